Source: an optimization exercise on an open RTL-to-GDS flow (aim: small area, a short achievable clock period and few clock cycles). Production flows keep margins and buffers that such runs may drop.
Where RTL was checked, it was by simulation tests only, not by an equivalence proof against the original.
Order is by start time. A run may have started before the one above it ended, and the first run may already hold edits.
Not every run is shown, and edits may drop behaviour that the tests do not exercise.
No functional check of the RTL was part of runs 1 to 11, 13 to 16, 18 to 33, 36, 40, 41, 45 and 56.

--- design.v ---
module sqrt_u32(
        input             clk,
        input             rst_n,
        input             vld_in,
        input      [31:0] x,
        output reg        vld_out,
        output     [15:0] y
    );
    localparam K  = 1;                  
    localparam F  = 2;                  
    localparam L  = (16 - F) / K;       
    localparam XW = 32 - 2 * F;         
    reg         busy;
    reg [3:0]   cnt;                    
    reg [15:0]  r;                      
    reg [15:0]  q;                      
    reg [XW-1:0] xs;                    
    assign y = q;
    function [31:0] step(input [31:0] rq, input [1:0] xx);
        reg [17:0] c;
        reg [17:0] d;
        begin
            c = {rq[31:16], xx};
            d = c - {1'b0, rq[14:0], 2'b01};
            if (!d[17])
                step = {d[15:0], rq[14:0], 1'b1};
            else
                step = {c[15:0], rq[14:0], 1'b0};
        end
    endfunction
    reg [31:0] ld;                      
    reg [31:0] it;                      
    integer k;
    always @* begin
        ld = 32'd0;
        for (k = 0; k < F; k = k + 1)
            ld = step(ld, x[31-2*k -: 2]);
        it = {r, q};
        for (k = 0; k < K; k = k + 1)
            it = step(it, xs[XW-1-2*k -: 2]);
    end
    always @(posedge clk or negedge rst_n) begin
        if (!rst_n) begin
            busy    <= 1'b0;
            vld_out <= 1'b0;
        end else begin
            vld_out <= busy && cnt == 4'd0;
            if (!busy)
                busy <= vld_in;
            else if (cnt == 4'd0)
                busy <= 1'b0;
        end
    end
    always @(posedge clk) begin
        if (!busy) begin
            if (vld_in) begin
                {r, q} <= ld;
                xs     <= x[XW-1:0];
                cnt    <= L - 1;
            end
        end else begin
            {r, q} <= it;
            xs     <= xs << (2 * K);
            cnt    <= cnt - 4'd1;
        end
    end
endmodule
--- run.sh ---
#!/bin/bash
# synth_recipe.tcl (not shown) runs the flow's synth.tcl, then flattens the netlist and writes it again
# the make line also repeats each setting of config.mk as NAME=value (left out here)
make -C /OpenROAD-flow-scripts/flow DESIGN_CONFIG=/design/flow/config.mk WORK_HOME=/design/flow/orfs CLKGATE_MAP_FILE= SYNTH_SCRIPT=/design/flow/synth_recipe.tcl finish
--- config.mk ---
export PLATFORM = sky130hd
export DESIGN_NAME = sqrt_u32
export DESIGN_NICKNAME = sqrt_u32
export VERILOG_FILES = /design/flow/design.v
export SDC_FILE = /design/flow/constraint.sdc
export NUM_CORES = 4
export LEC_CHECK = 0
export CAP_MARGIN = 20
export CORE_MARGIN = 2
export CORE_UTILIZATION = 40
export SLEW_MARGIN = 20
--- constraint.sdc ---
create_clock -name core_clock -period 10.0 [get_ports {clk}]
set_input_delay 2.0000 -clock core_clock [delete_from_list [all_inputs] [get_ports {clk}]]
set_output_delay 2.0000 -clock core_clock [all_outputs]
set_load 0.01 [all_outputs]
==> results of run 1 <==
==> path summary, 6_finish.rpt <==
kind	startpoint	slack [ns]	endpoint	cells past startpoint
setup reg to reg	r[12]$_DFFE_PP_	7.07	r[12]$_DFFE_PP_	7
hold reg to reg	cnt[3]$_SDFFCE_PN1P_	0.49	vld_out$_DFF_PN0_	1
max in group asynchronous	rst_n	8.05	busy$_DFF_PN0_	1
setup / recovery	x[28]	6.56	r[12]$_DFFE_PP_	7
hold / removal	cnt[3]$_SDFFCE_PN1P_	0.49	vld_out$_DFF_PN0_	1
min in group asynchronous	rst_n	1.82	vld_out$_DFF_PN0_	1
==> per-layer routing <==
layer	global-route usage (%)	up-vias	wire, um
met5	0	-	0
met4	5.13	0	52
met3	4.31	4	558
met2	26.1	91	4020
met1	22.5	1378	3870
li1	-	1426	-
==> placed cells by master (no fill, tap or decap), drive strengths merged, types with 2 or more instances in the layout <==
master	count
nor4	3
dfxtp	2
o211ai	9
o21ai	14
edfxtp	62
o221ai	4
mux2i	3
nand2b	5
clkbuf	10
nand3	6
buf	3
nor2	30
nor3	5
xnor2	11
bufinv	3
a211o	2
a311o	5
o21a	3
nand2	32
nor2b	2
ha	20
a22o	26
xor2	2
a21o	4
nand4	13
a21oi	27
clkinv	2
clkdlybuf4s50	51
o21bai	2
dfrtp	2
inv	24
==> flip-flops by register name (all words and copies together) (netlist names) <==
| signal | count |
|---|---|
| busy | 1 |
| q | 16 |
| r | 16 |
| cnt | 4 |
| vld_out | 1 |
| xs | 28 |
==> worst max-delay path: stages <==
cell and delay, ns:
clkdlybuf4s50_1 0.54, nor2_1 0.08, or2_2 0.29, a21oi_1 0.24, nand3b_1 0.25, inv_1 0.13, a311o_1 0.12
==> logic make-up after synthesis <==
| group | synth area share (%) |
|---|---|
| muxes | 1.16 |
| and+or+nand+nor | 13.1 |
| xor gates and xnor gates | 2.95 |
| adders and majority gates | 6.47 |
| AOI/OAI and AO/OA | 20.7 |
| DFF | 50.5 |
| buffers and inverters | 5.11 |
==> metrics by stage <==
| stage | worst slack (ns) | util (%) | hold WS, ns | cells | instance area [um2] |
|---|---|---|---|---|---|
| 3_5_place_dp | 6.20 | 47.8 | 0.483 | 516 | 4450 |
| 3_3_place_gp | 6.25 | 47.8 | 0.481 | 516 | 4450 |
| 6_report | 6.56 | 50.4 | 0.493 | 532 | 4700 |
| 5_1_grt | 6.43 | 50.4 | 0.500 | 532 | 4700 |
| 2_1_floorplan | 6.32 | - | 0.450 | 355 | 3870 |
| 4_1_cts | 6.56 | 50.4 | 0.496 | 532 | 4700 |
==> final cells by class <==
cell class / count / area (um2)
clock buffer: 10 / 128
clock inverter: 6 / 115
fill: 869 / 4630
inverter: 24 / 90.1
multi-input combinational: 243 / 1720
sequential: 66 / 1950
tap: 129 / 161
timing repair buffer: 54 / 533
==> reports/qor.yml, run 1 <==
finish:
  synthToLayoutAreaGrowth_pct: 21.5
  nNetsFinal: 453
  n_antenna_cell: 0
  layout-drive-gt1-share_pct: 9.18
sta:
  fin_skew_ns: 0.0137
  slew_viol_final: 0
  setup_viol: 0
  relSlewSlack_pct: 45.3
  timing.final.crit_share_pct: 34.4
  hold_viol_final: 0
  period_needed_ns: 3.44
  worst_pin_slew_ns: 0.819
  rsz0062_at_grt: "no"
  max_freq_mhz: 291
  setup_tns_ns: 0
global_routing:
  grt_usage_pct: 16.6
  grt_pass1_vias: 2722
  grt_pass1_wl_um: 13300
  grt_max_degree: 65
  grt_overflow: 0
  grt_antenna_before_repair: 0
status:
  outcome: "finished clean"
critical_path:
  crit_arrival_ns: 3.65
  criticalPathCategory: "input port to flip-flop"
  worstPathMaxFanout: 5
  critPathLaunchType: "input port"
  critPathCaptureType: "flip-flop"
  cp.required_ns: 10.21
clock_network:
  ctsHtreeMaxLevel: 3
  cts_setup_buffers: 0
  ctsHoldBuffers: 0
  insertion_delay_ns: 0.34
  cts_made_buffers: 9
  cts_tree: "done"
  cts_sinks: 66
  clkTransAtPathRegs_ns: 0.08
  cts_resized: 0
  clk_path_buf_depth: 2
  clock-root-buffer: "clkbuf_8"
synthesis:
  ys_types: 55
  syn-cell-area_um2: 3870
  synth.area.top_cells: "edfxtp_1, ha_1, a22o_1, nand2_1, a21oi_1"
  yosys-top-cells-count: "edfxtp_1, nand2_1, nor2_1, a22o_1, inv_1"
  synth_top_area_share_pct: 48.2
  synth.most_common_cell: "edfxtp_1"
  synth-seq-cells: 66
  ys.warnings.count: 1
  avgSynthCellArea_um2: 10.9
  yosys.area.top_type: "edfxtp_1"
  seq_area_frac_synth_pct: 50.5
  synth-edff-count: 62
  synth_fp_nets: 410
  synthArstFlopShare_pct: 3.03
  syn_inst: 355
  synth_top_flop_cell: "edfxtp_1"
drt:
  wl_per_cell_um: 16.0
  viasPerCell: 5.45
  first_pass_iters: 4
  finalWirelength_um: 8500
  num_vias: 2899
  detail-route-antenna-nets: 0
  drc: 0
  drt_iter0_drc: 237
floorplan:
  num_rows: 35
  initial_core_util_pct: 41.4
  num_io_pins: 52
  fp.dieW_um: 102
  core-area_um2: 9330
  die_h_um: 102
  dieArea_um2: 10500
worst_hold_path:
  hp-class: "flip-flop to flip-flop"
placed_design:
  port_buffers: 51
  dp_hpwl_um: 5760
  place_congestion: 0.903
flow_run:
  max_cap_violations: 0
Power of run 1 is not shown: the default activity estimate is doubtful for this run.
==> run 2, diff against run 1 <==
==> design.v (replaced) <==
module sqrt_u32(
        input             clk,
        input             rst_n,
        input             vld_in,
        input      [31:0] x,
        output reg        vld_out,
        output     [15:0] y
    );
    localparam K  = 1;                      
    localparam F  = 1;                      
    localparam G  = 0;                      
    localparam L  = (16 - F - G) / K;       
    localparam XW = 32 - 2 * F;             
    localparam CW = (L > 1) ? $clog2(L) : 1;
    reg          busy;
    reg [CW-1:0] cnt;                       
    reg [16:0]   r;                         
    reg [15:0]   q;                         
    reg [XW-1:0] xs;                        
    function [32:0] step(input [32:0] rq, input [1:0] xx);
        reg [18:0] c;
        reg [18:0] d;
        begin
            c = {rq[32:16], xx};
            if (!rq[32])
                d = c - {2'b00, rq[14:0], 2'b01};
            else
                d = c + {2'b00, rq[14:0], 2'b11};
            step = {d[16:0], rq[14:0], ~d[18]};
        end
    endfunction
    reg [32:0] ld;                          
    reg [32:0] it;                          
    reg [32:0] ot;                          
    integer k;
    always @* begin
        ld = 33'd0;
        for (k = 0; k < F; k = k + 1)
            ld = step(ld, x[31-2*k -: 2]);
        it = {r, q};
        for (k = 0; k < K; k = k + 1)
            it = step(it, xs[XW-1-2*k -: 2]);
        ot = {r, q};
        for (k = 0; k < G; k = k + 1)
            ot = step(ot, xs[XW-1-2*k -: 2]);
    end
    assign y = ot[15:0];
    always @(posedge clk or negedge rst_n) begin
        if (!rst_n) begin
            busy    <= 1'b0;
            vld_out <= 1'b0;
        end else begin
            vld_out <= busy && cnt == 0;
            if (!busy)
                busy <= vld_in;
            else if (cnt == 0)
                busy <= 1'b0;
        end
    end
    always @(posedge clk) begin
        if (!busy) begin
            {r, q} <= ld;
            xs     <= x[XW-1:0];
            cnt    <= L - 1;
        end else begin
            {r, q} <= it;
            xs     <= xs << (2 * K);
            cnt    <= cnt - 1'b1;
        end
    end
endmodule
==> reports/qor.yml, run 2 <==
status:
  outcome: "finished clean"
critical_path:
  rr_endpoint: "r[10]$_DFF_P_"
  crit_arrival_ns: 1.31  # -2.34 ns
  critPathTopFamily: "buffers and inverters"
  reg2reg_from: "r[16]$_DFF_P_"
  critPathLaunchType: "flip-flop"
  max_stage_delay_ns: 0.57  # +0.03 ns
  r2r_slack_ns: 7.16  # +0.09 ns
  criticalPathCategory: "flip-flop to output pin"
  path_cells: "clkdlybuf4s50_1"
  cp.required_ns: 8.00  # -2.21 ns
  ff2ff_path_depth: 7  # unchanged
  path_buf_inv: 1  # -1
  critPathCaptureType: "output pin"
  worstPathMaxFanout: 3  # -2
  cp_slowest_cell: "clkdlybuf4s50_1"
global_routing:
  grt_max_degree: 81  # +25%
  grt_pass1_wl_um: 10700  # -20%
  grt_usage_pct: 15.3  # -1.3 points
  grt_overflow: 0  # unchanged
  grt_pass1_vias: 2275  # -16%
  grt_antenna_before_repair: 0  # unchanged
finish:
  stdcell_area_um2: 4020  # -14%
  layout_common_cells: "dfxtp_1, clkdlybuf4s50_1, mux2_2, ha_1, xnor2_1"
  fillers: 799  # -8.1%
  largest_register: "xs"
  synthToLayoutAreaGrowth_pct: 19.0
  utilization_pct: 49.0  # -1.4 points
  largest_reg_flops: 30  # +7.1%
  nNetsFinal: 419  # -7.5%
  n_antenna_cell: 0  # unchanged
  layout_commonest_cell: "dfxtp_1"
  layout-drive-gt1-share_pct: 17.1  # +7.9 points
floorplan:
  num_io_pins: 52  # unchanged
  num_rows: 33  # -5.7%
  fp.dieW_um: 95.9  # -6.3%
  initial_core_util_pct: 41.1  # -0.32 points
  die_h_um: 95.9  # -6.3%
  core-area_um2: 8220  # -12%
  dieArea_um2: 9200  # -12%
synthesis:
  synth.area.top_cells: "dfxtp_1, mux2_2, ha_1, xnor2_1, buf_4"
  ys_types: 58  # +5.5%
  synth_fp_nets: 386  # -5.9%
  yosys-top-cells-count: "dfxtp_1, mux2_2, ha_1, xnor2_1, buf_4"
  ys.warnings.count: 1  # unchanged
  seq_area_frac_synth_pct: 41.2  # -9.3 points
  avgSynthCellArea_um2: 10.2  # -6.3%
  synthArstFlopShare_pct: 2.90  # -0.13 points
  syn_inst: 331  # -6.8%
  synth-edff-count: 0  # -100%
  synth_top_flop_cell: "dfxtp_1"
  syn-cell-area_um2: 3380  # -13%
  synth.most_common_cell: "dfxtp_1"
  yosys.area.top_type: "dfxtp_1"
  synth_top_area_share_pct: 39.7  # -8.5 points
  synth-seq-cells: 69  # +4.5%
placed_design:
  dpl_cell_area_um2: 3850  # -14%
  port_buffers: 51  # unchanged
  place_congestion: 0.741  # -18%
  place_ws_ns: 6.37  # +0.175 ns
  dp_hpwl_um: 4390  # -24%
worst_hold_path:
  min_to: "cnt[0]$_SDFF_PN0_"
  min_path_cells: 1  # unchanged
  hp-start: "cnt[0]$_SDFF_PN0_"
  hp-class: "flip-flop to flip-flop"
clock_network:
  clk_path_buf_depth: 2  # unchanged
  cts_tree: "done"
  insertion_delay_ns: 0.35  # about the same
  ctsHoldBuffers: 0  # unchanged
  cts_sinks: 69  # +4.5%
  clkTransAtPathRegs_ns: 0.08  # about the same
  clock-root-buffer: "clkbuf_8"
  cts_resized: 0  # unchanged
  cts_made_buffers: 9  # unchanged
  ctsHtreeMaxLevel: 3  # unchanged
  cts_setup_buffers: 0  # unchanged
drt:
  finalWirelength_um: 6320  # -26%
  wl_per_cell_um: 13.3  # -17%
  drc: 0  # unchanged
  viasPerCell: 5.01  # -8.1%
  detail-route-antenna-nets: 0  # unchanged
  drt_iter0_drc: 108  # -54%
  num_vias: 2375  # -18%
  first_pass_iters: 5  # +1
sta:
  timing.final.crit_share_pct: 33.1  # -1.3 points
  slew_viol_final: 0  # unchanged
  setup_tns_ns: 0  # unchanged
  hold_viol_final: 0  # unchanged
  setup_viol: 0  # unchanged
  rsz0062_at_grt: "no"
  max_freq_mhz: 302  # +4.1%
  worst_pin_slew_ns: 0.971  # +0.152 ns
  fin_skew_ns: 0.00573  # -0.00799 ns
  setup_slack_ns: 6.69  # +0.135 ns
  relSlewSlack_pct: 35.2  # -10 points
  period_needed_ns: 3.31  # -0.135 ns
flow_run:
  max_cap_violations: 0  # unchanged
-- run 2: how the worst max path moves through the flow --
stage	slack, ns	startpoint	cells after the start	end
floorplan	7.00	x[30]	7	r[15]$_DFF_P_
global placement	6.45	x[30]	7	r[9]$_DFF_P_
detailed placement	6.37	x[30]	7	r[9]$_DFF_P_
finish	6.69	q[0]$_DFF_P_	1	y[0]
global route	6.61	q[0]$_DFF_P_	1	y[0]
CTS	6.66	q[0]$_DFF_P_	1	y[0]
-- run 2: area by class of cell --
class	instances	area, um2	share of cell area [%]
Multi-Input combinational cell	221	1760	43.8
Inverter	10	37.5	0.933
Timing Repair Buffer	53	526	13.1
Sequential cell	69	1390	34.6
Clock buffer	9	124	3.08
Clock inverter	7	50.0	1.24
Tap cell	105	131	3.27
-- run 2: kinds of logic after synthesis --
logic type,after synthesis,share of synthesized area (%)
DFF,69,41.2
muxes,31,10.2
buffers and inverters,41,6.70
and+or+nand+nor,79,13.6
adders and majority gates,20,7.40
AOI/OAI and AO/OA,69,15.2
xor gates and xnor gates,22,5.70
-- run 2: routing by layer --
layer,GRT usage [%],routed length (um),vias to the layer above
met5,0,0,-
met4,7.86,157,0
met3,5.25,410,13
met2,22.1,2750,60
met1,20.0,3000,1086
li1,-,-,1216
-- run 2: through the flow --
step,hold slack [ns],instances
final,0.446,474
after global routing,0.471,474
after CTS,0.449,474
after detailed placement,0.436,458
after global placement,0.436,458
after floorplan,0.415,331
Power of run 2 is not shown: default switching activity piles up to over one toggle a cycle in this logic, so the estimate is an artifact.
==> run 3, diff against run 2 <==
--- a/design.v
+++ b/design.v
@@ -7,7 +7,7 @@
         output     [15:0] y
     );
     localparam K  = 1;                      
-    localparam F  = 1;                      
+    localparam F  = 2;                      
     localparam G  = 0;                      
     localparam L  = (16 - F - G) / K;       
     localparam XW = 32 - 2 * F;             
==> reports/qor.yml, run 3 <==
synthesis:
  synth_fp_nets: 381  # -1.3%
  synth_compound_area_share_pct: 13.7  # -1.5 points
  synth_top_area_share_pct: 40.0  # +0.26 points
  seq_area_frac_synth_pct: 41.5  # +0.32 points
  synth_top_family_by_area: "compound AO/OA/AOI/OAI gates"
  syn_inst: 326  # -1.5%
  synthXorXnorAreaFrac_pct: 6.99  # +1.3 points
  synth-edff-count: 0  # unchanged
  syn-cell-area_um2: 3260  # -3.6%
  synth-seq-cells: 67  # -2.9%
  synth.most_common_cell: "dfxtp_1"
  ys.warnings.count: 1  # unchanged
  avgSynthCellArea_um2: 9.99  # -2.2%
  synth_top_flop_cell: "dfxtp_1"
  yosys-top-cells-count: "dfxtp_1, mux2_2, xnor2_1, ha_1, buf_4"
  synth.area.top_cells: "dfxtp_1, mux2_2, ha_1, xnor2_1, buf_4"
  ys_types: 49  # -16%
  yosys.area.top_type: "dfxtp_1"
  synth_mux_area_share_pct: 9.91  # -0.31 points
  synthArstFlopShare_pct: 2.99  # +0.087 points
  synth_fa_ha_area_share_pct: 7.68  # +0.28 points
  synth-simple-area-share_pct: 12.8  # -0.79 points
critical_path:
  cp.required_ns: 8.00  # about the same
  worstPathMaxFanout: 3  # unchanged
  critPathTopFamily: "buffers and inverters"
  crit_arrival_ns: 1.33  # +0.02 ns
  max_stage_delay_ns: 0.58  # about the same
  cp_slowest_cell: "clkdlybuf4s50_1"
  critPathCaptureType: "output pin"
  path_buf_inv: 1  # unchanged
  criticalPathCategory: "flip-flop to output pin"
  path_cells: "clkdlybuf4s50_1"
  critPathLaunchType: "flip-flop"
finish:
  n_antenna_cell: 0  # unchanged
  layout_common_cells: "dfxtp_1, clkdlybuf4s50_1, mux2_2, xnor2_1, ha_1"
  utilization_pct: 50.8  # +1.8 points
  largest_register: "xs"
  nNetsFinal: 413  # -1.4%
  layout-drive-gt1-share_pct: 13.8  # -3.3 points
  layout_commonest_cell: "dfxtp_1"
  largest_reg_flops: 28  # -6.7%
  synthToLayoutAreaGrowth_pct: 21.8
clock_network:
  insertion_delay_ns: 0.35  # about the same
  cts_sinks: 67  # -2.9%
  cts_resized: 0  # unchanged
  clk_path_buf_depth: 2  # unchanged
  clkTransAtPathRegs_ns: 0.08  # about the same
  ctsHtreeMaxLevel: 3  # unchanged
  cts_setup_buffers: 0  # unchanged
  cts_tree: "done"
  ctsHoldBuffers: 0  # unchanged
  cts_made_buffers: 9  # unchanged
  clock-root-buffer: "clkbuf_8"
sta:
  rsz0062_at_grt: "no"
  timing.final.crit_share_pct: 33.3  # +0.22 points
  slew_viol_final: 0  # unchanged
  hold_viol_final: 0  # unchanged
  setup_viol: 0  # unchanged
  fin_skew_ns: 0.00805  # +0.00233 ns
  worst_pin_slew_ns: 0.957  # -0.0142 ns
  relSlewSlack_pct: 36.1  # +0.95 points
  max_freq_mhz: 300  # -0.65%
  period_needed_ns: 3.33  # +0.0215 ns
  hold-worst-slack_ns: 0.406  # -0.0395 ns
  setup_tns_ns: 0  # unchanged
floorplan:
  core-area_um2: 7810  # -5.0%
  fp.dieW_um: 94.2  # -1.8%
  die_h_um: 94.2  # -1.8%
  dieArea_um2: 8880  # -3.5%
  num_io_pins: 52  # unchanged
  initial_core_util_pct: 41.7  # +0.58 points
  num_rows: 32  # -3.0%
placed_design:
  place_congestion: 0.819  # +11%
  port_buffers: 51  # unchanged
  dp_hpwl_um: 4350  # -1.0%
worst_hold_path:
  hp-class: "flip-flop to flip-flop"
global_routing:
  grt_max_degree: 46  # -43%
  grt_pass1_wl_um: 10800  # +0.90%
  grt_antenna_before_repair: 0  # unchanged
  grt_usage_pct: 15.7  # +0.39 points
  grt_overflow: 0  # unchanged
  grt_pass1_vias: 2262  # -0.57%
flow_run:
  max_cap_violations: 0  # unchanged
drt:
  drc: 0  # unchanged
  first_pass_iters: 4  # -1
  finalWirelength_um: 6210  # -1.6%
  detail-route-antenna-nets: 0  # unchanged
  num_vias: 2339  # -1.5%
  wl_per_cell_um: 13.4  # +0.26%
  drt_iter0_drc: 79  # -27%
  viasPerCell: 5.03  # +0.39%
status:
  outcome: "finished clean"
==> run 3: cell types whose count changed after synthesis, sizes merged, moves of 5 or more <==
cell / previous run / this run
a21o: 6 / 15
nor2: 13 / 8
xnor2: 19 / 24
a21oi: 15 / 9
==> run 3: cell type report <==
type | instances | area [um2]
multi-input cells | 214 | 1660
clock buffers | 9 | 124
fillers | 737 | 3840
repair buffers | 53 | 526
flip-flops and latches | 67 | 1350
inverters | 13 | 48.8
well taps | 102 | 128
clock inverters | 7 | 124
==> run 3: kinds of logic after synthesis <==
logic type | after synthesis
buffers and inverters | 45
xor gates and xnor gates | 26
adders and majority gates | 20
muxes | 29
AOI/OAI and AO/OA | 63
DFF | 67
and+or+nand+nor | 76
==> run 3: path summary, 6_finish.rpt <==
path	startpoint	endpoint	slack (ns)	cells past startpoint
worst max-delay path	q[0]$_DFF_P_	y[0]	6.67	1
worst min-delay path	cnt[0]$_SDFF_PN1_	cnt[0]$_SDFF_PN1_	0.41	1
worst max register to register	r[16]$_DFF_P_	r[16]$_DFF_P_	7.01	7
worst min register to register	cnt[0]$_SDFF_PN1_	cnt[0]$_SDFF_PN1_	0.41	1
max in group asynchronous	rst_n	busy$_DFF_PN0_	8.05	1
min in group asynchronous	rst_n	vld_out$_DFF_PN0_	1.82	1
==> run 3: stage by stage <==
step / cells / worst slack (ns) / instance area, um2
after floorplan: 326 / 6.88 / 3260
after global placement: 449 / 6.46 / 3720
after detailed placement: 449 / 6.45 / 3720
after CTS: 465 / 6.65 / 3970
after global routing: 465 / 6.60 / 3970
final: 465 / 6.67 / 3970
==> run 3: per-layer routing <==
| layer | vias up | global-route usage [%] | share of wire (%) |
|---|---|---|---|
| met5 | - | 0 | 0 |
| li1 | 1201 | - | - |
| met2 | 51 | 23.4 | 45 |
| met3 | 10 | 3.93 | 5.3 |
| met1 | 1077 | 21.1 | 47 |
| met4 | 0 | 7.25 | 2.0 |
Power of run 3 is left out for the same reason.
==> run 4, diff against run 3 <==
--- a/design.v
+++ b/design.v
@@ -6,7 +6,7 @@
         output reg        vld_out,
         output     [15:0] y
     );
-    localparam K  = 1;                      
+    localparam K  = 2;                      
     localparam F  = 2;                      
     localparam G  = 0;                      
     localparam L  = (16 - F - G) / K;       
==> reports/qor.yml, run 4 <==
synthesis:
  avgSynthCellArea_um2: 9.50  # -4.9%
  yosys-top-cells-count: "dfxtp_1, ha_1, xnor2_1, mux2_2"
  synth.most_common_cell: "dfxtp_1"
  syn_inst: 412  # +26%
  ys_types: 50  # +2.0%
  yosys.area.top_type: "dfxtp_1"
  syn-cell-area_um2: 3910  # +20%
  synthArstFlopShare_pct: 3.03  # +0.045 points
  synth-edff-count: 0  # unchanged
  seq_area_frac_synth_pct: 34.0  # -7.5 points
  ys.warnings.count: 1  # unchanged
  synth.area.top_cells: "dfxtp_1, ha_1, mux2_2, xnor2_1, xor2_1"
  synth_top_area_share_pct: 32.7  # -7.2 points
  synth_top_flop_cell: "dfxtp_1"
  synth-seq-cells: 66  # -1.5%
  synth_fp_nets: 486  # +28%
clock_network:
  insertion_delay_ns: 0.36  # about the same
  ctsHoldBuffers: 0  # unchanged
  cts_tree: "done"
  clkTransAtPathRegs_ns: 0.08  # about the same
  cts_resized: 0  # unchanged
  cts_sinks: 66  # -1.5%
  clock-root-buffer: "clkbuf_8"
  clk_path_buf_depth: 2  # unchanged
  ctsHtreeMaxLevel: 3  # unchanged
  cts_made_buffers: 9  # unchanged
  cts_setup_buffers: 0  # unchanged
placed_design:
  place_congestion: 0.891  # +8.8%
  dp_hpwl_um: 6360  # +46%
  port_buffers: 51  # unchanged
  dpl_cell_area_um2: 4430  # +19%
sta:
  fin_skew_ns: 0.00691  # -0.00114 ns
  worst_pin_slew_ns: 1.07  # +0.111 ns
  hold_viol_final: 0  # unchanged
  period_needed_ns: 5.67  # +2.34 ns
  slew_viol_final: 0  # unchanged
  rsz0062_at_grt: "no"
  setup_tns_ns: 0  # unchanged
  relSlewSlack_pct: 28.7  # -7.4 points
  timing.final.crit_share_pct: 56.7  # +23 points
  setup_viol: 0  # unchanged
  max_freq_mhz: 176  # -41%
drt:
  viasPerCell: 5.14  # +2.1%
  drc: 0  # unchanged
  num_vias: 3010  # +29%
  drt_iter0_drc: 87  # +10%
  detail-route-antenna-nets: 0  # unchanged
  wl_per_cell_um: 14.2  # +6.6%
  finalWirelength_um: 8350  # +34%
  first_pass_iters: 4  # unchanged
flow_run:
  max_cap_violations: 0  # unchanged
worst_hold_path:
  min_path_cells: 1  # unchanged
  hp-class: "flip-flop to flip-flop"
  min_to: "cnt[0]$_SDFF_PN0_"
  hp-start: "cnt[0]$_SDFF_PN0_"
finish:
  layout_common_cells: "dfxtp_1, clkdlybuf4s50_1, ha_1, xnor2_1, mux2_2"
  largest_register: "xs"
  layout_commonest_cell: "dfxtp_1"
  n_antenna_cell: 0  # unchanged
  largest_reg_flops: 28  # unchanged
  stdcell_area_um2: 4610  # +16%
  nNetsFinal: 522  # +26%
  layout-drive-gt1-share_pct: 10.6  # -3.2 points
  synthToLayoutAreaGrowth_pct: 17.9
critical_path:
  rr_endpoint: "r[16]$_DFF_P_"
  r2r_slack_ns: 4.33  # -2.68 ns
  path_cells: "xnor2_1 > ha_1 > a21o_1 > a21oi_1 > o211ai_1 > o21a_2 > o311ai_4 > xor2_1 > ha_1 > a21oi_1 > nand2_1 > o21ai_0 > a211oi_1 > or3_1 > a31o_2"
  max_stage_delay_ns: 1.03  # +0.45 ns
  ff2ff_path_depth: 15  # +8
  cp.required_ns: 10.25  # +2.25 ns
  reg2reg_from: "r[16]$_DFF_P_"
  criticalPathCategory: "flip-flop to flip-flop"
  critPathLaunchType: "flip-flop"
  cp_slowest_cell: "dfxtp_1"
  worstPathMaxFanout: 16  # +13
  crit_arrival_ns: 5.92  # +4.59 ns
  critPathCaptureType: "flip-flop"
global_routing:
  grt_usage_pct: 17.3  # +1.7 points
  grt_overflow: 0  # unchanged
  grt_pass1_vias: 3038  # +34%
  grt_antenna_before_repair: 0  # unchanged
  grt_pass1_wl_um: 14000  # +30%
  grt_max_degree: 45  # -2.2%
floorplan:
  die_h_um: 103  # +9.2%
  num_io_pins: 52  # unchanged
  dieArea_um2: 10600  # +19%
  fp.dieW_um: 103  # +9.2%
  initial_core_util_pct: 40.6  # -1.1 points
  num_rows: 36  # +13%
  core-area_um2: 9640  # +23%
status:
  outcome: "finished clean"
[run 4: critical path: cells and delay by family, from the launching register on]
family / cells / cell delay, ns
compound gates: 9 / 2.91
flops: 1 / 1.03
fa+ha+maj: 2 / 0.78
simple gates: 2 / 0.45
xor+xnor: 2 / 0.38
[run 4: kinds of logic (layout without fill, tap and decap cells)]
kind of cell	Yosys count	in the layout	share of synthesized area [%]
and+or+nand+nor	97	97	12.9
buffers and inverters	44	85	5.95
adders and majority gates	39	39	12.5
AOI/OAI and AO/OA	90	90	16.1
muxes	26	26	7.42
xor gates and xnor gates	50	50	11.2
DFF	66	66	34.0
[run 4: how the worst max path moves through the flow]
stage                  start       endpoint  slack (ns)  cells past startpoint
3_5_place_dp   r[16]$_DFF_P_  r[16]$_DFF_P_        4.42                     15
6_report       r[16]$_DFF_P_  r[16]$_DFF_P_        4.33                     15
5_1_grt        r[16]$_DFF_P_  r[16]$_DFF_P_        3.95                     15
2_1_floorplan  r[16]$_DFF_P_  r[16]$_DFF_P_        5.20                     18
4_1_cts        r[16]$_DFF_P_  r[16]$_DFF_P_        4.38                     15
3_3_place_gp   r[16]$_DFF_P_  r[16]$_DFF_P_        4.67                     15
[run 4: routing by layer]
layer	GRT usage, %	share of wire [%]	routed length (um)
met1	20.8	46	3840
met2	28.6	46	3810
met3	5.56	5.7	479
met4	7.39	2.6	214
met5	0	0	0
[run 4: area by class of cell]
type                       instances  area [um2]
clock inverter                     7        61.3
tap                              133         166
clock buffer                       9         124
fill                             932        5020
sequential                        66        1330
multi-input combinational        302        2350
timing repair buffer              52         518
inverter                          17        63.8
[run 4: per-stage QoR]
step / instances / worst slack (ns) / util (%) / hold slack [ns]
after global routing: 586 / 3.95 / 47.9 / 0.450
after CTS: 586 / 4.38 / 47.9 / 0.423
after global placement: 570 / 4.67 / 46.0 / 0.407
after floorplan: 412 / 5.20 / - / 0.393
after detailed placement: 570 / 4.42 / 46.0 / 0.411
final: 586 / 4.33 / 47.9 / 0.418
Power of run 4 is left out for the same reason.
==> run 5, diff against run 4 <==
--- a/design.v
+++ b/design.v
@@ -6,8 +6,8 @@
         output reg        vld_out,
         output     [15:0] y
     );
-    localparam K  = 2;                      
-    localparam F  = 2;                      
+    localparam K  = 3;                      
+    localparam F  = 1;                      
     localparam G  = 0;                      
     localparam L  = (16 - F - G) / K;       
     localparam XW = 32 - 2 * F;             
==> reports/qor.yml, run 5 <==
sta:
  timing.final.crit_share_pct: 67.9  # +11 points
  setup_slack_ns: 3.21  # -1.12 ns
  max_freq_mhz: 147  # -17%
  setup_tns_ns: 0  # unchanged
  slew_viol_final: 0  # unchanged
  relSlewSlack_pct: 42.5  # +14 points
  fin_skew_ns: 0.0131  # +0.00616 ns
  rsz0062_at_grt: "no"
  hold-worst-slack_ns: 0.422  # +0.00339 ns
  setup_viol: 0  # unchanged
  period_needed_ns: 6.79  # +1.12 ns
  worst_pin_slew_ns: 0.861  # -0.207 ns
  hold_viol_final: 0  # unchanged
finish:
  layout_commonest_cell: "xnor2_1"
  layout_common_cells: "xnor2_1, dfxtp_1, ha_1, clkdlybuf4s50_1, a21oi_1"
  synthToLayoutAreaGrowth_pct: 16.3
  n_antenna_cell: 0  # unchanged
  fillers: 1229  # +32%
  stdcell_count: 783  # +34%
  stdcell_area_um2: 5910  # +28%
  largest_reg_flops: 30  # +7.1%
  layout-drive-gt1-share_pct: 8.84  # -1.8 points
  largest_register: "xs"
  utilization_pct: 47.2  # -0.66 points
  nNetsFinal: 697  # +34%
worst_hold_path:
  hp-class: "flip-flop to flip-flop"
  min_to: "cnt[0]$_SDFF_PN0_"
  hp-start: "cnt[0]$_SDFF_PN0_"
  min_path_cells: 1  # unchanged
synthesis:
  yosys.area.top_type: "dfxtp_1"
  synthArstFlopShare_pct: 2.94  # -0.089 points
  syn_inst: 574  # +39%
  synth_top_family_by_area: "compound AO/OA/AOI/OAI gates"
  avgSynthCellArea_um2: 8.85  # -6.8%
  synth_fa_ha_area_share_pct: 13.8  # +1.3 points
  synth-edff-count: 0  # unchanged
  synth_top_area_share_pct: 26.0  # -6.7 points
  synth.most_common_cell: "xnor2_1"
  synth_mux_area_share_pct: 5.94  # -1.5 points
  synthXorXnorAreaFrac_pct: 14.2  # +3.0 points
  synth.area.top_cells: "dfxtp_1, ha_1, xnor2_1, mux2_2, a21oi_1"
  yosys-top-cells-count: "xnor2_1, dfxtp_1, ha_1, a21oi_1, nor2_1"
  syn-cell-area_um2: 5080  # +30%
  seq_area_frac_synth_pct: 27.0  # -7.0 points
  ys_types: 64  # +28%
  synth-simple-area-share_pct: 14.5  # +1.6 points
  synth_compound_area_share_pct: 18.7  # +2.7 points
  synth_fp_nets: 665  # +37%
  synth_top_flop_cell: "dfxtp_1"
  synth-seq-cells: 68  # +3.0%
  ys.warnings.count: 1  # unchanged
floorplan:
  initial_core_util_pct: 40.6  # about the same
  dieArea_um2: 13600  # +29%
  core-area_um2: 12500  # +30%
  fp.dieW_um: 117  # +13%
  die_h_um: 117  # +13%
  num_io_pins: 52  # unchanged
  num_rows: 41  # +14%
global_routing:
  grt_pass1_vias: 3943  # +30%
  grt_max_degree: 64  # +42%
  grt_antenna_before_repair: 0  # unchanged
  grt_usage_pct: 19.3  # +1.9 points
  grt_overflow: 0  # unchanged
  grt_pass1_wl_um: 19800  # +41%
critical_path:
  worstPathMaxFanout: 16  # unchanged
  ff2ff_path_depth: 22  # +7
  crit_arrival_ns: 7.01  # +1.09 ns
  reg2reg_from: "r[16]$_DFF_P_"
  r2r_slack_ns: 3.21  # -1.12 ns
  rr_endpoint: "r[11]$_DFF_P_"
  critPathCaptureType: "flip-flop"
  critPathLaunchType: "flip-flop"
  criticalPathCategory: "flip-flop to flip-flop"
  cp.required_ns: 10.22  # -0.03 ns
flow_run:
  max_cap_violations: 0  # unchanged
clock_network:
  insertion_delay_ns: 0.35  # about the same
  ctsHtreeMaxLevel: 3  # unchanged
  cts_made_buffers: 9  # unchanged
  cts_resized: 0  # unchanged
  cts_tree: "done"
  clkTransAtPathRegs_ns: 0.05  # -0.03 ns
  ctsHoldBuffers: 0  # unchanged
  cts_setup_buffers: 0  # unchanged
  clk_path_buf_depth: 2  # unchanged
  clock-root-buffer: "clkbuf_16"
  cts_sinks: 68  # +3.0%
drt:
  wl_per_cell_um: 16.0  # +12%
  detail-route-antenna-nets: 0  # unchanged
  viasPerCell: 5.28  # +2.7%
  drc: 0  # unchanged
  finalWirelength_um: 12500  # +50%
  num_vias: 4131  # +37%
  drt_iter0_drc: 347  # +300%
  first_pass_iters: 7  # +3
placed_design:
  place_congestion: 0.865  # -3.0%
  dp_hpwl_um: 9740  # +53%
  dp.cells: 767  # +35%
  port_buffers: 51  # unchanged
  place_ws_ns: 3.20  # -1.22 ns
  dpl_cell_area_um2: 5620  # +27%
status:
  outcome: "finished clean"
[run 5: changes by cell type after synthesis, sizes merged, moves of 6 or more]
| cell | previous run | this run |
|---|---|---|
| nand4 | 2 | 11 |
| a21oi | 18 | 43 |
| inv | 17 | 28 |
| xor2 | 22 | 7 |
| nor2 | 22 | 29 |
| o21ai | 17 | 26 |
| nand2 | 18 | 26 |
| a21o | 8 | 14 |
| ha | 39 | 56 |
| xnor2 | 28 | 73 |
[run 5: layout make-up]
class / instances / area, um2 / area share (%)
multi-input cells: 447 / 3410 / 57.7
flip-flops and latches: 68 / 1370 / 23.2
repair buffers: 52 / 518 / 8.77
clock buffers: 10 / 239 / 4.04
well taps: 172 / 215 / 3.64
inverters: 28 / 105 / 1.78
clock inverters: 6 / 48.8 / 0.826
[run 5: routing by layer]
layer | GRT usage (%) | part of all wire (%)
met5 | 0 | 0
met3 | 3.94 | 5.0
met2 | 30.5 | 45
met1 | 24.9 | 47
met4 | 9.96 | 3.2
[run 5: how the worst max path moves through the flow]
stage,startpoint,endpoint
3_3_place_gp,r[16]$_DFF_P_,r[11]$_DFF_P_
3_5_place_dp,r[16]$_DFF_P_,r[11]$_DFF_P_
5_1_grt,r[16]$_DFF_P_,r[11]$_DFF_P_
4_1_cts,r[16]$_DFF_P_,r[11]$_DFF_P_
2_1_floorplan,r[16]$_DFF_P_,r[13]$_DFF_P_
6_report,r[16]$_DFF_P_,r[11]$_DFF_P_
[run 5: critical path, stage by stage, from the launching register on]
cell and delay [ns]:
dfxtp_1 0.88, xnor2_1 0.18, ha_1 0.43, nand4_1 0.25, nor4_1 0.29, nor3_1 0.09, and3_4 0.22, xnor2_4 0.53
xnor2_1 0.15, ha_1 0.40, o21a_1 0.18, o31ai_1 0.12, a21o_1 0.22, o311ai_1 0.33, nand2_2 0.37, xnor2_1 0.26
ha_1 0.34, o21ai_0 0.17, a211o_1 0.36, a21oi_1 0.27, o21ai_0 0.15, nor3b_1 0.16, o31ai_1 0.32
[run 5: logic make-up (layout without fill, tap and decap cells)]
logic type	count (synthesis)	after routing
simple gates	141	141
compound gates	143	143
flops	68	68
fa+ha+maj	56	56
xor+xnor	80	80
buf+inv	59	96
mux	27	27
Power of run 5 is left out for the same reason.
==> run 6, diff against run 5 <==
--- a/design.v
+++ b/design.v
@@ -6,8 +6,8 @@
         output reg        vld_out,
         output     [15:0] y
     );
-    localparam K  = 3;                      
-    localparam F  = 1;                      
+    localparam K  = 4;                      
+    localparam F  = 0;                      
     localparam G  = 0;                      
     localparam L  = (16 - F - G) / K;       
     localparam XW = 32 - 2 * F;             
==> reports/qor.yml, run 6 <==
status:
  outcome: "finished clean"
drt:
  wl_per_cell_um: 17.0  # +6.5%
  wl_met2_um: 6860  # +22%
  num_vias: 4586  # +11%
  drc: 0  # unchanged
  viasPerCell: 5.36  # +1.5%
  m1WireLength_um: 6470  # +10%
  dr_wl_met3_um: 829  # +33%
  detail-route-antenna-nets: 0  # unchanged
  first_pass_iters: 6  # -1
  drt_iter0_drc: 318  # -8.4%
  highest_layer: "met4"
  finalWirelength_um: 14600  # +16%
placed_design:
  port_buffers: 51  # unchanged
  dp_hpwl_um: 11400  # +17%
  place_congestion: 0.936  # +8.2%
sta:
  setup_viol: 0  # unchanged
  fin_skew_ns: 0.00882  # -0.00425 ns
  period_needed_ns: 9.11  # +2.32 ns
  slew_viol_final: 0  # unchanged
  hold_viol_final: 0  # unchanged
  rsz0062_at_grt: "no"
  timing.final.crit_share_pct: 91.1  # +23 points
  worst_pin_slew_ns: 0.930  # +0.0683 ns
  max_freq_mhz: 110  # -25%
  relSlewSlack_pct: 38.0  # -4.5 points
  setup_tns_ns: 0  # unchanged
synthesis:
  seq_area_frac_synth_pct: 23.3  # -3.7 points
  avgSynthCellArea_um2: 9.31  # +5.2%
  synth_fp_nets: 746  # +12%
  synth-edff-count: 0  # unchanged
  syn_inst: 640  # +11%
  synth-seq-cells: 69  # +1.5%
  syn-cell-area_um2: 5960  # +17%
  synth.most_common_cell: "xnor2_1"
  synthArstFlopShare_pct: 2.90  # -0.043 points
  synth_top_flop_cell: "dfxtp_1"
  ys.warnings.count: 1  # unchanged
  yosys-top-cells-count: "xnor2_1, ha_1, dfxtp_1, a21oi_1, inv_1"
  synth.area.top_cells: "dfxtp_1, ha_1, xnor2_1, mux2_2, a21oi_1"
  synth_top_area_share_pct: 22.5  # -3.5 points
  ys_types: 68  # +6.3%
  yosys.area.top_type: "dfxtp_1"
finish:
  layout_commonest_cell: "xnor2_1"
  largest_reg_flops: 32  # +6.7%
  n_antenna_cell: 0  # unchanged
  nNetsFinal: 773  # +11%
  largest_register: "xs"
  layout_common_cells: "xnor2_1, ha_1, dfxtp_1, a21oi_1, clkdlybuf4s50_1"
  layout-drive-gt1-share_pct: 13.7  # +4.9 points
  fillers: 1425  # +16%
  synthToLayoutAreaGrowth_pct: 14.9
clock_network:
  cts_resized: 0  # unchanged
  clk_path_buf_depth: 2  # unchanged
  cts_tree: "done"
  clkTransAtPathRegs_ns: 0.06  # about the same
  cts_sinks: 69  # +1.5%
  insertion_delay_ns: 0.34  # about the same
  clock-root-buffer: "clkbuf_16"
  ctsHtreeMaxLevel: 3  # unchanged
  ctsHoldBuffers: 0  # unchanged
  cts_setup_buffers: 0  # unchanged
  cts_made_buffers: 9  # unchanged
global_routing:
  grt_pass1_vias: 4547  # +15%
  use_met1_pct: 24.0  # -0.82 points
  grt_usage_pct: 18.7  # -0.55 points
  grt_overflow: 0  # unchanged
  grt_antenna_before_repair: 0  # unchanged
  grt-busiest-layer: "met2"
  use_met3_pct: 3.65  # -0.29 points
  grt_max_degree: 74  # +16%
  grt_pass1_wl_um: 23400  # +18%
  met2_usage_pct: 31.0  # +0.54 points
floorplan:
  dieArea_um2: 15900  # +17%
  initial_core_util_pct: 41.0  # +0.43 points
  die_h_um: 126  # +8.0%
  num_io_pins: 52  # unchanged
  fp.dieW_um: 126  # +8.0%
  core-area_um2: 14500  # +16%
  num_rows: 44  # +7.3%
critical_path:
  worstPathMaxFanout: 16  # unchanged
  cpMostUsedCell: "ha_1"
  r2r_slack_ns: 0.89  # -2.32 ns
  rr_endpoint: "r[16]$_SDFF_PN0_"
  cp_slowest_cell: "xnor2_4"
  critPathCaptureType: "flip-flop"
  crit_arrival_ns: 9.33  # +2.32 ns
  criticalPathCategory: "flip-flop to flip-flop"
  max_stage_delay_ns: 0.74  # -0.14 ns
  ff2ff_path_depth: 34  # +55%
  reg2reg_from: "r[16]$_SDFF_PN0_"
  critPathLaunchType: "flip-flop"
  cp.required_ns: 10.22  # about the same
worst_hold_path:
  hp-class: "flip-flop to flip-flop"
  min_to: "cnt[0]$_SDFF_PN1_"
  min_path_cells: 1  # unchanged
  hp-start: "cnt[0]$_SDFF_PN1_"
flow_run:
  max_cap_violations: 0  # unchanged
==> run 6: logic make-up (layout without fill, tap and decap cells) <==
logic type | Yosys count | count (layout) | synth area share (%)
xor+xnor | 112 | 112 | 19.7
flops | 69 | 69 | 23.3
simple gates | 136 | 136 | 12.9
compound gates | 154 | 154 | 18.2
buf+inv | 73 | 105 | 6.28
fa+ha+maj | 71 | 71 | 14.9
mux | 25 | 25 | 4.70
==> run 6: worst max-delay path by stage <==
stage               slack [ns]             start          endpoint
floorplan                 2.07  r[16]$_SDFF_PN0_  r[13]$_SDFF_PN0_
global placement          1.31  r[16]$_SDFF_PN0_  r[16]$_SDFF_PN0_
detailed placement        0.99  r[16]$_SDFF_PN0_  r[16]$_SDFF_PN0_
CTS                       0.95  r[16]$_SDFF_PN0_  r[16]$_SDFF_PN0_
global route              0.21  r[16]$_SDFF_PN0_  r[16]$_SDFF_PN0_
finish                    0.89  r[16]$_SDFF_PN0_  r[16]$_SDFF_PN0_
==> run 6: final cells by class <==
| type | instances | area [um2] | area share, % |
|---|---|---|---|
| inverters | 26 | 97.6 | 1.42 |
| clock buffers | 10 | 239 | 3.49 |
| multi-input cells | 498 | 4200 | 61.3 |
| well taps | 184 | 230 | 3.36 |
| clock inverters | 6 | 93.8 | 1.37 |
| repair buffers | 63 | 601 | 8.77 |
| flip-flops and latches | 69 | 1390 | 20.3 |
==> run 6: worst max-delay path: cells and delay by family (launching register included) <==
family | cells | cell delay, ns
compound gates | 19 | 3.81
xor+xnor | 7 | 2.25
fa+ha+maj | 4 | 1.41
buf+inv | 2 | 0.60
flops | 1 | 0.55
simple gates | 2 | 0.33
==> run 6: through the flow <==
stage / instance area, um2 / util, % / instances / hold WS, ns / setup WS (ns)
final: 6850 / 47.1 / 856 / 0.387 / 0.893
after floorplan: 5960 / - / 640 / 0.358 / 2.07
after global placement: 6520 / 44.8 / 840 / 0.364 / 1.31
after CTS: 6850 / 47.1 / 856 / 0.394 / 0.955
after global routing: 6850 / 47.1 / 856 / 0.403 / 0.211
after detailed placement: 6520 / 44.8 / 840 / 0.380 / 0.990
Power of run 6 is left out for the same reason.
==> run 7, diff against run 6 <==
--- a/design.v
+++ b/design.v
@@ -7,7 +7,7 @@
         output     [15:0] y
     );
     localparam K  = 4;                      
-    localparam F  = 0;                      
+    localparam F  = 4;                      
     localparam G  = 0;                      
     localparam L  = (16 - F - G) / K;       
     localparam XW = 32 - 2 * F;             
==> reports/qor.yml, run 7 <==
finish:
  layout-drive-gt1-share_pct: 8.16  # -5.5 points
  layout_commonest_cell: "xnor2_1"
  n_antenna_cell: 0  # unchanged
  layout_common_cells: "xnor2_1, ha_1, a21oi_1, dfxtp_1, clkdlybuf4s50_1"
  largest_register: "xs"
  nNetsFinal: 930  # +20%
  synthToLayoutAreaGrowth_pct: 14.9  # about the same
  largest_reg_flops: 24  # -25%
clock_network:
  ctsHoldBuffers: 0  # unchanged
  cts_resized: 0  # unchanged
  clkTransAtPathRegs_ns: 0.06  # about the same
  insertion_delay_ns: 0.33  # about the same
  cts_tree: "done"
  cts_sinks: 61  # -12%
  cts_setup_buffers: 0  # unchanged
  clock-root-buffer: "clkbuf_16"
  cts_made_buffers: 9  # unchanged
  clk_path_buf_depth: 2  # unchanged
  ctsHtreeMaxLevel: 3  # unchanged
placed_design:
  port_buffers: 51  # unchanged
  dp_hpwl_um: 13200  # +16%
  place_congestion: 0.917  # -2.0%
sta:
  worst_pin_slew_ns: 0.787  # -0.143 ns
  slew_viol_final: 0  # unchanged
  setup_tns_ns: 0  # unchanged
  relSlewSlack_pct: 47.3  # +9.2 points
  rsz0062_at_grt: "no"
  setup_viol: 0  # unchanged
  timing.final.crit_share_pct: 91.8  # +0.70 points
  hold_viol_final: 0  # unchanged
  max_freq_mhz: 109  # -0.77%
  period_needed_ns: 9.18  # +0.0705 ns
  fin_skew_ns: 0.0107  # +0.00187 ns
synthesis:
  synth-edff-count: 0  # unchanged
  synth.most_common_cell: "xnor2_1"
  ys.warnings.count: 1  # unchanged
  seq_area_frac_synth_pct: 19.1  # -4.3 points
  synth_fp_nets: 901  # +21%
  yosys.area.top_type: "dfxtp_1"
  syn-cell-area_um2: 6450  # +8.3%
  synth_top_flop_cell: "dfxtp_1"
  synthArstFlopShare_pct: 3.28  # +0.38 points
  avgSynthCellArea_um2: 8.33  # -11%
  synth.area.top_cells: "dfxtp_1, ha_1, xnor2_1, a21oi_1, xor2_1"
  synth-seq-cells: 61  # -12%
  ys_types: 60  # -12%
  synth_top_area_share_pct: 18.3  # -4.2 points
  syn_inst: 775  # +21%
  yosys-top-cells-count: "xnor2_1, ha_1, a21oi_1, dfxtp_1, inv_1"
drt:
  first_pass_iters: 5  # -1
  wl_per_cell_um: 16.0  # -5.9%
  detail-route-antenna-nets: 0  # unchanged
  drc: 0  # unchanged
  viasPerCell: 5.22  # -2.6%
  finalWirelength_um: 16400  # +13%
  num_vias: 5346  # +17%
  drt_iter0_drc: 306  # -3.8%
critical_path:
  reg2reg_from: "q[1]$_DFF_P_"
  startpoint: "q[1]$_DFF_P_"
  worstPathMaxFanout: 16  # unchanged
  criticalPathCategory: "flip-flop to flip-flop"
  max_stage_delay_ns: 0.53  # -0.21 ns
  cp_slowest_cell: "dfxtp_1"
  cp.required_ns: 10.18  # -0.04 ns
  critPathLaunchType: "flip-flop"
  critPathCaptureType: "flip-flop"
  crit_arrival_ns: 9.36  # +0.03 ns
status:
  outcome: "finished clean"
floorplan:
  num_rows: 46  # +4.5%
  dieArea_um2: 17200  # +8.0%
  initial_core_util_pct: 40.8  # -0.24 points
  die_h_um: 131  # +3.9%
  core-area_um2: 15800  # +8.9%
  num_io_pins: 52  # unchanged
  fp.dieW_um: 131  # +3.9%
global_routing:
  grt_max_degree: 68  # -8.1%
  grt_usage_pct: 20.1  # +1.4 points
  grt_pass1_vias: 5271  # +16%
  grt_antenna_before_repair: 0  # unchanged
  grt_pass1_wl_um: 26700  # +14%
  grt_overflow: 0  # unchanged
worst_hold_path:
  hp-start: "cnt[0]$_SDFF_PN0_"
  hp-class: "flip-flop to flip-flop"
flow_run:
  max_cap_violations: 0  # unchanged
run 7: kinds of logic (layout without fill, tap and decap cells):
kind of cell | count (synthesis) | after routing | synth area share, %
adder cells (fa/ha/maj) | 91 | 91 | 17.8
AND/OR/NAND/NOR | 158 | 158 | 12.5
AO/OA/AOI/OAI | 217 | 217 | 21.5
flip-flops | 61 | 61 | 19.1
multiplexers | 27 | 27 | 4.61
XOR/XNOR | 132 | 132 | 18.3
buffers and inverters | 89 | 123 | 6.28
run 7: final cells by class:
class	count	area [um2]
fill	1551	8410
clock inverter	6	71.3
sequential	61	1230
multi-input combinational	625	4830
timing repair buffer	65	616
tap	216	270
inverter	42	158
clock buffer	10	239
run 7: critical path, delay by kind of cell, from the launching register on:
family / cells / cell delay, ns
XOR/XNOR: 7 / 1.58
AO/OA/AOI/OAI: 14 / 4.20
AND/OR/NAND/NOR: 5 / 0.89
flip-flops: 1 / 0.53
adder cells (fa/ha/maj): 4 / 1.48
multiplexers: 2 / 0.35
run 7: path summary, 6_finish.rpt:
check                                    end  slack, ns  depth (start not counted)
hold reg to reg            cnt[0]$_SDFF_PN0_       0.42                          1
setup / recovery               r[15]$_DFF_P_       0.82                         32
max in group asynchronous     busy$_DFF_PN0_       8.05                          1
min in group asynchronous  vld_out$_DFF_PN0_       1.82                          1
hold / removal             cnt[0]$_SDFF_PN0_       0.42                          1
setup reg to reg               r[15]$_DFF_P_       0.82                         32
run 7: per-stage QoR:
| stage | hold WS, ns | setup slack [ns] | instance area [um2] | cells | utilization (%) |
|---|---|---|---|---|---|
| after floorplan | 0.392 | 0.976 | 6450 | 775 | - |
| after global placement | 0.404 | 0.722 | 7090 | 1009 | 44.8 |
| after detailed placement | 0.404 | 0.671 | 7090 | 1009 | 44.8 |
| after CTS | 0.420 | 0.625 | 7400 | 1025 | 46.8 |
| after global routing | 0.443 | 0.166 | 7410 | 1025 | 46.8 |
| final | 0.419 | 0.823 | 7410 | 1025 | 46.8 |
run 7: routing by layer:
metal  GRT usage [%]  part of all wire (%)  up-vias  wire [um]
met4            4.51                   1.2        0        205
met3            2.73                   4.4       13        727
li1                -                     -     2778          -
met5               0                     0        -          0
met2            33.4                    46      117       7520
met1            27.8                    49     2438       7990
Power of run 7 is left out for the same reason.
==> run 8, diff against run 7 <==
--- a/design.v
+++ b/design.v
@@ -6,8 +6,8 @@
         output reg        vld_out,
         output     [15:0] y
     );
-    localparam K  = 4;                      
-    localparam F  = 4;                      
+    localparam K  = 1;                      
+    localparam F  = 2;                      
     localparam G  = 0;                      
     localparam L  = (16 - F - G) / K;       
     localparam XW = 32 - 2 * F;             
--- a/config.mk
+++ b/config.mk
@@ -5,6 +5,7 @@
 export SDC_FILE = /design/flow/constraint.sdc
 export NUM_CORES = 4
 export LEC_CHECK = 0
+export ABC_CLOCK_PERIOD_IN_PS = 1500
 export CAP_MARGIN = 20
 export CORE_MARGIN = 2
 export CORE_UTILIZATION = 40
==> reports/qor.yml, run 8 <==
sta:
  timing.final.crit_share_pct: 33.3  # -58 points
  rsz0062_at_grt: "no"
  setup_viol: 0  # unchanged
  period_needed_ns: 3.33  # -5.85 ns
  worst_pin_slew_ns: 0.957  # +0.170 ns
  setup_tns_ns: 0  # unchanged
  hold_viol_final: 0  # unchanged
  hold-worst-slack_ns: 0.406  # -0.0132 ns
  max_freq_mhz: 300  # +180%
  relSlewSlack_pct: 36.1  # -11 points
  fin_skew_ns: 0.00805  # -0.00264 ns
  slew_viol_final: 0  # unchanged
critical_path:
  crit_arrival_ns: 1.33  # -8.03 ns
  worstPathMaxFanout: 3  # -13
  startpoint: "q[0]$_DFF_P_"
  cp.required_ns: 8.00  # -2.18 ns
  path_cells: "clkdlybuf4s50_1"
  cp_slowest_cell: "clkdlybuf4s50_1"
  reg2reg_from: "r[16]$_DFF_P_"
  max_stage_delay_ns: 0.58  # +0.05 ns
  critPathTopFamily: "buffers and inverters"
  criticalPathCategory: "flip-flop to output pin"
  critPathLaunchType: "flip-flop"
  path_buf_inv: 1  # +1
  critPathCaptureType: "output pin"
floorplan:
  initial_core_util_pct: 41.7  # +0.94 points
  dieArea_um2: 8880  # -48%
  num_io_pins: 52  # unchanged
  core-area_um2: 7810  # -51%
  die_h_um: 94.2  # -28%
  fp.dieW_um: 94.2  # -28%
  num_rows: 32  # -30%
global_routing:
  grt_max_degree: 46  # -32%
  grt_overflow: 0  # unchanged
  grt_pass1_vias: 2262  # -57%
  grt_antenna_before_repair: 0  # unchanged
  grt_usage_pct: 15.7  # -4.4 points
  grt_pass1_wl_um: 10800  # -60%
drt:
  finalWirelength_um: 6210  # -62%
  viasPerCell: 5.03  # -3.6%
  num_vias: 2339  # -56%
  drc: 0  # unchanged
  first_pass_iters: 4  # -1
  wl_per_cell_um: 13.4  # -17%
  drt_iter0_drc: 79  # -74%
  detail-route-antenna-nets: 0  # unchanged
synthesis:
  synth_fp_nets: 381  # -58%
  synth_compound_area_share_pct: 13.7  # -7.8 points
  synthArstFlopShare_pct: 2.99  # -0.29 points
  ys.warnings.count: 1  # unchanged
  synthXorXnorAreaFrac_pct: 6.99  # -11 points
  synth_mux_area_share_pct: 9.91  # +5.3 points
  syn_inst: 326  # -58%
  seq_area_frac_synth_pct: 41.5  # +22 points
  synth.most_common_cell: "dfxtp_1"
  synth-edff-count: 0  # unchanged
  avgSynthCellArea_um2: 9.99  # +20%
  synth-simple-area-share_pct: 12.8  # +0.29 points
  synth_fa_ha_area_share_pct: 7.68  # -10 points
  yosys.area.top_type: "dfxtp_1"
  synth_top_family_by_area: "compound AO/OA/AOI/OAI gates"
  ys_types: 49  # -18%
  syn-cell-area_um2: 3260  # -50%
  synth_top_area_share_pct: 40.0  # +22 points
  yosys-top-cells-count: "dfxtp_1, mux2_2, xnor2_1, ha_1, buf_4"
  synth.area.top_cells: "dfxtp_1, mux2_2, ha_1, xnor2_1, buf_4"
  synth_top_flop_cell: "dfxtp_1"
  synth-seq-cells: 67  # +9.8%
clock_network:
  clkTransAtPathRegs_ns: 0.08  # +0.02 ns
  clock-root-buffer: "clkbuf_8"
  cts_sinks: 67  # +9.8%
  clk_path_buf_depth: 2  # unchanged
  cts_setup_buffers: 0  # unchanged
  cts_resized: 0  # unchanged
  cts_made_buffers: 9  # unchanged
  insertion_delay_ns: 0.35  # +0.02 ns
  ctsHoldBuffers: 0  # unchanged
  ctsHtreeMaxLevel: 3  # unchanged
  cts_tree: "done"
finish:
  largest_register: "xs"
  nNetsFinal: 413  # -56%
  largest_reg_flops: 28  # +17%
  n_antenna_cell: 0  # unchanged
  layout-drive-gt1-share_pct: 13.8  # +5.6 points
  synthToLayoutAreaGrowth_pct: 21.8
  layout_commonest_cell: "dfxtp_1"
  layout_common_cells: "dfxtp_1, clkdlybuf4s50_1, mux2_2, xnor2_1, ha_1"
flow_run:
  max_cap_violations: 0  # unchanged
worst_hold_path:
  hp-start: "cnt[0]$_SDFF_PN1_"
  hp-class: "flip-flop to flip-flop"
placed_design:
  port_buffers: 51  # unchanged
  dp_hpwl_um: 4350  # -67%
  place_congestion: 0.819  # -11%
status:
  outcome: "finished clean"
run 8: logic make-up (layout without fill, tap and decap cells):
kind of cell             after synthesis  in the layout
AO/OA/AOI/OAI                         63             63
XOR/XNOR                              26             26
adder cells (fa/ha/maj)               20             20
buffers and inverters                 45             82
flip-flops                            67             67
multiplexers                          29             29
AND/OR/NAND/NOR                       76             76
run 8: path summary, 6_finish.rpt:
path                       slack (ns)  depth (start not counted)                 to
hold / removal                   0.41                          1  cnt[0]$_SDFF_PN1_
max in group asynchronous        8.05                          1     busy$_DFF_PN0_
setup reg to reg                 7.01                          7      r[16]$_DFF_P_
hold reg to reg                  0.41                          1  cnt[0]$_SDFF_PN1_
min in group asynchronous        1.82                          1  vld_out$_DFF_PN0_
setup / recovery                 6.67                          1               y[0]
run 8: final cells by class:
type | instances | area (um2)
clock buffers | 9 | 124
clock inverters | 7 | 124
fillers | 737 | 3840
inverters | 13 | 48.8
multi-input cells | 214 | 1660
flip-flops and latches | 67 | 1350
well taps | 102 | 128
repair buffers | 53 | 526
run 8: metal layers:
layer | track usage, % | vias up | share of wire, %
li1 | - | 1201 | -
met1 | 21.1 | 1077 | 47
met2 | 23.4 | 51 | 45
met3 | 3.93 | 10 | 5.3
met4 | 7.25 | 0 | 2.0
met5 | 0 | - | 0
run 8: metrics by stage:
stage                     setup WS (ns)  instances  cell area (um2)  util [%]
after CTS                          6.65        465             3970      50.8
after detailed placement           6.45        449             3720      47.6
after global routing               6.60        465             3970      50.8
final                              6.67        465             3970      50.8
after global placement             6.46        449             3720      47.6
after floorplan                    6.88        326             3260         -
Power of run 8 is left out for the same reason.
==> run 9, diff against run 8 <==
--- a/design.v
+++ b/design.v
@@ -6,7 +6,7 @@
         output reg        vld_out,
         output     [15:0] y
     );
-    localparam K  = 1;                      
+    localparam K  = 2;                      
     localparam F  = 2;                      
     localparam G  = 0;                      
     localparam L  = (16 - F - G) / K;       
==> reports/qor.yml, run 9 <==
status:
  outcome: "finished clean"
sta:
  relSlewSlack_pct: 28.7  # -7.4 points
  fin_skew_ns: 0.00691  # -0.00114 ns
  rsz0062_at_grt: "no"
  hold-worst-slack_ns: 0.418  # +0.0123 ns
  worst_pin_slew_ns: 1.07  # +0.111 ns
  setup_viol: 0  # unchanged
  setup_tns_ns: 0  # unchanged
  max_freq_mhz: 176  # -41%
  timing.final.crit_share_pct: 56.7  # +23 points
  hold_viol_final: 0  # unchanged
  setup_slack_ns: 4.33  # -2.34 ns
  period_needed_ns: 5.67  # +2.34 ns
  slew_viol_final: 0  # unchanged
drt:
  viasPerCell: 5.14  # +2.1%
  drc: 0  # unchanged
  detail-route-antenna-nets: 0  # unchanged
  drt_iter0_drc: 87  # +10%
  finalWirelength_um: 8350  # +34%
  num_vias: 3010  # +29%
  first_pass_iters: 4  # unchanged
  wl_per_cell_um: 14.2  # +6.6%
clock_network:
  clkTransAtPathRegs_ns: 0.08  # about the same
  clk_path_buf_depth: 2  # unchanged
  cts_tree: "done"
  insertion_delay_ns: 0.36  # about the same
  cts_made_buffers: 9  # unchanged
  ctsHoldBuffers: 0  # unchanged
  cts_resized: 0  # unchanged
  clock-root-buffer: "clkbuf_8"
  cts_setup_buffers: 0  # unchanged
  ctsHtreeMaxLevel: 3  # unchanged
  cts_sinks: 66  # -1.5%
critical_path:
  reg2reg_from: "r[16]$_DFF_P_"
  critPathCaptureType: "flip-flop"
  path_cells: "xnor2_1 > ha_1 > a21o_1 > a21oi_1 > o211ai_1 > o21a_2 > o311ai_4 > xor2_1 > ha_1 > a21oi_1 > nand2_1 > o21ai_0 > a211oi_1 > or3_1 > a31o_2"
  max_stage_delay_ns: 1.03  # +0.45 ns
  startpoint: "r[16]$_DFF_P_"
  cp.required_ns: 10.25  # +2.25 ns
  critPathLaunchType: "flip-flop"
  worstPathMaxFanout: 16  # +13
  cp_slowest_cell: "dfxtp_1"
  crit_arrival_ns: 5.92  # +4.59 ns
  criticalPathCategory: "flip-flop to flip-flop"
synthesis:
  synth-seq-cells: 66  # -1.5%
  avgSynthCellArea_um2: 9.50  # -4.9%
  ys.warnings.count: 1  # unchanged
  seq_area_frac_synth_pct: 34.0  # -7.5 points
  syn_inst: 412  # +26%
  synth_top_area_share_pct: 32.7  # -7.2 points
  synth_fp_nets: 486  # +28%
  synth-edff-count: 0  # unchanged
  synth_top_flop_cell: "dfxtp_1"
  synth.area.top_cells: "dfxtp_1, ha_1, mux2_2, xnor2_1, xor2_1"
  synth.most_common_cell: "dfxtp_1"
  yosys.area.top_type: "dfxtp_1"
  syn-cell-area_um2: 3910  # +20%
  ys_types: 50  # +2.0%
  yosys-top-cells-count: "dfxtp_1, ha_1, xnor2_1, mux2_2"
  synthArstFlopShare_pct: 3.03  # +0.045 points
floorplan:
  num_io_pins: 52  # unchanged
  fp.dieW_um: 103  # +9.2%
  num_rows: 36  # +13%
  core-area_um2: 9640  # +23%
  initial_core_util_pct: 40.6  # -1.1 points
  die_h_um: 103  # +9.2%
  dieArea_um2: 10600  # +19%
placed_design:
  place_congestion: 0.891  # +8.8%
  place_ws_ns: 4.42  # -2.02 ns
  dp.cells: 570  # +27%
  port_buffers: 51  # unchanged
  dp_hpwl_um: 6360  # +46%
worst_hold_path:
  hp-class: "flip-flop to flip-flop"
  hp-start: "cnt[0]$_SDFF_PN0_"
global_routing:
  grt_antenna_before_repair: 0  # unchanged
  met2_usage_pct: 28.6  # +5.2 points
  grt-busiest-layer: "met2"
  grt_max_degree: 45  # -2.2%
  use_met1_pct: 20.8  # -0.33 points
  grt_pass1_wl_um: 14000  # +30%
  use_met3_pct: 5.56  # +1.6 points
  grt_usage_pct: 17.3  # +1.7 points
  grt_pass1_vias: 3038  # +34%
  grt_overflow: 0  # unchanged
finish:
  largest_register: "xs"
  largest_reg_flops: 28  # unchanged
  stdcell_count: 586  # +26%
  nNetsFinal: 522  # +26%
  synthToLayoutAreaGrowth_pct: 17.9
  layout_common_cells: "dfxtp_1, clkdlybuf4s50_1, ha_1, xnor2_1, mux2_2"
  layout-drive-gt1-share_pct: 10.6  # -3.2 points
  fillers: 932  # +26%
  n_antenna_cell: 0  # unchanged
  layout_commonest_cell: "dfxtp_1"
flow_run:
  max_cap_violations: 0  # unchanged
-- run 9: changes by cell type after synthesis, moves of 4 or more --
cell | previous run | this run
o21ai_0 | 10 | 17
o21a_1 | 2 | 6
xor2_1 | 2 | 22
inv_1 | 13 | 17
a211oi_1 | 1 | 7
nor2_1 | 8 | 22
ha_1 | 20 | 39
a21o_1 | 15 | 8
a21oi_1 | 9 | 18
xnor2_1 | 24 | 28
-- run 9: area by class of cell --
type                    instances  area, um2  share of cell area [%]
inverters                      17       63.8                    1.38
multi-input cells             302       2350                    50.9
clock buffers                   9        124                    2.68
clock inverters                 7       61.3                    1.33
flip-flops and latches         66       1330                    28.9
well taps                     133        166                    3.61
repair buffers                 52        518                    11.2
-- run 9: metrics by stage --
step / util [%] / cell area (um2)
global placement: 46.0 / 4430
global route: 47.9 / 4610
floorplan: - / 3910
CTS: 47.9 / 4610
finish: 47.9 / 4610
detailed placement: 46.0 / 4430
-- run 9: kinds of logic after synthesis --
kind of cell | count (synthesis) | synth area share [%]
buffers and inverters | 44 | 5.95
adder cells (fa/ha/maj) | 39 | 12.5
AO/OA/AOI/OAI | 90 | 16.1
flip-flops | 66 | 34.0
XOR/XNOR | 50 | 11.2
AND/OR/NAND/NOR | 97 | 12.9
multiplexers | 26 | 7.42
-- run 9: critical path, delay by kind of cell, from the launching register on --
kind	cells	cell delay [ns]
xor gates and xnor gates	2	0.38
AOI/OAI and AO/OA	9	2.91
and+or+nand+nor	2	0.45
adders and majority gates	2	0.78
DFF	1	1.03
-- run 9: path summary, 6_finish.rpt --
| path | to | slack (ns) | cells past startpoint |
|---|---|---|---|
| setup reg to reg | r[16]$_DFF_P_ | 4.33 | 15 |
| hold reg to reg | cnt[0]$_SDFF_PN0_ | 0.42 | 1 |
| min in group asynchronous | vld_out$_DFF_PN0_ | 1.80 | 1 |
| setup / recovery | r[16]$_DFF_P_ | 4.33 | 15 |
| hold / removal | cnt[0]$_SDFF_PN0_ | 0.42 | 1 |
| max in group asynchronous | busy$_DFF_PN0_ | 8.07 | 1 |
-- run 9: per-layer routing --
| layer | vias to the layer above | wire length, um |
|---|---|---|
| met1 | 1400 | 3840 |
| li1 | 1519 | - |
| met3 | 19 | 479 |
| met4 | 0 | 214 |
| met5 | - | 0 |
| met2 | 72 | 3810 |
Power of run 9 is left out for the same reason.
==> run 10, diff against run 9 <==
--- a/design.v
+++ b/design.v
@@ -8,7 +8,7 @@
     );
     localparam K  = 2;                      
     localparam F  = 2;                      
-    localparam G  = 0;                      
+    localparam G  = 2;                      
     localparam L  = (16 - F - G) / K;       
     localparam XW = 32 - 2 * F;             
     localparam CW = (L > 1) ? $clog2(L) : 1;
--- a/config.mk
+++ b/config.mk
@@ -5,7 +5,6 @@
 export SDC_FILE = /design/flow/constraint.sdc
 export NUM_CORES = 4
 export LEC_CHECK = 0
-export ABC_CLOCK_PERIOD_IN_PS = 1500
 export CAP_MARGIN = 20
 export CORE_MARGIN = 2
 export CORE_UTILIZATION = 40
==> reports/qor.yml, run 10 <==
status:
  outcome: "finished clean"
finish:
  largest_register: "xs"
  synthToLayoutAreaGrowth_pct: 16.7
  layout-drive-gt1-share_pct: 10.1  # -0.49 points
  n_antenna_cell: 0  # unchanged
  largest_reg_flops: 28  # unchanged
  nNetsFinal: 554  # +6.1%
  utilization_pct: 48.3  # +0.40 points
  layout_common_cells: "dfxtp_1, clkdlybuf4s50_1, ha_1, xnor2_1, mux2_2"
  layout_commonest_cell: "dfxtp_1"
global_routing:
  grt_max_degree: 60  # +33%
  grt_antenna_before_repair: 0  # unchanged
  grt_usage_pct: 18.4  # +1.0 points
  grt_pass1_wl_um: 16500  # +17%
  grt_pass1_vias: 3324  # +9.4%
  grt_overflow: 0  # unchanged
worst_hold_path:
  hp-class: "flip-flop to flip-flop"
synthesis:
  synth-edff-count: 0  # unchanged
  ys_types: 58  # +16%
  yosys.area.top_type: "dfxtp_1"
  avgSynthCellArea_um2: 9.64  # +1.5%
  synth-simple-area-share_pct: 12.9  # about the same
  yosys-top-cells-count: "dfxtp_1, ha_1, xnor2_1, mux2_2"
  synthXorXnorAreaFrac_pct: 14.9  # +3.7 points
  synth_top_family_by_area: "compound AO/OA/AOI/OAI gates"
  ys.warnings.count: 1  # unchanged
  synthArstFlopShare_pct: 3.08  # +0.047 points
  synth.most_common_cell: "dfxtp_1"
  seq_area_frac_synth_pct: 30.6  # -3.4 points
  synth_top_area_share_pct: 29.4  # -3.3 points
  synth_fa_ha_area_share_pct: 11.4  # -1.1 points
  synth_top_flop_cell: "dfxtp_1"
  synth-seq-cells: 65  # -1.5%
  synth_fp_nets: 519  # +6.8%
  syn-cell-area_um2: 4290  # +9.6%
  syn_inst: 445  # +8.0%
  synth_mux_area_share_pct: 7.27  # -0.15 points
  synth.area.top_cells: "dfxtp_1, ha_1, xnor3_1, mux2_2, xnor2_1"
  synth_compound_area_share_pct: 17.4  # +1.4 points
flow_run:
  max_cap_violations: 0  # unchanged
critical_path:
  critPathLaunchType: "flip-flop"
  critPathCaptureType: "output pin"
  crit_arrival_ns: 5.47  # -0.45 ns
  cp.required_ns: 8.00  # -2.25 ns
  criticalPathCategory: "flip-flop to output pin"
  worstPathMaxFanout: 16  # unchanged
clock_network:
  clock-root-buffer: "clkbuf_8"
  cts_tree: "done"
  ctsHtreeMaxLevel: 3  # unchanged
  clkTransAtPathRegs_ns: 0.08  # about the same
  cts_sinks: 65  # -1.5%
  cts_resized: 0  # unchanged
  ctsHoldBuffers: 0  # unchanged
  cts_setup_buffers: 0  # unchanged
  clk_path_buf_depth: 2  # unchanged
  insertion_delay_ns: 0.35  # about the same
  cts_made_buffers: 9  # unchanged
sta:
  setup_tns_ns: 0  # unchanged
  relSlewSlack_pct: 40.3  # +12 points
  max_freq_mhz: 134  # -24%
  hold_viol_final: 0  # unchanged
  setup_viol: 0  # unchanged
  rsz0062_at_grt: "no"
  slew_viol_final: 0  # unchanged
  timing.final.crit_share_pct: 74.7  # +18 points
  period_needed_ns: 7.47  # +1.80 ns
  worst_pin_slew_ns: 0.894  # -0.174 ns
  fin_skew_ns: 0.00994  # +0.00303 ns
floorplan:
  num_io_pins: 52  # unchanged
  fp.dieW_um: 108  # +4.5%
  core-area_um2: 10400  # +7.6%
  die_h_um: 108  # +4.5%
  num_rows: 37  # +2.8%
  initial_core_util_pct: 41.3  # +0.76 points
  dieArea_um2: 11600  # +9.2%
placed_design:
  place_congestion: 0.816  # -8.4%
  port_buffers: 51  # unchanged
  dp_hpwl_um: 7500  # +18%
drt:
  drc: 0  # unchanged
  detail-route-antenna-nets: 0  # unchanged
  finalWirelength_um: 9870  # +18%
  drt_iter0_drc: 98  # +13%
  first_pass_iters: 4  # unchanged
  num_vias: 3253  # +8.1%
  viasPerCell: 5.24  # +2.0%
  wl_per_cell_um: 15.9  # +12%
-- run 10: cell types whose count changed after synthesis, moves of 4 or more --
cell and change:
xor2_1 -15, xnor3_1 +14, a21oi_1 +5, nand2_1 +5, a21o_1 +4, a31oi_1 +4, nand4_1 +4, or3_1 -4
-- run 10: path summary, 6_finish.rpt --
path / start / to / slack [ns] / cells after the start
min in group asynchronous: rst_n / busy$_DFF_PN0_ / 1.80 / 1
max: r[16]$_DFF_P_ / y[0] / 2.53 / 16
min reg2reg: cnt[0]$_SDFF_PN1_ / cnt[0]$_SDFF_PN1_ / 0.40 / 1
max reg2reg: r[16]$_DFF_P_ / r[14]$_DFF_P_ / 4.89 / 15
min: cnt[0]$_SDFF_PN1_ / cnt[0]$_SDFF_PN1_ / 0.40 / 1
max in group asynchronous: rst_n / busy$_DFF_PN0_ / 8.07 / 1
-- run 10: layout make-up --
class                      instances  area [um2]
sequential                        65        1310
clock buffer                      10         128
timing repair buffer              52         518
tap                              136         170
multi-input combinational        333        2740
clock inverter                     6        67.6
fill                            1029        5360
inverter                          19        71.3
-- run 10: critical path, cell delays in order, from the launching register on --
cell and delay, ns:
dfxtp_1 0.91, xnor2_1 0.21, ha_1 0.37, a21o_1 0.22, a22o_1 0.25, o311ai_4 0.34
a21oi_2 0.13, a21oi_4 0.49, xnor3_1 0.30, ha_1 0.36, o21a_1 0.19, o31a_1 0.14
o31ai_2 0.26, nand2b_1 0.16, a21oi_1 0.19, nand2_1 0.08, clkdlybuf4s50_1 0.49
-- run 10: layer usage --
metal | GRT usage [%] | up-vias | part of all wire [%]
li1 | - | 1648 | -
met1 | 24.3 | 1518 | 47
met2 | 30.1 | 80 | 46
met3 | 5.08 | 7 | 5.6
met4 | 3.75 | 0 | 0.85
met5 | 0 | - | 0
-- run 10: stage by stage --
step                      cells  hold WS [ns]  setup WS [ns]  cell area (um2)
final                       621         0.399           2.53             5010
after global routing        621         0.437           2.15             5010
after CTS                   621         0.401           2.47             5010
after detailed placement    605         0.380           2.87             4810
after global placement      605         0.376           3.02             4810
after floorplan             445         0.366           3.70             4290
Power of run 10 is left out for the same reason.
==> run 11, diff against run 10 <==
--- a/design.v
+++ b/design.v
@@ -6,9 +6,9 @@
         output reg        vld_out,
         output     [15:0] y
     );
-    localparam K  = 2;                      
-    localparam F  = 2;                      
-    localparam G  = 2;                      
+    localparam K  = 1;                      
+    localparam F  = 1;                      
+    localparam G  = 1;                      
     localparam L  = (16 - F - G) / K;       
     localparam XW = 32 - 2 * F;             
     localparam CW = (L > 1) ? $clog2(L) : 1;
==> reports/qor.yml, run 11 <==
synthesis:
  synth_top_family_by_area: "compound AO/OA/AOI/OAI gates"
  yosys.area.top_type: "dfxtp_1"
  synth_top_flop_cell: "dfxtp_1"
  synth-seq-cells: 68  # +4.6%
  avgSynthCellArea_um2: 10.6  # +9.8%
  ys.warnings.count: 1  # unchanged
  synth_fp_nets: 341  # -34%
  seq_area_frac_synth_pct: 45.3  # +15 points
  syn-cell-area_um2: 3030  # -29%
  synthXorXnorAreaFrac_pct: 8.39  # -6.5 points
  synth_compound_area_share_pct: 13.5  # -3.9 points
  synth.area.top_cells: "dfxtp_1, mux2_2, ha_1, xnor2_1, a21o_1"
  synth_fa_ha_area_share_pct: 8.27  # -3.1 points
  synth-edff-count: 0  # unchanged
  yosys-top-cells-count: "dfxtp_1, mux2_2, xnor2_1, ha_1"
  synth_top_area_share_pct: 43.7  # +14 points
  synthArstFlopShare_pct: 2.94  # -0.14 points
  synth-simple-area-share_pct: 10.2  # -2.7 points
  syn_inst: 286  # -36%
  synth_mux_area_share_pct: 11.4  # +4.1 points
  ys_types: 42  # -28%
  synth.most_common_cell: "dfxtp_1"
sta:
  max_freq_mhz: 182  # +36%
  hold-worst-slack_ns: 0.401  # +0.00215 ns
  hold_viol_final: 0  # unchanged
  setup_viol: 0  # unchanged
  setup_tns_ns: 0  # unchanged
  period_needed_ns: 5.50  # -1.97 ns
  rsz0062_at_grt: "no"
  worst_pin_slew_ns: 0.909  # +0.0149 ns
  relSlewSlack_pct: 39.3  # -0.99 points
  setup_slack_ns: 4.50  # +1.97 ns
  slew_viol_final: 0  # unchanged
  fin_skew_ns: 0.00703  # -0.00291 ns
  timing.final.crit_share_pct: 55.0  # -20 points
flow_run:
  max_cap_violations: 0  # unchanged
finish:
  largest_register: "xs"
  n_antenna_cell: 0  # unchanged
  layout_commonest_cell: "dfxtp_1"
  layout-drive-gt1-share_pct: 15.8  # +5.7 points
  synthToLayoutAreaGrowth_pct: 27.0
  largest_reg_flops: 30  # +7.1%
  nNetsFinal: 392  # -29%
  layout_common_cells: "dfxtp_1, clkdlybuf4s50_1, mux2_2, xnor2_1, ha_1"
  stdcell_area_um2: 3840  # -23%
floorplan:
  dieArea_um2: 8280  # -28%
  num_io_pins: 52  # unchanged
  die_h_um: 91.0  # -15%
  fp.dieW_um: 91.0  # -15%
  core-area_um2: 7290  # -30%
  initial_core_util_pct: 41.5  # +0.16 points
  num_rows: 31  # -16%
drt:
  num_vias: 2133  # -34%
  viasPerCell: 4.84  # -7.7%
  wl_per_cell_um: 13.0  # -18%
  first_pass_iters: 4  # unchanged
  detail-route-antenna-nets: 0  # unchanged
  drt_iter0_drc: 90  # -8.2%
  drc: 0  # unchanged
  finalWirelength_um: 5750  # -42%
worst_hold_path:
  hp-class: "flip-flop to flip-flop"
clock_network:
  clock-root-buffer: "clkbuf_8"
  cts_tree: "done"
  ctsHoldBuffers: 0  # unchanged
  cts_sinks: 68  # +4.6%
  cts_resized: 0  # unchanged
  clkTransAtPathRegs_ns: 0.07  # about the same
  cts_made_buffers: 9  # unchanged
  cts_setup_buffers: 0  # unchanged
  clk_path_buf_depth: 2  # unchanged
  insertion_delay_ns: 0.35  # about the same
  ctsHtreeMaxLevel: 3  # unchanged
placed_design:
  dpl_cell_area_um2: 3620  # -25%
  place_congestion: 0.796  # -2.5%
  dp_hpwl_um: 4010  # -47%
  place_ws_ns: 4.85  # +1.98 ns
  port_buffers: 51  # unchanged
critical_path:
  path_cells: "xnor2_1 > ha_1 > and2b_1 > o211ai_2 > a211o_1 > a211oi_2 > o21ai_1 > nand2_1 > clkdlybuf4s50_1"
  worstPathMaxFanout: 16  # unchanged
  max_stage_delay_ns: 0.92  # about the same
  criticalPathCategory: "flip-flop to output pin"
  critPathCaptureType: "output pin"
  cp.required_ns: 8.00  # about the same
  crit_arrival_ns: 3.50  # -1.97 ns
  critPathLaunchType: "flip-flop"
  cp_slowest_cell: "dfxtp_1"
global_routing:
  grt_max_degree: 71  # +18%
  grt_pass1_wl_um: 10100  # -39%
  grt_pass1_vias: 2202  # -34%
  grt_usage_pct: 15.3  # -3.1 points
  grt_overflow: 0  # unchanged
  grt_antenna_before_repair: 0  # unchanged
status:
  outcome: "finished clean"
-- run 11: worst paths after layout --
check	startpoint	endpoint	slack [ns]	depth (start not counted)
max in group asynchronous	rst_n	busy$_DFF_PN0_	8.06	1
max	r[16]$_DFF_P_	y[0]	4.50	9
min in group asynchronous	rst_n	vld_out$_DFF_PN0_	1.81	1
max reg2reg	r[16]$_DFF_P_	r[15]$_DFF_P_	7.16	8
min reg2reg	cnt[0]$_SDFF_PN1_	cnt[0]$_SDFF_PN1_	0.40	1
min	cnt[0]$_SDFF_PN1_	cnt[0]$_SDFF_PN1_	0.40	1
-- run 11: area by class of cell --
cell class                      count  area (um2)
Clock inverter                      4        72.6
Tap cell                           99         124
Inverter                           11        41.3
Clock buffer                       12         145
Multi-Input combinational cell    195        1570
Timing Repair Buffer               52         518
Sequential cell                    68        1370
Fill cell                         701        3450
-- run 11: cell families (layout without fill, tap and decap cells) --
logic type,after synthesis,count (layout)
xor+xnor,29,29
flops,68,68
fa+ha+maj,20,20
simple gates,59,59
compound gates,56,56
buf+inv,23,79
mux,31,31
-- run 11: worst max-delay path, delay by kind of cell (launching register included) --
kind | cells | cell delay, ns
adder cells (fa/ha/maj) | 1 | 0.37
buffers and inverters | 1 | 0.53
AND/OR/NAND/NOR | 2 | 0.27
flip-flops | 1 | 0.92
XOR/XNOR | 1 | 0.17
AO/OA/AOI/OAI | 4 | 0.88
-- run 11: stage by stage --
stage | util (%) | instances
floorplan | - | 286
global placement | 49.7 | 425
detailed placement | 49.7 | 425
CTS | 52.7 | 441
global route | 52.7 | 441
finish | 52.7 | 441
-- run 11: per-layer routing --
metal,global-route usage [%],vias up,share of wire (%)
met5,0,-,0
li1,-,1092,-
met4,7.20,0,2.2
met2,23.4,43,44
met3,4.32,12,4.4
met1,19.9,986,50
Power of run 11 is not shown: the default activity estimate is doubtful for this run.
==> run 12, diff against run 11 <==
--- a/design.v
+++ b/design.v
@@ -7,11 +7,11 @@
         output     [15:0] y
     );
     localparam K  = 1;                      
-    localparam F  = 1;                      
-    localparam G  = 1;                      
+    localparam F  = 2;                      
+    localparam G  = 0;                      
     localparam L  = (16 - F - G) / K;       
     localparam XW = 32 - 2 * F;             
-    localparam CW = (L > 1) ? $clog2(L) : 1;
+    localparam CW = (L > 8) ? 4 : (L > 4) ? 3 : (L > 2) ? 2 : 1;
     reg          busy;
     reg [CW-1:0] cnt;                       
     reg [16:0]   r;                         
==> reports/qor.yml, run 12 <==
status:
  outcome: "finished clean"
synthesis:
  ys.warnings.count: 1  # unchanged
  synth-seq-cells: 67  # -1.5%
  synth_top_area_share_pct: 40.0  # -3.7 points
  seq_area_frac_synth_pct: 41.5  # -3.8 points
  synthArstFlopShare_pct: 2.99  # +0.044 points
  synth.area.top_cells: "dfxtp_1, mux2_2, ha_1, xnor2_1, buf_4"
  yosys-top-cells-count: "dfxtp_1, mux2_2, xnor2_1, ha_1, buf_4"
  synth.most_common_cell: "dfxtp_1"
  synth-edff-count: 0  # unchanged
  synth_fp_nets: 381  # +12%
  syn_inst: 326  # +14%
  synth_top_flop_cell: "dfxtp_1"
  ys_types: 49  # +17%
  avgSynthCellArea_um2: 9.99  # -5.6%
  yosys.area.top_type: "dfxtp_1"
  syn-cell-area_um2: 3260  # +7.6%
placed_design:
  place_congestion: 0.819  # +2.9%
  dp_hpwl_um: 4350  # +8.4%
  dpl_cell_area_um2: 3720  # +2.7%
  port_buffers: 51  # unchanged
  dp.cells: 449  # +5.6%
floorplan:
  die_h_um: 94.2  # +3.6%
  dieArea_um2: 8880  # +7.3%
  fp.dieW_um: 94.2  # +3.6%
  num_rows: 32  # +3.2%
  core-area_um2: 7810  # +7.1%
  initial_core_util_pct: 41.7  # +0.21 points
  num_io_pins: 52  # unchanged
sta:
  setup_viol: 0  # unchanged
  max_freq_mhz: 300  # +65%
  setup_tns_ns: 0  # unchanged
  hold_viol_final: 0  # unchanged
  timing.final.crit_share_pct: 33.3  # -22 points
  period_needed_ns: 3.33  # -2.17 ns
  worst_pin_slew_ns: 0.957  # +0.0477 ns
  rsz0062_at_grt: "no"
  slew_viol_final: 0  # unchanged
  fin_skew_ns: 0.00805  # +0.00102 ns
  relSlewSlack_pct: 36.1  # -3.2 points
finish:
  synthToLayoutAreaGrowth_pct: 21.8
  layout_common_cells: "dfxtp_1, clkdlybuf4s50_1, mux2_2, xnor2_1, ha_1"
  stdcell_count: 465  # +5.4%
  n_antenna_cell: 0  # unchanged
  nNetsFinal: 413  # +5.4%
  layout-drive-gt1-share_pct: 13.8  # -2.0 points
  stdcell_area_um2: 3970  # +3.2%
  largest_reg_flops: 28  # -6.7%
  largest_register: "xs"
  layout_commonest_cell: "dfxtp_1"
drt:
  detail-route-antenna-nets: 0  # unchanged
  first_pass_iters: 4  # unchanged
  wl_per_cell_um: 13.4  # +2.5%
  num_vias: 2339  # +9.7%
  drc: 0  # unchanged
  finalWirelength_um: 6210  # +8.1%
  drt_iter0_drc: 79  # -12%
  viasPerCell: 5.03  # +4.0%
critical_path:
  cp_slowest_cell: "clkdlybuf4s50_1"
  cp.required_ns: 8.00  # about the same
  critPathCaptureType: "output pin"
  path_buf_inv: 1  # unchanged
  max_stage_delay_ns: 0.58  # -0.34 ns
  worstPathMaxFanout: 3  # -13
  path_cells: "clkdlybuf4s50_1"
  crit_arrival_ns: 1.33  # -2.17 ns
  critPathLaunchType: "flip-flop"
  criticalPathCategory: "flip-flop to output pin"
  critPathTopFamily: "buffers and inverters"
clock_network:
  cts_tree: "done"
  cts_resized: 0  # unchanged
  insertion_delay_ns: 0.35  # about the same
  clkTransAtPathRegs_ns: 0.08  # about the same
  cts_sinks: 67  # -1.5%
  ctsHoldBuffers: 0  # unchanged
  clock-root-buffer: "clkbuf_8"
  cts_setup_buffers: 0  # unchanged
  ctsHtreeMaxLevel: 3  # unchanged
  cts_made_buffers: 9  # unchanged
  clk_path_buf_depth: 2  # unchanged
global_routing:
  grt_pass1_vias: 2262  # +2.7%
  grt_overflow: 0  # unchanged
  grt_pass1_wl_um: 10800  # +6.8%
  grt_antenna_before_repair: 0  # unchanged
  grt_usage_pct: 15.7  # +0.35 points
  grt_max_degree: 46  # -35%
worst_hold_path:
  hp-class: "flip-flop to flip-flop"
flow_run:
  max_cap_violations: 0  # unchanged
## run 12: cell types whose count changed after synthesis, moves of 3 or more
cell       change
a21oi_1        -3
buf_4         +17
nand3_1        +5
nand4_1        +3
o2111ai_1      +3
o21ai_0        +6
or3_1          +5
xor2_1         -4
## run 12: layer usage
metal / wire (um) / part of all wire (%) / track usage [%]
met1: 2940 / 47 / 21.1
met3: 332 / 5.3 / 3.93
met2: 2810 / 45 / 23.4
met4: 125 / 2.0 / 7.25
met5: 0 / 0 / 0
## run 12: worst paths after layout
check / start / end / slack [ns] / cells past startpoint
max in group asynchronous: rst_n / busy$_DFF_PN0_ / 8.05 / 1
min in group asynchronous: rst_n / vld_out$_DFF_PN0_ / 1.82 / 1
min reg2reg: cnt[0]$_SDFF_PN1_ / cnt[0]$_SDFF_PN1_ / 0.41 / 1
max reg2reg: r[16]$_DFF_P_ / r[16]$_DFF_P_ / 7.01 / 7
max: q[0]$_DFF_P_ / y[0] / 6.67 / 1
min: cnt[0]$_SDFF_PN1_ / cnt[0]$_SDFF_PN1_ / 0.41 / 1
## run 12: cells by family after synthesis
family	Yosys count	share of synthesized area [%]
and+or+nand+nor	76	12.8
DFF	67	41.5
AOI/OAI and AO/OA	63	13.7
buffers and inverters	45	7.41
muxes	29	9.91
xor gates and xnor gates	26	6.99
adders and majority gates	20	7.68
## run 12: layout make-up
| cell class | count | area, um2 |
|---|---|---|
| Timing Repair Buffer | 53 | 526 |
| Multi-Input combinational cell | 214 | 1660 |
| Tap cell | 102 | 128 |
| Clock buffer | 9 | 124 |
| Fill cell | 737 | 3840 |
| Sequential cell | 67 | 1350 |
| Inverter | 13 | 48.8 |
| Clock inverter | 7 | 124 |
## run 12: per-stage QoR
stage | util (%) | hold slack, ns | setup WS (ns)
finish | 50.8 | 0.406 | 6.67
global placement | 47.6 | 0.384 | 6.46
floorplan | - | 0.372 | 6.88
detailed placement | 47.6 | 0.386 | 6.45
CTS | 50.8 | 0.408 | 6.65
global route | 50.8 | 0.421 | 6.60
Testbench counts for the RTL of run 12, summed over its fixed seeds: cycles 36,008.
Power of run 12 is not shown: default switching activity piles up to over one toggle a cycle in this logic, so the estimate is an artifact.
==> run 13, diff against run 12 <==
--- a/design.v
+++ b/design.v
@@ -6,8 +6,8 @@
         output reg        vld_out,
         output     [15:0] y
     );
-    localparam K  = 1;                      
-    localparam F  = 2;                      
+    localparam K  = 4;                      
+    localparam F  = 4;                      
     localparam G  = 0;                      
     localparam L  = (16 - F - G) / K;       
     localparam XW = 32 - 2 * F;             
--- a/config.mk
+++ b/config.mk
@@ -8,4 +8,5 @@
 export CAP_MARGIN = 20
 export CORE_MARGIN = 2
 export CORE_UTILIZATION = 40
+export SETUP_SLACK_MARGIN = 5
 export SLEW_MARGIN = 20
==> reports/qor.yml, run 13 <==
sta:
  setup_tns_ns: 0  # unchanged
  slew_viol_final: 0  # unchanged
  relSlewSlack_pct: 50.2  # +14 points
  max_freq_mhz: 127  # -58%
  rsz0062_at_grt: "yes"
  worst_pin_slew_ns: 0.747  # -0.210 ns
  setup_viol: 0  # unchanged
  timing.final.crit_share_pct: 78.8  # +46 points
  fin_skew_ns: 0.0105  # +0.00243 ns
  period_needed_ns: 7.88  # +4.56 ns
  hold_viol_final: 0  # unchanged
critical_path:
  criticalPathCategory: "flip-flop to flip-flop"
  reg2reg_from: "r[16]$_DFF_P_"
  max_stage_delay_ns: 0.42  # -0.16 ns
  ff2ff_path_depth: 37  # +30
  cp_slowest_cell: "a221o_2"
  startpoint: "r[16]$_DFF_P_"
  cp.required_ns: 10.20  # +2.20 ns
  critPathCaptureType: "flip-flop"
  critPathLaunchType: "flip-flop"
  critPathTopFamily: "compound AO/OA/AOI/OAI gates"
  crit_arrival_ns: 8.08  # +6.75 ns
  cp.depth: 37  # +36
  worstPathMaxFanout: 6  # +3
  rr_endpoint: "r[15]$_DFF_P_"
  r2r_slack_ns: 2.12  # -4.89 ns
  path_buf_inv: 5  # +4
synthesis:
  synth-edff-count: 0  # unchanged
  avgSynthCellArea_um2: 8.33  # -17%
  seq_area_frac_synth_pct: 19.1  # -22 points
  synth.most_common_cell: "xnor2_1"
  ys_types: 60  # +22%
  yosys-top-cells-count: "xnor2_1, ha_1, a21oi_1, dfxtp_1, inv_1"
  yosys.area.top_type: "dfxtp_1"
  synth_top_area_share_pct: 18.3  # -22 points
  ys.warnings.count: 1  # unchanged
  synth_fp_nets: 901  # +140%
  synthArstFlopShare_pct: 3.28  # +0.29 points
  synth_top_flop_cell: "dfxtp_1"
  synth.area.top_cells: "dfxtp_1, ha_1, xnor2_1, a21oi_1, xor2_1"
  syn_inst: 775  # +140%
  syn-cell-area_um2: 6450  # +98%
  synth-seq-cells: 61  # -9.0%
floorplan:
  fp.dieW_um: 131  # +39%
  die_h_um: 131  # +39%
  initial_core_util_pct: 40.8  # -0.94 points
  num_rows: 46  # +44%
  dieArea_um2: 17200  # +93%
  core-area_um2: 15800  # +100%
  num_io_pins: 52  # unchanged
global_routing:
  use_met1_pct: 27.9  # +6.8 points
  use_met3_pct: 4.07  # +0.14 points
  grt_pass1_vias: 5956  # +160%
  grt_max_degree: 68  # +48%
  grt_pass1_wl_um: 29700  # +180%
  grt-busiest-layer: "met2"
  met2_usage_pct: 38.6  # +15 points
  grt_overflow: 0  # unchanged
  grt_antenna_before_repair: 0  # unchanged
  grt_usage_pct: 22.5  # +6.9 points
finish:
  largest_reg_flops: 24  # -14%
  n_antenna_cell: 0  # unchanged
  layout_commonest_cell: "xnor2_1"
  layout-drive-gt1-share_pct: 26.2  # +12 points
  layout_common_cells: "xnor2_1, ha_1, buf_4, a21oi_1, dfxtp_1"
  largest_register: "xs"
  stdcell_count: 1098  # +140%
  synthToLayoutAreaGrowth_pct: 38.1
  nNetsFinal: 1003  # +140%
  fillers: 1360  # +85%
drt:
  drc: 0  # unchanged
  dr_wl_met3_um: 888  # +170%
  wl_per_cell_um: 17.9  # +34%
  wl_met2_um: 9710  # +240%
  num_vias: 6035  # +160%
  detail-route-antenna-nets: 0  # unchanged
  first_pass_iters: 5  # +1
  finalWirelength_um: 19600  # +220%
  drt_iter0_drc: 435  # +450%
  m1WireLength_um: 8430  # +190%
  highest_layer: "met4"
  viasPerCell: 5.50  # +9.3%
clock_network:
  clkTransAtPathRegs_ns: 0.06  # -0.02 ns
  cts_sinks: 61  # -9.0%
  ctsHtreeMaxLevel: 3  # unchanged
  clock-root-buffer: "clkbuf_16"
  clk_path_buf_depth: 2  # unchanged
  cts_tree: "done"
  cts_made_buffers: 9  # unchanged
  ctsHoldBuffers: 0  # unchanged
  insertion_delay_ns: 0.35  # about the same
placed_design:
  port_buffers: 51  # unchanged
  dp_hpwl_um: 13500  # +210%
  place_congestion: 0.953  # +16%
  dp.cells: 1002  # +120%
worst_hold_path:
  min_to: "cnt[0]$_SDFF_PN0_"
  min_path_cells: 1  # unchanged
  hp-class: "flip-flop to flip-flop"
  hp-start: "cnt[0]$_SDFF_PN0_"
flow_run:
  max_cap_violations: 0  # unchanged
status:
  outcome: "finished clean"
==> run 13: changes by cell type after synthesis, moves of 11 or more <==
| cell | before | now |
|---|---|---|
| a21oi_1 | 9 | 70 |
| nand2b_1 | 2 | 13 |
| o21ai_0 | 10 | 40 |
| inv_1 | 13 | 42 |
| nor2_1 | 8 | 34 |
| xor2_1 | 2 | 30 |
| buf_1 | 2 | 13 |
| xnor2_1 | 24 | 99 |
| ha_1 | 20 | 90 |
| nand2_1 | 16 | 34 |
| nor2b_1 | 4 | 15 |
| o21a_1 | 2 | 14 |
==> run 13: through the flow <==
step / setup slack (ns) / area, um2 / hold WS, ns / utilization, %
final: 2.12 / 8910 / 0.413 / 56.3
after global routing: 1.81 / 8910 / 0.441 / 56.3
after CTS: 2.28 / 8360 / 0.414 / 52.8
after detailed placement: 0.930 / 7190 / 0.404 / 45.5
after global placement: 0.925 / 7190 / 0.403 / 45.5
after floorplan: 2.08 / 6660 / 0.392 / -
==> run 13: final cells by class <==
class                      instances  area [um2]  area share (%)
multi-input combinational        625        5560            62.4
timing repair buffer             138        1340            15.1
sequential                        61        1250            14.0
tap                              216         270            3.03
clock buffer                      10         239            2.68
inverter                          42         158            1.77
clock inverter                     6        93.8            1.05
==> run 13: cell families (layout without fill, tap and decap cells) <==
family | Yosys count | in the layout | share of synthesized area, %
AO/OA/AOI/OAI | 217 | 217 | 21.5
XOR/XNOR | 132 | 132 | 18.3
adder cells (fa/ha/maj) | 91 | 91 | 17.8
buffers and inverters | 89 | 196 | 6.28
flip-flops | 61 | 61 | 19.1
multiplexers | 27 | 27 | 4.61
AND/OR/NAND/NOR | 158 | 158 | 12.5
==> run 13: repair_timing <==
| item | in CTS | in global routing |
|---|---|---|
| pin swaps | 40 | 42 |
| buffers inserted | 51 | 27 |
| endpoints found under the setup margin | 18 | 17 |
| gates resized for setup | 75 | 51 |
| cloned | 2 | 0 |
==> run 13: worst max path at each step <==
stage | to | slack [ns]
2_1_floorplan | r[15]$_DFF_P_ | 2.08
3_3_place_gp | r[15]$_DFF_P_ | 0.92
3_5_place_dp | r[15]$_DFF_P_ | 0.93
4_1_cts | r[15]$_DFF_P_ | 2.28
5_1_grt | r[15]$_DFF_P_ | 1.81
6_report | r[15]$_DFF_P_ | 2.12
Power of run 13 is left out for the same reason.
==> run 14, diff against run 13 <==
--- a/design.v
+++ b/design.v
@@ -6,8 +6,8 @@
         output reg        vld_out,
         output     [15:0] y
     );
-    localparam K  = 4;                      
-    localparam F  = 4;                      
+    localparam K  = 2;                      
+    localparam F  = 2;                      
     localparam G  = 0;                      
     localparam L  = (16 - F - G) / K;       
     localparam XW = 32 - 2 * F;             
==> reports/qor.yml, run 14 <==
finish:
  layout-drive-gt1-share_pct: 11.6  # -15 points
  fillers: 933  # -31%
  stdcell_area_um2: 4660  # -48%
  largest_register: "xs"
  layout_common_cells: "dfxtp_1, clkdlybuf4s50_1, ha_1, xnor2_1, mux2_2"
  utilization_pct: 48.4  # -7.9 points
  layout_commonest_cell: "dfxtp_1"
  nNetsFinal: 526  # -48%
  synthToLayoutAreaGrowth_pct: 19.1
  n_antenna_cell: 0  # unchanged
  largest_reg_flops: 28  # +17%
synthesis:
  synth.most_common_cell: "dfxtp_1"
  synth_top_area_share_pct: 32.7  # +14 points
  synth-edff-count: 0  # unchanged
  synth-seq-cells: 66  # +8.2%
  seq_area_frac_synth_pct: 34.0  # +15 points
  syn-cell-area_um2: 3910  # -39%
  synth.area.top_cells: "dfxtp_1, ha_1, mux2_2, xnor2_1, xor2_1"
  ys_types: 50  # -17%
  ys.warnings.count: 1  # unchanged
  synth_fp_nets: 486  # -46%
  avgSynthCellArea_um2: 9.50  # +14%
  synth_top_flop_cell: "dfxtp_1"
  synthArstFlopShare_pct: 3.03  # -0.25 points
  syn_inst: 412  # -47%
  yosys-top-cells-count: "dfxtp_1, ha_1, xnor2_1, mux2_2"
  yosys.area.top_type: "dfxtp_1"
global_routing:
  grt_pass1_wl_um: 14200  # -52%
  grt_antenna_before_repair: 0  # unchanged
  grt_pass1_vias: 3065  # -49%
  grt_usage_pct: 17.5  # -5.0 points
  grt_max_degree: 45  # -34%
  grt_overflow: 0  # unchanged
drt:
  num_vias: 3015  # -50%
  first_pass_iters: 4  # -1
  viasPerCell: 5.11  # -7.0%
  drt_iter0_drc: 98  # -77%
  finalWirelength_um: 8430  # -57%
  detail-route-antenna-nets: 0  # unchanged
  drc: 0  # unchanged
  wl_per_cell_um: 14.3  # -20%
flow_run:
  max_cap_violations: 0  # unchanged
critical_path:
  criticalPathCategory: "flip-flop to flip-flop"
  cp_slowest_cell: "dfxtp_4"
  startpoint: "r[16]$_DFF_P_"
  max_stage_delay_ns: 0.56  # +0.14 ns
  path_cells: "xnor2_1 > ha_1 > a21o_1 > a21oi_1 > o211ai_1 > o21a_2 > o311ai_4 > buf_12 > xor2_1 > ha_1 > a21oi_1 > nand2_1 > o21ai_0 > a211oi_1 > or3_1 > a31o_2"
  ff2ff_path_depth: 16  # -57%
  reg2reg_from: "r[16]$_DFF_P_"
  rr_endpoint: "r[16]$_DFF_P_"
  critPathTopFamily: "compound AO/OA/AOI/OAI gates"
  cp.required_ns: 10.25  # +0.05 ns
  critical_path.endpoint: "r[16]$_DFF_P_"
  worstPathMaxFanout: 16  # +10
  path_buf_inv: 1  # -4
  critPathLaunchType: "flip-flop"
  crit_arrival_ns: 4.81  # -3.27 ns
  r2r_slack_ns: 5.44  # +3.32 ns
  cp.depth: 16  # -57%
  critPathCaptureType: "flip-flop"
clock_network:
  clock-root-buffer: "clkbuf_8"
  clkTransAtPathRegs_ns: 0.08  # +0.02 ns
  cts_sinks: 66  # +8.2%
  cts_made_buffers: 9  # unchanged
  clk_path_buf_depth: 2  # unchanged
  insertion_delay_ns: 0.35  # about the same
  ctsHoldBuffers: 0  # unchanged
  ctsHtreeMaxLevel: 3  # unchanged
  cts_tree: "done"
floorplan:
  die_h_um: 103  # -21%
  fp.dieW_um: 103  # -21%
  num_io_pins: 52  # unchanged
  initial_core_util_pct: 40.6  # -0.19 points
  dieArea_um2: 10600  # -38%
  num_rows: 36  # -22%
  core-area_um2: 9640  # -39%
sta:
  relSlewSlack_pct: 58.7  # +8.5 points
  hold_viol_final: 0  # unchanged
  setup_tns_ns: 0  # unchanged
  slew_viol_final: 0  # unchanged
  period_needed_ns: 4.56  # -3.32 ns
  rsz0062_at_grt: "no"
  fin_skew_ns: 0.00692  # -0.00356 ns
  max_freq_mhz: 219  # +73%
  worst_pin_slew_ns: 0.612  # -0.135 ns
  setup_viol: 0  # unchanged
  timing.final.crit_share_pct: 45.6  # -33 points
placed_design:
  port_buffers: 51  # unchanged
  dpl_cell_area_um2: 4430  # -38%
  dp_hpwl_um: 6360  # -53%
  place_congestion: 0.891  # -6.4%
worst_hold_path:
  hp-class: "flip-flop to flip-flop"
status:
  outcome: "finished clean"
## run 14: cell type report
type	count	area (um2)	area share, %
well taps	133	166	3.57
inverters	17	63.8	1.37
flip-flops and latches	66	1340	28.7
clock inverters	7	61.3	1.32
multi-input cells	302	2350	50.4
clock buffers	9	124	2.66
repair buffers	56	561	12.0
## run 14: per-stage QoR
step	worst slack (ns)	hold WS (ns)	std cells
2_1_floorplan	5.20	0.393	412
3_3_place_gp	4.67	0.407	570
3_5_place_dp	4.42	0.411	570
4_1_cts	5.31	0.423	590
5_1_grt	5.11	0.450	590
6_report	5.44	0.418	590
## run 14: cell families after synthesis
| logic type | synth area share [%] |
|---|---|
| DFF | 34.0 |
| adders and majority gates | 12.5 |
| and+or+nand+nor | 12.9 |
| xor gates and xnor gates | 11.2 |
| AOI/OAI and AO/OA | 16.1 |
| muxes | 7.42 |
| buffers and inverters | 5.95 |
## run 14: worst min path at each step
stage                 startpoint                 to  slack, ns  cells past startpoint
2_1_floorplan  cnt[0]$_SDFF_PN0_  cnt[0]$_SDFF_PN0_       0.39                      1
3_3_place_gp   cnt[0]$_SDFF_PN0_  cnt[0]$_SDFF_PN0_       0.41                      1
3_5_place_dp   cnt[0]$_SDFF_PN0_  cnt[0]$_SDFF_PN0_       0.41                      1
4_1_cts        cnt[0]$_SDFF_PN0_  cnt[0]$_SDFF_PN0_       0.42                      1
5_1_grt        cnt[0]$_SDFF_PN0_  cnt[0]$_SDFF_PN0_       0.45                      1
6_report       cnt[0]$_SDFF_PN0_  cnt[0]$_SDFF_PN0_       0.42                      1
## run 14: repair_timing
item | 4_1_cts | 5_1_grt
resized for setup | 1 | 1
buffers inserted | 4 | 0
gates cloned | 0 | 0
pin swaps | 1 | 0
endpoints found under the setup margin | 13 | 4
## run 14: metal layers
layer | vias to the layer above | track usage, % | part of all wire (%)
li1 | 1527 | - | -
met4 | 0 | 7.49 | 2.7
met2 | 76 | 29.2 | 46
met3 | 22 | 5.42 | 6.4
met1 | 1390 | 20.9 | 45
met5 | - | 0 | 0
Power of run 14 is left out for the same reason.
==> run 15, diff against run 14 <==
--- a/design.v
+++ b/design.v
@@ -6,8 +6,8 @@
         output reg        vld_out,
         output     [15:0] y
     );
-    localparam K  = 2;                      
-    localparam F  = 2;                      
+    localparam K  = 3;                      
+    localparam F  = 1;                      
     localparam G  = 0;                      
     localparam L  = (16 - F - G) / K;       
     localparam XW = 32 - 2 * F;             
==> reports/qor.yml, run 15 <==
status:
  outcome: "finished clean"
clock_network:
  clkTransAtPathRegs_ns: 0.06  # -0.02 ns
  cts_tree: "done"
  cts_sinks: 68  # +3.0%
  clk_path_buf_depth: 2  # unchanged
  ctsHtreeMaxLevel: 3  # unchanged
  insertion_delay_ns: 0.34  # about the same
  clock-root-buffer: "clkbuf_16"
  cts_made_buffers: 9  # unchanged
  ctsHoldBuffers: 0  # unchanged
sta:
  rsz0062_at_grt: "yes"
  worst_pin_slew_ns: 0.681  # +0.0695 ns
  setup_slack_ns: 4.64  # -0.794 ns
  relSlewSlack_pct: 54.6  # -4.1 points
  hold_viol_final: 0  # unchanged
  hold-worst-slack_ns: 0.439  # +0.0206 ns
  timing.final.crit_share_pct: 53.6  # +7.9 points
  slew_viol_final: 0  # unchanged
  setup_tns_ns: 0  # unchanged
  period_needed_ns: 5.36  # +0.794 ns
  setup_viol: 0  # unchanged
  fin_skew_ns: 0.0101  # +0.00320 ns
  max_freq_mhz: 187  # -15%
synthesis:
  synth-simple-area-share_pct: 14.5  # +1.6 points
  ys.warnings.count: 1  # unchanged
  syn_inst: 574  # +39%
  synth_fa_ha_area_share_pct: 13.8  # +1.3 points
  synthXorXnorAreaFrac_pct: 14.2  # +3.0 points
  synth-seq-cells: 68  # +3.0%
  syn-cell-area_um2: 5080  # +30%
  synth_compound_area_share_pct: 18.7  # +2.7 points
  synth_top_area_share_pct: 26.0  # -6.7 points
  synth.area.top_cells: "dfxtp_1, ha_1, xnor2_1, mux2_2, a21oi_1"
  synth_mux_area_share_pct: 5.94  # -1.5 points
  seq_area_frac_synth_pct: 27.0  # -7.0 points
  yosys.area.top_type: "dfxtp_1"
  synth.most_common_cell: "xnor2_1"
  ys_types: 64  # +28%
  yosys-top-cells-count: "xnor2_1, dfxtp_1, ha_1, a21oi_1, nor2_1"
  avgSynthCellArea_um2: 8.85  # -6.8%
  synth-edff-count: 0  # unchanged
  synth_top_family_by_area: "compound AO/OA/AOI/OAI gates"
  synth_fp_nets: 665  # +37%
  synthArstFlopShare_pct: 2.94  # -0.089 points
  synth_top_flop_cell: "dfxtp_1"
finish:
  layout_common_cells: "dfxtp_1, xnor2_1, clkdlybuf4s50_1, buf_4, ha_1"
  layout-drive-gt1-share_pct: 30.2  # +19 points
  layout_commonest_cell: "dfxtp_1"
  nNetsFinal: 746  # +42%
  stdcell_area_um2: 6980  # +50%
  largest_reg_flops: 30  # +7.1%
  n_antenna_cell: 0  # unchanged
  fillers: 1121  # +20%
  largest_register: "xs"
  synthToLayoutAreaGrowth_pct: 37.4
worst_hold_path:
  hp-class: "flip-flop to flip-flop"
placed_design:
  dp_hpwl_um: 9960  # +57%
  dpl_cell_area_um2: 5830  # +32%
  place_congestion: 0.898  # +0.77%
  port_buffers: 51  # unchanged
  place_ws_ns: 3.81  # -0.608 ns
critical_path:
  cp_slowest_cell: "or3_1"
  worstPathMaxFanout: 8  # -8
  cpMostUsedCell: "xnor2_1"
  path_cells: "buf_12 > xnor2_1 > ha_1 > and2_4 > a22o_4 > o21ai_2 > and3_4 > xnor2_4 > buf_12 > buf_16 > xnor2_1 > ha_1 > nand3_2 > or2_4 > o311ai_4 > nand2_4 > xnor2_1 > ha_2 > o21ai_1 > a21oi_2 > o31ai_4 > a21oi_4 > or3_1 > o311ai_1"
  critPathCaptureType: "flip-flop"
  criticalPathCategory: "flip-flop to flip-flop"
  critPathLaunchType: "flip-flop"
  crit_arrival_ns: 5.58  # +0.77 ns
  max_stage_delay_ns: 0.40  # -0.16 ns
  cp.required_ns: 10.23  # -0.02 ns
floorplan:
  dieArea_um2: 13600  # +29%
  die_h_um: 117  # +13%
  initial_core_util_pct: 40.6  # about the same
  num_io_pins: 52  # unchanged
  num_rows: 41  # +14%
  core-area_um2: 12500  # +30%
  fp.dieW_um: 117  # +13%
global_routing:
  grt_usage_pct: 21.3  # +3.7 points
  grt_antenna_before_repair: 0  # unchanged
  grt_pass1_wl_um: 22200  # +56%
  grt_overflow: 0  # unchanged
  grt_max_degree: 64  # +42%
  grt_pass1_vias: 4346  # +42%
drt:
  drc: 0  # unchanged
  drt_iter0_drc: 282  # +190%
  first_pass_iters: 6  # +2
  wl_per_cell_um: 16.8  # +18%
  viasPerCell: 5.37  # +5.1%
  num_vias: 4467  # +48%
  finalWirelength_um: 14000  # +66%
  detail-route-antenna-nets: 0  # unchanged
flow_run:
  max_cap_violations: 0  # unchanged
[run 15: changes by cell type in the layout (fill, tap and decap cells not counted), sizes merged, moves of 6 or more]
cell,delta
a21o,+6
a21oi,+25
buf,+45
ha,+17
inv,+10
nand2,+8
nand4,+9
nor2,+7
o21ai,+9
xnor2,+45
xor2,-15
[run 15: critical path, delay by kind of cell (launching register included)]
| kind | cells | cell delay (ns) |
|---|---|---|
| and+or+nand+nor | 6 | 1.43 |
| AOI/OAI and AO/OA | 8 | 1.39 |
| adders and majority gates | 3 | 1.05 |
| xor gates and xnor gates | 4 | 0.56 |
| buffers and inverters | 3 | 0.44 |
| DFF | 1 | 0.37 |
[run 15: final cells by class]
class,count,area (um2),share of cell area [%]
multi-input combinational,447,3990,57.1
sequential,68,1390,19.9
timing repair buffer,101,978,14.0
clock buffer,9,225,3.23
tap,172,215,3.08
inverter,28,105,1.51
clock inverter,7,81.3,1.16
[run 15: path summary, 6_finish.rpt]
kind | start | end | slack [ns] | depth (start not counted)
worst max-delay path | r[16]$_DFF_P_ | r[16]$_DFF_P_ | 4.64 | 24
worst min register to register | cnt[0]$_SDFF_PN0_ | cnt[0]$_SDFF_PN0_ | 0.44 | 1
worst min-delay path | cnt[0]$_SDFF_PN0_ | cnt[0]$_SDFF_PN0_ | 0.44 | 1
min in group asynchronous | rst_n | vld_out$_DFF_PN0_ | 1.83 | 1
max in group asynchronous | rst_n | busy$_DFF_PN0_ | 8.05 | 1
worst max register to register | r[16]$_DFF_P_ | r[16]$_DFF_P_ | 4.64 | 24
[run 15: through the flow]
step / util, % / std cells
3_5_place_dp: 46.5 / 768
5_1_grt: 55.8 / 832
3_3_place_gp: 46.5 / 768
6_report: 55.8 / 832
4_1_cts: 53.8 / 821
2_1_floorplan: - / 574
[run 15: repair_timing]
item,in CTS,in global routing
cloned,2,0
endpoints found under the setup margin,16,16
pin swaps,53,25
gates resized for setup,67,35
setup buffers,35,11
[run 15: cell families after synthesis]
family,after synthesis
buf+inv,59
fa+ha+maj,56
xor+xnor,80
simple gates,141
flops,68
compound gates,143
mux,27
[run 15: layer usage]
metal  part of all wire [%]  vias to the layer above  GRT usage [%]
met1                     47                     2148           27.8
met3                    3.9                       19           4.36
li1                       -                     2197              -
met4                    2.0                        0           7.45
met2                     48                      103           34.9
met5                      0                        -              0
Power of run 15 is left out for the same reason.
==> run 16, diff against run 15 <==
--- a/design.v
+++ b/design.v
@@ -6,8 +6,8 @@
         output reg        vld_out,
         output     [15:0] y
     );
-    localparam K  = 3;                      
-    localparam F  = 1;                      
+    localparam K  = 2;                      
+    localparam F  = 2;                      
     localparam G  = 0;                      
     localparam L  = (16 - F - G) / K;       
     localparam XW = 32 - 2 * F;             
==> flow/run.sh (new file) <==
#!/bin/bash
set -euo pipefail
MARGIN=$(cat flow/margin.txt)
bash standard.sh \
  "SETUP_SLACK_MARGIN=$MARGIN" \
  "BUFFER_PORTS_ARGS=-buffer_cell sky130_fd_sc_hd__buf_1" \
  finish > standard.log 2>&1
==> flow/margin.txt (new file) <==
7
==> standard.sh (new file) <==
#!/bin/bash
# synth_recipe.tcl (not shown) runs the flow's synth.tcl, then flattens the netlist and writes it again
# the make line also repeats each setting of config.mk as NAME=value (left out here)
make -C /OpenROAD-flow-scripts/flow DESIGN_CONFIG=/design/flow/config.mk WORK_HOME=/design/flow/orfs CLKGATE_MAP_FILE= SYNTH_SCRIPT=/design/flow/synth_recipe.tcl "${@:-finish}"
--- a/config.mk
+++ b/config.mk
@@ -8,5 +8,4 @@
 export CAP_MARGIN = 20
 export CORE_MARGIN = 2
 export CORE_UTILIZATION = 40
-export SETUP_SLACK_MARGIN = 5
 export SLEW_MARGIN = 20
removed: run.sh
==> reports/qor.yml, run 16 <==
placed_design:
  dp_hpwl_um: 6180  # -38%
  port_buffers: 51  # unchanged
  place_congestion: 0.825  # -8.1%
  dp.cells: 570  # -26%
  place_ws_ns: 4.68  # +0.863 ns
finish:
  largest_reg_flops: 28  # -6.7%
  n_antenna_cell: 0  # unchanged
  fillers: 888  # -21%
  layout_commonest_cell: "dfxtp_1"
  regArea_um2: 1350  # -2.6%
  layout-drive-gt1-share_pct: 31.8  # +1.6 points
  layout_common_cells: "dfxtp_1, buf_1, buf_4, ha_1, mux2_2"
  largest_register: "xs"
  nNetsFinal: 566  # -24%
  multi_input_area_um2: 2760  # -31%
  synthToLayoutAreaGrowth_pct: 32.1
  stdcell_count: 630  # -24%
status:
  outcome: "finished clean"
synthesis:
  synth.area.top_cells: "dfxtp_1, ha_1, mux2_2, xnor2_1, xor2_1"
  synth.most_common_cell: "dfxtp_1"
  synth_top_flop_cell: "dfxtp_1"
  avgSynthCellArea_um2: 9.50  # +7.3%
  synth-seq-cells: 66  # -2.9%
  synth-edff-count: 0  # unchanged
  synth_top_area_share_pct: 32.7  # +6.7 points
  syn_inst: 412  # -28%
  ys_types: 50  # -22%
  yosys.area.top_type: "dfxtp_1"
  yosys-top-cells-count: "dfxtp_1, ha_1, xnor2_1, mux2_2"
  syn-cell-area_um2: 3910  # -23%
  seq_area_frac_synth_pct: 34.0  # +7.0 points
  ys.warnings.count: 1  # unchanged
  synthArstFlopShare_pct: 3.03  # +0.089 points
  synth_fp_nets: 486  # -27%
sta:
  setup_slack_ns: 5.96  # +1.32 ns
  worst_pin_slew_ns: 0.685  # +0.00375 ns
  setup_viol: 0  # unchanged
  relSlewSlack_pct: 53.7  # -0.83 points
  hold-worst-slack_ns: 0.418  # -0.0202 ns
  slew_viol_final: 0  # unchanged
  fin_skew_ns: 0.0104  # +0.000296 ns
  setup_tns_ns: 0  # unchanged
  max_freq_mhz: 248  # +33%
  hold_viol_final: 0  # unchanged
  timing.final.crit_share_pct: 40.4  # -13 points
  period_needed_ns: 4.04  # -1.32 ns
  rsz0062_at_grt: "yes"
global_routing:
  grt_pass1_vias: 3051  # -30%
  grt_max_degree: 61  # -4.7%
  grt_antenna_before_repair: 0  # unchanged
  grt_overflow: 0  # unchanged
  grt_usage_pct: 17.8  # -3.4 points
  grt_pass1_wl_um: 14500  # -34%
drt:
  drc: 0  # unchanged
  wl_per_cell_um: 14.9  # -12%
  first_pass_iters: 4  # -2
  drt_iter0_drc: 118  # -58%
  finalWirelength_um: 9360  # -33%
  num_vias: 3183  # -29%
  viasPerCell: 5.05  # -5.9%
  detail-route-antenna-nets: 0  # unchanged
clock_network:
  cts_made_buffers: 9  # unchanged
  clk_path_buf_depth: 2  # unchanged
  insertion_delay_ns: 0.34  # about the same
  clkTransAtPathRegs_ns: 0.08  # +0.02 ns
  ctsHoldBuffers: 0  # unchanged
  clock-root-buffer: "clkbuf_8"
  cts_tree: "done"
  ctsHtreeMaxLevel: 3  # unchanged
  cts_sinks: 66  # -2.9%
critical_path:
  path_cells: "buf_12 > xnor2_4 > ha_4 > a211o_1 > o211ai_1 > o211ai_1 > o21a_2 > o311ai_4 > buf_6 > xor2_1 > ha_1 > a21oi_2 > nand2_1 > o21ai_2 > a211oi_2 > or3_1 > a31o_2"
  cp_slowest_cell: "dfxtp_4"
  max_stage_delay_ns: 0.46  # +0.06 ns
  critPathCaptureType: "flip-flop"
  worstPathMaxFanout: 8  # unchanged
  cpMostUsedCell: "o211ai_1"
  criticalPathCategory: "flip-flop to flip-flop"
  crit_arrival_ns: 4.28  # -1.30 ns
  cp.required_ns: 10.24  # about the same
  critPathLaunchType: "flip-flop"
worst_hold_path:
  hp-class: "flip-flop to flip-flop"
floorplan:
  core-area_um2: 9640  # -23%
  num_io_pins: 52  # unchanged
  num_rows: 36  # -12%
  fp.dieW_um: 103  # -12%
  initial_core_util_pct: 40.6  # about the same
  dieArea_um2: 10600  # -22%
  die_h_um: 103  # -12%
flow_run:
  max_cap_violations: 0  # unchanged
[run 16: cell types whose count changed after synthesis, moves of 7 or more]
cell     change
inv_1        -9
xnor2_1     -44
nand2_1      -7
a21oi_1     -23
xor2_1      +15
nand4_1      -9
nor2_1       -7
o21ai_0      -8
ha_1        -17
[run 16: logic make-up (layout without fill, tap and decap cells)]
logic type	Yosys count	in the layout	synth area share [%]
simple gates	97	97	12.9
fa+ha+maj	39	39	12.5
flops	66	66	34.0
buf+inv	44	129	5.95
mux	26	26	7.42
xor+xnor	50	50	11.2
compound gates	90	90	16.1
[run 16: layout make-up]
type / instances / area share (%)
inverter: 17 / 1.23
timing repair buffer: 96 / 11.2
clock inverter: 6 / 2.18
sequential: 66 / 26.2
multi-input combinational: 302 / 53.3
clock buffer: 10 / 2.66
tap: 133 / 3.22
[run 16: critical path, delay by kind of cell (launching register included)]
family / cells / cell delay [ns]
AOI/OAI and AO/OA: 9 / 1.87
adders and majority gates: 2 / 0.55
DFF: 1 / 0.46
and+or+nand+nor: 2 / 0.44
buffers and inverters: 2 / 0.33
xor gates and xnor gates: 2 / 0.28
[run 16: through the flow]
step,instance area (um2),util (%)
finish,5170,53.6
CTS,4740,49.2
global placement,4170,43.3
detailed placement,4170,43.3
floorplan,4010,-
global route,5170,53.6
[run 16: worst paths after layout]
check	startpoint	end	slack [ns]	cells after the start
hold / removal	cnt[0]$_SDFF_PN0_	cnt[0]$_SDFF_PN0_	0.42	1
hold reg to reg	cnt[0]$_SDFF_PN0_	cnt[0]$_SDFF_PN0_	0.42	1
min in group asynchronous	rst_n	busy$_DFF_PN0_	1.42	1
max in group asynchronous	rst_n	busy$_DFF_PN0_	8.44	1
setup / recovery	r[16]$_DFF_P_	r[16]$_DFF_P_	5.96	17
setup reg to reg	r[16]$_DFF_P_	r[16]$_DFF_P_	5.96	17
[run 16: what timing repair did]
action                     CTS  global route
setup buffers               25            19
pin swaps                   22            44
setup endpoints to repair   19            24
gates resized for setup     30            50
[run 16: routing by layer]
metal  part of all wire, %  global-route usage [%]  vias up
met5                     0                       0        -
met1                    44                    22.5     1490
met4                   1.6                    6.78        0
met2                    49                    29.4       73
met3                   5.3                    4.34       13
li1                      -                       -     1607
Power of run 16 is left out for the same reason.
==> run 17, diff against run 16 <==
--- a/design.v
+++ b/design.v
@@ -6,7 +6,7 @@
         output reg        vld_out,
         output     [15:0] y
     );
-    localparam K  = 2;                      
+    localparam K  = 1;                      
     localparam F  = 2;                      
     localparam G  = 0;                      
     localparam L  = (16 - F - G) / K;       
==> flow/margin.txt (replaced) <==
7.3
==> reports/qor.yml, run 17 <==
status:
  outcome: "finished clean"
finish:
  largest_register: "xs"
  n_antenna_cell: 0  # unchanged
  synthToLayoutAreaGrowth_pct: 23.1
  nNetsFinal: 431  # -24%
  layout_commonest_cell: "dfxtp_1"
  stdcell_count: 483  # -23%
  layout_common_cells: "dfxtp_1, buf_1, mux2_2, xnor2_1, ha_1"
  largest_reg_flops: 28  # unchanged
  layout-drive-gt1-share_pct: 28.6  # -3.2 points
synthesis:
  yosys-top-cells-count: "dfxtp_1, mux2_2, xnor2_1, ha_1, buf_4"
  synth_top_flop_cell: "dfxtp_1"
  synthArstFlopShare_pct: 2.99  # -0.045 points
  avgSynthCellArea_um2: 9.99  # +5.2%
  synth-seq-cells: 67  # +1.5%
  ys.warnings.count: 1  # unchanged
  synth-edff-count: 0  # unchanged
  synth.area.top_cells: "dfxtp_1, mux2_2, ha_1, xnor2_1, buf_4"
  syn-cell-area_um2: 3260  # -17%
  synth_fp_nets: 381  # -22%
  synth.most_common_cell: "dfxtp_1"
  yosys.area.top_type: "dfxtp_1"
  syn_inst: 326  # -21%
  ys_types: 49  # -2.0%
  seq_area_frac_synth_pct: 41.5  # +7.5 points
  synth_top_area_share_pct: 40.0  # +7.2 points
global_routing:
  use_met1_pct: 19.8  # -2.7 points
  grt_antenna_before_repair: 0  # unchanged
  grt-busiest-layer: "met2"
  grt_usage_pct: 15.4  # -2.4 points
  grt_overflow: 0  # unchanged
  use_met3_pct: 4.98  # +0.64 points
  met2_usage_pct: 23.9  # -5.5 points
  grt_pass1_wl_um: 10700  # -26%
  grt_max_degree: 41  # -33%
  grt_pass1_vias: 2394  # -22%
drt:
  highest_layer: "met4"
  wl_per_cell_um: 13.2  # -12%
  dr_wl_met3_um: 363  # -27%
  viasPerCell: 5.05  # about the same
  finalWirelength_um: 6350  # -32%
  drc: 0  # unchanged
  num_vias: 2440  # -23%
  detail-route-antenna-nets: 0  # unchanged
  drt_iter0_drc: 59  # -50%
  wl_met2_um: 2850  # -38%
  m1WireLength_um: 3050  # -26%
  first_pass_iters: 4  # unchanged
placed_design:
  port_buffers: 51  # unchanged
  place_congestion: 0.834  # +1.1%
  dp.cells: 448  # -21%
  dp_hpwl_um: 4220  # -32%
floorplan:
  die_h_um: 94.2  # -8.4%
  dieArea_um2: 8880  # -16%
  num_io_pins: 52  # unchanged
  core-area_um2: 7810  # -19%
  fp.dieW_um: 94.2  # -8.4%
  initial_core_util_pct: 41.7  # +1.1 points
  num_rows: 32  # -11%
sta:
  fin_skew_ns: 0.00855  # -0.00187 ns
  rsz0062_at_grt: "yes"
  hold_viol_final: 0  # unchanged
  setup_tns_ns: 0  # unchanged
  worst_pin_slew_ns: 0.673  # -0.0123 ns
  period_needed_ns: 2.83  # -1.21 ns
  setup_viol: 0  # unchanged
  timing.final.crit_share_pct: 28.3  # -12 points
  max_freq_mhz: 353  # +43%
  slew_viol_final: 0  # unchanged
  relSlewSlack_pct: 55.1  # +1.4 points
flow_run:
  max_cap_violations: 0  # unchanged
clock_network:
  cts_tree: "done"
  insertion_delay_ns: 0.35  # about the same
  clk_path_buf_depth: 2  # unchanged
  clock-root-buffer: "clkbuf_8"
  clkTransAtPathRegs_ns: 0.07  # about the same
  ctsHtreeMaxLevel: 3  # unchanged
  cts_made_buffers: 9  # unchanged
  cts_sinks: 67  # +1.5%
critical_path:
  critPathCaptureType: "output pin"
  reg2reg_from: "r[16]$_DFF_P_"
  worstPathMaxFanout: 1  # -7
  cp.required_ns: 8.00  # -2.24 ns
  max_stage_delay_ns: 0.36  # -0.10 ns
  path_buf_inv: 1  # -1
  rr_endpoint: "r[13]$_DFF_P_"
  criticalPathCategory: "flip-flop to output pin"
  critPathTopFamily: "flip-flops"
  path_cells: "clkbuf_2"
  crit_arrival_ns: 0.83  # -3.45 ns
  ff2ff_path_depth: 7  # -10
  critPathLaunchType: "flip-flop"
  cp_slowest_cell: "dfrtp_1"
  r2r_slack_ns: 7.55  # +1.59 ns
worst_hold_path:
  min_to: "cnt[0]$_SDFF_PN1_"
  hp-class: "flip-flop to flip-flop"
  hp-start: "cnt[0]$_SDFF_PN1_"
  min_path_cells: 1  # unchanged
## run 17: cell types whose count changed after synthesis, moves of 4 or more
cell      delta
a21oi_1      -9
xor2_1      -20
ha_1        -19
o21a_1       -4
a21o_1       +7
nor2_1      -14
o21ai_0      -7
inv_1        -4
xnor2_1      -4
a211oi_1     -6
## run 17: worst reg2reg max path: stages, from the launching register on
cell	delay [ns]
dfxtp_4	0.52
xnor2_1	0.14
ha_1	0.37
a21o_1	0.23
a221oi_2	0.27
o21ai_1	0.12
or4_1	0.48
a31o_1	0.22
## run 17: cell families after synthesis
kind of cell             share of synthesized area [%]
multiplexers                                      9.91
AND/OR/NAND/NOR                                   12.8
flip-flops                                        41.5
XOR/XNOR                                          6.99
buffers and inverters                             7.41
AO/OA/AOI/OAI                                     13.7
adder cells (fa/ha/maj)                           7.68
## run 17: final cells by class
| type | count | area [um2] |
|---|---|---|
| clock buffers | 11 | 151 |
| fillers | 740 | 3800 |
| clock inverters | 5 | 85.1 |
| flip-flops and latches | 67 | 1380 |
| multi-input cells | 214 | 1730 |
| repair buffers | 71 | 492 |
| inverters | 13 | 48.8 |
| well taps | 102 | 128 |
## run 17: how the worst max path moves through the flow
stage                                 start            end  slack [ns]  cells after the start
after floorplan                       x[29]  r[12]$_DFF_P_        7.05                      5
after global placement                x[30]  r[16]$_DFF_P_        6.51                      5
after detailed placement              x[30]  r[16]$_DFF_P_        6.49                      5
after CTS                 vld_out$_DFF_PN0_        vld_out        7.15                      1
after global routing      vld_out$_DFF_PN0_        vld_out        7.14                      1
final                     vld_out$_DFF_PN0_        vld_out        7.17                      1
## run 17: what timing repair did
action / in CTS / in global routing
gates resized for setup: 55 / 13
pin swaps: 4 / 3
buffers inserted: 17 / 2
endpoints found under the setup margin: 31 / 29
hold buffers: 0 / 0
## run 17: through the flow
step | util (%) | cell area, um2 | hold slack (ns) | setup slack (ns)
floorplan | - | 3270 | 0.372 | 7.05
global placement | 43.5 | 3400 | 0.384 | 6.51
detailed placement | 43.5 | 3400 | 0.391 | 6.49
CTS | 50.4 | 3940 | 0.411 | 7.15
global route | 51.3 | 4010 | 0.420 | 7.14
finish | 51.3 | 4010 | 0.409 | 7.17
Testbench counts for the RTL of run 17, summed over its fixed seeds: cycles 36,008.
Power of run 17 is left out for the same reason.
==> run 18, diff against run 17 <==
--- a/design.v
+++ b/design.v
@@ -6,8 +6,8 @@
         output reg        vld_out,
         output     [15:0] y
     );
-    localparam K  = 1;                      
-    localparam F  = 2;                      
+    localparam K  = 4;                      
+    localparam F  = 0;                      
     localparam G  = 0;                      
     localparam L  = (16 - F - G) / K;       
     localparam XW = 32 - 2 * F;             
==> run.sh (new file) <==
#!/bin/bash
# synth_recipe.tcl (not shown) runs the flow's synth.tcl, then flattens the netlist and writes it again
# the make line also repeats each setting of config.mk as NAME=value (left out here)
make -C /OpenROAD-flow-scripts/flow DESIGN_CONFIG=/design/flow/config.mk WORK_HOME=/design/flow/orfs CLKGATE_MAP_FILE= SYNTH_SCRIPT=/design/flow/synth_recipe.tcl finish
--- a/config.mk
+++ b/config.mk
@@ -8,4 +8,5 @@
 export CAP_MARGIN = 20
 export CORE_MARGIN = 2
 export CORE_UTILIZATION = 40
+export SETUP_SLACK_MARGIN = 5
 export SLEW_MARGIN = 20
removed: flow/run.sh
removed: flow/margin.txt
removed: standard.sh
==> reports/qor.yml, run 18 <==
critical_path:
  critPathLaunchType: "flip-flop"
  cp.required_ns: 10.22  # +2.22 ns
  critPathCaptureType: "flip-flop"
  criticalPathCategory: "flip-flop to flip-flop"
  max_stage_delay_ns: 0.41  # +0.05 ns
  cp.depth: 36  # +35
  cpMostUsedCell: "xnor2_4"
  ff2ff_path_depth: 36  # +29
  crit_arrival_ns: 7.58  # +6.75 ns
  worstPathMaxFanout: 8  # +7
  path_buf_inv: 5  # +4
  critPathTopFamily: "compound AO/OA/AOI/OAI gates"
  cp_slowest_cell: "a2111o_1"
synthesis:
  synth.area.top_cells: "dfxtp_1, ha_1, xnor2_1, mux2_2, a21oi_1"
  syn-cell-area_um2: 5960  # +83%
  synth-edff-count: 0  # unchanged
  synth_top_flop_cell: "dfxtp_1"
  seq_area_frac_synth_pct: 23.3  # -18 points
  synth_fp_nets: 746  # +96%
  yosys.area.top_type: "dfxtp_1"
  syn_inst: 640  # +96%
  synthArstFlopShare_pct: 2.90  # -0.087 points
  synth.most_common_cell: "xnor2_1"
  avgSynthCellArea_um2: 9.31  # -6.8%
  yosys-top-cells-count: "xnor2_1, ha_1, dfxtp_1, a21oi_1, inv_1"
  ys_types: 68  # +39%
  synth_top_area_share_pct: 22.5  # -17 points
  ys.warnings.count: 1  # unchanged
  synth-seq-cells: 69  # +3.0%
finish:
  largest_reg_flops: 32  # +14%
  layout_commonest_cell: "dfxtp_1"
  layout_common_cells: "dfxtp_1, xnor2_1, buf_4, clkdlybuf4s50_1, ha_1"
  fillers: 1256  # +70%
  n_antenna_cell: 0  # unchanged
  synthToLayoutAreaGrowth_pct: 37.0
  largest_register: "xs"
  nNetsFinal: 837  # +94%
  layout-drive-gt1-share_pct: 33.0  # +4.4 points
drt:
  viasPerCell: 5.30  # +4.9%
  drc: 0  # unchanged
  drt_iter0_drc: 239  # +310%
  num_vias: 4875  # +100%
  wl_per_cell_um: 17.9  # +36%
  detail-route-antenna-nets: 0  # unchanged
  first_pass_iters: 4  # unchanged
  finalWirelength_um: 16500  # +160%
worst_hold_path:
  min_path_cells: 1  # unchanged
  hp-class: "flip-flop to flip-flop"
floorplan:
  core-area_um2: 14500  # +86%
  fp.dieW_um: 126  # +34%
  num_rows: 44  # +38%
  die_h_um: 126  # +34%
  dieArea_um2: 15900  # +79%
  initial_core_util_pct: 41.0  # -0.70 points
  num_io_pins: 52  # unchanged
placed_design:
  place_congestion: 0.939  # +13%
  port_buffers: 51  # unchanged
  dp_hpwl_um: 12000  # +190%
sta:
  rsz0062_at_grt: "yes"
  hold_viol_final: 0  # unchanged
  slew_viol_final: 0  # unchanged
  max_freq_mhz: 136  # -62%
  period_needed_ns: 7.35  # +4.52 ns
  setup_tns_ns: 0  # unchanged
  worst_pin_slew_ns: 0.708  # +0.0349 ns
  fin_skew_ns: 0.00850  # -0.0000479 ns
  relSlewSlack_pct: 52.8  # -2.3 points
  setup_viol: 0  # unchanged
  timing.final.crit_share_pct: 73.5  # +45 points
status:
  outcome: "finished clean"
clock_network:
  clk_path_buf_depth: 2  # unchanged
  clock-root-buffer: "clkbuf_16"
  ctsHoldBuffers: 0  # unchanged
  cts_made_buffers: 9  # unchanged
  insertion_delay_ns: 0.34  # about the same
  ctsHtreeMaxLevel: 3  # unchanged
  cts_sinks: 69  # +3.0%
  clkTransAtPathRegs_ns: 0.06  # about the same
  cts_tree: "done"
global_routing:
  grt-busiest-layer: "met2"
  grt_antenna_before_repair: 0  # unchanged
  grt_pass1_wl_um: 25900  # +140%
  grt_overflow: 0  # unchanged
  grt_max_degree: 74  # +80%
  use_met1_pct: 27.4  # +7.5 points
  met2_usage_pct: 34.2  # +10 points
  use_met3_pct: 3.02  # -2.0 points
  grt_usage_pct: 20.5  # +5.1 points
  grt_pass1_vias: 4919  # +110%
flow_run:
  max_cap_violations: 0  # unchanged
-- run 18: kinds of logic after synthesis --
logic type / after synthesis / synth area share (%)
mux: 25 / 4.70
fa+ha+maj: 71 / 14.9
flops: 69 / 23.3
xor+xnor: 112 / 19.7
buf+inv: 73 / 6.28
compound gates: 154 / 18.2
simple gates: 136 / 12.9
-- run 18: final cells by class --
class	instances	area (um2)	share of cell area (%)
clock buffers	9	225	2.76
clock inverters	7	62.6	0.766
inverters	26	97.6	1.19
multi-input cells	498	4960	60.7
flip-flops and latches	69	1400	17.2
well taps	184	230	2.82
repair buffers	127	1190	14.6
-- run 18: per-layer routing --
| metal | vias up | share of wire (%) |
|---|---|---|
| met5 | - | 0 |
| met4 | 0 | 2.2 |
| met3 | 28 | 3.9 |
| met2 | 104 | 48 |
| met1 | 2332 | 46 |
| li1 | 2411 | - |
-- run 18: final timing paths --
kind / start / to / slack, ns
worst max-delay path: r[16]$_SDFF_PN0_ / r[15]$_SDFF_PN0_ / 2.65
worst max register to register: r[16]$_SDFF_PN0_ / r[15]$_SDFF_PN0_ / 2.65
max in group asynchronous: rst_n / busy$_DFF_PN0_ / 8.04
worst min register to register: cnt[0]$_SDFF_PN1_ / cnt[0]$_SDFF_PN1_ / 0.38
worst min-delay path: cnt[0]$_SDFF_PN1_ / cnt[0]$_SDFF_PN1_ / 0.38
min in group asynchronous: rst_n / vld_out$_DFF_PN0_ / 1.82
-- run 18: stage by stage --
stage	hold slack, ns	setup slack (ns)	util (%)	std cells	instance area (um2)
floorplan	0.358	2.66	-	640	6270
global placement	0.364	1.18	46.8	842	6800
detailed placement	0.369	0.956	46.8	842	6800
CTS	0.384	2.72	53.1	901	7720
global route	0.413	2.36	56.2	920	8170
finish	0.379	2.65	56.2	920	8170
-- run 18: what timing repair did --
item                       in CTS  in global routing
pin swaps                      42                 37
setup buffers                  43                 19
gates cloned                    0                  0
gates resized for setup        62                 44
setup endpoints to repair      18                 17
Power of run 18 is left out for the same reason.
==> run 19, diff against run 18 <==
==> design.v (replaced) <==
module sqrt_u32(
        input             clk,
        input             rst_n,
        input             vld_in,
        input      [31:0] x,
        output reg        vld_out,
        output     [15:0] y
    );
    localparam F  = 2;                      
    localparam L  = (16 - F) / 2;           
    localparam XW = 32 - 2 * F;             
    reg          busy;
    reg [2:0]    cnt;                       
    reg [14:0]   r;                         
    reg [15:0]   q;                         
    reg [XW-1:0] xs;                        
    assign y = q;
    function [30:0] step(input [30:0] rq, input [3:0] xxxx);
        reg [18:0] c;
        reg [19:0] d1, d2, d3;
        reg        b1, b2;
        reg [14:0] rn;
        begin
            c  = {rq[30:16], xxxx};
            d1 = {1'b0, c} - {3'd0, rq[13:0], 3'b001};
            d2 = {1'b0, c} - {2'd0, rq[13:0], 4'b0100};
            d3 = {1'b0, c} - {3'd0, rq[13:0], 3'b000} - {2'd0, rq[13:0], 4'b0000} - 20'd9;
            b1 = !d2[19];
            b2 = b1 ? !d3[19] : !d1[19];
            case ({b1, b2})
                2'b00: rn = c[14:0];
                2'b01: rn = d1[14:0];
                2'b10: rn = d2[14:0];
                default: rn = d3[14:0];
            endcase
            step = {rn, rq[13:0], b1, b2};
        end
    endfunction
    reg [30:0] ld;                          
    reg [30:0] it;                          
    integer k;
    always @* begin
        ld = 31'd0;
        for (k = 0; k < F / 2; k = k + 1)
            ld = step(ld, x[31-4*k -: 4]);
        it = step({r, q}, xs[XW-1 -: 4]);
    end
    always @(posedge clk or negedge rst_n) begin
        if (!rst_n) begin
            busy    <= 1'b0;
            vld_out <= 1'b0;
        end else begin
            vld_out <= busy && cnt == 3'd0;
            if (!busy)
                busy <= vld_in;
            else if (cnt == 3'd0)
                busy <= 1'b0;
        end
    end
    always @(posedge clk) begin
        if (!busy) begin
            {r, q} <= ld;
            xs     <= x[XW-1:0];
            cnt    <= L - 1;
        end else begin
            {r, q} <= it;
            xs     <= xs << 4;
            cnt    <= cnt - 3'd1;
        end
    end
endmodule
==> flow/run.sh (new file) <==
#!/bin/bash
set -euo pipefail
MARGIN=$(cat flow/margin.txt)
bash standard.sh \
  "SETUP_SLACK_MARGIN=$MARGIN" \
  "BUFFER_PORTS_ARGS=-buffer_cell sky130_fd_sc_hd__buf_1" \
  finish > standard.log 2>&1
==> flow/margin.txt (new file) <==
7.2
==> standard.sh (new file) <==
#!/bin/bash
# synth_recipe.tcl (not shown) runs the flow's synth.tcl, then flattens the netlist and writes it again
# the make line also repeats each setting of config.mk as NAME=value (left out here)
make -C /OpenROAD-flow-scripts/flow DESIGN_CONFIG=/design/flow/config.mk WORK_HOME=/design/flow/orfs CLKGATE_MAP_FILE= SYNTH_SCRIPT=/design/flow/synth_recipe.tcl "${@:-finish}"
--- a/config.mk
+++ b/config.mk
@@ -8,5 +8,4 @@
 export CAP_MARGIN = 20
 export CORE_MARGIN = 2
 export CORE_UTILIZATION = 40
-export SETUP_SLACK_MARGIN = 5
 export SLEW_MARGIN = 20
removed: run.sh
==> reports/qor.yml, run 19 <==
status:
  outcome: "finished clean"
floorplan:
  dieArea_um2: 14000  # -12%
  core-area_um2: 12700  # -13%
  num_rows: 41  # -6.8%
  initial_core_util_pct: 41.2  # +0.23 points
  num_io_pins: 52  # unchanged
  fp.dieW_um: 118  # -6.2%
  die_h_um: 118  # -6.2%
synthesis:
  ys.warnings.count: 1  # unchanged
  synth_top_flop_cell: "dfxtp_1"
  synth_fa_ha_area_share_pct: 22.8  # +7.9 points
  synth-edff-count: 0  # unchanged
  yosys-top-cells-count: "ha_1, inv_1, dfxtp_1, nor2_1, mux2_2"
  synthArstFlopShare_pct: 3.13  # +0.23 points
  avgSynthCellArea_um2: 8.98  # -3.6%
  yosys.area.top_type: "dfxtp_1"
  synth_top_area_share_pct: 23.7  # +1.2 points
  synth.most_common_cell: "ha_1"
  synth_top_family_by_area: "adder cells"
  synthXorXnorAreaFrac_pct: 5.03  # -15 points
  synth_fp_nets: 704  # -5.6%
  synth-seq-cells: 64  # -7.2%
  seq_area_frac_synth_pct: 24.7  # +1.4 points
  synth.area.top_cells: "dfxtp_1, ha_1, mux2_2, fa_1, inv_1"
  ys_types: 67  # -1.5%
  syn_inst: 582  # -9.1%
  syn-cell-area_um2: 5230  # -12%
  synth_mux_area_share_pct: 8.09  # +3.4 points
  synth_compound_area_share_pct: 17.8  # -0.37 points
  synth-simple-area-share_pct: 14.4  # +1.5 points
critical_path:
  worstPathMaxFanout: 5  # -3
  criticalPathCategory: "flip-flop to flip-flop"
  path_cells: "ha_4 > fa_1 > inv_2 > ha_4 > buf_4 > or3_1 > o2111ai_2 > a311oi_1 > o21a_2 > nor3_1 > and3b_1 > o32a_1"
  critPathCaptureType: "flip-flop"
  reg2reg_from: "q[2]$_SDFF_PN0_"
  cpMostUsedCell: "ha_4"
  max_stage_delay_ns: 0.49  # +0.08 ns
  path_buf_inv: 2  # -3
  critPathLaunchType: "flip-flop"
  critPathTopFamily: "compound AO/OA/AOI/OAI gates"
  crit_arrival_ns: 3.53  # -4.05 ns
  startpoint: "q[2]$_SDFF_PN0_"
  cp.required_ns: 10.23  # about the same
  cp_slowest_cell: "fa_1"
clock_network:
  cts_sinks: 64  # -7.2%
  cts_tree: "done"
  cts_made_buffers: 9  # unchanged
  ctsHoldBuffers: 0  # unchanged
  insertion_delay_ns: 0.34  # about the same
  ctsHtreeMaxLevel: 3  # unchanged
  clk_path_buf_depth: 2  # unchanged
  clock-root-buffer: "clkbuf_16"
  clkTransAtPathRegs_ns: 0.06  # about the same
sta:
  rsz0062_at_grt: "yes"
  setup_viol: 0  # unchanged
  worst_pin_slew_ns: 0.692  # -0.0158 ns
  setup_tns_ns: 0  # unchanged
  period_needed_ns: 3.30  # -4.05 ns
  timing.final.crit_share_pct: 33.0  # -40 points
  fin_skew_ns: 0.00486  # -0.00365 ns
  relSlewSlack_pct: 53.5  # +0.66 points
  hold_viol_final: 0  # unchanged
  slew_viol_final: 0  # unchanged
  max_freq_mhz: 303  # +120%
drt:
  drc: 0  # unchanged
  first_pass_iters: 5  # +1
  finalWirelength_um: 13400  # -19%
  wl_per_cell_um: 15.9  # -12%
  viasPerCell: 5.29  # -0.15%
  num_vias: 4476  # -8.2%
  highest_layer: "met4"
  detail-route-antenna-nets: 0  # unchanged
  wl_met2_um: 6810  # -14%
  dr_wl_met3_um: 660  # +2.5%
  m1WireLength_um: 5780  # -24%
  drt_iter0_drc: 209  # -13%
finish:
  largest_register: "xs"
  nNetsFinal: 791  # -5.5%
  layout_commonest_cell: "inv_1"
  largest_reg_flops: 28  # -13%
  synthToLayoutAreaGrowth_pct: 28.2
  fillers: 1201  # -4.4%
  layout-drive-gt1-share_pct: 26.9  # -6.2 points
  layout_common_cells: "inv_1, ha_1, dfxtp_1, nor2_1, buf_1"
  n_antenna_cell: 0  # unchanged
placed_design:
  dp_hpwl_um: 9710  # -19%
  port_buffers: 51  # unchanged
  place_congestion: 0.918  # -2.2%
global_routing:
  grt_usage_pct: 19.5  # -0.93 points
  grt_pass1_wl_um: 22000  # -15%
  grt_max_degree: 45  # -39%
  grt_pass1_vias: 4496  # -8.6%
  grt_antenna_before_repair: 0  # unchanged
  grt_overflow: 0  # unchanged
worst_hold_path:
  hp-class: "flip-flop to flip-flop"
  hp-start: "cnt[0]$_SDFF_PN0_"
flow_run:
  max_cap_violations: 0  # unchanged
run 19: metal layers:
| metal | GRT usage, % | vias up |
|---|---|---|
| met5 | 0 | - |
| met4 | 6.40 | 0 |
| met3 | 4.15 | 18 |
| met2 | 34.6 | 112 |
| met1 | 23.4 | 2106 |
| li1 | - | 2240 |
run 19: final cells by class:
cell class                 instances  area [um2]  area share, %
clock buffer                       9         225           3.36
sequential                        64        1350           20.1
multi-input combinational        432        3890           58.1
inverter                          72         290           4.33
timing repair buffer              90         651           9.71
tap                              172         215           3.21
clock inverter                     7        80.1           1.19
run 19: path summary, 6_finish.rpt:
check                                    end  cells past startpoint  slack (ns)
setup / recovery               r[14]$_DFF_P_                     12        6.70
hold / removal             cnt[0]$_SDFF_PN0_                      1        0.43
setup reg to reg               r[14]$_DFF_P_                     12        6.70
hold reg to reg            cnt[0]$_SDFF_PN0_                      1        0.43
max in group asynchronous     busy$_DFF_PN0_                      1        8.43
min in group asynchronous  vld_out$_DFF_PN0_                      1        1.43
run 19: metrics by stage:
stage / util [%] / setup WS [ns] / instance area [um2] / std cells / hold slack (ns)
after floorplan: - / 6.81 / 5370 / 582 / 0.392
after global placement: 44.9 / 6.40 / 5690 / 791 / 0.404
after detailed placement: 44.9 / 6.30 / 5690 / 791 / 0.419
after CTS: 51.0 / 6.74 / 6460 / 833 / 0.429
after global routing: 52.9 / 6.62 / 6700 / 846 / 0.450
final: 52.9 / 6.70 / 6700 / 846 / 0.428
run 19: kinds of logic (layout without fill, tap and decap cells):
family | Yosys count | after routing
flops | 64 | 64
mux | 39 | 39
simple gates | 144 | 144
xor+xnor | 30 | 30
fa+ha+maj | 87 | 87
compound gates | 131 | 132
buf+inv | 87 | 178
run 19: timing repair:
action	CTS	global route
setup endpoints to repair	33	34
buffers inserted	25	13
pin swaps	19	22
resized for setup	80	30
cloned	1	0
run 19: worst register-to-register path, delay by kind of cell (launching register included):
family | cells | cell delay, ns
compound gates | 4 | 0.97
fa+ha+maj | 3 | 0.89
simple gates | 3 | 0.80
flops | 1 | 0.37
buf+inv | 2 | 0.17
Power of run 19 is left out for the same reason.
==> run 20, diff against run 19 <==
--- a/design.v
+++ b/design.v
@@ -6,7 +6,7 @@
         output reg        vld_out,
         output     [15:0] y
     );
-    localparam F  = 2;                      
+    localparam F  = 4;                      
     localparam L  = (16 - F) / 2;           
     localparam XW = 32 - 2 * F;             
     reg          busy;
==> reports/qor.yml, run 20 <==
status:
  outcome: "finished clean"
sta:
  timing.final.crit_share_pct: 44.0  # +11 points
  max_freq_mhz: 227  # -25%
  relSlewSlack_pct: 31.3  # -22 points
  setup_tns_ns: 0  # unchanged
  worst_pin_slew_ns: 1.03  # +0.339 ns
  hold_viol_final: 0  # unchanged
  rsz0062_at_grt: "yes"
  slew_viol_final: 0  # unchanged
  fin_skew_ns: 0.00619  # +0.00133 ns
  period_needed_ns: 4.40  # +1.10 ns
  setup_viol: 0  # unchanged
drt:
  detail-route-antenna-nets: 0  # unchanged
  num_vias: 5615  # +25%
  viasPerCell: 5.63  # +6.4%
  drt_iter0_drc: 301  # +44%
  drc: 0  # unchanged
  finalWirelength_um: 17400  # +30%
  wl_per_cell_um: 17.5  # +10%
  first_pass_iters: 5  # unchanged
synthesis:
  synth-seq-cells: 60  # -6.3%
  syn_inst: 727  # +25%
  synth_top_area_share_pct: 18.9  # -4.9 points
  synth.area.top_cells: "dfxtp_1, ha_1, fa_1, mux2_2, inv_1"
  syn-cell-area_um2: 6150  # +18%
  synthArstFlopShare_pct: 3.33  # +0.21 points
  synth_fp_nets: 867  # +23%
  synth-edff-count: 0  # unchanged
  ys.warnings.count: 1  # unchanged
  yosys.area.top_type: "dfxtp_1"
  synth.most_common_cell: "ha_1"
  ys_types: 77  # +15%
  avgSynthCellArea_um2: 8.46  # -5.8%
  seq_area_frac_synth_pct: 19.7  # -5.0 points
  synth_top_flop_cell: "dfxtp_1"
  yosys-top-cells-count: "ha_1, inv_1, dfxtp_1, nor2_1, a21oi_1"
finish:
  fillers: 1405  # +17%
  synthToLayoutAreaGrowth_pct: 27.3
  largest_reg_flops: 24  # -14%
  utilization_pct: 51.9  # -1.0 points
  layout_common_cells: "ha_1, inv_1, nor2_1, dfxtp_1, a21oi_1"
  n_antenna_cell: 0  # unchanged
  layout-drive-gt1-share_pct: 25.6  # -1.3 points
  layout_commonest_cell: "ha_1"
  stdcell_area_um2: 7830  # +17%
  stdcell_count: 997  # +18%
  largest_register: "xs"
  nNetsFinal: 944  # +19%
floorplan:
  num_io_pins: 52  # unchanged
  die_h_um: 128  # +8.2%
  core-area_um2: 15100  # +19%
  fp.dieW_um: 128  # +8.2%
  num_rows: 45  # +9.8%
  initial_core_util_pct: 40.7  # -0.50 points
  dieArea_um2: 16400  # +17%
placed_design:
  dpl_cell_area_um2: 6630  # +17%
  port_buffers: 51  # unchanged
  dp.cells: 946  # +20%
  dp_hpwl_um: 12700  # +31%
  place_congestion: 0.865  # -5.8%
worst_hold_path:
  min_path_cells: 1  # unchanged
  hp-start: "cnt[0]$_SDFF_PN1_"
  hp-class: "flip-flop to flip-flop"
global_routing:
  grt_antenna_before_repair: 0  # unchanged
  grt_pass1_vias: 5546  # +23%
  grt_pass1_wl_um: 28000  # +27%
  grt_max_degree: 54  # +20%
  grt_overflow: 0  # unchanged
  grt_usage_pct: 21.5  # +2.0 points
critical_path:
  reg2reg_from: "q[0]$_DFF_P_"
  max_stage_delay_ns: 0.33  # -0.16 ns
  path_cells: "buf_12 > inv_6 > ha_4 > or2_4 > a211oi_2 > a21oi_2 > inv_2 > ha_4 > a211o_4 > or2_4 > a211o_1 > a311oi_2 > o21ba_1"
  startpoint: "x[28]"
  cp.required_ns: 10.23  # about the same
  cp_slowest_cell: "a211o_4"
  ff2ff_path_depth: 12  # unchanged
  criticalPathCategory: "input port to flip-flop"
  critPathCaptureType: "flip-flop"
  critPathLaunchType: "input port"
  crit_arrival_ns: 4.63  # +1.10 ns
  worstPathMaxFanout: 8  # +3
clock_network:
  clock-root-buffer: "clkbuf_16"
  insertion_delay_ns: 0.34  # about the same
  cts_made_buffers: 9  # unchanged
  clk_path_buf_depth: 2  # unchanged
  ctsHtreeMaxLevel: 3  # unchanged
  cts_tree: "done"
  cts_sinks: 60  # -6.3%
  clkTransAtPathRegs_ns: 0.05  # about the same
  ctsHoldBuffers: 0  # unchanged
flow_run:
  max_cap_violations: 0  # unchanged
run 20: what timing repair did:
action,4_1_cts,5_1_grt
gates cloned,2,0
gates resized for setup,114,53
pin swaps,26,29
endpoints found under the setup margin,34,33
buffers inserted,23,10
run 20: layout make-up:
class	instances	area (um2)	share of cell area, %
inverter	78	325	4.16
sequential	60	1260	16.1
clock inverter	5	62.6	0.799
multi-input combinational	566	5030	64.3
tap	188	235	3.01
timing repair buffer	89	674	8.62
clock buffer	11	233	2.97
run 20: stage by stage:
| stage | worst slack (ns) | hold WS, ns |
|---|---|---|
| 2_1_floorplan | 5.31 | 0.358 |
| 3_3_place_gp | 4.35 | 0.367 |
| 3_5_place_dp | 4.27 | 0.369 |
| 4_1_cts | 5.66 | 0.381 |
| 5_1_grt | 5.53 | 0.396 |
| 6_report | 5.60 | 0.380 |
run 20: cells by family (layout without fill, tap and decap cells):
| kind of cell | count (synthesis) | count (layout) | share of synthesized area [%] |
|---|---|---|---|
| fa+ha+maj | 105 | 105 | 23.3 |
| simple gates | 188 | 188 | 15.3 |
| buf+inv | 101 | 183 | 6.53 |
| compound gates | 182 | 182 | 20.6 |
| flops | 60 | 60 | 19.7 |
| xor+xnor | 39 | 39 | 5.56 |
| mux | 52 | 52 | 9.02 |
run 20: final timing paths:
check	endpoint	slack, ns
setup / recovery	r[4]$_DFF_P_	5.60
hold / removal	cnt[0]$_SDFF_PN1_	0.38
setup reg to reg	r[10]$_DFF_P_	6.29
hold reg to reg	cnt[0]$_SDFF_PN1_	0.38
max in group asynchronous	busy$_DFF_PN0_	8.42
min in group asynchronous	vld_out$_DFF_PN0_	1.44
run 20: critical path, delay by kind of cell:
family	cells	cell delay, ns
AND/OR/NAND/NOR	2	0.56
buffers and inverters	3	0.21
adder cells (fa/ha/maj)	2	0.37
AO/OA/AOI/OAI	6	1.47
run 20: per-layer routing:
layer	track usage, %	wire [um]	share of wire [%]
met4	7.76	519	3.0
met1	27.4	7670	44
met2	36.9	8450	48
met5	0	0	0
met3	3.34	788	4.5
Power of run 20 is left out for the same reason.
==> run 21, diff against run 20 <==
==> design.v (replaced) <==
module sqrt_u32(
        input             clk,
        input             rst_n,
        input             vld_in,
        input      [31:0] x,
        output reg        vld_out,
        output     [15:0] y
    );
    reg          busy;
    reg [3:0]    cnt;                       
    reg [16:0]   r;                         
    reg [15:0]   q;                         
    reg [23:0]  xs;                        
    assign y = q;
    function [32:0] step(input [32:0] rq, input [1:0] xx);
        reg [18:0] c;
        reg [18:0] b;
        reg [18:0] d;
        reg        s;
        begin
            s = rq[32];
            c = {rq[32:16], xx};
            b = {{2{~s}}, rq[14:0] ^ {15{~s}}, 1'b1, s};
            d = c + b + {18'd0, ~s};
            step = {d[16:0], rq[14:0], ~d[18]};
        end
    endfunction
    reg [32:0] ld;                          
    always @* begin
        case (x[31:24])
            8'd0: ld = {17'h1ffff, 16'd0};
            8'd1: ld = {17'h00000, 16'd1};
            8'd2: ld = {17'h00001, 16'd1};
            8'd3: ld = {17'h00002, 16'd1};
            8'd4: ld = {17'h1fffb, 16'd2};
            8'd5: ld = {17'h1fffc, 16'd2};
            8'd6: ld = {17'h1fffd, 16'd2};
            8'd7: ld = {17'h1fffe, 16'd2};
            8'd8: ld = {17'h1ffff, 16'd2};
            8'd9: ld = {17'h00000, 16'd3};
            8'd10: ld = {17'h00001, 16'd3};
            8'd11: ld = {17'h00002, 16'd3};
            8'd12: ld = {17'h00003, 16'd3};
            8'd13: ld = {17'h00004, 16'd3};
            8'd14: ld = {17'h00005, 16'd3};
            8'd15: ld = {17'h00006, 16'd3};
            8'd16: ld = {17'h1fff7, 16'd4};
            8'd17: ld = {17'h1fff8, 16'd4};
            8'd18: ld = {17'h1fff9, 16'd4};
            8'd19: ld = {17'h1fffa, 16'd4};
            8'd20: ld = {17'h1fffb, 16'd4};
            8'd21: ld = {17'h1fffc, 16'd4};
            8'd22: ld = {17'h1fffd, 16'd4};
            8'd23: ld = {17'h1fffe, 16'd4};
            8'd24: ld = {17'h1ffff, 16'd4};
            8'd25: ld = {17'h00000, 16'd5};
            8'd26: ld = {17'h00001, 16'd5};
            8'd27: ld = {17'h00002, 16'd5};
            8'd28: ld = {17'h00003, 16'd5};
            8'd29: ld = {17'h00004, 16'd5};
            8'd30: ld = {17'h00005, 16'd5};
            8'd31: ld = {17'h00006, 16'd5};
            8'd32: ld = {17'h00007, 16'd5};
            8'd33: ld = {17'h00008, 16'd5};
            8'd34: ld = {17'h00009, 16'd5};
            8'd35: ld = {17'h0000a, 16'd5};
            8'd36: ld = {17'h1fff3, 16'd6};
            8'd37: ld = {17'h1fff4, 16'd6};
            8'd38: ld = {17'h1fff5, 16'd6};
            8'd39: ld = {17'h1fff6, 16'd6};
            8'd40: ld = {17'h1fff7, 16'd6};
            8'd41: ld = {17'h1fff8, 16'd6};
            8'd42: ld = {17'h1fff9, 16'd6};
            8'd43: ld = {17'h1fffa, 16'd6};
            8'd44: ld = {17'h1fffb, 16'd6};
            8'd45: ld = {17'h1fffc, 16'd6};
            8'd46: ld = {17'h1fffd, 16'd6};
            8'd47: ld = {17'h1fffe, 16'd6};
            8'd48: ld = {17'h1ffff, 16'd6};
            8'd49: ld = {17'h00000, 16'd7};
            8'd50: ld = {17'h00001, 16'd7};
            8'd51: ld = {17'h00002, 16'd7};
            8'd52: ld = {17'h00003, 16'd7};
            8'd53: ld = {17'h00004, 16'd7};
            8'd54: ld = {17'h00005, 16'd7};
            8'd55: ld = {17'h00006, 16'd7};
            8'd56: ld = {17'h00007, 16'd7};
            8'd57: ld = {17'h00008, 16'd7};
            8'd58: ld = {17'h00009, 16'd7};
            8'd59: ld = {17'h0000a, 16'd7};
            8'd60: ld = {17'h0000b, 16'd7};
            8'd61: ld = {17'h0000c, 16'd7};
            8'd62: ld = {17'h0000d, 16'd7};
            8'd63: ld = {17'h0000e, 16'd7};
            8'd64: ld = {17'h1ffef, 16'd8};
            8'd65: ld = {17'h1fff0, 16'd8};
            8'd66: ld = {17'h1fff1, 16'd8};
            8'd67: ld = {17'h1fff2, 16'd8};
            8'd68: ld = {17'h1fff3, 16'd8};
            8'd69: ld = {17'h1fff4, 16'd8};
            8'd70: ld = {17'h1fff5, 16'd8};
            8'd71: ld = {17'h1fff6, 16'd8};
            8'd72: ld = {17'h1fff7, 16'd8};
            8'd73: ld = {17'h1fff8, 16'd8};
            8'd74: ld = {17'h1fff9, 16'd8};
            8'd75: ld = {17'h1fffa, 16'd8};
            8'd76: ld = {17'h1fffb, 16'd8};
            8'd77: ld = {17'h1fffc, 16'd8};
            8'd78: ld = {17'h1fffd, 16'd8};
            8'd79: ld = {17'h1fffe, 16'd8};
            8'd80: ld = {17'h1ffff, 16'd8};
            8'd81: ld = {17'h00000, 16'd9};
            8'd82: ld = {17'h00001, 16'd9};
            8'd83: ld = {17'h00002, 16'd9};
            8'd84: ld = {17'h00003, 16'd9};
            8'd85: ld = {17'h00004, 16'd9};
            8'd86: ld = {17'h00005, 16'd9};
            8'd87: ld = {17'h00006, 16'd9};
            8'd88: ld = {17'h00007, 16'd9};
            8'd89: ld = {17'h00008, 16'd9};
            8'd90: ld = {17'h00009, 16'd9};
            8'd91: ld = {17'h0000a, 16'd9};
            8'd92: ld = {17'h0000b, 16'd9};
            8'd93: ld = {17'h0000c, 16'd9};
            8'd94: ld = {17'h0000d, 16'd9};
            8'd95: ld = {17'h0000e, 16'd9};
            8'd96: ld = {17'h0000f, 16'd9};
            8'd97: ld = {17'h00010, 16'd9};
            8'd98: ld = {17'h00011, 16'd9};
            8'd99: ld = {17'h00012, 16'd9};
            8'd100: ld = {17'h1ffeb, 16'd10};
            8'd101: ld = {17'h1ffec, 16'd10};
            8'd102: ld = {17'h1ffed, 16'd10};
            8'd103: ld = {17'h1ffee, 16'd10};
            8'd104: ld = {17'h1ffef, 16'd10};
            8'd105: ld = {17'h1fff0, 16'd10};
            8'd106: ld = {17'h1fff1, 16'd10};
            8'd107: ld = {17'h1fff2, 16'd10};
            8'd108: ld = {17'h1fff3, 16'd10};
            8'd109: ld = {17'h1fff4, 16'd10};
            8'd110: ld = {17'h1fff5, 16'd10};
            8'd111: ld = {17'h1fff6, 16'd10};
            8'd112: ld = {17'h1fff7, 16'd10};
            8'd113: ld = {17'h1fff8, 16'd10};
            8'd114: ld = {17'h1fff9, 16'd10};
            8'd115: ld = {17'h1fffa, 16'd10};
            8'd116: ld = {17'h1fffb, 16'd10};
            8'd117: ld = {17'h1fffc, 16'd10};
            8'd118: ld = {17'h1fffd, 16'd10};
            8'd119: ld = {17'h1fffe, 16'd10};
            8'd120: ld = {17'h1ffff, 16'd10};
            8'd121: ld = {17'h00000, 16'd11};
            8'd122: ld = {17'h00001, 16'd11};
            8'd123: ld = {17'h00002, 16'd11};
            8'd124: ld = {17'h00003, 16'd11};
            8'd125: ld = {17'h00004, 16'd11};
            8'd126: ld = {17'h00005, 16'd11};
            8'd127: ld = {17'h00006, 16'd11};
            8'd128: ld = {17'h00007, 16'd11};
            8'd129: ld = {17'h00008, 16'd11};
            8'd130: ld = {17'h00009, 16'd11};
            8'd131: ld = {17'h0000a, 16'd11};
            8'd132: ld = {17'h0000b, 16'd11};
            8'd133: ld = {17'h0000c, 16'd11};
            8'd134: ld = {17'h0000d, 16'd11};
            8'd135: ld = {17'h0000e, 16'd11};
            8'd136: ld = {17'h0000f, 16'd11};
            8'd137: ld = {17'h00010, 16'd11};
            8'd138: ld = {17'h00011, 16'd11};
            8'd139: ld = {17'h00012, 16'd11};
            8'd140: ld = {17'h00013, 16'd11};
            8'd141: ld = {17'h00014, 16'd11};
            8'd142: ld = {17'h00015, 16'd11};
            8'd143: ld = {17'h00016, 16'd11};
            8'd144: ld = {17'h1ffe7, 16'd12};
            8'd145: ld = {17'h1ffe8, 16'd12};
            8'd146: ld = {17'h1ffe9, 16'd12};
            8'd147: ld = {17'h1ffea, 16'd12};
            8'd148: ld = {17'h1ffeb, 16'd12};
            8'd149: ld = {17'h1ffec, 16'd12};
            8'd150: ld = {17'h1ffed, 16'd12};
            8'd151: ld = {17'h1ffee, 16'd12};
            8'd152: ld = {17'h1ffef, 16'd12};
            8'd153: ld = {17'h1fff0, 16'd12};
            8'd154: ld = {17'h1fff1, 16'd12};
            8'd155: ld = {17'h1fff2, 16'd12};
            8'd156: ld = {17'h1fff3, 16'd12};
            8'd157: ld = {17'h1fff4, 16'd12};
            8'd158: ld = {17'h1fff5, 16'd12};
            8'd159: ld = {17'h1fff6, 16'd12};
            8'd160: ld = {17'h1fff7, 16'd12};
            8'd161: ld = {17'h1fff8, 16'd12};
            8'd162: ld = {17'h1fff9, 16'd12};
            8'd163: ld = {17'h1fffa, 16'd12};
            8'd164: ld = {17'h1fffb, 16'd12};
            8'd165: ld = {17'h1fffc, 16'd12};
            8'd166: ld = {17'h1fffd, 16'd12};
            8'd167: ld = {17'h1fffe, 16'd12};
            8'd168: ld = {17'h1ffff, 16'd12};
            8'd169: ld = {17'h00000, 16'd13};
            8'd170: ld = {17'h00001, 16'd13};
            8'd171: ld = {17'h00002, 16'd13};
            8'd172: ld = {17'h00003, 16'd13};
            8'd173: ld = {17'h00004, 16'd13};
            8'd174: ld = {17'h00005, 16'd13};
            8'd175: ld = {17'h00006, 16'd13};
            8'd176: ld = {17'h00007, 16'd13};
            8'd177: ld = {17'h00008, 16'd13};
            8'd178: ld = {17'h00009, 16'd13};
            8'd179: ld = {17'h0000a, 16'd13};
            8'd180: ld = {17'h0000b, 16'd13};
            8'd181: ld = {17'h0000c, 16'd13};
            8'd182: ld = {17'h0000d, 16'd13};
            8'd183: ld = {17'h0000e, 16'd13};
            8'd184: ld = {17'h0000f, 16'd13};
            8'd185: ld = {17'h00010, 16'd13};
            8'd186: ld = {17'h00011, 16'd13};
            8'd187: ld = {17'h00012, 16'd13};
            8'd188: ld = {17'h00013, 16'd13};
            8'd189: ld = {17'h00014, 16'd13};
            8'd190: ld = {17'h00015, 16'd13};
            8'd191: ld = {17'h00016, 16'd13};
            8'd192: ld = {17'h00017, 16'd13};
            8'd193: ld = {17'h00018, 16'd13};
            8'd194: ld = {17'h00019, 16'd13};
            8'd195: ld = {17'h0001a, 16'd13};
            8'd196: ld = {17'h1ffe3, 16'd14};
            8'd197: ld = {17'h1ffe4, 16'd14};
            8'd198: ld = {17'h1ffe5, 16'd14};
            8'd199: ld = {17'h1ffe6, 16'd14};
            8'd200: ld = {17'h1ffe7, 16'd14};
            8'd201: ld = {17'h1ffe8, 16'd14};
            8'd202: ld = {17'h1ffe9, 16'd14};
            8'd203: ld = {17'h1ffea, 16'd14};
            8'd204: ld = {17'h1ffeb, 16'd14};
            8'd205: ld = {17'h1ffec, 16'd14};
            8'd206: ld = {17'h1ffed, 16'd14};
            8'd207: ld = {17'h1ffee, 16'd14};
            8'd208: ld = {17'h1ffef, 16'd14};
            8'd209: ld = {17'h1fff0, 16'd14};
            8'd210: ld = {17'h1fff1, 16'd14};
            8'd211: ld = {17'h1fff2, 16'd14};
            8'd212: ld = {17'h1fff3, 16'd14};
            8'd213: ld = {17'h1fff4, 16'd14};
            8'd214: ld = {17'h1fff5, 16'd14};
            8'd215: ld = {17'h1fff6, 16'd14};
            8'd216: ld = {17'h1fff7, 16'd14};
            8'd217: ld = {17'h1fff8, 16'd14};
            8'd218: ld = {17'h1fff9, 16'd14};
            8'd219: ld = {17'h1fffa, 16'd14};
            8'd220: ld = {17'h1fffb, 16'd14};
            8'd221: ld = {17'h1fffc, 16'd14};
            8'd222: ld = {17'h1fffd, 16'd14};
            8'd223: ld = {17'h1fffe, 16'd14};
            8'd224: ld = {17'h1ffff, 16'd14};
            8'd225: ld = {17'h00000, 16'd15};
            8'd226: ld = {17'h00001, 16'd15};
            8'd227: ld = {17'h00002, 16'd15};
            8'd228: ld = {17'h00003, 16'd15};
            8'd229: ld = {17'h00004, 16'd15};
            8'd230: ld = {17'h00005, 16'd15};
            8'd231: ld = {17'h00006, 16'd15};
            8'd232: ld = {17'h00007, 16'd15};
            8'd233: ld = {17'h00008, 16'd15};
            8'd234: ld = {17'h00009, 16'd15};
            8'd235: ld = {17'h0000a, 16'd15};
            8'd236: ld = {17'h0000b, 16'd15};
            8'd237: ld = {17'h0000c, 16'd15};
            8'd238: ld = {17'h0000d, 16'd15};
            8'd239: ld = {17'h0000e, 16'd15};
            8'd240: ld = {17'h0000f, 16'd15};
            8'd241: ld = {17'h00010, 16'd15};
            8'd242: ld = {17'h00011, 16'd15};
            8'd243: ld = {17'h00012, 16'd15};
            8'd244: ld = {17'h00013, 16'd15};
            8'd245: ld = {17'h00014, 16'd15};
            8'd246: ld = {17'h00015, 16'd15};
            8'd247: ld = {17'h00016, 16'd15};
            8'd248: ld = {17'h00017, 16'd15};
            8'd249: ld = {17'h00018, 16'd15};
            8'd250: ld = {17'h00019, 16'd15};
            8'd251: ld = {17'h0001a, 16'd15};
            8'd252: ld = {17'h0001b, 16'd15};
            8'd253: ld = {17'h0001c, 16'd15};
            8'd254: ld = {17'h0001d, 16'd15};
            8'd255: ld = {17'h0001e, 16'd15};
            default: ld = 33'd0;
        endcase
    end
    reg [32:0] it;                          
    integer k;
    always @* begin
        it = {r, q};
        for (k = 0; k < 1; k = k + 1)
            it = step(it, xs[23-2*k -: 2]);
    end
    always @(posedge clk or negedge rst_n) begin
        if (!rst_n) begin
            busy    <= 1'b0;
            vld_out <= 1'b0;
        end else begin
            vld_out <= busy && cnt == 4'd0;
            if (!busy)
                busy <= vld_in;
            else if (cnt == 4'd0)
                busy <= 1'b0;
        end
    end
    always @(posedge clk) begin
        if (!busy) begin
            {r, q} <= ld;
            xs     <= x[23:0];
            cnt    <= 4'd11;
        end else begin
            {r, q} <= it;
            xs     <= xs << 2;
            cnt    <= cnt - 4'd1;
        end
    end
endmodule
==> flow/margin.txt (replaced) <==
7.0
==> reports/qor.yml, run 21 <==
status:
  first-error: "ERROR: TCL interpreter returned an error: Source files actually used in the design:"
  outcome: "did not finish"
  stop_stage: "synthesis (1_2_yosys)"
synthesis:
  ys.warnings.count: 1  # unchanged
==> run 22, diff against run 21 <==
==> design.v (replaced) <==
module sqrt_u32(
        input             clk,
        input             rst_n,
        input             vld_in,
        input      [31:0] x,
        output reg        vld_out,
        output     [15:0] y
    );
    reg          busy;
    reg [3:0]    cnt;                       
    reg [16:0]   r;                         
    reg [15:0]   q;                         
    reg [25:0]  xs;                        
    assign y = q;
    function [32:0] step(input [32:0] rq, input [1:0] xx);
        reg [18:0] c;
        reg [18:0] b;
        reg [18:0] d;
        reg        s;
        begin
            s = rq[32];
            c = {rq[32:16], xx};
            b = {{2{~s}}, rq[14:0] ^ {15{~s}}, 1'b1, s};
            d = c + b + {18'd0, ~s};
            step = {d[16:0], rq[14:0], ~d[18]};
        end
    endfunction
    reg [32:0] ld;                          
    always @* begin
        case (x[31:26])
            6'd0: ld = {17'h1ffff, 16'd0};
            6'd1: ld = {17'h00000, 16'd1};
            6'd2: ld = {17'h00001, 16'd1};
            6'd3: ld = {17'h00002, 16'd1};
            6'd4: ld = {17'h1fffb, 16'd2};
            6'd5: ld = {17'h1fffc, 16'd2};
            6'd6: ld = {17'h1fffd, 16'd2};
            6'd7: ld = {17'h1fffe, 16'd2};
            6'd8: ld = {17'h1ffff, 16'd2};
            6'd9: ld = {17'h00000, 16'd3};
            6'd10: ld = {17'h00001, 16'd3};
            6'd11: ld = {17'h00002, 16'd3};
            6'd12: ld = {17'h00003, 16'd3};
            6'd13: ld = {17'h00004, 16'd3};
            6'd14: ld = {17'h00005, 16'd3};
            6'd15: ld = {17'h00006, 16'd3};
            6'd16: ld = {17'h1fff7, 16'd4};
            6'd17: ld = {17'h1fff8, 16'd4};
            6'd18: ld = {17'h1fff9, 16'd4};
            6'd19: ld = {17'h1fffa, 16'd4};
            6'd20: ld = {17'h1fffb, 16'd4};
            6'd21: ld = {17'h1fffc, 16'd4};
            6'd22: ld = {17'h1fffd, 16'd4};
            6'd23: ld = {17'h1fffe, 16'd4};
            6'd24: ld = {17'h1ffff, 16'd4};
            6'd25: ld = {17'h00000, 16'd5};
            6'd26: ld = {17'h00001, 16'd5};
            6'd27: ld = {17'h00002, 16'd5};
            6'd28: ld = {17'h00003, 16'd5};
            6'd29: ld = {17'h00004, 16'd5};
            6'd30: ld = {17'h00005, 16'd5};
            6'd31: ld = {17'h00006, 16'd5};
            6'd32: ld = {17'h00007, 16'd5};
            6'd33: ld = {17'h00008, 16'd5};
            6'd34: ld = {17'h00009, 16'd5};
            6'd35: ld = {17'h0000a, 16'd5};
            6'd36: ld = {17'h1fff3, 16'd6};
            6'd37: ld = {17'h1fff4, 16'd6};
            6'd38: ld = {17'h1fff5, 16'd6};
            6'd39: ld = {17'h1fff6, 16'd6};
            6'd40: ld = {17'h1fff7, 16'd6};
            6'd41: ld = {17'h1fff8, 16'd6};
            6'd42: ld = {17'h1fff9, 16'd6};
            6'd43: ld = {17'h1fffa, 16'd6};
            6'd44: ld = {17'h1fffb, 16'd6};
            6'd45: ld = {17'h1fffc, 16'd6};
            6'd46: ld = {17'h1fffd, 16'd6};
            6'd47: ld = {17'h1fffe, 16'd6};
            6'd48: ld = {17'h1ffff, 16'd6};
            6'd49: ld = {17'h00000, 16'd7};
            6'd50: ld = {17'h00001, 16'd7};
            6'd51: ld = {17'h00002, 16'd7};
            6'd52: ld = {17'h00003, 16'd7};
            6'd53: ld = {17'h00004, 16'd7};
            6'd54: ld = {17'h00005, 16'd7};
            6'd55: ld = {17'h00006, 16'd7};
            6'd56: ld = {17'h00007, 16'd7};
            6'd57: ld = {17'h00008, 16'd7};
            6'd58: ld = {17'h00009, 16'd7};
            6'd59: ld = {17'h0000a, 16'd7};
            6'd60: ld = {17'h0000b, 16'd7};
            6'd61: ld = {17'h0000c, 16'd7};
            6'd62: ld = {17'h0000d, 16'd7};
            6'd63: ld = {17'h0000e, 16'd7};
            default: ld = 33'd0;
        endcase
    end
    reg [32:0] it;                          
    integer k;
    always @* begin
        it = {r, q};
        for (k = 0; k < 1; k = k + 1)
            it = step(it, xs[25-2*k -: 2]);
    end
    always @(posedge clk or negedge rst_n) begin
        if (!rst_n) begin
            busy    <= 1'b0;
            vld_out <= 1'b0;
        end else begin
            vld_out <= busy && cnt == 4'd0;
            if (!busy)
                busy <= vld_in;
            else if (cnt == 4'd0)
                busy <= 1'b0;
        end
    end
    always @(posedge clk) begin
        if (!busy) begin
            {r, q} <= ld;
            xs     <= x[25:0];
            cnt    <= 4'd12;
        end else begin
            {r, q} <= it;
            xs     <= xs << 2;
            cnt    <= cnt - 4'd1;
        end
    end
endmodule
==> reports/qor.yml, run 22 <==
status:
  outcome: "finished clean"
global_routing:
  grt_antenna_before_repair: 0
  grt_max_degree: 60
  grt_overflow: 0
  grt_usage_pct: 16.0
  grt_pass1_vias: 2412
  grt_pass1_wl_um: 11300
finish:
  stdcell_count: 500
  nNetsFinal: 449
  layout_commonest_cell: "dfxtp_1"
  largest_reg_flops: 26
  layout-drive-gt1-share_pct: 17.7
  n_antenna_cell: 0
  regArea_um2: 1310
  fillers: 803
  layout_common_cells: "dfxtp_1, buf_1, mux2_2, nand2_1, ha_1"
  multi_input_area_um2: 1900
  largest_register: "xs"
  synthToLayoutAreaGrowth_pct: 14.0
synthesis:
  syn_inst: 345
  synth_top_family_by_area: "compound AO/OA/AOI/OAI gates"
  synth.area.top_cells: "dfxtp_1, ha_1, mux2_2, xnor2_1, a21oi_1"
  synth-edff-count: 0
  synth_mux_area_share_pct: 9.91
  synth_top_area_share_pct: 37.7
  synthArstFlopShare_pct: 3.08
  avgSynthCellArea_um2: 9.70
  synth-simple-area-share_pct: 13.7
  seq_area_frac_synth_pct: 39.2
  syn-cell-area_um2: 3350
  synth.most_common_cell: "dfxtp_1"
  synth_fp_nets: 404
  synth_top_flop_cell: "dfxtp_1"
  synthXorXnorAreaFrac_pct: 7.07
  synth-seq-cells: 65
  yosys.area.top_type: "dfxtp_1"
  synth_compound_area_share_pct: 16.0
  yosys-top-cells-count: "dfxtp_1, mux2_2, ha_1, nand2_1"
  synth_fa_ha_area_share_pct: 8.97
  ys_types: 53
  ys.warnings.count: 1  # unchanged
drt:
  viasPerCell: 5.08
  m1WireLength_um: 3280
  detail-route-antenna-nets: 0
  highest_layer: "met4"
  wl_per_cell_um: 13.4
  drt_iter0_drc: 81
  finalWirelength_um: 6690
  first_pass_iters: 5
  wl_met2_um: 3070
  dr_wl_met3_um: 235
  num_vias: 2542
  drc: 0
clock_network:
  cts_tree: "done"
  clk_path_buf_depth: 2
  cts_made_buffers: 9
  insertion_delay_ns: 0.35
  ctsHoldBuffers: 0
  clock-root-buffer: "clkbuf_8"
  clkTransAtPathRegs_ns: 0.08
  cts_sinks: 65
  ctsHtreeMaxLevel: 3
worst_hold_path:
  hp-class: "flip-flop to flip-flop"
  hp-start: "xs[3]$_DFF_P_"
  min_to: "xs[5]$_DFF_P_"
  min_path_cells: 1
sta:
  period_needed_ns: 2.96
  relSlewSlack_pct: 49.4
  setup_slack_ns: 7.04
  slew_viol_final: 0
  setup_viol: 0
  worst_pin_slew_ns: 0.758
  timing.final.crit_share_pct: 29.6
  fin_skew_ns: 0.00631
  rsz0062_at_grt: "no"
  hold_viol_final: 0
  max_freq_mhz: 338
  hold-worst-slack_ns: 0.454
  setup_tns_ns: 0
critical_path:
  cp.required_ns: 10.24
  critPathCaptureType: "flip-flop"
  critPathLaunchType: "input port"
  crit_arrival_ns: 3.20
  rr_endpoint: "r[16]$_DFF_P_"
  worstPathMaxFanout: 8
  r2r_slack_ns: 7.50
  ff2ff_path_depth: 7
  reg2reg_from: "r[16]$_DFF_P_"
  criticalPathCategory: "input port to flip-flop"
placed_design:
  dp.cells: 481
  dp_hpwl_um: 4700
  port_buffers: 51
  place_ws_ns: 6.28
  place_congestion: 0.873
floorplan:
  num_io_pins: 52
  core-area_um2: 8180
  dieArea_um2: 9120
  initial_core_util_pct: 40.9
  fp.dieW_um: 95.5
  num_rows: 33
  die_h_um: 95.5
flow_run:
  max_cap_violations: 0
run 22: final cells by class:
class | count | share of cell area, %
multi-input cells | 248 | 49.7
well taps | 105 | 3.44
flip-flops and latches | 65 | 34.4
clock inverters | 7 | 2.23
repair buffers | 55 | 5.87
clock buffers | 9 | 3.25
inverters | 11 | 1.08
run 22: critical path, stage by stage:
cell and delay, ns:
buf_1 0.31, nand2b_1 0.18, o32ai_2 0.11, o21ai_4 0.22
o21ai_1 0.09, mux2_4 0.28
run 22: worst max path at each step:
stage                          to    startpoint  cells after the start  slack [ns]
finish              r[16]$_DFF_P_         x[30]                      6        7.04
global route        r[16]$_DFF_P_         x[30]                      6        7.01
CTS                          y[0]  q[0]$_DFF_P_                      1        7.05
detailed placement  r[16]$_DFF_P_         x[31]                      5        6.28
global placement    r[16]$_DFF_P_         x[31]                      5        6.34
floorplan           r[16]$_DFF_P_         x[29]                      6        7.00
run 22: per-stage QoR:
step | utilization (%) | area (um2)
4_1_cts | 46.6 | 3810
3_5_place_dp | 43.6 | 3560
3_3_place_gp | 43.6 | 3560
2_1_floorplan | - | 3370
6_report | 46.7 | 3820
5_1_grt | 46.7 | 3820
run 22: kinds of logic (layout without fill, tap and decap cells):
kind of cell | Yosys count | after routing
AO/OA/AOI/OAI | 77 | 77
XOR/XNOR | 27 | 27
adder cells (fa/ha/maj) | 24 | 24
buffers and inverters | 32 | 82
flip-flops | 65 | 65
multiplexers | 30 | 30
AND/OR/NAND/NOR | 90 | 90
run 22: timing repair:
| action | in CTS | in global routing |
|---|---|---|
| resized for setup | 3 | 4 |
| endpoints found under the setup margin | 13 | 8 |
| buffers inserted | 3 | 0 |
| pin swaps | 1 | 1 |
run 22: per-layer routing:
metal	vias to the layer above	global-route usage [%]
met5	-	0
li1	1298	-
met3	9	3.56
met1	1196	20.9
met2	39	25.4
met4	0	6.79
Power of run 22 is left out for the same reason.
==> run 23, diff against run 22 <==
==> design.v (replaced) <==
module sqrt_u32(
        input             clk,
        input             rst_n,
        input             vld_in,
        input      [31:0] x,
        output reg        vld_out,
        output     [15:0] y
    );
    reg          busy;
    reg [3:0]    cnt;                       
    reg [16:0]   r;                         
    reg [15:0]   q;                         
    reg [27:0]  xs;                        
    assign y = q;
    function [32:0] step(input [32:0] rq, input [1:0] xx);
        reg [18:0] c;
        reg [18:0] b;
        reg [18:0] d;
        reg        s;
        begin
            s = rq[32];
            c = {rq[32:16], xx};
            b = {{2{~s}}, rq[14:0] ^ {15{~s}}, 1'b1, s};
            d = c + b + {18'd0, ~s};
            step = {d[16:0], rq[14:0], ~d[18]};
        end
    endfunction
    reg [32:0] ld;                          
    always @* begin
        case (x[31:28])
            4'd0: ld = {17'h1ffff, 16'd0};
            4'd1: ld = {17'h00000, 16'd1};
            4'd2: ld = {17'h00001, 16'd1};
            4'd3: ld = {17'h00002, 16'd1};
            4'd4: ld = {17'h1fffb, 16'd2};
            4'd5: ld = {17'h1fffc, 16'd2};
            4'd6: ld = {17'h1fffd, 16'd2};
            4'd7: ld = {17'h1fffe, 16'd2};
            4'd8: ld = {17'h1ffff, 16'd2};
            4'd9: ld = {17'h00000, 16'd3};
            4'd10: ld = {17'h00001, 16'd3};
            4'd11: ld = {17'h00002, 16'd3};
            4'd12: ld = {17'h00003, 16'd3};
            4'd13: ld = {17'h00004, 16'd3};
            4'd14: ld = {17'h00005, 16'd3};
            4'd15: ld = {17'h00006, 16'd3};
            default: ld = 33'd0;
        endcase
    end
    reg [32:0] it;                          
    integer k;
    always @* begin
        it = {r, q};
        for (k = 0; k < 1; k = k + 1)
            it = step(it, xs[27-2*k -: 2]);
    end
    always @(posedge clk or negedge rst_n) begin
        if (!rst_n) begin
            busy    <= 1'b0;
            vld_out <= 1'b0;
        end else begin
            vld_out <= busy && cnt == 4'd0;
            if (!busy)
                busy <= vld_in;
            else if (cnt == 4'd0)
                busy <= 1'b0;
        end
    end
    always @(posedge clk) begin
        if (!busy) begin
            {r, q} <= ld;
            xs     <= x[27:0];
            cnt    <= 4'd13;
        end else begin
            {r, q} <= it;
            xs     <= xs << 2;
            cnt    <= cnt - 4'd1;
        end
    end
endmodule
==> reports/qor.yml, run 23 <==
global_routing:
  grt_antenna_before_repair: 0  # unchanged
  grt_max_degree: 59  # -1.7%
  grt_pass1_wl_um: 9900  # -13%
  grt_pass1_vias: 2151  # -11%
  grt_usage_pct: 15.1  # -0.92 points
  grt_overflow: 0  # unchanged
finish:
  synthToLayoutAreaGrowth_pct: 17.7
  layout_commonest_cell: "dfxtp_1"
  multi_input_area_um2: 1640  # -14%
  largest_reg_flops: 28  # +7.7%
  fillers: 736  # -8.3%
  layout_common_cells: "dfxtp_1, buf_1, mux2_2, a21oi_1, ha_1"
  largest_register: "xs"
  n_antenna_cell: 0  # unchanged
  regArea_um2: 1350  # +3.0%
  layout-drive-gt1-share_pct: 14.1  # -3.6 points
  nNetsFinal: 414  # -7.8%
synthesis:
  seq_area_frac_synth_pct: 44.0  # +4.8 points
  synthArstFlopShare_pct: 2.99  # -0.092 points
  synth_top_area_share_pct: 42.4  # +4.7 points
  avgSynthCellArea_um2: 10.0  # +3.5%
  synth-edff-count: 0  # unchanged
  yosys-top-cells-count: "dfxtp_1, mux2_2, a21oi_1, ha_1, nand2_1"
  synth_fp_nets: 363  # -10%
  yosys.area.top_type: "dfxtp_1"
  ys_types: 39  # -26%
  syn-cell-area_um2: 3070  # -8.2%
  synth.area.top_cells: "dfxtp_1, mux2_2, ha_1, xnor2_1, a21oi_1"
  ys.warnings.count: 1  # unchanged
  syn_inst: 306  # -11%
  synth_top_flop_cell: "dfxtp_1"
  synth-seq-cells: 67  # +3.1%
  synth.most_common_cell: "dfxtp_1"
sta:
  relSlewSlack_pct: 56.8  # +7.4 points
  worst_pin_slew_ns: 0.647  # -0.111 ns
  hold_viol_final: 0  # unchanged
  setup_tns_ns: 0  # unchanged
  hold-worst-slack_ns: 0.424  # -0.0300 ns
  slew_viol_final: 0  # unchanged
  period_needed_ns: 2.90  # -0.0579 ns
  max_freq_mhz: 345  # +2.0%
  timing.final.crit_share_pct: 29.0  # -0.58 points
  rsz0062_at_grt: "no"
  fin_skew_ns: 0.00882  # +0.00251 ns
  setup_viol: 0  # unchanged
floorplan:
  fp.dieW_um: 91.6  # -4.0%
  dieArea_um2: 8400  # -7.9%
  die_h_um: 91.6  # -4.0%
  num_rows: 31  # -6.1%
  initial_core_util_pct: 41.9  # +0.96 points
  core-area_um2: 7330  # -10%
  num_io_pins: 52  # unchanged
critical_path:
  critPathTopFamily: "flip-flops"
  cp_slowest_cell: "dfxtp_1"
  worstPathMaxFanout: 3  # -5
  path_buf_inv: 1  # unchanged
  critPathLaunchType: "flip-flop"
  criticalPathCategory: "flip-flop to output pin"
  max_stage_delay_ns: 0.38  # +0.07 ns
  critPathCaptureType: "output pin"
  cp.required_ns: 8.00  # -2.24 ns
  path_cells: "buf_1"
  crit_arrival_ns: 0.90  # -2.30 ns
drt:
  wl_per_cell_um: 13.0  # -3.0%
  first_pass_iters: 4  # -1
  drt_iter0_drc: 57  # -30%
  viasPerCell: 4.90  # -3.6%
  detail-route-antenna-nets: 0  # unchanged
  finalWirelength_um: 5990  # -11%
  drc: 0  # unchanged
  num_vias: 2260  # -11%
clock_network:
  insertion_delay_ns: 0.35  # about the same
  clkTransAtPathRegs_ns: 0.07  # about the same
  ctsHtreeMaxLevel: 3  # unchanged
  cts_sinks: 67  # +3.1%
  clk_path_buf_depth: 2  # unchanged
  ctsHoldBuffers: 0  # unchanged
  cts_made_buffers: 9  # unchanged
  cts_tree: "done"
  clock-root-buffer: "clkbuf_8"
status:
  outcome: "finished clean"
placed_design:
  place_congestion: 0.862  # -1.2%
  dp_hpwl_um: 4260  # -9.2%
  port_buffers: 51  # unchanged
worst_hold_path:
  hp-class: "flip-flop to flip-flop"
flow_run:
  max_cap_violations: 0  # unchanged
run 23: timing repair:
item,in CTS,in global routing
setup buffers,0,0
resized for setup,2,0
endpoints found under the setup margin,2,0
run 23: metrics by stage:
stage / instances / instance area, um2 / utilization, % / setup WS, ns
2_1_floorplan: 306 / 3070 / - / 7.05
3_3_place_gp: 445 / 3350 / 45.7 / 6.64
3_5_place_dp: 445 / 3350 / 45.7 / 6.59
4_1_cts: 461 / 3610 / 49.3 / 7.06
5_1_grt: 461 / 3610 / 49.3 / 7.03
6_report: 461 / 3610 / 49.3 / 7.10
run 23: logic make-up (layout without fill, tap and decap cells):
kind of cell	after synthesis	after routing	share of synthesized area [%]
xor+xnor	25	25	7.13
fa+ha+maj	22	22	8.96
simple gates	70	70	11.9
compound gates	73	73	15.2
buf+inv	21	77	2.69
mux	28	28	10.2
flops	67	67	44.0
run 23: worst paths after layout:
kind	start	slack, ns	cells past startpoint	to
max	q[0]$_DFF_P_	7.10	1	y[0]
min	cnt[0]$_SDFF_PN1_	0.42	1	cnt[0]$_SDFF_PN1_
max reg2reg	r[16]$_DFF_P_	7.41	9	r[16]$_DFF_P_
min reg2reg	cnt[0]$_SDFF_PN1_	0.42	1	cnt[0]$_SDFF_PN1_
max in group asynchronous	rst_n	8.44	1	busy$_DFF_PN0_
min in group asynchronous	rst_n	1.42	1	vld_out$_DFF_PN0_
run 23: layout make-up:
cell class,count,area share [%]
Inverter,9,0.935
Clock inverter,7,3.88
Tap cell,99,3.43
Clock buffer,9,3.43
Sequential cell,67,37.5
Timing Repair Buffer,52,5.50
Multi-Input combinational cell,218,45.4
run 23: routing by layer:
| layer | GRT usage [%] | routed length (um) | up-vias |
|---|---|---|---|
| met5 | 0 | 0 | - |
| met4 | 5.68 | 78 | 0 |
| li1 | - | - | 1178 |
| met3 | 5.18 | 276 | 7 |
| met1 | 19.3 | 2870 | 1025 |
| met2 | 23.4 | 2760 | 50 |
Power of run 23 is left out for the same reason.
==> run 24, diff against run 23 <==
==> design.v (replaced) <==
module sqrt_u32(
        input             clk,
        input             rst_n,
        input             vld_in,
        input      [31:0] x,
        output reg        vld_out,
        output     [15:0] y
    );
    reg          busy;
    reg [3:0]    c;                         
    reg [16:0]   r;                         
    reg [13:0]   xh;                        
    reg [15:0]   z;                         
    assign y = z;
    function [32:0] step(input [32:0] rq, input [1:0] xx);
        reg [18:0] a;
        reg [18:0] b;
        reg [18:0] d;
        reg        s;
        begin
            s = rq[32];
            a = {rq[32:16], xx};
            b = {{2{~s}}, rq[14:0] ^ {15{~s}}, 1'b1, s};
            d = a + b + {18'd0, ~s};
            step = {d[16:0], rq[14:0], ~d[18]};
        end
    endfunction
    function [18:0] first(input [3:0] top);
        begin
            case (top)
            4'd0: first = {17'h1ffff, 2'd0};
            4'd1: first = {17'h00000, 2'd1};
            4'd2: first = {17'h00001, 2'd1};
            4'd3: first = {17'h00002, 2'd1};
            4'd4: first = {17'h1fffb, 2'd2};
            4'd5: first = {17'h1fffc, 2'd2};
            4'd6: first = {17'h1fffd, 2'd2};
            4'd7: first = {17'h1fffe, 2'd2};
            4'd8: first = {17'h1ffff, 2'd2};
            4'd9: first = {17'h00000, 2'd3};
            4'd10: first = {17'h00001, 2'd3};
            4'd11: first = {17'h00002, 2'd3};
            4'd12: first = {17'h00003, 2'd3};
            4'd13: first = {17'h00004, 2'd3};
            4'd14: first = {17'h00005, 2'd3};
            4'd15: first = {17'h00006, 2'd3};
            default: first = 19'd0;
            endcase
        end
    endfunction
    function [14:0] valid(input [3:0] cyc);
        begin
            case (cyc)
            4'd0: valid = 15'b000000000000011;
            4'd1: valid = 15'b000000000000111;
            4'd2: valid = 15'b000000000001111;
            4'd3: valid = 15'b000000000011111;
            4'd4: valid = 15'b000000000111111;
            4'd5: valid = 15'b000000001111111;
            4'd6: valid = 15'b000000011111111;
            4'd7: valid = 15'b000000111111111;
            4'd8: valid = 15'b000001111111111;
            4'd9: valid = 15'b000011111111111;
            4'd10: valid = 15'b000111111111111;
            4'd11: valid = 15'b001111111111111;
            4'd12: valid = 15'b011111111111111;
            4'd13: valid = 15'b111111111111111;
            default: valid = 15'h7fff;
            endcase
        end
    endfunction
    wire [18:0] ld = first(x[31:28]);
    reg [32:0] it;                          
    integer k;
    always @* begin
        it = {r, 1'b0, z[14:0] & valid(c)};
        for (k = 0; k < 1; k = k + 1)
            it = step(it, {xh[13-k], z[15-k]});
    end
    always @(posedge clk or negedge rst_n) begin
        if (!rst_n) begin
            busy    <= 1'b0;
            vld_out <= 1'b0;
        end else begin
            vld_out <= busy && c == 4'd13;
            if (!busy)
                busy <= vld_in;
            else if (c == 4'd13)
                busy <= 1'b0;
        end
    end
    always @(posedge clk) begin
        if (!busy) begin
            r  <= ld[18:2];
            xh <= {x[27], x[25], x[23], x[21], x[19], x[17], x[15], x[13], x[11], x[9], x[7], x[5], x[3], x[1]};
            z  <= {x[26], x[24], x[22], x[20], x[18], x[16], x[14], x[12], x[10], x[8], x[6], x[4], x[2], x[0], ld[1:0]};
            c  <= 4'd0;
        end else begin
            r  <= it[32:16];
            xh <= xh << 1;
            z  <= {z[14:0], it[0:0]};
            c  <= c + 4'd1;
        end
    end
endmodule
==> reports/qor.yml, run 24 <==
critical_path:
  cp.required_ns: 8.00  # about the same
  critPathTopFamily: "flip-flops"
  path_buf_inv: 1  # unchanged
  max_stage_delay_ns: 0.44  # +0.06 ns
  critPathCaptureType: "output pin"
  worstPathMaxFanout: 3  # unchanged
  path_cells: "buf_1"
  criticalPathCategory: "flip-flop to output pin"
  crit_arrival_ns: 0.95  # +0.05 ns
  critPathLaunchType: "flip-flop"
  cp_slowest_cell: "dfxtp_1"
worst_hold_path:
  hp-class: "flip-flop to flip-flop"
floorplan:
  initial_core_util_pct: 40.6  # -1.3 points
  core-area_um2: 7610  # +3.8%
  fp.dieW_um: 91.8  # +0.23%
  num_rows: 32  # +3.2%
  die_h_um: 91.8  # +0.23%
  dieArea_um2: 8440  # +0.47%
  num_io_pins: 52  # unchanged
placed_design:
  dp_hpwl_um: 4420  # +3.8%
  dpl_cell_area_um2: 3390  # +1.3%
  dp.cells: 447  # +0.45%
  place_congestion: 0.812  # -5.8%
  port_buffers: 51  # unchanged
synthesis:
  syn-cell-area_um2: 3090  # +0.49%
  synth.area.top_cells: "dfxtp_1, ha_1, mux2_2, xnor2_1, a21o_1"
  ys.warnings.count: 1  # unchanged
  synth_compound_area_share_pct: 13.6  # -1.6 points
  synthXorXnorAreaFrac_pct: 8.51  # +1.4 points
  synth_top_flop_cell: "dfxtp_1"
  synth-seq-cells: 66  # -1.5%
  yosys-top-cells-count: "dfxtp_1, nand2_1, mux2_2, ha_1, xnor2_1"
  synth_fp_nets: 363  # unchanged
  synth_top_area_share_pct: 41.5  # -0.85 points
  seq_area_frac_synth_pct: 43.1  # -0.86 points
  synth_mux_area_share_pct: 10.8  # +0.64 points
  synth-simple-area-share_pct: 11.2  # -0.63 points
  synth_fa_ha_area_share_pct: 10.1  # +1.2 points
  ys_types: 44  # +13%
  avgSynthCellArea_um2: 10.2  # +1.5%
  synth.most_common_cell: "dfxtp_1"
  synthArstFlopShare_pct: 3.03  # +0.045 points
  yosys.area.top_type: "dfxtp_1"
  synth_top_family_by_area: "compound AO/OA/AOI/OAI gates"
  syn_inst: 303  # -0.98%
  synth-edff-count: 0  # unchanged
drt:
  drt_iter0_drc: 40  # -30%
  wl_per_cell_um: 13.0  # -0.25%
  first_pass_iters: 4  # unchanged
  num_vias: 2246  # -0.62%
  viasPerCell: 4.84  # -1.3%
  detail-route-antenna-nets: 0  # unchanged
  finalWirelength_um: 6010  # +0.40%
  drc: 0  # unchanged
clock_network:
  insertion_delay_ns: 0.34  # about the same
  ctsHtreeMaxLevel: 3  # unchanged
  cts_tree: "done"
  clk_path_buf_depth: 2  # unchanged
  cts_made_buffers: 9  # unchanged
  clock-root-buffer: "clkbuf_8"
  clkTransAtPathRegs_ns: 0.07  # about the same
  cts_sinks: 66  # -1.5%
global_routing:
  grt_antenna_before_repair: 0  # unchanged
  grt_pass1_vias: 2223  # +3.3%
  grt_max_degree: 59  # unchanged
  grt_overflow: 0  # unchanged
  grt_usage_pct: 14.9  # -0.20 points
  grt_pass1_wl_um: 9940  # +0.41%
finish:
  fillers: 748  # +1.6%
  regArea_um2: 1330  # -1.6%
  layout_common_cells: "dfxtp_1, buf_1, nand2_1, mux2_2, ha_1"
  multi_input_area_um2: 1690  # +3.0%
  synthToLayoutAreaGrowth_pct: 17.2
  stdcell_area_um2: 3620  # about the same
  utilization_pct: 47.5  # -1.8 points
  layout_commonest_cell: "dfxtp_1"
  layout-drive-gt1-share_pct: 15.5  # +1.4 points
  stdcell_count: 464  # +0.65%
  nNetsFinal: 417  # +0.72%
  n_antenna_cell: 0  # unchanged
sta:
  rsz0062_at_grt: "no"
  period_needed_ns: 2.95  # +0.0505 ns
  max_freq_mhz: 339  # -1.7%
  timing.final.crit_share_pct: 29.5  # +0.50 points
  setup_tns_ns: 0  # unchanged
  relSlewSlack_pct: 57.2  # +0.37 points
  hold_viol_final: 0  # unchanged
  worst_pin_slew_ns: 0.642  # -0.00490 ns
  fin_skew_ns: 0.00658  # -0.00224 ns
  slew_viol_final: 0  # unchanged
  setup_viol: 0  # unchanged
status:
  outcome: "finished clean"
flow_run:
  max_cap_violations: 0  # unchanged
run 24: changes by cell type after synthesis, moves of 4 or more:
cell,previous run,this run
nor2_1,9,14
nor3_1,6,1
or3_1,1,6
o21ai_0,17,9
o21a_1,7,1
nand2_1,22,28
and2_1,15,2
a21oi_1,22,14
o211ai_1,4,0
nand3_1,1,6
a21o_1,4,14
run 24: path summary, 6_finish.rpt:
| check | start | cells past startpoint | slack [ns] | to |
|---|---|---|---|---|
| setup / recovery | z[1]$_DFF_P_ | 1 | 7.05 | y[1] |
| hold / removal | xh[8]$_DFF_P_ | 1 | 0.46 | xh[9]$_DFF_P_ |
| setup reg to reg | r[16]$_DFF_P_ | 9 | 7.35 | r[16]$_DFF_P_ |
| hold reg to reg | xh[8]$_DFF_P_ | 1 | 0.46 | xh[9]$_DFF_P_ |
| max in group asynchronous | rst_n | 1 | 8.43 | busy$_DFF_PN0_ |
| min in group asynchronous | rst_n | 1 | 1.43 | vld_out$_DFF_PN0_ |
run 24: cell type report:
| cell class | count | share of cell area, % |
|---|---|---|
| multi-input combinational | 216 | 46.7 |
| clock inverter | 4 | 1.38 |
| tap | 102 | 3.53 |
| timing repair buffer | 53 | 6.05 |
| clock buffer | 12 | 4.29 |
| inverter | 11 | 1.21 |
| sequential | 66 | 36.8 |
run 24: metrics by stage:
stage	setup WS, ns	hold WS (ns)
detailed placement	6.70	0.442
finish	7.05	0.456
CTS	7.03	0.460
global placement	6.42	0.436
global route	7.02	0.471
floorplan	7.03	0.433
run 24: what timing repair did:
action                                  4_1_cts  5_1_grt
endpoints found under the setup margin        9       15
hold endpoints to repair                      0        0
buffers inserted                              0        1
gates resized for setup                       1        1
pin swaps                                     0        1
hold buffers                                  0        0
run 24: layer usage:
| layer | wire length (um) | GRT usage [%] | up-vias | share of wire (%) |
|---|---|---|---|---|
| met5 | 0 | 0 | - | 0 |
| met4 | 82 | 5.35 | 0 | 1.4 |
| met3 | 201 | 3.94 | 9 | 3.3 |
| met2 | 2820 | 24.5 | 32 | 47 |
| met1 | 2900 | 18.7 | 1042 | 48 |
| li1 | - | - | 1163 | - |
Power of run 24 is left out for the same reason.
==> run 25, diff against run 24 <==
==> design.v (replaced) <==
module sqrt_u32(
        input             clk,
        input             rst_n,
        input             vld_in,
        input      [31:0] x,
        output reg        vld_out,
        output     [15:0] y
    );
    reg          busy;
    reg [3:0]    c;                         
    reg [16:0]   r;                         
    reg [12:0]   xh;                        
    reg [15:0]   z;                         
    assign y = z;
    function [32:0] step(input [32:0] rq, input [1:0] xx);
        reg [18:0] a;
        reg [18:0] b;
        reg [18:0] d;
        reg        s;
        begin
            s = rq[32];
            a = {rq[32:16], xx};
            b = {{2{~s}}, rq[14:0] ^ {15{~s}}, 1'b1, s};
            d = a + b + {18'd0, ~s};
            step = {d[16:0], rq[14:0], ~d[18]};
        end
    endfunction
    function [19:0] first(input [5:0] top);
        begin
            case (top)
            6'd0: first = {17'h1ffff, 3'd0};
            6'd1: first = {17'h00000, 3'd1};
            6'd2: first = {17'h00001, 3'd1};
            6'd3: first = {17'h00002, 3'd1};
            6'd4: first = {17'h1fffb, 3'd2};
            6'd5: first = {17'h1fffc, 3'd2};
            6'd6: first = {17'h1fffd, 3'd2};
            6'd7: first = {17'h1fffe, 3'd2};
            6'd8: first = {17'h1ffff, 3'd2};
            6'd9: first = {17'h00000, 3'd3};
            6'd10: first = {17'h00001, 3'd3};
            6'd11: first = {17'h00002, 3'd3};
            6'd12: first = {17'h00003, 3'd3};
            6'd13: first = {17'h00004, 3'd3};
            6'd14: first = {17'h00005, 3'd3};
            6'd15: first = {17'h00006, 3'd3};
            6'd16: first = {17'h1fff7, 3'd4};
            6'd17: first = {17'h1fff8, 3'd4};
            6'd18: first = {17'h1fff9, 3'd4};
            6'd19: first = {17'h1fffa, 3'd4};
            6'd20: first = {17'h1fffb, 3'd4};
            6'd21: first = {17'h1fffc, 3'd4};
            6'd22: first = {17'h1fffd, 3'd4};
            6'd23: first = {17'h1fffe, 3'd4};
            6'd24: first = {17'h1ffff, 3'd4};
            6'd25: first = {17'h00000, 3'd5};
            6'd26: first = {17'h00001, 3'd5};
            6'd27: first = {17'h00002, 3'd5};
            6'd28: first = {17'h00003, 3'd5};
            6'd29: first = {17'h00004, 3'd5};
            6'd30: first = {17'h00005, 3'd5};
            6'd31: first = {17'h00006, 3'd5};
            6'd32: first = {17'h00007, 3'd5};
            6'd33: first = {17'h00008, 3'd5};
            6'd34: first = {17'h00009, 3'd5};
            6'd35: first = {17'h0000a, 3'd5};
            6'd36: first = {17'h1fff3, 3'd6};
            6'd37: first = {17'h1fff4, 3'd6};
            6'd38: first = {17'h1fff5, 3'd6};
            6'd39: first = {17'h1fff6, 3'd6};
            6'd40: first = {17'h1fff7, 3'd6};
            6'd41: first = {17'h1fff8, 3'd6};
            6'd42: first = {17'h1fff9, 3'd6};
            6'd43: first = {17'h1fffa, 3'd6};
            6'd44: first = {17'h1fffb, 3'd6};
            6'd45: first = {17'h1fffc, 3'd6};
            6'd46: first = {17'h1fffd, 3'd6};
            6'd47: first = {17'h1fffe, 3'd6};
            6'd48: first = {17'h1ffff, 3'd6};
            6'd49: first = {17'h00000, 3'd7};
            6'd50: first = {17'h00001, 3'd7};
            6'd51: first = {17'h00002, 3'd7};
            6'd52: first = {17'h00003, 3'd7};
            6'd53: first = {17'h00004, 3'd7};
            6'd54: first = {17'h00005, 3'd7};
            6'd55: first = {17'h00006, 3'd7};
            6'd56: first = {17'h00007, 3'd7};
            6'd57: first = {17'h00008, 3'd7};
            6'd58: first = {17'h00009, 3'd7};
            6'd59: first = {17'h0000a, 3'd7};
            6'd60: first = {17'h0000b, 3'd7};
            6'd61: first = {17'h0000c, 3'd7};
            6'd62: first = {17'h0000d, 3'd7};
            6'd63: first = {17'h0000e, 3'd7};
            default: first = 20'd0;
            endcase
        end
    endfunction
    function [14:0] valid(input [3:0] cyc);
        begin
            case (cyc)
            4'd0: valid = 15'b000000000000111;
            4'd1: valid = 15'b000000000001111;
            4'd2: valid = 15'b000000000011111;
            4'd3: valid = 15'b000000000111111;
            4'd4: valid = 15'b000000001111111;
            4'd5: valid = 15'b000000011111111;
            4'd6: valid = 15'b000000111111111;
            4'd7: valid = 15'b000001111111111;
            4'd8: valid = 15'b000011111111111;
            4'd9: valid = 15'b000111111111111;
            4'd10: valid = 15'b001111111111111;
            4'd11: valid = 15'b011111111111111;
            4'd12: valid = 15'b111111111111111;
            default: valid = 15'h7fff;
            endcase
        end
    endfunction
    wire [19:0] ld = first(x[31:26]);
    reg [32:0] it;                          
    integer k;
    always @* begin
        it = {r, 1'b0, z[14:0] & valid(c)};
        for (k = 0; k < 1; k = k + 1)
            it = step(it, {xh[12-k], z[15-k]});
    end
    always @(posedge clk or negedge rst_n) begin
        if (!rst_n) begin
            busy    <= 1'b0;
            vld_out <= 1'b0;
        end else begin
            vld_out <= busy && c == 4'd12;
            if (!busy)
                busy <= vld_in;
            else if (c == 4'd12)
                busy <= 1'b0;
        end
    end
    always @(posedge clk) begin
        if (!busy) begin
            r  <= ld[19:3];
            xh <= {x[25], x[23], x[21], x[19], x[17], x[15], x[13], x[11], x[9], x[7], x[5], x[3], x[1]};
            z  <= {x[24], x[22], x[20], x[18], x[16], x[14], x[12], x[10], x[8], x[6], x[4], x[2], x[0], ld[2:0]};
            c  <= 4'd0;
        end else begin
            r  <= it[32:16];
            xh <= xh << 1;
            z  <= {z[14:0], it[0:0]};
            c  <= c + 4'd1;
        end
    end
endmodule
==> reports/qor.yml, run 25 <==
synthesis:
  syn_inst: 340  # +12%
  synth_top_family_by_area: "compound AO/OA/AOI/OAI gates"
  synth.area.top_cells: "dfxtp_1, ha_1, mux2_2, xnor2_1, nand2_1"
  synth_compound_area_share_pct: 16.4  # +2.8 points
  yosys-top-cells-count: "dfxtp_1, nand2_1, ha_1, mux2_2, xnor2_1"
  synth_top_area_share_pct: 37.3  # -4.2 points
  synthArstFlopShare_pct: 3.13  # +0.095 points
  synth_fa_ha_area_share_pct: 10.2  # +0.028 points
  synth-seq-cells: 64  # -3.0%
  synth_top_flop_cell: "dfxtp_1"
  ys.warnings.count: 1  # unchanged
  synth-edff-count: 0  # unchanged
  synth_fp_nets: 402  # +11%
  synthXorXnorAreaFrac_pct: 8.43  # -0.082 points
  synth_mux_area_share_pct: 9.07  # -1.8 points
  avgSynthCellArea_um2: 9.78  # -4.0%
  yosys.area.top_type: "dfxtp_1"
  syn-cell-area_um2: 3320  # +7.7%
  synth.most_common_cell: "dfxtp_1"
  seq_area_frac_synth_pct: 38.8  # -4.3 points
  synth-simple-area-share_pct: 12.1  # +0.89 points
  ys_types: 53  # +20%
flow_run:
  max_cap_violations: 0  # unchanged
sta:
  relSlewSlack_pct: 59.8  # +2.6 points
  fin_skew_ns: 0.00500  # -0.00158 ns
  period_needed_ns: 2.94  # -0.0159 ns
  max_freq_mhz: 341  # +0.54%
  setup_tns_ns: 0  # unchanged
  slew_viol_final: 0  # unchanged
  rsz0062_at_grt: "yes"
  hold_viol_final: 0  # unchanged
  setup_viol: 0  # unchanged
  worst_pin_slew_ns: 0.603  # -0.0393 ns
  timing.final.crit_share_pct: 29.4  # -0.16 points
global_routing:
  use_met3_pct: 2.69  # -1.3 points
  grt_antenna_before_repair: 0  # unchanged
  grt_usage_pct: 16.0  # +1.1 points
  grt_overflow: 0  # unchanged
  met2_usage_pct: 26.3  # +1.8 points
  grt_pass1_vias: 2455  # +10%
  grt_max_degree: 53  # -10%
  grt-busiest-layer: "met2"
  use_met1_pct: 20.2  # +1.4 points
  grt_pass1_wl_um: 11200  # +12%
critical_path:
  r2r_slack_ns: 7.17  # -0.18 ns
  cp_slowest_cell: "a311o_1"
  path_cells: "buf_12 > inv_12 > ha_4 > nand2b_1 > a311o_1 > a21oi_4 > nor2_2 > a211oi_1"
  startpoint: "x[27]"
  ff2ff_path_depth: 10  # +1
  max_stage_delay_ns: 0.30  # -0.14 ns
  reg2reg_from: "r[16]$_DFF_P_"
  cp.required_ns: 10.25  # +2.25 ns
  critPathLaunchType: "input port"
  critPathCaptureType: "flip-flop"
  crit_arrival_ns: 3.19  # +2.24 ns
  worstPathMaxFanout: 7  # +4
  rr_endpoint: "z[0]$_DFF_P_"
  criticalPathCategory: "input port to flip-flop"
worst_hold_path:
  hp-start: "xh[9]$_DFF_P_"
  min_path_cells: 1  # unchanged
  min_to: "xh[10]$_DFF_P_"
  hp-class: "flip-flop to flip-flop"
drt:
  finalWirelength_um: 6950  # +16%
  wl_per_cell_um: 13.8  # +6.9%
  first_pass_iters: 4  # unchanged
  num_vias: 2527  # +13%
  drt_iter0_drc: 181  # +350%
  viasPerCell: 5.03  # +4.0%
  drc: 0  # unchanged
  detail-route-antenna-nets: 0  # unchanged
clock_network:
  ctsHoldBuffers: 0  # unchanged
  cts_made_buffers: 9  # unchanged
  insertion_delay_ns: 0.33  # about the same
  cts_tree: "done"
  cts_sinks: 64  # -3.0%
  ctsHtreeMaxLevel: 3  # unchanged
  clk_path_buf_depth: 2  # unchanged
  clock-root-buffer: "clkbuf_8"
  clkTransAtPathRegs_ns: 0.07  # about the same
placed_design:
  port_buffers: 51  # unchanged
  dp_hpwl_um: 5110  # +15%
  place_congestion: 0.889  # +9.4%
finish:
  layout_commonest_cell: "dfxtp_1"
  n_antenna_cell: 0  # unchanged
  nNetsFinal: 454  # +8.9%
  layout-drive-gt1-share_pct: 17.1  # +1.7 points
  fillers: 780  # +4.3%
  synthToLayoutAreaGrowth_pct: 17.3
  layout_common_cells: "dfxtp_1, buf_1, nand2_1, ha_1, mux2_2"
floorplan:
  num_rows: 33  # +3.1%
  fp.dieW_um: 95.2  # +3.6%
  num_io_pins: 52  # unchanged
  initial_core_util_pct: 40.9  # +0.29 points
  die_h_um: 95.2  # +3.6%
  core-area_um2: 8130  # +6.9%
  dieArea_um2: 9060  # +7.4%
status:
  outcome: "finished clean"
[run 25: cell type report]
type | count | area [um2] | share of cell area (%)
sequential | 64 | 1290 | 33.1
clock inverter | 5 | 81.3 | 2.09
multi-input combinational | 242 | 1900 | 48.8
clock buffer | 11 | 131 | 3.37
tap | 105 | 131 | 3.37
inverter | 17 | 88.8 | 2.28
timing repair buffer | 58 | 273 | 6.99
[run 25: how the worst max path moves through the flow]
stage	endpoint	slack (ns)	cells after the start
finish	r[13]$_DFF_P_	7.06	8
global route	r[8]$_DFF_P_	7.00	8
CTS	r[8]$_DFF_P_	7.01	7
detailed placement	r[13]$_DFF_P_	6.20	8
global placement	r[13]$_DFF_P_	6.24	8
floorplan	r[13]$_DFF_P_	6.93	7
[run 25: critical path, delay by kind of cell]
| kind | cells | cell delay (ns) |
|---|---|---|
| AO/OA/AOI/OAI | 3 | 0.74 |
| adder cells (fa/ha/maj) | 1 | 0.15 |
| buffers and inverters | 2 | 0.15 |
| AND/OR/NAND/NOR | 2 | 0.13 |
[run 25: kinds of logic (layout without fill, tap and decap cells)]
kind of cell / count (synthesis) / in the layout
multiplexers: 27 / 27
XOR/XNOR: 32 / 32
AND/OR/NAND/NOR: 80 / 80
AO/OA/AOI/OAI: 76 / 76
flip-flops: 64 / 64
adder cells (fa/ha/maj): 27 / 27
buffers and inverters: 34 / 91
[run 25: through the flow]
step / area, um2 / hold WS, ns / setup slack, ns / utilization [%] / cells
after floorplan: 3390 / 0.433 / 6.93 / - / 340
after global placement: 3600 / 0.436 / 6.24 / 44.2 / 480
after detailed placement: 3600 / 0.440 / 6.20 / 44.2 / 480
after CTS: 3850 / 0.458 / 7.01 / 47.3 / 499
after global routing: 3900 / 0.467 / 7.00 / 47.9 / 502
final: 3900 / 0.454 / 7.06 / 47.9 / 502
[run 25: what timing repair did]
item,CTS,global route
resized for setup,7,11
setup buffers,3,3
setup endpoints to repair,16,15
pin swaps,1,3
[run 25: metal layers]
metal | share of wire (%) | vias to the layer above
met4 | 1.7 | 0
met2 | 47 | 65
li1 | - | 1293
met3 | 4.5 | 9
met1 | 46 | 1160
met5 | 0 | -
Power of run 25 is left out for the same reason.
==> run 26, diff against run 25 <==
==> design.v (replaced) <==
module sqrt_u32(
        input             clk,
        input             rst_n,
        input             vld_in,
        input      [31:0] x,
        output reg        vld_out,
        output     [15:0] y
    );
    reg          busy;
    reg [2:0]    c;                         
    reg [16:0]   r;                         
    reg [13:0]   xh;                        
    reg [15:0]   z;                         
    assign y = z;
    function [32:0] step(input [32:0] rq, input [1:0] xx);
        reg [18:0] a;
        reg [18:0] b;
        reg [18:0] d;
        reg        s;
        begin
            s = rq[32];
            a = {rq[32:16], xx};
            b = {{2{~s}}, rq[14:0] ^ {15{~s}}, 1'b1, s};
            d = a + b + {18'd0, ~s};
            step = {d[16:0], rq[14:0], ~d[18]};
        end
    endfunction
    function [18:0] first(input [3:0] top);
        begin
            case (top)
            4'd0: first = {17'h1ffff, 2'd0};
            4'd1: first = {17'h00000, 2'd1};
            4'd2: first = {17'h00001, 2'd1};
            4'd3: first = {17'h00002, 2'd1};
            4'd4: first = {17'h1fffb, 2'd2};
            4'd5: first = {17'h1fffc, 2'd2};
            4'd6: first = {17'h1fffd, 2'd2};
            4'd7: first = {17'h1fffe, 2'd2};
            4'd8: first = {17'h1ffff, 2'd2};
            4'd9: first = {17'h00000, 2'd3};
            4'd10: first = {17'h00001, 2'd3};
            4'd11: first = {17'h00002, 2'd3};
            4'd12: first = {17'h00003, 2'd3};
            4'd13: first = {17'h00004, 2'd3};
            4'd14: first = {17'h00005, 2'd3};
            4'd15: first = {17'h00006, 2'd3};
            default: first = 19'd0;
            endcase
        end
    endfunction
    function [14:0] valid(input [2:0] cyc);
        begin
            case (cyc)
            3'd0: valid = 15'b000000000000011;
            3'd1: valid = 15'b000000000001111;
            3'd2: valid = 15'b000000000111111;
            3'd3: valid = 15'b000000011111111;
            3'd4: valid = 15'b000001111111111;
            3'd5: valid = 15'b000111111111111;
            3'd6: valid = 15'b011111111111111;
            default: valid = 15'h7fff;
            endcase
        end
    endfunction
    wire [18:0] ld = first(x[31:28]);
    reg [32:0] it;                          
    integer k;
    always @* begin
        it = {r, 1'b0, z[14:0] & valid(c)};
        for (k = 0; k < 2; k = k + 1)
            it = step(it, {xh[13-k], z[15-k]});
    end
    always @(posedge clk or negedge rst_n) begin
        if (!rst_n) begin
            busy    <= 1'b0;
            vld_out <= 1'b0;
        end else begin
            vld_out <= busy && c == 3'd6;
            if (!busy)
                busy <= vld_in;
            else if (c == 3'd6)
                busy <= 1'b0;
        end
    end
    always @(posedge clk) begin
        if (!busy) begin
            r  <= ld[18:2];
            xh <= {x[27], x[25], x[23], x[21], x[19], x[17], x[15], x[13], x[11], x[9], x[7], x[5], x[3], x[1]};
            z  <= {x[26], x[24], x[22], x[20], x[18], x[16], x[14], x[12], x[10], x[8], x[6], x[4], x[2], x[0], ld[1:0]};
            c  <= 3'd0;
        end else begin
            r  <= it[32:16];
            xh <= xh << 2;
            z  <= {z[13:0], it[1:0]};
            c  <= c + 3'd1;
        end
    end
endmodule
==> flow/margin.txt (replaced) <==
6.2
==> reports/qor.yml, run 26 <==
status:
  outcome: "finished clean"
critical_path:
  path_cells: "inv_4 > ha_4 > nor3_4 > or3_4 > or3_4 > nand2_4 > xnor2_4 > ha_4 > o21a_1 > o31a_1 > o211ai_1 > a31o_4 > xnor2_4 > buf_12 > xnor2_4 > ha_2 > or4_4 > o22ai_4 > buf_6 > o31ai_4 > o221ai_2 > a31oi_1 > and3_1"
  cp_slowest_cell: "or4_4"
  crit_arrival_ns: 5.12  # +1.93 ns
  cpMostUsedCell: "xnor2_4"
  worstPathMaxFanout: 4  # -3
  cp.required_ns: 10.22  # -0.03 ns
  critPathTopFamily: "simple AND/OR/NAND/NOR gates"
  path_buf_inv: 3  # +1
  critPathLaunchType: "flip-flop"
  criticalPathCategory: "flip-flop to flip-flop"
  max_stage_delay_ns: 0.54  # +0.24 ns
  critPathCaptureType: "flip-flop"
floorplan:
  initial_core_util_pct: 40.9  # +0.075 points
  dieArea_um2: 9650  # +6.6%
  core-area_um2: 8680  # +6.7%
  die_h_um: 98.3  # +3.2%
  num_rows: 34  # +3.0%
  num_io_pins: 52  # unchanged
  fp.dieW_um: 98.3  # +3.2%
sta:
  period_needed_ns: 4.89  # +1.96 ns
  setup_tns_ns: 0  # unchanged
  relSlewSlack_pct: 63.1  # +3.3 points
  slew_viol_final: 0  # unchanged
  hold_viol_final: 0  # unchanged
  max_freq_mhz: 204  # -40%
  setup_viol: 0  # unchanged
  timing.final.crit_share_pct: 48.9  # +20 points
  worst_pin_slew_ns: 0.550  # -0.0533 ns
  fin_skew_ns: 0.00865  # +0.00365 ns
  rsz0062_at_grt: "yes"
flow_run:
  max_cap_violations: 0  # unchanged
clock_network:
  insertion_delay_ns: 0.32  # about the same
  clkTransAtPathRegs_ns: 0.11  # +0.04 ns
  ctsHtreeMaxLevel: 2  # -1
  cts_tree: "done"
  cts_made_buffers: 5  # -4
  cts_sinks: 52  # -19%
  ctsHoldBuffers: 0  # unchanged
  clk_path_buf_depth: 2  # unchanged
  clock-root-buffer: "clkbuf_8"
synthesis:
  synth_top_flop_cell: "dfxtp_1"
  yosys-top-cells-count: "xnor2_1, dfxtp_1, ha_1, mux2_2, a21oi_1"
  synth-edff-count: 0  # unchanged
  ys_types: 48  # -9.4%
  synth.most_common_cell: "xnor2_1"
  ys.warnings.count: 1  # unchanged
  synth_fp_nets: 462  # +15%
  synth_top_area_share_pct: 28.2  # -9.2 points
  synth-seq-cells: 52  # -19%
  avgSynthCellArea_um2: 9.23  # -5.6%
  seq_area_frac_synth_pct: 29.6  # -9.3 points
  synth.area.top_cells: "dfxtp_1, ha_1, xnor2_1, mux2_2, a21o_1"
  syn_inst: 385  # +13%
  synthArstFlopShare_pct: 3.85  # +0.72 points
  yosys.area.top_type: "dfxtp_1"
  syn-cell-area_um2: 3550  # +6.9%
drt:
  drc: 0  # unchanged
  detail-route-antenna-nets: 0  # unchanged
  viasPerCell: 5.41  # +7.4%
  drt_iter0_drc: 141  # -22%
  num_vias: 3125  # +24%
  first_pass_iters: 5  # +1
  finalWirelength_um: 9580  # +38%
  wl_per_cell_um: 16.6  # +20%
worst_hold_path:
  hp-class: "flip-flop to flip-flop"
global_routing:
  grt_pass1_vias: 3199  # +30%
  grt_usage_pct: 19.8  # +3.8 points
  grt_antenna_before_repair: 0  # unchanged
  grt_overflow: 0  # unchanged
  grt_max_degree: 34  # -36%
  grt_pass1_wl_um: 15400  # +37%
finish:
  multi_input_area_um2: 2810  # +48%
  largest_reg_flops: 17
  synthToLayoutAreaGrowth_pct: 32.0
  layout_commonest_cell: "buf_1"
  largest_register: "r"
  n_antenna_cell: 0  # unchanged
  nNetsFinal: 546  # +20%
  regArea_um2: 1060  # -18%
  layout_common_cells: "buf_1, dfxtp_1, xnor2_1, buf_4, ha_1"
  fillers: 802  # +2.8%
  layout-drive-gt1-share_pct: 29.8  # +13 points
placed_design:
  dp_hpwl_um: 6770  # +33%
  port_buffers: 51  # unchanged
  place_congestion: 0.822  # -7.5%
==> run 26: path summary, 6_finish.rpt <==
| path | start | to | slack [ns] | cells after the start |
|---|---|---|---|---|
| hold reg to reg | xh[4]$_DFF_P_ | xh[6]$_DFF_P_ | 0.46 | 1 |
| setup / recovery | c[0]$_SDFF_PN0_ | z[0]$_DFF_P_ | 5.11 | 23 |
| hold / removal | xh[4]$_DFF_P_ | xh[6]$_DFF_P_ | 0.46 | 1 |
| min in group asynchronous | rst_n | vld_out$_DFF_PN0_ | 1.44 | 1 |
| max in group asynchronous | rst_n | busy$_DFF_PN0_ | 8.42 | 1 |
| setup reg to reg | c[0]$_SDFF_PN0_ | z[0]$_DFF_P_ | 5.11 | 23 |
==> run 26: metal layers <==
metal  track usage [%]  vias up  wire length, um
met4              7.17        0              227
li1                  -     1534                -
met1              23.6     1476             4040
met5                 0        -                0
met2              35.5       96             4840
met3              3.65       19              467
==> run 26: cell families (layout without fill, tap and decap cells) <==
group                    after synthesis  in the layout  share of synthesized area (%)
XOR/XNOR                              59             59                           14.8
AO/OA/AOI/OAI                         99             99                           18.5
multiplexers                          29             29                           9.08
flip-flops                            52             52                           29.6
buffers and inverters                 31            116                           3.38
adder cells (fa/ha/maj)               42             42                           14.8
AND/OR/NAND/NOR                       73             73                           9.93
==> run 26: final cells by class <==
cell class / instances / area share [%]
Clock buffer: 5 / 1.47
Clock inverter: 3 / 0.720
Inverter: 20 / 1.76
Multi-Input combinational cell: 302 / 60.0
Sequential cell: 52 / 22.5
Tap cell: 108 / 2.88
Timing Repair Buffer: 88 / 10.7
==> run 26: metrics by stage <==
step | setup slack (ns) | hold slack (ns) | instances | area [um2] | utilization [%]
floorplan | 5.18 | 0.433 | 385 | 3660 | -
global placement | 4.65 | 0.438 | 535 | 3950 | 45.5
detailed placement | 4.49 | 0.439 | 535 | 3950 | 45.5
CTS | 5.15 | 0.468 | 569 | 4410 | 50.8
global route | 4.90 | 0.483 | 578 | 4690 | 54.1
finish | 5.11 | 0.463 | 578 | 4690 | 54.1
==> run 26: what timing repair did <==
item,4_1_cts,5_1_grt
resized for setup,36,37
setup buffers,26,9
endpoints found under the setup margin,16,16
pin swaps,40,18
Power of run 26 is left out for the same reason.
==> run 27, diff against run 26 <==
--- a/design.v
+++ b/design.v
@@ -7,7 +7,7 @@
         output     [15:0] y
     );
     reg          busy;
-    reg [2:0]    c;                         
+    reg [3:0]    c;                         
     reg [16:0]   r;                         
     reg [13:0]   xh;                        
     reg [15:0]   z;                         
@@ -48,26 +48,13 @@
             endcase
         end
     endfunction
-    function [14:0] valid(input [2:0] cyc);
-        begin
-            case (cyc)
-            3'd0: valid = 15'b000000000000011;
-            3'd1: valid = 15'b000000000001111;
-            3'd2: valid = 15'b000000000111111;
-            3'd3: valid = 15'b000000011111111;
-            3'd4: valid = 15'b000001111111111;
-            3'd5: valid = 15'b000111111111111;
-            3'd6: valid = 15'b011111111111111;
-            default: valid = 15'h7fff;
-            endcase
-        end
-    endfunction
+    wire [14:0] valid = {c >= 4'd13, c >= 4'd12, c >= 4'd11, c >= 4'd10, c >= 4'd9, c >= 4'd8, c >= 4'd7, c >= 4'd6, c >= 4'd5, c >= 4'd4, c >= 4'd3, c >= 4'd2, c >= 4'd1, 1'b1, 1'b1};
     wire [18:0] ld = first(x[31:28]);
     reg [32:0] it;                          
     integer k;
     always @* begin
-        it = {r, 1'b0, z[14:0] & valid(c)};
-        for (k = 0; k < 2; k = k + 1)
+        it = {r, 1'b0, z[14:0] & valid};
+        for (k = 0; k < 1; k = k + 1)
             it = step(it, {xh[13-k], z[15-k]});
     end
     always @(posedge clk or negedge rst_n) begin
@@ -75,10 +62,10 @@
             busy    <= 1'b0;
             vld_out <= 1'b0;
         end else begin
-            vld_out <= busy && c == 3'd6;
+            vld_out <= busy && c == 4'd13;
             if (!busy)
                 busy <= vld_in;
-            else if (c == 3'd6)
+            else if (c == 4'd13)
                 busy <= 1'b0;
         end
     end
@@ -87,12 +74,12 @@
             r  <= ld[18:2];
             xh <= {x[27], x[25], x[23], x[21], x[19], x[17], x[15], x[13], x[11], x[9], x[7], x[5], x[3], x[1]};
             z  <= {x[26], x[24], x[22], x[20], x[18], x[16], x[14], x[12], x[10], x[8], x[6], x[4], x[2], x[0], ld[1:0]};
-            c  <= 3'd0;
+            c  <= 4'd0;
         end else begin
             r  <= it[32:16];
-            xh <= xh << 2;
-            z  <= {z[13:0], it[1:0]};
-            c  <= c + 3'd1;
+            xh <= xh << 1;
+            z  <= {z[14:0], it[0:0]};
+            c  <= c + 4'd1;
         end
     end
 endmodule
==> flow/margin.txt (replaced) <==
7.0
==> reports/qor.yml, run 27 <==
clock_network:
  clock-root-buffer: "clkbuf_8"
  cts_sinks: 53  # +1.9%
  clkTransAtPathRegs_ns: 0.10  # about the same
  clk_path_buf_depth: 2  # unchanged
  cts_tree: "done"
  cts_made_buffers: 5  # unchanged
  ctsHtreeMaxLevel: 2  # unchanged
  insertion_delay_ns: 0.31  # about the same
drt:
  drt_iter0_drc: 60  # -57%
  drc: 0  # unchanged
  viasPerCell: 4.90  # -9.3%
  finalWirelength_um: 5760  # -40%
  num_vias: 2158  # -31%
  detail-route-antenna-nets: 0  # unchanged
  wl_per_cell_um: 13.1  # -21%
  first_pass_iters: 5  # unchanged
finish:
  fillers: 639  # -20%
  utilization_pct: 49.4  # -4.7 points
  layout-drive-gt1-share_pct: 20.9  # -8.9 points
  n_antenna_cell: 0  # unchanged
  synthToLayoutAreaGrowth_pct: 19.2
  largest_reg_flops: 17  # unchanged
  layout_common_cells: "buf_1, dfxtp_1, mux2_2, xnor2_1, ha_1"
  nNetsFinal: 403  # -26%
  layout_commonest_cell: "buf_1"
  largest_register: "r"
synthesis:
  synth.most_common_cell: "dfxtp_1"
  synth_compound_area_share_pct: 16.5  # -1.9 points
  ys.warnings.count: 1  # unchanged
  yosys-top-cells-count: "dfxtp_1, mux2_2, ha_1, xnor2_1, a21oi_1"
  syn_inst: 286  # -26%
  synth_fa_ha_area_share_pct: 11.1  # -3.7 points
  avgSynthCellArea_um2: 9.83  # +6.6%
  synth_top_flop_cell: "dfxtp_1"
  synth-simple-area-share_pct: 10.3  # +0.35 points
  syn-cell-area_um2: 2810  # -21%
  ys_types: 45  # -6.3%
  synthXorXnorAreaFrac_pct: 9.34  # -5.4 points
  synth.area.top_cells: "dfxtp_1, ha_1, mux2_2, xnor2_1, a21o_1"
  synth_top_family_by_area: "compound AO/OA/AOI/OAI gates"
  synth_mux_area_share_pct: 11.5  # +2.4 points
  seq_area_frac_synth_pct: 38.1  # +8.5 points
  synth_top_area_share_pct: 36.3  # +8.1 points
  yosys.area.top_type: "dfxtp_1"
  synth-seq-cells: 53  # +1.9%
  synthArstFlopShare_pct: 3.77  # -0.073 points
  synth-edff-count: 0  # unchanged
  synth_fp_nets: 346  # -25%
floorplan:
  initial_core_util_pct: 41.4  # +0.45 points
  die_h_um: 87.9  # -11%
  num_rows: 30  # -12%
  dieArea_um2: 7720  # -20%
  num_io_pins: 52  # unchanged
  core-area_um2: 6790  # -22%
  fp.dieW_um: 87.9  # -11%
sta:
  worst_pin_slew_ns: 0.620  # +0.0701 ns
  timing.final.crit_share_pct: 28.9  # -20 points
  max_freq_mhz: 346  # +69%
  slew_viol_final: 0  # unchanged
  setup_viol: 0  # unchanged
  fin_skew_ns: 0.00624  # -0.00241 ns
  period_needed_ns: 2.89  # -2.00 ns
  relSlewSlack_pct: 58.7  # -4.4 points
  setup_tns_ns: 0  # unchanged
  hold_viol_final: 0  # unchanged
  rsz0062_at_grt: "yes"
global_routing:
  use_met3_pct: 3.02  # -0.63 points
  grt_antenna_before_repair: 0  # unchanged
  grt_max_degree: 55  # +62%
  grt_pass1_vias: 2053  # -36%
  met2_usage_pct: 26.2  # -9.3 points
  use_met1_pct: 20.5  # -3.1 points
  grt-busiest-layer: "met2"
  grt_pass1_wl_um: 9400  # -39%
  grt_usage_pct: 15.5  # -4.3 points
  grt_overflow: 0  # unchanged
status:
  outcome: "finished clean"
placed_design:
  port_buffers: 51  # unchanged
  place_congestion: 0.886  # +7.7%
  dp_hpwl_um: 4370  # -36%
critical_path:
  path_cells: "buf_1"
  ff2ff_path_depth: 13  # -43%
  criticalPathCategory: "flip-flop to output pin"
  critical_path.endpoint: "y[14]"
  startpoint: "z[14]$_DFF_P_"
  rr_endpoint: "z[0]$_DFF_P_"
  cp.depth: 1  # -96%
  worstPathMaxFanout: 3  # -1
  crit_arrival_ns: 0.89  # -4.23 ns
  critPathTopFamily: "flip-flops"
  reg2reg_from: "c[1]$_SDFF_PN0_"
  cp_slowest_cell: "dfxtp_1"
  r2r_slack_ns: 7.16  # +2.05 ns
  cp.required_ns: 8.00  # -2.22 ns
  critPathCaptureType: "output pin"
  critPathLaunchType: "flip-flop"
  path_buf_inv: 1  # -2
  max_stage_delay_ns: 0.42  # -0.12 ns
worst_hold_path:
  hp-class: "flip-flop to flip-flop"
flow_run:
  max_cap_violations: 0  # unchanged
==> run 27: worst min path at each step <==
stage / from / end / slack [ns] / depth (start not counted)
finish: c[0]$_SDFF_PN0_ / c[0]$_SDFF_PN0_ / 0.45 / 1
CTS: xh[10]$_DFF_P_ / xh[11]$_DFF_P_ / 0.47 / 1
global route: xh[11]$_DFF_P_ / xh[12]$_DFF_P_ / 0.48 / 1
detailed placement: xh[11]$_DFF_P_ / xh[12]$_DFF_P_ / 0.44 / 1
floorplan: xh[9]$_DFF_P_ / xh[10]$_DFF_P_ / 0.43 / 1
global placement: xh[11]$_DFF_P_ / xh[12]$_DFF_P_ / 0.44 / 1
==> run 27: what timing repair did <==
action | 4_1_cts | 5_1_grt
pin swaps | 4 | 11
setup endpoints to repair | 15 | 10
gates resized for setup | 6 | 18
buffers inserted | 4 | 5
hold buffers | 0 | 0
==> run 27: area by class of cell <==
class,count,area [um2],area share [%]
multi-input combinational,210,1730,51.5
clock inverter,2,17.5,0.522
timing repair buffer,61,279,8.32
sequential,53,1080,32.2
tap,96,120,3.58
inverter,12,48.8,1.46
clock buffer,6,82.6,2.46
==> run 27: logic make-up (layout without fill, tap and decap cells) <==
| family | count (synthesis) | count (layout) |
|---|---|---|
| AO/OA/AOI/OAI | 67 | 67 |
| AND/OR/NAND/NOR | 59 | 59 |
| flip-flops | 53 | 53 |
| XOR/XNOR | 30 | 30 |
| multiplexers | 29 | 29 |
| adder cells (fa/ha/maj) | 25 | 25 |
| buffers and inverters | 23 | 81 |
==> run 27: per-stage QoR <==
| stage | instances | setup WS (ns) | cell area (um2) | hold WS (ns) |
|---|---|---|---|---|
| 6_report | 440 | 7.11 | 3350 | 0.453 |
| 3_5_place_dp | 423 | 6.36 | 3090 | 0.439 |
| 2_1_floorplan | 286 | 7.01 | 2810 | 0.433 |
| 5_1_grt | 440 | 6.97 | 3350 | 0.478 |
| 4_1_cts | 435 | 7.01 | 3240 | 0.466 |
| 3_3_place_gp | 423 | 6.46 | 3090 | 0.437 |
==> run 27: per-layer routing <==
layer / up-vias / wire, um
li1: 1129 / -
met5: - / 0
met1: 983 / 2780
met2: 40 / 2760
met3: 6 / 173
met4: 0 / 45
Power of run 27 is left out for the same reason.
==> run 28, diff against run 27 <==
--- a/design.v
+++ b/design.v
@@ -7,7 +7,7 @@
         output     [15:0] y
     );
     reg          busy;
-    reg [3:0]    c;                         
+    reg [2:0]    c;                         
     reg [16:0]   r;                         
     reg [13:0]   xh;                        
     reg [15:0]   z;                         
@@ -48,13 +48,13 @@
             endcase
         end
     endfunction
-    wire [14:0] valid = {c >= 4'd13, c >= 4'd12, c >= 4'd11, c >= 4'd10, c >= 4'd9, c >= 4'd8, c >= 4'd7, c >= 4'd6, c >= 4'd5, c >= 4'd4, c >= 4'd3, c >= 4'd2, c >= 4'd1, 1'b1, 1'b1};
+    wire [14:0] valid = {1'b0, c >= 3'd6, c >= 3'd6, c >= 3'd5, c >= 3'd5, c >= 3'd4, c >= 3'd4, c >= 3'd3, c >= 3'd3, c >= 3'd2, c >= 3'd2, c >= 3'd1, c >= 3'd1, 1'b1, 1'b1};
     wire [18:0] ld = first(x[31:28]);
     reg [32:0] it;                          
     integer k;
     always @* begin
         it = {r, 1'b0, z[14:0] & valid};
-        for (k = 0; k < 1; k = k + 1)
+        for (k = 0; k < 2; k = k + 1)
             it = step(it, {xh[13-k], z[15-k]});
     end
     always @(posedge clk or negedge rst_n) begin
@@ -62,10 +62,10 @@
             busy    <= 1'b0;
             vld_out <= 1'b0;
         end else begin
-            vld_out <= busy && c == 4'd13;
+            vld_out <= busy && c == 3'd6;
             if (!busy)
                 busy <= vld_in;
-            else if (c == 4'd13)
+            else if (c == 3'd6)
                 busy <= 1'b0;
         end
     end
@@ -74,12 +74,12 @@
             r  <= ld[18:2];
             xh <= {x[27], x[25], x[23], x[21], x[19], x[17], x[15], x[13], x[11], x[9], x[7], x[5], x[3], x[1]};
             z  <= {x[26], x[24], x[22], x[20], x[18], x[16], x[14], x[12], x[10], x[8], x[6], x[4], x[2], x[0], ld[1:0]};
-            c  <= 4'd0;
+            c  <= 3'd0;
         end else begin
             r  <= it[32:16];
-            xh <= xh << 1;
-            z  <= {z[14:0], it[0:0]};
-            c  <= c + 4'd1;
+            xh <= xh << 2;
+            z  <= {z[13:0], it[1:0]};
+            c  <= c + 3'd1;
         end
     end
 endmodule
==> flow/margin.txt (replaced) <==
6.2
==> reports/qor.yml, run 28 <==
critical_path:
  max_stage_delay_ns: 0.54  # +0.12 ns
  worstPathMaxFanout: 4  # +1
  cpMostUsedCell: "o21a_1"
  criticalPathCategory: "flip-flop to flip-flop"
  path_cells: "inv_4 > ha_4 > or4_4 > nand2_4 > xnor2_2 > ha_1 > o21a_1 > o31a_1 > o311ai_4 > nand4_2 > nand2_4 > xnor2_4 > a2bb2oi_2 > o22ai_4 > ha_4 > o21a_1 > o21a_1 > o21ai_2 > a21boi_2 > o31ai_4 > a211oi_2 > or3_1 > a31o_2"
  crit_arrival_ns: 5.11  # +4.22 ns
  critPathLaunchType: "flip-flop"
  critPathCaptureType: "flip-flop"
  cp.required_ns: 10.22  # +2.22 ns
  cp_slowest_cell: "or4_4"
  r2r_slack_ns: 5.11  # -2.05 ns
synthesis:
  synth_top_area_share_pct: 28.2  # -8.1 points
  synth_fp_nets: 457  # +32%
  synth.area.top_cells: "dfxtp_1, ha_1, mux2_2, xnor2_1, xor2_1"
  ys.warnings.count: 1  # unchanged
  avgSynthCellArea_um2: 9.38  # -4.6%
  synthArstFlopShare_pct: 3.85  # +0.073 points
  yosys-top-cells-count: "dfxtp_1, ha_1, xnor2_1, mux2_2, nor2_1"
  synth_top_flop_cell: "dfxtp_1"
  ys_types: 53  # +18%
  seq_area_frac_synth_pct: 29.6  # -8.5 points
  yosys.area.top_type: "dfxtp_1"
  syn-cell-area_um2: 3550  # +26%
  syn_inst: 379  # +33%
  synth-seq-cells: 52  # -1.9%
  synth.most_common_cell: "dfxtp_1"
  synth-edff-count: 0  # unchanged
sta:
  timing.final.crit_share_pct: 48.9  # +20 points
  hold_viol_final: 0  # unchanged
  slew_viol_final: 0  # unchanged
  relSlewSlack_pct: 51.9  # -6.8 points
  period_needed_ns: 4.89  # +2.00 ns
  setup_viol: 0  # unchanged
  setup_tns_ns: 0  # unchanged
  worst_pin_slew_ns: 0.713  # +0.0939 ns
  rsz0062_at_grt: "yes"
  fin_skew_ns: 0.00762  # +0.00138 ns
  setup_slack_ns: 5.11  # -2.00 ns
  max_freq_mhz: 205  # -41%
drt:
  first_pass_iters: 4  # -1
  num_vias: 3089  # +43%
  wl_per_cell_um: 16.3  # +25%
  detail-route-antenna-nets: 0  # unchanged
  drc: 0  # unchanged
  drt_iter0_drc: 88  # +47%
  finalWirelength_um: 9470  # +65%
  viasPerCell: 5.33  # +8.6%
floorplan:
  dieArea_um2: 9660  # +25%
  die_h_um: 98.3  # +12%
  initial_core_util_pct: 41.0  # -0.44 points
  num_rows: 34  # +13%
  num_io_pins: 52  # unchanged
  core-area_um2: 8680  # +28%
  fp.dieW_um: 98.3  # +12%
placed_design:
  dp_hpwl_um: 6620  # +52%
  place_ws_ns: 4.44  # -1.93 ns
  port_buffers: 51  # unchanged
  dpl_cell_area_um2: 3910  # +27%
  place_congestion: 0.870  # -1.8%
clock_network:
  cts_setup_buffers: 20  # +16
  cts_sinks: 52  # -1.9%
  clkTransAtPathRegs_ns: 0.10  # about the same
  ctsHtreeMaxLevel: 2  # unchanged
  insertion_delay_ns: 0.31  # about the same
  cts_resized: 21  # +15
  clock-root-buffer: "clkbuf_8"
  clk_path_buf_depth: 2  # unchanged
  ctsHoldBuffers: 0  # unchanged
  cts_tree: "done"
  cts_made_buffers: 5  # unchanged
finish:
  layout-drive-gt1-share_pct: 29.4  # +8.5 points
  synthToLayoutAreaGrowth_pct: 29.8
  layout_common_cells: "buf_1, dfxtp_1, buf_4, ha_1, mux2_2"
  largest_register: "r"
  utilization_pct: 53.2  # +3.8 points
  largest_reg_flops: 17  # unchanged
  n_antenna_cell: 0  # unchanged
  stdcell_area_um2: 4620  # +38%
  layout_commonest_cell: "buf_1"
  nNetsFinal: 549  # +36%
global_routing:
  grt_antenna_before_repair: 0  # unchanged
  grt_usage_pct: 19.0  # +3.5 points
  grt_max_degree: 56  # +1.8%
  grt_overflow: 0  # unchanged
  grt_pass1_vias: 3127  # +52%
  grt_pass1_wl_um: 14800  # +57%
worst_hold_path:
  hp-class: "flip-flop to flip-flop"
status:
  outcome: "finished clean"
flow_run:
  max_cap_violations: 0  # unchanged
==> run 28: cell types whose count changed after synthesis, moves of 5 or more <==
cell	previous run	this run
ha_1	25	43
xor2_1	6	21
nor2_1	16	25
nand2_1	15	21
a31o_2	1	6
o21a_1	1	6
or3_1	3	8
xnor2_1	24	29
==> run 28: cell families (layout without fill, tap and decap cells) <==
family	after synthesis	after routing	synth area share (%)
flops	52	52	29.6
simple gates	93	93	13.3
mux	28	28	8.80
compound gates	86	86	17.1
buf+inv	25	118	2.75
xor+xnor	51	51	13.1
fa+ha+maj	44	44	15.5
==> run 28: area by class of cell <==
| class | count | area, um2 |
|---|---|---|
| inverter | 15 | 63.8 |
| clock inverter | 2 | 60.1 |
| fill | 809 | 4060 |
| clock buffer | 6 | 72.6 |
| sequential | 52 | 1060 |
| tap | 108 | 135 |
| multi-input combinational | 302 | 2680 |
| timing repair buffer | 95 | 544 |
==> run 28: routing by layer <==
layer	GRT usage, %	share of wire (%)	vias up
li1	-	-	1532
met1	24.8	46	1461
met2	32.1	48	81
met3	3.15	4.2	15
met4	6.22	2.2	0
met5	0	0	-
==> run 28: path summary, 6_finish.rpt <==
path                                  from  depth (start not counted)                 to
setup reg to reg           c[1]$_SDFF_PN0_                         23      r[15]$_DFF_P_
min in group asynchronous            rst_n                          1  vld_out$_DFF_PN0_
hold reg to reg              xh[6]$_DFF_P_                          1      xh[8]$_DFF_P_
max in group asynchronous            rst_n                          1     busy$_DFF_PN0_
setup / recovery           c[1]$_SDFF_PN0_                         23      r[15]$_DFF_P_
hold / removal               xh[6]$_DFF_P_                          1      xh[8]$_DFF_P_
==> run 28: per-stage QoR <==
stage / std cells / hold WS, ns
2_1_floorplan: 379 / 0.433
3_3_place_gp: 530 / 0.438
3_5_place_dp: 530 / 0.443
4_1_cts: 558 / 0.467
5_1_grt: 580 / 0.476
6_report: 580 / 0.458
==> run 28: critical path: cells and delay by family, from the launching register on <==
kind / cells / cell delay (ns)
flip-flops: 1 / 0.38
AND/OR/NAND/NOR: 5 / 1.29
adder cells (fa/ha/maj): 3 / 0.69
XOR/XNOR: 2 / 0.20
buffers and inverters: 1 / 0.04
AO/OA/AOI/OAI: 12 / 2.18
Power of run 28 is left out for the same reason.
==> run 29, diff against run 28 <==
--- a/design.v
+++ b/design.v
@@ -7,7 +7,7 @@
         output     [15:0] y
     );
     reg          busy;
-    reg [2:0]    c;                         
+    reg [3:0]    c;                         
     reg [16:0]   r;                         
     reg [13:0]   xh;                        
     reg [15:0]   z;                         
@@ -48,13 +48,27 @@
             endcase
         end
     endfunction
-    wire [14:0] valid = {1'b0, c >= 3'd6, c >= 3'd6, c >= 3'd5, c >= 3'd5, c >= 3'd4, c >= 3'd4, c >= 3'd3, c >= 3'd3, c >= 3'd2, c >= 3'd2, c >= 3'd1, c >= 3'd1, 1'b1, 1'b1};
+    wire [14:0] valid = {(c[3] & (c[2] & (c[1] | c[0]))),
+                     (c[3] & c[2]),
+                     (c[3] & (c[2] | (c[1] & c[0]))),
+                     (c[3] & (c[2] | c[1])),
+                     (c[3] & (c[2] | (c[1] | c[0]))),
+                     c[3],
+                     (c[3] | (c[2] & (c[1] & c[0]))),
+                     (c[3] | (c[2] & c[1])),
+                     (c[3] | (c[2] & (c[1] | c[0]))),
+                     (c[3] | c[2]),
+                     (c[3] | (c[2] | (c[1] & c[0]))),
+                     (c[3] | (c[2] | c[1])),
+                     (c[3] | (c[2] | (c[1] | c[0]))),
+                     1'b1,
+                     1'b1};
     wire [18:0] ld = first(x[31:28]);
     reg [32:0] it;                          
     integer k;
     always @* begin
         it = {r, 1'b0, z[14:0] & valid};
-        for (k = 0; k < 2; k = k + 1)
+        for (k = 0; k < 1; k = k + 1)
             it = step(it, {xh[13-k], z[15-k]});
     end
     always @(posedge clk or negedge rst_n) begin
@@ -62,10 +76,10 @@
             busy    <= 1'b0;
             vld_out <= 1'b0;
         end else begin
-            vld_out <= busy && c == 3'd6;
+            vld_out <= busy && c == 4'd13;
             if (!busy)
                 busy <= vld_in;
-            else if (c == 3'd6)
+            else if (c == 4'd13)
                 busy <= 1'b0;
         end
     end
@@ -74,12 +88,12 @@
             r  <= ld[18:2];
             xh <= {x[27], x[25], x[23], x[21], x[19], x[17], x[15], x[13], x[11], x[9], x[7], x[5], x[3], x[1]};
             z  <= {x[26], x[24], x[22], x[20], x[18], x[16], x[14], x[12], x[10], x[8], x[6], x[4], x[2], x[0], ld[1:0]};
-            c  <= 3'd0;
+            c  <= 4'd0;
         end else begin
             r  <= it[32:16];
-            xh <= xh << 2;
-            z  <= {z[13:0], it[1:0]};
-            c  <= c + 3'd1;
+            xh <= xh << 1;
+            z  <= {z[14:0], it[0:0]};
+            c  <= c + 4'd1;
         end
     end
 endmodule
==> flow/margin.txt (replaced) <==
7.0
--- a/config.mk
+++ b/config.mk
@@ -7,5 +7,7 @@
 export LEC_CHECK = 0
 export CAP_MARGIN = 20
 export CORE_MARGIN = 2
-export CORE_UTILIZATION = 40
+export CORE_UTILIZATION = 60
+export CTS_CLUSTER_DIAMETER = 100
+export CTS_CLUSTER_SIZE = 40
 export SLEW_MARGIN = 20
==> reports/qor.yml, run 29 <==
critical_path:
  ff2ff_path_depth: 11  # -52%
  critPathLaunchType: "flip-flop"
  worstPathMaxFanout: 3  # -1
  r2r_slack_ns: 7.15  # +2.04 ns
  rr_endpoint: "r[16]$_DFF_P_"
  criticalPathCategory: "flip-flop to output pin"
  crit_arrival_ns: 0.88  # -4.23 ns
  critPathTopFamily: "flip-flops"
  max_stage_delay_ns: 0.39  # -0.15 ns
  reg2reg_from: "c[2]$_SDFF_PN0_"
  path_cells: "buf_1"
  path_buf_inv: 1  # unchanged
  critPathCaptureType: "output pin"
  cp_slowest_cell: "dfxtp_1"
  startpoint: "z[15]$_DFF_P_"
  cp.required_ns: 8.00  # -2.22 ns
synthesis:
  synth_fp_nets: 366  # -20%
  seq_area_frac_synth_pct: 36.3  # +6.7 points
  ys_types: 54  # +1.9%
  synth.area.top_cells: "dfxtp_1, ha_1, mux2_2, xnor2_1, o21ai_0"
  yosys-top-cells-count: "dfxtp_1, ha_1, mux2_2, xnor2_1, nor2_1"
  syn_inst: 304  # -20%
  avgSynthCellArea_um2: 9.71  # +3.5%
  synth-edff-count: 0  # unchanged
  synth.most_common_cell: "dfxtp_1"
  yosys.area.top_type: "dfxtp_1"
  synth_top_flop_cell: "dfxtp_1"
  synth-seq-cells: 53  # +1.9%
  ys.warnings.count: 1  # unchanged
  syn-cell-area_um2: 2950  # -17%
  synth_top_area_share_pct: 34.6  # +6.4 points
  synthArstFlopShare_pct: 3.77  # -0.073 points
finish:
  largest_reg_flops: 17  # unchanged
  synthToLayoutAreaGrowth_pct: 12.3
  layout-drive-gt1-share_pct: 14.8  # -15 points
  largest_register: "r"
  n_antenna_cell: 0  # unchanged
  nNetsFinal: 412  # -25%
  layout_common_cells: "dfxtp_1, buf_1, mux2_2, ha_1, xnor2_1"
worst_hold_path:
  hp-class: "flip-flop to flip-flop"
  min_to: "xh[8]$_DFF_P_"
  min_path_cells: 1  # unchanged
  hp-start: "xh[7]$_DFF_P_"
floorplan:
  initial_core_util_pct: 62.5  # +22 points
  die_h_um: 74.1  # -25%
  num_rows: 25  # -26%
  dieArea_um2: 5500  # -43%
  num_io_pins: 52  # unchanged
  core-area_um2: 4720  # -46%
  fp.dieW_um: 74.1  # -25%
sta:
  max_freq_mhz: 347  # +70%
  worst_pin_slew_ns: 0.721  # +0.00723 ns
  rsz0062_at_grt: "no"
  relSlewSlack_pct: 51.9  # about the same
  setup_viol: 0  # unchanged
  slew_viol_final: 0  # unchanged
  period_needed_ns: 2.88  # -2.01 ns
  hold_viol_final: 0  # unchanged
  timing.final.crit_share_pct: 28.8  # -20 points
  fin_skew_ns: 0.00898  # +0.00135 ns
  setup_tns_ns: 0  # unchanged
placed_design:
  port_buffers: 51  # unchanged
  place_congestion: 0.952  # +9.5%
  dp_hpwl_um: 4680  # -29%
global_routing:
  grt_max_degree: 43  # -23%
  grt_pass1_vias: 2191  # -30%
  grt_antenna_before_repair: 0  # unchanged
  grt_pass1_wl_um: 10100  # -32%
  grt_usage_pct: 23.7  # +4.7 points
  grt_overflow: 0  # unchanged
drt:
  finalWirelength_um: 6280  # -34%
  wl_per_cell_um: 15.0  # -8.0%
  drt_iter0_drc: 133  # +51%
  drc: 0  # unchanged
  first_pass_iters: 4  # unchanged
  num_vias: 2334  # -24%
  detail-route-antenna-nets: 0  # unchanged
  viasPerCell: 5.58  # +4.8%
clock_network:
  ctsHtreeMaxLevel: 2  # unchanged
  clkTransAtPathRegs_ns: 0.10  # about the same
  cts_made_buffers: 5  # unchanged
  cts_tree: "done"
  insertion_delay_ns: 0.31  # about the same
  cts_sinks: 53  # +1.9%
  ctsHoldBuffers: 0  # unchanged
  clk_path_buf_depth: 2  # unchanged
  clock-root-buffer: "clkbuf_8"
status:
  outcome: "finished clean"
flow_run:
  max_cap_violations: 0  # unchanged
[run 29: cell types whose count changed in the layout (fill, tap and decap cells not counted), sizes merged, moves of 5 or more]
cell,previous run,this run
o21ai,15,22
xor2,21,5
a21o,15,9
nor2,25,17
nand2b,1,6
ha,43,27
nor2b,8,1
or3,8,2
xnor2,30,18
buf,95,54
o31ai,1,7
nand2,22,17
nand3,8,2
[run 29: timing repair]
item | in CTS | in global routing
buffers inserted | 0 | 2
setup endpoints to repair | 3 | 1
gates resized for setup | 1 | 0
pin swaps | 0 | 2
[run 29: worst max path at each step]
stage	cells after the start	slack (ns)	end
after floorplan	7	7.02	r[15]$_DFF_P_
after global placement	7	6.83	r[11]$_DFF_P_
after detailed placement	7	6.77	r[11]$_DFF_P_
after CTS	7	7.11	r[11]$_DFF_P_
after global routing	12	7.00	r[16]$_DFF_P_
final	1	7.12	y[15]
[run 29: per-layer routing]
metal | share of wire (%) | GRT usage [%] | routed length [um] | up-vias
met4 | 0.92 | 5.25 | 58 | 0
li1 | - | - | - | 1189
met3 | 3.1 | 3.39 | 194 | 6
met2 | 49 | 40.2 | 3050 | 59
met5 | 0 | 0 | 0 | -
met1 | 47 | 32.1 | 2980 | 1080
[run 29: logic make-up (layout without fill, tap and decap cells)]
group / after synthesis / count (layout) / synth area share, %
flops: 53 / 53 / 36.3
compound gates: 83 / 83 / 20.1
simple gates: 62 / 62 / 10.6
mux: 28 / 28 / 10.6
buf+inv: 28 / 75 / 4.15
fa+ha+maj: 27 / 27 / 11.4
xor+xnor: 23 / 23 / 6.82
[run 29: final cells by class]
type | count | area, um2
fillers | 390 | 1410
well taps | 67 | 83.8
repair buffers | 54 | 214
multi-input cells | 223 | 1760
clock inverters | 3 | 68.8
clock buffers | 5 | 68.8
inverters | 13 | 50.0
flip-flops and latches | 53 | 1070
[run 29: stage by stage]
stage	util (%)	cell area (um2)	hold slack, ns	cells	worst slack, ns
after global routing	70.2	3310	0.473	418	7.00
after CTS	69.9	3300	0.469	416	7.11
after global placement	66.9	3160	0.437	408	6.83
final	70.2	3310	0.465	418	7.12
after detailed placement	66.9	3160	0.443	408	6.77
after floorplan	-	2950	0.433	304	7.02
Power of run 29 is left out for the same reason.
==> run 30, diff against run 29 <==
--- a/config.mk
+++ b/config.mk
@@ -7,7 +7,5 @@
 export LEC_CHECK = 0
 export CAP_MARGIN = 20
 export CORE_MARGIN = 2
-export CORE_UTILIZATION = 60
-export CTS_CLUSTER_DIAMETER = 100
-export CTS_CLUSTER_SIZE = 40
+export CORE_UTILIZATION = 40
 export SLEW_MARGIN = 20
==> reports/qor.yml, run 30 <==
status:
  outcome: "finished clean"
worst_hold_path:
  min_path_cells: 1  # unchanged
  hp-class: "flip-flop to flip-flop"
  min_to: "xh[8]$_DFF_P_"
  hp-start: "xh[7]$_DFF_P_"
synthesis:
  synth.area.top_cells: "dfxtp_1, ha_1, mux2_2, xnor2_1, o21ai_0"
  synth-seq-cells: 53  # unchanged
  synthArstFlopShare_pct: 3.77  # unchanged
  synth.most_common_cell: "dfxtp_1"
  syn-cell-area_um2: 2950  # unchanged
  synth_top_flop_cell: "dfxtp_1"
  syn_inst: 304  # unchanged
  synth_fp_nets: 366  # unchanged
  synth-edff-count: 0  # unchanged
  avgSynthCellArea_um2: 9.71  # unchanged
  yosys.area.top_type: "dfxtp_1"
  ys_types: 54  # unchanged
  yosys-top-cells-count: "dfxtp_1, ha_1, mux2_2, xnor2_1, nor2_1"
  synth_top_area_share_pct: 34.6  # unchanged
  ys.warnings.count: 1  # unchanged
  seq_area_frac_synth_pct: 36.3  # unchanged
critical_path:
  max_stage_delay_ns: 0.39  # about the same
  rr_endpoint: "r[16]$_DFF_P_"
  critPathLaunchType: "flip-flop"
  crit_arrival_ns: 0.89  # about the same
  cp_slowest_cell: "dfxtp_1"
  critPathTopFamily: "flip-flops"
  worstPathMaxFanout: 3  # unchanged
  criticalPathCategory: "flip-flop to output pin"
  path_buf_inv: 1  # unchanged
  ff2ff_path_depth: 12  # +1
  r2r_slack_ns: 7.21  # +0.06 ns
  critPathCaptureType: "output pin"
  path_cells: "buf_1"
  cp.required_ns: 8.00  # about the same
  reg2reg_from: "c[2]$_SDFF_PN0_"
sta:
  period_needed_ns: 2.89  # +0.00605 ns
  hold_viol_final: 0  # unchanged
  timing.final.crit_share_pct: 28.9  # +0.060 points
  hold-worst-slack_ns: 0.465  # -0.000123 ns
  setup_tns_ns: 0  # unchanged
  max_freq_mhz: 347  # -0.21%
  worst_pin_slew_ns: 0.729  # +0.00849 ns
  relSlewSlack_pct: 51.3  # -0.57 points
  setup_viol: 0  # unchanged
  rsz0062_at_grt: "no"
  fin_skew_ns: 0.0122  # +0.00318 ns
  slew_viol_final: 0  # unchanged
clock_network:
  clock-root-buffer: "clkbuf_8"
  cts_made_buffers: 5  # unchanged
  cts_sinks: 53  # unchanged
  clk_path_buf_depth: 2  # unchanged
  insertion_delay_ns: 0.31  # about the same
  ctsHtreeMaxLevel: 2  # unchanged
  ctsHoldBuffers: 0  # unchanged
  cts_tree: "done"
  clkTransAtPathRegs_ns: 0.11  # about the same
drt:
  drc: 0  # unchanged
  first_pass_iters: 4  # unchanged
  wl_per_cell_um: 14.0  # -7.0%
  viasPerCell: 5.18  # -7.1%
  num_vias: 2328  # -0.26%
  detail-route-antenna-nets: 0  # unchanged
  finalWirelength_um: 6270  # -0.13%
  drt_iter0_drc: 128  # -3.8%
placed_design:
  port_buffers: 51  # unchanged
  place_congestion: 0.878  # -7.8%
  dp_hpwl_um: 4810  # +2.7%
global_routing:
  grt_antenna_before_repair: 0  # unchanged
  grt_pass1_vias: 2290  # +4.5%
  grt_pass1_wl_um: 10600  # +5.8%
  grt_usage_pct: 15.9  # -7.8 points
  grt_max_degree: 43  # unchanged
  grt_overflow: 0  # unchanged
finish:
  fillers: 746  # +91%
  layout-drive-gt1-share_pct: 15.1  # +0.33 points
  largest_reg_flops: 17  # unchanged
  multi_input_area_um2: 1760  # +0.14%
  layout_commonest_cell: "buf_1"
  layout_common_cells: "buf_1, dfxtp_1, mux2_2, ha_1, xnor2_1"
  largest_register: "r"
  n_antenna_cell: 0  # unchanged
  regArea_um2: 1070  # +0.12%
  synthToLayoutAreaGrowth_pct: 12.3  # about the same
  nNetsFinal: 411  # -0.24%
floorplan:
  core-area_um2: 7210  # +53%
  num_rows: 31  # +24%
  die_h_um: 89.9  # +21%
  num_io_pins: 52  # unchanged
  fp.dieW_um: 89.9  # +21%
  initial_core_util_pct: 40.9  # -22 points
  dieArea_um2: 8080  # +47%
flow_run:
  max_cap_violations: 0  # unchanged
[run 30: metrics by stage]
step | worst slack [ns] | utilization [%] | area (um2) | instances
floorplan | 7.02 | - | 2950 | 304
global placement | 6.80 | 44.4 | 3200 | 440
detailed placement | 6.79 | 44.4 | 3200 | 440
CTS | 7.08 | 45.8 | 3300 | 448
global route | 7.05 | 46.0 | 3320 | 449
finish | 7.11 | 46.0 | 3320 | 449
[run 30: worst max-delay path by stage]
stage                          from       endpoint  slack (ns)  cells past startpoint
finish                z[15]$_DFF_P_          y[15]        7.11                      1
floorplan                     x[28]  r[15]$_DFF_P_        7.02                      7
global route        c[1]$_SDFF_PN0_  r[16]$_DFF_P_        7.05                     13
CTS                           x[28]  r[15]$_DFF_P_        7.08                      7
global placement              x[28]  r[11]$_DFF_P_        6.80                      7
detailed placement            x[28]  r[11]$_DFF_P_        6.79                      7
[run 30: final cells by class]
| cell class | instances | share of cell area [%] |
|---|---|---|
| Inverter | 13 | 1.51 |
| Multi-Input combinational cell | 223 | 53.1 |
| Clock inverter | 3 | 1.02 |
| Tap cell | 99 | 3.74 |
| Timing Repair Buffer | 53 | 6.23 |
| Sequential cell | 53 | 32.3 |
| Clock buffer | 5 | 2.08 |
[run 30: cells by family (layout without fill, tap and decap cells)]
family | Yosys count | count (layout) | share of synthesized area, %
AOI/OAI and AO/OA | 83 | 83 | 20.1
xor gates and xnor gates | 23 | 23 | 6.82
adders and majority gates | 27 | 27 | 11.4
buffers and inverters | 28 | 74 | 4.15
DFF | 53 | 53 | 36.3
muxes | 28 | 28 | 10.6
and+or+nand+nor | 62 | 62 | 10.6
[run 30: layer usage]
metal | vias to the layer above | wire length, um | track usage, %
met4 | 0 | 105 | 4.74
li1 | 1185 | - | -
met5 | - | 0 | 0
met1 | 1080 | 3000 | 21.2
met3 | 11 | 273 | 3.19
met2 | 52 | 2900 | 26.1
[run 30: timing repair]
action                                  4_1_cts  5_1_grt
gates resized for setup                       1        2
pin swaps                                     0        1
setup buffers                                 0        1
endpoints found under the setup margin        4        5
Power of run 30 is left out for the same reason.
==> run 31, diff against run 30 <==
==> design.v (replaced) <==
module sqrt_u32(
        input             clk,
        input             rst_n,
        input             vld_in,
        input      [31:0] x,
        output reg        vld_out,
        output     [15:0] y
    );
    reg          busy;
    reg [3:0]    c;                         
    reg [16:0]   r;                         
    reg [12:0]   xh;                        
    reg [15:0]   z;                         
    assign y = z;
    function [32:0] step(input [32:0] rq, input [1:0] xx);
        reg [17:0] a;
        reg [17:0] b;
        reg [17:0] d;
        reg        s;
        begin
            s = rq[32];
            a = {rq[31:16], xx};
            b = {~s, rq[14:0] ^ {15{~s}}, 1'b1, s};
            d = a + b + {17'd0, ~s};
            step = {d[16:0], rq[14:0], ~d[17]};
        end
    endfunction
    function [7:0] first(input [5:0] top);
        begin
            case (top)
            6'd0: first = {5'd31, 3'd0};
            6'd1: first = {5'd0, 3'd1};
            6'd2: first = {5'd1, 3'd1};
            6'd3: first = {5'd2, 3'd1};
            6'd4: first = {5'd27, 3'd2};
            6'd5: first = {5'd28, 3'd2};
            6'd6: first = {5'd29, 3'd2};
            6'd7: first = {5'd30, 3'd2};
            6'd8: first = {5'd31, 3'd2};
            6'd9: first = {5'd0, 3'd3};
            6'd10: first = {5'd1, 3'd3};
            6'd11: first = {5'd2, 3'd3};
            6'd12: first = {5'd3, 3'd3};
            6'd13: first = {5'd4, 3'd3};
            6'd14: first = {5'd5, 3'd3};
            6'd15: first = {5'd6, 3'd3};
            6'd16: first = {5'd23, 3'd4};
            6'd17: first = {5'd24, 3'd4};
            6'd18: first = {5'd25, 3'd4};
            6'd19: first = {5'd26, 3'd4};
            6'd20: first = {5'd27, 3'd4};
            6'd21: first = {5'd28, 3'd4};
            6'd22: first = {5'd29, 3'd4};
            6'd23: first = {5'd30, 3'd4};
            6'd24: first = {5'd31, 3'd4};
            6'd25: first = {5'd0, 3'd5};
            6'd26: first = {5'd1, 3'd5};
            6'd27: first = {5'd2, 3'd5};
            6'd28: first = {5'd3, 3'd5};
            6'd29: first = {5'd4, 3'd5};
            6'd30: first = {5'd5, 3'd5};
            6'd31: first = {5'd6, 3'd5};
            6'd32: first = {5'd7, 3'd5};
            6'd33: first = {5'd8, 3'd5};
            6'd34: first = {5'd9, 3'd5};
            6'd35: first = {5'd10, 3'd5};
            6'd36: first = {5'd19, 3'd6};
            6'd37: first = {5'd20, 3'd6};
            6'd38: first = {5'd21, 3'd6};
            6'd39: first = {5'd22, 3'd6};
            6'd40: first = {5'd23, 3'd6};
            6'd41: first = {5'd24, 3'd6};
            6'd42: first = {5'd25, 3'd6};
            6'd43: first = {5'd26, 3'd6};
            6'd44: first = {5'd27, 3'd6};
            6'd45: first = {5'd28, 3'd6};
            6'd46: first = {5'd29, 3'd6};
            6'd47: first = {5'd30, 3'd6};
            6'd48: first = {5'd31, 3'd6};
            6'd49: first = {5'd0, 3'd7};
            6'd50: first = {5'd1, 3'd7};
            6'd51: first = {5'd2, 3'd7};
            6'd52: first = {5'd3, 3'd7};
            6'd53: first = {5'd4, 3'd7};
            6'd54: first = {5'd5, 3'd7};
            6'd55: first = {5'd6, 3'd7};
            6'd56: first = {5'd7, 3'd7};
            6'd57: first = {5'd8, 3'd7};
            6'd58: first = {5'd9, 3'd7};
            6'd59: first = {5'd10, 3'd7};
            6'd60: first = {5'd11, 3'd7};
            6'd61: first = {5'd12, 3'd7};
            6'd62: first = {5'd13, 3'd7};
            6'd63: first = {5'd14, 3'd7};
            default: first = 8'd0;
            endcase
        end
    endfunction
    wire [14:0] valid = {(c[3] & c[2]),
                     (c[3] & (c[2] | (c[1] & c[0]))),
                     (c[3] & (c[2] | c[1])),
                     (c[3] & (c[2] | (c[1] | c[0]))),
                     c[3],
                     (c[3] | (c[2] & (c[1] & c[0]))),
                     (c[3] | (c[2] & c[1])),
                     (c[3] | (c[2] & (c[1] | c[0]))),
                     (c[3] | c[2]),
                     (c[3] | (c[2] | (c[1] & c[0]))),
                     (c[3] | (c[2] | c[1])),
                     (c[3] | (c[2] | (c[1] | c[0]))),
                     1'b1,
                     1'b1,
                     1'b1};
    wire [7:0] ld = first(x[31:26]);
    reg [32:0] it;                          
    integer k;
    always @* begin
        it = {r, 1'b0, z[14:0] & valid};
        for (k = 0; k < 1; k = k + 1)
            it = step(it, {xh[12-k], z[15-k]});
    end
    always @(posedge clk or negedge rst_n) begin
        if (!rst_n) begin
            busy    <= 1'b0;
            vld_out <= 1'b0;
        end else begin
            vld_out <= busy && c == 4'd12;
            if (!busy)
                busy <= vld_in;
            else if (c == 4'd12)
                busy <= 1'b0;
        end
    end
    always @(posedge clk) begin
        if (!busy) begin
            r  <= {{12{ld[7]}}, ld[7:3]};
            xh <= {x[25], x[23], x[21], x[19], x[17], x[15], x[13], x[11], x[9], x[7], x[5], x[3], x[1]};
            z  <= {x[24], x[22], x[20], x[18], x[16], x[14], x[12], x[10], x[8], x[6], x[4], x[2], x[0], ld[2:0]};
            c  <= 4'd0;
        end else begin
            r  <= it[32:16];
            xh <= xh << 1;
            z  <= {z[14:0], it[0:0]};
            c  <= c + 4'd1;
        end
    end
endmodule
==> reports/qor.yml, run 31 <==
global_routing:
  grt_usage_pct: 15.3  # -0.62 points
  grt-busiest-layer: "met2"
  use_met1_pct: 20.4  # -0.85 points
  grt_pass1_vias: 2133  # -6.9%
  grt_antenna_before_repair: 0  # unchanged
  met2_usage_pct: 25.0  # -1.1 points
  use_met3_pct: 3.32  # +0.14 points
  grt_max_degree: 65  # +51%
  grt_overflow: 0  # unchanged
  grt_pass1_wl_um: 9490  # -11%
synthesis:
  synth_top_family_by_area: "compound AO/OA/AOI/OAI gates"
  synth-simple-area-share_pct: 11.5  # +0.88 points
  synth_fa_ha_area_share_pct: 9.97  # -1.5 points
  synth_top_area_share_pct: 34.7  # +0.071 points
  synth.most_common_cell: "dfxtp_1"
  yosys-top-cells-count: "dfxtp_1, xnor2_1, mux2_2, ha_1, nor2_1"
  syn-cell-area_um2: 2890  # -2.2%
  ys_types: 47  # -13%
  avgSynthCellArea_um2: 9.56  # -1.5%
  synth_top_flop_cell: "dfxtp_1"
  synthArstFlopShare_pct: 3.85  # +0.073 points
  ys.warnings.count: 1  # unchanged
  seq_area_frac_synth_pct: 36.4  # +0.11 points
  synth-seq-cells: 52  # -1.9%
  synth.area.top_cells: "dfxtp_1, ha_1, mux2_2, xnor2_1, a21o_1"
  synth_fp_nets: 360  # -1.6%
  syn_inst: 302  # -0.66%
  synth-edff-count: 0  # unchanged
  synth_mux_area_share_pct: 11.8  # +1.2 points
  synthXorXnorAreaFrac_pct: 9.10  # +2.3 points
  yosys.area.top_type: "dfxtp_1"
  synth_compound_area_share_pct: 17.6  # -2.5 points
sta:
  setup_tns_ns: 0  # unchanged
  period_needed_ns: 3.04  # +0.155 ns
  timing.final.crit_share_pct: 30.4  # +1.6 points
  rsz0062_at_grt: "yes"
  slew_viol_final: 0  # unchanged
  fin_skew_ns: 0.0145  # +0.00235 ns
  max_freq_mhz: 329  # -5.1%
  hold_viol_final: 0  # unchanged
  worst_pin_slew_ns: 0.706  # -0.0236 ns
  relSlewSlack_pct: 53.0  # +1.6 points
  setup_viol: 0  # unchanged
clock_network:
  clock-root-buffer: "clkbuf_8"
  cts_sinks: 52  # -1.9%
  clkTransAtPathRegs_ns: 0.10  # about the same
  cts_tree: "done"
  ctsHtreeMaxLevel: 2  # unchanged
  clk_path_buf_depth: 2  # unchanged
  cts_made_buffers: 5  # unchanged
  insertion_delay_ns: 0.31  # about the same
placed_design:
  dp.cells: 435  # -1.1%
  dp_hpwl_um: 4350  # -9.5%
  place_congestion: 0.787  # -10%
  port_buffers: 51  # unchanged
  dpl_cell_area_um2: 3190  # -0.47%
finish:
  nNetsFinal: 412  # +0.24%
  largest_reg_flops: 17  # unchanged
  stdcell_area_um2: 3390  # +2.3%
  layout_common_cells: "buf_1, dfxtp_1, xnor2_1, mux2_2, ha_1"
  stdcell_count: 451  # +0.45%
  regArea_um2: 1060  # -1.4%
  layout-drive-gt1-share_pct: 18.0  # +2.9 points
  multi_input_area_um2: 1770  # +0.36%
  fillers: 699  # -6.3%
  synthToLayoutAreaGrowth_pct: 17.4
  largest_register: "r"
  layout_commonest_cell: "buf_1"
  n_antenna_cell: 0  # unchanged
floorplan:
  num_rows: 30  # -3.2%
  num_io_pins: 52  # unchanged
  core-area_um2: 6910  # -4.3%
  dieArea_um2: 7910  # -2.1%
  fp.dieW_um: 89.0  # -1.0%
  die_h_um: 89.0  # -1.0%
  initial_core_util_pct: 41.8  # +0.90 points
worst_hold_path:
  hp-class: "flip-flop to flip-flop"
flow_run:
  max_cap_violations: 0  # unchanged
status:
  outcome: "finished clean"
drt:
  dr_wl_met3_um: 160  # -41%
  m1WireLength_um: 2890  # -3.6%
  viasPerCell: 4.93  # -4.9%
  wl_per_cell_um: 13.2  # -5.7%
  finalWirelength_um: 5940  # -5.3%
  detail-route-antenna-nets: 0  # unchanged
  first_pass_iters: 4  # unchanged
  drc: 0  # unchanged
  wl_met2_um: 2820  # -2.7%
  highest_layer: "met4"
  drt_iter0_drc: 57  # -55%
  num_vias: 2224  # -4.5%
critical_path:
  critPathCaptureType: "flip-flop"
  criticalPathCategory: "input port to flip-flop"
  worstPathMaxFanout: 7  # +4
  crit_arrival_ns: 3.25  # +2.36 ns
  cp.required_ns: 10.21  # +2.21 ns
  critPathLaunchType: "input port"
==> run 31: cell count changes after synthesis, sizes merged, moves of 4 or more <==
| cell | delta |
|---|---|
| xnor2 | +8 |
| mux2i | +5 |
| o21a | -5 |
| o31ai | -5 |
| a21o | +4 |
| ha | -4 |
| nor2b | +4 |
==> run 31: per-stage QoR <==
stage          worst slack (ns)  utilization, %  hold slack [ns]
2_1_floorplan              6.84               -            0.433
3_3_place_gp               6.20            46.1            0.443
3_5_place_dp               6.18            46.1            0.442
4_1_cts                    6.96            48.6            0.464
5_1_grt                    6.93            49.1            0.468
6_report                   6.96            49.1            0.449
==> run 31: worst max-delay path: stages <==
cell      delay, ns
buf_8          0.08
clkinv_4       0.04
ha_4           0.16
nand2b_4       0.07
a311o_1        0.22
a21oi_4        0.11
or3_1          0.38
mux2i_1        0.14
nor2_1         0.05
==> run 31: path summary, 6_finish.rpt <==
| check | slack (ns) | start | cells past startpoint | to |
|---|---|---|---|---|
| worst max-delay path | 6.96 | x[26] | 9 | r[14]$_DFF_P_ |
| worst min-delay path | 0.45 | c[0]$_SDFF_PN0_ | 1 | c[0]$_SDFF_PN0_ |
| worst max register to register | 7.06 | c[1]$_SDFF_PN0_ | 11 | r[16]$_DFF_P_ |
| worst min register to register | 0.45 | c[0]$_SDFF_PN0_ | 1 | c[0]$_SDFF_PN0_ |
| max in group asynchronous | 8.41 | rst_n | 1 | busy$_DFF_PN0_ |
| min in group asynchronous | 1.45 | rst_n | 1 | vld_out$_DFF_PN0_ |
==> run 31: timing repair <==
action | CTS | global route
buffers inserted | 6 | 2
endpoints found under the setup margin | 14 | 13
hold buffers | 0 | 0
resized for setup | 13 | 9
pin swaps | 5 | 6
==> run 31: cell type report <==
cell class	instances	share of cell area (%)
clock inverters	2	0.480
repair buffers	60	8.60
inverters	12	1.96
multi-input cells	223	52.1
flip-flops and latches	52	31.2
clock buffers	6	2.14
well taps	96	3.54
==> run 31: kinds of logic (layout without fill, tap and decap cells) <==
group / Yosys count / in the layout
simple gates: 67 / 67
xor+xnor: 30 / 30
fa+ha+maj: 23 / 23
mux: 31 / 31
compound gates: 72 / 72
flops: 52 / 52
buf+inv: 27 / 80
Power of run 31 is left out for the same reason.
==> run 32, diff against run 31 <==
==> design.v (replaced) <==
module sqrt_u32(
        input             clk,
        input             rst_n,
        input             vld_in,
        input      [31:0] x,
        output reg        vld_out,
        output     [15:0] y
    );
    reg          busy;
    reg [3:0]    c;                         
    reg [16:0]   r;                         
    reg [11:0]   xh;                        
    reg [15:0]   z;                         
    assign y = z;
    function [32:0] step(input [32:0] rq, input [1:0] xx);
        reg [17:0] a;
        reg [17:0] b;
        reg [17:0] d;
        reg        s;
        begin
            s = rq[32];
            a = {rq[31:16], xx};
            b = {~s, rq[14:0] ^ {15{~s}}, 1'b1, s};
            d = a + b + {17'd0, ~s};
            step = {d[16:0], rq[14:0], ~d[17]};
        end
    endfunction
    function [9:0] first(input [7:0] top);
        begin
            case (top)
            8'd0: first = {6'd63, 4'd0};
            8'd1: first = {6'd0, 4'd1};
            8'd2: first = {6'd1, 4'd1};
            8'd3: first = {6'd2, 4'd1};
            8'd4: first = {6'd59, 4'd2};
            8'd5: first = {6'd60, 4'd2};
            8'd6: first = {6'd61, 4'd2};
            8'd7: first = {6'd62, 4'd2};
            8'd8: first = {6'd63, 4'd2};
            8'd9: first = {6'd0, 4'd3};
            8'd10: first = {6'd1, 4'd3};
            8'd11: first = {6'd2, 4'd3};
            8'd12: first = {6'd3, 4'd3};
            8'd13: first = {6'd4, 4'd3};
            8'd14: first = {6'd5, 4'd3};
            8'd15: first = {6'd6, 4'd3};
            8'd16: first = {6'd55, 4'd4};
            8'd17: first = {6'd56, 4'd4};
            8'd18: first = {6'd57, 4'd4};
            8'd19: first = {6'd58, 4'd4};
            8'd20: first = {6'd59, 4'd4};
            8'd21: first = {6'd60, 4'd4};
            8'd22: first = {6'd61, 4'd4};
            8'd23: first = {6'd62, 4'd4};
            8'd24: first = {6'd63, 4'd4};
            8'd25: first = {6'd0, 4'd5};
            8'd26: first = {6'd1, 4'd5};
            8'd27: first = {6'd2, 4'd5};
            8'd28: first = {6'd3, 4'd5};
            8'd29: first = {6'd4, 4'd5};
            8'd30: first = {6'd5, 4'd5};
            8'd31: first = {6'd6, 4'd5};
            8'd32: first = {6'd7, 4'd5};
            8'd33: first = {6'd8, 4'd5};
            8'd34: first = {6'd9, 4'd5};
            8'd35: first = {6'd10, 4'd5};
            8'd36: first = {6'd51, 4'd6};
            8'd37: first = {6'd52, 4'd6};
            8'd38: first = {6'd53, 4'd6};
            8'd39: first = {6'd54, 4'd6};
            8'd40: first = {6'd55, 4'd6};
            8'd41: first = {6'd56, 4'd6};
            8'd42: first = {6'd57, 4'd6};
            8'd43: first = {6'd58, 4'd6};
            8'd44: first = {6'd59, 4'd6};
            8'd45: first = {6'd60, 4'd6};
            8'd46: first = {6'd61, 4'd6};
            8'd47: first = {6'd62, 4'd6};
            8'd48: first = {6'd63, 4'd6};
            8'd49: first = {6'd0, 4'd7};
            8'd50: first = {6'd1, 4'd7};
            8'd51: first = {6'd2, 4'd7};
            8'd52: first = {6'd3, 4'd7};
            8'd53: first = {6'd4, 4'd7};
            8'd54: first = {6'd5, 4'd7};
            8'd55: first = {6'd6, 4'd7};
            8'd56: first = {6'd7, 4'd7};
            8'd57: first = {6'd8, 4'd7};
            8'd58: first = {6'd9, 4'd7};
            8'd59: first = {6'd10, 4'd7};
            8'd60: first = {6'd11, 4'd7};
            8'd61: first = {6'd12, 4'd7};
            8'd62: first = {6'd13, 4'd7};
            8'd63: first = {6'd14, 4'd7};
            8'd64: first = {6'd47, 4'd8};
            8'd65: first = {6'd48, 4'd8};
            8'd66: first = {6'd49, 4'd8};
            8'd67: first = {6'd50, 4'd8};
            8'd68: first = {6'd51, 4'd8};
            8'd69: first = {6'd52, 4'd8};
            8'd70: first = {6'd53, 4'd8};
            8'd71: first = {6'd54, 4'd8};
            8'd72: first = {6'd55, 4'd8};
            8'd73: first = {6'd56, 4'd8};
            8'd74: first = {6'd57, 4'd8};
            8'd75: first = {6'd58, 4'd8};
            8'd76: first = {6'd59, 4'd8};
            8'd77: first = {6'd60, 4'd8};
            8'd78: first = {6'd61, 4'd8};
            8'd79: first = {6'd62, 4'd8};
            8'd80: first = {6'd63, 4'd8};
            8'd81: first = {6'd0, 4'd9};
            8'd82: first = {6'd1, 4'd9};
            8'd83: first = {6'd2, 4'd9};
            8'd84: first = {6'd3, 4'd9};
            8'd85: first = {6'd4, 4'd9};
            8'd86: first = {6'd5, 4'd9};
            8'd87: first = {6'd6, 4'd9};
            8'd88: first = {6'd7, 4'd9};
            8'd89: first = {6'd8, 4'd9};
            8'd90: first = {6'd9, 4'd9};
            8'd91: first = {6'd10, 4'd9};
            8'd92: first = {6'd11, 4'd9};
            8'd93: first = {6'd12, 4'd9};
            8'd94: first = {6'd13, 4'd9};
            8'd95: first = {6'd14, 4'd9};
            8'd96: first = {6'd15, 4'd9};
            8'd97: first = {6'd16, 4'd9};
            8'd98: first = {6'd17, 4'd9};
            8'd99: first = {6'd18, 4'd9};
            8'd100: first = {6'd43, 4'd10};
            8'd101: first = {6'd44, 4'd10};
            8'd102: first = {6'd45, 4'd10};
            8'd103: first = {6'd46, 4'd10};
            8'd104: first = {6'd47, 4'd10};
            8'd105: first = {6'd48, 4'd10};
            8'd106: first = {6'd49, 4'd10};
            8'd107: first = {6'd50, 4'd10};
            8'd108: first = {6'd51, 4'd10};
            8'd109: first = {6'd52, 4'd10};
            8'd110: first = {6'd53, 4'd10};
            8'd111: first = {6'd54, 4'd10};
            8'd112: first = {6'd55, 4'd10};
            8'd113: first = {6'd56, 4'd10};
            8'd114: first = {6'd57, 4'd10};
            8'd115: first = {6'd58, 4'd10};
            8'd116: first = {6'd59, 4'd10};
            8'd117: first = {6'd60, 4'd10};
            8'd118: first = {6'd61, 4'd10};
            8'd119: first = {6'd62, 4'd10};
            8'd120: first = {6'd63, 4'd10};
            8'd121: first = {6'd0, 4'd11};
            8'd122: first = {6'd1, 4'd11};
            8'd123: first = {6'd2, 4'd11};
            8'd124: first = {6'd3, 4'd11};
            8'd125: first = {6'd4, 4'd11};
            8'd126: first = {6'd5, 4'd11};
            8'd127: first = {6'd6, 4'd11};
            8'd128: first = {6'd7, 4'd11};
            8'd129: first = {6'd8, 4'd11};
            8'd130: first = {6'd9, 4'd11};
            8'd131: first = {6'd10, 4'd11};
            8'd132: first = {6'd11, 4'd11};
            8'd133: first = {6'd12, 4'd11};
            8'd134: first = {6'd13, 4'd11};
            8'd135: first = {6'd14, 4'd11};
            8'd136: first = {6'd15, 4'd11};
            8'd137: first = {6'd16, 4'd11};
            8'd138: first = {6'd17, 4'd11};
            8'd139: first = {6'd18, 4'd11};
            8'd140: first = {6'd19, 4'd11};
            8'd141: first = {6'd20, 4'd11};
            8'd142: first = {6'd21, 4'd11};
            8'd143: first = {6'd22, 4'd11};
            8'd144: first = {6'd39, 4'd12};
            8'd145: first = {6'd40, 4'd12};
            8'd146: first = {6'd41, 4'd12};
            8'd147: first = {6'd42, 4'd12};
            8'd148: first = {6'd43, 4'd12};
            8'd149: first = {6'd44, 4'd12};
            8'd150: first = {6'd45, 4'd12};
            8'd151: first = {6'd46, 4'd12};
            8'd152: first = {6'd47, 4'd12};
            8'd153: first = {6'd48, 4'd12};
            8'd154: first = {6'd49, 4'd12};
            8'd155: first = {6'd50, 4'd12};
            8'd156: first = {6'd51, 4'd12};
            8'd157: first = {6'd52, 4'd12};
            8'd158: first = {6'd53, 4'd12};
            8'd159: first = {6'd54, 4'd12};
            8'd160: first = {6'd55, 4'd12};
            8'd161: first = {6'd56, 4'd12};
            8'd162: first = {6'd57, 4'd12};
            8'd163: first = {6'd58, 4'd12};
            8'd164: first = {6'd59, 4'd12};
            8'd165: first = {6'd60, 4'd12};
            8'd166: first = {6'd61, 4'd12};
            8'd167: first = {6'd62, 4'd12};
            8'd168: first = {6'd63, 4'd12};
            8'd169: first = {6'd0, 4'd13};
            8'd170: first = {6'd1, 4'd13};
            8'd171: first = {6'd2, 4'd13};
            8'd172: first = {6'd3, 4'd13};
            8'd173: first = {6'd4, 4'd13};
            8'd174: first = {6'd5, 4'd13};
            8'd175: first = {6'd6, 4'd13};
            8'd176: first = {6'd7, 4'd13};
            8'd177: first = {6'd8, 4'd13};
            8'd178: first = {6'd9, 4'd13};
            8'd179: first = {6'd10, 4'd13};
            8'd180: first = {6'd11, 4'd13};
            8'd181: first = {6'd12, 4'd13};
            8'd182: first = {6'd13, 4'd13};
            8'd183: first = {6'd14, 4'd13};
            8'd184: first = {6'd15, 4'd13};
            8'd185: first = {6'd16, 4'd13};
            8'd186: first = {6'd17, 4'd13};
            8'd187: first = {6'd18, 4'd13};
            8'd188: first = {6'd19, 4'd13};
            8'd189: first = {6'd20, 4'd13};
            8'd190: first = {6'd21, 4'd13};
            8'd191: first = {6'd22, 4'd13};
            8'd192: first = {6'd23, 4'd13};
            8'd193: first = {6'd24, 4'd13};
            8'd194: first = {6'd25, 4'd13};
            8'd195: first = {6'd26, 4'd13};
            8'd196: first = {6'd35, 4'd14};
            8'd197: first = {6'd36, 4'd14};
            8'd198: first = {6'd37, 4'd14};
            8'd199: first = {6'd38, 4'd14};
            8'd200: first = {6'd39, 4'd14};
            8'd201: first = {6'd40, 4'd14};
            8'd202: first = {6'd41, 4'd14};
            8'd203: first = {6'd42, 4'd14};
            8'd204: first = {6'd43, 4'd14};
            8'd205: first = {6'd44, 4'd14};
            8'd206: first = {6'd45, 4'd14};
            8'd207: first = {6'd46, 4'd14};
            8'd208: first = {6'd47, 4'd14};
            8'd209: first = {6'd48, 4'd14};
            8'd210: first = {6'd49, 4'd14};
            8'd211: first = {6'd50, 4'd14};
            8'd212: first = {6'd51, 4'd14};
            8'd213: first = {6'd52, 4'd14};
            8'd214: first = {6'd53, 4'd14};
            8'd215: first = {6'd54, 4'd14};
            8'd216: first = {6'd55, 4'd14};
            8'd217: first = {6'd56, 4'd14};
            8'd218: first = {6'd57, 4'd14};
            8'd219: first = {6'd58, 4'd14};
            8'd220: first = {6'd59, 4'd14};
            8'd221: first = {6'd60, 4'd14};
            8'd222: first = {6'd61, 4'd14};
            8'd223: first = {6'd62, 4'd14};
            8'd224: first = {6'd63, 4'd14};
            8'd225: first = {6'd0, 4'd15};
            8'd226: first = {6'd1, 4'd15};
            8'd227: first = {6'd2, 4'd15};
            8'd228: first = {6'd3, 4'd15};
            8'd229: first = {6'd4, 4'd15};
            8'd230: first = {6'd5, 4'd15};
            8'd231: first = {6'd6, 4'd15};
            8'd232: first = {6'd7, 4'd15};
            8'd233: first = {6'd8, 4'd15};
            8'd234: first = {6'd9, 4'd15};
            8'd235: first = {6'd10, 4'd15};
            8'd236: first = {6'd11, 4'd15};
            8'd237: first = {6'd12, 4'd15};
            8'd238: first = {6'd13, 4'd15};
            8'd239: first = {6'd14, 4'd15};
            8'd240: first = {6'd15, 4'd15};
            8'd241: first = {6'd16, 4'd15};
            8'd242: first = {6'd17, 4'd15};
            8'd243: first = {6'd18, 4'd15};
            8'd244: first = {6'd19, 4'd15};
            8'd245: first = {6'd20, 4'd15};
            8'd246: first = {6'd21, 4'd15};
            8'd247: first = {6'd22, 4'd15};
            8'd248: first = {6'd23, 4'd15};
            8'd249: first = {6'd24, 4'd15};
            8'd250: first = {6'd25, 4'd15};
            8'd251: first = {6'd26, 4'd15};
            8'd252: first = {6'd27, 4'd15};
            8'd253: first = {6'd28, 4'd15};
            8'd254: first = {6'd29, 4'd15};
            8'd255: first = {6'd30, 4'd15};
            default: first = 10'd0;
            endcase
        end
    endfunction
    wire [14:0] valid = {(c[3] & (c[2] | (c[1] & c[0]))),
                     (c[3] & (c[2] | c[1])),
                     (c[3] & (c[2] | (c[1] | c[0]))),
                     c[3],
                     (c[3] | (c[2] & (c[1] & c[0]))),
                     (c[3] | (c[2] & c[1])),
                     (c[3] | (c[2] & (c[1] | c[0]))),
                     (c[3] | c[2]),
                     (c[3] | (c[2] | (c[1] & c[0]))),
                     (c[3] | (c[2] | c[1])),
                     (c[3] | (c[2] | (c[1] | c[0]))),
                     1'b1,
                     1'b1,
                     1'b1,
                     1'b1};
    wire [9:0] ld = first(x[31:24]);
    reg [32:0] it;                          
    integer k;
    always @* begin
        it = {r, 1'b0, z[14:0] & valid};
        for (k = 0; k < 1; k = k + 1)
            it = step(it, {xh[11-k], z[15-k]});
    end
    always @(posedge clk or negedge rst_n) begin
        if (!rst_n) begin
            busy    <= 1'b0;
            vld_out <= 1'b0;
        end else begin
            vld_out <= busy && c == 4'd11;
            if (!busy)
                busy <= vld_in;
            else if (c == 4'd11)
                busy <= 1'b0;
        end
    end
    always @(posedge clk) begin
        if (!busy) begin
            r  <= {{11{ld[9]}}, ld[9:4]};
            xh <= {x[23], x[21], x[19], x[17], x[15], x[13], x[11], x[9], x[7], x[5], x[3], x[1]};
            z  <= {x[22], x[20], x[18], x[16], x[14], x[12], x[10], x[8], x[6], x[4], x[2], x[0], ld[3:0]};
            c  <= 4'd0;
        end else begin
            r  <= it[32:16];
            xh <= xh << 1;
            z  <= {z[14:0], it[0:0]};
            c  <= c + 4'd1;
        end
    end
endmodule
==> reports/qor.yml, run 32 <==
critical_path:
  criticalPathCategory: "input port to flip-flop"
  max_stage_delay_ns: 0.29  # -0.09 ns
  reg2reg_from: "c[1]$_SDFF_PN0_"
  cp.required_ns: 10.19  # -0.02 ns
  critPathCaptureType: "flip-flop"
  path_cells: "buf_8 > inv_12 > ha_4 > nand2b_4 > a21oi_2 > o221ai_2 > a221oi_4 > buf_6 > or3_1"
  ff2ff_path_depth: 12  # +1
  crit_arrival_ns: 3.32  # +0.07 ns
  critPathLaunchType: "input port"
  r2r_slack_ns: 7.07  # about the same
  cp_slowest_cell: "or3_1"
  rr_endpoint: "r[12]$_DFF_P_"
  worstPathMaxFanout: 8  # +1
sta:
  max_freq_mhz: 320  # -2.6%
  hold-worst-slack_ns: 0.458  # +0.00933 ns
  setup_tns_ns: 0  # unchanged
  hold_viol_final: 0  # unchanged
  period_needed_ns: 3.12  # +0.0820 ns
  worst_pin_slew_ns: 0.713  # +0.00750 ns
  slew_viol_final: 0  # unchanged
  setup_viol: 0  # unchanged
  timing.final.crit_share_pct: 31.2  # +0.82 points
  fin_skew_ns: 0.0117  # -0.00276 ns
  relSlewSlack_pct: 52.5  # -0.50 points
  setup_slack_ns: 6.88  # -0.0820 ns
  rsz0062_at_grt: "yes"
clock_network:
  ctsHtreeMaxLevel: 2  # unchanged
  cts_made_buffers: 5  # unchanged
  cts_tree: "done"
  cts_sinks: 51  # -1.9%
  insertion_delay_ns: 0.31  # about the same
  clk_path_buf_depth: 2  # unchanged
  clkTransAtPathRegs_ns: 0.09  # about the same
  clock-root-buffer: "clkbuf_8"
finish:
  synthToLayoutAreaGrowth_pct: 24.9
  n_antenna_cell: 0  # unchanged
  fillers: 783  # +12%
  stdcell_area_um2: 4280  # +26%
  layout_commonest_cell: "dfxtp_1"
  largest_reg_flops: 17  # unchanged
  largest_register: "r"
  layout-drive-gt1-share_pct: 25.3  # +7.3 points
  nNetsFinal: 508  # +23%
  regArea_um2: 1040  # -1.9%
  multi_input_area_um2: 2410  # +36%
  layout_common_cells: "dfxtp_1, buf_1, xnor2_1, nor2_1, ha_1"
global_routing:
  grt_antenna_before_repair: 0  # unchanged
  grt_overflow: 0  # unchanged
  grt_usage_pct: 18.3  # +3.0 points
  grt_pass1_wl_um: 13400  # +41%
  grt_max_degree: 66  # +1.5%
  grt_pass1_vias: 2787  # +31%
drt:
  drt_iter0_drc: 237  # +320%
  finalWirelength_um: 8430  # +42%
  num_vias: 3001  # +35%
  viasPerCell: 5.44  # +10%
  detail-route-antenna-nets: 0  # unchanged
  drc: 0  # unchanged
  first_pass_iters: 4  # unchanged
  wl_per_cell_um: 15.3  # +16%
floorplan:
  initial_core_util_pct: 41.5  # -0.31 points
  fp.dieW_um: 96.6  # +8.5%
  num_rows: 33  # +10%
  die_h_um: 96.6  # +8.5%
  num_io_pins: 52  # unchanged
  core-area_um2: 8260  # +20%
  dieArea_um2: 9320  # +18%
synthesis:
  synth-edff-count: 0  # unchanged
  ys_types: 63  # +34%
  synth_top_area_share_pct: 28.6  # -6.0 points
  synth.area.top_cells: "dfxtp_1, ha_1, mux2_2, xnor2_1, a21oi_1"
  synthArstFlopShare_pct: 3.92  # +0.075 points
  synth_fp_nets: 449  # +25%
  yosys.area.top_type: "dfxtp_1"
  synth.most_common_cell: "dfxtp_1"
  seq_area_frac_synth_pct: 30.1  # -6.3 points
  synth-seq-cells: 51  # -1.9%
  ys.warnings.count: 1  # unchanged
  avgSynthCellArea_um2: 8.83  # -7.6%
  yosys-top-cells-count: "dfxtp_1, nor2_1, ha_1, nand2_1, xnor2_1"
  syn-cell-area_um2: 3430  # +19%
  syn_inst: 388  # +28%
  synth_top_flop_cell: "dfxtp_1"
worst_hold_path:
  hp-start: "xh[5]$_DFF_P_"
  min_path_cells: 1  # unchanged
  hp-class: "flip-flop to flip-flop"
  min_to: "xh[6]$_DFF_P_"
placed_design:
  port_buffers: 51  # unchanged
  place_ws_ns: 5.49  # -0.696 ns
  dp_hpwl_um: 5860  # +35%
  dpl_cell_area_um2: 3720  # +17%
  place_congestion: 0.951  # +21%
status:
  outcome: "finished clean"
flow_run:
  max_cap_violations: 0  # unchanged
==> run 32: cells by family after synthesis <==
logic type	after synthesis	share of synthesized area (%)
AOI/OAI and AO/OA	108	23.3
and+or+nand+nor	102	15.2
DFF	51	30.1
buffers and inverters	45	5.48
xor gates and xnor gates	30	7.67
muxes	26	8.80
adders and majority gates	26	9.49
==> run 32: worst max path at each step <==
stage | start | to | cells after the start
after floorplan | x[25] | r[14]$_DFF_P_ | 10
after global placement | x[27] | r[16]$_DFF_P_ | 7
after detailed placement | x[27] | r[16]$_DFF_P_ | 7
after CTS | x[24] | r[16]$_DFF_P_ | 10
after global routing | x[28] | r[16]$_DFF_P_ | 8
final | x[25] | r[12]$_DFF_P_ | 9
==> run 32: what timing repair did <==
item                                    in CTS  in global routing
buffers inserted                            11                 10
hold buffers                                 0                  0
endpoints found under the setup margin      17                 16
cloned                                       1                  0
gates resized for setup                     60                 15
pin swaps                                   16                 12
==> run 32: routing by layer <==
layer	part of all wire, %	routed length, um	GRT usage (%)
met1	48	4050	25.9
met2	47	3950	29.5
met3	4.2	357	2.79
met4	0.87	73	3.76
met5	0	0	0
==> run 32: final cells by class <==
cell class                      instances  area share, %
Inverter                               23           2.57
Tap cell                              105           3.07
Clock buffer                            6           1.93
Clock inverter                          1          0.117
Timing Repair Buffer                   74           11.8
Multi-Input combinational cell        292           56.3
Sequential cell                        51           24.2
==> run 32: worst max-delay path, delay by kind of cell <==
family	cells	cell delay, ns
AOI/OAI and AO/OA	3	0.38
adders and majority gates	1	0.17
buffers and inverters	3	0.31
and+or+nand+nor	2	0.44
==> run 32: stage by stage <==
step                std cells  utilization (%)
finish                    552             51.8
global placement          523             45.1
floorplan                 388                -
detailed placement        523             45.1
CTS                       542             49.9
global route              552             51.8
Power of run 32 is not shown: the default activity estimate is doubtful for this run.
==> run 33, diff against run 32 <==
==> design.v (replaced) <==
module sqrt_u32(
        input             clk,
        input             rst_n,
        input             vld_in,
        input      [31:0] x,
        output reg        vld_out,
        output     [15:0] y
    );
    reg          busy;
    reg [3:0]    c;                         
    reg [16:0]   r;                         
    reg [12:0]   xh;                        
    reg [15:0]   z;                         
    assign y = z;
    function [32:0] step(input [32:0] rq, input [1:0] xx);
        reg [17:0] a;
        reg [17:0] b;
        reg [17:0] d;
        reg        s;
        begin
            s = rq[32];
            a = {rq[31:16], xx};
            b = {~s, rq[14:0] ^ {15{~s}}, 1'b1, s};
            d = a + b + {17'd0, ~s};
            step = {d[16:0], rq[14:0], ~d[17]};
        end
    endfunction
    function [19:0] first(input [5:0] top);
        begin
            case (top)
            6'd0: first = {17'd131071, 3'd0};
            6'd1: first = {17'd0, 3'd1};
            6'd2: first = {17'd1, 3'd1};
            6'd3: first = {17'd2, 3'd1};
            6'd4: first = {17'd131067, 3'd2};
            6'd5: first = {17'd131068, 3'd2};
            6'd6: first = {17'd131069, 3'd2};
            6'd7: first = {17'd131070, 3'd2};
            6'd8: first = {17'd131071, 3'd2};
            6'd9: first = {17'd0, 3'd3};
            6'd10: first = {17'd1, 3'd3};
            6'd11: first = {17'd2, 3'd3};
            6'd12: first = {17'd3, 3'd3};
            6'd13: first = {17'd4, 3'd3};
            6'd14: first = {17'd5, 3'd3};
            6'd15: first = {17'd6, 3'd3};
            6'd16: first = {17'd131063, 3'd4};
            6'd17: first = {17'd131064, 3'd4};
            6'd18: first = {17'd131065, 3'd4};
            6'd19: first = {17'd131066, 3'd4};
            6'd20: first = {17'd131067, 3'd4};
            6'd21: first = {17'd131068, 3'd4};
            6'd22: first = {17'd131069, 3'd4};
            6'd23: first = {17'd131070, 3'd4};
            6'd24: first = {17'd131071, 3'd4};
            6'd25: first = {17'd0, 3'd5};
            6'd26: first = {17'd1, 3'd5};
            6'd27: first = {17'd2, 3'd5};
            6'd28: first = {17'd3, 3'd5};
            6'd29: first = {17'd4, 3'd5};
            6'd30: first = {17'd5, 3'd5};
            6'd31: first = {17'd6, 3'd5};
            6'd32: first = {17'd7, 3'd5};
            6'd33: first = {17'd8, 3'd5};
            6'd34: first = {17'd9, 3'd5};
            6'd35: first = {17'd10, 3'd5};
            6'd36: first = {17'd131059, 3'd6};
            6'd37: first = {17'd131060, 3'd6};
            6'd38: first = {17'd131061, 3'd6};
            6'd39: first = {17'd131062, 3'd6};
            6'd40: first = {17'd131063, 3'd6};
            6'd41: first = {17'd131064, 3'd6};
            6'd42: first = {17'd131065, 3'd6};
            6'd43: first = {17'd131066, 3'd6};
            6'd44: first = {17'd131067, 3'd6};
            6'd45: first = {17'd131068, 3'd6};
            6'd46: first = {17'd131069, 3'd6};
            6'd47: first = {17'd131070, 3'd6};
            6'd48: first = {17'd131071, 3'd6};
            6'd49: first = {17'd0, 3'd7};
            6'd50: first = {17'd1, 3'd7};
            6'd51: first = {17'd2, 3'd7};
            6'd52: first = {17'd3, 3'd7};
            6'd53: first = {17'd4, 3'd7};
            6'd54: first = {17'd5, 3'd7};
            6'd55: first = {17'd6, 3'd7};
            6'd56: first = {17'd7, 3'd7};
            6'd57: first = {17'd8, 3'd7};
            6'd58: first = {17'd9, 3'd7};
            6'd59: first = {17'd10, 3'd7};
            6'd60: first = {17'd11, 3'd7};
            6'd61: first = {17'd12, 3'd7};
            6'd62: first = {17'd13, 3'd7};
            6'd63: first = {17'd14, 3'd7};
            default: first = 20'd0;
            endcase
        end
    endfunction
    wire [14:0] valid = {(c[3] & c[2]),
                     (c[3] & (c[2] | (c[1] & c[0]))),
                     (c[3] & (c[2] | c[1])),
                     (c[3] & (c[2] | (c[1] | c[0]))),
                     c[3],
                     (c[3] | (c[2] & (c[1] & c[0]))),
                     (c[3] | (c[2] & c[1])),
                     (c[3] | (c[2] & (c[1] | c[0]))),
                     (c[3] | c[2]),
                     (c[3] | (c[2] | (c[1] & c[0]))),
                     (c[3] | (c[2] | c[1])),
                     (c[3] | (c[2] | (c[1] | c[0]))),
                     1'b1,
                     1'b1,
                     1'b1};
    wire [19:0] ld = first(x[31:26]);
    reg [32:0] it;                          
    integer k;
    always @* begin
        it = {r, 1'b0, z[14:0] & valid};
        for (k = 0; k < 1; k = k + 1)
            it = step(it, {xh[12-k], z[15-k]});
    end
    always @(posedge clk or negedge rst_n) begin
        if (!rst_n) begin
            busy    <= 1'b0;
            vld_out <= 1'b0;
        end else begin
            vld_out <= busy && c == 4'd12;
            if (!busy)
                busy <= vld_in;
            else if (c == 4'd12)
                busy <= 1'b0;
        end
    end
    always @(posedge clk) begin
        if (!busy) begin
            r  <= ld[19:3];
            xh <= {x[25], x[23], x[21], x[19], x[17], x[15], x[13], x[11], x[9], x[7], x[5], x[3], x[1]};
            z  <= {x[24], x[22], x[20], x[18], x[16], x[14], x[12], x[10], x[8], x[6], x[4], x[2], x[0], ld[2:0]};
            c  <= 4'd0;
        end else begin
            r  <= it[32:16];
            xh <= xh << 1;
            z  <= {z[14:0], it[0:0]};
            c  <= c + 4'd1;
        end
    end
endmodule
==> reports/qor.yml, run 33 <==
status:
  outcome: "finished clean"
synthesis:
  synth_top_flop_cell: "dfxtp_1"
  synth-simple-area-share_pct: 11.5  # -3.7 points
  synth_fa_ha_area_share_pct: 9.97  # +0.47 points
  synth.most_common_cell: "dfxtp_1"
  ys.warnings.count: 1  # unchanged
  syn-cell-area_um2: 2890  # -16%
  yosys.area.top_type: "dfxtp_1"
  synth_mux_area_share_pct: 11.8  # +3.0 points
  syn_inst: 302  # -22%
  synth_top_area_share_pct: 34.7  # +6.0 points
  synth_top_family_by_area: "compound AO/OA/AOI/OAI gates"
  synth-edff-count: 0  # unchanged
  synth_compound_area_share_pct: 17.6  # -5.7 points
  seq_area_frac_synth_pct: 36.4  # +6.3 points
  synth.area.top_cells: "dfxtp_1, ha_1, mux2_2, xnor2_1, a21o_1"
  synth-seq-cells: 52  # +2.0%
  avgSynthCellArea_um2: 9.56  # +8.3%
  ys_types: 47  # -25%
  yosys-top-cells-count: "dfxtp_1, xnor2_1, mux2_2, ha_1, nor2_1"
  synthArstFlopShare_pct: 3.85  # -0.075 points
  synthXorXnorAreaFrac_pct: 9.10  # +1.4 points
  synth_fp_nets: 360  # -20%
global_routing:
  grt_usage_pct: 15.3  # -3.0 points
  grt_pass1_wl_um: 9490  # -29%
  grt_antenna_before_repair: 0  # unchanged
  grt_overflow: 0  # unchanged
  grt_max_degree: 65  # -1.5%
  grt_pass1_vias: 2133  # -23%
drt:
  first_pass_iters: 4  # unchanged
  finalWirelength_um: 5940  # -30%
  detail-route-antenna-nets: 0  # unchanged
  num_vias: 2224  # -26%
  drt_iter0_drc: 57  # -76%
  viasPerCell: 4.93  # -9.3%
  wl_per_cell_um: 13.2  # -14%
  drc: 0  # unchanged
clock_network:
  clk_path_buf_depth: 2  # unchanged
  insertion_delay_ns: 0.31  # about the same
  ctsHoldBuffers: 0  # unchanged
  cts_tree: "done"
  cts_sinks: 52  # +2.0%
  clock-root-buffer: "clkbuf_8"
  ctsHtreeMaxLevel: 2  # unchanged
  cts_made_buffers: 5  # unchanged
  clkTransAtPathRegs_ns: 0.10  # about the same
finish:
  nNetsFinal: 412  # -19%
  synthToLayoutAreaGrowth_pct: 17.4
  fillers: 699  # -11%
  layout_common_cells: "buf_1, dfxtp_1, xnor2_1, mux2_2, ha_1"
  layout-drive-gt1-share_pct: 18.0  # -7.3 points
  largest_reg_flops: 17  # unchanged
  largest_register: "r"
  n_antenna_cell: 0  # unchanged
  layout_commonest_cell: "buf_1"
critical_path:
  crit_arrival_ns: 3.25  # -0.07 ns
  max_stage_delay_ns: 0.38  # +0.09 ns
  cp.required_ns: 10.21  # +0.02 ns
  cp_slowest_cell: "or3_1"
  worstPathMaxFanout: 7  # -1
  r2r_slack_ns: 7.06  # about the same
  reg2reg_from: "c[1]$_SDFF_PN0_"
  criticalPathCategory: "input port to flip-flop"
  startpoint: "x[26]"
  path_buf_inv: 2  # -1
  path_cells: "buf_8 > clkinv_4 > ha_4 > nand2b_4 > a311o_1 > a21oi_4 > or3_1 > mux2i_1 > nor2_1"
  critPathCaptureType: "flip-flop"
  critPathLaunchType: "input port"
  critPathTopFamily: "simple AND/OR/NAND/NOR gates"
sta:
  rsz0062_at_grt: "yes"
  worst_pin_slew_ns: 0.706  # -0.00750 ns
  setup_viol: 0  # unchanged
  relSlewSlack_pct: 53.0  # +0.50 points
  slew_viol_final: 0  # unchanged
  fin_skew_ns: 0.0145  # +0.00276 ns
  max_freq_mhz: 329  # +2.7%
  hold_viol_final: 0  # unchanged
  period_needed_ns: 3.04  # -0.0820 ns
  setup_tns_ns: 0  # unchanged
  timing.final.crit_share_pct: 30.4  # -0.82 points
placed_design:
  place_congestion: 0.787  # -17%
  dp_hpwl_um: 4350  # -26%
  port_buffers: 51  # unchanged
worst_hold_path:
  hp-class: "flip-flop to flip-flop"
  hp-start: "c[0]$_SDFF_PN0_"
floorplan:
  dieArea_um2: 7910  # -15%
  core-area_um2: 6910  # -16%
  num_io_pins: 52  # unchanged
  fp.dieW_um: 89.0  # -7.9%
  initial_core_util_pct: 41.8  # +0.31 points
  die_h_um: 89.0  # -7.9%
  num_rows: 30  # -9.1%
flow_run:
  max_cap_violations: 0  # unchanged
==> run 33: changes by cell type in the layout (fill, tap and decap cells not counted), moves of 6 or more <==
cell,delta
a21o_1,+6
o31ai_1,-6
inv_1,-10
buf_4,-12
nand2_1,-6
==> run 33: stage by stage <==
stage               std cells  util (%)  cell area (um2)  hold WS (ns)  setup slack (ns)
finish                    451      49.1             3390         0.449              6.96
global route              451      49.1             3390         0.468              6.93
CTS                       449      48.6             3360         0.464              6.96
detailed placement        435      46.1             3190         0.442              6.18
global placement          435      46.1             3190         0.443              6.20
floorplan                 302         -             2930         0.433              6.84
==> run 33: layer usage <==
metal | GRT usage (%) | up-vias | wire length (um)
met5 | 0 | - | 0
met4 | 4.48 | 0 | 70
met3 | 3.32 | 7 | 160
met2 | 25.0 | 31 | 2820
met1 | 20.4 | 1013 | 2890
li1 | - | 1173 | -
==> run 33: kinds of logic after synthesis <==
| group | after synthesis |
|---|---|
| flip-flops | 52 |
| AND/OR/NAND/NOR | 67 |
| AO/OA/AOI/OAI | 72 |
| buffers and inverters | 27 |
| adder cells (fa/ha/maj) | 23 |
| multiplexers | 31 |
| XOR/XNOR | 30 |
==> run 33: worst register-to-register path: cells and delay by family (launching register included) <==
family / cells / cell delay, ns
xor gates and xnor gates: 1 / 0.19
adders and majority gates: 2 / 0.55
buffers and inverters: 2 / 0.17
muxes: 1 / 0.13
DFF: 1 / 0.36
AOI/OAI and AO/OA: 5 / 1.42
==> run 33: what timing repair did <==
action                     4_1_cts  5_1_grt
buffers inserted                 6        2
pin swaps                        5        6
setup endpoints to repair       14       13
gates resized for setup         13        9
==> run 33: layout make-up <==
cell class                 instances  area [um2]  area share [%]
clock buffer                       6        72.6            2.14
clock inverter                     2        16.3           0.480
inverter                          12        66.3            1.96
multi-input combinational        223        1770            52.1
sequential                        52        1060            31.2
tap                               96         120            3.54
timing repair buffer              60         292            8.60
==> run 33: final timing paths <==
kind	end	cells after the start
worst min-delay path	c[0]$_SDFF_PN0_	1
worst max-delay path	r[14]$_DFF_P_	9
min in group asynchronous	vld_out$_DFF_PN0_	1
worst min register to register	c[0]$_SDFF_PN0_	1
max in group asynchronous	busy$_DFF_PN0_	1
worst max register to register	r[16]$_DFF_P_	11
Power of run 33 is not shown: default switching activity piles up to over one toggle a cycle in this logic, so the estimate is an artifact.
==> run 34, diff against run 33 <==
==> design.v (replaced) <==
module sqrt_u32(
        input             clk,
        input             rst_n,
        input             vld_in,
        input      [31:0] x,
        output reg        vld_out,
        output     [15:0] y
    );
    reg          busy;
    reg [3:0]    c;                         
    reg [16:0]   r;                         
    reg [12:0]   xh;                        
    reg [15:0]   z;                         
    assign y = z;
    function [32:0] step(input [32:0] rq, input [1:0] xx);
        reg [18:0] a;
        reg [18:0] b;
        reg [18:0] d;
        reg        s;
        begin
            s = rq[32];
            a = {rq[32:16], xx};
            b = {{2{~s}}, rq[14:0] ^ {15{~s}}, 1'b1, s};
            d = a + b + {18'd0, ~s};
            step = {d[16:0], rq[14:0], ~d[18]};
        end
    endfunction
    function [19:0] first(input [5:0] top);
        begin
            case (top)
            6'd0: first = {17'h1ffff, 3'd0};
            6'd1: first = {17'h00000, 3'd1};
            6'd2: first = {17'h00001, 3'd1};
            6'd3: first = {17'h00002, 3'd1};
            6'd4: first = {17'h1fffb, 3'd2};
            6'd5: first = {17'h1fffc, 3'd2};
            6'd6: first = {17'h1fffd, 3'd2};
            6'd7: first = {17'h1fffe, 3'd2};
            6'd8: first = {17'h1ffff, 3'd2};
            6'd9: first = {17'h00000, 3'd3};
            6'd10: first = {17'h00001, 3'd3};
            6'd11: first = {17'h00002, 3'd3};
            6'd12: first = {17'h00003, 3'd3};
            6'd13: first = {17'h00004, 3'd3};
            6'd14: first = {17'h00005, 3'd3};
            6'd15: first = {17'h00006, 3'd3};
            6'd16: first = {17'h1fff7, 3'd4};
            6'd17: first = {17'h1fff8, 3'd4};
            6'd18: first = {17'h1fff9, 3'd4};
            6'd19: first = {17'h1fffa, 3'd4};
            6'd20: first = {17'h1fffb, 3'd4};
            6'd21: first = {17'h1fffc, 3'd4};
            6'd22: first = {17'h1fffd, 3'd4};
            6'd23: first = {17'h1fffe, 3'd4};
            6'd24: first = {17'h1ffff, 3'd4};
            6'd25: first = {17'h00000, 3'd5};
            6'd26: first = {17'h00001, 3'd5};
            6'd27: first = {17'h00002, 3'd5};
            6'd28: first = {17'h00003, 3'd5};
            6'd29: first = {17'h00004, 3'd5};
            6'd30: first = {17'h00005, 3'd5};
            6'd31: first = {17'h00006, 3'd5};
            6'd32: first = {17'h00007, 3'd5};
            6'd33: first = {17'h00008, 3'd5};
            6'd34: first = {17'h00009, 3'd5};
            6'd35: first = {17'h0000a, 3'd5};
            6'd36: first = {17'h1fff3, 3'd6};
            6'd37: first = {17'h1fff4, 3'd6};
            6'd38: first = {17'h1fff5, 3'd6};
            6'd39: first = {17'h1fff6, 3'd6};
            6'd40: first = {17'h1fff7, 3'd6};
            6'd41: first = {17'h1fff8, 3'd6};
            6'd42: first = {17'h1fff9, 3'd6};
            6'd43: first = {17'h1fffa, 3'd6};
            6'd44: first = {17'h1fffb, 3'd6};
            6'd45: first = {17'h1fffc, 3'd6};
            6'd46: first = {17'h1fffd, 3'd6};
            6'd47: first = {17'h1fffe, 3'd6};
            6'd48: first = {17'h1ffff, 3'd6};
            6'd49: first = {17'h00000, 3'd7};
            6'd50: first = {17'h00001, 3'd7};
            6'd51: first = {17'h00002, 3'd7};
            6'd52: first = {17'h00003, 3'd7};
            6'd53: first = {17'h00004, 3'd7};
            6'd54: first = {17'h00005, 3'd7};
            6'd55: first = {17'h00006, 3'd7};
            6'd56: first = {17'h00007, 3'd7};
            6'd57: first = {17'h00008, 3'd7};
            6'd58: first = {17'h00009, 3'd7};
            6'd59: first = {17'h0000a, 3'd7};
            6'd60: first = {17'h0000b, 3'd7};
            6'd61: first = {17'h0000c, 3'd7};
            6'd62: first = {17'h0000d, 3'd7};
            6'd63: first = {17'h0000e, 3'd7};
            default: first = 20'd0;
            endcase
        end
    endfunction
    wire [14:0] valid = {(c[3] & c[2]),
                     (c[3] & (c[2] | (c[1] & c[0]))),
                     (c[3] & (c[2] | c[1])),
                     (c[3] & (c[2] | (c[1] | c[0]))),
                     c[3],
                     (c[3] | (c[2] & (c[1] & c[0]))),
                     (c[3] | (c[2] & c[1])),
                     (c[3] | (c[2] & (c[1] | c[0]))),
                     (c[3] | c[2]),
                     (c[3] | (c[2] | (c[1] & c[0]))),
                     (c[3] | (c[2] | c[1])),
                     (c[3] | (c[2] | (c[1] | c[0]))),
                     1'b1,
                     1'b1,
                     1'b1};
    wire [19:0] ld = first(x[31:26]);
    reg [32:0] it;                          
    integer k;
    always @* begin
        it = {r, 1'b0, z[14:0] & valid};
        for (k = 0; k < 1; k = k + 1)
            it = step(it, {xh[12-k], z[15-k]});
    end
    always @(posedge clk or negedge rst_n) begin
        if (!rst_n) begin
            busy    <= 1'b0;
            vld_out <= 1'b0;
        end else begin
            vld_out <= busy && c == 4'd12;
            if (!busy)
                busy <= vld_in;
            else if (c == 4'd12)
                busy <= 1'b0;
        end
    end
    always @(posedge clk) begin
        if (!busy) begin
            r  <= ld[19:3];
            xh <= {x[25], x[23], x[21], x[19], x[17], x[15], x[13], x[11], x[9], x[7], x[5], x[3], x[1]};
            z  <= {x[24], x[22], x[20], x[18], x[16], x[14], x[12], x[10], x[8], x[6], x[4], x[2], x[0], ld[2:0]};
            c  <= 4'd0;
        end else begin
            r  <= it[32:16];
            xh <= xh << 1;
            z  <= {z[14:0], it[0:0]};
            c  <= c + 4'd1;
        end
    end
endmodule
==> reports/qor.yml, run 34 <==
status:
  outcome: "finished clean"
critical_path:
  crit_arrival_ns: 3.12  # -0.13 ns
  cp.required_ns: 10.19  # -0.02 ns
  path_cells: "buf_1 > inv_1 > ha_2 > nand2b_1 > a21oi_1 > o21ai_4 > o31a_1 > o311ai_1"
  critPathTopFamily: "compound AO/OA/AOI/OAI gates"
  ff2ff_path_depth: 12  # +1
  criticalPathCategory: "input port to flip-flop"
  cp_slowest_cell: "o21ai_4"
  max_stage_delay_ns: 0.31  # -0.07 ns
  critPathCaptureType: "flip-flop"
  worstPathMaxFanout: 8  # +1
  critPathLaunchType: "input port"
  cp.depth: 8  # -1
  path_buf_inv: 2  # unchanged
sta:
  relSlewSlack_pct: 65.3  # +12 points
  max_freq_mhz: 341  # +3.8%
  setup_slack_ns: 7.07  # +0.112 ns
  rsz0062_at_grt: "yes"
  timing.final.crit_share_pct: 29.3  # -1.1 points
  slew_viol_final: 0  # unchanged
  period_needed_ns: 2.93  # -0.112 ns
  worst_pin_slew_ns: 0.520  # -0.186 ns
  setup_tns_ns: 0  # unchanged
  setup_viol: 0  # unchanged
  hold_viol_final: 0  # unchanged
  fin_skew_ns: 0.00686  # -0.00765 ns
clock_network:
  clk_path_buf_depth: 2  # unchanged
  ctsHoldBuffers: 0  # unchanged
  insertion_delay_ns: 0.31  # about the same
  cts_made_buffers: 5  # unchanged
  clkTransAtPathRegs_ns: 0.10  # about the same
  cts_tree: "done"
  ctsHtreeMaxLevel: 2  # unchanged
  clock-root-buffer: "clkbuf_8"
  cts_sinks: 52  # unchanged
flow_run:
  max_cap_violations: 0  # unchanged
drt:
  wl_per_cell_um: 13.6  # +3.2%
  detail-route-antenna-nets: 0  # unchanged
  num_vias: 2342  # +5.3%
  drc: 0  # unchanged
  finalWirelength_um: 6170  # +3.9%
  viasPerCell: 5.16  # +4.6%
  drt_iter0_drc: 71  # +25%
  first_pass_iters: 4  # unchanged
placed_design:
  port_buffers: 51  # unchanged
  place_ws_ns: 6.24  # +0.0613 ns
  place_congestion: 0.809  # +2.7%
  dpl_cell_area_um2: 3150  # -1.1%
  dp_hpwl_um: 4570  # +5.0%
finish:
  synthToLayoutAreaGrowth_pct: 14.4
  layout_commonest_cell: "buf_1"
  layout_common_cells: "buf_1, dfxtp_1, mux2_2, ha_1, xnor2_1"
  layout-drive-gt1-share_pct: 15.8  # -2.3 points
  largest_register: "r"
  n_antenna_cell: 0  # unchanged
  stdcell_area_um2: 3330  # -1.8%
  fillers: 735  # +5.2%
  largest_reg_flops: 17  # unchanged
  nNetsFinal: 415  # +0.73%
  multi_input_area_um2: 1740  # -1.3%
  regArea_um2: 1050  # -0.47%
synthesis:
  synth_fp_nets: 362  # +0.56%
  seq_area_frac_synth_pct: 36.1  # -0.27 points
  synth_top_area_share_pct: 34.4  # -0.25 points
  synth.most_common_cell: "dfxtp_1"
  yosys-top-cells-count: "dfxtp_1, ha_1, mux2_2, xnor2_1, nor2_1"
  ys.warnings.count: 1  # unchanged
  synth.area.top_cells: "dfxtp_1, ha_1, mux2_2, xnor2_1, xor2_1"
  avgSynthCellArea_um2: 9.66  # +1.1%
  yosys.area.top_type: "dfxtp_1"
  synth_top_flop_cell: "dfxtp_1"
  synthArstFlopShare_pct: 3.85  # unchanged
  synth-edff-count: 0  # unchanged
  syn_inst: 301  # -0.33%
  ys_types: 50  # +6.4%
  syn-cell-area_um2: 2910  # +0.74%
  synth-seq-cells: 52  # unchanged
global_routing:
  grt_usage_pct: 15.6  # +0.32 points
  grt_antenna_before_repair: 0  # unchanged
  grt_pass1_vias: 2140  # +0.33%
  grt_max_degree: 46  # -29%
  grt_pass1_wl_um: 9680  # +2.0%
  grt_overflow: 0  # unchanged
floorplan:
  initial_core_util_pct: 40.8  # -1.1 points
  core-area_um2: 7140  # +3.3%
  fp.dieW_um: 89.3  # +0.35%
  dieArea_um2: 7970  # +0.71%
  die_h_um: 89.3  # +0.35%
  num_io_pins: 52  # unchanged
  num_rows: 31  # +3.3%
worst_hold_path:
  hp-class: "flip-flop to flip-flop"
  min_path_cells: 1  # unchanged
run 34: cell types whose count changed after synthesis, sizes merged, moves of 4 or more:
cell    change
nor2        -4
a21o        -5
nand2       -4
o311ai      +4
nand3       +4
mux2i       -5
xor2        +4
xnor2       -9
nand4       +5
run 34: final timing paths:
kind / slack [ns] / start / end
max: 7.07 / x[26] / r[12]$_DFF_P_
min: 0.47 / xh[10]$_DFF_P_ / xh[11]$_DFF_P_
max reg2reg: 7.19 / c[1]$_SDFF_PN0_ / r[16]$_DFF_P_
min reg2reg: 0.47 / xh[10]$_DFF_P_ / xh[11]$_DFF_P_
max in group asynchronous: 8.43 / rst_n / busy$_DFF_PN0_
min in group asynchronous: 1.45 / rst_n / vld_out$_DFF_PN0_
run 34: final cells by class:
type,instances,area share (%)
clock buffers,5,2.07
flip-flops and latches,52,31.6
multi-input cells,222,52.4
well taps,99,3.72
inverters,13,1.58
clock inverters,3,0.827
repair buffers,60,7.78
run 34: cells by family after synthesis:
family	after synthesis	share of synthesized area [%]
DFF	52	36.1
xor gates and xnor gates	25	7.53
AOI/OAI and AO/OA	79	19.0
muxes	26	10.0
buffers and inverters	27	4.56
adders and majority gates	26	11.2
and+or+nand+nor	66	11.6
run 34: per-stage QoR:
stage                     hold WS [ns]  util, %  instances
final                            0.466     46.6        454
after global routing             0.480     46.6        454
after CTS                        0.470     45.7        446
after detailed placement         0.444     44.1        438
after global placement           0.438     44.1        438
after floorplan                  0.430        -        301
run 34: what timing repair did:
item / in CTS / in global routing
pin swaps: 1 / 1
setup endpoints to repair: 12 / 7
cloned: 0 / 0
buffers inserted: 0 / 8
gates resized for setup: 2 / 3
run 34: metal layers:
layer / GRT usage, % / up-vias / wire [um]
li1: - / 1196 / -
met1: 19.6 / 1077 / 2880
met2: 26.8 / 61 / 2920
met3: 3.88 / 8 / 274
met4: 3.80 / 0 / 97
met5: 0 / - / 0
Testbench counts for the RTL of run 34, summed over its fixed seeds: cycles 33,608.
Power of run 34 is left out for the same reason.
==> run 35, diff against run 34 <==
--- a/design.v
+++ b/design.v
@@ -96,21 +96,7 @@
             endcase
         end
     endfunction
-    wire [14:0] valid = {(c[3] & c[2]),
-                     (c[3] & (c[2] | (c[1] & c[0]))),
-                     (c[3] & (c[2] | c[1])),
-                     (c[3] & (c[2] | (c[1] | c[0]))),
-                     c[3],
-                     (c[3] | (c[2] & (c[1] & c[0]))),
-                     (c[3] | (c[2] & c[1])),
-                     (c[3] | (c[2] & (c[1] | c[0]))),
-                     (c[3] | c[2]),
-                     (c[3] | (c[2] | (c[1] & c[0]))),
-                     (c[3] | (c[2] | c[1])),
-                     (c[3] | (c[2] | (c[1] | c[0]))),
-                     1'b1,
-                     1'b1,
-                     1'b1};
+    wire [14:0] valid = {c >= 4'd12, c >= 4'd11, c >= 4'd10, c >= 4'd9, c >= 4'd8, c >= 4'd7, c >= 4'd6, c >= 4'd5, c >= 4'd4, c >= 4'd3, c >= 4'd2, c >= 4'd1, 1'b1, 1'b1, 1'b1};
     wire [19:0] ld = first(x[31:26]);
     reg [32:0] it;                          
     integer k;
==> reports/qor.yml, run 35 <==
status:
  outcome: "finished clean"
critical_path:
  critPathLaunchType: "input port"
  path_cells: "buf_1 > inv_2 > ha_4 > nand2b_1 > maj3_2 > a21oi_2 > a221o_1 > nand3b_1"
  path_buf_inv: 2  # unchanged
  criticalPathCategory: "input port to flip-flop"
  critPathCaptureType: "flip-flop"
  max_stage_delay_ns: 0.28  # -0.03 ns
  crit_arrival_ns: 3.12  # about the same
  cp_slowest_cell: "a221o_1"
  critPathTopFamily: "adder cells"
  cp.required_ns: 10.21  # +0.02 ns
  worstPathMaxFanout: 3  # -5
sta:
  hold_viol_final: 0  # unchanged
  worst_pin_slew_ns: 0.951  # +0.431 ns
  setup_slack_ns: 7.09  # +0.0188 ns
  rsz0062_at_grt: "no"
  max_freq_mhz: 344  # +0.65%
  setup_tns_ns: 0  # unchanged
  fin_skew_ns: 0.00817  # +0.00130 ns
  timing.final.crit_share_pct: 29.1  # -0.19 points
  period_needed_ns: 2.91  # -0.0188 ns
  setup_viol: 0  # unchanged
  slew_viol_final: 0  # unchanged
  relSlewSlack_pct: 36.6  # -29 points
floorplan:
  fp.dieW_um: 90.3  # +1.1%
  die_h_um: 90.3  # +1.1%
  core-area_um2: 7210  # +1.1%
  num_rows: 31  # unchanged
  initial_core_util_pct: 41.3  # +0.52 points
  dieArea_um2: 8150  # +2.3%
  num_io_pins: 52  # unchanged
finish:
  layout-drive-gt1-share_pct: 13.9  # -1.9 points
  regArea_um2: 1050  # unchanged
  synthToLayoutAreaGrowth_pct: 13.0
  layout_common_cells: "buf_1, dfxtp_1, mux2_2, ha_1"
  nNetsFinal: 420  # +1.2%
  utilization_pct: 46.6  # about the same
  multi_input_area_um2: 1850  # +6.2%
  layout_commonest_cell: "buf_1"
  stdcell_count: 460  # +1.3%
  n_antenna_cell: 0  # unchanged
  largest_reg_flops: 17  # unchanged
  largest_register: "r"
  fillers: 732  # -0.41%
global_routing:
  grt_max_degree: 50  # +8.7%
  grt_usage_pct: 17.2  # +1.6 points
  grt_overflow: 0  # unchanged
  grt_pass1_vias: 2468  # +15%
  grt_antenna_before_repair: 0  # unchanged
  grt_pass1_wl_um: 11600  # +19%
clock_network:
  ctsHoldBuffers: 0  # unchanged
  insertion_delay_ns: 0.31  # about the same
  clkTransAtPathRegs_ns: 0.10  # about the same
  cts_made_buffers: 5  # unchanged
  cts_tree: "done"
  clock-root-buffer: "clkbuf_8"
  cts_sinks: 52  # unchanged
  ctsHtreeMaxLevel: 2  # unchanged
  clk_path_buf_depth: 2  # unchanged
drt:
  num_vias: 2387  # +1.9%
  drt_iter0_drc: 111  # +56%
  drc: 0  # unchanged
  first_pass_iters: 4  # unchanged
  viasPerCell: 5.19  # +0.59%
  detail-route-antenna-nets: 0  # unchanged
  finalWirelength_um: 6880  # +11%
  wl_per_cell_um: 14.9  # +10%
synthesis:
  synthArstFlopShare_pct: 3.85  # unchanged
  ys_types: 55  # +10%
  syn_inst: 315  # +4.7%
  synth_mux_area_share_pct: 10.5  # +0.44 points
  synth_compound_area_share_pct: 20.1  # +1.1 points
  synth_fp_nets: 374  # +3.3%
  synth-edff-count: 0  # unchanged
  syn-cell-area_um2: 2980  # +2.4%
  avgSynthCellArea_um2: 9.45  # -2.2%
  yosys.area.top_type: "dfxtp_1"
  ys.warnings.count: 1  # unchanged
  synth-seq-cells: 52  # unchanged
  synth.area.top_cells: "dfxtp_1, ha_1, mux2_2, xnor2_1, a21oi_1"
  synth-simple-area-share_pct: 13.2  # +1.6 points
  synthXorXnorAreaFrac_pct: 7.06  # -0.47 points
  synth_top_area_share_pct: 33.6  # -0.80 points
  synth_top_family_by_area: "compound AO/OA/AOI/OAI gates"
  synth_top_flop_cell: "dfxtp_1"
  synth.most_common_cell: "dfxtp_1"
  yosys-top-cells-count: "dfxtp_1, mux2_2, ha_1, a21oi_1, nand2_1"
  synth_fa_ha_area_share_pct: 10.4  # -0.76 points
  seq_area_frac_synth_pct: 35.3  # -0.83 points
placed_design:
  place_ws_ns: 6.72  # +0.480 ns
  dp_hpwl_um: 5270  # +15%
  dp.cells: 452  # +3.2%
  place_congestion: 0.866  # +7.0%
  port_buffers: 51  # unchanged
worst_hold_path:
  hp-class: "flip-flop to flip-flop"
flow_run:
  max_cap_violations: 0  # unchanged
-- run 35: cell count changes after synthesis, sizes merged, moves of 3 or more --
cell	delta
o21ai	-6
nand2	+6
a21oi	+8
nand4	-4
buf	-3
o2111ai	+4
o311ai	-4
-- run 35: layout make-up --
cell class	count	area share (%)
sequential	52	31.3
clock inverter	2	0.483
tap	99	3.68
timing repair buffer	52	5.91
multi-input combinational	237	55.1
clock buffer	5	2.05
inverter	13	1.52
-- run 35: kinds of logic after synthesis --
logic type      after synthesis
xor+xnor                     24
simple gates                 77
fa+ha+maj                    25
mux                          28
buf+inv                      26
compound gates               83
flops                        52
-- run 35: path summary, 6_finish.rpt --
check / depth (start not counted) / end / slack, ns / from
setup reg to reg: 8 / r[15]$_DFF_P_ / 7.20 / r[16]$_DFF_P_
max in group asynchronous: 1 / busy$_DFF_PN0_ / 8.42 / rst_n
min in group asynchronous: 1 / busy$_DFF_PN0_ / 1.45 / rst_n
hold / removal: 1 / xh[2]$_DFF_P_ / 0.46 / xh[1]$_DFF_P_
hold reg to reg: 1 / xh[2]$_DFF_P_ / 0.46 / xh[1]$_DFF_P_
setup / recovery: 8 / r[13]$_DFF_P_ / 7.09 / x[26]
-- run 35: repair_timing --
action / 4_1_cts / 5_1_grt
setup endpoints to repair: 0 / 7
setup buffers: 0 / 1
hold endpoints to repair: 0 / 0
gates resized for setup: 0 / 2
-- run 35: worst register-to-register path: stages (launching register included) --
cell and delay [ns]:
dfxtp_1 0.54, inv_1 0.38, xnor2_1 0.26, ha_1 0.40
a21oi_1 0.34, inv_1 0.09, a211oi_2 0.40, a211o_1 0.19
o211ai_1 0.09
-- run 35: routing by layer --
layer / share of wire, % / wire [um] / vias up / track usage, %
met5: 0 / 0 / - / 0
met4: 0.96 / 66 / 0 / 3.33
met3: 4.0 / 275 / 6 / 3.67
met2: 48 / 3310 / 52 / 30.6
met1: 47 / 3230 / 1101 / 21.6
li1: - / - / 1228 / -
-- run 35: through the flow --
stage | hold WS, ns | cell area (um2)
2_1_floorplan | 0.433 | 3010
3_3_place_gp | 0.436 | 3260
3_5_place_dp | 0.442 | 3260
4_1_cts | 0.468 | 3350
5_1_grt | 0.478 | 3360
6_report | 0.464 | 3360
Testbench counts for the RTL of run 35, summed over its fixed seeds: cycles 33,608.
Power of run 35 is left out for the same reason.
==> run 36, diff against run 35 <==
==> design.v (replaced) <==
module sqrt_u32(
        input             clk,
        input             rst_n,
        input             vld_in,
        input      [31:0] x,
        output reg        vld_out,
        output     [15:0] y
    );
    reg          busy;
    reg [16:0]   r;                         
    reg [13:0]   m;                         
    reg [15:0]   z;                         
    assign y = z;
    function [32:0] step(input [32:0] rq, input [1:0] xx);
        reg [18:0] a;
        reg [18:0] b;
        reg [18:0] d;
        reg        s;
        begin
            s = rq[32];
            a = {rq[32:16], xx};
            b = {{2{~s}}, rq[14:0] ^ {15{~s}}, 1'b1, s};
            d = a + b + {18'd0, ~s};
            step = {d[16:0], rq[14:0], ~d[18]};
        end
    endfunction
    function [19:0] first(input [5:0] top);
        begin
            case (top)
            6'd0: first = {17'd131071, 3'd0};
            6'd1: first = {17'd0, 3'd1};
            6'd2: first = {17'd1, 3'd1};
            6'd3: first = {17'd2, 3'd1};
            6'd4: first = {17'd131067, 3'd2};
            6'd5: first = {17'd131068, 3'd2};
            6'd6: first = {17'd131069, 3'd2};
            6'd7: first = {17'd131070, 3'd2};
            6'd8: first = {17'd131071, 3'd2};
            6'd9: first = {17'd0, 3'd3};
            6'd10: first = {17'd1, 3'd3};
            6'd11: first = {17'd2, 3'd3};
            6'd12: first = {17'd3, 3'd3};
            6'd13: first = {17'd4, 3'd3};
            6'd14: first = {17'd5, 3'd3};
            6'd15: first = {17'd6, 3'd3};
            6'd16: first = {17'd131063, 3'd4};
            6'd17: first = {17'd131064, 3'd4};
            6'd18: first = {17'd131065, 3'd4};
            6'd19: first = {17'd131066, 3'd4};
            6'd20: first = {17'd131067, 3'd4};
            6'd21: first = {17'd131068, 3'd4};
            6'd22: first = {17'd131069, 3'd4};
            6'd23: first = {17'd131070, 3'd4};
            6'd24: first = {17'd131071, 3'd4};
            6'd25: first = {17'd0, 3'd5};
            6'd26: first = {17'd1, 3'd5};
            6'd27: first = {17'd2, 3'd5};
            6'd28: first = {17'd3, 3'd5};
            6'd29: first = {17'd4, 3'd5};
            6'd30: first = {17'd5, 3'd5};
            6'd31: first = {17'd6, 3'd5};
            6'd32: first = {17'd7, 3'd5};
            6'd33: first = {17'd8, 3'd5};
            6'd34: first = {17'd9, 3'd5};
            6'd35: first = {17'd10, 3'd5};
            6'd36: first = {17'd131059, 3'd6};
            6'd37: first = {17'd131060, 3'd6};
            6'd38: first = {17'd131061, 3'd6};
            6'd39: first = {17'd131062, 3'd6};
            6'd40: first = {17'd131063, 3'd6};
            6'd41: first = {17'd131064, 3'd6};
            6'd42: first = {17'd131065, 3'd6};
            6'd43: first = {17'd131066, 3'd6};
            6'd44: first = {17'd131067, 3'd6};
            6'd45: first = {17'd131068, 3'd6};
            6'd46: first = {17'd131069, 3'd6};
            6'd47: first = {17'd131070, 3'd6};
            6'd48: first = {17'd131071, 3'd6};
            6'd49: first = {17'd0, 3'd7};
            6'd50: first = {17'd1, 3'd7};
            6'd51: first = {17'd2, 3'd7};
            6'd52: first = {17'd3, 3'd7};
            6'd53: first = {17'd4, 3'd7};
            6'd54: first = {17'd5, 3'd7};
            6'd55: first = {17'd6, 3'd7};
            6'd56: first = {17'd7, 3'd7};
            6'd57: first = {17'd8, 3'd7};
            6'd58: first = {17'd9, 3'd7};
            6'd59: first = {17'd10, 3'd7};
            6'd60: first = {17'd11, 3'd7};
            6'd61: first = {17'd12, 3'd7};
            6'd62: first = {17'd13, 3'd7};
            6'd63: first = {17'd14, 3'd7};
            default: first = 20'd0;
            endcase
        end
    endfunction
    wire [19:0] ld = first(x[31:26]);
    wire [14:0] valid = {~|m[11:0],
                        ~|m[10:0],
                        ~|m[9:0],
                        ~|m[8:0],
                        ~|m[7:0],
                        ~|m[6:0],
                        ~|m[5:0],
                        ~|m[4:0],
                        ~|m[3:0],
                        ~|m[2:0],
                        ~|m[1:0],
                        ~|m[0:0],
                        1'b1,
                        1'b1,
                        1'b1};
    wire        last = valid[14];           
    wire [32:0] it = step({r, 1'b0, z[14:0] & valid}, {m[13], z[15]});
    always @(posedge clk or negedge rst_n) begin
        if (!rst_n) begin
            busy    <= 1'b0;
            vld_out <= 1'b0;
        end else begin
            vld_out <= busy && last;
            if (!busy)
                busy <= vld_in;
            else if (last)
                busy <= 1'b0;
        end
    end
    always @(posedge clk) begin
        if (!busy) begin
            r <= ld[19:3];
            m <= {x[25], x[23], x[21], x[19], x[17], x[15], x[13], x[11], x[9], x[7], x[5], x[3], x[1], 1'b1};
            z <= {x[24], x[22], x[20], x[18], x[16], x[14], x[12], x[10], x[8], x[6], x[4], x[2], x[0], ld[2:0]};
        end else begin
            r <= it[32:16];
            m <= {m[12:0], 1'b0};
            z <= {z[14:0], it[0]};
        end
    end
endmodule
==> reports/qor.yml, run 36 <==
status:
  outcome: "finished clean"
clock_network:
  clk_path_buf_depth: 2  # unchanged
  cts_resized: 13  # +13
  insertion_delay_ns: 0.30  # about the same
  clock-root-buffer: "clkbuf_8"
  ctsHtreeMaxLevel: 2  # unchanged
  cts_tree: "done"
  cts_sinks: 49  # -5.8%
  cts_setup_buffers: 11  # +11
  cts_made_buffers: 5  # unchanged
  clkTransAtPathRegs_ns: 0.09  # about the same
  ctsHoldBuffers: 0  # unchanged
drt:
  m1WireLength_um: 3010  # -6.7%
  finalWirelength_um: 6610  # -3.8%
  drt_iter0_drc: 70  # -37%
  wl_met2_um: 3250  # -1.7%
  num_vias: 2321  # -2.8%
  drc: 0  # unchanged
  dr_wl_met3_um: 252  # -8.4%
  highest_layer: "met4"
  viasPerCell: 5.35  # +3.1%
  first_pass_iters: 4  # unchanged
  detail-route-antenna-nets: 0  # unchanged
  wl_per_cell_um: 15.2  # +1.9%
floorplan:
  core-area_um2: 6720  # -6.9%
  num_io_pins: 52  # unchanged
  num_rows: 30  # -3.2%
  dieArea_um2: 7580  # -7.0%
  die_h_um: 87.1  # -3.5%
  initial_core_util_pct: 41.1  # -0.18 points
  fp.dieW_um: 87.1  # -3.5%
placed_design:
  dp_hpwl_um: 4720  # -10%
  port_buffers: 51  # unchanged
  place_ws_ns: 6.59  # -0.131 ns
  place_congestion: 0.840  # -3.0%
synthesis:
  synth_top_flop_cell: "dfxtp_1"
  synth.area.top_cells: "dfxtp_1, mux2_2, ha_1, xnor2_1, a21oi_1"
  ys_types: 47  # -15%
  synth-seq-cells: 49  # -5.8%
  synth_top_area_share_pct: 34.1  # +0.46 points
  yosys-top-cells-count: "dfxtp_1, mux2_2, ha_1, xnor2_1, nand2_1"
  yosys.area.top_type: "dfxtp_1"
  syn-cell-area_um2: 2760  # -7.3%
  synth_fp_nets: 349  # -6.7%
  ys.warnings.count: 1  # unchanged
  synth.most_common_cell: "dfxtp_1"
  seq_area_frac_synth_pct: 35.9  # +0.59 points
  avgSynthCellArea_um2: 9.52  # +0.73%
  synthArstFlopShare_pct: 4.08  # +0.24 points
  synth-edff-count: 0  # unchanged
  syn_inst: 290  # -7.9%
global_routing:
  grt_usage_pct: 18.0  # +0.83 points
  grt-busiest-layer: "met2"
  grt_overflow: 0  # unchanged
  met2_usage_pct: 31.4  # +0.86 points
  grt_pass1_wl_um: 10900  # -6.1%
  grt_pass1_vias: 2347  # -4.9%
  grt_max_degree: 43  # -14%
  grt_antenna_before_repair: 0  # unchanged
  use_met3_pct: 2.84  # -0.83 points
  use_met1_pct: 23.1  # +1.6 points
finish:
  nNetsFinal: 412  # -1.9%
  layout_commonest_cell: "buf_1"
  synthToLayoutAreaGrowth_pct: 21.4
  multi_input_area_um2: 1790  # -3.6%
  layout_common_cells: "buf_1, dfxtp_1, mux2_2, ha_1, xnor2_1"
  largest_reg_flops: 17  # unchanged
  utilization_pct: 49.9  # +3.3 points
  n_antenna_cell: 0  # unchanged
  fillers: 650  # -11%
  layout-drive-gt1-share_pct: 24.3  # +10 points
  largest_register: "r"
  regArea_um2: 996  # -5.4%
sta:
  hold_viol_final: 0  # unchanged
  max_freq_mhz: 332  # -3.4%
  relSlewSlack_pct: 63.3  # +27 points
  worst_pin_slew_ns: 0.549  # -0.402 ns
  slew_viol_final: 0  # unchanged
  fin_skew_ns: 0.00660  # -0.00157 ns
  setup_viol: 0  # unchanged
  rsz0062_at_grt: "yes"
  timing.final.crit_share_pct: 30.1  # +1.0 points
  period_needed_ns: 3.01  # +0.104 ns
  setup_tns_ns: 0  # unchanged
  setup_slack_ns: 6.99  # -0.104 ns
critical_path:
  cp.required_ns: 10.18  # -0.03 ns
  critPathLaunchType: "flip-flop"
  worstPathMaxFanout: 3  # unchanged
  criticalPathCategory: "flip-flop to flip-flop"
  crit_arrival_ns: 3.19  # +0.07 ns
  critPathCaptureType: "flip-flop"
flow_run:
  max_cap_violations: 0  # unchanged
worst_hold_path:
  hp-class: "flip-flop to flip-flop"
run 36: cell types whose count changed after synthesis, sizes merged, moves of 4 or more:
| cell | delta |
|---|---|
| o211ai | -6 |
| a21o | -5 |
| a21oi | -5 |
| xnor2 | +5 |
| buf | -4 |
| o2111ai | -4 |
run 36: metrics by stage:
step	instance area [um2]	instances	hold slack (ns)
6_report	3350	434	0.465
5_1_grt	3350	434	0.480
4_1_cts	3260	431	0.469
3_5_place_dp	3030	412	0.444
3_3_place_gp	3030	412	0.447
2_1_floorplan	2790	290	0.433
run 36: path summary, 6_finish.rpt:
path,startpoint,end,slack [ns],cells past startpoint
max in group asynchronous,rst_n,vld_out$_DFF_PN0_,8.42,1
worst max register to register,m[3]$_DFF_P_,r[15]$_DFF_P_,6.99,14
worst min-delay path,m[12]$_DFF_P_,m[13]$_DFF_P_,0.46,1
worst min register to register,m[12]$_DFF_P_,m[13]$_DFF_P_,0.46,1
min in group asynchronous,rst_n,busy$_DFF_PN0_,1.46,1
worst max-delay path,m[3]$_DFF_P_,r[15]$_DFF_P_,6.99,14
run 36: layout make-up:
| class | count | area share, % |
|---|---|---|
| Multi-Input combinational cell | 218 | 53.3 |
| Sequential cell | 49 | 29.7 |
| Timing Repair Buffer | 65 | 8.96 |
| Tap cell | 80 | 2.99 |
| Clock buffer | 6 | 2.16 |
| Inverter | 13 | 1.64 |
| Clock inverter | 2 | 1.05 |
| Timing Repair inverter | 1 | 0.224 |
run 36: worst max-delay path, cell delays in order, from the launching register on:
cell and delay [ns]:
dfxtp_2 0.33, or4_4 0.56, nor4_4 0.17, buf_4 0.16, nand3_1 0.09, xnor2_1 0.14, ha_1 0.32, nand2_2 0.07
buf_4 0.13, buf_4 0.13, or3_1 0.34, o211ai_1 0.14, a41oi_2 0.08, xor2_1 0.16, o21ai_1 0.07
run 36: kinds of logic (layout without fill, tap and decap cells):
logic type               after synthesis  in the layout  share of synthesized area, %
AND/OR/NAND/NOR                       69             69                          13.4
adder cells (fa/ha/maj)               24             24                          10.9
buffers and inverters                 23             87                          3.17
AO/OA/AOI/OAI                         71             71                          17.0
flip-flops                            49             49                          35.9
XOR/XNOR                              26             26                          8.25
multiplexers                          28             28                          11.4
Power of run 36 is left out for the same reason.
==> run 37, diff against run 36 <==
==> design.v: back to that of run 34 <==
==> flow/margin.txt (replaced) <==
7.2
==> reports/qor.yml, run 37 <==
status:
  outcome: "finished clean"
synthesis:
  synth_top_area_share_pct: 34.4  # +0.34 points
  synth_top_flop_cell: "dfxtp_1"
  synth.most_common_cell: "dfxtp_1"
  ys_types: 50  # +6.4%
  synthArstFlopShare_pct: 3.85  # -0.24 points
  synth_fp_nets: 362  # +3.7%
  synth-edff-count: 0  # unchanged
  avgSynthCellArea_um2: 9.66  # +1.5%
  syn-cell-area_um2: 2910  # +5.3%
  yosys-top-cells-count: "dfxtp_1, ha_1, mux2_2, xnor2_1, nor2_1"
  synth.area.top_cells: "dfxtp_1, ha_1, mux2_2, xnor2_1, xor2_1"
  syn_inst: 301  # +3.8%
  yosys.area.top_type: "dfxtp_1"
  seq_area_frac_synth_pct: 36.1  # +0.24 points
  synth-seq-cells: 52  # +6.1%
  ys.warnings.count: 1  # unchanged
finish:
  design.seq.count: 52  # +6.1%
  buffer_area_share_pct: 14.2  # +5.2 points
  largestClassByArea: "multi-input combinational cells"
  layout-drive-gt1-share_pct: 35.4  # +11 points
  sh_seq_area_pct: 29.0  # -0.67 points
  multi_input_cells: 222  # +1.8%
  layout_commonest_cell: "dfxtp_1"
  n_all_buffers: 78  # +20%
  n_antenna_cell: 0  # unchanged
  synthToLayoutAreaGrowth_pct: 28.1
  largest_register: "r"
  clkbuf_count: 5  # -1
  area_share_clock_buf_inv_pct: 2.59  # -0.62 points
  fillers: 698  # +7.4%
  multi_input_area_share_pct: 49.0  # -4.3 points
  regArea_um2: 1080  # +8.7%
  nNetsFinal: 433  # +5.1%
  largest_reg_flops: 17  # unchanged
  multi_input_area_um2: 1820  # +2.2%
  layout_common_cells: "dfxtp_1, buf_1, buf_4, mux2_2, ha_1"
  n_all_inverters: 13  # -1
clock_network:
  insertion_delay_ns: 0.31  # about the same
  ctsHoldBuffers: 0  # unchanged
  cts_sinks: 52  # +6.1%
  clkTransAtPathRegs_ns: 0.10  # about the same
  clock-root-buffer: "clkbuf_8"
  clk_path_buf_depth: 2  # unchanged
  cts_tree: "done"
  ctsHtreeMaxLevel: 2  # unchanged
  cts_made_buffers: 5  # unchanged
sta:
  hold-worst-slack_ns: 0.436  # -0.0286 ns
  hold_viol_final: 0  # unchanged
  setup_viol: 0  # unchanged
  max_freq_mhz: 355  # +7.0%
  timing.final.crit_share_pct: 28.2  # -2.0 points
  rsz0062_at_grt: "yes"
  fin_skew_ns: 0.0107  # +0.00413 ns
  setup_tns_ns: 0  # unchanged
  worst_pin_slew_ns: 0.529  # -0.0201 ns
  relSlewSlack_pct: 64.7  # +1.4 points
  period_needed_ns: 2.82  # -0.198 ns
  slew_viol_final: 0  # unchanged
critical_path:
  criticalPathCategory: "flip-flop to output pin"
  path_buf_inv: 1  # -2
  cp_slowest_cell: "dfrtp_1"
  critPathTopFamily: "flip-flops"
  cp.required_ns: 8.00  # -2.18 ns
  critPathLaunchType: "flip-flop"
  critPathCaptureType: "output pin"
  r2r_slack_ns: 7.34  # +0.35 ns
  path_cells: "clkbuf_2"
  worstPathMaxFanout: 1  # -2
  max_stage_delay_ns: 0.38  # -0.18 ns
  crit_arrival_ns: 0.82  # -2.37 ns
placed_design:
  dp_hpwl_um: 4630  # -2.0%
  port_buffers: 51  # unchanged
  place_congestion: 0.809  # -3.6%
global_routing:
  grt_antenna_before_repair: 0  # unchanged
  grt_pass1_vias: 2176  # -7.3%
  grt_usage_pct: 16.4  # -1.7 points
  grt_max_degree: 46  # +7.0%
  grt_pass1_wl_um: 10000  # -7.6%
  grt_overflow: 0  # unchanged
drt:
  drt_iter0_drc: 90  # +29%
  first_pass_iters: 4  # unchanged
  drc: 0  # unchanged
  num_vias: 2393  # +3.1%
  wl_per_cell_um: 14.0  # -8.4%
  detail-route-antenna-nets: 0  # unchanged
  finalWirelength_um: 6590  # -0.39%
  viasPerCell: 5.07  # -5.2%
floorplan:
  die_h_um: 89.3  # +2.5%
  num_io_pins: 52  # unchanged
  initial_core_util_pct: 40.8  # -0.34 points
  dieArea_um2: 7970  # +5.1%
  num_rows: 31  # +3.3%
  core-area_um2: 7140  # +6.2%
  n_tap_cell: 99  # +24%
  fp.dieW_um: 89.3  # +2.5%
flow_run:
  max_cap_violations: 0  # unchanged
worst_hold_path:
  hp-class: "flip-flop to flip-flop"
run 37: cell count changes after synthesis, sizes merged, moves of 5 or more:
cell / change
o21ai: +5
buf: +7
nand3: +5
nand4: +7
a21o: +6
xnor2: -5
nand2: -7
run 37: per-stage QoR:
step / util, % / worst slack, ns / cells / area [um2]
floorplan: - / 7.16 / 301 / 2970
global placement: 44.8 / 6.48 / 438 / 3200
detailed placement: 44.8 / 6.44 / 438 / 3200
CTS: 48.4 / 7.18 / 458 / 3450
global route: 52.2 / 7.15 / 472 / 3730
finish: 52.2 / 7.18 / 472 / 3730
run 37: cells by family (layout without fill, tap and decap cells):
logic type                 count (synthesis)  in the layout  synth area share [%]
and+or+nand+nor                           66             66                  11.6
buffers and inverters                     27             99                  4.56
adders and majority gates                 26             26                  11.2
xor gates and xnor gates                  25             25                  7.53
AOI/OAI and AO/OA                         79             79                  19.0
DFF                                       52             52                  36.1
muxes                                     26             26                  10.0
run 37: path summary, 6_finish.rpt:
| check | startpoint | end | cells past startpoint |
|---|---|---|---|
| worst max-delay path | vld_out$_DFF_PN0_ | vld_out | 1 |
| worst min-delay path | c[0]$_SDFF_PN0_ | c[0]$_SDFF_PN0_ | 1 |
| worst max register to register | c[1]$_SDFF_PN0_ | r[16]$_DFF_P_ | 12 |
| worst min register to register | c[0]$_SDFF_PN0_ | c[0]$_SDFF_PN0_ | 1 |
| max in group asynchronous | rst_n | busy$_DFF_PN0_ | 1 |
| min in group asynchronous | rst_n | busy$_DFF_PN0_ | 1 |
run 37: repair_timing:
action / 4_1_cts / 5_1_grt
buffers inserted: 12 / 14
gates resized for setup: 40 / 46
pin swaps: 1 / 7
endpoints found under the setup margin: 31 / 32
run 37: worst reg2reg max path, stage by stage, from the launching register on:
cell and delay (ns):
dfxtp_4 0.37, ha_1 0.20, inv_1 0.07, ha_1 0.14, inv_1 0.05, o21ai_1 0.17, xnor2_1 0.17, ha_2 0.35
a21o_2 0.27, a311oi_2 0.28, o21a_2 0.22, o211a_1 0.18, o311ai_2 0.08
run 37: per-layer routing:
layer	share of wire [%]	track usage, %	up-vias
met3	4.6	3.32	8
met2	49	27.0	55
met1	46	21.6	1101
met5	0	0	-
met4	0.97	4.88	0
li1	-	-	1229
Testbench counts for the RTL of run 37, summed over its fixed seeds: cycles 33,608.
Power of run 37 is left out for the same reason.
==> run 38, diff against run 37 <==
==> flow/margin.txt (replaced) <==
6.8
==> reports/qor.yml, run 38 <==
finish:
  synthToLayoutAreaGrowth_pct: 12.6
  layout_common_cells: "buf_1, dfxtp_1, ha_1, mux2_2, xnor2_1"
  regArea_um2: 1050  # -2.9%
  layout-drive-gt1-share_pct: 12.7  # -23 points
  utilization_pct: 45.9  # -6.3 points
  largest_reg_flops: 17  # unchanged
  nNetsFinal: 407  # -6.0%
  layout_commonest_cell: "buf_1"
  largest_register: "r"
  n_antenna_cell: 0  # unchanged
  fillers: 706  # +1.1%
  multi_input_area_um2: 1740  # -4.8%
synthesis:
  avgSynthCellArea_um2: 9.66  # unchanged
  synth.most_common_cell: "dfxtp_1"
  synth_fp_nets: 362  # unchanged
  synth.area.top_cells: "dfxtp_1, ha_1, mux2_2, xnor2_1, xor2_1"
  yosys-top-cells-count: "dfxtp_1, ha_1, mux2_2, xnor2_1, nor2_1"
  ys_types: 50  # unchanged
  synth_top_area_share_pct: 34.4  # unchanged
  yosys.area.top_type: "dfxtp_1"
  syn-cell-area_um2: 2910  # unchanged
  synthArstFlopShare_pct: 3.85  # unchanged
  synth-seq-cells: 52  # unchanged
  synth_top_flop_cell: "dfxtp_1"
  syn_inst: 301  # unchanged
  synth-edff-count: 0  # unchanged
  seq_area_frac_synth_pct: 36.1  # unchanged
  ys.warnings.count: 1  # unchanged
critical_path:
  worstPathMaxFanout: 12  # +11
  startpoint: "x[26]"
  criticalPathCategory: "input port to flip-flop"
  ff2ff_path_depth: 8  # -4
  critical_path.endpoint: "r[12]$_DFF_P_"
  critPathCaptureType: "flip-flop"
  crit_arrival_ns: 3.23  # +2.41 ns
  rr_endpoint: "r[11]$_DFF_P_"
  critPathLaunchType: "input port"
  path_cells: "buf_1 > inv_1 > ha_1 > nand2b_1 > a21oi_1 > o21ai_4 > o31a_1 > o311ai_1"
  cp.required_ns: 10.19  # +2.19 ns
  reg2reg_from: "r[16]$_DFF_P_"
  r2r_slack_ns: 7.05  # -0.29 ns
  max_stage_delay_ns: 0.36  # -0.02 ns
  cp_slowest_cell: "o21ai_4"
clock_network:
  clk_path_buf_depth: 2  # unchanged
  cts_tree: "done"
  cts_made_buffers: 5  # unchanged
  clkTransAtPathRegs_ns: 0.10  # about the same
  ctsHtreeMaxLevel: 2  # unchanged
  insertion_delay_ns: 0.31  # about the same
  cts_sinks: 52  # unchanged
  cts_setup_buffers: 0  # -12
  clock-root-buffer: "clkbuf_8"
  ctsHoldBuffers: 0  # unchanged
drt:
  viasPerCell: 5.17  # +2.0%
  num_vias: 2307  # -3.6%
  detail-route-antenna-nets: 0  # unchanged
  first_pass_iters: 4  # unchanged
  wl_per_cell_um: 13.6  # -2.5%
  finalWirelength_um: 6070  # -7.8%
  drc: 0  # unchanged
  drt_iter0_drc: 110  # +22%
sta:
  relSlewSlack_pct: 61.4  # -3.3 points
  setup_tns_ns: 0  # unchanged
  period_needed_ns: 3.03  # +0.219 ns
  timing.final.crit_share_pct: 30.3  # +2.2 points
  setup_viol: 0  # unchanged
  max_freq_mhz: 330  # -7.2%
  fin_skew_ns: 0.00849  # -0.00224 ns
  slew_viol_final: 0  # unchanged
  hold_viol_final: 0  # unchanged
  worst_pin_slew_ns: 0.578  # +0.0489 ns
  rsz0062_at_grt: "no"
global_routing:
  grt_antenna_before_repair: 0  # unchanged
  grt_overflow: 0  # unchanged
  grt_pass1_vias: 2163  # -0.60%
  grt_pass1_wl_um: 10100  # +0.21%
  met2_usage_pct: 25.9  # -1.1 points
  grt_max_degree: 46  # unchanged
  grt_usage_pct: 16.2  # -0.13 points
  grt-busiest-layer: "met2"
  use_met3_pct: 3.23  # -0.092 points
  use_met1_pct: 21.9  # +0.31 points
floorplan:
  fp.dieW_um: 89.3  # unchanged
  num_rows: 31  # unchanged
  num_io_pins: 52  # unchanged
  die_h_um: 89.3  # unchanged
  core-area_um2: 7140  # unchanged
  dieArea_um2: 7970  # unchanged
  initial_core_util_pct: 40.8  # unchanged
worst_hold_path:
  hp-class: "flip-flop to flip-flop"
status:
  outcome: "finished clean"
placed_design:
  port_buffers: 51  # unchanged
  place_congestion: 0.803  # -0.83%
  dp_hpwl_um: 4550  # -1.7%
flow_run:
  max_cap_violations: 0  # unchanged
run 38: cell counts after synthesis:
Identical to the previous run, type by type.
run 38: what timing repair did:
action | in CTS | in global routing
gates resized for setup | 1 | 1
pin swaps | 0 | 0
setup endpoints to repair | 12 | 5
gates cloned | 0 | 0
run 38: cell type report:
type / count / area share [%]
well taps: 99 / 3.78
repair buffers: 52 / 6.08
clock inverters: 3 / 1.41
multi-input cells: 222 / 53.0
flip-flops and latches: 52 / 32.1
clock buffers: 5 / 2.10
inverters: 13 / 1.49
run 38: kinds of logic after synthesis:
logic type	Yosys count	share of synthesized area [%]
and+or+nand+nor	66	11.6
xor gates and xnor gates	25	7.53
AOI/OAI and AO/OA	79	19.0
buffers and inverters	27	4.56
muxes	26	10.0
adders and majority gates	26	11.2
DFF	52	36.1
run 38: layer usage:
layer	up-vias	share of wire [%]
met4	0	2.1
met2	63	46
met3	10	4.4
met5	-	0
li1	1179	-
met1	1055	47
run 38: metrics by stage:
step	cell area [um2]	setup WS, ns	hold slack [ns]	instances
after floorplan	2910	6.87	0.430	301
after global placement	3150	6.26	0.438	438
after detailed placement	3150	6.21	0.439	438
after CTS	3270	6.83	0.468	446
after global routing	3270	6.80	0.483	446
final	3270	6.97	0.462	446
run 38: worst min path at each step:
| stage | startpoint | endpoint | slack [ns] | cells past startpoint |
|---|---|---|---|---|
| floorplan | c[0]$_SDFF_PN0_ | c[0]$_SDFF_PN0_ | 0.43 | 1 |
| global placement | xh[0]$_SDFF_PP0_ | xh[1]$_DFF_P_ | 0.44 | 1 |
| detailed placement | xh[11]$_DFF_P_ | xh[12]$_DFF_P_ | 0.44 | 1 |
| CTS | xh[11]$_DFF_P_ | xh[12]$_DFF_P_ | 0.47 | 1 |
| global route | xh[2]$_DFF_P_ | xh[3]$_DFF_P_ | 0.48 | 1 |
| finish | xh[2]$_DFF_P_ | xh[3]$_DFF_P_ | 0.46 | 1 |
run 38: critical path: cells and delay by family:
family                     cells  cell delay (ns)
buffers and inverters          2             0.15
and+or+nand+nor                1             0.12
adders and majority gates      1             0.22
AOI/OAI and AO/OA              4             0.73
Power of run 38 is left out for the same reason.
==> run 39, diff against run 38 <==
==> flow/margin.txt (replaced) <==
7.0
--- a/config.mk
+++ b/config.mk
@@ -7,5 +7,5 @@
 export LEC_CHECK = 0
 export CAP_MARGIN = 20
 export CORE_MARGIN = 2
-export CORE_UTILIZATION = 40
+export CORE_UTILIZATION = 70
 export SLEW_MARGIN = 20
==> reports/qor.yml, run 39 <==
status:
  outcome: "finished clean"
drt:
  drt_iter0_drc: 209  # +90%
  drc: 0  # unchanged
  wl_per_cell_um: 14.9  # +9.8%
  num_vias: 2382  # +3.3%
  detail-route-antenna-nets: 0  # unchanged
  viasPerCell: 5.87  # +13%
  finalWirelength_um: 6070  # about the same
  first_pass_iters: 4  # unchanged
sta:
  setup_slack_ns: 7.07  # +0.106 ns
  setup_viol: 0  # unchanged
  rsz0062_at_grt: "yes"
  setup_tns_ns: 0  # unchanged
  max_freq_mhz: 342  # +3.6%
  fin_skew_ns: 0.00723  # -0.00127 ns
  slew_viol_final: 0  # unchanged
  hold_viol_final: 0  # unchanged
  period_needed_ns: 2.93  # -0.106 ns
  worst_pin_slew_ns: 0.507  # -0.0713 ns
  timing.final.crit_share_pct: 29.3  # -1.1 points
  relSlewSlack_pct: 66.2  # +4.8 points
floorplan:
  initial_core_util_pct: 72.7  # +32 points
  core-area_um2: 4000  # -44%
  fp.dieW_um: 68.5  # -23%
  num_rows: 23  # -26%
  num_io_pins: 52  # unchanged
  die_h_um: 68.5  # -23%
  dieArea_um2: 4690  # -41%
synthesis:
  synth-seq-cells: 52  # unchanged
  ys_types: 50  # unchanged
  ys.warnings.count: 1  # unchanged
  yosys.area.top_type: "dfxtp_1"
  synth_top_area_share_pct: 34.4  # unchanged
  yosys-top-cells-count: "dfxtp_1, ha_1, mux2_2, xnor2_1, nor2_1"
  syn-cell-area_um2: 2910  # unchanged
  synth.most_common_cell: "dfxtp_1"
  synth_top_flop_cell: "dfxtp_1"
  synth_fp_nets: 362  # unchanged
  synth-edff-count: 0  # unchanged
  seq_area_frac_synth_pct: 36.1  # unchanged
  avgSynthCellArea_um2: 9.66  # unchanged
  synth.area.top_cells: "dfxtp_1, ha_1, mux2_2, xnor2_1, xor2_1"
  synthArstFlopShare_pct: 3.85  # unchanged
  syn_inst: 301  # unchanged
clock_network:
  cts_made_buffers: 5  # unchanged
  insertion_delay_ns: 0.30  # about the same
  cts_sinks: 52  # unchanged
  ctsHtreeMaxLevel: 2  # unchanged
  clock-root-buffer: "clkbuf_8"
  ctsHoldBuffers: 0  # unchanged
  clk_path_buf_depth: 2  # unchanged
  clkTransAtPathRegs_ns: 0.09  # about the same
  cts_tree: "done"
finish:
  regArea_um2: 1050  # unchanged
  fillers: 252  # -64%
  n_antenna_cell: 0  # unchanged
  layout_commonest_cell: "buf_1"
  layout_common_cells: "buf_1, dfxtp_1, mux2_2, ha_1, xnor2_1"
  nNetsFinal: 416  # +2.2%
  largest_reg_flops: 17  # unchanged
  synthToLayoutAreaGrowth_pct: 13.5
  largest_register: "r"
  multi_input_area_um2: 1740  # +0.43%
  layout-drive-gt1-share_pct: 15.7  # +3.1 points
global_routing:
  grt_antenna_before_repair: 0  # unchanged
  grt_usage_pct: 27.4  # +11 points
  grt_pass1_vias: 2085  # -3.6%
  grt_overflow: 0  # unchanged
  grt_pass1_wl_um: 9670  # -3.8%
  grt_max_degree: 46  # unchanged
critical_path:
  criticalPathCategory: "input port to flip-flop"
  critPathTopFamily: "compound AO/OA/AOI/OAI gates"
  critPathLaunchType: "input port"
  worstPathMaxFanout: 8  # -4
  critPathCaptureType: "flip-flop"
  path_cells: "buf_1 > inv_1 > ha_2 > nand2b_1 > a21oi_1 > o21ai_4 > o31a_1 > o311ai_1"
  cp.required_ns: 10.18  # about the same
  path_buf_inv: 2  # unchanged
  cp_slowest_cell: "o21ai_4"
  max_stage_delay_ns: 0.30  # -0.06 ns
  crit_arrival_ns: 3.10  # -0.13 ns
placed_design:
  place_congestion: 0.889  # +11%
  dp_hpwl_um: 4310  # -5.2%
  place_ws_ns: 6.27  # +0.0664 ns
  port_buffers: 51  # unchanged
flow_run:
  max_cap_violations: 0  # unchanged
worst_hold_path:
  hp-class: "flip-flop to flip-flop"
==> run 39: cell count changes in the layout (fill, tap and decap cells not counted), sizes merged <==
cell,change
inv,-2
clkbuf,+2
buf,+9
==> run 39: worst paths after layout <==
| check | startpoint | endpoint | slack [ns] | cells past startpoint |
|---|---|---|---|---|
| max in group asynchronous | rst_n | busy$_DFF_PN0_ | 8.40 | 1 |
| max reg2reg | r[16]$_DFF_P_ | r[15]$_DFF_P_ | 7.19 | 10 |
| min in group asynchronous | rst_n | vld_out$_DFF_PN0_ | 1.47 | 1 |
| min reg2reg | xh[11]$_DFF_P_ | xh[12]$_DFF_P_ | 0.46 | 1 |
| max | x[26] | r[12]$_DFF_P_ | 7.07 | 8 |
| min | xh[11]$_DFF_P_ | xh[12]$_DFF_P_ | 0.46 | 1 |
==> run 39: cells by family (layout without fill, tap and decap cells) <==
kind of cell               after synthesis  count (layout)  share of synthesized area (%)
xor gates and xnor gates                25              25                           7.53
muxes                                   26              26                           10.0
DFF                                     52              52                           36.1
adders and majority gates               26              26                           11.2
buffers and inverters                   27              82                           4.56
AOI/OAI and AO/OA                       79              79                           19.0
and+or+nand+nor                         66              66                           11.6
==> run 39: routing by layer <==
layer	GRT usage, %	vias to the layer above	part of all wire [%]
li1	-	1202	-
met1	38.3	1101	47
met2	44.8	74	47
met3	3.78	5	5.4
met4	6.00	0	0.66
met5	0	-	0
==> run 39: final cells by class <==
cell class,count,share of cell area [%]
Tap cell,50,1.89
Sequential cell,52,31.8
Clock inverter,1,0.909
Clock buffer,7,2.92
Multi-Input combinational cell,222,52.8
Inverter,13,1.59
Timing Repair Buffer,61,8.07
==> run 39: repair_timing <==
action	in CTS	in global routing
pin swaps	1	1
setup endpoints to repair	12	8
resized for setup	2	2
setup buffers	0	9
==> run 39: metrics by stage <==
| stage | std cells | hold slack, ns | util (%) | cell area [um2] |
|---|---|---|---|---|
| after floorplan | 301 | 0.430 | - | 2920 |
| after global placement | 389 | 0.435 | 77.2 | 3090 |
| after detailed placement | 389 | 0.440 | 77.2 | 3090 |
| after CTS | 397 | 0.462 | 80.7 | 3230 |
| after global routing | 406 | 0.467 | 82.6 | 3300 |
| final | 406 | 0.457 | 82.6 | 3300 |
Power of run 39 is left out for the same reason.
==> run 40, diff against run 39 <==
==> design.v (replaced) <==
module sqrt_u32(
        input             clk,
        input             rst_n,
        input             vld_in,
        input      [31:0] x,
        output reg        vld_out,
        output     [15:0] y
    );
    reg          busy;
    reg [2:0]    c;                         
    reg [16:0]   r;                         
    reg [15:0]   q;                         
    reg [23:0]   xs;                        
    assign y = q;
    function [32:0] step(input [32:0] rq, input [1:0] xx);
        reg [18:0] a;
        reg [18:0] b;
        reg [18:0] d;
        reg        s;
        begin
            s = rq[32];
            a = {rq[32:16], xx};
            b = {{2{~s}}, rq[14:0] ^ {15{~s}}, 1'b1, s};
            d = a + b + {18'd0, ~s};
            step = {d[16:0], rq[14:0], ~d[18]};
        end
    endfunction
    function [5:0] first(input [3:0] top);
        begin
            case (top)
            4'd0: first = {4'd15, 2'd0};
            4'd1: first = {4'd0, 2'd1};
            4'd2: first = {4'd1, 2'd1};
            4'd3: first = {4'd2, 2'd1};
            4'd4: first = {4'd11, 2'd2};
            4'd5: first = {4'd12, 2'd2};
            4'd6: first = {4'd13, 2'd2};
            4'd7: first = {4'd14, 2'd2};
            4'd8: first = {4'd15, 2'd2};
            4'd9: first = {4'd0, 2'd3};
            4'd10: first = {4'd1, 2'd3};
            4'd11: first = {4'd2, 2'd3};
            4'd12: first = {4'd3, 2'd3};
            4'd13: first = {4'd4, 2'd3};
            4'd14: first = {4'd5, 2'd3};
            4'd15: first = {4'd6, 2'd3};
            default: first = 6'd0;
            endcase
        end
    endfunction
    wire [5:0] ld2 = first(x[31:28]);
    wire        s2 = ld2[5];
    wire [5:0]  a2 = {ld2[5:2], x[27:26]};
    wire [5:0]  b2 = {~s2, ~s2, ld2[1:0] ^ {2{~s2}}, 1'b1, s2};
    wire [5:0]  d2 = a2 + b2 + {5'd0, ~s2};
    wire [7:0] ld3 = {d2[4:0], ld2[1:0], ~d2[5]};
    wire        s3 = ld3[7];
    wire [6:0]  a3 = {ld3[7:3], x[25:24]};
    wire [6:0]  b3 = {~s3, ~s3, ld3[2:0] ^ {3{~s3}}, 1'b1, s3};
    wire [6:0]  d3 = a3 + b3 + {6'd0, ~s3};
    wire [9:0] ld4 = {d3[5:0], ld3[2:0], ~d3[6]};
    wire [9:0] ld = ld4;            
    reg [32:0] it;                          
    integer k;
    always @* begin
        it = {r, q};
        for (k = 0; k < 2; k = k + 1)
            it = step(it, xs[23-2*k -: 2]);
    end
    always @(posedge clk or negedge rst_n) begin
        if (!rst_n) begin
            busy    <= 1'b0;
            vld_out <= 1'b0;
        end else begin
            vld_out <= busy && c == 3'd5;
            if (!busy)
                busy <= vld_in;
            else if (c == 3'd5)
                busy <= 1'b0;
        end
    end
    always @(posedge clk) begin
        if (!busy) begin
            r  <= {{11{ld[9]}}, ld[9:4]};
            q  <= {12'd0, ld[3:0]};
            xs <= x[23:0];
            c  <= 3'd0;
        end else begin
            r  <= it[32:16];
            q  <= it[15:0];
            xs <= xs << 4;
            c  <= c + 3'd1;
        end
    end
endmodule
==> flow/margin.txt (replaced) <==
6.0
--- a/config.mk
+++ b/config.mk
@@ -7,5 +7,5 @@
 export LEC_CHECK = 0
 export CAP_MARGIN = 20
 export CORE_MARGIN = 2
-export CORE_UTILIZATION = 70
+export CORE_UTILIZATION = 40
 export SLEW_MARGIN = 20
==> reports/qor.yml, run 40 <==
synthesis:
  yosys-top-cells-count: "dfxtp_1, ha_1, xnor2_1, a21oi_1, xor2_1"
  synth_top_area_share_pct: 28.4  # -6.0 points
  seq_area_frac_synth_pct: 29.6  # -6.5 points
  synth-edff-count: 0  # unchanged
  ys.warnings.count: 1  # unchanged
  ys_types: 49  # -2.0%
  syn-cell-area_um2: 4220  # +45%
  yosys.area.top_type: "dfxtp_1"
  synthArstFlopShare_pct: 3.23  # -0.62 points
  avgSynthCellArea_um2: 9.22  # -4.6%
  synth.most_common_cell: "dfxtp_1"
  synth.area.top_cells: "dfxtp_1, ha_1, xnor2_1, mux2_2, xor2_1"
  synth_top_flop_cell: "dfxtp_1"
  synth-seq-cells: 62  # +19%
  synth_fp_nets: 545  # +51%
  syn_inst: 458  # +52%
critical_path:
  critPathCaptureType: "flip-flop"
  path_buf_inv: 2  # unchanged
  max_stage_delay_ns: 0.35  # +0.05 ns
  path_cells: "buf_12 > inv_12 > ha_2 > nor3_2 > a21oi_2 > ha_1 > a21o_1 > a21oi_2 > xnor2_2 > xor2_1 > ha_1 > o21a_1 > o21a_1 > o21ai_2 > nor2b_4 > mux2_4 > a211o_1"
  critPathTopFamily: "compound AO/OA/AOI/OAI gates"
  r2r_slack_ns: 5.57  # -1.62 ns
  rr_endpoint: "r[14]$_DFF_P_"
  crit_arrival_ns: 5.03  # +1.93 ns
  worstPathMaxFanout: 5  # -3
  cp.required_ns: 10.23  # +0.05 ns
  cp_slowest_cell: "mux2_4"
  criticalPathCategory: "input port to flip-flop"
  reg2reg_from: "q[9]$_SDFF_PN0_"
  critPathLaunchType: "input port"
  ff2ff_path_depth: 16  # +6
clock_network:
  ctsHoldBuffers: 0  # unchanged
  cts_tree: "done"
  ctsHtreeMaxLevel: 3  # +1
  cts_sinks: 62  # +19%
  clock-root-buffer: "clkbuf_8"
  insertion_delay_ns: 0.35  # +0.05 ns
  cts_made_buffers: 9  # +4
  clk_path_buf_depth: 2  # unchanged
  clkTransAtPathRegs_ns: 0.08  # about the same
floorplan:
  num_io_pins: 52  # unchanged
  die_h_um: 107  # +56%
  core-area_um2: 10300  # +160%
  dieArea_um2: 11400  # +140%
  fp.dieW_um: 107  # +56%
  initial_core_util_pct: 41.1  # -32 points
  num_rows: 37  # +61%
placed_design:
  place_congestion: 0.852  # -4.2%
  dp.cells: 634  # +63%
  dp_hpwl_um: 6980  # +62%
  port_buffers: 51  # unchanged
drt:
  detail-route-antenna-nets: 0  # unchanged
  drc: 0  # unchanged
  wl_per_cell_um: 14.4  # -3.4%
  num_vias: 3521  # +48%
  first_pass_iters: 4  # unchanged
  drt_iter0_drc: 157  # -25%
  finalWirelength_um: 9840  # +62%
  viasPerCell: 5.16  # -12%
sta:
  worst_pin_slew_ns: 0.601  # +0.0938 ns
  max_freq_mhz: 208  # -39%
  period_needed_ns: 4.80  # +1.87 ns
  setup_viol: 0  # unchanged
  timing.final.crit_share_pct: 48.0  # +19 points
  relSlewSlack_pct: 60.0  # -6.3 points
  rsz0062_at_grt: "yes"
  slew_viol_final: 0  # unchanged
  setup_tns_ns: 0  # unchanged
  hold_viol_final: 0  # unchanged
  fin_skew_ns: 0.0153  # +0.00803 ns
worst_hold_path:
  hp-class: "flip-flop to flip-flop"
  min_to: "xs[16]$_DFF_P_"
  hp-start: "xs[12]$_DFF_P_"
  min_path_cells: 1  # unchanged
finish:
  layout_common_cells: "dfxtp_1, buf_1, ha_1, xnor2_1, buf_4"
  synthToLayoutAreaGrowth_pct: 24.0
  largest_reg_flops: 24  # +7
  layout_commonest_cell: "dfxtp_1"
  stdcell_count: 682  # +68%
  layout-drive-gt1-share_pct: 20.9  # +5.1 points
  largest_register: "xs"
  nNetsFinal: 628  # +51%
  n_antenna_cell: 0  # unchanged
global_routing:
  grt_max_degree: 54  # +17%
  grt_usage_pct: 17.8  # -9.6 points
  grt_overflow: 0  # unchanged
  grt_antenna_before_repair: 0  # unchanged
  grt_pass1_vias: 3424  # +64%
  grt_pass1_wl_um: 16000  # +66%
status:
  outcome: "finished clean"
flow_run:
  max_cap_violations: 0  # unchanged
==> run 40: cell types whose count changed after synthesis, sizes merged, moves of 10 or more <==
cell / change
ha: +26
inv: +11
xor2: +17
xnor2: +26
dfxtp: +10
nor2b: +11
and2: +12
a21o: +11
a21oi: +21
==> run 40: final cells by class <==
| cell class | instances | area [um2] |
|---|---|---|
| well taps | 136 | 170 |
| inverters | 24 | 115 |
| clock inverters | 7 | 72.6 |
| multi-input cells | 360 | 3010 |
| fillers | 981 | 5040 |
| flip-flops and latches | 62 | 1260 |
| repair buffers | 84 | 488 |
| clock buffers | 9 | 124 |
==> run 40: how the worst max path moves through the flow <==
| stage | slack, ns | cells past startpoint | from | endpoint |
|---|---|---|---|---|
| 4_1_cts | 5.26 | 19 | x[29] | r[16]$_DFF_P_ |
| 5_1_grt | 5.08 | 19 | x[29] | r[16]$_DFF_P_ |
| 3_3_place_gp | 4.54 | 17 | r[16]$_DFF_P_ | r[14]$_DFF_P_ |
| 3_5_place_dp | 4.50 | 17 | x[28] | r[16]$_DFF_P_ |
| 6_report | 5.20 | 17 | x[28] | r[16]$_DFF_P_ |
| 2_1_floorplan | 5.09 | 16 | x[28] | r[16]$_DFF_P_ |
==> run 40: through the flow <==
stage	worst slack (ns)	instance area [um2]	util [%]	hold WS [ns]
after floorplan	5.09	4320	-	0.427
after global placement	4.54	4630	45.0	0.435
after detailed placement	4.50	4630	45.0	0.441
after CTS	5.26	5130	49.9	0.460
after global routing	5.08	5240	51.0	0.469
final	5.20	5240	51.0	0.456
==> run 40: what timing repair did <==
item	in CTS	in global routing
setup endpoints to repair	16	16
gates cloned	1	0
pin swaps	10	13
gates resized for setup	28	15
setup buffers	25	6
==> run 40: kinds of logic after synthesis <==
logic type | count (synthesis) | share of synthesized area [%]
buf+inv | 37 | 3.55
flops | 62 | 29.6
xor+xnor | 68 | 14.1
fa+ha+maj | 52 | 15.4
compound gates | 109 | 17.4
mux | 28 | 7.32
simple gates | 102 | 12.6
==> run 40: routing by layer <==
layer	track usage, %	up-vias	routed length, um
met5	0	-	0
met4	5.38	0	152
met2	30.2	63	4630
met3	3.77	13	411
li1	-	1783	-
met1	22.8	1662	4640
Power of run 40 is left out for the same reason.
==> run 41, diff against run 40 <==
--- a/design.v
+++ b/design.v
@@ -9,9 +9,9 @@
     reg          busy;
     reg [2:0]    c;                         
     reg [16:0]   r;                         
-    reg [15:0]   q;                         
-    reg [23:0]   xs;                        
-    assign y = q;
+    reg [11:0]   xh;                        
+    reg [15:0]   z;                         
+    assign y = z;
     function [32:0] step(input [32:0] rq, input [1:0] xx);
         reg [18:0] a;
         reg [18:0] b;
@@ -60,12 +60,27 @@
     wire [6:0]  d3 = a3 + b3 + {6'd0, ~s3};
     wire [9:0] ld4 = {d3[5:0], ld3[2:0], ~d3[6]};
     wire [9:0] ld = ld4;            
+    wire [14:0] valid = {1'b0,
+                     (c[2] & (c[1] | c[0])),
+                     (c[2] & (c[1] | c[0])),
+                     c[2],
+                     c[2],
+                     (c[2] | (c[1] & c[0])),
+                     (c[2] | (c[1] & c[0])),
+                     (c[2] | c[1]),
+                     (c[2] | c[1]),
+                     (c[2] | (c[1] | c[0])),
+                     (c[2] | (c[1] | c[0])),
+                     1'b1,
+                     1'b1,
+                     1'b1,
+                     1'b1};
     reg [32:0] it;                          
     integer k;
     always @* begin
-        it = {r, q};
+        it = {r, 1'b0, z[14:0] & valid};
         for (k = 0; k < 2; k = k + 1)
-            it = step(it, xs[23-2*k -: 2]);
+            it = step(it, {xh[11-k], z[15-k]});
     end
     always @(posedge clk or negedge rst_n) begin
         if (!rst_n) begin
@@ -82,13 +97,13 @@
     always @(posedge clk) begin
         if (!busy) begin
             r  <= {{11{ld[9]}}, ld[9:4]};
-            q  <= {12'd0, ld[3:0]};
-            xs <= x[23:0];
+            xh <= {x[23], x[21], x[19], x[17], x[15], x[13], x[11], x[9], x[7], x[5], x[3], x[1]};
+            z  <= {x[22], x[20], x[18], x[16], x[14], x[12], x[10], x[8], x[6], x[4], x[2], x[0], ld[3:0]};
             c  <= 3'd0;
         end else begin
             r  <= it[32:16];
-            q  <= it[15:0];
-            xs <= xs << 4;
+            xh <= xh << 2;
+            z  <= {z[13:0], it[1:0]};
             c  <= c + 3'd1;
         end
     end
==> reports/qor.yml, run 41 <==
synthesis:
  ys.warnings.count: 1  # unchanged
  synth.most_common_cell: "ha_1"
  synth.area.top_cells: "dfxtp_1, ha_1, xnor2_1, mux2_2, a21o_1"
  synthArstFlopShare_pct: 4.00  # +0.77 points
  synth_compound_area_share_pct: 19.0  # +1.6 points
  yosys-top-cells-count: "ha_1, dfxtp_1, xnor2_1, inv_1, nor2_1"
  avgSynthCellArea_um2: 9.06  # -1.7%
  synth_fp_nets: 525  # -3.7%
  synth_fa_ha_area_share_pct: 16.4  # +0.99 points
  ys_types: 54  # +10%
  synth-simple-area-share_pct: 13.0  # +0.30 points
  syn_inst: 438  # -4.4%
  synthXorXnorAreaFrac_pct: 14.1  # about the same
  synth_mux_area_share_pct: 7.53  # +0.22 points
  synth-edff-count: 0  # unchanged
  synth_top_flop_cell: "dfxtp_1"
  synth-seq-cells: 50  # -19%
  seq_area_frac_synth_pct: 25.5  # -4.2 points
  syn-cell-area_um2: 3970  # -6.0%
  yosys.area.top_type: "dfxtp_1"
  synth_top_area_share_pct: 24.2  # -4.2 points
  synth_top_family_by_area: "compound AO/OA/AOI/OAI gates"
placed_design:
  port_buffers: 51  # unchanged
  place_congestion: 0.848  # -0.52%
  dp_hpwl_um: 7330  # +5.0%
finish:
  fillers: 905  # -7.7%
  layout_common_cells: "buf_1, dfxtp_1, ha_1, xnor2_1, buf_4"
  layout_commonest_cell: "buf_1"
  largest_reg_flops: 17  # -29%
  synthToLayoutAreaGrowth_pct: 25.7
  layout-drive-gt1-share_pct: 24.1  # +3.2 points
  multi_input_area_um2: 3000  # -0.37%
  largest_register: "r"
  regArea_um2: 1020  # -19%
  n_antenna_cell: 0  # unchanged
  nNetsFinal: 613  # -2.4%
critical_path:
  reg2reg_from: "c[0]$_SDFF_PN0_"
  worstPathMaxFanout: 6  # +1
  rr_endpoint: "r[13]$_DFF_P_"
  crit_arrival_ns: 4.95  # -0.08 ns
  criticalPathCategory: "input port to flip-flop"
  ff2ff_path_depth: 21  # +5
  critPathLaunchType: "input port"
  critPathCaptureType: "flip-flop"
  cp.required_ns: 10.21  # -0.02 ns
  r2r_slack_ns: 5.35  # -0.22 ns
sta:
  rsz0062_at_grt: "yes"
  relSlewSlack_pct: 52.1  # -7.9 points
  worst_pin_slew_ns: 0.719  # +0.118 ns
  hold_viol_final: 0  # unchanged
  period_needed_ns: 4.73  # -0.0674 ns
  setup_tns_ns: 0  # unchanged
  setup_viol: 0  # unchanged
  timing.final.crit_share_pct: 47.3  # -0.67 points
  fin_skew_ns: 0.00827  # -0.00698 ns
  slew_viol_final: 0  # unchanged
  max_freq_mhz: 211  # +1.4%
clock_network:
  insertion_delay_ns: 0.31  # -0.04 ns
  ctsHtreeMaxLevel: 2  # -1
  clk_path_buf_depth: 2  # unchanged
  cts_made_buffers: 5  # -4
  cts_tree: "done"
  clock-root-buffer: "clkbuf_8"
  cts_sinks: 50  # -19%
  ctsHoldBuffers: 0  # unchanged
  clkTransAtPathRegs_ns: 0.10  # +0.02 ns
drt:
  drt_iter0_drc: 199  # +27%
  viasPerCell: 5.19  # +0.55%
  first_pass_iters: 5  # +1
  wl_per_cell_um: 15.1  # +4.6%
  finalWirelength_um: 9960  # +1.2%
  drc: 0  # unchanged
  detail-route-antenna-nets: 0  # unchanged
  num_vias: 3426  # -2.7%
floorplan:
  num_io_pins: 52  # unchanged
  die_h_um: 104  # -2.9%
  fp.dieW_um: 104  # -2.9%
  initial_core_util_pct: 41.0  # -0.11 points
  dieArea_um2: 10700  # -5.8%
  core-area_um2: 9680  # -5.8%
  num_rows: 36  # -2.7%
worst_hold_path:
  min_to: "c[0]$_SDFF_PN0_"
  hp-start: "c[0]$_SDFF_PN0_"
  hp-class: "flip-flop to flip-flop"
  min_path_cells: 1  # unchanged
global_routing:
  grt_overflow: 0  # unchanged
  grt_max_degree: 59  # +9.3%
  grt_usage_pct: 18.8  # +0.95 points
  grt_pass1_wl_um: 16400  # +2.2%
  grt_pass1_vias: 3378  # -1.3%
  grt_antenna_before_repair: 0  # unchanged
status:
  outcome: "finished clean"
flow_run:
  max_cap_violations: 0  # unchanged
[run 41: how the worst max path moves through the flow]
stage                      from       endpoint  slack [ns]
after floorplan           x[29]  r[15]$_DFF_P_        5.22
after global placement    x[28]  r[12]$_DFF_P_        4.35
after detailed placement  x[29]  r[12]$_DFF_P_        4.30
after CTS                 x[28]  r[14]$_DFF_P_        5.31
after global routing      x[28]   r[6]$_DFF_P_        5.04
final                     x[28]  r[14]$_DFF_P_        5.27
[run 41: layout make-up]
| class | instances | share of cell area [%] |
|---|---|---|
| inverters | 28 | 2.56 |
| clock buffers | 6 | 1.66 |
| well taps | 133 | 3.34 |
| repair buffers | 90 | 10.7 |
| flip-flops and latches | 50 | 20.4 |
| multi-input cells | 351 | 60.1 |
| clock inverters | 2 | 1.20 |
[run 41: timing repair]
action	CTS	global route
buffers inserted	27	10
setup endpoints to repair	16	16
gates resized for setup	42	9
pin swaps	33	9
cloned	1	0
[run 41: cell families after synthesis]
family | after synthesis
AO/OA/AOI/OAI | 105
XOR/XNOR | 63
multiplexers | 27
flip-flops | 50
AND/OR/NAND/NOR | 102
adder cells (fa/ha/maj) | 52
buffers and inverters | 38
other | 1
[run 41: metal layers]
metal  vias up  share of wire (%)  GRT usage (%)
met4         0                2.5           6.85
met1      1579                 46           24.5
met5         -                  0              0
met3        20                5.0           2.96
li1       1734                  -              -
met2        93                 47           31.3
[run 41: critical path: stages]
cell      delay [ns]
buf_8           0.09
inv_8           0.03
ha_4            0.15
nor2b_4         0.12
a21o_1          0.20
ha_2            0.18
nor3_2          0.16
nor2_1          0.07
a21o_1          0.19
a21oi_2         0.17
xor2_1          0.17
ha_1            0.27
o21a_1          0.13
o21a_1          0.18
o21ai_1         0.11
nand2b_1        0.10
xnor2_2         0.21
buf_4           0.17
nor2_4          0.06
a21o_1          0.19
[run 41: per-stage QoR]
step                cells  hold WS [ns]  area, um2  setup slack [ns]  util [%]
floorplan             438         0.433       4060              5.22         -
global placement      614         0.438       4360              4.35      45.1
detailed placement    614         0.440       4360              4.30      45.1
CTS                   650         0.442       4880              5.31      50.4
global route          660         0.463       4990              5.04      51.5
finish                660         0.437       4990              5.27      51.5
Power of run 41 is left out for the same reason.
==> run 42, diff against run 41 <==
==> design.v: back to that of run 34 <==
==> flow/margin.txt (replaced) <==
6.9
--- a/config.mk
+++ b/config.mk
@@ -5,7 +5,8 @@
 export SDC_FILE = /design/flow/constraint.sdc
 export NUM_CORES = 4
 export LEC_CHECK = 0
+export ABC_AREA = 1
 export CAP_MARGIN = 20
 export CORE_MARGIN = 2
-export CORE_UTILIZATION = 40
+export CORE_UTILIZATION = 55
 export SLEW_MARGIN = 20
==> reports/qor.yml, run 42 <==
critical_path:
  critPathLaunchType: "input port"
  rr_endpoint: "r[14]$_DFF_P_"
  cp.required_ns: 10.18  # -0.03 ns
  critPathTopFamily: "buffers and inverters"
  path_buf_inv: 4  # +1
  max_stage_delay_ns: 0.22  # -0.05 ns
  path_cells: "buf_1 > inv_1 > ha_1 > inv_1 > nor2_1 > nand3_1 > nand3_1 > o21ai_1 > nor2_2 > inv_2 > o21ai_0"
  ff2ff_path_depth: 12  # -43%
  critPathCaptureType: "flip-flop"
  cp_slowest_cell: "inv_2"
  reg2reg_from: "r[16]$_DFF_P_"
  startpoint: "x[26]"
  criticalPathCategory: "input port to flip-flop"
  r2r_slack_ns: 7.37  # +2.02 ns
  worstPathMaxFanout: 13  # +7
  crit_arrival_ns: 3.10  # -1.85 ns
clock_network:
  clk_path_buf_depth: 2  # unchanged
  cts_resized: 0  # -100%
  ctsHoldBuffers: 0  # unchanged
  cts_setup_buffers: 0  # -100%
  clkTransAtPathRegs_ns: 0.09  # about the same
  cts_tree: "done"
  cts_made_buffers: 5  # unchanged
  clock-root-buffer: "clkbuf_8"
  cts_sinks: 52  # +4.0%
  insertion_delay_ns: 0.30  # about the same
  ctsHtreeMaxLevel: 2  # unchanged
sta:
  worst_pin_slew_ns: 0.764  # +0.0448 ns
  timing.final.crit_share_pct: 29.1  # -18 points
  fin_skew_ns: 0.00453  # -0.00374 ns
  hold_viol_final: 0  # unchanged
  slew_viol_final: 0  # unchanged
  rsz0062_at_grt: "no"
  relSlewSlack_pct: 49.0  # -3.1 points
  period_needed_ns: 2.91  # -1.82 ns
  setup_viol: 0  # unchanged
  max_freq_mhz: 343  # +63%
  setup_tns_ns: 0  # unchanged
synthesis:
  yosys.area.top_type: "dfxtp_1"
  syn-cell-area_um2: 3060  # -23%
  ys_types: 30  # -44%
  synthArstFlopShare_pct: 3.85  # -0.15 points
  syn_inst: 463  # +5.7%
  yosys-top-cells-count: "nand2_1, inv_1, dfxtp_1, ha_1, nand3_1"
  ys.warnings.count: 1  # unchanged
  synth-edff-count: 0  # unchanged
  synth-seq-cells: 52  # +4.0%
  synth.most_common_cell: "nand2_1"
  synth_top_area_share_pct: 32.7  # +8.5 points
  synth_fp_nets: 524  # -0.19%
  synth_top_flop_cell: "dfxtp_1"
  seq_area_frac_synth_pct: 34.4  # +8.9 points
  synth.area.top_cells: "dfxtp_1, nand2_1, ha_1, inv_1, nand3_1"
  avgSynthCellArea_um2: 6.60  # -27%
status:
  outcome: "finished clean"
worst_hold_path:
  hp-start: "xh[9]$_DFF_P_"
  min_to: "xh[10]$_DFF_P_"
  min_path_cells: 2  # +1
  hp-class: "flip-flop to flip-flop"
floorplan:
  num_io_pins: 52  # unchanged
  die_h_um: 78.6  # -24%
  fp.dieW_um: 78.6  # -24%
  dieArea_um2: 6170  # -43%
  num_rows: 27  # -25%
  initial_core_util_pct: 56.2  # +15 points
  core-area_um2: 5440  # -44%
finish:
  largest_register: "r"
  nNetsFinal: 571  # -6.9%
  layout_commonest_cell: "nand2_1"
  layout-drive-gt1-share_pct: 2.54  # -22 points
  layout_common_cells: "nand2_1, inv_1, buf_1, dfxtp_1, ha_1"
  n_antenna_cell: 0  # unchanged
  synthToLayoutAreaGrowth_pct: 10.4
  utilization_pct: 62.1  # +11 points
  fillers: 570  # -37%
  largest_reg_flops: 17  # unchanged
global_routing:
  grt_pass1_vias: 2531  # -25%
  grt_antenna_before_repair: 0  # unchanged
  grt_usage_pct: 22.4  # +3.6 points
  grt_pass1_wl_um: 10900  # -33%
  grt_overflow: 0  # unchanged
  grt_max_degree: 47  # -20%
drt:
  detail-route-antenna-nets: 0  # unchanged
  num_vias: 2755  # -20%
  drc: 0  # unchanged
  wl_per_cell_um: 11.2  # -26%
  drt_iter0_drc: 129  # -35%
  finalWirelength_um: 6530  # -34%
  first_pass_iters: 4  # -1
  viasPerCell: 4.73  # -9.0%
placed_design:
  place_congestion: 0.867  # +2.3%
  dp_hpwl_um: 5060  # -31%
  port_buffers: 51  # unchanged
flow_run:
  max_cap_violations: 0  # unchanged
-- run 42: cell types whose count changed in the layout (fill, tap and decap cells not counted), sizes merged, moves of 26 or more --
cell / delta
buf: -38
ha: -26
inv: +43
nand2: +175
xnor2: -38
-- run 42: final cells by class --
class / count / area, um2 / area share, %
clock inverter: 2 / 13.8 / 0.408
timing repair buffer: 52 / 199 / 5.89
inverter: 70 / 263 / 7.78
clock buffer: 6 / 82.6 / 2.45
tap: 72 / 90.1 / 2.67
multi-input combinational: 329 / 1680 / 49.7
sequential: 52 / 1050 / 31.1
-- run 42: cells by family after synthesis --
group,share of synthesized area [%]
AOI/OAI and AO/OA,6.18
and+or+nand+nor,32.5
muxes,0.327
adders and majority gates,10.6
xor gates and xnor gates,5.16
DFF,34.4
buffers and inverters,10.8
-- run 42: stage by stage --
step                std cells  setup slack, ns  area, um2  hold slack, ns
detailed placement        575             6.76       3280           0.412
global placement          575             6.79       3280           0.408
floorplan                 463             7.05       3060           0.403
CTS                       583             7.09       3380           0.437
finish                    583             7.09       3380           0.434
global route              583             6.99       3380           0.456
-- run 42: worst max-delay path by stage --
stage	endpoint	slack (ns)	depth (start not counted)
global route	r[7]$_DFF_P_	6.99	11
floorplan	r[6]$_DFF_P_	7.05	11
global placement	r[7]$_DFF_P_	6.79	11
detailed placement	r[7]$_DFF_P_	6.76	11
CTS	r[7]$_DFF_P_	7.09	11
finish	r[7]$_DFF_P_	7.09	11
-- run 42: worst reg2reg max path: cells and delay by family, from the launching register on --
kind                     cells  cell delay, ns
flip-flops                   1            0.83
AO/OA/AOI/OAI                1            0.16
adder cells (fa/ha/maj)      1            0.35
XOR/XNOR                     1            0.23
buffers and inverters        3            0.40
AND/OR/NAND/NOR              6            0.55
-- run 42: layer usage --
| metal | part of all wire [%] | GRT usage (%) |
|---|---|---|
| met5 | 0 | 0 |
| met4 | 0.57 | 7.37 |
| met3 | 2.4 | 3.45 |
| met2 | 46 | 37.9 |
| met1 | 51 | 29.1 |
Testbench counts for the RTL of run 42, summed over its fixed seeds: cycles 33,608.
Power of run 42 is left out for the same reason.
==> run 43, diff against run 42 <==
==> flow/margin.txt (replaced) <==
7.0
==> reports/qor.yml, run 43 <==
worst_hold_path:
  min_to: "xh[10]$_DFF_P_"
  min_path_cells: 2  # unchanged
  hp-class: "flip-flop to flip-flop"
  hp-start: "xh[9]$_DFF_P_"
critical_path:
  critPathLaunchType: "flip-flop"
  cp.required_ns: 8.00  # -2.18 ns
  path_buf_inv: 1  # -3
  ff2ff_path_depth: 12  # unchanged
  max_stage_delay_ns: 0.41  # +0.19 ns
  rr_endpoint: "r[13]$_DFF_P_"
  crit_arrival_ns: 0.89  # -2.21 ns
  criticalPathCategory: "flip-flop to output pin"
  critPathTopFamily: "flip-flops"
  path_cells: "buf_1"
  reg2reg_from: "r[16]$_DFF_P_"
  r2r_slack_ns: 7.38  # about the same
  cp_slowest_cell: "dfxtp_1"
  critPathCaptureType: "output pin"
  worstPathMaxFanout: 4  # -9
clock_network:
  cts_resized: 0  # unchanged
  clk_path_buf_depth: 2  # unchanged
  insertion_delay_ns: 0.30  # about the same
  cts_sinks: 52  # unchanged
  cts_made_buffers: 5  # unchanged
  cts_tree: "done"
  cts_setup_buffers: 0  # unchanged
  clkTransAtPathRegs_ns: 0.09  # about the same
  ctsHtreeMaxLevel: 2  # unchanged
  ctsHoldBuffers: 0  # unchanged
  clock-root-buffer: "clkbuf_8"
sta:
  timing.final.crit_share_pct: 28.9  # -0.25 points
  fin_skew_ns: 0.00418  # -0.000359 ns
  setup_viol: 0  # unchanged
  hold-worst-slack_ns: 0.434  # +0.00000200 ns
  relSlewSlack_pct: 49.0  # about the same
  slew_viol_final: 0  # unchanged
  max_freq_mhz: 346  # +0.86%
  setup_tns_ns: 0  # unchanged
  hold_viol_final: 0  # unchanged
  worst_pin_slew_ns: 0.764  # +0.000152 ns
  rsz0062_at_grt: "no"
  period_needed_ns: 2.89  # -0.0249 ns
synthesis:
  seq_area_frac_synth_pct: 34.4  # unchanged
  synth-seq-cells: 52  # unchanged
  syn_inst: 463  # unchanged
  ys.warnings.count: 1  # unchanged
  syn-cell-area_um2: 3060  # unchanged
  yosys-top-cells-count: "nand2_1, inv_1, dfxtp_1, ha_1, nand3_1"
  synth_top_flop_cell: "dfxtp_1"
  synth.area.top_cells: "dfxtp_1, nand2_1, ha_1, inv_1, nand3_1"
  synth_top_area_share_pct: 32.7  # unchanged
  ys_types: 30  # unchanged
  synthArstFlopShare_pct: 3.85  # unchanged
  yosys.area.top_type: "dfxtp_1"
  synth_fp_nets: 524  # unchanged
  synth-edff-count: 0  # unchanged
  synth.most_common_cell: "nand2_1"
  avgSynthCellArea_um2: 6.60  # unchanged
placed_design:
  place_congestion: 0.867  # unchanged
  port_buffers: 51  # unchanged
  dp_hpwl_um: 5060  # unchanged
  dp.cells: 575  # unchanged
finish:
  layout_commonest_cell: "nand2_1"
  largest_register: "r"
  layout_common_cells: "nand2_1, inv_1, buf_1, dfxtp_1, ha_1"
  stdcell_count: 583  # unchanged
  nNetsFinal: 571  # unchanged
  layout-drive-gt1-share_pct: 2.54  # unchanged
  largest_reg_flops: 17  # unchanged
  n_antenna_cell: 0  # unchanged
  synthToLayoutAreaGrowth_pct: 10.5  # about the same
  utilization_pct: 62.1  # about the same
status:
  outcome: "finished clean"
flow_run:
  max_cap_violations: 0  # unchanged
floorplan:
  initial_core_util_pct: 56.2  # unchanged
  die_h_um: 78.6  # unchanged
  num_rows: 27  # unchanged
  core-area_um2: 5440  # unchanged
  num_io_pins: 52  # unchanged
  dieArea_um2: 6170  # unchanged
  fp.dieW_um: 78.6  # unchanged
drt:
  drt_iter0_drc: 123  # -4.7%
  num_vias: 2788  # +1.2%
  first_pass_iters: 4  # unchanged
  detail-route-antenna-nets: 0  # unchanged
  finalWirelength_um: 6510  # -0.28%
  viasPerCell: 4.78  # +1.2%
  drc: 0  # unchanged
  wl_per_cell_um: 11.2  # -0.28%
global_routing:
  grt_max_degree: 47  # unchanged
  grt_pass1_wl_um: 10900  # unchanged
  grt_overflow: 0  # unchanged
  grt_pass1_vias: 2531  # unchanged
  grt_antenna_before_repair: 0  # unchanged
  grt_usage_pct: 22.4  # unchanged
## run 43: cell counts after synthesis
Identical to the previous run, type by type.
## run 43: kinds of logic after synthesis
family | Yosys count | share of synthesized area (%)
and+or+nand+nor | 249 | 32.5
adders and majority gates | 26 | 10.6
DFF | 52 | 34.4
AOI/OAI and AO/OA | 35 | 6.18
muxes | 1 | 0.327
xor gates and xnor gates | 18 | 5.16
buffers and inverters | 82 | 10.8
## run 43: how the worst max path moves through the flow
stage                  start            to  slack [ns]  cells past startpoint
2_1_floorplan          x[26]  r[6]$_DFF_P_        7.05                     11
3_3_place_gp           x[26]  r[7]$_DFF_P_        6.79                     11
3_5_place_dp           x[26]  r[7]$_DFF_P_        6.76                     11
4_1_cts                x[26]  r[7]$_DFF_P_        7.09                     11
5_1_grt        z[15]$_DFF_P_         y[15]        7.04                      1
6_report       z[15]$_DFF_P_         y[15]        7.11                      1
## run 43: area by class of cell
| class | count | area, um2 |
|---|---|---|
| well taps | 72 | 90.1 |
| inverters | 70 | 265 |
| clock buffers | 6 | 82.6 |
| multi-input cells | 329 | 1680 |
| repair buffers | 52 | 199 |
| fillers | 570 | 2060 |
| clock inverters | 2 | 13.8 |
| flip-flops and latches | 52 | 1050 |
## run 43: metal layers
metal / part of all wire, % / vias to the layer above / wire length, um / global-route usage [%]
li1: - / 1509 / - / -
met1: 49 / 1222 / 3200 / 29.1
met2: 46 / 51 / 3000 / 37.9
met3: 3.8 / 6 / 249 / 3.45
met4: 1.0 / 0 / 66 / 7.37
met5: 0 / - / 0 / 0
## run 43: per-stage QoR
stage | cell area, um2 | setup slack, ns
final | 3380 | 7.11
after global routing | 3380 | 7.04
after CTS | 3380 | 7.09
after detailed placement | 3280 | 6.76
after global placement | 3280 | 6.79
after floorplan | 3060 | 7.05
Power of run 43 is left out for the same reason.
==> run 44, diff against run 43 <==
--- a/config.mk
+++ b/config.mk
@@ -5,7 +5,6 @@
 export SDC_FILE = /design/flow/constraint.sdc
 export NUM_CORES = 4
 export LEC_CHECK = 0
-export ABC_AREA = 1
 export CAP_MARGIN = 20
 export CORE_MARGIN = 2
 export CORE_UTILIZATION = 55
==> reports/qor.yml, run 44 <==
status:
  outcome: "finished clean"
synthesis:
  syn_inst: 301  # -35%
  avgSynthCellArea_um2: 9.66  # +46%
  synth_mux_area_share_pct: 10.0  # +9.7 points
  synth_fa_ha_area_share_pct: 11.2  # +0.54 points
  synth.area.top_cells: "dfxtp_1, ha_1, mux2_2, xnor2_1, xor2_1"
  synth-simple-area-share_pct: 11.6  # -21 points
  synth-edff-count: 0  # unchanged
  synth.most_common_cell: "dfxtp_1"
  synth_top_family_by_area: "compound AO/OA/AOI/OAI gates"
  seq_area_frac_synth_pct: 36.1  # +1.7 points
  syn-cell-area_um2: 2910  # -4.8%
  synth_fp_nets: 362  # -31%
  ys.warnings.count: 1  # unchanged
  synth_top_flop_cell: "dfxtp_1"
  synth_compound_area_share_pct: 19.0  # +13 points
  ys_types: 50  # +67%
  synth-seq-cells: 52  # unchanged
  yosys.area.top_type: "dfxtp_1"
  yosys-top-cells-count: "dfxtp_1, ha_1, mux2_2, xnor2_1, nor2_1"
  synthXorXnorAreaFrac_pct: 7.53  # +2.4 points
  synthArstFlopShare_pct: 3.85  # unchanged
  synth_top_area_share_pct: 34.4  # +1.7 points
critical_path:
  critPathLaunchType: "flip-flop"
  cp.required_ns: 8.00  # about the same
  critPathCaptureType: "output pin"
  r2r_slack_ns: 7.18  # -0.20 ns
  critPathTopFamily: "flip-flops"
  crit_arrival_ns: 0.91  # +0.02 ns
  cp.depth: 1  # unchanged
  worstPathMaxFanout: 4  # unchanged
  criticalPathCategory: "flip-flop to output pin"
  max_stage_delay_ns: 0.44  # +0.03 ns
  path_buf_inv: 1  # unchanged
  ff2ff_path_depth: 9  # -3
  path_cells: "buf_1"
  cp_slowest_cell: "dfxtp_1"
placed_design:
  place_congestion: 0.827  # -4.6%
  dp_hpwl_um: 4420  # -13%
  dpl_cell_area_um2: 3110  # -5.0%
  place_ws_ns: 6.22  # -0.546 ns
  port_buffers: 51  # unchanged
global_routing:
  met2_usage_pct: 35.4  # -2.5 points
  use_met1_pct: 28.0  # -1.1 points
  grt-busiest-layer: "met2"
  grt_pass1_wl_um: 10100  # -7.3%
  grt_usage_pct: 21.0  # -1.4 points
  grt_max_degree: 46  # -2.1%
  grt_pass1_vias: 2282  # -9.8%
  grt_overflow: 0  # unchanged
  use_met3_pct: 4.47  # +1.0 points
  grt_antenna_before_repair: 0  # unchanged
sta:
  fin_skew_ns: 0.00351  # -0.000669 ns
  worst_pin_slew_ns: 0.504  # -0.260 ns
  hold_viol_final: 0  # unchanged
  hold-worst-slack_ns: 0.463  # +0.0288 ns
  slew_viol_final: 0  # unchanged
  setup_viol: 0  # unchanged
  setup_slack_ns: 7.09  # -0.0269 ns
  setup_tns_ns: 0  # unchanged
  timing.final.crit_share_pct: 29.1  # +0.27 points
  relSlewSlack_pct: 66.4  # +17 points
  rsz0062_at_grt: "no"
  period_needed_ns: 2.91  # +0.0269 ns
  max_freq_mhz: 343  # -0.92%
drt:
  finalWirelength_um: 6010  # -7.7%
  first_pass_iters: 4  # unchanged
  drc: 0  # unchanged
  num_vias: 2340  # -16%
  viasPerCell: 5.53  # +16%
  drt_iter0_drc: 134  # +8.9%
  detail-route-antenna-nets: 0  # unchanged
  wl_per_cell_um: 14.2  # +27%
clock_network:
  clk_path_buf_depth: 2  # unchanged
  insertion_delay_ns: 0.30  # about the same
  cts_made_buffers: 5  # unchanged
  clkTransAtPathRegs_ns: 0.10  # about the same
  ctsHtreeMaxLevel: 2  # unchanged
  clock-root-buffer: "clkbuf_8"
  cts_sinks: 52  # unchanged
  cts_tree: "done"
finish:
  synthToLayoutAreaGrowth_pct: 12.8
  layout_common_cells: "buf_1, dfxtp_1, mux2_2, ha_1, xnor2_1"
  stdcell_area_um2: 3280  # -2.9%
  n_antenna_cell: 0  # unchanged
  fillers: 479  # -16%
  layout_commonest_cell: "buf_1"
  layout-drive-gt1-share_pct: 15.6  # +13 points
  largest_register: "r"
  largest_reg_flops: 17  # unchanged
  regArea_um2: 1050  # unchanged
  nNetsFinal: 413  # -28%
  multi_input_area_um2: 1750  # +4.6%
floorplan:
  core-area_um2: 5110  # -6.1%
  fp.dieW_um: 76.7  # -2.3%
  die_h_um: 76.7  # -2.3%
  num_io_pins: 52  # unchanged
  initial_core_util_pct: 57.0  # +0.76 points
  num_rows: 26  # -3.7%
  dieArea_um2: 5890  # -4.6%
flow_run:
  max_cap_violations: 0  # unchanged
worst_hold_path:
  min_path_cells: 1  # -1
  hp-class: "flip-flop to flip-flop"
[run 44: cell count changes after synthesis, moves of 7 or more]
cell | before | now
inv_1 | 68 | 12
mux2_2 | 0 | 25
nand2_1 | 194 | 13
nand2b_1 | 0 | 7
nand3_1 | 25 | 7
nand4_1 | 0 | 7
o211ai_1 | 1 | 8
o21ai_1 | 1 | 9
xnor2_1 | 6 | 17
[run 44: logic make-up after synthesis]
kind of cell             count (synthesis)
XOR/XNOR                                25
flip-flops                              52
AO/OA/AOI/OAI                           79
adder cells (fa/ha/maj)                 26
buffers and inverters                   27
multiplexers                            26
AND/OR/NAND/NOR                         66
[run 44: worst paths after layout]
path	startpoint	to
hold reg to reg	xh[10]$_DFF_P_	xh[11]$_DFF_P_
setup reg to reg	r[16]$_DFF_P_	r[16]$_DFF_P_
min in group asynchronous	rst_n	busy$_DFF_PN0_
max in group asynchronous	rst_n	vld_out$_DFF_PN0_
setup / recovery	z[15]$_DFF_P_	y[15]
hold / removal	xh[10]$_DFF_P_	xh[11]$_DFF_P_
[run 44: repair_timing]
action / in CTS / in global routing
hold buffers: 0 / 0
endpoints found under the setup margin: 12 / 14
setup buffers: 3 / 3
pin swaps: 1 / 1
gates resized for setup: 2 / 4
[run 44: area by class of cell]
type	count	share of cell area, %
Sequential cell	52	32.0
Clock inverter	3	0.686
Timing Repair Buffer	58	7.44
Multi-Input combinational cell	222	53.5
Tap cell	70	2.67
Clock buffer	5	2.10
Inverter	13	1.60
[run 44: layer usage]
metal	vias up	share of wire, %
li1	1188	-
met1	1085	48
met2	61	46
met3	6	4.5
met4	0	0.88
met5	-	0
[run 44: through the flow]
stage	utilization (%)	cells
final	64.2	423
after global routing	64.2	423
after CTS	63.4	420
after detailed placement	61.0	409
after global placement	61.0	409
after floorplan	-	301
Power of run 44 is left out for the same reason.
==> run 45, diff against run 44 <==
--- a/design.v
+++ b/design.v
@@ -13,16 +13,14 @@
     reg [15:0]   z;                         
     assign y = z;
     function [32:0] step(input [32:0] rq, input [1:0] xx);
-        reg [18:0] a;
-        reg [18:0] b;
-        reg [18:0] d;
+        reg [15:0] b;
+        reg [15:0] d;
         reg        s;
         begin
             s = rq[32];
-            a = {rq[32:16], xx};
-            b = {{2{~s}}, rq[14:0] ^ {15{~s}}, 1'b1, s};
-            d = a + b + {18'd0, ~s};
-            step = {d[16:0], rq[14:0], ~d[18]};
+            b = {1'b0, rq[14:0]} ^ {16{~s}};
+            d = rq[31:16] + b + {15'd0, xx[1] | xx[0]};
+            step = {d[14:0], xx[1] ~^ xx[0], ~xx[0], rq[14:0], ~d[15]};
         end
     endfunction
     function [19:0] first(input [5:0] top);
==> reports/qor.yml, run 45 <==
sta:
  worst_pin_slew_ns: 0.961  # +0.457 ns
  slew_viol_final: 0  # unchanged
  setup_viol: 0  # unchanged
  max_freq_mhz: 339  # -1.3%
  hold_viol_final: 0  # unchanged
  setup_tns_ns: 0  # unchanged
  timing.final.crit_share_pct: 29.5  # +0.40 points
  fin_skew_ns: 0.0158  # +0.0123 ns
  period_needed_ns: 2.95  # +0.0396 ns
  relSlewSlack_pct: 35.9  # -30 points
  rsz0062_at_grt: "yes"
  setup_slack_ns: 7.05  # -0.0396 ns
synthesis:
  synth_top_area_share_pct: 34.5  # +0.10 points
  syn_inst: 312  # +3.7%
  yosys.area.top_type: "dfxtp_1"
  synth-edff-count: 0  # unchanged
  synth_top_family_by_area: "compound AO/OA/AOI/OAI gates"
  synth_fp_nets: 370  # +2.2%
  synthXorXnorAreaFrac_pct: 7.55  # +0.023 points
  avgSynthCellArea_um2: 9.30  # -3.8%
  seq_area_frac_synth_pct: 36.2  # +0.11 points
  synth-seq-cells: 52  # unchanged
  synth.most_common_cell: "dfxtp_1"
  synth_mux_area_share_pct: 10.7  # +0.72 points
  yosys-top-cells-count: "dfxtp_1, mux2_2, ha_1, o21ai_0, nand2_1"
  synth-simple-area-share_pct: 13.8  # +2.1 points
  ys.warnings.count: 1  # unchanged
  synth_fa_ha_area_share_pct: 10.8  # -0.40 points
  synth_compound_area_share_pct: 16.3  # -2.7 points
  synth.area.top_cells: "dfxtp_1, mux2_2, ha_1, xor2_1, o21ai_0"
  synth_top_flop_cell: "dfxtp_1"
  synthArstFlopShare_pct: 3.85  # unchanged
  ys_types: 50  # unchanged
  syn-cell-area_um2: 2900  # -0.30%
drt:
  viasPerCell: 5.46  # -1.3%
  detail-route-antenna-nets: 0  # unchanged
  first_pass_iters: 4  # unchanged
  num_vias: 2343  # +0.13%
  drt_iter0_drc: 173  # +29%
  drc: 0  # unchanged
  wl_per_cell_um: 13.9  # -2.2%
  finalWirelength_um: 5960  # -0.80%
clock_network:
  insertion_delay_ns: 0.31  # about the same
  clkTransAtPathRegs_ns: 0.10  # about the same
  ctsHtreeMaxLevel: 2  # unchanged
  cts_sinks: 52  # unchanged
  cts_tree: "done"
  cts_made_buffers: 5  # unchanged
  clk_path_buf_depth: 2  # unchanged
  clock-root-buffer: "clkbuf_8"
critical_path:
  critPathLaunchType: "input port"
  critPathCaptureType: "flip-flop"
  criticalPathCategory: "input port to flip-flop"
  worstPathMaxFanout: 7  # +3
  crit_arrival_ns: 3.16  # +2.25 ns
  reg2reg_from: "r[16]$_DFF_P_"
  ff2ff_path_depth: 9  # unchanged
  rr_endpoint: "r[12]$_DFF_P_"
  r2r_slack_ns: 7.20  # +0.02 ns
  cp.required_ns: 10.21  # +2.21 ns
finish:
  multi_input_area_um2: 1760  # +0.43%
  nNetsFinal: 416  # +0.73%
  largest_register: "r"
  stdcell_count: 429  # +1.4%
  n_antenna_cell: 0  # unchanged
  largest_reg_flops: 17  # unchanged
  layout-drive-gt1-share_pct: 16.2  # +0.58 points
  layout_commonest_cell: "dfxtp_1"
  layout_common_cells: "dfxtp_1, buf_1, mux2_2, o21ai_0"
  fillers: 462  # -3.5%
  regArea_um2: 1060  # +0.48%
  synthToLayoutAreaGrowth_pct: 14.1
floorplan:
  fp.dieW_um: 76.6  # -0.14%
  die_h_um: 76.6  # -0.14%
  initial_core_util_pct: 56.8  # -0.17 points
  dieArea_um2: 5870  # -0.29%
  num_rows: 26  # unchanged
  core-area_um2: 5110  # unchanged
  num_io_pins: 52  # unchanged
placed_design:
  place_ws_ns: 6.41  # +0.187 ns
  dp_hpwl_um: 4520  # +2.5%
  place_congestion: 0.866  # +4.7%
  dp.cells: 418  # +2.2%
  port_buffers: 51  # unchanged
worst_hold_path:
  hp-start: "xh[9]$_DFF_P_"
  min_to: "xh[10]$_DFF_P_"
  hp-class: "flip-flop to flip-flop"
  min_path_cells: 1  # unchanged
global_routing:
  grt_max_degree: 50  # +8.7%
  grt_antenna_before_repair: 0  # unchanged
  grt_usage_pct: 21.6  # +0.56 points
  grt_pass1_vias: 2166  # -5.1%
  grt_overflow: 0  # unchanged
  grt_pass1_wl_um: 10100  # +0.14%
flow_run:
  max_cap_violations: 0  # unchanged
status:
  outcome: "finished clean"
-- run 45: cell count changes after synthesis, sizes merged, moves of 4 or more --
cell	before	now
nand2	13	22
xnor2	17	7
xor2	8	18
nand2b	7	3
ha	26	21
nand4	7	2
a21oi	14	19
inv	13	17
-- run 45: worst max path at each step --
stage                    endpoint  cells after the start          start
floorplan            z[0]$_DFF_P_                      8          x[27]
global placement    r[10]$_DFF_P_                      8          x[27]
detailed placement  r[10]$_DFF_P_                      8          x[27]
CTS                 r[12]$_DFF_P_                      9  r[16]$_DFF_P_
global route        r[12]$_DFF_P_                      9  r[16]$_DFF_P_
finish              r[13]$_DFF_P_                      8          x[26]
-- run 45: critical path, cell delays in order --
cell and delay, ns:
buf_4 0.13, inv_6 0.05, ha_4 0.14, nand2b_1 0.06, maj3_2 0.34, a21o_4 0.25
buf_4 0.14, o311ai_0 0.07
-- run 45: final cells by class --
cell class | instances | share of cell area [%]
repair buffers | 54 | 6.88
flip-flops and latches | 52 | 31.9
clock buffers | 5 | 2.08
multi-input cells | 228 | 53.3
well taps | 70 | 2.65
inverters | 17 | 2.46
clock inverters | 3 | 0.756
-- run 45: cells by family (layout without fill, tap and decap cells) --
group / Yosys count / in the layout
XOR/XNOR: 25 / 25
multiplexers: 28 / 28
adder cells (fa/ha/maj): 24 / 24
flip-flops: 52 / 52
AO/OA/AOI/OAI: 74 / 74
AND/OR/NAND/NOR: 77 / 77
buffers and inverters: 32 / 79
-- run 45: metrics by stage --
stage | util [%] | hold WS (ns) | area (um2)
6_report | 64.8 | 0.464 | 3310
5_1_grt | 64.8 | 0.479 | 3310
4_1_cts | 63.9 | 0.466 | 3270
3_5_place_dp | 61.5 | 0.440 | 3140
3_3_place_gp | 61.5 | 0.436 | 3140
2_1_floorplan | - | 0.430 | 2940
-- run 45: timing repair --
item | 4_1_cts | 5_1_grt
hold endpoints to repair | 0 | 0
buffers inserted | 2 | 1
pin swaps | 1 | 2
gates resized for setup | 6 | 10
endpoints found under the setup margin | 8 | 9
gates cloned | 0 | 0
hold buffers | 0 | 0
-- run 45: routing by layer --
layer / global-route usage [%] / wire length [um] / up-vias
met5: 0 / 0 / -
li1: - / - / 1198
met2: 31.8 / 2610 / 59
met4: 6.36 / 34 / 0
met1: 31.7 / 3050 / 1084
met3: 4.38 / 272 / 2
Power of run 45 is left out for the same reason.
==> run 46, diff against run 45 <==
--- a/design.v
+++ b/design.v
@@ -13,14 +13,14 @@
     reg [15:0]   z;                         
     assign y = z;
     function [32:0] step(input [32:0] rq, input [1:0] xx);
-        reg [15:0] b;
-        reg [15:0] d;
+        reg [16:0] b;
+        reg [16:0] d;
         reg        s;
         begin
             s = rq[32];
-            b = {1'b0, rq[14:0]} ^ {16{~s}};
-            d = rq[31:16] + b + {15'd0, xx[1] | xx[0]};
-            step = {d[14:0], xx[1] ~^ xx[0], ~xx[0], rq[14:0], ~d[15]};
+            b = {2'b00, rq[14:0]} ^ {17{~s}};
+            d = rq[32:16] + b + {16'd0, xx[1] | xx[0]};
+            step = {d[14:0], xx[1] ~^ xx[0], ~xx[0], rq[14:0], ~d[16]};
         end
     endfunction
     function [19:0] first(input [5:0] top);
==> flow/margin.txt (replaced) <==
7.1
==> reports/qor.yml, run 46 <==
critical_path:
  max_stage_delay_ns: 0.41  # +0.07 ns
  critPathCaptureType: "output pin"
  worstPathMaxFanout: 3  # -4
  cp_slowest_cell: "dfxtp_1"
  criticalPathCategory: "flip-flop to output pin"
  critPathLaunchType: "flip-flop"
  cp.required_ns: 8.00  # -2.21 ns
  crit_arrival_ns: 0.88  # -2.28 ns
  path_cells: "buf_1"
  cp.depth: 1  # -7
  critPathTopFamily: "flip-flops"
  ff2ff_path_depth: 12  # +3
  path_buf_inv: 1  # -2
synthesis:
  yosys.area.top_type: "dfxtp_1"
  synth.area.top_cells: "dfxtp_1, mux2_2, ha_1, xnor2_1, o21ai_0"
  synth.most_common_cell: "dfxtp_1"
  ys.warnings.count: 1  # unchanged
  syn_inst: 295  # -5.4%
  synth_top_area_share_pct: 34.9  # +0.44 points
  avgSynthCellArea_um2: 9.71  # +4.4%
  yosys-top-cells-count: "dfxtp_1, mux2_2, ha_1, xnor2_1, inv_1"
  seq_area_frac_synth_pct: 36.7  # +0.46 points
  syn-cell-area_um2: 2860  # -1.3%
  synth_fp_nets: 355  # -4.1%
  synthArstFlopShare_pct: 3.85  # unchanged
  synth-seq-cells: 52  # unchanged
  synth-edff-count: 0  # unchanged
  ys_types: 52  # +4.0%
  synth_top_flop_cell: "dfxtp_1"
sta:
  max_freq_mhz: 347  # +2.4%
  hold_viol_final: 0  # unchanged
  period_needed_ns: 2.88  # -0.0705 ns
  fin_skew_ns: 0.00856  # -0.00722 ns
  hold-worst-slack_ns: 0.432  # -0.0317 ns
  setup_viol: 0  # unchanged
  rsz0062_at_grt: "yes"
  relSlewSlack_pct: 61.3  # +25 points
  worst_pin_slew_ns: 0.577  # -0.384 ns
  slew_viol_final: 0  # unchanged
  timing.final.crit_share_pct: 28.8  # -0.71 points
  setup_tns_ns: 0  # unchanged
finish:
  layout_common_cells: "buf_1, dfxtp_1, mux2_2, ha_1, xnor2_1"
  utilization_pct: 64.7  # -0.078 points
  fillers: 450  # -2.6%
  synthToLayoutAreaGrowth_pct: 14.6
  largest_register: "r"
  nNetsFinal: 404  # -2.9%
  n_antenna_cell: 0  # unchanged
  layout-drive-gt1-share_pct: 19.4  # +3.3 points
  largest_reg_flops: 17  # unchanged
  layout_commonest_cell: "buf_1"
worst_hold_path:
  min_path_cells: 1  # unchanged
  hp-class: "flip-flop to flip-flop"
drt:
  drt_iter0_drc: 114  # -34%
  first_pass_iters: 5  # +1
  drc: 0  # unchanged
  viasPerCell: 5.43  # -0.55%
  wl_per_cell_um: 14.3  # +3.0%
  finalWirelength_um: 5940  # -0.32%
  detail-route-antenna-nets: 0  # unchanged
  num_vias: 2254  # -3.8%
placed_design:
  place_congestion: 0.846  # -2.3%
  dp_hpwl_um: 4270  # -5.7%
  port_buffers: 51  # unchanged
global_routing:
  grt_pass1_vias: 2132  # -1.6%
  grt_overflow: 0  # unchanged
  grt_pass1_wl_um: 9810  # -3.1%
  grt_usage_pct: 21.0  # -0.60 points
  grt_max_degree: 47  # -6.0%
  grt_antenna_before_repair: 0  # unchanged
clock_network:
  insertion_delay_ns: 0.30  # about the same
  clock-root-buffer: "clkbuf_8"
  clkTransAtPathRegs_ns: 0.10  # about the same
  cts_tree: "done"
  ctsHtreeMaxLevel: 2  # unchanged
  ctsHoldBuffers: 0  # unchanged
  clk_path_buf_depth: 2  # unchanged
  cts_sinks: 52  # unchanged
  cts_made_buffers: 5  # unchanged
floorplan:
  die_h_um: 76.2  # -0.59%
  initial_core_util_pct: 56.4  # -0.35 points
  dieArea_um2: 5800  # -1.2%
  fp.dieW_um: 76.2  # -0.59%
  num_rows: 26  # unchanged
  num_io_pins: 52  # unchanged
  core-area_um2: 5070  # -0.64%
flow_run:
  max_cap_violations: 0  # unchanged
status:
  outcome: "finished clean"
-- run 46: changes by cell type after synthesis, moves of 4 or more --
cell      previous run  this run
a21oi_1             19         8
o21ai_1              0         4
xnor2_1              7        19
nor2_1              18        12
nand2_1             20        16
o21ai_0             21        13
o211ai_1             9         2
xor2_1              18         5
-- run 46: repair_timing --
action,in CTS,in global routing
endpoints found under the setup margin,14,18
resized for setup,3,16
setup buffers,0,5
pin swaps,0,2
-- run 46: cell families after synthesis --
logic type | after synthesis | synth area share (%)
multiplexers | 29 | 11.3
AO/OA/AOI/OAI | 61 | 15.1
buffers and inverters | 34 | 5.15
flip-flops | 52 | 36.7
XOR/XNOR | 24 | 7.34
adder cells (fa/ha/maj) | 25 | 11.4
AND/OR/NAND/NOR | 70 | 13.0
-- run 46: final cells by class --
cell class | count | area, um2 | share of cell area [%]
clock buffers | 5 | 68.8 | 2.10
clock inverters | 3 | 22.5 | 0.686
inverters | 19 | 95.1 | 2.90
multi-input cells | 209 | 1710 | 51.9
flip-flops and latches | 52 | 1060 | 32.4
well taps | 70 | 87.6 | 2.67
repair buffers | 57 | 241 | 7.36
-- run 46: worst paths after layout --
kind	from	to	slack, ns
max	z[0]$_DFF_P_	y[0]	7.12
max in group asynchronous	rst_n	busy$_DFF_PN0_	8.40
min reg2reg	c[0]$_SDFF_PN0_	c[0]$_SDFF_PN0_	0.43
max reg2reg	c[1]$_SDFF_PN0_	z[0]$_DFF_P_	7.18
min	c[0]$_SDFF_PN0_	c[0]$_SDFF_PN0_	0.43
min in group asynchronous	rst_n	vld_out$_DFF_PN0_	1.47
-- run 46: per-stage QoR --
step / std cells / worst slack [ns] / instance area [um2]
after floorplan: 295 / 7.06 / 2910
after detailed placement: 402 / 6.71 / 3120
final: 415 / 7.12 / 3280
after global routing: 415 / 7.04 / 3280
after CTS: 410 / 7.04 / 3210
after global placement: 402 / 6.74 / 3120
-- run 46: metal layers --
layer / vias up / routed length, um / GRT usage [%]
met2: 70 / 2960 / 37.4
met1: 1042 / 2630 / 26.1
li1: 1136 / - / -
met4: 0 / 47 / 4.91
met3: 6 / 299 / 4.27
met5: - / 0 / 0
Testbench counts for the RTL of run 46, summed over its fixed seeds: cycles 33,608.
Power of run 46 is left out for the same reason.
==> run 47, diff against run 46 <==
==> flow/margin.txt (replaced) <==
7.0
==> reports/qor.yml, run 47 <==
sta:
  hold_viol_final: 0  # unchanged
  period_needed_ns: 2.92  # +0.0380 ns
  max_freq_mhz: 342  # -1.3%
  timing.final.crit_share_pct: 29.2  # +0.38 points
  relSlewSlack_pct: 61.3  # about the same
  slew_viol_final: 0  # unchanged
  fin_skew_ns: 0.00527  # -0.00330 ns
  setup_viol: 0  # unchanged
  rsz0062_at_grt: "yes"
  setup_tns_ns: 0  # unchanged
  worst_pin_slew_ns: 0.566  # -0.0113 ns
flow_run:
  max_cap_violations: 0  # unchanged
floorplan:
  core-area_um2: 5070  # unchanged
  num_io_pins: 52  # unchanged
  initial_core_util_pct: 56.4  # unchanged
  fp.dieW_um: 76.2  # unchanged
  die_h_um: 76.2  # unchanged
  dieArea_um2: 5800  # unchanged
  num_rows: 26  # unchanged
finish:
  n_antenna_cell: 0  # unchanged
  largest_register: "r"
  multi_input_area_um2: 1690  # -1.0%
  regArea_um2: 1050  # -0.82%
  layout-drive-gt1-share_pct: 14.3  # -5.1 points
  synthToLayoutAreaGrowth_pct: 13.0
  fillers: 459  # +2.0%
  nNetsFinal: 402  # -0.50%
  largest_reg_flops: 17  # unchanged
  layout_commonest_cell: "buf_1"
  layout_common_cells: "buf_1, dfxtp_1, mux2_2, ha_1, xnor2_1"
clock_network:
  cts_sinks: 52  # unchanged
  insertion_delay_ns: 0.30  # about the same
  cts_made_buffers: 5  # unchanged
  clock-root-buffer: "clkbuf_8"
  clk_path_buf_depth: 2  # unchanged
  ctsHoldBuffers: 0  # unchanged
  cts_tree: "done"
  ctsHtreeMaxLevel: 2  # unchanged
  clkTransAtPathRegs_ns: 0.10  # about the same
global_routing:
  use_met3_pct: 4.03  # -0.24 points
  grt_pass1_vias: 2087  # -2.1%
  grt_pass1_wl_um: 9770  # -0.42%
  grt-busiest-layer: "met2"
  grt_overflow: 0  # unchanged
  met2_usage_pct: 34.4  # -3.0 points
  grt_antenna_before_repair: 0  # unchanged
  grt_usage_pct: 20.9  # about the same
  grt_max_degree: 47  # unchanged
  use_met1_pct: 28.2  # +2.1 points
status:
  outcome: "finished clean"
critical_path:
  critPathLaunchType: "input port"
  crit_arrival_ns: 3.12  # +2.24 ns
  cp.required_ns: 10.20  # +2.20 ns
  worstPathMaxFanout: 6  # +3
  r2r_slack_ns: 7.17  # about the same
  criticalPathCategory: "input port to flip-flop"
  critPathCaptureType: "flip-flop"
placed_design:
  place_congestion: 0.863  # +2.1%
  dp_hpwl_um: 4240  # -0.60%
  port_buffers: 51  # unchanged
synthesis:
  synth_top_area_share_pct: 34.9  # unchanged
  synth-seq-cells: 52  # unchanged
  synth.most_common_cell: "dfxtp_1"
  ys.warnings.count: 1  # unchanged
  syn_inst: 295  # unchanged
  synth_fp_nets: 355  # unchanged
  yosys-top-cells-count: "dfxtp_1, mux2_2, ha_1, xnor2_1, inv_1"
  synth-edff-count: 0  # unchanged
  synth.area.top_cells: "dfxtp_1, mux2_2, ha_1, xnor2_1, o21ai_0"
  ys_types: 52  # unchanged
  yosys.area.top_type: "dfxtp_1"
  synthArstFlopShare_pct: 3.85  # unchanged
  seq_area_frac_synth_pct: 36.7  # unchanged
  synth_top_flop_cell: "dfxtp_1"
  syn-cell-area_um2: 2860  # unchanged
  avgSynthCellArea_um2: 9.71  # unchanged
drt:
  drc: 0  # unchanged
  viasPerCell: 5.33  # -1.9%
  detail-route-antenna-nets: 0  # unchanged
  num_vias: 2200  # -2.4%
  wl_per_cell_um: 13.8  # -3.3%
  finalWirelength_um: 5720  # -3.7%
  first_pass_iters: 5  # unchanged
  drt_iter0_drc: 104  # -8.8%
worst_hold_path:
  hp-class: "flip-flop to flip-flop"
[run 47: cell counts after synthesis]
No cell type changed its count.
[run 47: cells by family after synthesis]
kind of cell    share of synthesized area [%]
compound gates                           15.1
xor+xnor                                 7.34
fa+ha+maj                                11.4
buf+inv                                  5.15
flops                                    36.7
mux                                      11.3
simple gates                             13.0
[run 47: path summary, 6_finish.rpt]
path,startpoint,to,cells after the start
max,x[30],r[11]$_DFF_P_,5
min,xh[10]$_DFF_P_,xh[11]$_DFF_P_,1
max reg2reg,c[0]$_SDFF_PN0_,z[0]$_DFF_P_,12
min reg2reg,xh[10]$_DFF_P_,xh[11]$_DFF_P_,1
max in group asynchronous,rst_n,vld_out$_DFF_PN0_,1
min in group asynchronous,rst_n,busy$_DFF_PN0_,1
[run 47: metrics by stage]
stage	utilization (%)	hold WS [ns]	instances	worst slack [ns]	instance area, um2
after floorplan	-	0.414	295	7.00	2870
after global placement	60.7	0.435	402	6.83	3080
after detailed placement	60.7	0.441	402	6.78	3080
after CTS	62.9	0.464	410	7.03	3190
after global routing	63.8	0.477	413	6.98	3240
final	63.8	0.459	413	7.08	3240
[run 47: critical path, stage by stage]
cell	delay [ns]
buf_1	0.13
nor3_1	0.26
a211oi_1	0.08
o21a_1	0.26
or3_1	0.38
[run 47: routing by layer]
layer	share of wire [%]	routed length [um]
met1	48	2770
met4	1.0	58
met5	0	0
met3	4.8	272
met2	46	2620
[run 47: layout make-up]
class	instances	area share (%)
clock buffer	6	2.24
clock inverter	2	1.20
inverter	19	2.28
multi-input combinational	209	52.2
sequential	52	32.6
tap	70	2.71
timing repair buffer	55	6.84
[run 47: repair_timing]
action	CTS	global route
endpoints found under the hold margin	0	0
setup buffers	0	3
resized for setup	0	6
endpoints found under the setup margin	0	5
Power of run 47 is left out for the same reason.
==> run 48, diff against run 47 <==
--- a/config.mk
+++ b/config.mk
@@ -7,5 +7,5 @@
 export LEC_CHECK = 0
 export CAP_MARGIN = 20
 export CORE_MARGIN = 2
-export CORE_UTILIZATION = 55
+export CORE_UTILIZATION = 62
 export SLEW_MARGIN = 20
==> reports/qor.yml, run 48 <==
clock_network:
  cts_sinks: 52  # unchanged
  clkTransAtPathRegs_ns: 0.09  # about the same
  ctsHtreeMaxLevel: 2  # unchanged
  ctsHoldBuffers: 0  # unchanged
  insertion_delay_ns: 0.30  # about the same
  cts_tree: "done"
  clk_path_buf_depth: 2  # unchanged
  clock-root-buffer: "clkbuf_8"
  cts_made_buffers: 5  # unchanged
floorplan:
  dieArea_um2: 5180  # -11%
  num_io_pins: 52  # unchanged
  num_rows: 24  # -7.7%
  initial_core_util_pct: 64.9  # +8.4 points
  die_h_um: 72.0  # -5.5%
  core-area_um2: 4410  # -13%
  fp.dieW_um: 72.0  # -5.5%
drt:
  detail-route-antenna-nets: 0  # unchanged
  first_pass_iters: 4  # -1
  num_vias: 2193  # -0.32%
  wl_per_cell_um: 14.1  # +2.1%
  finalWirelength_um: 5550  # -2.9%
  drc: 0  # unchanged
  viasPerCell: 5.58  # +4.8%
  drt_iter0_drc: 101  # -2.9%
global_routing:
  grt_max_degree: 47  # unchanged
  grt_antenna_before_repair: 0  # unchanged
  grt_usage_pct: 23.5  # +2.5 points
  grt_pass1_vias: 2240  # +7.3%
  grt_pass1_wl_um: 9690  # -0.85%
  grt_overflow: 0  # unchanged
synthesis:
  yosys-top-cells-count: "dfxtp_1, mux2_2, ha_1, xnor2_1, inv_1"
  synth_fp_nets: 355  # unchanged
  synth_top_area_share_pct: 34.9  # unchanged
  synth.most_common_cell: "dfxtp_1"
  synth-edff-count: 0  # unchanged
  synth-seq-cells: 52  # unchanged
  avgSynthCellArea_um2: 9.71  # unchanged
  syn-cell-area_um2: 2860  # unchanged
  ys.warnings.count: 1  # unchanged
  yosys.area.top_type: "dfxtp_1"
  synthArstFlopShare_pct: 3.85  # unchanged
  ys_types: 52  # unchanged
  seq_area_frac_synth_pct: 36.7  # unchanged
  syn_inst: 295  # unchanged
  synth.area.top_cells: "dfxtp_1, mux2_2, ha_1, xnor2_1, o21ai_0"
  synth_top_flop_cell: "dfxtp_1"
sta:
  setup_tns_ns: 0  # unchanged
  rsz0062_at_grt: "no"
  timing.final.crit_share_pct: 29.4  # +0.18 points
  slew_viol_final: 0  # unchanged
  worst_pin_slew_ns: 0.554  # -0.0115 ns
  hold-worst-slack_ns: 0.459  # +0.0000730 ns
  fin_skew_ns: 0.00217  # -0.00310 ns
  relSlewSlack_pct: 63.0  # +1.7 points
  max_freq_mhz: 340  # -0.62%
  period_needed_ns: 2.94  # +0.0183 ns
  setup_viol: 0  # unchanged
  hold_viol_final: 0  # unchanged
critical_path:
  path_cells: "buf_1"
  cp.depth: 1  # -4
  rr_endpoint: "z[0]$_DFF_P_"
  reg2reg_from: "r[16]$_DFF_P_"
  worstPathMaxFanout: 3  # -3
  path_buf_inv: 1  # unchanged
  critPathLaunchType: "flip-flop"
  critPathCaptureType: "output pin"
  crit_arrival_ns: 0.94  # -2.18 ns
  r2r_slack_ns: 7.16  # about the same
  cp.required_ns: 8.00  # -2.20 ns
  critPathTopFamily: "flip-flops"
  cp_slowest_cell: "dfxtp_1"
  ff2ff_path_depth: 9  # -3
  criticalPathCategory: "flip-flop to output pin"
  max_stage_delay_ns: 0.45  # +0.07 ns
flow_run:
  max_cap_violations: 0  # unchanged
placed_design:
  port_buffers: 51  # unchanged
  dpl_cell_area_um2: 3060  # -0.73%
  dp_hpwl_um: 4210  # -0.87%
  place_congestion: 0.872  # +1.0%
  dp.cells: 384  # -4.5%
status:
  outcome: "finished clean"
worst_hold_path:
  min_to: "xh[6]$_DFF_P_"
  hp-class: "flip-flop to flip-flop"
  hp-start: "xh[5]$_DFF_P_"
  min_path_cells: 1  # unchanged
finish:
  fillers: 368  # -20%
  regArea_um2: 1050  # -0.12%
  stdcell_count: 393  # -4.8%
  nNetsFinal: 400  # -0.50%
  layout_common_cells: "buf_1, dfxtp_1, mux2_2, ha_1, xnor2_1"
  n_antenna_cell: 0  # unchanged
  layout_commonest_cell: "buf_1"
  multi_input_area_um2: 1680  # -0.59%
  largest_reg_flops: 17  # unchanged
  stdcell_area_um2: 3190  # -1.3%
  largest_register: "r"
  layout-drive-gt1-share_pct: 13.8  # -0.50 points
  synthToLayoutAreaGrowth_pct: 11.5
run 48: layout make-up:
| type | count | share of cell area [%] |
|---|---|---|
| multi-input combinational | 209 | 52.5 |
| sequential | 52 | 32.9 |
| timing repair buffer | 53 | 6.46 |
| clock buffer | 6 | 2.59 |
| inverter | 19 | 2.23 |
| tap | 52 | 2.04 |
| clock inverter | 2 | 1.21 |
run 48: through the flow:
stage | setup WS [ns] | utilization (%)
final | 7.06 | 72.4
after global routing | 7.01 | 72.4
after CTS | 7.05 | 72.1
after detailed placement | 6.80 | 69.3
after global placement | 6.82 | 69.3
after floorplan | 7.00 | -
run 48: worst max path at each step:
| stage | start | to | slack [ns] |
|---|---|---|---|
| 3_5_place_dp | x[30] | r[11]$_DFF_P_ | 6.80 |
| 6_report | z[2]$_DFF_P_ | y[2] | 7.06 |
| 5_1_grt | x[26] | r[11]$_DFF_P_ | 7.01 |
| 3_3_place_gp | x[28] | r[11]$_DFF_P_ | 6.82 |
| 2_1_floorplan | x[26] | r[3]$_DFF_P_ | 7.00 |
| 4_1_cts | z[2]$_DFF_P_ | y[2] | 7.05 |
run 48: per-layer routing:
metal / wire [um] / global-route usage (%)
met5: 0 / 0
met1: 2700 / 32.0
met4: 76 / 5.87
met3: 257 / 4.72
met2: 2520 / 38.5
run 48: timing repair:
action                     CTS  global route
gates resized for setup      0             3
buffers inserted             0             1
setup endpoints to repair    0             3
run 48: cells by family after synthesis:
group	count (synthesis)	share of synthesized area (%)
multiplexers	29	11.3
buffers and inverters	34	5.15
XOR/XNOR	24	7.34
flip-flops	52	36.7
AND/OR/NAND/NOR	70	13.0
adder cells (fa/ha/maj)	25	11.4
AO/OA/AOI/OAI	61	15.1
Power of run 48 is left out for the same reason.
==> run 49, diff against run 48 <==
--- a/config.mk
+++ b/config.mk
@@ -7,5 +7,5 @@
 export LEC_CHECK = 0
 export CAP_MARGIN = 20
 export CORE_MARGIN = 2
-export CORE_UTILIZATION = 62
+export CORE_UTILIZATION = 48
 export SLEW_MARGIN = 20
==> reports/qor.yml, run 49 <==
status:
  outcome: "finished clean"
synthesis:
  syn_inst: 295  # unchanged
  yosys.area.top_type: "dfxtp_1"
  seq_area_frac_synth_pct: 36.7  # unchanged
  synth.most_common_cell: "dfxtp_1"
  ys_types: 52  # unchanged
  synth-seq-cells: 52  # unchanged
  yosys-top-cells-count: "dfxtp_1, mux2_2, ha_1, xnor2_1, inv_1"
  syn-cell-area_um2: 2860  # unchanged
  synth.area.top_cells: "dfxtp_1, mux2_2, ha_1, xnor2_1, o21ai_0"
  synth_fp_nets: 355  # unchanged
  synthArstFlopShare_pct: 3.85  # unchanged
  synth-edff-count: 0  # unchanged
  ys.warnings.count: 1  # unchanged
  synth_top_area_share_pct: 34.9  # unchanged
  avgSynthCellArea_um2: 9.71  # unchanged
  synth_top_flop_cell: "dfxtp_1"
critical_path:
  reg2reg_from: "r[16]$_DFF_P_"
  r2r_slack_ns: 7.14  # -0.02 ns
  path_buf_inv: 1  # unchanged
  critPathCaptureType: "output pin"
  startpoint: "z[2]$_DFF_P_"
  cp_slowest_cell: "dfxtp_1"
  critPathTopFamily: "flip-flops"
  crit_arrival_ns: 0.90  # -0.04 ns
  critPathLaunchType: "flip-flop"
  criticalPathCategory: "flip-flop to output pin"
  cp.required_ns: 8.00  # about the same
  worstPathMaxFanout: 3  # unchanged
  max_stage_delay_ns: 0.42  # -0.03 ns
  path_cells: "buf_1"
clock_network:
  ctsHtreeMaxLevel: 2  # unchanged
  clkTransAtPathRegs_ns: 0.09  # about the same
  cts_made_buffers: 5  # unchanged
  insertion_delay_ns: 0.31  # about the same
  clk_path_buf_depth: 2  # unchanged
  cts_sinks: 52  # unchanged
  clock-root-buffer: "clkbuf_8"
  cts_tree: "done"
sta:
  worst_pin_slew_ns: 0.586  # +0.0319 ns
  setup_tns_ns: 0  # unchanged
  timing.final.crit_share_pct: 29.0  # -0.42 points
  rsz0062_at_grt: "yes"
  slew_viol_final: 0  # unchanged
  period_needed_ns: 2.90  # -0.0419 ns
  relSlewSlack_pct: 59.9  # -3.1 points
  fin_skew_ns: 0.00837  # +0.00620 ns
  setup_viol: 0  # unchanged
  hold_viol_final: 0  # unchanged
  max_freq_mhz: 345  # +1.4%
floorplan:
  num_rows: 28  # +17%
  fp.dieW_um: 81.2  # +13%
  num_io_pins: 52  # unchanged
  initial_core_util_pct: 49.0  # -16 points
  die_h_um: 81.2  # +13%
  core-area_um2: 5850  # +33%
  dieArea_um2: 6600  # +27%
drt:
  viasPerCell: 5.15  # -7.7%
  detail-route-antenna-nets: 0  # unchanged
  wl_per_cell_um: 14.2  # +0.41%
  num_vias: 2164  # -1.3%
  drt_iter0_drc: 75  # -26%
  first_pass_iters: 4  # unchanged
  finalWirelength_um: 5960  # +7.3%
  drc: 0  # unchanged
finish:
  layout_common_cells: "buf_1, dfxtp_1, mux2_2, ha_1, xnor2_1"
  nNetsFinal: 404  # +1.0%
  largest_reg_flops: 17  # unchanged
  fillers: 526  # +43%
  n_antenna_cell: 0  # unchanged
  layout_commonest_cell: "buf_1"
  largest_register: "r"
  synthToLayoutAreaGrowth_pct: 13.6
  layout-drive-gt1-share_pct: 15.1  # +1.3 points
placed_design:
  port_buffers: 51  # unchanged
  place_congestion: 0.898  # +3.0%
  dp_hpwl_um: 4390  # +4.5%
global_routing:
  grt_usage_pct: 19.7  # -3.7 points
  grt_antenna_before_repair: 0  # unchanged
  grt_max_degree: 47  # unchanged
  grt_pass1_wl_um: 10000  # +3.3%
  grt_pass1_vias: 2135  # -4.7%
  grt_overflow: 0  # unchanged
flow_run:
  max_cap_violations: 0  # unchanged
worst_hold_path:
  hp-class: "flip-flop to flip-flop"
  hp-start: "xh[10]$_DFF_P_"
[run 49: layout make-up]
type | instances | area, um2 | area share, %
Clock buffer | 6 | 82.6 | 2.54
Clock inverter | 2 | 38.8 | 1.19
Inverter | 19 | 75.1 | 2.31
Multi-Input combinational cell | 209 | 1670 | 51.4
Sequential cell | 52 | 1050 | 32.4
Tap cell | 75 | 93.8 | 2.88
Timing Repair Buffer | 57 | 236 | 7.27
[run 49: per-stage QoR]
stage / instance area, um2 / util, % / cells / hold slack (ns) / setup slack [ns]
6_report: 3250 / 55.6 / 420 / 0.460 / 7.10
3_3_place_gp: 3090 / 52.8 / 407 / 0.436 / 6.82
3_5_place_dp: 3090 / 52.8 / 407 / 0.442 / 6.81
4_1_cts: 3210 / 54.9 / 415 / 0.465 / 7.01
5_1_grt: 3250 / 55.6 / 420 / 0.480 / 6.96
2_1_floorplan: 2870 / - / 295 / 0.414 / 7.00
[run 49: timing repair]
item	in CTS	in global routing
setup endpoints to repair	0	3
gates resized for setup	0	4
buffers inserted	0	5
hold buffers	0	0
[run 49: logic make-up after synthesis]
logic type,Yosys count,share of synthesized area (%)
compound gates,61,15.1
simple gates,70,13.0
xor+xnor,24,7.34
fa+ha+maj,25,11.4
flops,52,36.7
mux,29,11.3
buf+inv,34,5.15
[run 49: worst paths after layout]
kind | end | depth (start not counted)
setup / recovery | y[2] | 1
hold / removal | xh[11]$_DFF_P_ | 1
setup reg to reg | z[0]$_DFF_P_ | 9
hold reg to reg | xh[11]$_DFF_P_ | 1
max in group asynchronous | busy$_DFF_PN0_ | 1
min in group asynchronous | vld_out$_DFF_PN0_ | 1
[run 49: routing by layer]
| layer | vias to the layer above | wire length, um | GRT usage (%) |
|---|---|---|---|
| li1 | 1141 | - | - |
| met1 | 973 | 2920 | 27.0 |
| met2 | 46 | 2730 | 31.7 |
| met3 | 4 | 264 | 4.44 |
| met4 | 0 | 42 | 4.58 |
| met5 | - | 0 | 0 |
Power of run 49 is left out for the same reason.
==> run 50, diff against run 49 <==
--- a/design.v
+++ b/design.v
@@ -7,7 +7,7 @@
         output     [15:0] y
     );
     reg          busy;
-    reg [3:0]    c;                         
+    reg [6:0]    jc;                        
     reg [16:0]   r;                         
     reg [12:0]   xh;                        
     reg [15:0]   z;                         
@@ -94,21 +94,22 @@
             endcase
         end
     endfunction
-    wire [14:0] valid = {(c[3] & c[2]),
-                     (c[3] & (c[2] | (c[1] & c[0]))),
-                     (c[3] & (c[2] | c[1])),
-                     (c[3] & (c[2] | (c[1] | c[0]))),
-                     c[3],
-                     (c[3] | (c[2] & (c[1] & c[0]))),
-                     (c[3] | (c[2] & c[1])),
-                     (c[3] | (c[2] & (c[1] | c[0]))),
-                     (c[3] | c[2]),
-                     (c[3] | (c[2] | (c[1] & c[0]))),
-                     (c[3] | (c[2] | c[1])),
-                     (c[3] | (c[2] | (c[1] | c[0]))),
+    wire [14:0] valid = {(jc[6] & ~jc[4]),
+                     (jc[6] & ~jc[3]),
+                     (jc[6] & ~jc[2]),
+                     (jc[6] & ~jc[1]),
+                     (jc[6] & ~jc[0]),
+                     jc[6],
+                     (jc[5] | jc[6]),
+                     (jc[4] | jc[6]),
+                     (jc[3] | jc[6]),
+                     (jc[2] | jc[6]),
+                     (jc[1] | jc[6]),
+                     (jc[0] | jc[6]),
                      1'b1,
                      1'b1,
                      1'b1};
+    wire        last = (jc[6] & ~jc[4]);
     wire [19:0] ld = first(x[31:26]);
     reg [32:0] it;                          
     integer k;
@@ -122,10 +123,10 @@
             busy    <= 1'b0;
             vld_out <= 1'b0;
         end else begin
-            vld_out <= busy && c == 4'd12;
+            vld_out <= busy && last;
             if (!busy)
                 busy <= vld_in;
-            else if (c == 4'd12)
+            else if (last)
                 busy <= 1'b0;
         end
     end
@@ -134,12 +135,12 @@
             r  <= ld[19:3];
             xh <= {x[25], x[23], x[21], x[19], x[17], x[15], x[13], x[11], x[9], x[7], x[5], x[3], x[1]};
             z  <= {x[24], x[22], x[20], x[18], x[16], x[14], x[12], x[10], x[8], x[6], x[4], x[2], x[0], ld[2:0]};
-            c  <= 4'd0;
+            jc <= 7'd0;
         end else begin
             r  <= it[32:16];
             xh <= xh << 1;
             z  <= {z[14:0], it[0:0]};
-            c  <= c + 4'd1;
+            jc <= {jc[5:0], ~jc[6]};
         end
     end
 endmodule
==> flow/margin.txt (replaced) <==
6.9
--- a/config.mk
+++ b/config.mk
@@ -7,5 +7,5 @@
 export LEC_CHECK = 0
 export CAP_MARGIN = 20
 export CORE_MARGIN = 2
-export CORE_UTILIZATION = 48
+export CORE_UTILIZATION = 55
 export SLEW_MARGIN = 20
==> reports/qor.yml, run 50 <==
status:
  outcome: "finished clean"
clock_network:
  cts_resized: 1  # +1
  cts_setup_buffers: 0  # unchanged
  clock-root-buffer: "clkbuf_8"
  cts_sinks: 55  # +5.8%
  insertion_delay_ns: 0.31  # about the same
  clkTransAtPathRegs_ns: 0.10  # about the same
  cts_made_buffers: 5  # unchanged
  ctsHtreeMaxLevel: 2  # unchanged
  cts_tree: "done"
  ctsHoldBuffers: 0  # unchanged
  clk_path_buf_depth: 2  # unchanged
floorplan:
  num_io_pins: 52  # unchanged
  dieArea_um2: 6040  # -8.5%
  die_h_um: 77.7  # -4.4%
  initial_core_util_pct: 57.8  # +8.8 points
  num_rows: 26  # -7.1%
  fp.dieW_um: 77.7  # -4.4%
  core-area_um2: 5170  # -12%
drt:
  drt_iter0_drc: 78  # +4.0%
  detail-route-antenna-nets: 0  # unchanged
  drc: 0  # unchanged
  viasPerCell: 5.40  # +4.9%
  first_pass_iters: 4  # unchanged
  num_vias: 2205  # +1.9%
  finalWirelength_um: 5910  # -0.87%
  wl_per_cell_um: 14.5  # +2.0%
finish:
  nNetsFinal: 395  # -2.2%
  layout_commonest_cell: "dfxtp_1"
  synthToLayoutAreaGrowth_pct: 9.30
  layout-drive-gt1-share_pct: 15.4  # +0.31 points
  stdcell_count: 408  # -2.9%
  layout_common_cells: "dfxtp_1, buf_1, mux2_2, xnor2_1, ha_1"
  largest_reg_flops: 17  # unchanged
  largest_register: "r"
  n_antenna_cell: 0  # unchanged
synthesis:
  yosys-top-cells-count: "dfxtp_1, mux2_2, ha_1, xnor2_1, o21ai_0"
  ys.warnings.count: 1  # unchanged
  synthArstFlopShare_pct: 3.64  # -0.21 points
  synth_fp_nets: 354  # -0.28%
  avgSynthCellArea_um2: 10.1  # +4.0%
  synth_top_area_share_pct: 35.5  # +0.56 points
  synth-edff-count: 0  # unchanged
  ys_types: 54  # +3.8%
  synth.area.top_cells: "dfxtp_1, mux2_2, ha_1, xnor2_1, o21ai_0"
  syn-cell-area_um2: 2990  # +4.3%
  synth-seq-cells: 55  # +5.8%
  synth.most_common_cell: "dfxtp_1"
  synth_top_flop_cell: "dfxtp_1"
  syn_inst: 296  # +0.34%
  yosys.area.top_type: "dfxtp_1"
  seq_area_frac_synth_pct: 37.2  # +0.49 points
worst_hold_path:
  hp-class: "flip-flop to flip-flop"
  hp-start: "jc[5]$_SDFF_PN0_"
  min_to: "jc[6]$_SDFF_PN0_"
  min_path_cells: 1  # unchanged
global_routing:
  grt_usage_pct: 20.7  # +0.96 points
  grt_overflow: 0  # unchanged
  grt_pass1_wl_um: 9960  # -0.49%
  grt_max_degree: 46  # -2.1%
  grt_antenna_before_repair: 0  # unchanged
  grt_pass1_vias: 2202  # +3.1%
placed_design:
  port_buffers: 51  # unchanged
  dp.cells: 400  # -1.7%
  dp_hpwl_um: 4380  # -0.33%
  place_congestion: 0.852  # -5.1%
  place_ws_ns: 6.54  # -0.272 ns
sta:
  rsz0062_at_grt: "no"
  worst_pin_slew_ns: 0.745  # +0.159 ns
  slew_viol_final: 0  # unchanged
  setup_viol: 0  # unchanged
  period_needed_ns: 2.95  # +0.0553 ns
  hold_viol_final: 0  # unchanged
  timing.final.crit_share_pct: 29.5  # +0.55 points
  fin_skew_ns: 0.00740  # -0.000974 ns
  relSlewSlack_pct: 50.3  # -9.6 points
  hold-worst-slack_ns: 0.461  # +0.000943 ns
  setup_slack_ns: 7.05  # -0.0553 ns
  setup_tns_ns: 0  # unchanged
  max_freq_mhz: 339  # -1.9%
critical_path:
  crit_arrival_ns: 3.12  # +2.22 ns
  worstPathMaxFanout: 13  # +10
  cp.required_ns: 10.17  # +2.17 ns
  reg2reg_from: "r[16]$_DFF_P_"
  critPathCaptureType: "flip-flop"
  critPathLaunchType: "input port"
  ff2ff_path_depth: 8  # -1
  rr_endpoint: "z[0]$_DFF_P_"
  criticalPathCategory: "input port to flip-flop"
  r2r_slack_ns: 7.24  # +0.10 ns
flow_run:
  max_cap_violations: 0  # unchanged
run 50: cell count changes after synthesis, moves of 3 or more:
cell / delta
a21oi_2: +3
nand3_1: -4
o21ai_0: +4
a211oi_1: -3
inv_1: -5
o31ai_2: +3
nand3b_1: +3
a21o_1: -3
clkbuf_1: -3
dfxtp_1: +3
and2_1: +5
run 50: logic make-up after synthesis:
logic type / synth area share (%)
and+or+nand+nor: 12.7
muxes: 10.1
xor gates and xnor gates: 7.04
AOI/OAI and AO/OA: 17.8
adders and majority gates: 10.1
buffers and inverters: 5.02
DFF: 37.2
run 50: area by class of cell:
cell class	count	area, um2
Multi-Input combinational cell	211	1730
Clock inverter	3	22.5
Tap cell	70	87.6
Inverter	12	45.0
Sequential cell	55	1110
Clock buffer	5	68.8
Timing Repair Buffer	52	201
Fill cell	464	1910
run 50: per-layer routing:
layer  GRT usage (%)  up-vias  share of wire, %
met2            35.7       44                50
met1            25.8     1029                46
met3            4.53        4               3.6
met4            6.07        0              0.66
li1                -     1128                 -
met5               0        -                 0
run 50: per-stage QoR:
| stage | cell area (um2) | utilization (%) |
|---|---|---|
| floorplan | 2990 | - |
| global placement | 3170 | 61.3 |
| detailed placement | 3170 | 61.3 |
| CTS | 3260 | 63.1 |
| global route | 3270 | 63.1 |
| finish | 3270 | 63.1 |
run 50: how the worst max path moves through the flow:
stage          start            end  slack [ns]  cells after the start
6_report       x[29]   r[6]$_DFF_P_        7.05                      6
5_1_grt        x[29]  r[13]$_DFF_P_        6.92                      6
4_1_cts        x[28]  r[13]$_DFF_P_        7.01                      6
3_5_place_dp   x[31]  r[13]$_DFF_P_        6.54                      5
3_3_place_gp   x[31]  r[13]$_DFF_P_        6.55                      5
2_1_floorplan  x[28]  r[10]$_DFF_P_        7.01                      7
run 50: critical path, stage by stage:
cell and delay (ns):
buf_1 0.20, nand2b_1 0.22, a21oi_1 0.11, a21o_1 0.20, nand2_2 0.23, o21ai_0 0.16
Testbench counts for the RTL of run 50, summed over its fixed seeds: cycles 33,608.
Power of run 50 is left out for the same reason.
==> run 51, diff against run 50 <==
==> flow/margin.txt (replaced) <==
7.1
==> reports/qor.yml, run 51 <==
finish:
  utilization_pct: 64.7  # +1.6 points
  nNetsFinal: 398  # +0.76%
  largest_register: "r"
  stdcell_area_um2: 3350  # +2.5%
  n_antenna_cell: 0  # unchanged
  layout_commonest_cell: "dfxtp_1"
  layout-drive-gt1-share_pct: 19.9  # +4.6 points
  layout_common_cells: "dfxtp_1, buf_1, mux2_2, xnor2_1, ha_1"
  synthToLayoutAreaGrowth_pct: 12.1
  largest_reg_flops: 17  # unchanged
clock_network:
  cts_sinks: 55  # unchanged
  clock-root-buffer: "clkbuf_8"
  clk_path_buf_depth: 2  # unchanged
  ctsHoldBuffers: 0  # unchanged
  ctsHtreeMaxLevel: 2  # unchanged
  clkTransAtPathRegs_ns: 0.10  # about the same
  insertion_delay_ns: 0.31  # about the same
  cts_made_buffers: 5  # unchanged
  cts_tree: "done"
critical_path:
  path_cells: "buf_1"
  critPathLaunchType: "flip-flop"
  cp.required_ns: 8.00  # -2.17 ns
  max_stage_delay_ns: 0.39  # +0.16 ns
  cp_slowest_cell: "dfxtp_1"
  critPathTopFamily: "flip-flops"
  critPathCaptureType: "output pin"
  criticalPathCategory: "flip-flop to output pin"
  crit_arrival_ns: 0.86  # -2.26 ns
  worstPathMaxFanout: 3  # -10
  path_buf_inv: 1  # unchanged
synthesis:
  yosys.area.top_type: "dfxtp_1"
  syn_inst: 296  # unchanged
  syn-cell-area_um2: 2990  # unchanged
  synth-seq-cells: 55  # unchanged
  synth_fp_nets: 354  # unchanged
  synth-edff-count: 0  # unchanged
  synth_top_area_share_pct: 35.5  # unchanged
  yosys-top-cells-count: "dfxtp_1, mux2_2, ha_1, xnor2_1, o21ai_0"
  synthArstFlopShare_pct: 3.64  # unchanged
  synth.most_common_cell: "dfxtp_1"
  synth_top_flop_cell: "dfxtp_1"
  seq_area_frac_synth_pct: 37.2  # unchanged
  avgSynthCellArea_um2: 10.1  # unchanged
  synth.area.top_cells: "dfxtp_1, mux2_2, ha_1, xnor2_1, o21ai_0"
  ys_types: 54  # unchanged
  ys.warnings.count: 1  # unchanged
sta:
  slew_viol_final: 0  # unchanged
  worst_pin_slew_ns: 0.735  # -0.00935 ns
  fin_skew_ns: 0.00277  # -0.00463 ns
  hold_viol_final: 0  # unchanged
  timing.final.crit_share_pct: 28.6  # -0.90 points
  max_freq_mhz: 349  # +3.2%
  setup_tns_ns: 0  # unchanged
  rsz0062_at_grt: "no"
  hold-worst-slack_ns: 0.462  # +0.000397 ns
  period_needed_ns: 2.86  # -0.0905 ns
  relSlewSlack_pct: 50.9  # +0.62 points
  setup_viol: 0  # unchanged
drt:
  drc: 0  # unchanged
  viasPerCell: 5.39  # -0.23%
  first_pass_iters: 4  # unchanged
  detail-route-antenna-nets: 0  # unchanged
  wl_per_cell_um: 14.1  # -2.3%
  drt_iter0_drc: 75  # -3.8%
  num_vias: 2216  # +0.50%
  finalWirelength_um: 5810  # -1.6%
global_routing:
  grt_usage_pct: 19.6  # -1.1 points
  grt_max_degree: 46  # unchanged
  grt-busiest-layer: "met2"
  use_met3_pct: 3.49  # -1.0 points
  grt_pass1_vias: 2082  # -5.4%
  met2_usage_pct: 34.1  # -1.6 points
  grt_pass1_wl_um: 9490  # -4.7%
  grt_antenna_before_repair: 0  # unchanged
  grt_overflow: 0  # unchanged
  use_met1_pct: 24.8  # -1.0 points
floorplan:
  fp.dieW_um: 77.7  # unchanged
  num_io_pins: 52  # unchanged
  num_rows: 26  # unchanged
  core-area_um2: 5170  # unchanged
  die_h_um: 77.7  # unchanged
  initial_core_util_pct: 57.8  # unchanged
  dieArea_um2: 6040  # unchanged
placed_design:
  dpl_cell_area_um2: 3180  # +0.47%
  port_buffers: 51  # unchanged
  place_congestion: 0.866  # +1.5%
  dp_hpwl_um: 4370  # -0.13%
flow_run:
  max_cap_violations: 0  # unchanged
status:
  outcome: "finished clean"
worst_hold_path:
  hp-class: "flip-flop to flip-flop"
[run 51: cell counts after synthesis]
Identical to the previous run, type by type.
[run 51: through the flow]
step / std cells / setup slack [ns]
finish: 411 / 7.14
global route: 411 / 7.10
CTS: 408 / 7.12
detailed placement: 400 / 6.66
global placement: 400 / 6.72
floorplan: 296 / 7.11
[run 51: cells by family (layout without fill, tap and decap cells)]
| group | count (synthesis) | count (layout) | synth area share, % |
|---|---|---|---|
| simple gates | 71 | 71 | 12.7 |
| compound gates | 66 | 66 | 17.8 |
| flops | 55 | 55 | 37.2 |
| buf+inv | 30 | 75 | 5.02 |
| mux | 27 | 27 | 10.1 |
| xor+xnor | 24 | 24 | 7.04 |
| fa+ha+maj | 23 | 23 | 10.1 |
[run 51: worst paths after layout]
path	cells past startpoint	startpoint	endpoint	slack, ns
setup / recovery	1	z[12]$_DFF_P_	y[12]	7.14
setup reg to reg	10	r[16]$_DFF_P_	r[15]$_DFF_P_	7.35
max in group asynchronous	1	rst_n	busy$_DFF_PN0_	8.42
min in group asynchronous	1	rst_n	vld_out$_DFF_PN0_	1.45
hold reg to reg	1	jc[5]$_SDFF_PN0_	jc[6]$_SDFF_PN0_	0.46
hold / removal	1	jc[5]$_SDFF_PN0_	jc[6]$_SDFF_PN0_	0.46
[run 51: layout make-up]
| class | instances | area [um2] |
|---|---|---|
| inverter | 12 | 48.8 |
| multi-input combinational | 211 | 1750 |
| timing repair buffer | 55 | 231 |
| sequential | 55 | 1120 |
| fill | 462 | 1820 |
| clock inverter | 3 | 46.3 |
| clock buffer | 5 | 68.8 |
| tap | 70 | 87.6 |
[run 51: routing by layer]
metal	wire length, um	vias up
met4	65	0
met5	0	-
met2	2900	44
li1	-	1138
met1	2640	1026
met3	208	8
[run 51: timing repair]
item | CTS | global route
gates resized for setup | 5 | 10
setup buffers | 0 | 3
hold endpoints to repair | 0 | 0
endpoints found under the setup margin | 15 | 18
Power of run 51 is left out for the same reason.
==> run 52, diff against run 51 <==
==> flow/margin.txt (replaced) <==
7.2
==> reports/qor.yml, run 52 <==
critical_path:
  cp_slowest_cell: "dfrtp_1"
  startpoint: "vld_out$_DFF_PN0_"
  rr_endpoint: "z[0]$_DFF_P_"
  critPathTopFamily: "flip-flops"
  worstPathMaxFanout: 1  # -2
  path_buf_inv: 1  # unchanged
  max_stage_delay_ns: 0.37  # -0.02 ns
  cp.depth: 1  # unchanged
  cp.required_ns: 8.00  # about the same
  reg2reg_from: "z[15]$_DFF_P_"
  critical_path.endpoint: "vld_out"
  path_cells: "clkbuf_2"
  ff2ff_path_depth: 11  # +1
  criticalPathCategory: "flip-flop to output pin"
  critPathCaptureType: "output pin"
  r2r_slack_ns: 7.34  # about the same
  crit_arrival_ns: 0.79  # -0.07 ns
  critPathLaunchType: "flip-flop"
sta:
  timing.final.crit_share_pct: 27.9  # -0.72 points
  worst_pin_slew_ns: 0.729  # -0.00630 ns
  hold_viol_final: 0  # unchanged
  fin_skew_ns: 0.00626  # +0.00349 ns
  relSlewSlack_pct: 51.3  # +0.42 points
  max_freq_mhz: 359  # +2.6%
  slew_viol_final: 0  # unchanged
  rsz0062_at_grt: "yes"
  period_needed_ns: 2.79  # -0.0723 ns
  setup_slack_ns: 7.21  # +0.0723 ns
  setup_viol: 0  # unchanged
  setup_tns_ns: 0  # unchanged
synthesis:
  yosys-top-cells-count: "dfxtp_1, mux2_2, ha_1, xnor2_1, o21ai_0"
  synthArstFlopShare_pct: 3.64  # unchanged
  synth_top_area_share_pct: 35.5  # unchanged
  syn-cell-area_um2: 2990  # unchanged
  syn_inst: 296  # unchanged
  yosys.area.top_type: "dfxtp_1"
  avgSynthCellArea_um2: 10.1  # unchanged
  synth-seq-cells: 55  # unchanged
  synth_fp_nets: 354  # unchanged
  synth_top_flop_cell: "dfxtp_1"
  synth.area.top_cells: "dfxtp_1, mux2_2, ha_1, xnor2_1, o21ai_0"
  synth.most_common_cell: "dfxtp_1"
  seq_area_frac_synth_pct: 37.2  # unchanged
  synth-edff-count: 0  # unchanged
  ys_types: 54  # unchanged
  ys.warnings.count: 1  # unchanged
drt:
  first_pass_iters: 4  # unchanged
  detail-route-antenna-nets: 0  # unchanged
  drt_iter0_drc: 88  # +17%
  viasPerCell: 5.41  # +0.43%
  drc: 0  # unchanged
  finalWirelength_um: 5960  # +2.5%
  wl_per_cell_um: 14.1  # -0.21%
  num_vias: 2285  # +3.1%
global_routing:
  grt_pass1_vias: 2164  # +3.9%
  grt_pass1_wl_um: 9840  # +3.7%
  grt_antenna_before_repair: 0  # unchanged
  grt_max_degree: 46  # unchanged
  grt_overflow: 0  # unchanged
  grt_usage_pct: 20.3  # +0.75 points
placed_design:
  dp.cells: 400  # unchanged
  place_congestion: 0.866  # +0.10%
  place_ws_ns: 6.61  # -0.0462 ns
  dpl_cell_area_um2: 3220  # +1.0%
  port_buffers: 51  # unchanged
  dp_hpwl_um: 4360  # -0.29%
clock_network:
  ctsHoldBuffers: 0  # unchanged
  cts_tree: "done"
  ctsHtreeMaxLevel: 2  # unchanged
  cts_sinks: 55  # unchanged
  clkTransAtPathRegs_ns: 0.10  # about the same
  clock-root-buffer: "clkbuf_8"
  clk_path_buf_depth: 2  # unchanged
  cts_made_buffers: 5  # unchanged
  insertion_delay_ns: 0.31  # about the same
floorplan:
  core-area_um2: 5170  # unchanged
  dieArea_um2: 6040  # unchanged
  num_rows: 26  # unchanged
  fp.dieW_um: 77.7  # unchanged
  num_io_pins: 52  # unchanged
  die_h_um: 77.7  # unchanged
  initial_core_util_pct: 57.8  # unchanged
finish:
  layout_commonest_cell: "dfxtp_1"
  n_antenna_cell: 0  # unchanged
  stdcell_area_um2: 3560  # +6.5%
  largest_register: "r"
  largest_reg_flops: 17  # unchanged
  layout-drive-gt1-share_pct: 31.5  # +12 points
  stdcell_count: 422  # +2.7%
  layout_common_cells: "dfxtp_1, buf_1, mux2_2, xnor2_1, ha_1"
  synthToLayoutAreaGrowth_pct: 19.3
  fillers: 417  # -9.7%
  nNetsFinal: 409  # +2.8%
worst_hold_path:
  hp-class: "flip-flop to flip-flop"
  min_path_cells: 1  # unchanged
flow_run:
  max_cap_violations: 0  # unchanged
status:
  outcome: "finished clean"
==> run 52: layer usage <==
metal | vias up | global-route usage [%] | share of wire [%]
met4 | 0 | 5.36 | 1.0
met5 | - | 0 | 0
met3 | 6 | 3.49 | 3.1
met1 | 1084 | 26.3 | 44
li1 | 1157 | - | -
met2 | 38 | 35.0 | 52
==> run 52: worst min path at each step <==
stage | start | endpoint
3_3_place_gp | jc[5]$_SDFF_PN0_ | jc[6]$_SDFF_PN0_
5_1_grt | xh[9]$_DFF_P_ | xh[10]$_DFF_P_
6_report | jc[5]$_SDFF_PN0_ | jc[6]$_SDFF_PN0_
4_1_cts | jc[5]$_SDFF_PN0_ | jc[6]$_SDFF_PN0_
2_1_floorplan | jc[5]$_SDFF_PN0_ | jc[6]$_SDFF_PN0_
3_5_place_dp | jc[5]$_SDFF_PN0_ | jc[6]$_SDFF_PN0_
==> run 52: area by class of cell <==
| type | instances | area [um2] | area share [%] |
|---|---|---|---|
| clock inverter | 3 | 22.5 | 0.632 |
| timing repair buffer | 66 | 414 | 11.6 |
| clock buffer | 5 | 68.8 | 1.93 |
| inverter | 12 | 53.8 | 1.51 |
| sequential | 55 | 1140 | 31.9 |
| multi-input combinational | 211 | 1780 | 50.0 |
| tap | 70 | 87.6 | 2.46 |
==> run 52: kinds of logic after synthesis <==
kind of cell | after synthesis | share of synthesized area (%)
and+or+nand+nor | 71 | 12.7
DFF | 55 | 37.2
muxes | 27 | 10.1
buffers and inverters | 30 | 5.02
AOI/OAI and AO/OA | 66 | 17.8
xor gates and xnor gates | 24 | 7.04
adders and majority gates | 23 | 10.1
==> run 52: repair_timing <==
item	CTS	global route
buffers inserted	7	7
setup endpoints to repair	32	27
pin swaps	0	1
resized for setup	41	16
endpoints found under the hold margin	0	0
==> run 52: per-stage QoR <==
stage               utilization (%)  hold slack (ns)
floorplan                         -            0.424
global placement               62.2            0.434
detailed placement             62.2            0.442
CTS                            66.3            0.468
global route                   68.9            0.479
finish                         68.9            0.464
Power of run 52 is not shown: the default activity estimate is doubtful for this run.
==> run 53, diff against run 52 <==
==> flow/margin.txt (replaced) <==
7.0
==> reports/qor.yml, run 53 <==
critical_path:
  rr_endpoint: "z[0]$_DFF_P_"
  path_cells: "buf_1"
  cp.required_ns: 8.00  # about the same
  crit_arrival_ns: 0.88  # +0.09 ns
  max_stage_delay_ns: 0.40  # +0.03 ns
  reg2reg_from: "r[16]$_DFF_P_"
  critPathCaptureType: "output pin"
  critPathTopFamily: "flip-flops"
  ff2ff_path_depth: 8  # -3
  worstPathMaxFanout: 3  # +2
  cp.depth: 1  # unchanged
  r2r_slack_ns: 7.23  # -0.11 ns
  criticalPathCategory: "flip-flop to output pin"
  path_buf_inv: 1  # unchanged
  cp_slowest_cell: "dfxtp_1"
  critPathLaunchType: "flip-flop"
drt:
  num_vias: 2204  # -3.5%
  drc: 0  # unchanged
  first_pass_iters: 4  # unchanged
  wl_per_cell_um: 14.5  # +3.0%
  finalWirelength_um: 5930  # -0.42%
  drt_iter0_drc: 93  # +5.7%
  viasPerCell: 5.40  # -0.24%
  detail-route-antenna-nets: 0  # unchanged
synthesis:
  synthArstFlopShare_pct: 3.64  # unchanged
  ys.warnings.count: 1  # unchanged
  synth_top_area_share_pct: 35.5  # unchanged
  seq_area_frac_synth_pct: 37.2  # unchanged
  synth-edff-count: 0  # unchanged
  synth_fp_nets: 354  # unchanged
  synth-seq-cells: 55  # unchanged
  synth.area.top_cells: "dfxtp_1, mux2_2, ha_1, xnor2_1, o21ai_0"
  synth.most_common_cell: "dfxtp_1"
  yosys.area.top_type: "dfxtp_1"
  yosys-top-cells-count: "dfxtp_1, mux2_2, ha_1, xnor2_1, o21ai_0"
  syn-cell-area_um2: 2990  # unchanged
  synth_top_flop_cell: "dfxtp_1"
  ys_types: 54  # unchanged
  avgSynthCellArea_um2: 10.1  # unchanged
  syn_inst: 296  # unchanged
placed_design:
  place_congestion: 0.852  # -1.6%
  port_buffers: 51  # unchanged
  dp_hpwl_um: 4380  # +0.42%
flow_run:
  max_cap_violations: 0  # unchanged
finish:
  layout_commonest_cell: "dfxtp_1"
  layout_common_cells: "dfxtp_1, buf_1, mux2_2, xnor2_1, ha_1"
  n_antenna_cell: 0  # unchanged
  largest_reg_flops: 17  # unchanged
  layout-drive-gt1-share_pct: 15.4  # -16 points
  largest_register: "r"
  fillers: 462  # +11%
  utilization_pct: 63.2  # -5.7 points
  synthToLayoutAreaGrowth_pct: 9.46
  nNetsFinal: 395  # -3.4%
sta:
  rsz0062_at_grt: "no"
  fin_skew_ns: 0.00721  # +0.000951 ns
  max_freq_mhz: 347  # -3.2%
  hold_viol_final: 0  # unchanged
  setup_tns_ns: 0  # unchanged
  worst_pin_slew_ns: 0.769  # +0.0395 ns
  timing.final.crit_share_pct: 28.8  # +0.91 points
  relSlewSlack_pct: 48.7  # -2.6 points
  setup_viol: 0  # unchanged
  slew_viol_final: 0  # unchanged
  period_needed_ns: 2.88  # +0.0908 ns
clock_network:
  ctsHtreeMaxLevel: 2  # unchanged
  cts_sinks: 55  # unchanged
  clock-root-buffer: "clkbuf_8"
  clkTransAtPathRegs_ns: 0.10  # about the same
  cts_resized: 1  # -98%
  ctsHoldBuffers: 0  # unchanged
  cts_tree: "done"
  cts_made_buffers: 5  # unchanged
  insertion_delay_ns: 0.32  # about the same
  clk_path_buf_depth: 2  # unchanged
  cts_setup_buffers: 0  # -7
floorplan:
  core-area_um2: 5170  # unchanged
  fp.dieW_um: 77.7  # unchanged
  die_h_um: 77.7  # unchanged
  initial_core_util_pct: 57.8  # unchanged
  dieArea_um2: 6040  # unchanged
  num_rows: 26  # unchanged
  num_io_pins: 52  # unchanged
global_routing:
  grt_overflow: 0  # unchanged
  grt_antenna_before_repair: 0  # unchanged
  grt_max_degree: 46  # unchanged
  grt_pass1_vias: 2202  # +1.8%
  grt_pass1_wl_um: 9960  # +1.2%
  grt_usage_pct: 20.7  # +0.38 points
status:
  outcome: "finished clean"
worst_hold_path:
  min_to: "jc[6]$_SDFF_PN0_"
  hp-class: "flip-flop to flip-flop"
  hp-start: "jc[5]$_SDFF_PN0_"
  min_path_cells: 1  # unchanged
-- run 53: final cells by class --
cell class,instances,area [um2],share of cell area [%]
clock inverter,3,22.5,0.689
timing repair buffer,52,201,6.16
multi-input combinational,211,1730,53.0
tap,70,87.6,2.68
clock buffer,5,68.8,2.10
sequential,55,1110,34.0
inverter,12,45.0,1.38
-- run 53: worst max-delay path by stage --
stage / from / end
finish: z[15]$_DFF_P_ / y[15]
detailed placement: x[31] / r[13]$_DFF_P_
CTS: x[28] / r[13]$_DFF_P_
floorplan: x[28] / r[10]$_DFF_P_
global route: x[29] / r[4]$_DFF_P_
global placement: x[31] / r[13]$_DFF_P_
-- run 53: cell families after synthesis --
group | synth area share (%)
flops | 37.2
fa+ha+maj | 10.1
buf+inv | 5.02
simple gates | 12.7
mux | 10.1
compound gates | 17.8
xor+xnor | 7.04
-- run 53: metrics by stage --
step | hold WS (ns) | std cells | setup slack (ns) | cell area [um2]
2_1_floorplan | 0.424 | 296 | 7.01 | 2990
3_3_place_gp | 0.433 | 400 | 6.55 | 3170
3_5_place_dp | 0.439 | 400 | 6.54 | 3170
4_1_cts | 0.463 | 408 | 7.01 | 3260
5_1_grt | 0.484 | 408 | 7.02 | 3270
6_report | 0.459 | 408 | 7.12 | 3270
-- run 53: per-layer routing --
metal | global-route usage [%] | up-vias | part of all wire, %
li1 | - | 1130 | -
met1 | 25.8 | 1028 | 46
met4 | 6.07 | 0 | 1.1
met3 | 4.53 | 7 | 3.2
met5 | 0 | - | 0
met2 | 35.7 | 39 | 49
Power of run 53 is left out: the tool's default activity adds up to more than one toggle a clock period on the data nets, which glitch-free logic cannot reach.
==> run 54, diff against run 53 <==
--- a/config.mk
+++ b/config.mk
@@ -8,4 +8,6 @@
 export CAP_MARGIN = 20
 export CORE_MARGIN = 2
 export CORE_UTILIZATION = 55
+export CTS_CLUSTER_DIAMETER = 100
+export CTS_CLUSTER_SIZE = 30
 export SLEW_MARGIN = 20
==> reports/qor.yml, run 54 <==
drt:
  finalWirelength_um: 5930  # unchanged
  first_pass_iters: 4  # unchanged
  detail-route-antenna-nets: 0  # unchanged
  viasPerCell: 5.40  # unchanged
  drt_iter0_drc: 93  # unchanged
  wl_per_cell_um: 14.5  # unchanged
  num_vias: 2204  # unchanged
  drc: 0  # unchanged
sta:
  hold_viol_final: 0  # unchanged
  rsz0062_at_grt: "no"
  max_freq_mhz: 347  # unchanged
  period_needed_ns: 2.88  # unchanged
  fin_skew_ns: 0.00721  # unchanged
  setup_tns_ns: 0  # unchanged
  timing.final.crit_share_pct: 28.8  # unchanged
  slew_viol_final: 0  # unchanged
  setup_viol: 0  # unchanged
  relSlewSlack_pct: 48.7  # unchanged
  worst_pin_slew_ns: 0.769  # unchanged
finish:
  synthToLayoutAreaGrowth_pct: 9.46  # unchanged
  layout_common_cells: "dfxtp_1, buf_1, mux2_2, xnor2_1, ha_1"
  multi_input_area_um2: 1730  # unchanged
  fillers: 462  # unchanged
  nNetsFinal: 395  # unchanged
  largest_register: "r"
  largest_reg_flops: 17  # unchanged
  layout-drive-gt1-share_pct: 15.4  # unchanged
  n_antenna_cell: 0  # unchanged
  layout_commonest_cell: "dfxtp_1"
  regArea_um2: 1110  # unchanged
global_routing:
  grt_antenna_before_repair: 0  # unchanged
  grt_overflow: 0  # unchanged
  grt_pass1_wl_um: 9960  # unchanged
  grt_pass1_vias: 2202  # unchanged
  grt_usage_pct: 20.7  # unchanged
  grt_max_degree: 46  # unchanged
synthesis:
  ys_types: 54  # unchanged
  ys.warnings.count: 1  # unchanged
  synth_top_area_share_pct: 35.5  # unchanged
  synth-seq-cells: 55  # unchanged
  synth-edff-count: 0  # unchanged
  yosys-top-cells-count: "dfxtp_1, mux2_2, ha_1, xnor2_1, o21ai_0"
  seq_area_frac_synth_pct: 37.2  # unchanged
  synth.most_common_cell: "dfxtp_1"
  avgSynthCellArea_um2: 10.1  # unchanged
  synthArstFlopShare_pct: 3.64  # unchanged
  synth.area.top_cells: "dfxtp_1, mux2_2, ha_1, xnor2_1, o21ai_0"
  syn-cell-area_um2: 2990  # unchanged
  synth_top_flop_cell: "dfxtp_1"
  synth_fp_nets: 354  # unchanged
  yosys.area.top_type: "dfxtp_1"
  syn_inst: 296  # unchanged
critical_path:
  path_buf_inv: 1  # unchanged
  critPathLaunchType: "flip-flop"
  worstPathMaxFanout: 3  # unchanged
  critPathCaptureType: "output pin"
  criticalPathCategory: "flip-flop to output pin"
  crit_arrival_ns: 0.88  # about the same
  critPathTopFamily: "flip-flops"
  cp.required_ns: 8.00  # about the same
  max_stage_delay_ns: 0.40  # about the same
  cp_slowest_cell: "dfxtp_1"
  path_cells: "buf_1"
placed_design:
  port_buffers: 51  # unchanged
  place_congestion: 0.852  # unchanged
  dp_hpwl_um: 4380  # unchanged
floorplan:
  num_rows: 26  # unchanged
  dieArea_um2: 6040  # unchanged
  die_h_um: 77.7  # unchanged
  core-area_um2: 5170  # unchanged
  num_io_pins: 52  # unchanged
  initial_core_util_pct: 57.8  # unchanged
  fp.dieW_um: 77.7  # unchanged
clock_network:
  cts_setup_buffers: 0  # unchanged
  ctsHoldBuffers: 0  # unchanged
  insertion_delay_ns: 0.32  # about the same
  cts_sinks: 55  # unchanged
  cts_made_buffers: 5  # unchanged
  ctsHtreeMaxLevel: 2  # unchanged
  cts_tree: "done"
  clk_path_buf_depth: 2  # unchanged
  clock-root-buffer: "clkbuf_8"
  cts_resized: 1  # unchanged
  clkTransAtPathRegs_ns: 0.10  # about the same
status:
  outcome: "finished clean"
flow_run:
  max_cap_violations: 0  # unchanged
worst_hold_path:
  hp-class: "flip-flop to flip-flop"
[run 54: cell counts in the layout (fill, tap and decap cells not counted)]
Identical to the previous run, type by type.
[run 54: stage by stage]
step	worst slack (ns)	util, %	std cells	area, um2	hold WS [ns]
after floorplan	7.01	-	296	2990	0.424
after global placement	6.55	61.3	400	3170	0.433
after detailed placement	6.54	61.3	400	3170	0.439
after CTS	7.01	63.1	408	3260	0.463
after global routing	7.02	63.2	408	3270	0.484
final	7.12	63.2	408	3270	0.459
[run 54: final cells by class]
cell class                      instances  area share, %
Tap cell                               70           2.68
Sequential cell                        55           34.0
Timing Repair Buffer                   52           6.16
Clock inverter                          3          0.689
Clock buffer                            5           2.10
Inverter                               12           1.38
Multi-Input combinational cell        211           53.0
[run 54: cells by family after synthesis]
family | share of synthesized area [%]
adder cells (fa/ha/maj) | 10.1
AO/OA/AOI/OAI | 17.8
XOR/XNOR | 7.04
multiplexers | 10.1
buffers and inverters | 5.02
AND/OR/NAND/NOR | 12.7
flip-flops | 37.2
[run 54: path summary, 6_finish.rpt]
check                      slack [ns]                end              from  cells past startpoint
min reg2reg                      0.46   jc[6]$_SDFF_PN0_  jc[5]$_SDFF_PN0_                      1
max in group asynchronous        8.44  vld_out$_DFF_PN0_             rst_n                      1
max                              7.12              y[15]     z[15]$_DFF_P_                      1
min in group asynchronous        1.44     busy$_DFF_PN0_             rst_n                      1
max reg2reg                      7.23       z[0]$_DFF_P_     r[16]$_DFF_P_                      8
min                              0.46   jc[6]$_SDFF_PN0_  jc[5]$_SDFF_PN0_                      1
[run 54: metal layers]
layer  up-vias  routed length, um  global-route usage, %
met2        39               2920                   35.7
met1      1028               2750                   25.8
li1       1130                  -                      -
met3         7                189                   4.53
met4         0                 68                   6.07
met5         -                  0                      0
[run 54: worst register-to-register path, stage by stage, from the launching register on]
cell       delay (ns)
dfxtp_1          0.48
inv_1            0.33
xnor2_1          0.33
ha_1             0.32
a21o_1           0.23
a221oi_4         0.43
o31ai_2          0.15
a2111oi_2        0.33
nor2_1           0.06
Power of run 54 is left out for the same reason.
==> run 55, diff against run 54 <==
--- a/config.mk
+++ b/config.mk
@@ -8,6 +8,7 @@
 export CAP_MARGIN = 20
 export CORE_MARGIN = 2
 export CORE_UTILIZATION = 55
-export CTS_CLUSTER_DIAMETER = 100
-export CTS_CLUSTER_SIZE = 30
+export CTS_BUF_LIST = sky130_fd_sc_hd__clkbuf_16
+export CTS_CLUSTER_DIAMETER = 200
+export CTS_CLUSTER_SIZE = 60
 export SLEW_MARGIN = 20
==> reports/qor.yml, run 55 <==
clock_network:
  clk_path_buf_depth: 2  # unchanged
  cts_sinks: 55  # unchanged
  ctsHoldBuffers: 0  # unchanged
  clock-root-buffer: "clkbuf_16"
  cts_made_buffers: 5  # unchanged
  insertion_delay_ns: 0.29  # -0.03 ns
  cts_tree: "done"
  ctsHtreeMaxLevel: 2  # unchanged
  clkTransAtPathRegs_ns: 0.07  # -0.03 ns
sta:
  worst_pin_slew_ns: 0.775  # +0.00636 ns
  max_freq_mhz: 350  # +0.94%
  timing.final.crit_share_pct: 28.5  # -0.27 points
  setup_viol: 0  # unchanged
  fin_skew_ns: 0.00547  # -0.00174 ns
  slew_viol_final: 0  # unchanged
  setup_tns_ns: 0  # unchanged
  hold_viol_final: 0  # unchanged
  relSlewSlack_pct: 48.3  # -0.42 points
  period_needed_ns: 2.85  # -0.0268 ns
  rsz0062_at_grt: "no"
synthesis:
  synth_top_flop_cell: "dfxtp_1"
  seq_area_frac_synth_pct: 37.2  # unchanged
  synth_top_area_share_pct: 35.5  # unchanged
  avgSynthCellArea_um2: 10.1  # unchanged
  syn-cell-area_um2: 2990  # unchanged
  ys.warnings.count: 1  # unchanged
  yosys-top-cells-count: "dfxtp_1, mux2_2, ha_1, xnor2_1, o21ai_0"
  synth.most_common_cell: "dfxtp_1"
  yosys.area.top_type: "dfxtp_1"
  synth_fp_nets: 354  # unchanged
  syn_inst: 296  # unchanged
  synth-seq-cells: 55  # unchanged
  synth-edff-count: 0  # unchanged
  ys_types: 54  # unchanged
  synthArstFlopShare_pct: 3.64  # unchanged
  synth.area.top_cells: "dfxtp_1, mux2_2, ha_1, xnor2_1, o21ai_0"
finish:
  largest_register: "r"
  utilization_pct: 64.5  # +1.3 points
  multi_input_area_um2: 1740  # +0.43%
  nNetsFinal: 395  # unchanged
  largest_reg_flops: 17  # unchanged
  n_antenna_cell: 0  # unchanged
  fillers: 457  # -1.1%
  layout_common_cells: "dfxtp_1, buf_1, mux2_2, xnor2_1, ha_1"
  regArea_um2: 1110  # unchanged
  layout_commonest_cell: "dfxtp_1"
  layout-drive-gt1-share_pct: 16.0  # +0.59 points
  synthToLayoutAreaGrowth_pct: 11.6
global_routing:
  grt_pass1_wl_um: 10100  # +1.1%
  grt_usage_pct: 20.8  # +0.099 points
  grt_max_degree: 46  # unchanged
  grt_pass1_vias: 2206  # +0.18%
  grt_overflow: 0  # unchanged
  grt_antenna_before_repair: 0  # unchanged
floorplan:
  dieArea_um2: 6040  # unchanged
  initial_core_util_pct: 57.8  # unchanged
  num_rows: 26  # unchanged
  num_io_pins: 52  # unchanged
  die_h_um: 77.7  # unchanged
  core-area_um2: 5170  # unchanged
  fp.dieW_um: 77.7  # unchanged
status:
  outcome: "finished clean"
flow_run:
  max_cap_violations: 0  # unchanged
drt:
  finalWirelength_um: 5970  # +0.73%
  num_vias: 2223  # +0.86%
  viasPerCell: 5.45  # +0.86%
  detail-route-antenna-nets: 0  # unchanged
  first_pass_iters: 5  # +1
  wl_per_cell_um: 14.6  # +0.73%
  drc: 0  # unchanged
  drt_iter0_drc: 58  # -38%
placed_design:
  port_buffers: 51  # unchanged
  place_congestion: 0.852  # unchanged
  dp_hpwl_um: 4380  # unchanged
critical_path:
  crit_arrival_ns: 3.00  # +2.12 ns
  critPathCaptureType: "flip-flop"
  reg2reg_from: "r[16]$_DFF_P_"
  startpoint: "x[29]"
  worstPathMaxFanout: 13  # +10
  cp.required_ns: 10.14  # +2.14 ns
  critPathLaunchType: "input port"
  criticalPathCategory: "input port to flip-flop"
worst_hold_path:
  hp-class: "flip-flop to flip-flop"
  hp-start: "jc[5]$_SDFF_PN0_"
## run 55: cell count changes in the layout (fill, tap and decap cells not counted)
cell	delta
clkbuf_16	+5
clkbuf_8	-5
buf_1	-1
buf_2	+1
nand2b_1	-1
nand2b_4	+1
## run 55: worst paths after layout
kind | endpoint | slack (ns) | depth (start not counted)
worst max register to register | z[0]$_DFF_P_ | 7.23 | 8
worst min register to register | jc[6]$_SDFF_PN0_ | 0.45 | 1
worst max-delay path | r[8]$_DFF_P_ | 7.15 | 6
min in group asynchronous | busy$_DFF_PN0_ | 1.47 | 1
worst min-delay path | jc[6]$_SDFF_PN0_ | 0.45 | 1
max in group asynchronous | vld_out$_DFF_PN0_ | 8.40 | 1
## run 55: cells by family after synthesis
logic type               Yosys count  synth area share (%)
AND/OR/NAND/NOR                   71                  12.7
AO/OA/AOI/OAI                     66                  17.8
multiplexers                      27                  10.1
adder cells (fa/ha/maj)           23                  10.1
buffers and inverters             30                  5.02
flip-flops                        55                  37.2
XOR/XNOR                          24                  7.04
## run 55: cell type report
cell class | instances | share of cell area [%]
Clock buffer | 5 | 3.75
Clock inverter | 3 | 0.675
Inverter | 12 | 1.35
Multi-Input combinational cell | 211 | 52.2
Sequential cell | 55 | 33.3
Tap cell | 70 | 2.63
Timing Repair Buffer | 52 | 6.08
## run 55: critical path, stage by stage
cell and delay, ns:
buf_1 0.21, nand2b_4 0.20, a21oi_1 0.08, a21o_1 0.22, nand2_4 0.17, o21ai_0 0.12
## run 55: through the flow
step | area, um2 | worst slack, ns | hold slack, ns | instances
floorplan | 2990 | 7.01 | 0.424 | 296
global placement | 3170 | 6.55 | 0.433 | 400
detailed placement | 3170 | 6.54 | 0.439 | 400
CTS | 3320 | 7.01 | 0.455 | 408
global route | 3340 | 7.01 | 0.479 | 408
finish | 3340 | 7.15 | 0.452 | 408
## run 55: repair_timing
item                       in CTS  in global routing
setup endpoints to repair      13                 14
buffers inserted                0                  0
gates resized for setup         2                  4
## run 55: per-layer routing
metal / global-route usage [%] / wire [um]
met5: 0 / 0
met4: 4.11 / 31
met3: 4.42 / 193
met2: 36.7 / 3040
met1: 26.1 / 2710
Power of run 55 is left out for the same reason.
==> run 56, diff against run 55 <==
--- a/design.v
+++ b/design.v
@@ -13,14 +13,14 @@
     reg [15:0]   z;                         
     assign y = z;
     function [32:0] step(input [32:0] rq, input [1:0] xx);
-        reg [16:0] b;
+        reg [15:0] b;
         reg [16:0] d;
         reg        s;
         begin
             s = rq[32];
-            b = {2'b00, rq[14:0]} ^ {17{~s}};
-            d = rq[32:16] + b + {16'd0, xx[1] | xx[0]};
-            step = {d[14:0], xx[1] ~^ xx[0], ~xx[0], rq[14:0], ~d[16]};
+            b = {1'b0, rq[14:0]} ^ {16{~s}};
+            d = {1'b0, rq[31:16]} + {1'b0, b} + {16'd0, xx[1] | xx[0]};
+            step = {d[14:0], xx[1] ~^ xx[0], ~xx[0], rq[14:0], d[16]};
         end
     endfunction
     function [19:0] first(input [5:0] top);
--- a/config.mk
+++ b/config.mk
@@ -8,7 +8,4 @@
 export CAP_MARGIN = 20
 export CORE_MARGIN = 2
 export CORE_UTILIZATION = 55
-export CTS_BUF_LIST = sky130_fd_sc_hd__clkbuf_16
-export CTS_CLUSTER_DIAMETER = 200
-export CTS_CLUSTER_SIZE = 60
 export SLEW_MARGIN = 20
==> reports/qor.yml, run 56 <==
status:
  outcome: "finished clean"
synthesis:
  synth-seq-cells: 55  # unchanged
  synth.most_common_cell: "dfxtp_1"
  yosys-top-cells-count: "dfxtp_1, mux2_2, ha_1, xnor2_1, o21ai_0"
  syn_inst: 296  # unchanged
  syn-cell-area_um2: 2990  # unchanged
  synth-edff-count: 0  # unchanged
  seq_area_frac_synth_pct: 37.2  # unchanged
  avgSynthCellArea_um2: 10.1  # unchanged
  synth.area.top_cells: "dfxtp_1, mux2_2, ha_1, xnor2_1, o21ai_0"
  synth_top_flop_cell: "dfxtp_1"
  ys_types: 54  # unchanged
  synth_top_area_share_pct: 35.5  # unchanged
  yosys.area.top_type: "dfxtp_1"
  synthArstFlopShare_pct: 3.64  # unchanged
  synth_fp_nets: 354  # unchanged
  ys.warnings.count: 1  # unchanged
drt:
  drt_iter0_drc: 93  # +60%
  viasPerCell: 5.40  # -0.85%
  finalWirelength_um: 5930  # -0.72%
  drc: 0  # unchanged
  wl_per_cell_um: 14.5  # -0.72%
  num_vias: 2204  # -0.85%
  first_pass_iters: 4  # -1
  detail-route-antenna-nets: 0  # unchanged
sta:
  slew_viol_final: 0  # unchanged
  rsz0062_at_grt: "no"
  fin_skew_ns: 0.00721  # +0.00174 ns
  relSlewSlack_pct: 48.7  # +0.42 points
  timing.final.crit_share_pct: 28.8  # +0.27 points
  hold_viol_final: 0  # unchanged
  period_needed_ns: 2.88  # +0.0268 ns
  setup_viol: 0  # unchanged
  max_freq_mhz: 347  # -0.93%
  worst_pin_slew_ns: 0.769  # -0.00636 ns
  setup_tns_ns: 0  # unchanged
finish:
  layout-drive-gt1-share_pct: 15.4  # -0.59 points
  stdcell_count: 408  # unchanged
  layout_common_cells: "dfxtp_1, buf_1, mux2_2, xnor2_1, ha_1"
  fillers: 462  # +1.1%
  largest_reg_flops: 17  # unchanged
  synthToLayoutAreaGrowth_pct: 9.46
  regArea_um2: 1110  # unchanged
  nNetsFinal: 395  # unchanged
  layout_commonest_cell: "dfxtp_1"
  largest_register: "r"
  n_antenna_cell: 0  # unchanged
  multi_input_area_um2: 1730  # -0.43%
placed_design:
  dp_hpwl_um: 4380  # unchanged
  place_congestion: 0.852  # unchanged
  dp.cells: 400  # unchanged
  port_buffers: 51  # unchanged
worst_hold_path:
  min_path_cells: 1  # unchanged
  hp-start: "jc[5]$_SDFF_PN0_"
  hp-class: "flip-flop to flip-flop"
  min_to: "jc[6]$_SDFF_PN0_"
global_routing:
  grt_antenna_before_repair: 0  # unchanged
  grt_pass1_vias: 2202  # -0.18%
  grt_max_degree: 46  # unchanged
  grt_overflow: 0  # unchanged
  grt_usage_pct: 20.7  # -0.099 points
  grt_pass1_wl_um: 9960  # -1.1%
clock_network:
  clock-root-buffer: "clkbuf_8"
  ctsHtreeMaxLevel: 2  # unchanged
  clk_path_buf_depth: 2  # unchanged
  cts_setup_buffers: 0  # unchanged
  cts_tree: "done"
  cts_made_buffers: 5  # unchanged
  cts_sinks: 55  # unchanged
  clkTransAtPathRegs_ns: 0.10  # +0.03 ns
  insertion_delay_ns: 0.32  # +0.03 ns
critical_path:
  max_stage_delay_ns: 0.40  # +0.18 ns
  critPathCaptureType: "output pin"
  critPathLaunchType: "flip-flop"
  criticalPathCategory: "flip-flop to output pin"
  critPathTopFamily: "flip-flops"
  cp_slowest_cell: "dfxtp_1"
  cp.required_ns: 8.00  # -2.14 ns
  rr_endpoint: "z[0]$_DFF_P_"
  reg2reg_from: "r[16]$_DFF_P_"
  ff2ff_path_depth: 8  # unchanged
  path_cells: "buf_1"
  path_buf_inv: 1  # unchanged
  crit_arrival_ns: 0.88  # -2.12 ns
  r2r_slack_ns: 7.23  # about the same
  worstPathMaxFanout: 3  # -10
floorplan:
  num_rows: 26  # unchanged
  num_io_pins: 52  # unchanged
  core-area_um2: 5170  # unchanged
  die_h_um: 77.7  # unchanged
  dieArea_um2: 6040  # unchanged
  fp.dieW_um: 77.7  # unchanged
  initial_core_util_pct: 57.8  # unchanged
flow_run:
  max_cap_violations: 0  # unchanged
==> run 56: per-stage QoR <==
| step | setup slack [ns] | util (%) | hold slack, ns | instance area [um2] |
|---|---|---|---|---|
| after floorplan | 7.01 | - | 0.424 | 2990 |
| after global placement | 6.55 | 61.3 | 0.433 | 3170 |
| after detailed placement | 6.54 | 61.3 | 0.439 | 3170 |
| after CTS | 7.01 | 63.1 | 0.463 | 3260 |
| after global routing | 7.02 | 63.2 | 0.484 | 3270 |
| final | 7.12 | 63.2 | 0.459 | 3270 |
==> run 56: final cells by class <==
class,instances,share of cell area [%]
sequential,55,34.0
clock buffer,5,2.10
multi-input combinational,211,53.0
inverter,12,1.38
timing repair buffer,52,6.16
tap,70,2.68
clock inverter,3,0.689
==> run 56: what timing repair did <==
action / 4_1_cts / 5_1_grt
setup endpoints to repair: 13 / 13
hold buffers: 0 / 0
resized for setup: 1 / 3
==> run 56: worst reg2reg max path, stage by stage (launching register included) <==
cell,delay [ns]
dfxtp_1,0.48
inv_1,0.33
xnor2_1,0.33
ha_1,0.32
a21o_1,0.23
a221oi_4,0.43
o31ai_2,0.15
a2111oi_2,0.33
nor2_1,0.06
==> run 56: how the worst max path moves through the flow <==
stage / slack, ns / cells past startpoint / end / from
floorplan: 7.01 / 7 / r[10]$_DFF_P_ / x[28]
global placement: 6.55 / 5 / r[13]$_DFF_P_ / x[31]
detailed placement: 6.54 / 5 / r[13]$_DFF_P_ / x[31]
CTS: 7.01 / 6 / r[13]$_DFF_P_ / x[28]
global route: 7.02 / 6 / r[4]$_DFF_P_ / x[29]
finish: 7.12 / 1 / y[15] / z[15]$_DFF_P_
==> run 56: kinds of logic after synthesis <==
| kind of cell | synth area share, % |
|---|---|
| adders and majority gates | 10.1 |
| DFF | 37.2 |
| AOI/OAI and AO/OA | 17.8 |
| muxes | 10.1 |
| and+or+nand+nor | 12.7 |
| xor gates and xnor gates | 7.04 |
| buffers and inverters | 5.02 |
==> run 56: routing by layer <==
metal | up-vias | track usage (%) | part of all wire, %
met2 | 39 | 35.7 | 49
li1 | 1130 | - | -
met3 | 7 | 4.53 | 3.2
met1 | 1028 | 25.8 | 46
met4 | 0 | 6.07 | 1.1
met5 | - | 0 | 0
Power of run 56 is left out for the same reason.

static timing again, ports no longer ideal:
No port has a modelled driver above. Below, the same layouts with a new extraction and two added sets of constraints. Step 1 sets driving cells, clkbuf_16 on the clock port and buf_2 on the other inputs (assumed; they add their load-dependent delay and slew). Step 2 times the ports against the registers' clock, not the clock port: input delays grow and output delays shrink by t, the midpoint of the rising clock arrivals with the driver on. a / b / c = no drivers / after step 1 / after step 2; a / b = the first two.
run	t, ns	slack for setup (ns)	worst setup path after step 2	worst data-port slew with drivers (ns)
run 1	0.368	6.558 / 6.558 / 6.190	input to register	0.04
run 2	0.379	6.693 / 6.661 / 6.388	input to register	0.05
run 3	0.373	6.672 / 6.640 / 6.431	input to register	0.04
run 4	0.383	4.332 / 4.332 / 4.332	register to register	0.05
run 5	0.383	3.210 / 3.210 / 3.210	register to register	0.04
run 6	0.380	0.893 / 0.893 / 0.893	register to register	0.04
run 7	0.364	0.823 / 0.823 / 0.823	register to register	0.04
run 8	0.373	6.672 / 6.640 / 6.431	input to register	0.04
run 9	0.383	4.332 / 4.332 / 4.332	register to register	0.05
run 10	0.379	2.529 / 2.497 / 2.876	register to output	0.04
run 11	0.375	4.500 / 4.468 / 4.843	register to output	0.04
run 12	0.373	6.672 / 6.640 / 6.431	input to register	0.04
run 13	0.383	2.115 / 2.115 / 2.115	register to register	0.04
run 14	0.379	5.437 / 5.437 / 5.437	register to register	0.05
run 15	0.369	4.643 / 4.643 / 4.643	register to register	0.04
run 16	0.370	5.961 / 5.961 / 5.961	register to register	0.04
run 17	0.373	7.170 / 7.139 / 6.863	input to register	0.05
run 18	0.369	2.649 / 2.649 / 2.649	register to register	0.04
run 19	0.384	6.697 / 6.697 / 6.476	input to register	0.04
run 20	0.374	5.601 / 5.577 / 5.203	input to register	0.06
run 22	0.371	7.041 / 7.047 / 6.676	input to register	0.04
run 23	0.371	7.099 / 7.072 / 6.742	input to register	0.04
run 24	0.364	7.048 / 7.020 / 6.802	input to register	0.04
run 25	0.364	7.064 / 7.052 / 6.687	input to register	0.06
run 26	0.350	5.107 / 5.107 / 5.107	register to register	0.04
run 27	0.329	7.108 / 7.082 / 6.792	input to register	0.03
run 28	0.342	5.110 / 5.110 / 5.110	register to register	0.04
run 29	0.332	7.121 / 7.093 / 6.805	input to register	0.04
run 30	0.337	7.115 / 7.086 / 6.925	input to register	0.03
run 31	0.330	6.959 / 6.934 / 6.604	input to register	0.06
run 32	0.332	6.877 / 6.858 / 6.526	input to register	0.09
run 33	0.330	6.959 / 6.934 / 6.604	input to register	0.06
run 34	0.335	7.071 / 7.077 / 6.744	input to register	0.04
run 35	0.332	7.090 / 7.076 / 6.763	input to register	0.04
run 36	0.331	6.986 / 6.986 / 6.720	input to register	0.03
run 37	0.339	7.185 / 7.153 / 6.849	input to register	0.05
run 38	0.337	6.966 / 6.975 / 6.639	input to register	0.03
run 39	0.324	7.072 / 7.072 / 6.755	input to register	0.04
run 40	0.377	5.200 / 5.168 / 4.791	input to register	0.06
run 41	0.334	5.267 / 5.234 / 4.900	input to register	0.06
run 42	0.327	7.089 / 7.094 / 6.769	input to register	0.03
run 43	0.331	7.114 / 7.085 / 6.838	input to register	0.03
run 44	0.329	7.087 / 7.057 / 6.824	input to register	0.03
run 45	0.335	7.047 / 7.036 / 6.719	input to register	0.05
run 46	0.327	7.118 / 7.089 / 6.830	input to register	0.03
run 47	0.329	7.080 / 7.089 / 6.760	input to register	0.03
run 48	0.331	7.061 / 7.033 / 6.798	input to register	0.03
run 49	0.330	7.103 / 7.075 / 6.799	input to register	0.03
run 50	0.332	7.048 / 7.052 / 6.720	input to register	0.03
run 51	0.331	7.139 / 7.114 / 6.840	input to register	0.03
run 52	0.332	7.211 / 7.184 / 6.930	input to register	0.03
run 53	0.338	7.120 / 7.094 / 6.813	input to register	0.03
run 54	0.338	7.120 / 7.094 / 6.813	input to register	0.03
run 55	0.319	7.147 / 7.123 / 6.837	input to register	0.03
run 56	0.338	7.120 / 7.094 / 6.813	input to register	0.03
After both steps setup and hold are still met in every run listed. For run 40, which loses most, drivers alone change the setup slack by -0.032 ns; drivers and shift together by -0.409 ns.
